What follows belongs to an exercise in optimizing a design on an open flow for small area and a short achievable clock period; a production flow would make more cautious choices. Where RTL was checked, it was by simulation tests only, not by an equivalence proof against the original. The runs stand in the order in which they began. Some may have run side by side, so a run need not build on the results above it, and the first need not be the original design. Not every run is shown, and edits may drop behaviour that the tests do not exercise. The RTL of runs 2 to 14, 17, 23 to 25, 27, 29, 38 to 41, 44, 45, 47, 48, 50 and 59 was laid out without a check of its function. The clock port is modelled as an ideal driver; clocking choices that lean on that would not hold on a real chip. Power figures rest on the tool's default switching activity, not on a simulated workload.

## flow/run.sh

```bash
#!/bin/bash
# synth_recipe.tcl (not shown) runs the flow's synth.tcl, then flattens the netlist and writes it again
# the make line also repeats each setting of config.mk as NAME=value (left out here)
make -C /OpenROAD-flow-scripts/flow DESIGN_CONFIG=/design/flow/config.mk WORK_HOME=/design/flow/orfs CLKGATE_MAP_FILE= SYNTH_SCRIPT=/design/flow/synth_recipe.tcl finish
```

## flow/design.v

```verilog
module fifo29(
    input Clk,
    input [31:0] dataIn,
    input RD,
    input WR,
    input EN,
    input Rst,
    output reg [31:0] dataOut,
    output EMPTY,
    output FULL
);
reg [31:0] FIFO [7:0];
reg [2:0] readCounter, writeCounter;
reg [3:0] Count;
wire do_rd = RD && Count > 0;
wire do_wr = WR && Count < 8;
assign EMPTY = (Count == 0);
assign FULL = (Count == 8);
always @(posedge Clk) begin
    if (EN) begin
        if (Rst) begin
            readCounter <= 0;
            writeCounter <= 0;
            Count <= 0;
        end else begin
            if (do_rd) begin
                dataOut <= FIFO[readCounter];
                readCounter <= (readCounter + 1) % 8;
            end
            if (do_wr) begin
                FIFO[writeCounter] <= dataIn;
                writeCounter <= (writeCounter + 1) % 8;
            end
            if (do_rd && !do_wr)
                Count <= Count - 1;
            else if (do_wr && !do_rd)
                Count <= Count + 1;
        end
    end
end
endmodule
```

## flow/constraint.sdc

```tcl
create_clock -name core_clock -period 3.0 [get_ports {Clk}]
set_input_delay 0.6000 -clock core_clock [delete_from_list [all_inputs] [get_ports {Clk}]]
set_output_delay 0.6000 -clock core_clock [all_outputs]
set_load 0.01 [all_outputs]
```

## flow/config.mk

```make
export PLATFORM = sky130hd
export DESIGN_NAME = fifo29
export DESIGN_NICKNAME = fifo29
export VERILOG_FILES = /design/flow/design.v
export SDC_FILE = /design/flow/constraint.sdc
export NUM_CORES = 4
export LEC_CHECK = 0
export CAP_MARGIN = 20
export CORE_MARGIN = 2
export CORE_UTILIZATION = 40
export SLEW_MARGIN = 20
```

==> impl_metrics.json, run 1 <==
{
  "via_per_inst": 5.11,
  "layout_commonest_cell": "edfxtp_1",
  "antenna_left": 0,
  "crit_family": "simple AND/OR/NAND/NOR gates",
  "antenna_found_initial": 0,
  "numPortBuffers": 70,
  "final_max_slew_viol_count": 0,
  "critPathMaxStageDelay_ns": 0.50,
  "syn_to_final_growth_pct": 20.6,
  "status": "no timing/DRC/antenna violations",
  "clockBufferDepth": 3,
  "routed_wl_um": 20600,
  "cap_violations": 0,
  "syn_nets": 511,
  "die_w_um": 171,
  "synthCells": 471,
  "leakage_uw": 0.00423,
  "grt_pass1_vias": 5518,
  "cts_sinks": 298,
  "grt_max_degree": 44,
  "period_needed_ns": 2.72,
  "ios": 71,
  "slowest_stage": "edfxtp_1",
  "ys.flop_type": "edfxtp_1",
  "die_h_um": 171,
  "required_ns": 3.28,
  "vias": 5019,
  "antennaDiodeCount": 0,
  "hold_violations": 0,
  "layout_common_cells": "298 x edfxtp_1, 70 x clkdlybuf4s50_1, 63 x mux4_2, 33 x mux2_2, 31 x clkbuf_16",
  "p_per_area_nw_per_um2": 632,
  "post-route-period-util_pct": 90.7,
  "yosysWarningCount": 1,
  "arrival_ns": 3.01,
  "cts_tree": "done",
  "layout.nets": 621,
  "rsz0062_at_grt": "no",
  "ys_types": 28,
  "place.gp.congestion": 0.768,
  "tns_ns": 0,
  "fmax_ghz": 0.367,
  "clkLatencyLatePin_ns": 0.54,
  "cts.clk_slew.worst_paths_ns": 0.06,
  "synth_area_um2": 11200,
  "crit_type": "register to register",
  "grt_usage_pct": 14.4,
  "ir_worst_vdd_v": 0.000416,
  "cp_common_cell": "nor2_1",
  "setup_viol": 0,
  "core_area_um2": 27700,
  "cp_max_fo": 7,
  "synth-seq-cells": 298,
  "worstPathCellList": "nor4_2 -> nand2b_1 -> nor2_1 -> xor2_1 -> ha_1 -> nor2_1 -> o21ai_0 -> a21boi_0 -> mux2_2",
  "synth_edf_count": 298,
  "rows": 61,
  "finalPower_uw": 8560,
  "hold_slack_ns": 0.628,
  "die_area_um2": 29400,
  "final_layout_size_suffix_gt1_share_pct": 28.3,
  "ys_seq_area_share_pct": 79.8,
  "wl_per_cell_um": 21.0,
  "hold_path.class": "register to register",
  "dp_hpwl_um": 11700,
  "critPathCaptureType": "register",
  "cts_root_buffer": "clkbuf_16",
  "dr.pass1.iters": 4,
  "drt_iter0_markers": 389,
  "grt_pass1_wl_um": 31800,
  "clock_skew_ns": 0.00910,
  "globalRoute.totalOverflow": 0,
  "postSynth.asyncResetShare_pct": 0,
  "syn-mean-instance-area_um2": 23.8,
  "initial_core_util_pct": 40.5,
  "cts_made_buffers": 30,
  "yosys.area.top_type": "edfxtp_1",
  "relSlewSlack_pct": 55.6,
  "netlist_top_cells_area": "edfxtp_1 80%, mux4_2 13%, mux2_2 3.3%, buf_6 0.60%, nor2_1 0.54%",
  "synth.top_cell.area_share_pct": 79.8,
  "cp-start-kind": "register",
  "cp_num_buf_inv": 0,
  "h-tree-depth": 1,
  "tightestPinTransition_ns": 0.666,
  "drc_errors": 0
}
[power by group]
group / internal, uW / switching (uW) / leakage (uW)
Combinational: 247 / 232 / 0.00110
Clock: 1960 / 1450 / 0.000436
Sequential: 4640 / 26.7 / 0.00269
Total: 6850 / 1710 / 0.00423
[final timing paths]
check             startpoint              end  slack (ns)  cells past startpoint
max                 Count[0]         Count[2]        0.28                      9
min reg2reg  writeCounter[0]  writeCounter[0]        0.63                      1
min          writeCounter[0]  writeCounter[0]        0.63                      1
max reg2reg         Count[0]         Count[2]        0.28                      9
[layer usage]
metal  up-vias  wire length (um)  track usage, %
li1       2202                 -               -
met1      2685              8530            18.3
met2       105             11000            26.0
met3        27               725            2.19
met4         0               342            3.32
met5         -                 0               0
[registers in the layout, indices dropped and copies added, names as in the netlist]
signal / cells
writeCounter: 3
FIFO: 256
Count: 4
readCounter: 3
dataOut: 32
[synthesized netlist by cell type, types with 3 or more instances]
master      n
buf_2       3
mux2_2     33
nor2_1     16
buf_1       3
ha_1        3
nand2b_1    4
buf_6       6
mux4_2     63
edfxtp_1  298
nor3_1      3
o21ai_0     5
clkbuf_1    7
nor2b_1     5
[logic make-up (layout without fill, tap and decap cells)]
family / Yosys count / count (layout) / synth area share [%]
muxes: 98 / 98 / 16.3
xor gates and xnor gates: 3 / 3 / 0.234
and+or+nand+nor: 37 / 37 / 1.66
adders and majority gates: 3 / 3 / 0.335
AOI/OAI and AO/OA: 11 / 11 / 0.591
buffers and inverters: 21 / 154 / 1.14
DFF: 298 / 298 / 79.8
[final cells by class]
cell class	count	area (um^2)
inverter	2	7.51
sequential	298	8950
clock inverter	17	103
clock buffer	38	802
fill	2259	14200
multi-input combinational	152	2230
timing repair buffer	97	966
tap	378	473
[through the flow]
step / utilization [%] / cells / area (um^2) / setup WS, ns
global route: 48.8 / 982 / 13500 / 0.0718
detailed placement: 45.5 / 927 / 12600 / 0.0296
floorplan: - / 471 / 11200 / 0.149
finish: 48.8 / 982 / 13500 / 0.278
CTS: 48.8 / 982 / 13500 / 0.241
global placement: 45.5 / 927 / 12600 / 0.203
[repair_timing]
action	CTS	global route
setup buffers	0	0
gates resized for setup	0	1
endpoints found under the setup margin	0	1
hold buffers	0	0
==> run 2, diff against run 1 <==
==> flow/design.v (replaced) <==
module fifo29(
    input Clk,
    input [31:0] dataIn,
    input RD,
    input WR,
    input EN,
    input Rst,
    output reg [31:0] dataOut,
    output EMPTY,
    output FULL
);
reg [31:0] FIFO [7:0];
reg [2:0] readCounter, writeCounter;
reg emptyR, fullR;
wire act = EN && !Rst;
wire do_rd = RD && !emptyR;
wire do_wr = WR && !fullR;
wire [2:0] rdNext = readCounter + 3'd1;
wire [2:0] wrNext = writeCounter + 3'd1;
wire lastWord = (rdNext == writeCounter);
wire lastSlot = (wrNext == readCounter);
assign EMPTY = emptyR;
assign FULL = fullR;
always @(posedge Clk) begin
    if (EN) begin
        if (Rst) begin
            readCounter <= 0;
            writeCounter <= 0;
            emptyR <= 1'b1;
            fullR <= 1'b0;
        end else begin
            if (do_rd)
                readCounter <= rdNext;
            if (do_wr)
                writeCounter <= wrNext;
            if (do_rd && !do_wr) begin
                emptyR <= lastWord;
                fullR <= 1'b0;
            end else if (do_wr && !do_rd) begin
                emptyR <= 1'b0;
                fullR <= lastSlot;
            end
        end
    end
end
always @(posedge Clk) begin
    if (act && do_wr)
        FIFO[writeCounter] <= dataIn;
    if (act && do_rd)
        dataOut <= FIFO[readCounter];
end
endmodule
==> run 2 against run 1 <==
Against the previous run: non-clock buffer count decreased by 1; die area decreased by 0.90%; worst hold slack gained 0.049 ns; synthesized cell count is 3.8% lower; clock power barely moved; global-route usage about the same; final cell count is 2.0% lower; count of clock-buffer cells in the layout rose by 1; combinational power fell by 11%; sequential cell count shrank 2.
==> impl_metrics.json, run 2 <==
{
  "grt_pass1_vias": 5252,
  "p_per_area_nw_per_um2": 633,
  "cp_num_buf_inv": 2,
  "h-tree-depth": 1,
  "cts.clk_slew.worst_paths_ns": 0.06,
  "synthCells": 453,
  "ys_seq_area_share_pct": 80.0,
  "layout_common_cells": "296 x edfxtp_1, 70 x clkdlybuf4s50_1, 55 x mux4_2, 32 x mux2_2, 31 x clkbuf_16",
  "finalInstanceArea_um2": 13400,
  "rows": 61,
  "reg2reg_depth": 3,
  "dp_hpwl_um": 11900,
  "leakage_uw": 0.00421,
  "layout.nets": 600,
  "dr.pass1.iters": 4,
  "worstPathCellList": "clkdlybuf4s50_1 -> nand2b_1 -> or3b_2 -> nor3_4 -> buf_4",
  "synthSimpleGateAreaFrac_pct": 1.17,
  "cts_sinks": 296,
  "setup_viol": 0,
  "grt_max_degree": 41,
  "cts_made_buffers": 30,
  "hold_path_end": "writeCounter[0]",
  "ys_types": 25,
  "finalPower_uw": 8470,
  "crit_type": "input pin to register",
  "period_needed_ns": 2.15,
  "antenna_left": 0,
  "core_area_um2": 27600,
  "ios": 71,
  "max_flop_register": "FIFO",
  "synth.top_cell.area_share_pct": 80.0,
  "synth-seq-cells": 296,
  "synth_top_family_by_area": "multiplexers",
  "post-route-period-util_pct": 71.8,
  "hold_depth": 1,
  "clock_skew_ns": 0.00845,
  "die_area_um2": 29100,
  "postSynth.asyncResetShare_pct": 0,
  "seq_area_um2": 8890,
  "final_max_slew_viol_count": 0,
  "antenna_found_initial": 0,
  "via_per_inst": 4.97,
  "ys.flop_type": "edfxtp_1",
  "critPathCaptureType": "register",
  "largest_reg_flops": 256,
  "cts_resized": 0,
  "place.gp.congestion": 0.721,
  "initial_core_util_pct": 40.3,
  "regToRegSetupSlack_ns": 0.97,
  "status": "no timing/DRC/antenna violations",
  "drc_errors": 0,
  "crit_family": "simple AND/OR/NAND/NOR gates",
  "largest_registers": "FIFO x256, dataOut x32",
  "synth-xor-area-share_pct": 0.630,
  "routed_wl_um": 20200,
  "arrival_ns": 2.37,
  "place_area_um2": 12500,
  "r2r_end": "dataOut[2]",
  "critPathLaunch": "EN",
  "required_ns": 3.22,
  "die_h_um": 171,
  "tightestPinTransition_ns": 0.618,
  "cap_violations": 0,
  "clkLatencyLatePin_ns": 0.54,
  "critPathMaxStageDelay_ns": 0.60,
  "slowest_stage": "or3b_2",
  "hold_path.class": "register to register",
  "cp_max_fo": 19,
  "synth_area_um2": 11100,
  "pre_cts_ws_ns": 0.272,
  "yosys.area.top_type": "edfxtp_1"
}
[run 2: cell types whose count changed after synthesis, moves of 4 or more]
cell | before | now
mux4_1 | 1 | 9
mux4_2 | 63 | 55
nor2_1 | 16 | 11
o21ai_0 | 5 | 0
xnor2_1 | 2 | 6
[run 2: worst reg2reg max path, delay by kind of cell (launching register included)]
family	cells	cell delay [ns]
buffers and inverters	1	0.48
flip-flops	1	0.39
multiplexers	2	0.91
[run 2: report_power, final]
group          internal [uW]  total (uW)  leakage (uW)  switching (uW)
Clock                   1970        3430      0.000449            1460
Combinational            219         426       0.00108             207
Sequential              4600        4610       0.00267            16.0
[run 2: layer usage]
layer | global-route usage [%] | vias up | part of all wire [%]
met3 | 2.80 | 27 | 4.9
met2 | 24.4 | 105 | 50
li1 | - | 2143 | -
met4 | 3.20 | 0 | 1.5
met5 | 0 | - | 0
met1 | 19.4 | 2510 | 44
[run 2: cells by family after synthesis]
kind of cell | count (synthesis)
AOI/OAI and AO/OA | 4
xor gates and xnor gates | 8
adders and majority gates | 2
buffers and inverters | 21
DFF | 296
muxes | 96
and+or+nand+nor | 26
[run 2: layout make-up]
| cell class | count | share of cell area, % |
|---|---|---|
| Multi-Input combinational cell | 136 | 16.2 |
| Tap cell | 378 | 3.54 |
| Clock inverter | 15 | 0.758 |
| Antenna cell | 1 | 0.0187 |
| Inverter | 1 | 0.0281 |
| Timing Repair Buffer | 96 | 6.98 |
| Clock buffer | 39 | 6.02 |
| Sequential cell | 296 | 66.4 |
[run 2: metrics by stage]
step | util (%) | std cells | setup TNS, ns | hold slack (ns)
2_1_floorplan | - | 453 | -19.59 | 0.615
3_3_place_gp | 45.2 | 907 | 0 | 0.650
3_5_place_dp | 45.2 | 907 | 0 | 0.671
4_1_cts | 48.5 | 961 | 0 | 0.680
5_1_grt | 48.5 | 961 | 0 | 0.720
6_report | 48.5 | 962 | 0 | 0.677
==> run 3, diff against run 2 <==
--- a/flow/design.v
+++ b/flow/design.v
@@ -17,2 +17,4 @@
 wire do_wr = WR && !fullR;
+wire rdGo = act && do_rd;
+wire wrGo = act && do_wr;
 wire [2:0] rdNext = readCounter + 3'd1;
@@ -46,7 +48,15 @@
 always @(posedge Clk) begin
-    if (act && do_wr)
+    if (wrGo)
         FIFO[writeCounter] <= dataIn;
-    if (act && do_rd)
-        dataOut <= FIFO[readCounter];
 end
+wire [7:0] rdSel = {8{rdGo}} & (8'd1 << readCounter);
+reg [31:0] rdData;
+integer k;
+always @* begin
+    rdData = dataOut & {32{!rdGo}};
+    for (k = 0; k < 8; k = k + 1)
+        rdData = rdData | (FIFO[k] & {32{rdSel[k]}});
+end
+always @(posedge Clk)
+    dataOut <= rdData;
 endmodule
==> run 3 against run 2 <==
Against the previous run: worst setup slack lost 0.21 ns; global-route usage increased by 1.8 points; first-iteration DRC count rose by 87%; register-to-register slack lost 0.34 ns; worst hold slack got worse by 0.19 ns; synthesized cell count increased by 34%; combinational power rose by 81%; clock power rose by 2%; wire length up 16%; core utilization rose by 0.44 points; critical endpoint is now dataOut[30]; largest cell class unchanged; largest power group unchanged.
==> impl_metrics.json, run 3 <==
{
  "globalRoute.totalOverflow": 0,
  "tns_ns": 0,
  "arrival_ns": 2.78,
  "yosys.area.top_type": "edfxtp_1",
  "hold_violations": 0,
  "antennaDiodeCount": 0,
  "placed_cells": 1000,
  "post_cts_buffers": 0,
  "dp_hpwl_um": 13000,
  "ios": 71,
  "yosysWarningCount": 1,
  "status": "no timing/DRC/antenna violations",
  "layout_common_cells": "264 x edfxtp_1, 70 x clkdlybuf4s50_1, 50 x mux2_2, 37 x nor2_1",
  "cap_violations": 0,
  "clkLatencyLatePin_ns": 0.55,
  "cts-hold-fix-buffers": 0,
  "cp_common_cell": "ha_1",
  "ys_seq_area_share_pct": 78.0,
  "hold_path.class": "register to register",
  "post-route-period-util_pct": 78.9,
  "relSlewSlack_pct": 36.8,
  "grt_pass1_vias": 6098,
  "cts_resized": 0,
  "netlist_top_cells_area": "edfxtp_1 72%, dfxtp_1 5.8%, mux2_2 5.1%, a222oi_1 2.9%, a31oi_1 1.8%",
  "drt_iter0_markers": 595,
  "slowest_stage": "a222oi_1",
  "h-tree-depth": 1,
  "critPathMaxStageDelay_ns": 0.55,
  "cp-start-kind": "register",
  "ys.flop_type": "edfxtp_1",
  "p_per_area_nw_per_um2": 680,
  "cts_root_buffer": "clkbuf_16",
  "synth.top_cell.area_share_pct": 72.1,
  "crit_type": "register to register",
  "dr.pass1.iters": 8,
  "cp_max_fo": 20,
  "largest_reg_flops": 256,
  "synth_edf_count": 264,
  "die_h_um": 170,
  "final_max_slew_viol_count": 0,
  "grt_pass1_wl_um": 35400,
  "worstPathCellList": "ha_1 -> ha_1 -> buf_4 -> a222oi_1 -> a31oi_1",
  "clockBufferDepth": 3,
  "cts.clk_slew.worst_paths_ns": 0.06,
  "hold_slack_ns": 0.488,
  "numPortBuffers": 70,
  "leakage_uw": 0.00429,
  "initial_core_util_pct": 40.8,
  "syn_nets": 651,
  "rsz0062_at_grt": "no",
  "fmax_ghz": 0.423,
  "ir_worst_vdd_v": 0.000547,
  "synth-seq-cells": 296,
  "synth_area_um2": 11000,
  "tightestPinTransition_ns": 0.947,
  "core_area_um2": 27000,
  "drc_errors": 0,
  "place.gp.congestion": 0.728,
  "max_flop_register": "FIFO",
  "synthCells": 607,
  "ys_types": 33,
  "antenna_found_initial": 0,
  "die_w_um": 170,
  "via_per_inst": 5.62,
  "setup_viol": 0,
  "layout_commonest_cell": "edfxtp_1",
  "grt_usage_pct": 16.2,
  "routed_wl_um": 23500,
  "rows": 60,
  "clock_skew_ns": 0.0103,
  "syn-mean-instance-area_um2": 18.1,
  "period_needed_ns": 2.37,
  "cts_made_buffers": 30,
  "wl_per_cell_um": 22.2,
  "cp_num_buf_inv": 1,
  "yosys.cell_count.top_type": "edfxtp_1",
  "largest_registers": "FIFO x256, dataOut x32",
  "layout.nets": 735,
  "grt_max_degree": 65,
  "antenna_left": 0,
  "vias": 5937,
  "die_area_um2": 28800,
  "final_layout_size_suffix_gt1_share_pct": 18.9,
  "postSynth.asyncResetShare_pct": 0,
  "fin_cells": 1056,
  "crit_family": "adder cells",
  "finalPower_uw": 8970,
  "cts_tree": "done",
  "synthTopCellsByCount": "264 x edfxtp_1, 50 x mux2_2, 43 x nor2_1",
  "syn_to_final_growth_pct": 20.1,
  "critPathCaptureType": "register",
  "required_ns": 3.41,
  "cts_sinks": 296
}
-- run 3: final cells by class --
type,instances,area [um^2]
Clock inverter,6,32.5
Sequential cell,296,8570
Multi-Input combinational cell,268,2280
Fill cell,2178,13700
Inverter,3,11.3
Timing Repair Buffer,92,978
Clock buffer,50,907
Tap cell,341,427
-- run 3: kinds of logic after synthesis --
logic type	after synthesis	share of synthesized area [%]
adder cells (fa/ha/maj)	7	0.797
AO/OA/AOI/OAI	136	9.89
flip-flops	296	78.0
multiplexers	60	6.49
XOR/XNOR	6	0.478
buffers and inverters	43	1.97
AND/OR/NAND/NOR	59	2.42
-- run 3: worst register-to-register path, stage by stage, from the launching register on --
cell	delay (ns)
edfxtp_1	0.49
ha_1	0.27
ha_1	0.43
buf_4	0.35
a222oi_1	0.55
a31oi_1	0.14
-- run 3: metrics by stage --
step                      worst slack [ns]  utilization, %  instance area (um^2)
after floorplan                    -0.0439               -                 11000
after global placement               0.286            45.5                 12300
after detailed placement             0.293            45.5                 12300
after CTS                            0.652            49.0                 13200
after global routing                 0.569            49.0                 13200
final                                0.633            49.0                 13200
-- run 3: report_power, final --
part,switching (uW),internal (uW),total (uW)
combinational,376,393,770
sequential,77.1,4620,4700
clock,1460,2050,3510
total,1910,7060,8970
-- run 3: final timing paths --
| check | endpoint | startpoint | cells past startpoint | slack [ns] |
|---|---|---|---|---|
| max reg2reg | dataOut[30] | readCounter[0] | 5 | 0.63 |
| min reg2reg | dataOut[13] | dataOut[13] | 2 | 0.49 |
| max | dataOut[30] | readCounter[0] | 5 | 0.63 |
| min | dataOut[13] | dataOut[13] | 2 | 0.49 |
-- run 3: metal layers --
| metal | share of wire (%) | GRT usage, % | wire length (um) | up-vias |
|---|---|---|---|---|
| met4 | 2.2 | 4.01 | 505 | 0 |
| met1 | 43 | 21.9 | 10100 | 3027 |
| met5 | 0 | 0 | 0 | - |
| met2 | 48 | 27.7 | 11400 | 211 |
| met3 | 6.5 | 2.43 | 1520 | 37 |
| li1 | - | - | - | 2662 |
==> run 4, diff against run 3 <==
--- a/flow/config.mk
+++ b/flow/config.mk
@@ -7,2 +7,3 @@
 export LEC_CHECK = 0
+export ABC_AREA = 1
 export CAP_MARGIN = 20
==> run 4 against run 3 <==
Against the previous run: final area increased by 5.8%; synthesized area increased by 7.1%; highest routed layer unchanged; still clean on timing, DRC and antenna; die area increased by 6.9%; critical path type unchanged; combinational power decreased by 5.2%; power increased by 0.90%; worst setup slack improved by 0.24 ns.
==> impl_metrics.json, run 4 <==
{
  "netlist_top_cells_area": "edfxtp_1 67%, nand3_1 8.2%, nand2_1 7.5%, dfxtp_1 5.4%, nor2_1 3.6%",
  "crit_family": "simple AND/OR/NAND/NOR gates",
  "r2r-start": "readCounter[0]",
  "vias": 7197,
  "r2r_end": "dataOut[31]",
  "period_needed_ns": 2.13,
  "synthCells": 1001,
  "clockBufferDepth": 3,
  "rows": 62,
  "required_ns": 3.43,
  "hold_slack_ns": 0.530,
  "synth.top_cell.area_share_pct": 67.3,
  "cp_num_buf_inv": 1,
  "pre_cts_ws_ns": 0.348,
  "cts_made_buffers": 30,
  "post_cts_buffers": 0,
  "max_flop_register": "FIFO",
  "synth_edf_count": 264,
  "hold_depth": 4,
  "yosys.area.top_type": "edfxtp_1",
  "cts_root_buffer": "clkbuf_16",
  "cts_resized": 0,
  "place.gp.congestion": 0.763,
  "worstPathCellList": "ha_1 -> ha_1 -> buf_4 -> nand2_1 -> nor2_1 -> nor2_1 -> nand3_1",
  "cts.clk_slew.worst_paths_ns": 0.06,
  "syn-mean-instance-area_um2": 11.8,
  "fin_cells": 1492,
  "cts_sinks": 296,
  "setup_viol": 0,
  "ys.flop_type": "edfxtp_1",
  "rsz0062_at_grt": "no",
  "largest_reg_flops": 256,
  "drt_iter0_markers": 567,
  "critPathMaxStageDelay_ns": 0.48,
  "status": "no timing/DRC/antenna violations",
  "dr.pass1.iters": 5,
  "min_from": "FIFO[6][5]",
  "antenna_left": 0,
  "post-route-period-util_pct": 70.9,
  "core_area_um2": 28900,
  "layout_common_cells": "264 x edfxtp_1, 235 x nand2_1, 194 x nand3_1, 107 x nor2_1, 82 x inv_1",
  "routed_wl_um": 25600,
  "grt_pass1_vias": 7033,
  "critPathCaptureType": "register",
  "fmax_ghz": 0.470,
  "ys_seq_area_share_pct": 72.8,
  "syn_nets": 1045,
  "globalRoute.totalOverflow": 0,
  "layout.nets": 1128,
  "clock_skew_ns": 0.00731,
  "cts_tree": "done",
  "largest_registers": "FIFO x256, dataOut x32",
  "grt_pass1_wl_um": 40000,
  "reg2reg_depth": 7,
  "cts-hold-fix-buffers": 0,
  "layout_commonest_cell": "edfxtp_1",
  "clkLatencyLatePin_ns": 0.55,
  "postSynth.asyncResetShare_pct": 0,
  "die_area_um2": 30800,
  "dp_hpwl_um": 15200,
  "tightestPinTransition_ns": 0.535,
  "initial_core_util_pct": 40.8,
  "regToRegSetupSlack_ns": 0.87,
  "numPortBuffers": 70,
  "p_per_area_nw_per_um2": 648,
  "antennaDiodeCount": 0,
  "grt_max_degree": 71,
  "synth_area_um2": 11800,
  "fin_ws_ns": 0.872,
  "die_w_um": 176,
  "hold_path_end": "dataOut[5]",
  "synthTopCellsByCount": "264 x edfxtp_1, 235 x nand2_1, 194 x nand3_1",
  "synth-seq-cells": 296,
  "ir_worst_vdd_v": 0.000389,
  "finalPower_uw": 9050,
  "antenna_found_initial": 0,
  "ys_types": 29,
  "cp_max_fo": 26,
  "leakage_uw": 0.00535,
  "yosysWarningCount": 1,
  "relSlewSlack_pct": 64.3,
  "final_layout_size_suffix_gt1_share_pct": 8.03,
  "arrival_ns": 2.56,
  "die_h_um": 176,
  "h-tree-depth": 1,
  "cap_violations": 0,
  "yosys.cell_count.top_type": "edfxtp_1",
  "hold_violations": 0,
  "final_max_slew_viol_count": 0,
  "via_per_inst": 4.82,
  "grt_usage_pct": 16.8,
  "crit_type": "register to register",
  "wl_per_cell_um": 17.2,
  "drc_errors": 0,
  "syn_to_final_growth_pct": 18.6,
  "placed_cells": 1436,
  "slowest_stage": "edfxtp_1",
  "ios": 71,
  "hold_path.class": "register to register",
  "cp-start-kind": "register"
}
==> run 4: per-layer routing <==
metal	routed length, um	GRT usage, %
met2	12400	28.8
met4	503	3.75
met3	1180	2.45
met5	0	0
met1	11500	22.9
==> run 4: stage by stage <==
stage	setup TNS (ns)	utilization (%)	instance area, um^2
6_report	0	48.4	14000
5_1_grt	0	48.4	14000
4_1_cts	0	48.4	14000
3_5_place_dp	0	45.1	13000
3_3_place_gp	0	45.1	13000
2_1_floorplan	-95.86	-	11800
==> run 4: worst register-to-register path, stage by stage (launching register included) <==
cell,delay [ns]
edfxtp_1,0.48
ha_1,0.27
ha_1,0.18
buf_4,0.26
nand2_1,0.46
nor2_1,0.08
nor2_1,0.19
nand3_1,0.09
==> run 4: area by class of cell <==
class / count / area (um^2)
timing repair buffer: 97 / 1030
inverter: 85 / 322
tap: 384 / 480
clock buffer: 50 / 907
sequential: 296 / 8570
multi-input combinational: 574 / 2600
clock inverter: 6 / 57.6
fill: 2565 / 14900
==> run 4: cells by family after synthesis <==
family,after synthesis,share of synthesized area (%)
compound gates,7,0.340
xor+xnor,3,0.223
fa+ha+maj,7,0.744
buf+inv,131,5.59
flops,296,72.8
simple gates,557,20.3
==> run 4: report_power, final <==
part / total, uW / switching [uW] / internal (uW)
Sequential: 4720 / 93.7 / 4630
Combinational: 730 / 373 / 357
Clock: 3610 / 1470 / 2130
==> run 4: worst max path at each step <==
stage          slack (ns)           start  cells after the start           to
2_1_floorplan       -0.75             Rst                      6   FIFO[3][0]
3_3_place_gp         0.32              WR                      8  FIFO[3][17]
3_5_place_dp         0.35              WR                      8  FIFO[3][20]
4_1_cts              0.80  readCounter[0]                      7  dataOut[31]
5_1_grt              0.72              WR                      8  FIFO[3][17]
6_report             0.87  readCounter[0]                      7  dataOut[31]
==> run 5, diff against run 4 <==
--- a/flow/design.v
+++ b/flow/design.v
@@ -51,10 +51,8 @@
 end
-wire [7:0] rdSel = {8{rdGo}} & (8'd1 << readCounter);
-reg [31:0] rdData;
-integer k;
-always @* begin
-    rdData = dataOut & {32{!rdGo}};
-    for (k = 0; k < 8; k = k + 1)
-        rdData = rdData | (FIFO[k] & {32{rdSel[k]}});
-end
+wire [7:0] rdDec = {8{rdGo}} & (8'd1 << readCounter);
+wire [31:0] rdData;
+fifo29_rdmux rdmux (.sel(rdDec), .hold(!rdGo), .q(dataOut),
+    .w0(FIFO[0]), .w1(FIFO[1]), .w2(FIFO[2]), .w3(FIFO[3]),
+    .w4(FIFO[4]), .w5(FIFO[5]), .w6(FIFO[6]), .w7(FIFO[7]),
+    .y(rdData));
 always @(posedge Clk)
@@ -62 +60,25 @@
 endmodule
+module fifo29_rdmux(
+    input [7:0] sel,
+    input hold,
+    input [31:0] q,
+    input [31:0] w0, w1, w2, w3, w4, w5, w6, w7,
+    output [31:0] y
+);
+wire [31:0] n0, n1, n2;
+genvar b;
+generate
+    for (b = 0; b < 32; b = b + 1) begin : gBit
+        fifo29_aoi222 g0 (.a0(w0[b]), .s0(sel[0]), .a1(w1[b]), .s1(sel[1]), .a2(w2[b]), .s2(sel[2]), .y(n0[b]));
+        fifo29_aoi222 g1 (.a0(w3[b]), .s0(sel[3]), .a1(w4[b]), .s1(sel[4]), .a2(w5[b]), .s2(sel[5]), .y(n1[b]));
+        fifo29_aoi222 g2 (.a0(w6[b]), .s0(sel[6]), .a1(w7[b]), .s1(sel[7]), .a2(q[b]), .s2(hold), .y(n2[b]));
+    end
+endgenerate
+assign y = ~(n0 & n1 & n2);
+endmodule
+module fifo29_aoi222(
+    input a0, s0, a1, s1, a2, s2,
+    output y
+);
+assign y = ~((a0 & s0) | (a1 & s1) | (a2 & s2));
+endmodule
--- a/flow/config.mk
+++ b/flow/config.mk
@@ -7,3 +7,2 @@
 export LEC_CHECK = 0
-export ABC_AREA = 1
 export CAP_MARGIN = 20
@@ -12 +11,3 @@
 export SLEW_MARGIN = 20
+export SYNTH_HIERARCHICAL = 1
+export SYNTH_MINIMUM_KEEP_SIZE = 0
==> run 5 against run 4 <==
Against the previous run: synthesized cell count shrank 52%; largest cell class unchanged; critical path type is now register to output pin; non-clock buffer count rose by 4; core utilization increased by 1.8 points; synthesized area decreased by 14%; final area fell by 10%.
==> impl_metrics.json, run 5 <==
{
  "status": "no timing/DRC/antenna violations",
  "syn_to_final_growth_pct": 24.1,
  "cts_root_buffer": "clkbuf_16",
  "required_ns": 2.40,
  "die_w_um": 163,
  "vias": 5563,
  "min_from": "FIFO[4][3]",
  "synth_area_um2": 10100,
  "post_cts_buffers": 0,
  "numPortBuffers": 70,
  "clkLatencyLatePin_ns": 0.55,
  "antenna_found_initial": 1,
  "tns_ns": 0,
  "cts.clk_slew.worst_paths_ns": 0.06,
  "largest_registers": "FIFO x256, dataOut x32",
  "place.gp.congestion": 0.783,
  "hold_violations": 0,
  "yosys.cell_count.top_type": "edfxtp_1",
  "critPathLaunch": "dataOut[4]",
  "nFillCells": 2050,
  "layout_common_cells": "264 x edfxtp_1, 96 x a222oi_1, 70 x clkdlybuf4s50_1, 32 x nand3_1, 32 x dfxtp_1",
  "post-route-period-util_pct": 71.5,
  "dp_hpwl_um": 13200,
  "yosysWarningCount": 7,
  "syn-mean-instance-area_um2": 20.9,
  "fmax_ghz": 0.466,
  "layout.nets": 656,
  "slowest_stage": "clkdlybuf4s50_1",
  "dr.pass1.iters": 9,
  "antenna_left": 0,
  "grt_pass1_wl_um": 34700,
  "pre_cts_ws_ns": 0.324,
  "clock_skew_ns": 0.0172,
  "wl_per_cell_um": 23.5,
  "grt_usage_pct": 17.2,
  "cp-start-kind": "register",
  "drc_errors": 0,
  "postSynth.asyncResetShare_pct": 0,
  "cts-hold-fix-buffers": 0,
  "core_area_um2": 25000,
  "crit_family": "buffers and inverters",
  "cap_violations": 0,
  "tightestPinTransition_ns": 0.546,
  "synthTopCellsByCount": "264 x edfxtp_1, 96 x a222oi_1, 32 x dfxtp_1, 32 x nand3_1, 11 x nor2_1",
  "routed_wl_um": 22700,
  "rows": 58,
  "grt_max_degree": 33,
  "r2r-start": "readCounter[0]",
  "die_area_um2": 26500,
  "ios": 71,
  "cts_resized": 0,
  "syn_nets": 527,
  "leakage_uw": 0.00408,
  "cp_num_buf_inv": 1,
  "ir_worst_vdd_v": 0.000408,
  "final_max_slew_viol_count": 0,
  "cts_tree": "done",
  "clockBufferDepth": 3,
  "critPathMaxStageDelay_ns": 0.58,
  "synthCells": 483,
  "synth.top_cell.area_share_pct": 78.5,
  "final_layout_size_suffix_gt1_share_pct": 13.1,
  "critPathCaptureType": "output pin",
  "setup_viol": 0,
  "globalRoute.totalOverflow": 0,
  "grt_pass1_vias": 5783,
  "layout_commonest_cell": "edfxtp_1",
  "ys_types": 28,
  "die_h_um": 163,
  "via_per_inst": 5.76,
  "ys.flop_type": "edfxtp_1",
  "max_flop_register": "FIFO",
  "p_per_area_nw_per_um2": 701,
  "hold_path.class": "register to register",
  "synth-seq-cells": 296,
  "cts_made_buffers": 29,
  "initial_core_util_pct": 40.5,
  "synth_edf_count": 264,
  "yosys.area.top_type": "edfxtp_1",
  "h-tree-depth": 1,
  "antennaDiodeCount": 0,
  "drt_iter0_markers": 880,
  "netlist_top_cells_area": "edfxtp_1 78%, a222oi_1 9.5%, dfxtp_1 6.3%, nand3_1 1.6%, ha_1 0.87%",
  "crit_type": "register to output pin",
  "ys_seq_area_share_pct": 84.8,
  "period_needed_ns": 2.14,
  "arrival_ns": 1.54,
  "worstPathCellList": "clkdlybuf4s50_1",
  "rsz0062_at_grt": "no",
  "relSlewSlack_pct": 63.6,
  "fin_ws_ns": 0.855,
  "cp_max_fo": 2,
  "cts_sinks": 296,
  "largest_reg_flops": 256
}
[run 5: worst paths after layout]
kind | end | slack, ns | depth (start not counted)
worst max-delay path | dataOut[4] | 0.86 | 1
worst min-delay path | dataOut[3] | 0.47 | 2
worst min register to register | dataOut[3] | 0.47 | 2
worst max register to register | dataOut[4] | 0.90 | 6
[run 5: area by class of cell]
class	count	area, um^2	area share [%]
sequential	296	8570	68.3
clock inverter	18	144	1.15
inverter	4	15.0	0.120
clock buffer	36	772	6.16
tap	330	413	3.29
timing repair buffer	101	1060	8.44
multi-input combinational	180	1570	12.5
[run 5: routing by layer]
layer / GRT usage, % / part of all wire [%] / up-vias
li1: - / - / 2443
met1: 23.4 / 41 / 2854
met2: 29.1 / 50 / 234
met3: 2.95 / 7.8 / 30
met4: 4.22 / 1.5 / 2
met5: 0 / 0.057 / -
[run 5: stage by stage]
step                      total power (uW)  instance area [um^2]  hold slack, ns  instances  utilization, %
after floorplan                       5030                 10100           0.445        483               -
after detailed placement              5450                 11600           0.459        911            46.6
final                                 8790                 12500           0.473        965            50.2
after CTS                             8870                 12500           0.473        965            50.2
after global placement                5430                 11600           0.455        911            46.6
after global routing                  9100                 12500           0.495        965            50.2
[run 5: power breakdown]
part / switching [uW] / internal (uW)
registers: 99.2 / 4630
logic: 268 / 358
clock network: 1440 / 1990
total: 1810 / 6980
[run 5: Yosys stat by module, one instance, submodules excluded]
module,times used,cells inside
fifo29,1,355
fifo29_rdmux,1,32
fifo29_aoi222,96,1
[run 5: cell families after synthesis]
logic type	count (synthesis)	synth area share, %
buffers and inverters	7	0.272
XOR/XNOR	6	0.520
AO/OA/AOI/OAI	100	9.85
AND/OR/NAND/NOR	67	3.69
adder cells (fa/ha/maj)	7	0.867
flip-flops	296	84.8
==> run 6, diff against run 5 <==
==> flow/flow/run.sh (new file) <==
#!/bin/bash
set -euo pipefail
bash standard.sh "BUFFER_PORTS_ARGS=-buffer_cell sky130_fd_sc_hd__buf_2" finish > flow.log 2>&1
==> flow/standard.sh (new file) <==
#!/bin/bash
# synth_recipe.tcl (not shown) runs the flow's synth.tcl, then flattens the netlist and writes it again
# the make line also repeats each setting of config.mk as NAME=value (left out here)
make -C /OpenROAD-flow-scripts/flow DESIGN_CONFIG=/design/flow/config.mk WORK_HOME=/design/flow/orfs CLKGATE_MAP_FILE= SYNTH_SCRIPT=/design/flow/synth_recipe.tcl "${@:-finish}"
removed: flow/run.sh
==> run 6 against run 5 <==
Against the previous run: clock power up 13%; critical endpoint is now dataOut[1]; final area decreased by 2.3%; global-route usage up 0.78 points; sequential cell count did not move; wire length rose by 4.5%; die area is the same; power grew 3.4%; fmax shrank 2.8%; worst hold slack lost 0.16 ns.
==> impl_metrics.json, run 6 <==
{
  "leakage_uw": 0.00413,
  "synth-seq-cells": 296,
  "grt_max_degree": 33,
  "grt_usage_pct": 18.0,
  "routed_wl_um": 23700,
  "die_h_um": 163,
  "relSlewSlack_pct": 53.1,
  "placed_cells": 904,
  "postSynth.asyncResetShare_pct": 0,
  "largest_registers": "FIFO x256, dataOut x32",
  "numPortBuffers": 70,
  "syn-mean-instance-area_um2": 20.9,
  "synth_edf_count": 264,
  "yosys.cell_count.top_type": "edfxtp_1",
  "globalRoute.totalOverflow": 0,
  "synth_area_um2": 10100,
  "ys_types": 28,
  "tns_ns": 0,
  "syn_nets": 527,
  "cts_made_buffers": 30,
  "cp_max_fo": 10,
  "hold_slack_ns": 0.314,
  "pre_cts_ws_ns": 0.500,
  "final_layout_size_suffix_gt1_share_pct": 24.3,
  "layout.nets": 650,
  "wl_per_cell_um": 24.7,
  "ys.flop_type": "edfxtp_1",
  "place.gp.congestion": 0.793,
  "cts_resized": 0,
  "netlist_top_cells_area": "edfxtp_1 78%, a222oi_1 9.5%, dfxtp_1 6.3%, nand3_1 1.6%, ha_1 0.87%",
  "cp-start-kind": "register",
  "post-route-period-util_pct": 73.6,
  "layout_common_cells": "264 x edfxtp_1, 96 x a222oi_1, 70 x buf_2, 32 x nand3_1, 32 x dfxtp_1",
  "max_flop_register": "FIFO",
  "antenna_found_initial": 4,
  "ir_worst_vdd_v": 0.000453,
  "core_area_um2": 25000,
  "arrival_ns": 2.69,
  "initial_core_util_pct": 40.5,
  "post_cts_buffers": 0,
  "h-tree-depth": 1,
  "rows": 58,
  "cap_violations": 0,
  "wl_met3_um": 2090,
  "wl_met1_um": 9730,
  "fin_ws_ns": 0.793,
  "dr_wl_met2_um": 11500,
  "worstPathCellList": "nor2b_1 -> and3b_1 -> and3_1 -> buf_4 -> a222oi_1 -> nand3_1",
  "critPathCaptureType": "register",
  "yosysWarningCount": 7,
  "cts_sinks": 296,
  "ys_seq_area_share_pct": 84.8,
  "crit_type": "register to register",
  "clockBufferDepth": 3,
  "cts.clk_slew.worst_paths_ns": 0.06,
  "cp_num_buf_inv": 1,
  "grt_pass1_wl_um": 35400,
  "regToRegSetupSlack_ns": 0.79,
  "required_ns": 3.48,
  "synthCells": 483,
  "clkLatencyLatePin_ns": 0.55,
  "fmax_ghz": 0.453,
  "period_needed_ns": 2.21,
  "setup_viol": 0,
  "maxUsedRoutingLayer": "met5",
  "dr.pass1.iters": 6,
  "fin_util_pct": 49.1,
  "grt_pass1_vias": 5783,
  "via_per_inst": 5.77,
  "critPathMaxStageDelay_ns": 0.65,
  "cts_root_buffer": "clkbuf_16",
  "yosys.area.top_type": "edfxtp_1",
  "clock_skew_ns": 0.0115,
  "slowest_stage": "and3_1",
  "dp_hpwl_um": 12100,
  "p_per_area_nw_per_um2": 741,
  "hold_path.class": "input pin to register",
  "vias": 5545,
  "status": "no timing/DRC/antenna violations",
  "rsz0062_at_grt": "no",
  "drt_iter0_markers": 782,
  "die_area_um2": 26500,
  "tightestPinTransition_ns": 0.704,
  "synth.top_cell.area_share_pct": 78.5,
  "syn_to_final_growth_pct": 21.3,
  "antenna_left": 0,
  "die_w_um": 163,
  "layout_commonest_cell": "edfxtp_1",
  "final_max_slew_viol_count": 0,
  "crit_family": "simple AND/OR/NAND/NOR gates",
  "ios": 71,
  "cts_tree": "done",
  "hold_violations": 0,
  "drc_errors": 0,
  "synthTopCellsByCount": "264 x edfxtp_1, 96 x a222oi_1, 32 x dfxtp_1, 32 x nand3_1, 11 x nor2_1",
  "fin_cells": 961,
  "cts-hold-fix-buffers": 0,
  "largest_reg_flops": 256
}
==> run 6: cell counts after synthesis <==
No cell type changed its count.
==> run 6: modules after synthesis, one instance, submodules excluded <==
module	flip-flops and latches	cells
fifo29_rdmux	0	32
fifo29_aoi222	0	1
fifo29	296	355
==> run 6: cell type report <==
| cell class | count | area (um^2) |
|---|---|---|
| multi-input combinational | 180 | 1570 |
| clock buffer | 39 | 846 |
| inverter | 4 | 15.0 |
| tap | 330 | 413 |
| fill | 2068 | 12700 |
| antenna | 1 | 2.50 |
| sequential | 296 | 8570 |
| timing repair buffer | 94 | 631 |
| clock inverter | 17 | 213 |
==> run 6: worst register-to-register path, stage by stage, from the launching register on <==
cell      delay [ns]
edfxtp_1        0.38
nor2b_1         0.21
and3b_1         0.32
and3_1          0.65
buf_4           0.32
a222oi_1        0.13
nand3_1         0.12
==> run 6: final timing paths <==
| path | end | depth (start not counted) | from |
|---|---|---|---|
| worst max-delay path | dataOut[1] | 6 | emptyR |
| worst min-delay path | FIFO[1][6] | 1 | dataIn[6] |
| worst max register to register | dataOut[1] | 6 | emptyR |
| worst min register to register | dataOut[24] | 2 | FIFO[4][24] |
==> run 6: per-stage QoR <==
stage	area (um^2)	total power, uW
finish	12300	9090
global route	12300	9390
CTS	12300	9160
detailed placement	11200	5290
global placement	11200	5270
floorplan	10100	5030
==> run 6: per-layer routing <==
metal,GRT usage (%),up-vias
met5,0,-
met4,4.38,6
met3,3.95,40
met2,29.1,255
met1,25.0,2807
li1,-,2437
==> run 6: logic make-up after synthesis <==
group           after synthesis  share of synthesized area [%]
compound gates              100                           9.85
buf+inv                       7                          0.272
simple gates                 67                           3.69
fa+ha+maj                     7                          0.867
flops                       296                           84.8
xor+xnor                      6                          0.520
==> run 6: where the power goes <==
part / switching, uW / total (uW) / internal (uW)
Combinational: 256 / 481 / 225
Sequential: 90.7 / 4720 / 4620
Clock: 1480 / 3890 / 2410
==> run 7, diff against run 6 <==
--- a/flow/config.mk
+++ b/flow/config.mk
@@ -10,2 +10,5 @@
 export CORE_UTILIZATION = 40
+export CTS_BUF_LIST = sky130_fd_sc_hd__clkbuf_16
+export CTS_CLUSTER_DIAMETER = 80
+export CTS_CLUSTER_SIZE = 25
 export SLEW_MARGIN = 20
==> run 7 against run 6 <==
Against the previous run: synthesized cell count stayed put; clock skew grew 0.0064 ns; die area did not move; critical path type unchanged; largest cell class unchanged; largest power group unchanged.
==> impl_metrics.json, run 7 <==
{
  "status": "no timing/DRC/antenna violations",
  "leakage_uw": 0.00384,
  "globalRoute.totalOverflow": 0,
  "critical_path_depth": 6,
  "ys_types": 28,
  "grt_pass1_vias": 5625,
  "cts_made_buffers": 15,
  "max_flop_register": "FIFO",
  "antenna_left": 0,
  "multi_input_area_um2": 1570,
  "r2r-start": "emptyR",
  "power.internal_uw": 5840,
  "synth-seq-cells": 296,
  "layout_common_cells": "264 x edfxtp_1, 96 x a222oi_1, 70 x buf_2, 32 x nand3_1, 32 x dfxtp_1",
  "syn_to_final_growth_pct": 15.1,
  "cp-start-kind": "register",
  "cts_tree": "done",
  "place_area_um2": 11200,
  "relSlewSlack_pct": 55.4,
  "hold_depth": 1,
  "fin_util_pct": 46.6,
  "yosysWarningCount": 7,
  "tns_ns": 0,
  "syn-mean-instance-area_um2": 20.9,
  "p_sw_uw": 1520,
  "seq_area_um2": 8570,
  "hold_path_end": "FIFO[1][6]",
  "pwr-share-clk_pct": 29.5,
  "top_usage_layer": "met2",
  "critPathMaxStageDelay_ns": 0.63,
  "nFillCells": 2139,
  "ys_seq_area_share_pct": 84.8,
  "setup_viol": 0,
  "finalPower_uw": 7360,
  "via_per_inst": 5.91,
  "reg2reg_depth": 6,
  "rows": 58,
  "die_w_um": 163,
  "ir_worst_vdd_v": 0.000309,
  "required_ns": 3.43,
  "initial_core_util_pct": 40.5,
  "synthTopCellsByCount": "264 x edfxtp_1, 96 x a222oi_1, 32 x dfxtp_1, 32 x nand3_1, 11 x nor2_1",
  "numPortBuffers": 70,
  "antenna_found_initial": 5,
  "met1_usage_pct": 24.4,
  "postSynth.asyncResetShare_pct": 0,
  "layout_commonest_cell": "edfxtp_1",
  "arrival_ns": 2.63,
  "die_area_um2": 26500,
  "layout.nets": 635,
  "final_max_slew_viol_count": 0,
  "core_area_um2": 25000,
  "grtUsageMet2_pct": 28.6,
  "largest_reg_flops": 256,
  "netlist_top_cells_area": "edfxtp_1 78%, a222oi_1 9.5%, dfxtp_1 6.3%, nand3_1 1.6%, ha_1 0.87%",
  "clockBufferDepth": 3,
  "syn_nets": 527,
  "r2r_end": "dataOut[30]",
  "seq_power_share_pct": 63.9,
  "hold_slack_ns": 0.355,
  "rsz0062_at_grt": "no",
  "synthCells": 483,
  "min_from": "dataIn[6]",
  "wl_per_cell_um": 25.1,
  "synth.top_cell.area_share_pct": 78.5,
  "hold_violations": 0,
  "cp_num_buf_inv": 1,
  "drc_errors": 0,
  "dr.pass1.iters": 8,
  "cts_root_buffer": "clkbuf_16",
  "post-route-period-util_pct": 73.1,
  "die_h_um": 163,
  "cp_max_fo": 10,
  "grt_pass1_wl_um": 34600,
  "critPathCaptureType": "register",
  "post_cts_buffers": 0,
  "fmax_ghz": 0.456,
  "synth_area_um2": 10100,
  "final_layout_size_suffix_gt1_share_pct": 20.7,
  "period_needed_ns": 2.19,
  "cap_violations": 0,
  "ios": 71,
  "fin_ws_ns": 0.806,
  "cts_sinks": 296,
  "drt_iter0_markers": 792,
  "grt_usage_pct": 17.6,
  "regToRegSetupSlack_ns": 0.81,
  "ys.flop_type": "edfxtp_1",
  "grt_max_degree": 33,
  "largest_registers": "FIFO x256, dataOut x32",
  "slowest_stage": "and3_1",
  "crit_type": "register to register",
  "worstPathCellList": "nor2b_1 -> and3b_1 -> and3_1 -> buf_4 -> a222oi_1 -> nand3_1",
  "combPwrFrac_pct": 6.5,
  "clkLatencyLatePin_ns": 0.50,
  "place.gp.congestion": 0.793,
  "placed_cells": 904,
  "use_met3_pct": 3.59,
  "clock_skew_ns": 0.0180,
  "tightestPinTransition_ns": 0.669,
  "fin_cells": 927,
  "dp_hpwl_um": 12100
}
## run 7: cell counts after synthesis
No cell type changed its count.
## run 7: final cells by class
| class | count | area share [%] |
|---|---|---|
| Sequential cell | 296 | 73.7 |
| Multi-Input combinational cell | 180 | 13.5 |
| Timing Repair Buffer | 94 | 5.42 |
| Tap cell | 330 | 3.55 |
| Clock buffer | 15 | 3.23 |
| Clock inverter | 6 | 0.463 |
| Inverter | 4 | 0.129 |
| Antenna cell | 2 | 0.0430 |
## run 7: metal layers
metal	vias up	routed length, um
met4	6	418
met1	2804	9550
met5	-	28
met3	31	1980
li1	2387	-
met2	249	11300
## run 7: logic make-up (layout without fill, tap and decap cells)
group / Yosys count / in the layout / synth area share, %
compound gates: 100 / 100 / 9.85
fa+ha+maj: 7 / 7 / 0.867
buf+inv: 7 / 119 / 0.272
simple gates: 67 / 67 / 3.69
flops: 296 / 296 / 84.8
xor+xnor: 6 / 6 / 0.520
other cells: 0 / 2 / 0
## run 7: modules after synthesis (local to each module, per instance)
module	area, um^2	cells	times used
fifo29	8980	355	1
fifo29_aoi222	10.0	1	96
fifo29_rdmux	160	32	1
## run 7: worst max-delay path by stage
| stage | startpoint | end |
|---|---|---|
| 2_1_floorplan | Rst | FIFO[2][0] |
| 3_3_place_gp | RD | dataOut[23] |
| 3_5_place_dp | RD | dataOut[30] |
| 4_1_cts | emptyR | dataOut[30] |
| 5_1_grt | emptyR | dataOut[7] |
| 6_report | emptyR | dataOut[30] |
## run 7: power groups by stage
| stage | logic [uW] | registers (uW) | clock network (uW) |
|---|---|---|---|
| 2_1_floorplan | 197 | 4830 | 0 |
| 3_3_place_gp | 472 | 4800 | 0 |
| 3_5_place_dp | 487 | 4800 | 0 |
| 4_1_cts | 489 | 4710 | 2240 |
| 5_1_grt | 531 | 4720 | 2390 |
| 6_report | 480 | 4710 | 2170 |
==> run 8, diff against run 7 <==
--- a/flow/config.mk
+++ b/flow/config.mk
@@ -10,5 +10,3 @@
 export CORE_UTILIZATION = 40
-export CTS_BUF_LIST = sky130_fd_sc_hd__clkbuf_16
-export CTS_CLUSTER_DIAMETER = 80
-export CTS_CLUSTER_SIZE = 25
+export SETUP_SLACK_MARGIN = 1.4
 export SLEW_MARGIN = 20
==> run 8 against run 7 <==
Against the previous run: sequential cell count unchanged; register-to-register slack improved by 0.23 ns; critical path type unchanged; final cell count increased by 11%; combinational power increased by 47%; worst hold slack got worse by 0.034 ns; sequential power increased by 1%; core utilization increased by 8.7 points; critical path depth decreased by 2.
==> impl_metrics.json, run 8 <==
{
  "final_layout_size_suffix_gt1_share_pct": 38.1,
  "finalInstanceArea_um2": 13800,
  "tns_ns": 0,
  "postSynth.asyncResetShare_pct": 0,
  "leakage_uw": 0.00469,
  "synthTopCellsByCount": "264 x edfxtp_1, 96 x a222oi_1, 32 x dfxtp_1, 32 x nand3_1, 11 x nor2_1",
  "largest_reg_flops": 256,
  "dp_hpwl_um": 11900,
  "min_from": "dataIn[17]",
  "crit_path_end": "FIFO[0][22]",
  "hold_slack_ns": 0.322,
  "ios": 71,
  "ys_types": 28,
  "critical_path_depth": 4,
  "rsz0062_at_grt": "yes",
  "yosys.area.top_type": "edfxtp_1",
  "die_area_um2": 26500,
  "ys.flop_type": "edfxtp_1",
  "critPathMaxStageDelay_ns": 0.57,
  "cts_root_buffer": "clkbuf_16",
  "arrival_ns": 2.19,
  "dr.pass1.iters": 9,
  "ys_seq_area_share_pct": 84.8,
  "hold_path.class": "input pin to register",
  "antenna_found_initial": 3,
  "synth-seq-cells": 296,
  "core_area_um2": 25000,
  "max_flop_register": "FIFO",
  "vias": 6175,
  "slowest_stage": "or4b_4",
  "r2r_end": "FIFO[0][22]",
  "post-route-period-util_pct": 65.5,
  "largest_registers": "FIFO x256, dataOut x32",
  "grt_pass1_vias": 6111,
  "required_ns": 3.23,
  "layout_common_cells": "264 x edfxtp_1, 96 x a222oi_1, 56 x buf_6, 39 x clkbuf_16, 38 x buf_2",
  "h-tree-depth": 1,
  "cts_tree": "done",
  "setup_viol": 0,
  "netlist_top_cells_area": "edfxtp_1 78%, a222oi_1 9.5%, dfxtp_1 6.3%, nand3_1 1.6%, ha_1 0.87%",
  "syn-mean-instance-area_um2": 20.9,
  "fin_util_pct": 55.3,
  "drc_errors": 0,
  "synthCells": 483,
  "yosys.cell_count.top_type": "edfxtp_1",
  "syn_to_final_growth_pct": 36.7,
  "die_w_um": 163,
  "worstPathCellList": "nand2b_4 -> or4b_4 -> nor3_4 -> buf_12",
  "period_needed_ns": 1.97,
  "fin_ws_ns": 1.03,
  "r2r-start": "fullR",
  "routed_wl_um": 29100,
  "initial_core_util_pct": 40.5,
  "rows": 58,
  "grt_usage_pct": 20.8,
  "tightestPinTransition_ns": 0.467,
  "clkLatencyLatePin_ns": 0.55,
  "reg2reg_depth": 4,
  "syn_nets": 527,
  "synth_area_um2": 10100,
  "cp-start-kind": "register",
  "status": "no timing/DRC/antenna violations",
  "cts.clk_slew.worst_paths_ns": 0.07,
  "p_per_area_nw_per_um2": 641,
  "critPathCaptureType": "register",
  "fmax_ghz": 0.509,
  "layout_commonest_cell": "edfxtp_1",
  "crit_family": "simple AND/OR/NAND/NOR gates",
  "hold_violations": 0,
  "place.gp.congestion": 0.776,
  "regToRegSetupSlack_ns": 1.03,
  "synth.top_cell.area_share_pct": 78.5,
  "yosysWarningCount": 7,
  "drt_iter0_markers": 1031,
  "via_per_inst": 5.98,
  "cts_made_buffers": 28,
  "cp_num_buf_inv": 1,
  "numPortBuffers": 70,
  "clockBufferDepth": 3,
  "cp_max_fo": 32,
  "antenna_left": 0,
  "cts_sinks": 296,
  "hold_path_end": "FIFO[3][17]",
  "cap_violations": 0,
  "wl_per_cell_um": 28.2,
  "grt_max_degree": 33,
  "synth_edf_count": 264,
  "clock_skew_ns": 0.0109,
  "grt_pass1_wl_um": 40100,
  "globalRoute.totalOverflow": 0,
  "relSlewSlack_pct": 68.8,
  "pre_cts_ws_ns": 0.603,
  "place_area_um2": 11100,
  "ir_worst_vdd_v": 0.000338,
  "crit_type": "register to register",
  "critPathLaunch": "fullR",
  "die_h_um": 163,
  "layout.nets": 723,
  "final_max_slew_viol_count": 0,
  "hold_depth": 1
}
## run 8: cell counts after synthesis
Identical to the previous run, type by type.
## run 8: per-stage QoR
stage,std cells,power [uW]
2_1_floorplan,483,5030
4_1_cts,1009,8850
5_1_grt,1031,9110
3_5_place_dp,898,5280
3_3_place_gp,898,5270
6_report,1032,8860
## run 8: metal layers
layer / global-route usage [%] / part of all wire [%] / wire length (um) / vias up
li1: - / - / - / 2600
met1: 27.4 / 38 / 11000 / 3159
met2: 34.0 / 48 / 14000 / 361
met3: 4.94 / 11 / 3340 / 53
met4: 7.24 / 2.5 / 738 / 2
met5: 0 / 0.045 / 13 / -
## run 8: layout make-up
type	instances	area, um^2
fill	1888	11200
sequential	296	8610
timing repair buffer	163	2170
multi-input combinational	186	1710
clock buffer	33	741
tap	330	413
clock inverter	18	133
inverter	4	23.8
antenna	2	5.00
## run 8: cells by family (layout without fill, tap and decap cells)
kind of cell | Yosys count | in the layout | synth area share [%]
buffers and inverters | 7 | 218 | 0.272
and+or+nand+nor | 67 | 73 | 3.69
AOI/OAI and AO/OA | 100 | 100 | 9.85
xor gates and xnor gates | 6 | 6 | 0.520
DFF | 296 | 296 | 84.8
adders and majority gates | 7 | 7 | 0.867
other | 0 | 2 | 0
## run 8: report_power, final
part	leakage (uW)	total, uW	switching [uW]	internal (uW)
Sequential	0.00266	4760	111	4650
Combinational	0.00162	704	299	405
Clock	0.000422	3390	1470	1920
Total	0.00469	8860	1880	6980
## run 8: what timing repair did
| item | in CTS | in global routing |
|---|---|---|
| setup endpoints to repair | 324 | 320 |
| cloned | 21 | 13 |
| hold buffers | 0 | 0 |
| resized for setup | 145 | 23 |
| pin swaps | 37 | 26 |
| buffers inserted | 39 | 8 |
## run 8: worst register-to-register path, stage by stage (launching register included)
cell and delay (ns):
edfxtp_1 0.42, nand2b_4 0.17, or4b_4 0.57, nor3_4 0.20, buf_12 0.24
==> run 9, diff against run 8 <==
--- a/flow/design.v
+++ b/flow/design.v
@@ -47,9 +47,22 @@
 end
+wire [7:0] wrSlot = {8{!fullR}} & (8'd1 << writeCounter);
+wire [7:0] rdSlot = {8{!emptyR}} & (8'd1 << readCounter);
+wire [7:0] wrEn, rdSel;
+wire rdAny;
+genvar g;
+generate
+    for (g = 0; g < 8; g = g + 1) begin : gPort
+        fifo29_gate4 gw (.en(EN), .req(WR), .rst(Rst), .ok(wrSlot[g]), .y(wrEn[g]));
+        fifo29_gate4 gr (.en(EN), .req(RD), .rst(Rst), .ok(rdSlot[g]), .y(rdSel[g]));
+    end
+endgenerate
+fifo29_gate4 gh (.en(EN), .req(RD), .rst(Rst), .ok(!emptyR), .y(rdAny));
+integer i;
 always @(posedge Clk) begin
-    if (wrGo)
-        FIFO[writeCounter] <= dataIn;
+    for (i = 0; i < 8; i = i + 1)
+        if (wrEn[i])
+            FIFO[i] <= dataIn;
 end
-wire [7:0] rdDec = {8{rdGo}} & (8'd1 << readCounter);
 wire [31:0] rdData;
-fifo29_rdmux rdmux (.sel(rdDec), .hold(!rdGo), .q(dataOut),
+fifo29_rdmux rdmux (.sel(rdSel), .hold(!rdAny), .q(dataOut),
     .w0(FIFO[0]), .w1(FIFO[1]), .w2(FIFO[2]), .w3(FIFO[3]),
@@ -84 +97,7 @@
 endmodule
+module fifo29_gate4(
+    input en, req, rst, ok,
+    output y
+);
+assign y = en & req & !rst & ok;
+endmodule
--- a/flow/config.mk
+++ b/flow/config.mk
@@ -10,3 +10,6 @@
 export CORE_UTILIZATION = 40
-export SETUP_SLACK_MARGIN = 1.4
+export CTS_BUF_LIST = sky130_fd_sc_hd__clkbuf_16
+export CTS_CLUSTER_DIAMETER = 80
+export CTS_CLUSTER_SIZE = 25
+export SETUP_SLACK_MARGIN = 1.2
 export SLEW_MARGIN = 20
==> run 9 against run 8 <==
Against the previous run: critical endpoint is now dataOut[16]; sequential cell count did not move; critical path type unchanged; largest power group unchanged; non-clock buffer count decreased by 42; worst hold slack better by 0.045 ns.
==> impl_metrics.json, run 9 <==
{
  "antenna_left": 0,
  "grt_max_degree": 33,
  "p_sw_uw": 1610,
  "initial_core_util_pct": 40.9,
  "cts_made_buffers": 15,
  "grt_usage_pct": 19.3,
  "dr_wl_met2_um": 13600,
  "globalRoute.totalOverflow": 0,
  "final_layout_size_suffix_gt1_share_pct": 30.5,
  "yosysWarningCount": 9,
  "hold_slack_ns": 0.367,
  "pwr-share-clk_pct": 29.3,
  "drt_iter0_markers": 1035,
  "cts.clk_slew.worst_paths_ns": 0.10,
  "switching_share_pct": 21.5,
  "grt_pass1_wl_um": 38100,
  "fin_util_pct": 50.6,
  "die_w_um": 165,
  "finalInstanceArea_um2": 12800,
  "r2r-start": "readCounter[0]",
  "grt_pass1_vias": 6042,
  "wl_met3_um": 3670,
  "synthTopCellsByCount": "264 x edfxtp_1, 96 x a222oi_1, 32 x dfxtp_1, 32 x nand3_1, 17 x and4b_1",
  "ys_seq_area_share_pct": 82.9,
  "hold_path.class": "input pin to register",
  "nFillCells": 2047,
  "routed_wl_um": 28700,
  "largest_reg_flops": 256,
  "netlist_top_cells_area": "edfxtp_1 77%, a222oi_1 9.3%, dfxtp_1 6.2%, and4b_1 1.6%, nand3_1 1.5%",
  "min_from": "dataIn[31]",
  "use_met3_pct": 5.27,
  "arrival_ns": 2.35,
  "cts_sinks": 296,
  "tns_ns": 0,
  "ir_worst_vdd_v": 0.000415,
  "placed_cells": 908,
  "largest_registers": "FIFO x256, dataOut x32",
  "power.internal_uw": 5900,
  "cts_root_buffer": "clkbuf_16",
  "clockBufferDepth": 3,
  "cp_max_fo": 8,
  "rsz0062_at_grt": "yes",
  "cts_tree": "done",
  "synth_edf_count": 264,
  "numPortBuffers": 70,
  "setup_viol": 0,
  "ys.flop_type": "edfxtp_1",
  "h-tree-depth": 1,
  "clock_skew_ns": 0.0113,
  "synth_area_um2": 10300,
  "seq_power_share_pct": 62.7,
  "core_area_um2": 25300,
  "hold_violations": 0,
  "die_h_um": 165,
  "wl_per_cell_um": 28.9,
  "worstPathCellList": "buf_6 -> ha_4 -> and3_4 -> and4b_4 -> clkbuf_16 -> a222oi_1 -> nand3_1",
  "layout_common_cells": "264 x edfxtp_1, 96 x a222oi_1, 70 x buf_2, 32 x nand3_1, 32 x dfxtp_1",
  "dr.pass1.iters": 10,
  "fin_cells": 992,
  "syn-mean-instance-area_um2": 20.6,
  "fin_ws_ns": 1.01,
  "grtUsageMet2_pct": 31.8,
  "met1_usage_pct": 26.0,
  "cp_num_buf_inv": 2,
  "hold_depth": 1,
  "clkLatencyLatePin_ns": 0.50,
  "layout_commonest_cell": "edfxtp_1",
  "p_per_area_nw_per_um2": 589,
  "via_per_inst": 6.21,
  "finalPower_uw": 7520,
  "layout.nets": 701,
  "critPathLaunch": "readCounter[0]",
  "drc_errors": 0,
  "crit_type": "register to register",
  "ios": 71,
  "crit_family": "simple AND/OR/NAND/NOR gates",
  "die_area_um2": 27100,
  "required_ns": 3.37,
  "top_usage_layer": "met2",
  "syn_to_final_growth_pct": 23.5,
  "place_area_um2": 11200,
  "critical_path_depth": 7,
  "vias": 6165,
  "post-route-period-util_pct": 66.3,
  "status": "no timing/DRC/antenna violations",
  "slowest_stage": "edfxtp_1",
  "wl_met1_um": 10900,
  "combPwrFrac_pct": 8.0,
  "leakage_uw": 0.00426,
  "yosys.cell_count.top_type": "edfxtp_1",
  "max_flop_register": "FIFO",
  "reg2reg_depth": 7,
  "cp-start-kind": "register",
  "antenna_found_initial": 3,
  "maxUsedRoutingLayer": "met5",
  "rows": 58,
  "yosys.area.top_type": "edfxtp_1",
  "fmax_ghz": 0.503,
  "critPathMaxStageDelay_ns": 0.48,
  "critPathCaptureType": "register",
  "cap_violations": 0,
  "pre_cts_ws_ns": 0.548
}
run 9: cell count changes after synthesis, sizes merged, moves of 2 or more:
cell    delta
and3       -3
and4b     +17
clkbuf     -2
ha         +5
inv        +4
nand2b     -3
nor2       -6
nor2b      +4
nor3       -2
nor3b      +6
run 9: layout make-up:
class | count | area [um^2] | area share (%)
inverter | 8 | 33.8 | 0.264
clock inverter | 10 | 63.8 | 0.500
timing repair buffer | 121 | 1160 | 9.08
tap | 330 | 413 | 3.23
clock buffer | 15 | 375 | 2.94
antenna | 2 | 5.00 | 0.0392
sequential | 296 | 8570 | 67.1
multi-input combinational | 210 | 2150 | 16.9
run 9: power by group through the flow:
stage / clock (uW) / sequential [uW] / combinational, uW
6_report: 2200 / 4710 / 600
5_1_grt: 2390 / 4730 / 656
4_1_cts: 2220 / 4710 / 562
3_5_place_dp: 0 / 4810 / 511
3_3_place_gp: 0 / 4810 / 489
2_1_floorplan: 0 / 4840 / 213
run 9: modules after synthesis, one instance, submodules excluded:
module	cells	flip-flops and latches	cell area, um^2
fifo29_gate4	1	0	10.0
fifo29_rdmux	32	0	160
fifo29_aoi222	1	0	10.0
fifo29	356	296	9050
run 9: cells by family after synthesis:
group                    count (synthesis)  share of synthesized area (%)
buffers and inverters                   10                          0.448
AND/OR/NAND/NOR                         77                           5.09
AO/OA/AOI/OAI                          100                           9.62
XOR/XNOR                                 6                          0.508
flip-flops                             296                           82.9
adder cells (fa/ha/maj)                 12                           1.45
run 9: path summary, 6_finish.rpt:
kind                               endpoint  slack (ns)
worst max-delay path            dataOut[16]        1.01
worst min-delay path            FIFO[5][31]        0.37
worst max register to register  dataOut[16]        1.01
worst min register to register  dataOut[28]        0.48
run 9: repair_timing:
action / CTS / global route
hold endpoints to repair: 0 / 0
hold buffers: 0 / 0
setup buffers: 27 / 5
setup endpoints to repair: 289 / 289
pin swaps: 14 / 19
cloned: 11 / 14
resized for setup: 37 / 54
==> run 10, diff against run 9 <==
==> flow/design.v (replaced) <==
module fifo29(
    input Clk,
    input [31:0] dataIn,
    input RD,
    input WR,
    input EN,
    input Rst,
    output reg [31:0] dataOut,
    output EMPTY,
    output FULL
);
reg [31:0] FIFO [7:0];
reg [7:0] rdOk, wrOk;
reg emptyR, fullR;
wire act = EN && !Rst;
wire rdGo = act && RD && !emptyR;
wire wrGo = act && WR && !fullR;
wire [7:0] rdPtr = emptyR ? wrOk : rdOk;
wire [7:0] wrPtr = fullR ? rdOk : wrOk;
wire [7:0] rdPtrInc = {rdPtr[6:0], rdPtr[7]};
wire [7:0] wrPtrInc = {wrPtr[6:0], wrPtr[7]};
wire lastWord = |(rdPtrInc & wrPtr);
wire lastSlot = |(wrPtrInc & rdPtr);
wire [7:0] rdPtrN = rdGo ? rdPtrInc : rdPtr;
wire [7:0] wrPtrN = wrGo ? wrPtrInc : wrPtr;
wire emptyN = (rdGo && !wrGo) ? lastWord : (wrGo ? 1'b0 : emptyR);
wire fullN = (wrGo && !rdGo) ? lastSlot : (rdGo ? 1'b0 : fullR);
assign EMPTY = emptyR;
assign FULL = fullR;
always @(posedge Clk) begin
    if (EN) begin
        if (Rst) begin
            rdOk <= 8'd0;
            wrOk <= 8'd1;
            emptyR <= 1'b1;
            fullR <= 1'b0;
        end else begin
            rdOk <= rdPtrN & {8{!emptyN}};
            wrOk <= wrPtrN & {8{!fullN}};
            emptyR <= emptyN;
            fullR <= fullN;
        end
    end
end
wire [7:0] wrEn = {8{act && WR}} & wrOk;
integer i;
always @(posedge Clk) begin
    for (i = 0; i < 8; i = i + 1)
        if (wrEn[i])
            FIFO[i] <= dataIn;
end
wire [7:0] rdSel = {8{act && RD}} & rdOk;
wire [31:0] rdData;
fifo29_rdmux rdmux (.sel(rdSel), .hold(!rdGo), .q(dataOut),
    .w0(FIFO[0]), .w1(FIFO[1]), .w2(FIFO[2]), .w3(FIFO[3]),
    .w4(FIFO[4]), .w5(FIFO[5]), .w6(FIFO[6]), .w7(FIFO[7]),
    .y(rdData));
always @(posedge Clk)
    dataOut <= rdData;
endmodule
module fifo29_rdmux(
    input [7:0] sel,
    input hold,
    input [31:0] q,
    input [31:0] w0, w1, w2, w3, w4, w5, w6, w7,
    output [31:0] y
);
wire [31:0] n0, n1, n2;
genvar b;
generate
    for (b = 0; b < 32; b = b + 1) begin : gBit
        fifo29_aoi222 g0 (.a0(w0[b]), .s0(sel[0]), .a1(w1[b]), .s1(sel[1]), .a2(w2[b]), .s2(sel[2]), .y(n0[b]));
        fifo29_aoi222 g1 (.a0(w3[b]), .s0(sel[3]), .a1(w4[b]), .s1(sel[4]), .a2(w5[b]), .s2(sel[5]), .y(n1[b]));
        fifo29_aoi222 g2 (.a0(w6[b]), .s0(sel[6]), .a1(w7[b]), .s1(sel[7]), .a2(q[b]), .s2(hold), .y(n2[b]));
    end
endgenerate
assign y = ~(n0 & n1 & n2);
endmodule
module fifo29_aoi222(
    input a0, s0, a1, s1, a2, s2,
    output y
);
assign y = ~((a0 & s0) | (a1 & s1) | (a2 & s2));
endmodule
==> run 10 against run 9 <==
Against the previous run: critical endpoint is now rdOk[7]; critical path type unchanged; non-clock buffer count is 9 lower; core utilization is 2.9 points lower; sequential power is 3% higher; wire length is 6.2% lower; critical path depth is 2 lower; die area is 4.6% higher; fmax is 0.31% higher; combinational power is 16% lower; clock skew is 0.012 ns higher; still clean; via count is 3.0% higher.
==> impl_metrics.json, run 10 <==
{
  "top_usage_layer": "met2",
  "drc_errors": 0,
  "slowest_stage": "edfxtp_1",
  "synth_edf_count": 274,
  "clockBufferDepth": 3,
  "synth_area_um2": 10800,
  "finalInstanceArea_um2": 12800,
  "hold_depth": 1,
  "layout_commonest_cell": "edfxtp_1",
  "critPathCaptureType": "register",
  "reg2reg_depth": 5,
  "cap_violations": 0,
  "hold_path_end": "FIFO[3][24]",
  "tightestPinTransition_ns": 0.631,
  "drt_iter0_markers": 1034,
  "cts_root_buffer": "clkbuf_16",
  "place.gp.congestion": 0.846,
  "max_flop_register": "FIFO",
  "initial_core_util_pct": 40.5,
  "synthAdderAreaFrac_pct": 0,
  "critical_path_depth": 5,
  "hold_violations": 0,
  "tns_ns": 0,
  "final_max_slew_viol_count": 0,
  "netlist_top_cells_area": "edfxtp_1 76%, a222oi_1 8.9%, dfxtp_1 5.9%, nand3_1 1.5%, mux2i_1 1.5%",
  "ys.flop_type": "edfxtp_1",
  "core_area_um2": 26700,
  "cts_sinks": 306,
  "rsz0062_at_grt": "yes",
  "antenna_left": 0,
  "cp-start-kind": "register",
  "grt_pass1_wl_um": 39500,
  "post_cts_buffers": 6,
  "cts_made_buffers": 16,
  "r2r-start": "rdOk[0]",
  "synthSimpleGateAreaFrac_pct": 4.17,
  "cp_max_fo": 6,
  "via_per_inst": 6.13,
  "rows": 60,
  "vias": 6352,
  "cts_tree": "done",
  "largest_registers": "FIFO x256, dataOut x32",
  "wl_met3_um": 2360,
  "globalRoute.totalOverflow": 0,
  "dp_hpwl_um": 15200,
  "synth-xor-area-share_pct": 0,
  "wl_per_cell_um": 25.9,
  "setup_viol": 0,
  "use_met3_pct": 3.27,
  "die_area_um2": 28400,
  "relSlewSlack_pct": 57.9,
  "period_needed_ns": 1.98,
  "ys_seq_area_share_pct": 81.9,
  "wl_met1_um": 10900,
  "grtUsageMet2_pct": 30.4,
  "status": "no timing/DRC/antenna violations",
  "clkLatencyLatePin_ns": 0.50,
  "r2r_end": "rdOk[7]",
  "critPathMaxStageDelay_ns": 0.59,
  "ir_worst_vdd_v": 0.000650,
  "grt_max_degree": 34,
  "crit_family": "flip-flops",
  "postSynth.asyncResetShare_pct": 0,
  "syn_nets": 598,
  "layout.nets": 721,
  "maxUsedRoutingLayer": "met4",
  "nFillCells": 2251,
  "die_w_um": 169,
  "final_layout_size_suffix_gt1_share_pct": 25.1,
  "cp_num_buf_inv": 0,
  "grt_usage_pct": 18.5
}
run 10: cell types whose count changed after synthesis, moves of 6 or more:
cell      previous run  this run
edfxtp_1           264       274
clkbuf_1             0         7
ha_1                12         0
a21oi_1              0        28
nor3b_1              6         0
nor2_1               5        31
mux2i_1              0        16
o22ai_1              0         8
run 10: power by group:
group	leakage, uW	internal [uW]	switching (uW)	total [uW]
Clock	0.000273	1050	1280	2330
Combinational	0.000997	208	298	506
Sequential	0.00277	4760	83.1	4850
Total	0.00403	6020	1660	7680
run 10: final cells by class:
| cell class | instances | area [um^2] | area share [%] |
|---|---|---|---|
| Sequential cell | 306 | 8870 | 69.5 |
| Multi-Input combinational cell | 243 | 2140 | 16.8 |
| Timing Repair Buffer | 112 | 810 | 6.35 |
| Tap cell | 341 | 427 | 3.35 |
| Clock buffer | 17 | 425 | 3.34 |
| Clock inverter | 11 | 57.6 | 0.451 |
| Inverter | 5 | 22.5 | 0.177 |
| Antenna cell | 1 | 2.50 | 0.0196 |
run 10: modules after synthesis (local to each module, per instance):
module,flip-flops and latches,cells,times used
fifo29_rdmux,0,32,1
fifo29,306,433,1
fifo29_aoi222,0,1,96
run 10: worst max path at each step:
stage / startpoint / to / slack (ns)
4_1_cts: fullR / rdOk[7] / 1.08
2_1_floorplan: Rst / dataOut[0] / 0.94
3_3_place_gp: Rst / dataOut[29] / 0.53
5_1_grt: fullR / rdOk[7] / 0.97
3_5_place_dp: RD / dataOut[12] / 0.45
6_report: rdOk[0] / rdOk[7] / 1.02
run 10: through the flow:
| step | setup WS [ns] | util (%) | power [uW] | cells |
|---|---|---|---|---|
| global route | 0.971 | 47.7 | 7950 | 1035 |
| detailed placement | 0.453 | 44.6 | 5390 | 990 |
| CTS | 1.08 | 47.3 | 7710 | 1026 |
| finish | 1.02 | 47.7 | 7680 | 1036 |
| floorplan | 0.936 | - | 5150 | 561 |
| global placement | 0.534 | 44.6 | 5370 | 990 |
==> run 11, diff against run 10 <==
==> flow/design.v: back to that of run 9 <==
==> flow/flow/run.sh (replaced) <==
#!/bin/bash
# The standard layout (standard.sh), with two changes:
#  - plain buffers (buf_2) instead of delay buffers on the ports;
#  - a hand-built two-level clock tree, made by flow/pre_cts.tcl before CTS.
# ORFS's own logs stay under orfs/logs; make's output goes to flow.log.
set -euo pipefail
here=$(pwd)
bash standard.sh "BUFFER_PORTS_ARGS=-buffer_cell sky130_fd_sc_hd__buf_2" \
  "PRE_CTS_TCL=$here/flow/pre_cts.tcl" finish > flow.log 2>&1
==> flow/flow/mtree.tcl (new file) <==

# balanced k-means: points are {obj x y}; returns list of cluster index per point, and centers
proc bk_means {pts k iters} {
  set n [llength $pts]
  set sorted [lsort -real -index 1 $pts]
  set cx {}; set cy {}
  for {set c 0} {$c < $k} {incr c} {
    set s [lindex $sorted [expr {int(($c + 0.5) * $n / $k)}]]
    lappend cx [lindex $s 1]; lappend cy [lindex $s 2]
  }
  set cap [expr {int(ceil(1.05 * $n / $k))}]
  for {set iter 0} {$iter < $iters} {incr iter} {
    # all (point, cluster, distance) triples, greedily assigned shortest first under capacity
    set trip {}
    for {set i 0} {$i < $n} {incr i} {
      set p [lindex $pts $i]
      for {set c 0} {$c < $k} {incr c} {
        lappend trip [list $i $c [expr {abs([lindex $p 1]-[lindex $cx $c]) + abs([lindex $p 2]-[lindex $cy $c])}]]
      }
    }
    set asg [lrepeat $n -1]
    set cnt [lrepeat $k 0]
    foreach t [lsort -real -index 2 $trip] {
      lassign $t i c d
      if {[lindex $asg $i] >= 0 || [lindex $cnt $c] >= $cap} continue
      lset asg $i $c
      lset cnt $c [expr {[lindex $cnt $c] + 1}]
    }
    set sx [lrepeat $k 0.0]; set sy [lrepeat $k 0.0]
    for {set i 0} {$i < $n} {incr i} {
      set c [lindex $asg $i]; set p [lindex $pts $i]
      lset sx $c [expr {[lindex $sx $c] + [lindex $p 1]}]
      lset sy $c [expr {[lindex $sy $c] + [lindex $p 2]}]
    }
    for {set c 0} {$c < $k} {incr c} {
      if {[lindex $cnt $c] > 0} {
        lset cx $c [expr {[lindex $sx $c] / [lindex $cnt $c]}]
        lset cy $c [expr {[lindex $sy $c] / [lindex $cnt $c]}]
      }
    }
  }
  return [list $asg $cx $cy $cnt]
}

proc mt_buffer {block master name innet x y} {
  set net [odb::dbNet_create $block ${name}_net]
  $net setSigType CLOCK
  set b [odb::dbInst_create $block $master $name]
  [$b findITerm A] connect $innet
  [$b findITerm X] connect $net
  $b setLocation [expr {int($x) - [$master getWidth]/2}] [expr {int($y)}]
  $b setPlacementStatus PLACED
  $b setSourceType TIMING
  return $net
}

proc manual_clock_tree {nleaf nmid leafcell midcell} {
  set block [ord::get_db_block]
  set clknet [$block findNet Clk]
  set sinks {}
  foreach it [$clknet getITerms] {
    set inst [$it getInst]
    lassign [$inst getLocation] x y
    set m [$inst getMaster]
    lappend sinks [list $it [expr {$x + [$m getWidth]/2}] [expr {$y + [$m getHeight]/2}]]
  }
  lassign [bk_means $sinks $nleaf 30] asg cx cy cnt
  set leafm [[ord::get_db] findMaster $leafcell]
  set leafin [lrepeat $nleaf $clknet]
  if {$nmid > 0} {
    set midm [[ord::get_db] findMaster $midcell]
    set lpts {}
    for {set c 0} {$c < $nleaf} {incr c} { lappend lpts [list $c [lindex $cx $c] [lindex $cy $c]] }
    lassign [bk_means $lpts $nmid 30] masg mx my mcnt
    set midnets {}
    for {set m 0} {$m < $nmid} {incr m} {
      lappend midnets [mt_buffer $block $midm clkbuf_mid_$m $clknet [lindex $mx $m] [lindex $my $m]]
    }
    for {set c 0} {$c < $nleaf} {incr c} { lset leafin $c [lindex $midnets [lindex $masg $c]] }
    puts "manual clock tree: mids $mcnt"
  }
  set leafnets {}
  for {set c 0} {$c < $nleaf} {incr c} {
    lappend leafnets [mt_buffer $block $leafm clkbuf_leaf_$c [lindex $leafin $c] [lindex $cx $c] [lindex $cy $c]]
  }
  for {set i 0} {$i < [llength $sinks]} {incr i} {
    set it [lindex [lindex $sinks $i] 0]
    $it disconnect
    $it connect [lindex $leafnets [lindex $asg $i]]
  }
  $clknet setSigType CLOCK
  puts "manual clock tree: [llength $sinks] sinks, $nleaf leaves, counts $cnt"
}
==> flow/flow/pre_cts.tcl (new file) <==
# Hook run by ORFS before CTS: build a shallow clock tree by hand (port -> 4 middle
# buffers -> 12 leaf buffers -> flip-flops). TritonCTS then finds the clock already
# buffered and leaves it alone.
source [file join [file dirname [info script]] mtree.tcl]
manual_clock_tree 12 4 sky130_fd_sc_hd__clkbuf_16 sky130_fd_sc_hd__clkbuf_16
--- a/flow/config.mk
+++ b/flow/config.mk
@@ -10,5 +10,2 @@
 export CORE_UTILIZATION = 40
-export CTS_BUF_LIST = sky130_fd_sc_hd__clkbuf_16
-export CTS_CLUSTER_DIAMETER = 80
-export CTS_CLUSTER_SIZE = 25
 export SETUP_SLACK_MARGIN = 1.2
==> run 11 against run 10 <==
Against the previous run: still clean; clock power down 12%; core utilization increased by 4.0 points; synthesized area shrank 4.5%; sequential share of layout area is 4.0 points lower; fmax grew 2.6%; via count fell by 1.4%; worst hold slack improved by 0.12 ns; wire length is 7.9% higher; synthesized cell count down 11%; power down 3.7%; worst setup slack improved by 0.050 ns; register-to-register slack improved by 0.05 ns; highest routed layer is now met5.
==> impl_metrics.json, run 11 <==
{
  "status": "no timing/DRC/antenna violations",
  "layout.nets": 716,
  "die_area_um2": 27100,
  "drt_iter0_markers": 1058,
  "relSlewSlack_pct": 74.6,
  "syn-mean-instance-area_um2": 20.6,
  "max_flop_register": "FIFO",
  "postSynth.asyncResetShare_pct": 0,
  "top_power_group": "sequential cells",
  "pg_seq_uw": 4710,
  "rows": 58,
  "crit_family": "simple AND/OR/NAND/NOR gates",
  "yosys.area.top_type": "edfxtp_1",
  "combPwrFrac_pct": 8.6,
  "die_w_um": 165,
  "setup_viol": 0,
  "place_area_um2": 11200,
  "wl_met1_um": 11100,
  "yosysWarningCount": 9,
  "hold_depth": 2,
  "place.gp.congestion": 0.804,
  "final_max_slew_viol_count": 0,
  "ir_worst_vdd_v": 0.000306,
  "antenna_left": 0,
  "min_from": "FIFO[7][28]",
  "worstPathCellList": "ha_2 -> ha_4 -> nor2b_4 -> and4b_4 -> buf_12 -> a222oi_1 -> nand3_1",
  "grt_pass1_wl_um": 39600,
  "clock_skew_ns": 0.0424,
  "arrival_ns": 2.09,
  "dp_hpwl_um": 11800,
  "fmax_ghz": 0.517,
  "layout_common_cells": "264 x edfxtp_1, 96 x a222oi_1, 67 x buf_2, 32 x nand3_1, 32 x dfxtp_1",
  "grt_max_degree": 33,
  "final_layout_size_suffix_gt1_share_pct": 31.9,
  "met1_usage_pct": 27.5,
  "cts-hold-fix-buffers": 0,
  "fin_cells": 996,
  "critPathCaptureType": "register",
  "synth_edf_count": 264,
  "hold_path.class": "register to register",
  "p_comb_uw": 638,
  "post-route-period-util_pct": 64.5,
  "numPortBuffers": 70,
  "antenna_found_initial": 2,
  "grt_usage_pct": 20.0,
  "globalRoute.totalOverflow": 0,
  "synth.top_cell.area_share_pct": 76.7,
  "switching_share_pct": 20.5,
  "synthCells": 501,
  "slowest_stage": "edfxtp_1",
  "top_usage_layer": "met2",
  "leakage_uw": 0.00436,
  "p_sw_uw": 1510,
  "yosys.cell_count.top_type": "edfxtp_1",
  "use_met3_pct": 3.87,
  "critical_path_depth": 7,
  "placed_cells": 908,
  "initial_core_util_pct": 40.9,
  "ios": 71,
  "finalPower_uw": 7400,
  "dr.pass1.iters": 10,
  "core_area_um2": 25300,
  "largest_registers": "FIFO x256, dataOut x32",
  "grt_pass1_vias": 6129,
  "regToRegSetupSlack_ns": 1.07,
  "largest_reg_flops": 256,
  "powerClk_uw": 2050,
  "ys.flop_type": "edfxtp_1",
  "p_per_area_nw_per_um2": 566,
  "tightestPinTransition_ns": 0.381,
  "cts.clk_slew.worst_paths_ns": 0.09
}
==> run 11: changes by cell type in the layout (fill, tap and decap cells not counted), sizes merged, moves of 10 or more <==
cell / change
a21oi: -29
nor2: -26
buf: +18
and4b: +16
mux2i: -16
ha: +12
edfxtp: -10
==> run 11: area by class of cell, without the clock buffers <==
class / instances / area, um^2
antenna: 1 / 2.50
fill: 1989 / 12200
multi-input combinational: 209 / 2150
tap: 330 / 413
sequential: 296 / 8570
inverter: 8 / 38.8
timing repair buffer: 136 / 1500
==> run 11: timing repair <==
action                                 CTS  global route
endpoints found under the hold margin    0             0
pin swaps                               23            25
gates cloned                            17            11
setup buffers                           36             7
resized for setup                       80            41
setup endpoints to repair              288           257
==> run 11: logic make-up (layout without fill, tap and decap cells) <==
family / Yosys count / count (layout) / share of synthesized area [%]
other: 0 / 1 / 0
and+or+nand+nor: 77 / 91 / 5.09
DFF: 296 / 296 / 82.9
xor gates and xnor gates: 6 / 6 / 0.508
AOI/OAI and AO/OA: 100 / 100 / 9.62
buffers and inverters: 10 / 160 / 0.448
adders and majority gates: 12 / 12 / 1.45
==> run 11: worst register-to-register path: cells and delay by family (launching register included) <==
kind	cells	cell delay (ns)
AND/OR/NAND/NOR	3	0.47
flip-flops	1	0.45
adder cells (fa/ha/maj)	2	0.39
AO/OA/AOI/OAI	1	0.34
buffers and inverters	1	0.15
==> run 11: through the flow <==
stage | setup WS, ns | utilization (%) | hold slack (ns)
after floorplan | 1.20 | - | 0.445
after global placement | 0.642 | 44.3 | 0.453
after detailed placement | 0.548 | 44.3 | 0.464
after CTS | 1.01 | 50.0 | 0.463
after global routing | 0.987 | 51.7 | 0.506
final | 1.07 | 51.8 | 0.481
==> run 11: worst max-delay path by stage <==
stage,startpoint,to,slack [ns]
after floorplan,writeCounter[0],FIFO[7][0],1.20
after global placement,Rst,dataOut[21],0.64
after detailed placement,EN,dataOut[0],0.55
after CTS,EN,dataOut[0],1.01
after global routing,readCounter[1],dataOut[0],0.99
final,readCounter[1],dataOut[26],1.07
==> run 12, diff against run 11 <==
--- a/flow/design.v
+++ b/flow/design.v
@@ -19,4 +19,4 @@
 wire wrGo = act && do_wr;
-wire [2:0] rdNext = readCounter + 3'd1;
-wire [2:0] wrNext = writeCounter + 3'd1;
+wire [2:0] rdNext = {readCounter[2] ^ (readCounter[1] & readCounter[0]), readCounter[1] ^ readCounter[0], !readCounter[0]};
+wire [2:0] wrNext = {writeCounter[2] ^ (writeCounter[1] & writeCounter[0]), writeCounter[1] ^ writeCounter[0], !writeCounter[0]};
 wire lastWord = (rdNext == writeCounter);
@@ -25,23 +25,13 @@
 assign FULL = fullR;
+wire hold = !EN;
+wire clear = EN && Rst;
+wire [2:0] rdStep = rdGo ? rdNext : readCounter;
+wire [2:0] wrStep = wrGo ? wrNext : writeCounter;
+wire emptyStep = (rdGo && !wrGo) ? lastWord : (wrGo ? 1'b0 : emptyR);
+wire fullStep = (wrGo && !rdGo) ? lastSlot : (rdGo ? 1'b0 : fullR);
 always @(posedge Clk) begin
-    if (EN) begin
-        if (Rst) begin
-            readCounter <= 0;
-            writeCounter <= 0;
-            emptyR <= 1'b1;
-            fullR <= 1'b0;
-        end else begin
-            if (do_rd)
-                readCounter <= rdNext;
-            if (do_wr)
-                writeCounter <= wrNext;
-            if (do_rd && !do_wr) begin
-                emptyR <= lastWord;
-                fullR <= 1'b0;
-            end else if (do_wr && !do_rd) begin
-                emptyR <= 1'b0;
-                fullR <= lastSlot;
-            end
-        end
-    end
+    readCounter <= ({3{act}} & rdStep) | ({3{hold}} & readCounter);
+    writeCounter <= ({3{act}} & wrStep) | ({3{hold}} & writeCounter);
+    emptyR <= (act & emptyStep) | clear | (hold & emptyR);
+    fullR <= (act & fullStep) | (hold & fullR);
 end
--- a/flow/config.mk
+++ b/flow/config.mk
@@ -10,3 +10,3 @@
 export CORE_UTILIZATION = 40
-export SETUP_SLACK_MARGIN = 1.2
+export SETUP_SLACK_MARGIN = 1.5
 export SLEW_MARGIN = 20
==> run 12 against run 11 <==
Against the previous run: via count grew 5.2%; final area grew 5.3%; critical path depth shrank 1; fmax grew 2.8%; clock skew shrank 0.00088 ns; clock power grew 2%; worst hold slack lost 0.0052 ns.
==> impl_metrics.json, run 12 <==
{
  "status": "no timing/DRC/antenna violations",
  "routed_wl_um": 31000,
  "min_from": "FIFO[1][21]",
  "worstPathCellList": "ha_4 -> ha_1 -> and2b_2 -> and4b_4 -> a222oi_1 -> nand3_1",
  "synthMuxAreaShare_pct": 0.109,
  "hold_path.class": "register to register",
  "grt_pass1_wl_um": 41800,
  "drc_errors": 0,
  "cp_max_fo": 8,
  "synth_edf_count": 256,
  "synthSimpleGateAreaFrac_pct": 4.88,
  "crit_type": "register to register",
  "period_needed_ns": 1.88,
  "syn_nets": 559,
  "arrival_ns": 2.07,
  "critPathCaptureType": "register",
  "netlist_top_cells_area": "edfxtp_1 75%, a222oi_1 9.3%, dfxtp_1 7.8%, and4b_1 1.7%, nand3_1 1.7%",
  "numPortBuffers": 70,
  "cts_resized": 98,
  "die_area_um2": 27000,
  "regToRegSetupSlack_ns": 1.12,
  "hold_violations": 0,
  "syn-mean-instance-area_um2": 20.2,
  "max_flop_register": "FIFO",
  "crit_path_end": "dataOut[8]",
  "reg2reg_depth": 6,
  "relSlewSlack_pct": 73.6,
  "largest_registers": "FIFO x256, dataOut x32",
  "fin_cells": 1043,
  "layout_commonest_cell": "edfxtp_1",
  "setup_viol": 0,
  "rows": 58,
  "critPathMaxStageDelay_ns": 0.37,
  "place.gp.congestion": 0.722,
  "synth-xor-area-share_pct": 0.426,
  "crit_family": "simple AND/OR/NAND/NOR gates",
  "wl_per_cell_um": 29.7,
  "synth_top_family_by_area": "compound AO/OA/AOI/OAI gates",
  "multi_input_area_um2": 2230,
  "via_per_inst": 6.32,
  "tns_ns": 0,
  "critPathLaunch": "readCounter[1]",
  "cap_violations": 0,
  "placed_cells": 914,
  "cp_num_buf_inv": 0,
  "antenna_found_initial": 1,
  "cts.clk_slew.worst_paths_ns": 0.09,
  "synthTopCellsByCount": "256 x edfxtp_1, 96 x a222oi_1, 40 x dfxtp_1",
  "die_h_um": 164,
  "required_ns": 3.18,
  "antenna_left": 0,
  "final_layout_size_suffix_gt1_share_pct": 36.7,
  "initial_core_util_pct": 40.8,
  "r2r_end": "dataOut[8]",
  "fin_ws_ns": 1.12,
  "tightestPinTransition_ns": 0.396,
  "synth_area_um2": 10300,
  "globalRoute.totalOverflow": 0,
  "ios": 71,
  "core_area_um2": 25200,
  "critical_path_depth": 6,
  "finalPower_uw": 8190,
  "final_max_slew_viol_count": 0,
  "hold_depth": 2,
  "fmax_ghz": 0.531,
  "p_per_area_nw_per_um2": 595,
  "clkLatencyLatePin_ns": 0.32,
  "synth-seq-cells": 296,
  "yosys.cell_count.top_type": "edfxtp_1",
  "largest_reg_flops": 256,
  "post-route-period-util_pct": 62.7
}
==> run 12: changes by cell type after synthesis, sizes merged, moves of 3 or more <==
cell    previous run  this run
dfxtp             32        40
edfxtp           264       256
and3               3         9
nor3b              6         1
inv                8        12
nor2               5         1
a22o               0         3
o21a               3         0
o21ai              0         3
==> run 12: per-layer routing <==
metal / track usage, % / share of wire, % / up-vias
met4: 4.67 / 3.3 / 2
met5: 0 / 0.042 / -
met1: 29.1 / 37 / 3317
li1: - / - / 2759
met2: 34.8 / 47 / 435
met3: 5.30 / 13 / 74
==> run 12: area by class of cell, without the clock buffers <==
type	count	area share, %
Sequential cell	296	61.9
Multi-Input combinational cell	219	16.2
Timing Repair Buffer	170	15.6
Tap cell	330	3.00
Inverter	12	0.400
==> run 12: kinds of logic after synthesis <==
kind of cell,Yosys count
AOI/OAI and AO/OA,107
xor gates and xnor gates,5
adders and majority gates,12
buffers and inverters,13
DFF,296
muxes,1
and+or+nand+nor,76
==> run 12: per-module statistics from Yosys (local to each module, per instance) <==
module         flip-flops and latches  copies in the design  cells inside
fifo29_rdmux                        0                     1            32
fifo29                            296                     1           365
fifo29_aoi222                       0                    96             1
fifo29_gate4                        0                    17             1
==> run 12: worst reg2reg max path, stage by stage, from the launching register on <==
cell	delay, ns
dfxtp_4	0.37
ha_4	0.17
ha_1	0.17
and2b_2	0.27
and4b_4	0.31
a222oi_1	0.33
nand3_1	0.14
==> run 12: stage by stage <==
| stage | cell area [um^2] | hold slack, ns | util, % |
|---|---|---|---|
| after CTS | 13400 | 0.461 | 53.3 |
| after detailed placement | 11300 | 0.462 | 44.7 |
| final | 13800 | 0.476 | 54.7 |
| after floorplan | 10400 | 0.445 | - |
| after global placement | 11300 | 0.449 | 44.7 |
| after global routing | 13800 | 0.501 | 54.7 |
==> run 12: report_power, final <==
part / switching (uW) / internal, uW
Sequential: 177 / 4750
Combinational: 576 / 600
Clock: 1130 / 963
==> run 13, diff against run 12 <==
--- a/flow/design.v
+++ b/flow/design.v
@@ -12,13 +12,11 @@
 reg [31:0] FIFO [7:0];
-reg [2:0] readCounter, writeCounter;
+reg [7:0] rdPtr, wrPtr;
 reg emptyR, fullR;
 wire act = EN && !Rst;
-wire do_rd = RD && !emptyR;
-wire do_wr = WR && !fullR;
-wire rdGo = act && do_rd;
-wire wrGo = act && do_wr;
-wire [2:0] rdNext = {readCounter[2] ^ (readCounter[1] & readCounter[0]), readCounter[1] ^ readCounter[0], !readCounter[0]};
-wire [2:0] wrNext = {writeCounter[2] ^ (writeCounter[1] & writeCounter[0]), writeCounter[1] ^ writeCounter[0], !writeCounter[0]};
-wire lastWord = (rdNext == writeCounter);
-wire lastSlot = (wrNext == readCounter);
+wire rdGo = act && RD && !emptyR;
+wire wrGo = act && WR && !fullR;
+wire [7:0] rdPtrInc = {rdPtr[6:0], rdPtr[7]};
+wire [7:0] wrPtrInc = {wrPtr[6:0], wrPtr[7]};
+wire lastWord = |(rdPtrInc & wrPtr);
+wire lastSlot = |(wrPtrInc & rdPtr);
 assign EMPTY = emptyR;
@@ -27,4 +25,4 @@
 wire clear = EN && Rst;
-wire [2:0] rdStep = rdGo ? rdNext : readCounter;
-wire [2:0] wrStep = wrGo ? wrNext : writeCounter;
+wire [7:0] rdStep = rdGo ? rdPtrInc : rdPtr;
+wire [7:0] wrStep = wrGo ? wrPtrInc : wrPtr;
 wire emptyStep = (rdGo && !wrGo) ? lastWord : (wrGo ? 1'b0 : emptyR);
@@ -32,4 +30,4 @@
 always @(posedge Clk) begin
-    readCounter <= ({3{act}} & rdStep) | ({3{hold}} & readCounter);
-    writeCounter <= ({3{act}} & wrStep) | ({3{hold}} & writeCounter);
+    rdPtr <= ({8{act}} & rdStep) | ({8{hold}} & rdPtr) | {7'd0, clear};
+    wrPtr <= ({8{act}} & wrStep) | ({8{hold}} & wrPtr) | {7'd0, clear};
     emptyR <= (act & emptyStep) | clear | (hold & emptyR);
@@ -37,4 +35,4 @@
 end
-wire [7:0] wrSlot = {8{!fullR}} & (8'd1 << writeCounter);
-wire [7:0] rdSlot = {8{!emptyR}} & (8'd1 << readCounter);
+wire [7:0] wrSlot = {8{!fullR}} & wrPtr;
+wire [7:0] rdSlot = {8{!emptyR}} & rdPtr;
 wire [7:0] wrEn, rdSel;
==> run 13 against run 12 <==
Against the previous run: still clean; via count shrank 0.93%; worst hold slack gained 0.0026 ns; sequential share of layout area grew 1.5 points; clock power is essentially flat; synthesized area grew 2.1%; highest routed layer unchanged; sequential cell count grew 10; wire length shrank 3.3%; largest power group unchanged; worst setup slack gained 0.085 ns; synthesized cell count grew 2.9%; first-iteration DRC count shrank 4.6%.
==> impl_metrics.json, run 13 <==
{
  "via_per_inst": 6.20,
  "die_area_um2": 27600,
  "rows": 59,
  "reg2reg_depth": 8,
  "initial_core_util_pct": 40.5,
  "clock_skew_ns": 0.0313,
  "yosys.area.top_type": "edfxtp_1",
  "nFillCells": 1962,
  "multi_input_area_um2": 1850,
  "hold_violations": 0,
  "synth_edf_count": 256,
  "postSynth.asyncResetShare_pct": 0,
  "largest_reg_flops": 256,
  "layout_common_cells": "256 x edfxtp_1, 96 x a222oi_1, 65 x buf_2, 43 x dfxtp_1, 33 x buf_12",
  "globalRoute.totalOverflow": 0,
  "final_max_slew_viol_count": 0,
  "netlist_top_cells_area": "edfxtp_1 73%, dfxtp_1 9.5%, a222oi_1 9.1%, and4b_1 1.6%, nand3_1 1.5%",
  "numPortBuffers": 70,
  "setup_viol": 0,
  "grt_max_degree": 33,
  "drc_errors": 0,
  "place.gp.congestion": 0.768,
  "die_h_um": 166,
  "yosys.cell_count.top_type": "edfxtp_1",
  "antenna_left": 0,
  "grt_pass1_vias": 6344,
  "synthTopCellsByCount": "256 x edfxtp_1, 96 x a222oi_1, 50 x dfxtp_1",
  "maxUsedRoutingLayer": "met5",
  "crit_type": "input pin to register",
  "largest_registers": "FIFO x256, dataOut x32",
  "synthCells": 525,
  "grt_pass1_wl_um": 41600,
  "clkLatencyLatePin_ns": 0.32,
  "max_flop_register": "FIFO",
  "tightestPinTransition_ns": 0.474,
  "antenna_found_initial": 3,
  "critPathCaptureType": "register",
  "layout_commonest_cell": "edfxtp_1",
  "wl_met1_um": 11400,
  "ir_worst_vdd_v": 0.000485,
  "crit_path_end": "dataOut[5]",
  "status": "no timing/DRC/antenna violations",
  "cts.clk_slew.worst_paths_ns": 0.10,
  "grtUsageMet2_pct": 33.9,
  "cap_violations": 0,
  "wl_per_cell_um": 28.5,
  "arrival_ns": 1.96,
  "fmax_ghz": 0.557,
  "synth-seq-cells": 306,
  "syn-mean-instance-area_um2": 20.0,
  "grt_usage_pct": 20.2,
  "slowest_stage": "and4b_1",
  "tns_ns": 0,
  "top_usage_layer": "met2",
  "synth_area_um2": 10500,
  "layout.nets": 755,
  "cp-start-kind": "input pin",
  "r2r-start": "emptyR",
  "ios": 71,
  "ys_seq_area_share_pct": 82.7,
  "cp_max_fo": 6,
  "dp_hpwl_um": 12700,
  "worstPathCellList": "buf_16 -> and4b_1 -> clkinvlp_4 -> buf_12 -> buf_4 -> buf_6 -> a222oi_1 -> nand3_1",
  "critPathLaunch": "Rst",
  "ys_types": 34,
  "regToRegSetupSlack_ns": 1.23,
  "synth.top_cell.area_share_pct": 73.2,
  "dr.pass1.iters": 6,
  "period_needed_ns": 1.80,
  "vias": 6526,
  "ys.flop_type": "edfxtp_1"
}
run 13: changes by cell type in the layout (fill, tap and decap cells not counted), moves of 5 or more:
cell and change:
buf_6 +6, buf_16 +5, dfxtp_1 +12, dfxtp_4 -5, buf_12 -7, and4b_4 -20, a22oi_1 +9, and3_4 -8
nor2b_1 +10, a22o_1 +8, ha_4 -8
run 13: kinds of logic after synthesis:
family          Yosys count  synth area share (%)
buf+inv                  12                 0.548
simple gates             78                  4.90
mux                       2                 0.250
flops                   306                  82.7
compound gates          127                  11.6
run 13: worst min path at each step:
stage                             end  slack, ns  cells after the start         from
after floorplan            dataOut[0]       0.44                      2   FIFO[4][0]
after global placement    dataOut[17]       0.45                      2  FIFO[4][17]
after detailed placement  dataOut[30]       0.46                      2  FIFO[4][30]
after CTS                 dataOut[30]       0.46                      2  FIFO[4][30]
after global routing      dataOut[14]       0.50                      2  FIFO[4][14]
final                     dataOut[30]       0.48                      2  FIFO[4][30]
run 13: area by class of cell, without the clock buffers:
type	count	area share [%]
flip-flops and latches	306	63.3
repair buffers	177	16.9
diodes	2	0.0364
inverters	8	0.246
multi-input cells	209	13.5
well taps	335	3.05
run 13: report_power, final:
part	total, uW	switching [uW]	internal (uW)
combinational	899	444	456
clock	2110	1150	964
sequential	5010	178	4840
run 13: what timing repair did:
action | CTS | global route
resized for setup | 76 | 31
setup buffers | 41 | 21
cloned | 24 | 7
pin swaps | 21 | 16
endpoints found under the hold margin | 0 | 0
endpoints found under the setup margin | 306 | 272
run 13: through the flow:
| stage | instance area [um^2] | worst slack (ns) | hold WS, ns | total power [uW] | instances |
|---|---|---|---|---|---|
| floorplan | 10500 | 1.30 | 0.445 | 5460 | 525 |
| global placement | 11500 | 0.708 | 0.449 | 5850 | 942 |
| detailed placement | 11500 | 0.673 | 0.457 | 5880 | 942 |
| CTS | 13300 | 1.02 | 0.457 | 7620 | 1023 |
| global route | 13700 | 1.13 | 0.498 | 8290 | 1052 |
| finish | 13700 | 1.20 | 0.479 | 8020 | 1053 |
==> run 14, diff against run 13 <==
--- a/flow/config.mk
+++ b/flow/config.mk
@@ -9,3 +9,3 @@
 export CORE_MARGIN = 2
-export CORE_UTILIZATION = 40
+export CORE_UTILIZATION = 55
 export SETUP_SLACK_MARGIN = 1.5
==> run 14 against run 13 <==
Against the previous run: still clean on timing, DRC and antenna; via count shrank 3.2%; combinational power shrank 2%; critical path type unchanged; core utilization grew 17 points; largest power group unchanged; final area shrank 4.4%; critical path depth shrank 2; sequential share of layout area grew 3.0 points.
==> impl_metrics.json, run 14 <==
{
  "regToRegSetupSlack_ns": 1.32,
  "largest_reg_flops": 256,
  "drt_iter0_markers": 815,
  "die_w_um": 142,
  "fin_cells": 929,
  "nFillCells": 1153,
  "period_needed_ns": 1.69,
  "die_area_um2": 20200,
  "clock_skew_ns": 0.0266,
  "core_area_um2": 18700,
  "hold_depth": 2,
  "netlist_top_cells_area": "edfxtp_1 73%, dfxtp_1 9.5%, a222oi_1 9.1%, and4b_1 1.6%, nand3_1 1.5%",
  "tns_ns": 0,
  "r2r_end": "dataOut[11]",
  "critPathCaptureType": "register",
  "hold_path_end": "dataOut[14]",
  "cp_num_buf_inv": 3,
  "fmax_ghz": 0.593,
  "final_layout_size_suffix_gt1_share_pct": 31.3,
  "drc_errors": 0,
  "rsz0062_at_grt": "yes",
  "hold_slack_ns": 0.478,
  "yosysWarningCount": 9,
  "antenna_found_initial": 2,
  "ys_types": 34,
  "syn_nets": 562,
  "leakage_uw": 0.00446,
  "final_max_slew_viol_count": 0,
  "arrival_ns": 1.86,
  "syn-mean-instance-area_um2": 20.0,
  "p_per_area_nw_per_um2": 605,
  "grt_usage_pct": 26.2,
  "dr.pass1.iters": 6,
  "max_flop_register": "FIFO",
  "post_cts_buffers": 43,
  "ys.flop_type": "edfxtp_1",
  "synthTopCellsByCount": "256 x edfxtp_1, 96 x a222oi_1, 50 x dfxtp_1",
  "hold_path.class": "register to register",
  "crit_type": "input pin to register",
  "rows": 50,
  "via_per_inst": 6.80,
  "cap_violations": 0,
  "yosys.cell_count.top_type": "edfxtp_1",
  "synth-seq-cells": 306,
  "place_area_um2": 11300,
  "yosys.area.top_type": "edfxtp_1",
  "numPortBuffers": 70,
  "cp_max_fo": 32,
  "place.gp.congestion": 0.831,
  "tightestPinTransition_ns": 0.458,
  "cp-start-kind": "input pin",
  "layout_commonest_cell": "edfxtp_1",
  "required_ns": 3.18,
  "grt_pass1_vias": 6249,
  "ios": 71,
  "cts_resized": 66,
  "worstPathCellList": "buf_16 -> and4b_1 -> clkinv_1 -> buf_12 -> a222oi_1 -> nand3_1",
  "cts.clk_slew.worst_paths_ns": 0.10,
  "grt_pass1_wl_um": 38900,
  "grt_max_degree": 33,
  "relSlewSlack_pct": 69.5,
  "routed_wl_um": 27000,
  "layout_common_cells": "256 x edfxtp_1, 96 x a222oi_1, 68 x buf_2, 39 x dfxtp_1, 32 x nand3_1",
  "min_from": "FIFO[4][14]",
  "postSynth.asyncResetShare_pct": 0,
  "slowest_stage": "a222oi_1",
  "synthCells": 525,
  "hold_violations": 0,
  "initial_core_util_pct": 56.2,
  "vias": 6315,
  "ir_worst_vdd_v": 0.000663,
  "status": "no timing/DRC/antenna violations",
  "reg2reg_depth": 5,
  "synth_area_um2": 10500,
  "pre_cts_ws_ns": 0.734,
  "r2r-start": "emptyR",
  "dp_hpwl_um": 11700,
  "wl_per_cell_um": 29.0,
  "crit_family": "compound AO/OA/AOI/OAI gates",
  "placed_cells": 835,
  "globalRoute.totalOverflow": 0,
  "largest_registers": "FIFO x256, dataOut x32",
  "layout.nets": 732,
  "die_h_um": 142,
  "setup_viol": 0,
  "fin_ws_ns": 1.31,
  "critPathMaxStageDelay_ns": 0.44,
  "finalInstanceArea_um2": 13100,
  "clkLatencyLatePin_ns": 0.32,
  "synth_edf_count": 256,
  "cts-hold-fix-buffers": 0,
  "antenna_left": 0,
  "ys_seq_area_share_pct": 82.7,
  "synth.top_cell.area_share_pct": 73.2,
  "post-route-period-util_pct": 56.2,
  "syn_to_final_growth_pct": 25.0
}
run 14: cell counts after synthesis:
No cell type changed its count.
run 14: area by class of cell, without the clock buffers:
class / count / area, um^2 / share of cell area (%)
Sequential cell: 306 / 8710 / 66.3
Antenna cell: 2 / 5.00 / 0.0381
Inverter: 8 / 30.0 / 0.229
Multi-Input combinational cell: 215 / 1970 / 15.0
Timing Repair Buffer: 148 / 1720 / 13.1
Tap cell: 234 / 293 / 2.23
run 14: cells by family (layout without fill, tap and decap cells):
group / count (synthesis) / after routing / synth area share [%]
DFF: 306 / 306 / 82.7
AOI/OAI and AO/OA: 127 / 127 / 11.6
buffers and inverters: 12 / 172 / 0.548
muxes: 2 / 2 / 0.250
and+or+nand+nor: 78 / 86 / 4.90
other: 0 / 2 / 0
run 14: where the power goes:
part           switching (uW)  internal (uW)
combinational             440            443
clock                    1120            963
sequential                140           4830
run 14: tightest hold or removal path: stages, from the launching register on:
cell and delay [ns]:
edfxtp_1 0.34, a222oi_1 0.06, nand3_1 0.07
run 14: Yosys stat by module, one instance, submodules excluded:
module / times used / flops+latches
fifo29: 1 / 306
fifo29_aoi222: 96 / 0
fifo29_gate4: 17 / 0
fifo29_rdmux: 1 / 0
run 14: how the worst max path moves through the flow:
stage / start / endpoint / cells after the start
floorplan: emptyR / dataOut[0] / 6
global placement: Rst / dataOut[21] / 5
detailed placement: Rst / dataOut[3] / 5
CTS: RD / dataOut[3] / 5
global route: Rst / dataOut[11] / 6
finish: Rst / dataOut[11] / 6
run 14: metrics by stage:
stage | utilization [%] | power, uW
floorplan | - | 5460
global placement | 60.2 | 5810
detailed placement | 60.2 | 5830
CTS | 69.3 | 7590
global route | 70.2 | 8200
finish | 70.2 | 7940
run 14: layer usage:
| metal | vias up | track usage (%) | wire (um) |
|---|---|---|---|
| li1 | 2743 | - | - |
| met1 | 3188 | 36.1 | 10500 |
| met2 | 319 | 43.5 | 13200 |
| met3 | 65 | 4.61 | 2500 |
| met4 | 0 | 7.84 | 777 |
| met5 | - | 0 | 0 |
==> run 15, diff against run 14 <==
==> flow/design.v (replaced) <==
module fifo29(
    input Clk,
    input [31:0] dataIn,
    input RD,
    input WR,
    input EN,
    input Rst,
    output reg [31:0] dataOut,
    output reg EMPTY,
    output reg FULL
);
reg [31:0] FIFO [7:0];
reg [7:0] rdPtr, wrPtr;
reg notEmpty, notFull;
wire act = EN && !Rst;
wire rdGo = act && RD && notEmpty;
wire wrGo = act && WR && notFull;
wire [7:0] rdPtrInc = {rdPtr[6:0], rdPtr[7]};
wire [7:0] wrPtrInc = {wrPtr[6:0], wrPtr[7]};
wire lastWord = |(rdPtrInc & wrPtr);
wire lastSlot = |(wrPtrInc & rdPtr);
wire hold = !EN;
wire clear = EN && Rst;
wire [7:0] rdStep = rdGo ? rdPtrInc : rdPtr;
wire [7:0] wrStep = wrGo ? wrPtrInc : wrPtr;
wire emptyStep = (rdGo && !wrGo) ? lastWord : (wrGo ? 1'b0 : !notEmpty);
wire fullStep = (wrGo && !rdGo) ? lastSlot : (rdGo ? 1'b0 : !notFull);
wire emptyNext = (act & emptyStep) | clear | (hold & !notEmpty);
wire fullNext = (act & fullStep) | (hold & !notFull);
always @(posedge Clk) begin
    rdPtr <= ({8{act}} & rdStep) | ({8{hold}} & rdPtr) | {7'd0, clear};
    wrPtr <= ({8{act}} & wrStep) | ({8{hold}} & wrPtr) | {7'd0, clear};
    notEmpty <= !emptyNext;
    notFull <= !fullNext;
    EMPTY <= emptyNext;
    FULL <= fullNext;
end
wire [7:0] wrSlot = {8{notFull}} & wrPtr;
wire [7:0] rdSlot = {8{notEmpty}} & rdPtr;
wire [31:0] wrEn [7:0];
wire [31:0] rdSel [7:0];
wire [31:0] rdHold;
genvar g, c;
generate
    for (c = 0; c < 4; c = c + 1) begin : gLane
        for (g = 0; g < 8; g = g + 1) begin : gWord
            fifo29_gate4 gw (.en(EN), .req(WR), .rst(Rst), .ok(wrSlot[g]), .y(wrEn[g][8*c]));
            fifo29_gate4 gr (.en(EN), .req(RD), .rst(Rst), .ok(rdSlot[g]), .y(rdSel[g][8*c]));
            assign wrEn[g][8*c+7:8*c+1] = {7{wrEn[g][8*c]}};
            assign rdSel[g][8*c+7:8*c+1] = {7{rdSel[g][8*c]}};
        end
        fifo29_nand4 gh (.en(EN), .req(RD), .rst(Rst), .ok(notEmpty), .y(rdHold[8*c]));
        assign rdHold[8*c+7:8*c+1] = {7{rdHold[8*c]}};
    end
endgenerate
integer i, b;
always @(posedge Clk) begin
    for (i = 0; i < 8; i = i + 1)
        for (b = 0; b < 32; b = b + 1)
            if (wrEn[i][b])
                FIFO[i][b] <= dataIn[b];
end
wire [31:0] rdData;
genvar k;
generate
    for (k = 0; k < 32; k = k + 1) begin : gBit
        wire n0, n1, n2;
        fifo29_aoi222 g0 (.a0(FIFO[0][k]), .s0(rdSel[0][k]), .a1(FIFO[1][k]), .s1(rdSel[1][k]), .a2(FIFO[2][k]), .s2(rdSel[2][k]), .y(n0));
        fifo29_aoi222 g1 (.a0(FIFO[3][k]), .s0(rdSel[3][k]), .a1(FIFO[4][k]), .s1(rdSel[4][k]), .a2(FIFO[5][k]), .s2(rdSel[5][k]), .y(n1));
        fifo29_aoi222 g2 (.a0(FIFO[6][k]), .s0(rdSel[6][k]), .a1(FIFO[7][k]), .s1(rdSel[7][k]), .a2(dataOut[k]), .s2(rdHold[k]), .y(n2));
        assign rdData[k] = ~(n0 & n1 & n2);
    end
endgenerate
always @(posedge Clk)
    dataOut <= rdData;
endmodule
module fifo29_aoi222(
    input a0, s0, a1, s1, a2, s2,
    output y
);
assign y = ~((a0 & s0) | (a1 & s1) | (a2 & s2));
endmodule
module fifo29_gate4(
    input en, req, rst, ok,
    output y
);
assign y = en & req & !rst & ok;
endmodule
module fifo29_nand4(
    input en, req, rst, ok,
    output y
);
assign y = !(en & req & !rst & ok);
endmodule
--- a/flow/config.mk
+++ b/flow/config.mk
@@ -9,3 +9,3 @@
 export CORE_MARGIN = 2
-export CORE_UTILIZATION = 55
+export CORE_UTILIZATION = 40
 export SETUP_SLACK_MARGIN = 1.5
==> run 15 against run 14 <==
Against the previous run: first-iteration DRC count rose by 35%; critical path depth decreased by 1; synthesized cell count up 10%; sequential share of layout area is 0.67 points higher; critical path type is now register to register; largest cell class unchanged; critical endpoint is now dataOut[1].
==> impl_metrics.json, run 15 <==
{
  "ys.flop_type": "edfxtp_1",
  "required_ns": 3.14,
  "relSlewSlack_pct": 71.2,
  "numPortBuffers": 70,
  "syn_to_final_growth_pct": 18.2,
  "die_area_um2": 28900,
  "initial_core_util_pct": 40.8,
  "pg_seq_uw": 5080,
  "layout_common_cells": "256 x edfxtp_1, 96 x a222oi_1, 66 x buf_2, 51 x and4b_4, 48 x dfxtp_1",
  "grt_pass1_wl_um": 39900,
  "routed_wl_um": 27100,
  "tightestPinTransition_ns": 0.431,
  "drc_errors": 0,
  "dp_hpwl_um": 16000,
  "syn_nets": 617,
  "cts-hold-fix-buffers": 0,
  "max_flop_register": "FIFO",
  "ys_types": 32,
  "cp_max_fo": 8,
  "combPwrFrac_pct": 12.5,
  "synth.top_cell.area_share_pct": 69.7,
  "post-route-period-util_pct": 54.1,
  "grt_usage_pct": 18.0,
  "rows": 60,
  "ios": 71,
  "cts.clk_slew.worst_paths_ns": 0.10,
  "antennaDiodeCount": 0,
  "setup_viol": 0,
  "tns_ns": 0,
  "antenna_found_initial": 0,
  "synth-seq-cells": 308,
  "die_h_um": 170,
  "powerClk_uw": 2120,
  "power.internal_uw": 6360,
  "wl_per_cell_um": 26.1,
  "fin_cells": 1036,
  "status": "no timing/DRC/antenna violations",
  "period_needed_ns": 1.62,
  "vias": 6591,
  "dr.pass1.iters": 9,
  "p_comb_uw": 1020,
  "nFillCells": 2224,
  "via_per_inst": 6.36,
  "yosys.area.top_type": "edfxtp_1",
  "fmax_ghz": 0.616,
  "syn-mean-instance-area_um2": 19.0,
  "clock_skew_ns": 0.0399,
  "grtUsageMet2_pct": 29.6,
  "grt_pass1_vias": 6634,
  "ys_seq_area_share_pct": 79.1,
  "rsz0062_at_grt": "yes",
  "final_max_slew_viol_count": 0,
  "p_per_area_nw_per_um2": 630,
  "layout_commonest_cell": "edfxtp_1",
  "postSynth.asyncResetShare_pct": 0,
  "synthTopCellsByCount": "256 x edfxtp_1, 96 x a222oi_1, 64 x and4b_1",
  "met1_usage_pct": 25.5,
  "largest_registers": "FIFO x256, dataOut x32",
  "top_usage_layer": "met2",
  "top_power_group": "sequential cells",
  "antenna_left": 0,
  "largest_reg_flops": 256,
  "cap_violations": 0,
  "cp-start-kind": "register",
  "layout.nets": 734,
  "clkLatencyLatePin_ns": 0.33,
  "placed_cells": 993,
  "hold_path.class": "register to register",
  "p_sw_uw": 1850,
  "hold_violations": 0,
  "switching_share_pct": 22.5,
  "synthCells": 580,
  "arrival_ns": 1.76,
  "globalRoute.totalOverflow": 0,
  "drt_iter0_markers": 1104,
  "die_w_um": 170,
  "final_layout_size_suffix_gt1_share_pct": 30.8,
  "critPathCaptureType": "register",
  "ir_worst_vdd_v": 0.000296,
  "yosysWarningCount": 9,
  "yosys.cell_count.top_type": "edfxtp_1",
  "crit_type": "register to register",
  "leakage_uw": 0.00428,
  "seq_power_share_pct": 61.8,
  "grt_max_degree": 41,
  "netlist_top_cells_area": "edfxtp_1 70%, dfxtp_1 9.4%, a222oi_1 8.7%, and4b_1 5.8%, nand3_1 1.5%",
  "synth_area_um2": 11000,
  "synth_edf_count": 256,
  "pwr-share-clk_pct": 25.8,
  "use_met3_pct": 2.09,
  "finalPower_uw": 8220,
  "core_area_um2": 27000,
  "hold_slack_ns": 0.479,
  "place.gp.congestion": 0.847
}
-- run 15: worst max-delay path, stage by stage (launching register included) --
cell and delay, ns:
dfxtp_4 0.40, buf_6 0.15, and2_4 0.16, and4b_4 0.26, a222oi_1 0.37, nand3_1 0.12
-- run 15: final timing paths --
path	start	endpoint	slack, ns	cells after the start
setup / recovery	notEmpty	dataOut[1]	1.38	5
hold / removal	FIFO[4][30]	dataOut[30]	0.48	2
setup reg to reg	notEmpty	dataOut[1]	1.38	5
hold reg to reg	FIFO[4][30]	dataOut[30]	0.48	2
-- run 15: what timing repair did --
action,4_1_cts,5_1_grt
gates resized for setup,155,33
pin swaps,27,38
cloned,8,0
setup endpoints to repair,308,289
setup buffers,15,4
-- run 15: cell type report, without the clock buffers --
| type | instances | area (um^2) | share of cell area (%) |
|---|---|---|---|
| multi-input cells | 264 | 2560 | 19.6 |
| well taps | 341 | 427 | 3.27 |
| flip-flops and latches | 308 | 8740 | 67.0 |
| inverters | 4 | 15.0 | 0.115 |
| repair buffers | 103 | 901 | 6.91 |
-- run 15: per-layer routing --
metal / part of all wire [%] / vias up
met3: 7.4 / 50
met2: 48 / 293
met1: 42 / 3354
met5: 0 / -
met4: 2.8 / 0
li1: - / 2894
-- run 15: per-module statistics from Yosys, one instance, submodules excluded --
module / cells / copies in the design / flops+latches / cell area [um^2]
fifo29: 416 / 1 / 308 / 9400
fifo29_aoi222: 1 / 96 / 0 / 10.0
fifo29_gate4: 1 / 64 / 0 / 10.0
fifo29_nand4: 1 / 4 / 0 / 8.76
-- run 15: cell families after synthesis --
kind of cell	synth area share, %
AOI/OAI and AO/OA	11.3
and+or+nand+nor	9.24
DFF	79.1
buffers and inverters	0.306
-- run 15: through the flow --
stage          util [%]  setup slack [ns]  cell area, um^2
2_1_floorplan         -              1.57            11000
3_3_place_gp       43.8             0.679            11800
3_5_place_dp       43.8             0.560            11800
4_1_cts            47.9              1.11            13000
5_1_grt            48.3              1.30            13000
6_report           48.3              1.38            13000
==> run 16, diff against run 15 <==
--- a/flow/config.mk
+++ b/flow/config.mk
@@ -9,3 +9,3 @@
 export CORE_MARGIN = 2
-export CORE_UTILIZATION = 40
+export CORE_UTILIZATION = 70
 export SETUP_SLACK_MARGIN = 1.5
==> run 16 against run 15 <==
Against the previous run: critical path depth is 1 lower; synthesized cell count did not move; core utilization rose by 37 points; sequential power barely moved; fmax down 4.9%; wire length grew 0.54%; register-to-register slack lost 0.08 ns; highest routed layer unchanged; sequential share of layout area is 0.26 points higher; clock skew is 0.00084 ns lower; final cell count decreased by 12%; power is essentially flat; first-iteration DRC count is 19% higher.
==> impl_metrics.json, run 16 <==
{
  "tightestPinTransition_ns": 0.498,
  "synthSimpleGateAreaFrac_pct": 9.24,
  "cts.clk_slew.worst_paths_ns": 0.10,
  "grt_max_degree": 42,
  "hold_path.class": "register to register",
  "rsz0062_at_grt": "yes",
  "core_area_um2": 15300,
  "syn_to_final_growth_pct": 17.8,
  "tns_ns": 0,
  "largest_reg_flops": 256,
  "synthTopCellsByCount": "256 x edfxtp_1, 96 x a222oi_1, 64 x and4b_1",
  "wl_met3_um": 2880,
  "layout_common_cells": "256 x edfxtp_1, 96 x a222oi_1, 67 x buf_2, 54 x and4b_4, 46 x dfxtp_1",
  "min_from": "FIFO[4][20]",
  "ios": 71,
  "p_per_area_nw_per_um2": 632,
  "post-route-period-util_pct": 56.9,
  "reg2reg_depth": 4,
  "finalInstanceArea_um2": 13000,
  "cap_violations": 0,
  "dr_wl_met2_um": 13300,
  "via_per_inst": 7.69,
  "ir_worst_vdd_v": 0.000767,
  "r2r-start": "notEmpty",
  "status": "no timing/DRC/antenna violations",
  "pre_cts_ws_ns": 0.497,
  "required_ns": 3.18,
  "die_area_um2": 16800,
  "syn_nets": 617,
  "synthCells": 580,
  "synthMuxAreaShare_pct": 0,
  "critPathLaunch": "notEmpty",
  "dr.pass1.iters": 7,
  "antenna_found_initial": 0,
  "dp_hpwl_um": 14600,
  "hold_violations": 0,
  "initial_core_util_pct": 72.0,
  "layout.nets": 741,
  "r2r_end": "dataOut[31]",
  "cts-hold-fix-buffers": 0,
  "syn-mean-instance-area_um2": 19.0,
  "die_h_um": 130,
  "ys.flop_type": "edfxtp_1",
  "globalRoute.totalOverflow": 0,
  "arrival_ns": 1.88,
  "rows": 45,
  "synth-xor-area-share_pct": 0,
  "placed_cells": 861,
  "crit_path_end": "dataOut[31]",
  "setup_viol": 0,
  "wl_per_cell_um": 29.8,
  "routed_wl_um": 27200,
  "largest_registers": "FIFO x256, dataOut x32",
  "cp_max_fo": 8,
  "period_needed_ns": 1.71,
  "max_flop_register": "FIFO",
  "layout_commonest_cell": "edfxtp_1",
  "ys_seq_area_share_pct": 79.1,
  "fin_cells": 913,
  "fin_ws_ns": 1.29,
  "ys_types": 32,
  "synth_edf_count": 256,
  "final_layout_size_suffix_gt1_share_pct": 31.8,
  "hold_slack_ns": 0.478,
  "place_area_um2": 11700,
  "leakage_uw": 0.00431,
  "cp-start-kind": "register",
  "place.gp.congestion": 0.893,
  "antenna_left": 0,
  "final_max_slew_viol_count": 0,
  "crit_type": "register to register",
  "synth_top_family_by_area": "compound AO/OA/AOI/OAI gates",
  "vias": 7025,
  "yosys.cell_count.top_type": "edfxtp_1",
  "synth-seq-cells": 308,
  "critPathCaptureType": "register",
  "regToRegSetupSlack_ns": 1.29,
  "yosys.area.top_type": "edfxtp_1",
  "maxUsedRoutingLayer": "met4",
  "synth.top_cell.area_share_pct": 69.7,
  "synth_compound_area_share_pct": 11.3,
  "grt_pass1_vias": 6750,
  "drc_errors": 0,
  "grt_usage_pct": 31.8,
  "die_w_um": 130,
  "netlist_top_cells_area": "edfxtp_1 70%, dfxtp_1 9.4%, a222oi_1 8.7%, and4b_1 5.8%, nand3_1 1.5%",
  "finalPower_uw": 8220,
  "fmax_ghz": 0.586,
  "synthAdderAreaFrac_pct": 0,
  "clkLatencyLatePin_ns": 0.32,
  "fin_util_pct": 84.9,
  "synth_area_um2": 11000,
  "numPortBuffers": 70,
  "relSlewSlack_pct": 66.8,
  "grt_pass1_wl_um": 39500,
  "yosysWarningCount": 9,
  "clock_skew_ns": 0.0391,
  "wl_met1_um": 10200,
  "postSynth.asyncResetShare_pct": 0,
  "drt_iter0_markers": 1309,
  "antennaDiodeCount": 0
}
==> run 16: cell counts after synthesis <==
Identical to the previous run, type by type.
==> run 16: cell families after synthesis <==
kind of cell,Yosys count
compound gates,133
buf+inv,8
flops,308
simple gates,131
==> run 16: worst min-delay path by stage <==
stage	slack, ns	cells after the start	endpoint
final	0.48	2	dataOut[20]
after global routing	0.51	2	dataOut[16]
after CTS	0.46	2	dataOut[29]
after detailed placement	0.46	2	dataOut[27]
after global placement	0.45	2	dataOut[20]
after floorplan	0.44	2	dataOut[0]
==> run 16: layout make-up, without the clock buffers <==
cell class                      instances  area, um^2
Fill cell                             717        2320
Inverter                                4        15.0
Multi-Input combinational cell        264        2590
Sequential cell                       308        8740
Tap cell                              211         264
Timing Repair Buffer                  110         985
==> run 16: per-layer routing <==
metal / up-vias / global-route usage [%]
met2: 530 / 51.7
met4: 0 / 11.3
met1: 3523 / 44.9
li1: 2897 / -
met5: - / 0
met3: 75 / 5.12
==> run 16: Yosys stat by module (local to each module, per instance) <==
module	copies in the design	flops+latches
fifo29_nand4	4	0
fifo29_gate4	64	0
fifo29_aoi222	96	0
fifo29	1	308
==> run 16: power by group <==
| group | switching, uW | leakage (uW) | internal, uW |
|---|---|---|---|
| clock | 1130 | 0.000197 | 963 |
| combinational | 550 | 0.00137 | 517 |
| sequential | 172 | 0.00274 | 4890 |
| total | 1850 | 0.00431 | 6370 |
==> run 16: critical path, stage by stage (launching register included) <==
cell	delay [ns]
dfxtp_4	0.39
and2_1	0.22
and4b_1	0.33
a222oi_1	0.43
nand3_1	0.18
==> run 16: timing repair <==
action / CTS / global route
buffers inserted: 19 / 8
endpoints found under the setup margin: 308 / 295
pin swaps: 55 / 23
hold endpoints to repair: 0 / 0
resized for setup: 154 / 48
cloned: 9 / 0
==> run 17, diff against run 16 <==
--- a/flow/design.v
+++ b/flow/design.v
@@ -12,3 +12,3 @@
 reg [31:0] FIFO [7:0];
-reg [7:0] rdPtr, wrPtr;
+reg [7:0] rdOk, wrOk;
 reg notEmpty, notFull;
@@ -17,2 +17,4 @@
 wire wrGo = act && WR && notFull;
+wire [7:0] rdPtr = notEmpty ? rdOk : wrOk;
+wire [7:0] wrPtr = notFull ? wrOk : rdOk;
 wire [7:0] rdPtrInc = {rdPtr[6:0], rdPtr[7]};
@@ -30,4 +32,4 @@
 always @(posedge Clk) begin
-    rdPtr <= ({8{act}} & rdStep) | ({8{hold}} & rdPtr) | {7'd0, clear};
-    wrPtr <= ({8{act}} & wrStep) | ({8{hold}} & wrPtr) | {7'd0, clear};
+    rdOk <= ({8{act & !emptyStep}} & rdStep) | ({8{hold}} & rdOk);
+    wrOk <= ({8{act & !fullStep}} & wrStep) | ({8{hold}} & wrOk) | {7'd0, clear};
     notEmpty <= !emptyNext;
@@ -37,4 +39,4 @@
 end
-wire [7:0] wrSlot = {8{notFull}} & wrPtr;
-wire [7:0] rdSlot = {8{notEmpty}} & rdPtr;
+wire [7:0] wrSlot = wrOk;
+wire [7:0] rdSlot = rdOk;
 wire [31:0] wrEn [7:0];
--- a/flow/config.mk
+++ b/flow/config.mk
@@ -9,4 +9,4 @@
 export CORE_MARGIN = 2
-export CORE_UTILIZATION = 70
-export SETUP_SLACK_MARGIN = 1.5
+export CORE_UTILIZATION = 55
+export SETUP_SLACK_MARGIN = 1.6
 export SLEW_MARGIN = 20
==> run 17 against run 16 <==
Against the previous run: critical path depth is 2 higher; first-iteration DRC count is 0.76% lower; wire length is 7.9% higher; fmax is 14% lower.
==> impl_metrics.json, run 17 <==
{
  "place.gp.congestion": 0.833,
  "rsz0062_at_grt": "yes",
  "fin_util_pct": 68.8,
  "tns_ns": 0,
  "via_per_inst": 6.96,
  "clkLatencyLatePin_ns": 0.32,
  "die_h_um": 148,
  "initial_core_util_pct": 56.0,
  "multi_input_area_um2": 2940,
  "synth_edf_count": 256,
  "dr.pass1.iters": 10,
  "cp-start-kind": "register",
  "vias": 7258,
  "grt_pass1_wl_um": 44000,
  "yosysWarningCount": 9,
  "syn_to_final_growth_pct": 22.7,
  "tightestPinTransition_ns": 0.546,
  "seq_area_um2": 8780,
  "pg_seq_uw": 5650,
  "critPathMaxStageDelay_ns": 0.53,
  "numPortBuffers": 70,
  "arrival_ns": 2.21,
  "nFillCells": 1328,
  "ys_types": 31,
  "setup_viol": 0,
  "syn_nets": 664,
  "hold_violations": 0,
  "slowest_stage": "or4_4",
  "synthTopCellsByCount": "256 x edfxtp_1, 96 x a222oi_1, 64 x and4b_1",
  "cp_num_buf_inv": 1,
  "power.internal_uw": 7390,
  "cts.clk_slew.worst_paths_ns": 0.11,
  "required_ns": 3.23,
  "layout.nets": 812,
  "ir_worst_vdd_v": 0.000550,
  "drt_iter0_markers": 1299,
  "ys.flop_type": "edfxtp_1",
  "dr_wl_met2_um": 14200,
  "hold_path.class": "register to register",
  "wl_met1_um": 11400,
  "p_comb_uw": 2450,
  "die_w_um": 148,
  "post-route-period-util_pct": 65.9,
  "place_area_um2": 12000,
  "yosys.area.top_type": "edfxtp_1",
  "synthCells": 627,
  "drc_errors": 0,
  "dp_hpwl_um": 15200,
  "p_sw_uw": 2830,
  "yosys.cell_count.top_type": "edfxtp_1",
  "finalInstanceArea_um2": 13900,
  "netlist_top_cells_area": "edfxtp_1 68%, dfxtp_1 9.2%, a222oi_1 8.5%, and4b_1 5.6%, nand3_1 1.5%",
  "layout_commonest_cell": "edfxtp_1",
  "maxUsedRoutingLayer": "met4",
  "crit_type": "register to register",
  "cp_max_fo": 8,
  "grt_pass1_vias": 7432,
  "ys_seq_area_share_pct": 77.0,
  "antennaDiodeCount": 0,
  "wl_met3_um": 2880,
  "synth.top_cell.area_share_pct": 67.8,
  "grt_max_degree": 41,
  "layout_common_cells": "256 x edfxtp_1, 96 x a222oi_1, 57 x buf_2, 51 x and4b_4, 39 x dfxtp_2",
  "crit_family": "compound AO/OA/AOI/OAI gates",
  "synth-seq-cells": 308,
  "critPathCaptureType": "register",
  "routed_wl_um": 29300,
  "die_area_um2": 21800,
  "final_layout_size_suffix_gt1_share_pct": 37.9,
  "rows": 52,
  "largest_reg_flops": 256,
  "p_per_area_nw_per_um2": 735,
  "grt_usage_pct": 26.3,
  "largest_registers": "FIFO x256, dataOut x32",
  "final_max_slew_viol_count": 0,
  "relSlewSlack_pct": 63.4,
  "powerClk_uw": 2130,
  "top_power_group": "sequential cells",
  "synth_area_um2": 11300,
  "antenna_left": 0,
  "syn-mean-instance-area_um2": 18.1,
  "period_needed_ns": 1.98,
  "ios": 71,
  "worstPathCellList": "buf_6 -> mux2i_4 -> o22ai_1 -> or4_4 -> a31o_4 -> o22ai_2",
  "globalRoute.totalOverflow": 0,
  "combPwrFrac_pct": 23.9,
  "fmax_ghz": 0.506,
  "clock_skew_ns": 0.0261,
  "pwr-share-clk_pct": 20.8,
  "postSynth.asyncResetShare_pct": 0,
  "seq_power_share_pct": 55.3,
  "wl_per_cell_um": 28.1,
  "switching_share_pct": 27.7,
  "antenna_found_initial": 0,
  "leakage_uw": 0.00464,
  "core_area_um2": 20200,
  "max_flop_register": "FIFO",
  "cap_violations": 0,
  "status": "no timing/DRC/antenna violations"
}
run 17: cell families (layout without fill, tap and decap cells):
family | after synthesis | count (layout) | share of synthesized area (%)
and+or+nand+nor | 134 | 134 | 8.78
AOI/OAI and AO/OA | 150 | 150 | 11.8
DFF | 308 | 308 | 77.0
muxes | 16 | 16 | 1.52
buffers and inverters | 19 | 165 | 0.905
run 17: metrics by stage:
stage / setup WS (ns) / cells / power (uW) / hold slack, ns
5_1_grt: 0.961 / 1043 / 10600 / 0.508
6_report: 1.02 / 1043 / 10200 / 0.482
2_1_floorplan: 1.20 / 627 / 6460 / 0.445
4_1_cts: 1.14 / 1035 / 9420 / 0.461
3_3_place_gp: 0.591 / 961 / 7060 / 0.453
3_5_place_dp: 0.492 / 961 / 7110 / 0.460
run 17: routing by layer:
metal / track usage, % / vias to the layer above
li1: - / 3108
met5: 0 / -
met1: 37.6 / 3642
met2: 42.9 / 435
met3: 3.73 / 73
met4: 7.60 / 0
run 17: final cells by class, without the clock buffers:
type	count	area share (%)
well taps	270	2.43
flip-flops and latches	308	63.1
inverters	11	0.297
repair buffers	138	10.2
multi-input cells	300	21.1
run 17: per-module statistics from Yosys, one instance, submodules excluded:
module | times used | area, um^2
fifo29_gate4 | 64 | 10.0
fifo29_aoi222 | 96 | 10.0
fifo29 | 1 | 9700
fifo29_nand4 | 4 | 8.76
run 17: final timing paths:
check         startpoint          end  slack, ns  cells past startpoint
max             notEmpty      rdOk[5]       1.02                      6
min          FIFO[4][26]  dataOut[26]       0.48                      2
max reg2reg     notEmpty      rdOk[5]       1.02                      6
min reg2reg  FIFO[4][26]  dataOut[26]       0.48                      2
run 17: timing repair:
action / CTS / global route
hold buffers: 0 / 0
gates resized for setup: 203 / 64
endpoints found under the setup margin: 308 / 221
setup buffers: 42 / 8
pin swaps: 45 / 16
gates cloned: 16 / 0
==> run 18, diff against run 17 <==
--- a/flow/design.v
+++ b/flow/design.v
@@ -12,3 +12,3 @@
 reg [31:0] FIFO [7:0];
-reg [7:0] rdOk, wrOk;
+reg [7:0] rdPtr, wrPtr;
 reg notEmpty, notFull;
@@ -17,4 +17,2 @@
 wire wrGo = act && WR && notFull;
-wire [7:0] rdPtr = notEmpty ? rdOk : wrOk;
-wire [7:0] wrPtr = notFull ? wrOk : rdOk;
 wire [7:0] rdPtrInc = {rdPtr[6:0], rdPtr[7]};
@@ -32,4 +30,4 @@
 always @(posedge Clk) begin
-    rdOk <= ({8{act & !emptyStep}} & rdStep) | ({8{hold}} & rdOk);
-    wrOk <= ({8{act & !fullStep}} & wrStep) | ({8{hold}} & wrOk) | {7'd0, clear};
+    rdPtr <= ({8{act}} & rdStep) | ({8{hold}} & rdPtr) | {7'd0, clear};
+    wrPtr <= ({8{act}} & wrStep) | ({8{hold}} & wrPtr) | {7'd0, clear};
     notEmpty <= !emptyNext;
@@ -39,4 +37,4 @@
 end
-wire [7:0] wrSlot = wrOk;
-wire [7:0] rdSlot = rdOk;
+wire [7:0] wrSlot = {8{notFull}} & wrPtr;
+wire [7:0] rdSlot = {8{notEmpty}} & rdPtr;
 wire [31:0] wrEn [7:0];
--- a/flow/config.mk
+++ b/flow/config.mk
@@ -10,3 +10,3 @@
 export CORE_UTILIZATION = 55
-export SETUP_SLACK_MARGIN = 1.6
+export SETUP_SLACK_MARGIN = 1.5
 export SLEW_MARGIN = 20
==> run 18 against run 17 <==
Against the previous run: final area shrank 6.6%; global-route usage fell by 2.7 points; clock skew shrank 0.0087 ns; worst hold slack worse by 0.0096 ns; critical path type unchanged; largest power group unchanged; highest routed layer unchanged.
==> impl_metrics.json, run 18 <==
{
  "hold_depth": 2,
  "place_area_um2": 11700,
  "hold_path.class": "register to register",
  "leakage_uw": 0.00429,
  "synthCells": 580,
  "die_w_um": 146,
  "vias": 6626,
  "grt_pass1_vias": 6500,
  "dp_hpwl_um": 15000,
  "rows": 51,
  "via_per_inst": 6.91,
  "combPwrFrac_pct": 12.5,
  "fin_ws_ns": 1.40,
  "grt_pass1_wl_um": 39000,
  "drt_iter0_markers": 974,
  "p_comb_uw": 1020,
  "seq_power_share_pct": 61.9,
  "arrival_ns": 1.79,
  "use_met3_pct": 2.54,
  "status": "no timing/DRC/antenna violations",
  "syn-mean-instance-area_um2": 19.0,
  "netlist_top_cells_area": "edfxtp_1 70%, dfxtp_1 9.4%, a222oi_1 8.7%, and4b_1 5.8%, nand3_1 1.5%",
  "dr.pass1.iters": 7,
  "nFillCells": 1369,
  "hold_path_end": "dataOut[29]",
  "crit_type": "register to register",
  "powerClk_uw": 2090,
  "pre_cts_ws_ns": 0.617,
  "antenna_left": 0,
  "synth.top_cell.area_share_pct": 69.7,
  "ys_seq_area_share_pct": 79.1,
  "worstPathCellList": "and2_2 -> and4b_4 -> buf_4 -> a222oi_1 -> nand3_1",
  "initial_core_util_pct": 56.3,
  "min_from": "FIFO[4][29]",
  "ys_types": 32,
  "cp_max_fo": 6,
  "hold_violations": 0,
  "die_area_um2": 21200,
  "slowest_stage": "dfxtp_2",
  "reg2reg_depth": 5,
  "post-route-period-util_pct": 53.3,
  "r2r_end": "dataOut[1]",
  "placed_cells": 916,
  "regToRegSetupSlack_ns": 1.40,
  "pg_seq_uw": 5060,
  "critPathCaptureType": "register",
  "grt_max_degree": 37,
  "largest_reg_flops": 256,
  "fin_util_pct": 66.4,
  "clkLatencyLatePin_ns": 0.31,
  "switching_share_pct": 22.1,
  "wl_per_cell_um": 27.2,
  "hold_slack_ns": 0.473,
  "final_max_slew_viol_count": 0,
  "yosysWarningCount": 9,
  "top_usage_layer": "met2",
  "globalRoute.totalOverflow": 0,
  "setup_viol": 0,
  "tightestPinTransition_ns": 0.360,
  "die_h_um": 146,
  "relSlewSlack_pct": 76.0,
  "required_ns": 3.19,
  "wl_met3_um": 2280,
  "largest_registers": "FIFO x256, dataOut x32",
  "yosys.cell_count.top_type": "edfxtp_1",
  "synth_edf_count": 256,
  "tns_ns": 0,
  "top_power_group": "sequential cells",
  "ir_worst_vdd_v": 0.000488,
  "critPathMaxStageDelay_ns": 0.37,
  "r2r-start": "rdPtr[6]",
  "fmax_ghz": 0.625,
  "numPortBuffers": 70,
  "syn_to_final_growth_pct": 17.9,
  "maxUsedRoutingLayer": "met4",
  "synth_area_um2": 11000,
  "layout.nets": 733,
  "drc_errors": 0,
  "dr_wl_met2_um": 12300,
  "synthTopCellsByCount": "256 x edfxtp_1, 96 x a222oi_1, 64 x and4b_1",
  "cts.clk_slew.worst_paths_ns": 0.10,
  "synth-seq-cells": 308,
  "p_sw_uw": 1800,
  "finalInstanceArea_um2": 13000,
  "grt_usage_pct": 23.7,
  "cts-hold-fix-buffers": 0,
  "cp-start-kind": "register",
  "wl_met1_um": 10900,
  "finalPower_uw": 8180,
  "p_per_area_nw_per_um2": 629,
  "fin_cells": 959,
  "place.gp.congestion": 0.758,
  "met1_usage_pct": 35.1,
  "yosys.area.top_type": "edfxtp_1",
  "power.internal_uw": 6370,
  "cap_violations": 0,
  "layout_common_cells": "256 x edfxtp_1, 96 x a222oi_1, 66 x buf_2, 59 x and4b_4, 48 x dfxtp_1",
  "antennaDiodeCount": 0,
  "core_area_um2": 19600,
  "ys.flop_type": "edfxtp_1",
  "antenna_found_initial": 0,
  "postSynth.asyncResetShare_pct": 0
}
==> run 18: cell types whose count changed after synthesis, moves of 10 or more <==
cell	previous run	this run
nand2_1	24	2
a22oi_1	1	12
and2_1	1	17
a22o_1	0	10
mux2i_1	15	0
o21ai_0	27	0
==> run 18: cell type report, without the clock buffers <==
| cell class | instances | area [um^2] | share of cell area, % |
|---|---|---|---|
| tap | 265 | 332 | 2.55 |
| sequential | 308 | 8740 | 67.2 |
| multi-input combinational | 264 | 2560 | 19.7 |
| timing repair buffer | 102 | 961 | 7.39 |
| inverter | 4 | 15.0 | 0.115 |
==> run 18: timing repair <==
item	4_1_cts	5_1_grt
endpoints found under the setup margin	308	196
setup buffers	10	7
cloned	10	0
resized for setup	145	50
pin swaps	31	20
==> run 18: worst max-delay path: cells and delay by family, from the launching register on <==
kind / cells / cell delay [ns]
AOI/OAI and AO/OA: 1 / 0.35
buffers and inverters: 1 / 0.14
DFF: 1 / 0.37
and+or+nand+nor: 3 / 0.62
==> run 18: how the worst max path moves through the flow <==
stage | slack [ns] | from | to | cells after the start
final | 1.40 | rdPtr[6] | dataOut[1] | 5
after global routing | 1.34 | rdPtr[7] | dataOut[0] | 4
after CTS | 1.19 | EN | dataOut[23] | 5
after detailed placement | 0.62 | Rst | dataOut[17] | 4
after global placement | 0.64 | Rst | dataOut[23] | 4
after floorplan | 1.57 | Rst | dataOut[0] | 3
==> run 18: logic make-up (layout without fill, tap and decap cells) <==
group | after synthesis | in the layout | share of synthesized area (%)
DFF | 308 | 308 | 79.1
and+or+nand+nor | 131 | 131 | 9.24
AOI/OAI and AO/OA | 133 | 133 | 11.3
buffers and inverters | 8 | 122 | 0.306
==> run 18: modules after synthesis, one instance, submodules excluded <==
module         cell area, um^2  flops+latches  times used  cells inside
fifo29_aoi222             10.0              0          96             1
fifo29                    9400            308           1           416
fifo29_gate4              10.0              0          64             1
fifo29_nand4              8.76              0           4             1
==> run 19, diff against run 18 <==
--- a/flow/config.mk
+++ b/flow/config.mk
@@ -10,3 +10,3 @@
 export CORE_UTILIZATION = 55
-export SETUP_SLACK_MARGIN = 1.5
+export SETUP_SLACK_MARGIN = 1.3
 export SLEW_MARGIN = 20
==> run 19 against run 18 <==
Against the previous run: die area did not move; largest cell class unchanged; final cell count fell by 1.5%; critical endpoint is now dataOut[20]; sequential cell count did not move; highest routed layer unchanged; worst hold slack got worse by 0.0012 ns; combinational power fell by 6%; clock skew fell by 0.0040 ns; wire length fell by 3.2%; core utilization fell by 1.7 points; sequential share of layout area rose by 1.7 points; critical path depth fell by 1; critical path type unchanged; sequential power barely moved.
==> impl_metrics.json, run 19 <==
{
  "status": "no timing/DRC/antenna violations",
  "period_needed_ns": 1.62,
  "arrival_ns": 1.80,
  "dp_hpwl_um": 15000,
  "top_power_group": "sequential cells",
  "vias": 6506,
  "drc_errors": 0,
  "synth_edf_count": 256,
  "globalRoute.totalOverflow": 0,
  "core_area_um2": 19600,
  "crit_type": "register to register",
  "die_area_um2": 21200,
  "wl_per_cell_um": 26.7,
  "pg_seq_uw": 5060,
  "synth_compound_area_share_pct": 11.3,
  "nFillCells": 1411,
  "drt_iter0_markers": 859,
  "initial_core_util_pct": 56.3,
  "final_max_slew_viol_count": 0,
  "cp_max_fo": 8,
  "slowest_stage": "dfxtp_1",
  "syn_to_final_growth_pct": 14.9,
  "grt_pass1_wl_um": 38100,
  "fmax_ghz": 0.617,
  "dr.pass1.iters": 9,
  "grt_max_degree": 73,
  "pre_cts_ws_ns": 0.617,
  "grt_usage_pct": 23.1,
  "ys_types": 32,
  "die_w_um": 146,
  "synth-xor-area-share_pct": 0,
  "antenna_found_initial": 0,
  "die_h_um": 146,
  "layout_common_cells": "256 x edfxtp_1, 96 x a222oi_1, 66 x buf_2, 50 x dfxtp_1, 40 x and4b_4",
  "numPortBuffers": 70,
  "tns_ns": 0,
  "syn_nets": 617,
  "yosysWarningCount": 9,
  "hold_path.class": "register to register",
  "ir_worst_vdd_v": 0.000492,
  "fin_ws_ns": 1.38,
  "cts.clk_slew.worst_paths_ns": 0.10,
  "max_flop_register": "FIFO",
  "p_comb_uw": 955,
  "synth_area_um2": 11000,
  "ys_seq_area_share_pct": 79.1,
  "finalInstanceArea_um2": 12700,
  "layout_commonest_cell": "edfxtp_1",
  "leakage_uw": 0.00419,
  "grt_pass1_vias": 6323,
  "ios": 71,
  "yosys.area.top_type": "edfxtp_1",
  "powerClk_uw": 2090,
  "antennaDiodeCount": 0,
  "placed_cells": 916,
  "largest_reg_flops": 256,
  "antenna_left": 0,
  "switching_share_pct": 22.0,
  "combPwrFrac_pct": 11.8,
  "synthCells": 580,
  "critPathCaptureType": "register",
  "synthSimpleGateAreaFrac_pct": 9.24,
  "routed_wl_um": 25200,
  "synthTopCellsByCount": "256 x edfxtp_1, 96 x a222oi_1, 64 x and4b_1",
  "final_layout_size_suffix_gt1_share_pct": 25.6,
  "seq_power_share_pct": 62.4,
  "netlist_top_cells_area": "edfxtp_1 70%, dfxtp_1 9.4%, a222oi_1 8.7%, and4b_1 5.8%, nand3_1 1.5%",
  "place.gp.congestion": 0.758,
  "synthMuxAreaShare_pct": 0,
  "syn-mean-instance-area_um2": 19.0,
  "yosys.cell_count.top_type": "edfxtp_1"
}
run 19: cell count changes in the layout (fill, tap and decap cells not counted), moves of 3 or more:
| cell | previous run | this run |
|---|---|---|
| buf_6 | 4 | 1 |
| buf_16 | 9 | 5 |
| and2_2 | 11 | 1 |
| and4b_4 | 59 | 40 |
| and2_4 | 4 | 0 |
| buf_4 | 13 | 8 |
| and4b_2 | 5 | 22 |
| and2_1 | 2 | 16 |
run 19: what timing repair did:
item                       in CTS  in global routing
cloned                          7                  0
setup endpoints to repair     308                130
setup buffers                   6                  0
resized for setup             124                 10
pin swaps                      26                  4
run 19: layer usage:
| layer | track usage [%] | vias to the layer above | wire, um | part of all wire [%] |
|---|---|---|---|---|
| met5 | 0 | - | 0 | 0 |
| met4 | 4.02 | 0 | 447 | 1.8 |
| met3 | 2.57 | 41 | 1880 | 7.4 |
| met2 | 37.8 | 301 | 12000 | 48 |
| met1 | 34.7 | 3314 | 10900 | 43 |
| li1 | - | 2850 | - | - |
run 19: critical path, delay by kind of cell, from the launching register on:
family | cells | cell delay, ns
flops | 1 | 0.39
compound gates | 1 | 0.39
simple gates | 3 | 0.71
run 19: final timing paths:
| check | from | slack [ns] | cells after the start | end |
|---|---|---|---|---|
| worst max-delay path | rdPtr[6] | 1.38 | 4 | dataOut[20] |
| worst min-delay path | FIFO[4][29] | 0.47 | 2 | dataOut[29] |
| worst max register to register | rdPtr[6] | 1.38 | 4 | dataOut[20] |
| worst min register to register | FIFO[4][29] | 0.47 | 2 | dataOut[29] |
run 19: cell type report, without the clock buffers:
type / instances / area [um^2] / share of cell area (%)
sequential: 308 / 8730 / 68.9
timing repair buffer: 88 / 744 / 5.87
inverter: 4 / 15.0 / 0.118
tap: 265 / 332 / 2.62
multi-input combinational: 264 / 2450 / 19.3
run 19: per-module statistics from Yosys (local to each module, per instance):
module | flops+latches | cells | copies in the design
fifo29 | 308 | 416 | 1
fifo29_gate4 | 0 | 1 | 64
fifo29_nand4 | 0 | 1 | 4
fifo29_aoi222 | 0 | 1 | 96
==> run 20, diff against run 19 <==
--- a/flow/config.mk
+++ b/flow/config.mk
@@ -10,3 +10,3 @@
 export CORE_UTILIZATION = 55
-export SETUP_SLACK_MARGIN = 1.3
+export SETUP_SLACK_MARGIN = 1.5
 export SLEW_MARGIN = 20
@@ -14 +14,2 @@
 export SYNTH_MINIMUM_KEEP_SIZE = 0
+export TNS_END_PERCENT = 10
==> run 20 against run 19 <==
Against the previous run: power rose by 0.16%; sequential power barely moved; clock skew rose by 0.0015 ns; synthesized cell count did not move; via count did not move; worst hold slack got worse by 0.0052 ns; combinational power rose by 2.5%; core utilization rose by 0.43 points; final area rose by 0.66%; sequential cell count did not move; critical path depth rose by 1; final cell count rose by 0.85%; critical path type unchanged; largest power group unchanged; highest routed layer unchanged.
==> impl_metrics.json, run 20 <==
{
  "status": "no timing/DRC/antenna violations",
  "cp_max_fo": 6,
  "p_sw_uw": 1780,
  "antenna_left": 0,
  "ir_worst_vdd_v": 0.000489,
  "pre_cts_ws_ns": 0.617,
  "synth_area_um2": 11000,
  "crit_type": "register to register",
  "regToRegSetupSlack_ns": 1.40,
  "cp-start-kind": "register",
  "largest_reg_flops": 256,
  "cts.clk_slew.worst_paths_ns": 0.10,
  "yosys.area.top_type": "edfxtp_1",
  "hold_path_end": "dataOut[29]",
  "vias": 6506,
  "drc_errors": 0,
  "via_per_inst": 6.83,
  "power.internal_uw": 6350,
  "synth-seq-cells": 308,
  "cts-hold-fix-buffers": 0,
  "syn_nets": 617,
  "yosysWarningCount": 9,
  "dr.pass1.iters": 10,
  "hold_depth": 2,
  "placed_cells": 916,
  "fin_ws_ns": 1.40,
  "die_w_um": 146,
  "arrival_ns": 1.78,
  "ys.flop_type": "edfxtp_1",
  "wl_per_cell_um": 26.6,
  "synth.top_cell.area_share_pct": 69.7,
  "ios": 71,
  "antennaDiodeCount": 0,
  "final_layout_size_suffix_gt1_share_pct": 27.6,
  "max_flop_register": "FIFO",
  "leakage_uw": 0.00425,
  "core_area_um2": 19600,
  "tightestPinTransition_ns": 0.432,
  "largest_registers": "FIFO x256, dataOut x32",
  "cts_resized": 112,
  "tns_ns": 0,
  "netlist_top_cells_area": "edfxtp_1 70%, dfxtp_1 9.4%, a222oi_1 8.7%, and4b_1 5.8%, nand3_1 1.5%",
  "grt_max_degree": 73,
  "r2r-start": "rdPtr[6]",
  "grt_pass1_vias": 6341,
  "switching_share_pct": 21.9,
  "routed_wl_um": 25300,
  "setup_viol": 0,
  "rsz0062_at_grt": "yes",
  "dp_hpwl_um": 15000,
  "relSlewSlack_pct": 71.1,
  "layout_common_cells": "256 x edfxtp_1, 96 x a222oi_1, 66 x buf_2, 48 x dfxtp_1, 37 x and4b_4",
  "hold_slack_ns": 0.466,
  "clkLatencyLatePin_ns": 0.30,
  "post_cts_buffers": 6,
  "postSynth.asyncResetShare_pct": 0,
  "drt_iter0_markers": 895,
  "seq_power_share_pct": 62.2,
  "layout_commonest_cell": "edfxtp_1",
  "clock_skew_ns": 0.0148,
  "ys_seq_area_share_pct": 79.1,
  "globalRoute.totalOverflow": 0,
  "die_h_um": 146,
  "syn-mean-instance-area_um2": 19.0,
  "post-route-period-util_pct": 53.2,
  "required_ns": 3.18,
  "syn_to_final_growth_pct": 15.7,
  "p_per_area_nw_per_um2": 637,
  "finalPower_uw": 8120,
  "initial_core_util_pct": 56.3,
  "numPortBuffers": 70,
  "die_area_um2": 21200,
  "cap_violations": 0,
  "synth_edf_count": 256,
  "fmax_ghz": 0.627,
  "hold_violations": 0,
  "hold_path.class": "register to register",
  "critPathCaptureType": "register",
  "synthTopCellsByCount": "256 x edfxtp_1, 96 x a222oi_1, 64 x and4b_1",
  "final_max_slew_viol_count": 0,
  "place.gp.congestion": 0.758,
  "combPwrFrac_pct": 12.0,
  "ys_types": 32,
  "layout.nets": 727,
  "r2r_end": "dataOut[1]",
  "grt_pass1_wl_um": 38000,
  "min_from": "FIFO[4][29]",
  "synthCells": 580,
  "antenna_found_initial": 0,
  "yosys.cell_count.top_type": "edfxtp_1",
  "period_needed_ns": 1.60,
  "grt_usage_pct": 23.1,
  "rows": 51,
  "fin_cells": 953,
  "reg2reg_depth": 5,
  "pwr-share-clk_pct": 25.7
}
-- run 20: cell counts after synthesis --
Identical to the previous run, type by type.
-- run 20: power groups by stage --
stage	sequential [uW]	clock, uW	combinational, uW
2_1_floorplan	5220	0	380
3_3_place_gp	5150	0	861
3_5_place_dp	5160	0	884
4_1_cts	5160	1670	953
5_1_grt	5090	2280	1060
6_report	5060	2090	979
-- run 20: cells by family after synthesis --
group	after synthesis	share of synthesized area [%]
buf+inv	8	0.306
simple gates	131	9.24
flops	308	79.1
compound gates	133	11.3
-- run 20: cell type report, without the clock buffers --
cell class	instances	area, um^2
multi-input cells	264	2450
repair buffers	96	826
well taps	265	332
fillers	1392	6830
flip-flops and latches	308	8740
inverters	4	15.0
-- run 20: worst max-delay path by stage --
stage                        start           to  slack (ns)  cells past startpoint
after floorplan                Rst   dataOut[0]        1.57                      3
after global placement         Rst  dataOut[23]        0.64                      4
after detailed placement       Rst  dataOut[17]        0.62                      4
after CTS                       EN  dataOut[23]        1.19                      5
after global routing      notEmpty  dataOut[23]        1.35                      5
final                     rdPtr[6]   dataOut[1]        1.40                      5
-- run 20: per-layer routing --
| metal | global-route usage, % | wire length (um) |
|---|---|---|
| met1 | 34.2 | 10700 |
| met2 | 37.8 | 12000 |
| met3 | 2.82 | 2170 |
| met4 | 4.12 | 553 |
| met5 | 0 | 0 |
-- run 20: critical path, stage by stage (launching register included) --
cell      delay (ns)
dfxtp_2         0.37
and2_2          0.26
and4b_4         0.24
buf_4           0.14
a222oi_1        0.34
nand3_1         0.12
-- run 20: stage by stage --
step,util [%],instance area [um^2]
3_5_place_dp,59.9,11700
5_1_grt,65.1,12800
3_3_place_gp,59.9,11700
4_1_cts,64.5,12600
2_1_floorplan,-,11000
6_report,65.1,12800
-- run 20: Yosys stat by module, one instance, submodules excluded --
module / times used / flip-flops and latches
fifo29_nand4: 4 / 0
fifo29: 1 / 308
fifo29_aoi222: 96 / 0
fifo29_gate4: 64 / 0
==> run 21, diff against run 20 <==
--- a/flow/config.mk
+++ b/flow/config.mk
@@ -10,2 +10,3 @@
 export CORE_UTILIZATION = 55
+export GPL_TIMING_DRIVEN = 0
 export SETUP_SLACK_MARGIN = 1.5
@@ -14,2 +15 @@
 export SYNTH_MINIMUM_KEEP_SIZE = 0
-export TNS_END_PERCENT = 10
==> run 21 against run 20 <==
Against the previous run: final cell count up 0.84%; sequential cell count unchanged; worst setup slack worse by 0.088 ns; clock skew up 0.025 ns; first-iteration DRC count up 1.5%; combinational power up 4%; sequential share of layout area down 1.2 points; sequential power about the same; core utilization up 1.2 points; final area up 1.8%; die area unchanged; largest power group unchanged.
==> impl_metrics.json, run 21 <==
{
  "core_area_um2": 19600,
  "numPortBuffers": 70,
  "final_max_slew_viol_count": 0,
  "synthAdderAreaFrac_pct": 0,
  "synthSimpleGateAreaFrac_pct": 9.24,
  "hold_depth": 2,
  "routed_wl_um": 26500,
  "crit_type": "register to register",
  "synthCells": 580,
  "relSlewSlack_pct": 73.3,
  "required_ns": 3.19,
  "ir_worst_vdd_v": 0.000500,
  "grt_pass1_vias": 6556,
  "yosysWarningCount": 9,
  "tns_ns": 0,
  "tightestPinTransition_ns": 0.400,
  "ios": 71,
  "fin_ws_ns": 1.32,
  "drt_iter0_markers": 908,
  "yosys.cell_count.top_type": "edfxtp_1",
  "postSynth.asyncResetShare_pct": 0,
  "ys_seq_area_share_pct": 79.1,
  "vias": 6747,
  "arrival_ns": 1.87,
  "die_w_um": 146,
  "finalPower_uw": 8180,
  "syn_to_final_growth_pct": 17.8,
  "max_flop_register": "FIFO",
  "fin_util_pct": 66.3,
  "antenna_left": 0,
  "syn_nets": 617,
  "ys.flop_type": "edfxtp_1",
  "globalRoute.totalOverflow": 0,
  "clock_skew_ns": 0.0398,
  "synth_area_um2": 11000,
  "place.gp.congestion": 0.845,
  "grt_max_degree": 38,
  "cp-start-kind": "register",
  "layout.nets": 735,
  "p_per_area_nw_per_um2": 629,
  "dr.pass1.iters": 8,
  "status": "no timing/DRC/antenna violations",
  "syn-mean-instance-area_um2": 19.0,
  "hold_path.class": "register to register",
  "synthMuxAreaShare_pct": 0,
  "largest_registers": "FIFO x256, dataOut x32",
  "seq_area_um2": 8740,
  "ys_types": 32,
  "multi_input_area_um2": 2550,
  "synth-xor-area-share_pct": 0,
  "synth.top_cell.area_share_pct": 69.7,
  "clkLatencyLatePin_ns": 0.32,
  "nFillCells": 1351,
  "layout_commonest_cell": "edfxtp_1",
  "setup_viol": 0,
  "antennaDiodeCount": 0,
  "synth-seq-cells": 308,
  "hold_slack_ns": 0.450,
  "netlist_top_cells_area": "edfxtp_1 70%, dfxtp_1 9.4%, a222oi_1 8.7%, and4b_1 5.8%, nand3_1 1.5%",
  "largest_reg_flops": 256,
  "yosys.area.top_type": "edfxtp_1",
  "leakage_uw": 0.00429,
  "initial_core_util_pct": 56.3,
  "antenna_found_initial": 0,
  "regToRegSetupSlack_ns": 1.32,
  "die_h_um": 146,
  "synthTopCellsByCount": "256 x edfxtp_1, 96 x a222oi_1, 64 x and4b_1",
  "grt_usage_pct": 24.0,
  "synth_top_family_by_area": "compound AO/OA/AOI/OAI gates",
  "fmax_ghz": 0.594,
  "reg2reg_depth": 6,
  "final_layout_size_suffix_gt1_share_pct": 30.0,
  "dp_hpwl_um": 14800,
  "drc_errors": 0,
  "rsz0062_at_grt": "yes",
  "layout_common_cells": "256 x edfxtp_1, 96 x a222oi_1, 68 x buf_2, 59 x and4b_4, 49 x dfxtp_1",
  "post-route-period-util_pct": 56.1,
  "critPathCaptureType": "register",
  "die_area_um2": 21200,
  "grt_pass1_wl_um": 39100,
  "hold_violations": 0,
  "via_per_inst": 7.02,
  "cp_max_fo": 6,
  "synth_edf_count": 256,
  "cts.clk_slew.worst_paths_ns": 0.10,
  "synth_compound_area_share_pct": 11.3,
  "rows": 51,
  "period_needed_ns": 1.68,
  "wl_per_cell_um": 27.6,
  "pre_cts_ws_ns": 0.217,
  "cap_violations": 0
}
[run 21: cell counts after synthesis]
No cell type changed its count.
[run 21: power breakdown]
group | leakage (uW) | switching (uW) | internal, uW | total, uW
clock network | 0.000197 | 1140 | 964 | 2110
logic | 0.00135 | 511 | 511 | 1020
registers | 0.00274 | 158 | 4890 | 5050
total | 0.00429 | 1810 | 6370 | 8180
[run 21: metal layers]
metal / vias to the layer above / part of all wire, % / GRT usage (%)
li1: 2882 / - / -
met1: 3453 / 40 / 34.3
met2: 359 / 49 / 39.2
met3: 53 / 9.2 / 3.23
met4: 0 / 2.6 / 7.16
met5: - / 0 / 0
[run 21: layout make-up, without the clock buffers]
class / instances / area share [%]
Tap cell: 265 / 2.55
Sequential cell: 308 / 67.2
Buffer: 4 / 0.270
Multi-Input combinational cell: 264 / 19.6
Inverter: 4 / 0.116
Timing Repair Buffer: 100 / 7.16
[run 21: per-module statistics from Yosys (local to each module, per instance)]
module,cells inside,area (um^2),times used,flip-flops and latches
fifo29,416,9400,1,308
fifo29_aoi222,1,10.0,96,0
fifo29_gate4,1,10.0,64,0
fifo29_nand4,1,8.76,4,0
[run 21: through the flow]
| step | cells | cell area [um^2] |
|---|---|---|
| floorplan | 580 | 11000 |
| global placement | 915 | 11700 |
| detailed placement | 915 | 11700 |
| CTS | 953 | 12800 |
| global route | 961 | 13000 |
| finish | 961 | 13000 |
[run 21: repair_timing]
action / in CTS / in global routing
pin swaps: 29 / 34
gates resized for setup: 150 / 42
hold buffers: 0 / 0
setup buffers: 12 / 7
endpoints found under the setup margin: 308 / 289
gates cloned: 10 / 1
[run 21: critical path: stages (launching register included)]
cell      delay [ns]
dfxtp_4         0.38
buf_6           0.13
and2_2          0.24
and4b_2         0.30
buf_12          0.14
a222oi_1        0.21
nand3_1         0.14
[run 21: path summary, 6_finish.rpt]
path	end	startpoint
max reg2reg	dataOut[4]	notEmpty
min	dataOut[0]	FIFO[4][0]
max	dataOut[4]	notEmpty
min reg2reg	dataOut[0]	FIFO[4][0]
==> run 22, diff against run 21 <==
--- a/flow/config.mk
+++ b/flow/config.mk
@@ -10,4 +10,3 @@
 export CORE_UTILIZATION = 55
-export GPL_TIMING_DRIVEN = 0
-export SETUP_SLACK_MARGIN = 1.5
+export SETUP_SLACK_MARGIN = 1.7
 export SLEW_MARGIN = 20
==> run 22 against run 21 <==
Against the previous run: final cell count up 3.0%; synthesized area is the same; via count increased by 2.5%; final area is 6.3% higher; sequential cell count stayed put; worst hold slack better by 0.019 ns; highest routed layer unchanged.
==> impl_metrics.json, run 22 <==
{
  "powerClk_uw": 2110,
  "seq_area_um2": 8800,
  "combPwrFrac_pct": 16.2,
  "synth.top_cell.area_share_pct": 69.7,
  "vias": 6914,
  "layout.nets": 764,
  "cp-start-kind": "input pin",
  "p_per_area_nw_per_um2": 627,
  "final_max_slew_viol_count": 0,
  "grt_usage_pct": 25.0,
  "dominant_cells": "sequential cells",
  "tns_ns": 0,
  "arrival_ns": 1.68,
  "syn_to_final_growth_pct": 25.2,
  "r2r-start": "notEmpty",
  "synth_area_um2": 11000,
  "p_comb_uw": 1400,
  "synth_edf_count": 256,
  "max_flop_register": "FIFO",
  "switching_share_pct": 22.0,
  "ys_types": 32,
  "syn_nets": 617,
  "via_per_inst": 6.98,
  "regToRegSetupSlack_ns": 1.51,
  "synthCells": 580,
  "largest_registers": "FIFO x256, dataOut x32",
  "clkLatencyLatePin_ns": 0.32,
  "antenna_left": 0,
  "antenna_found_initial": 0,
  "initial_core_util_pct": 56.3,
  "layout_commonest_cell": "edfxtp_1",
  "power.internal_uw": 6750,
  "finalPower_uw": 8660,
  "numPortBuffers": 70,
  "ios": 71,
  "antennaDiodeCount": 0,
  "rows": 51,
  "post-route-period-util_pct": 49.7,
  "cp_max_fo": 8,
  "pwr-share-clk_pct": 24.4,
  "netlist_top_cells_area": "edfxtp_1 70%, dfxtp_1 9.4%, a222oi_1 8.7%, and4b_1 5.8%, nand3_1 1.5%",
  "grt_pass1_wl_um": 40800,
  "place.gp.congestion": 0.777,
  "postSynth.asyncResetShare_pct": 0,
  "crit_type": "input pin to register",
  "die_h_um": 146,
  "critPathLaunch": "RD",
  "ir_worst_vdd_v": 0.000559,
  "routed_wl_um": 27600,
  "yosysWarningCount": 9,
  "leakage_uw": 0.00460,
  "nFillCells": 1249,
  "seq_power_share_pct": 59.4,
  "core_area_um2": 19600,
  "setup_viol": 0,
  "nonClockInverterCount": 4,
  "largest_reg_flops": 256,
  "rsz0062_at_grt": "yes",
  "relSlewSlack_pct": 75.2,
  "place_area_um2": 11800,
  "synthTopCellsByCount": "256 x edfxtp_1, 96 x a222oi_1, 64 x and4b_1",
  "grt_pass1_vias": 6903,
  "ys_seq_area_share_pct": 79.1,
  "pg_seq_uw": 5140,
  "drt_iter0_markers": 984,
  "fin_util_pct": 70.5,
  "critPathCaptureType": "register",
  "die_area_um2": 21200,
  "period_needed_ns": 1.49,
  "seq_area_share_pct": 63.7,
  "clock_skew_ns": 0.0381,
  "grt_max_degree": 28,
  "status": "no timing/DRC/antenna violations",
  "die_w_um": 146,
  "multi_input_area_share_pct": 19.2,
  "crit_path_end": "dataOut[10]",
  "top_power_group": "sequential cells",
  "hold_path.class": "register to register",
  "layout_common_cells": "256 x edfxtp_1, 96 x a222oi_1, 64 x and4b_4, 43 x dfxtp_2, 38 x buf_6",
  "seq_cells": 308,
  "p_sw_uw": 1910,
  "final_layout_size_suffix_gt1_share_pct": 41.1,
  "required_ns": 3.19,
  "dr.pass1.iters": 9,
  "synth-seq-cells": 308,
  "hold_violations": 0,
  "wl_per_cell_um": 27.9,
  "cts.clk_slew.worst_paths_ns": 0.11,
  "tightestPinTransition_ns": 0.372,
  "yosys.cell_count.top_type": "edfxtp_1",
  "multi_input_gates": 264,
  "dp_hpwl_um": 15000,
  "finalInstanceArea_um2": 13800,
  "multi_input_area_um2": 2660,
  "yosys.area.top_type": "edfxtp_1",
  "cap_violations": 0,
  "tapCellCount": 265,
  "r2r_end": "dataOut[10]",
  "ys.flop_type": "edfxtp_1",
  "drc_errors": 0,
  "reg2reg_depth": 4,
  "globalRoute.totalOverflow": 0,
  "fmax_ghz": 0.671,
  "syn-mean-instance-area_um2": 19.0
}
-- run 22: cell counts after synthesis --
No cell type changed its count.
-- run 22: timing repair --
item                       4_1_cts  5_1_grt
setup buffers                   18       21
setup endpoints to repair      308      333
pin swaps                       51       45
cloned                          18        2
gates resized for setup        139      148
hold buffers                     0        0
-- run 22: per-layer routing --
layer  global-route usage, %  routed length (um)  vias up
li1                        -                   -     2954
met1                    35.2               10900     3494
met2                    41.9               13400      396
met3                    4.08                2570       70
met4                    5.15                 719        0
met5                       0                   0        -
-- run 22: worst max-delay path: stages --
cell      delay (ns)
buf_16          0.12
buf_8           0.14
and4b_4         0.26
a222oi_1        0.42
nand3_1         0.13
-- run 22: per-module statistics from Yosys, one instance, submodules excluded --
module / area [um^2] / cells
fifo29_nand4: 8.76 / 1
fifo29_gate4: 10.0 / 1
fifo29: 9400 / 416
fifo29_aoi222: 10.0 / 1
-- run 22: logic make-up (layout without fill, tap and decap cells) --
family | count (synthesis) | in the layout | share of synthesized area, %
compound gates | 133 | 133 | 11.3
buf+inv | 8 | 153 | 0.306
flops | 308 | 308 | 79.1
simple gates | 131 | 131 | 9.24
-- run 22: through the flow --
stage | setup slack (ns) | hold slack, ns | cells
final | 1.51 | 0.469 | 990
after global routing | 1.43 | 0.491 | 990
after CTS | 1.15 | 0.457 | 967
after detailed placement | 0.612 | 0.458 | 915
after global placement | 0.633 | 0.449 | 915
after floorplan | 1.57 | 0.445 | 580
-- run 22: worst min-delay path by stage --
| stage | from | to | slack (ns) | cells past startpoint |
|---|---|---|---|---|
| after floorplan | FIFO[4][0] | dataOut[0] | 0.44 | 2 |
| after CTS | FIFO[4][3] | dataOut[3] | 0.46 | 2 |
| after detailed placement | FIFO[4][3] | dataOut[3] | 0.46 | 2 |
| after global placement | FIFO[4][12] | dataOut[12] | 0.45 | 2 |
| final | FIFO[4][3] | dataOut[3] | 0.47 | 2 |
| after global routing | FIFO[4][12] | dataOut[12] | 0.49 | 2 |
==> run 23, diff against run 22 <==
--- a/flow/design.v
+++ b/flow/design.v
@@ -14,2 +14,3 @@
 reg notEmpty, notFull;
+reg [7:0] rdOk;
 wire act = EN && !Rst;
@@ -29,4 +30,6 @@
 wire fullNext = (act & fullStep) | (hold & !notFull);
+wire [7:0] rdPtrNext = ({8{act}} & rdStep) | ({8{hold}} & rdPtr) | {7'd0, clear};
 always @(posedge Clk) begin
-    rdPtr <= ({8{act}} & rdStep) | ({8{hold}} & rdPtr) | {7'd0, clear};
+    rdPtr <= rdPtrNext;
+    rdOk <= rdPtrNext & {8{!emptyNext}};
     wrPtr <= ({8{act}} & wrStep) | ({8{hold}} & wrPtr) | {7'd0, clear};
@@ -38,3 +41,3 @@
 wire [7:0] wrSlot = {8{notFull}} & wrPtr;
-wire [7:0] rdSlot = {8{notEmpty}} & rdPtr;
+wire [7:0] rdSlot = rdOk;
 wire [31:0] wrEn [7:0];
--- a/flow/config.mk
+++ b/flow/config.mk
@@ -10,3 +10,3 @@
 export CORE_UTILIZATION = 55
-export SETUP_SLACK_MARGIN = 1.7
+export SETUP_SLACK_MARGIN = 1.5
 export SLEW_MARGIN = 20
@@ -14 +14,2 @@
 export SYNTH_MINIMUM_KEEP_SIZE = 0
+export TNS_END_PERCENT = 10
==> run 23 against run 22 <==
Against the previous run: still clean; global-route usage decreased by 0.56 points; critical path depth decreased by 3; worst setup slack worse by 0.048 ns; largest cell class unchanged.
==> impl_metrics.json, run 23 <==
{
  "yosys.area.top_type": "edfxtp_1",
  "relSlewSlack_pct": 59.1,
  "ys_seq_area_share_pct": 78.5,
  "setup_viol": 0,
  "r2r_end": "FIFO[2][13]",
  "clock_skew_ns": 0.0206,
  "grt_usage_pct": 24.4,
  "r2r-start": "wrPtr[2]",
  "yosysWarningCount": 9,
  "vias": 6702,
  "die_w_um": 148,
  "synth-seq-cells": 316,
  "syn_nets": 633,
  "postSynth.asyncResetShare_pct": 0,
  "leakage_uw": 0.00432,
  "final_layout_size_suffix_gt1_share_pct": 28.3,
  "yosys.cell_count.top_type": "edfxtp_1",
  "hold_depth": 2,
  "hold_path_end": "dataOut[4]",
  "grt_pass1_vias": 6690,
  "min_from": "FIFO[4][4]",
  "syn_to_final_growth_pct": 16.3,
  "required_ns": 2.99,
  "via_per_inst": 6.90,
  "ios": 71,
  "multi_input_area_um2": 2640,
  "fin_ws_ns": 1.46,
  "antenna_left": 0,
  "largest_registers": "FIFO x256, dataOut x32",
  "p_per_area_nw_per_um2": 634,
  "routed_wl_um": 27100,
  "crit_type": "register to register",
  "hold_path.class": "register to register",
  "arrival_ns": 1.53,
  "nFillCells": 1403,
  "numPortBuffers": 70,
  "antennaDiodeCount": 0,
  "netlist_top_cells_area": "edfxtp_1 68%, dfxtp_1 11%, a222oi_1 8.5%, and4b_1 5.7%, nand3_1 1.5%",
  "max_flop_register": "FIFO",
  "cts-hold-fix-buffers": 0,
  "antenna_found_initial": 0,
  "fmax_ghz": 0.650,
  "clkLatencyLatePin_ns": 0.32,
  "seq_area_um2": 8890,
  "synth_area_um2": 11300,
  "globalRoute.totalOverflow": 0,
  "ir_worst_vdd_v": 0.000529,
  "critPathCaptureType": "register",
  "final_max_slew_viol_count": 0,
  "layout_commonest_cell": "edfxtp_1",
  "synth.top_cell.area_share_pct": 67.9,
  "cp_max_fo": 8,
  "drc_errors": 0,
  "syn-mean-instance-area_um2": 19.0,
  "synthCells": 596,
  "tns_ns": 0,
  "synth_edf_count": 256,
  "drt_iter0_markers": 1111,
  "core_area_um2": 20200,
  "cp-start-kind": "register",
  "wl_per_cell_um": 27.8,
  "rsz0062_at_grt": "yes",
  "rows": 52,
  "status": "no timing/DRC/antenna violations",
  "die_h_um": 148,
  "dr.pass1.iters": 6,
  "ys_types": 31,
  "period_needed_ns": 1.54,
  "place.gp.congestion": 0.840,
  "cts.clk_slew.worst_paths_ns": 0.09,
  "post-route-period-util_pct": 51.3,
  "reg2reg_depth": 2,
  "die_area_um2": 21800,
  "layout.nets": 741,
  "layout_common_cells": "256 x edfxtp_1, 96 x a222oi_1, 66 x buf_2, 58 x dfxtp_1, 49 x and4b_4",
  "grt_pass1_wl_um": 40200,
  "tightestPinTransition_ns": 0.614,
  "regToRegSetupSlack_ns": 1.46,
  "initial_core_util_pct": 56.0,
  "hold_violations": 0,
  "synthTopCellsByCount": "256 x edfxtp_1, 96 x a222oi_1, 64 x and4b_1",
  "cap_violations": 0,
  "pre_cts_ws_ns": 0.534,
  "ys.flop_type": "edfxtp_1",
  "largest_reg_flops": 256,
  "dp_hpwl_um": 15500,
  "grt_max_degree": 37
}
## run 23: timing repair
item,in CTS,in global routing
gates cloned,12,0
hold endpoints to repair,0,0
pin swaps,30,4
setup buffers,7,0
resized for setup,131,26
endpoints found under the setup margin,316,301
## run 23: routing by layer
metal	global-route usage [%]	share of wire, %	up-vias
li1	-	-	2930
met1	35.8	42	3405
met2	39.4	47	323
met3	3.77	8.9	44
met4	5.48	2.5	0
met5	0	0	-
## run 23: area by class of cell, without the clock buffers
class | count | share of cell area, %
tap | 270 | 2.56
inverter | 4 | 0.114
sequential | 316 | 67.5
timing repair buffer | 94 | 6.69
multi-input combinational | 272 | 20.1
## run 23: logic make-up (layout without fill, tap and decap cells)
group                  count (synthesis)  count (layout)  synth area share (%)
buffers and inverters                  9             114                 0.464
AO/OA/AOI/OAI                        144             144                  12.2
flip-flops                           316             316                  78.5
AND/OR/NAND/NOR                      127             128                  8.89
## run 23: worst max-delay path by stage
stage | from | to | slack (ns) | cells past startpoint
floorplan | EN | rdOk[2] | 1.52 | 6
global route | wrPtr[2] | FIFO[2][13] | 1.43 | 2
finish | wrPtr[2] | FIFO[2][13] | 1.46 | 2
CTS | Rst | EMPTY | 1.27 | 6
detailed placement | Rst | dataOut[26] | 0.53 | 4
global placement | Rst | dataOut[26] | 0.55 | 4
## run 23: metrics by stage
step	instance area (um^2)	hold WS (ns)	power, uW	cells	utilization, %
finish	13200	0.480	8350	972	65.1
global placement	12000	0.451	6180	937	59.4
CTS	13100	0.463	8000	972	64.8
floorplan	11300	0.445	5770	596	-
global route	13200	0.502	8650	972	65.1
detailed placement	12000	0.456	6210	937	59.4
## run 23: where the power goes
part	leakage, uW	internal, uW	switching, uW	total (uW)
clock network	0.000197	964	1160	2120
logic	0.00132	509	512	1020
registers	0.00280	5010	196	5210
## run 23: critical path: stages, from the launching register on
cell     delay (ns)
dfxtp_1        0.45
and2_1         0.33
and4b_2        0.44
==> run 24, diff against run 23 <==
--- a/flow/design.v
+++ b/flow/design.v
@@ -14,3 +14,2 @@
 reg notEmpty, notFull;
-reg [7:0] rdOk;
 wire act = EN && !Rst;
@@ -30,6 +29,4 @@
 wire fullNext = (act & fullStep) | (hold & !notFull);
-wire [7:0] rdPtrNext = ({8{act}} & rdStep) | ({8{hold}} & rdPtr) | {7'd0, clear};
 always @(posedge Clk) begin
-    rdPtr <= rdPtrNext;
-    rdOk <= rdPtrNext & {8{!emptyNext}};
+    rdPtr <= ({8{act}} & rdStep) | ({8{hold}} & rdPtr) | {7'd0, clear};
     wrPtr <= ({8{act}} & wrStep) | ({8{hold}} & wrPtr) | {7'd0, clear};
@@ -41,3 +38,3 @@
 wire [7:0] wrSlot = {8{notFull}} & wrPtr;
-wire [7:0] rdSlot = rdOk;
+wire [7:0] rdSlot = {8{notEmpty}} & rdPtr;
 wire [31:0] wrEn [7:0];
@@ -47,11 +44,11 @@
 generate
-    for (c = 0; c < 4; c = c + 1) begin : gLane
+    for (c = 0; c < 2; c = c + 1) begin : gLane
         for (g = 0; g < 8; g = g + 1) begin : gWord
-            fifo29_gate4 gw (.en(EN), .req(WR), .rst(Rst), .ok(wrSlot[g]), .y(wrEn[g][8*c]));
-            fifo29_gate4 gr (.en(EN), .req(RD), .rst(Rst), .ok(rdSlot[g]), .y(rdSel[g][8*c]));
-            assign wrEn[g][8*c+7:8*c+1] = {7{wrEn[g][8*c]}};
-            assign rdSel[g][8*c+7:8*c+1] = {7{rdSel[g][8*c]}};
+            fifo29_gate4 gw (.en(EN), .req(WR), .rst(Rst), .ok(wrSlot[g]), .y(wrEn[g][16*c]));
+            fifo29_gate4 gr (.en(EN), .req(RD), .rst(Rst), .ok(rdSlot[g]), .y(rdSel[g][16*c]));
+            assign wrEn[g][16*c+15:16*c+1] = {15{wrEn[g][16*c]}};
+            assign rdSel[g][16*c+15:16*c+1] = {15{rdSel[g][16*c]}};
         end
-        fifo29_nand4 gh (.en(EN), .req(RD), .rst(Rst), .ok(notEmpty), .y(rdHold[8*c]));
-        assign rdHold[8*c+7:8*c+1] = {7{rdHold[8*c]}};
+        fifo29_nand4 gh (.en(EN), .req(RD), .rst(Rst), .ok(notEmpty), .y(rdHold[16*c]));
+        assign rdHold[16*c+15:16*c+1] = {15{rdHold[16*c]}};
     end
==> run 24 against run 23 <==
Against the previous run: register-to-register slack worse by 0.21 ns; sequential cell count down 8; sequential share of layout area up 0.81 points; worst setup slack worse by 0.21 ns; critical path depth rose by 2; clock power about the same; clock skew up 0.0064 ns; final cell count shrank 1.1%; first-iteration DRC count down 6.0%; fmax shrank 12%; critical path type unchanged; critical endpoint is now FIFO[2][1]; largest cell class unchanged.
==> impl_metrics.json, run 24 <==
{
  "status": "no timing/DRC/antenna violations",
  "largest_reg_flops": 256,
  "critPathMaxStageDelay_ns": 0.60,
  "die_w_um": 143,
  "synth_edf_count": 256,
  "grt_pass1_vias": 6174,
  "yosysWarningCount": 9,
  "arrival_ns": 1.78,
  "largest_registers": "FIFO x256, dataOut x32",
  "syn_nets": 583,
  "max_flop_register": "FIFO",
  "initial_core_util_pct": 55.5,
  "die_h_um": 143,
  "clock_skew_ns": 0.0270,
  "syn-mean-instance-area_um2": 19.6,
  "synth-seq-cells": 308,
  "worstPathCellList": "and2_1 -> and4b_2 -> buf_4 -> buf_8",
  "cap_violations": 0,
  "ir_worst_vdd_v": 0.000516,
  "globalRoute.totalOverflow": 0,
  "routed_wl_um": 26400,
  "relSlewSlack_pct": 71.1,
  "cts.clk_slew.worst_paths_ns": 0.10,
  "ys.flop_type": "edfxtp_1",
  "wl_met3_um": 2340,
  "p_per_area_nw_per_um2": 635,
  "rsz0062_at_grt": "yes",
  "maxUsedRoutingLayer": "met4",
  "antenna_found_initial": 1,
  "critPathCaptureType": "register",
  "netlist_top_cells_area": "edfxtp_1 72%, dfxtp_1 9.7%, a222oi_1 9.0%, and4b_1 3.0%, nand3_1 1.5%",
  "core_area_um2": 19300,
  "tns_ns": 0,
  "via_per_inst": 6.71,
  "use_met3_pct": 3.07,
  "nFillCells": 1326,
  "power.internal_uw": 6330,
  "numPortBuffers": 70,
  "place.gp.congestion": 0.761,
  "ios": 71,
  "dp_hpwl_um": 14100,
  "required_ns": 3.03,
  "layout_common_cells": "256 x edfxtp_1, 96 x a222oi_1, 66 x buf_2, 50 x dfxtp_1, 32 x nand3_1",
  "met1_usage_pct": 36.7,
  "grt_max_degree": 28,
  "final_layout_size_suffix_gt1_share_pct": 24.3,
  "pwr-share-clk_pct": 25.9,
  "dr.pass1.iters": 6,
  "fmax_ghz": 0.571,
  "crit_family": "flip-flops",
  "place_area_um2": 11600,
  "die_area_um2": 20600,
  "synth_area_um2": 10700,
  "tightestPinTransition_ns": 0.433,
  "rows": 51,
  "cp_num_buf_inv": 2,
  "ys_seq_area_share_pct": 81.6,
  "drc_errors": 0,
  "hold_violations": 0,
  "ys_types": 32,
  "slowest_stage": "dfxtp_1",
  "syn_to_final_growth_pct": 19.5,
  "grt_usage_pct": 24.9,
  "leakage_uw": 0.00440,
  "multi_input_area_um2": 1960,
  "wl_met1_um": 10900,
  "vias": 6447,
  "switching_share_pct": 21.9,
  "postSynth.asyncResetShare_pct": 0,
  "wl_per_cell_um": 27.5,
  "seq_power_share_pct": 62.4
}
run 24: path summary, 6_finish.rpt:
| path | start | end | slack [ns] | depth (start not counted) |
|---|---|---|---|---|
| max | notFull | FIFO[2][1] | 1.25 | 4 |
| min | FIFO[5][22] | dataOut[22] | 0.48 | 2 |
| max reg2reg | notFull | FIFO[2][1] | 1.25 | 4 |
| min reg2reg | FIFO[5][22] | dataOut[22] | 0.48 | 2 |
run 24: timing repair:
item	4_1_cts	5_1_grt
resized for setup	58	22
pin swaps	19	25
endpoints found under the setup margin	308	277
buffers inserted	11	10
endpoints found under the hold margin	0	0
gates cloned	12	0
run 24: cell type report, without the clock buffers:
type                       count  area share (%)
antenna                        1          0.0196
inverter                       4           0.117
multi-input combinational    230            15.3
sequential                   308            68.3
tap                          265            2.59
timing repair buffer         137            10.5
run 24: Yosys stat by module (local to each module, per instance):
module / flops+latches / times used / cell area (um^2)
fifo29_nand4: 0 / 2 / 8.76
fifo29: 308 / 1 / 9400
fifo29_gate4: 0 / 32 / 10.0
fifo29_aoi222: 0 / 96 / 10.0
run 24: kinds of logic after synthesis:
kind of cell | Yosys count | share of synthesized area (%)
flip-flops | 308 | 81.6
AO/OA/AOI/OAI | 133 | 11.7
AND/OR/NAND/NOR | 97 | 6.38
buffers and inverters | 8 | 0.316
run 24: metrics by stage:
step / hold slack [ns] / total power (uW) / worst slack, ns / cells / util [%]
floorplan: 0.445 / 5590 / 1.36 / 546 / -
global placement: 0.450 / 5980 / 0.740 / 911 / 60.4
detailed placement: 0.459 / 6020 / 0.610 / 911 / 60.4
CTS: 0.458 / 7750 / 1.20 / 950 / 65.5
global route: 0.493 / 8400 / 1.22 / 960 / 66.3
finish: 0.478 / 8110 / 1.25 / 961 / 66.3
run 24: power by group through the flow:
stage / sequential (uW) / clock (uW) / combinational, uW
after detailed placement: 5160 / 0 / 862
final: 5060 / 2110 / 947
after global placement: 5140 / 0 / 838
after CTS: 5160 / 1670 / 923
after global routing: 5090 / 2290 / 1030
after floorplan: 5220 / 0 / 368
==> run 25, diff against run 24 <==
--- a/flow/design.v
+++ b/flow/design.v
@@ -44,11 +44,11 @@
 generate
-    for (c = 0; c < 2; c = c + 1) begin : gLane
+    for (c = 0; c < 1; c = c + 1) begin : gLane
         for (g = 0; g < 8; g = g + 1) begin : gWord
-            fifo29_gate4 gw (.en(EN), .req(WR), .rst(Rst), .ok(wrSlot[g]), .y(wrEn[g][16*c]));
-            fifo29_gate4 gr (.en(EN), .req(RD), .rst(Rst), .ok(rdSlot[g]), .y(rdSel[g][16*c]));
-            assign wrEn[g][16*c+15:16*c+1] = {15{wrEn[g][16*c]}};
-            assign rdSel[g][16*c+15:16*c+1] = {15{rdSel[g][16*c]}};
+            fifo29_gate4 gw (.en(EN), .req(WR), .rst(Rst), .ok(wrSlot[g]), .y(wrEn[g][32*c]));
+            fifo29_gate4 gr (.en(EN), .req(RD), .rst(Rst), .ok(rdSlot[g]), .y(rdSel[g][32*c]));
+            assign wrEn[g][32*c+31:32*c+1] = {31{wrEn[g][32*c]}};
+            assign rdSel[g][32*c+31:32*c+1] = {31{rdSel[g][32*c]}};
         end
-        fifo29_nand4 gh (.en(EN), .req(RD), .rst(Rst), .ok(notEmpty), .y(rdHold[16*c]));
-        assign rdHold[16*c+15:16*c+1] = {15{rdHold[16*c]}};
+        fifo29_nand4 gh (.en(EN), .req(RD), .rst(Rst), .ok(notEmpty), .y(rdHold[32*c]));
+        assign rdHold[32*c+31:32*c+1] = {31{rdHold[32*c]}};
     end
==> run 25 against run 24 <==
Against the previous run: synthesized area shrank 1.6%; global-route usage shrank 0.069 points; worst setup slack gained 0.14 ns; still clean on timing, DRC and antenna; largest cell class unchanged; critical path depth grew 2; worst hold slack gained 0.0032 ns; first-iteration DRC count shrank 2.2%; clock power is essentially flat; wire length shrank 2.4%; power shrank 0.21%; final area shrank 1.1%.
==> impl_metrics.json, run 25 <==
{
  "status": "no timing/DRC/antenna violations",
  "r2r-start": "notEmpty",
  "required_ns": 3.18,
  "grt_pass1_vias": 6179,
  "antenna_found_initial": 2,
  "place.gp.congestion": 0.871,
  "synth_top_family_by_area": "compound AO/OA/AOI/OAI gates",
  "dr.pass1.iters": 9,
  "dp_hpwl_um": 13200,
  "postSynth.asyncResetShare_pct": 0,
  "final_layout_size_suffix_gt1_share_pct": 26.5,
  "fmax_ghz": 0.620,
  "core_area_um2": 18800,
  "grt_pass1_wl_um": 37600,
  "switching_share_pct": 21.9,
  "yosys.area.top_type": "edfxtp_1",
  "synth.top_cell.area_share_pct": 73.0,
  "combPwrFrac_pct": 11.3,
  "pg_seq_uw": 5070,
  "place_area_um2": 11400,
  "crit_family": "simple AND/OR/NAND/NOR gates",
  "die_h_um": 142,
  "cp_num_buf_inv": 2,
  "slowest_stage": "dfxtp_4",
  "p_comb_uw": 917,
  "cp-start-kind": "register",
  "min_from": "FIFO[4][22]",
  "antennaDiodeCount": 0,
  "via_per_inst": 6.91,
  "ios": 71,
  "critPathCaptureType": "register",
  "arrival_ns": 1.80,
  "synth_compound_area_share_pct": 11.9,
  "yosysWarningCount": 9,
  "period_needed_ns": 1.61,
  "initial_core_util_pct": 56.1,
  "cp_max_fo": 8,
  "crit_path_end": "dataOut[14]",
  "cts.clk_slew.worst_paths_ns": 0.10,
  "layout_commonest_cell": "edfxtp_1",
  "drt_iter0_markers": 1021,
  "clock_skew_ns": 0.0251,
  "synth_edf_count": 256,
  "rsz0062_at_grt": "yes",
  "ys.flop_type": "edfxtp_1",
  "post-route-period-util_pct": 53.7,
  "nFillCells": 1257,
  "largest_registers": "FIFO x256, dataOut x32",
  "wl_per_cell_um": 28.4,
  "seq_power_share_pct": 62.6,
  "tightestPinTransition_ns": 0.488,
  "vias": 6280,
  "p_per_area_nw_per_um2": 640,
  "synthCells": 529,
  "synth-xor-area-share_pct": 0,
  "numPortBuffers": 70,
  "reg2reg_depth": 6,
  "regToRegSetupSlack_ns": 1.39,
  "power.internal_uw": 6320,
  "setup_viol": 0,
  "grt_usage_pct": 24.8,
  "powerClk_uw": 2110,
  "max_flop_register": "FIFO",
  "globalRoute.totalOverflow": 0,
  "r2r_end": "dataOut[14]",
  "relSlewSlack_pct": 67.5,
  "synthTopCellsByCount": "256 x edfxtp_1, 96 x a222oi_1, 52 x dfxtp_1",
  "synthAdderAreaFrac_pct": 0,
  "p_sw_uw": 1770,
  "antenna_left": 0,
  "finalInstanceArea_um2": 12600
}
-- run 25: routing by layer --
| layer | track usage (%) | part of all wire [%] | up-vias |
|---|---|---|---|
| met1 | 35.8 | 40 | 3210 |
| met3 | 2.56 | 8.1 | 39 |
| met5 | 0 | 0.081 | - |
| met2 | 41.7 | 49 | 331 |
| li1 | - | - | 2696 |
| met4 | 5.26 | 2.2 | 4 |
-- run 25: modules after synthesis, one instance, submodules excluded --
module / cells / copies in the design / area, um^2 / flip-flops and latches
fifo29_gate4: 1 / 16 / 10.0 / 0
fifo29: 416 / 1 / 9400 / 308
fifo29_nand4: 1 / 1 / 8.76 / 0
fifo29_aoi222: 1 / 96 / 10.0 / 0
-- run 25: cell families (layout without fill, tap and decap cells) --
group / after synthesis / after routing
buffers and inverters: 8 / 154
flip-flops: 308 / 308
AND/OR/NAND/NOR: 80 / 80
AO/OA/AOI/OAI: 133 / 133
-- run 25: timing repair --
action | 4_1_cts | 5_1_grt
cloned | 8 | 2
setup endpoints to repair | 307 | 286
pin swaps | 27 | 28
hold buffers | 0 | 0
resized for setup | 69 | 17
buffers inserted | 24 | 9
-- run 25: stage by stage --
stage | hold WS, ns | worst slack [ns] | power, uW | utilization, % | cells
floorplan | 0.445 | 0.943 | 5580 | - | 529
global placement | 0.451 | 0.641 | 5970 | 60.9 | 850
detailed placement | 0.457 | 0.564 | 6010 | 60.9 | 850
CTS | 0.457 | 1.18 | 7730 | 66.6 | 898
global route | 0.499 | 1.33 | 8380 | 67.4 | 909
finish | 0.482 | 1.39 | 8100 | 67.4 | 909
-- run 25: cell type report, without the clock buffers --
cell class	instances	share of cell area [%]
Multi-Input combinational cell	213	14.4
Timing Repair Buffer	134	10.9
Sequential cell	308	69.2
Tap cell	234	2.32
Inverter	4	0.119
-- run 25: worst register-to-register path: stages (launching register included) --
cell	delay, ns
dfxtp_4	0.38
buf_6	0.14
and2_4	0.13
and4b_4	0.25
buf_12	0.16
a222oi_1	0.31
nand3_1	0.12
==> run 26, diff against run 25 <==
--- a/flow/design.v
+++ b/flow/design.v
@@ -14,2 +14,3 @@
 reg notEmpty, notFull;
+reg [7:0] rdOk;
 wire act = EN && !Rst;
@@ -29,4 +30,6 @@
 wire fullNext = (act & fullStep) | (hold & !notFull);
+wire [7:0] rdPtrNext = ({8{act}} & rdStep) | ({8{hold}} & rdPtr) | {7'd0, clear};
 always @(posedge Clk) begin
-    rdPtr <= ({8{act}} & rdStep) | ({8{hold}} & rdPtr) | {7'd0, clear};
+    rdPtr <= rdPtrNext;
+    rdOk <= rdPtrNext & {8{!emptyNext}};
     wrPtr <= ({8{act}} & wrStep) | ({8{hold}} & wrPtr) | {7'd0, clear};
@@ -38,3 +41,3 @@
 wire [7:0] wrSlot = {8{notFull}} & wrPtr;
-wire [7:0] rdSlot = {8{notEmpty}} & rdPtr;
+wire [7:0] rdSlot = rdOk;
 wire [31:0] wrEn [7:0];
@@ -44,11 +47,11 @@
 generate
-    for (c = 0; c < 1; c = c + 1) begin : gLane
+    for (c = 0; c < 2; c = c + 1) begin : gLane
         for (g = 0; g < 8; g = g + 1) begin : gWord
-            fifo29_gate4 gw (.en(EN), .req(WR), .rst(Rst), .ok(wrSlot[g]), .y(wrEn[g][32*c]));
-            fifo29_gate4 gr (.en(EN), .req(RD), .rst(Rst), .ok(rdSlot[g]), .y(rdSel[g][32*c]));
-            assign wrEn[g][32*c+31:32*c+1] = {31{wrEn[g][32*c]}};
-            assign rdSel[g][32*c+31:32*c+1] = {31{rdSel[g][32*c]}};
+            fifo29_gate4 gw (.en(EN), .req(WR), .rst(Rst), .ok(wrSlot[g]), .y(wrEn[g][16*c]));
+            fifo29_gate4 gr (.en(EN), .req(RD), .rst(Rst), .ok(rdSlot[g]), .y(rdSel[g][16*c]));
+            assign wrEn[g][16*c+15:16*c+1] = {15{wrEn[g][16*c]}};
+            assign rdSel[g][16*c+15:16*c+1] = {15{rdSel[g][16*c]}};
         end
-        fifo29_nand4 gh (.en(EN), .req(RD), .rst(Rst), .ok(notEmpty), .y(rdHold[32*c]));
-        assign rdHold[32*c+31:32*c+1] = {31{rdHold[32*c]}};
+        fifo29_nand4 gh (.en(EN), .req(RD), .rst(Rst), .ok(notEmpty), .y(rdHold[16*c]));
+        assign rdHold[16*c+15:16*c+1] = {15{rdHold[16*c]}};
     end
==> run 26 against run 25 <==
Against the previous run: sequential share of layout area grew 1.6 points; largest cell class unchanged; sequential cell count grew 8; register-to-register slack improved by 0.12 ns; final area down 0.51%; sequential power is 3% higher; core utilization is 2.9 points lower; critical path depth decreased by 3; worst hold slack lost 0.0094 ns; synthesized area up 4.4%; fmax is 7.8% higher; die area increased by 4.3%; clock skew decreased by 0.0025 ns.
==> impl_metrics.json, run 26 <==
{
  "syn_to_final_growth_pct": 14.4,
  "synth-seq-cells": 316,
  "ys_types": 31,
  "post-route-period-util_pct": 49.9,
  "p_per_area_nw_per_um2": 658,
  "regToRegSetupSlack_ns": 1.50,
  "max_flop_register": "FIFO",
  "grt_pass1_wl_um": 39500,
  "layout.nets": 717,
  "crit_type": "register to register",
  "r2r_end": "FIFO[4][10]",
  "finalPower_uw": 8280,
  "min_from": "FIFO[4][24]",
  "synth_edf_count": 256,
  "ir_worst_vdd_v": 0.000520,
  "rows": 51,
  "place.gp.congestion": 0.825,
  "die_area_um2": 21100,
  "wl_per_cell_um": 28.4,
  "cap_violations": 0,
  "pre_cts_ws_ns": 0.432,
  "layout_common_cells": "256 x edfxtp_1, 96 x a222oi_1, 67 x buf_2, 58 x dfxtp_1, 33 x nand3_1",
  "initial_core_util_pct": 56.3,
  "r2r-start": "wrPtr[4]",
  "routed_wl_um": 26800,
  "synth_top_family_by_area": "compound AO/OA/AOI/OAI gates",
  "syn_nets": 599,
  "yosys.cell_count.top_type": "edfxtp_1",
  "cp-start-kind": "register",
  "synth-xor-area-share_pct": 0,
  "largest_registers": "FIFO x256, dataOut x32",
  "drt_iter0_markers": 1062,
  "grt_max_degree": 30,
  "rsz0062_at_grt": "yes",
  "required_ns": 3.00,
  "arrival_ns": 1.50,
  "hold_slack_ns": 0.472,
  "syn-mean-instance-area_um2": 19.6,
  "fmax_ghz": 0.669,
  "status": "no timing/DRC/antenna violations",
  "ys_seq_area_share_pct": 80.9,
  "antenna_left": 0,
  "largest_reg_flops": 256,
  "yosys.area.top_type": "edfxtp_1",
  "synthMuxAreaShare_pct": 0,
  "cts-hold-fix-buffers": 0,
  "synthTopCellsByCount": "256 x edfxtp_1, 96 x a222oi_1, 60 x dfxtp_1",
  "setup_viol": 0,
  "die_h_um": 145,
  "place_area_um2": 11800,
  "final_max_slew_viol_count": 0,
  "core_area_um2": 19500,
  "vias": 6432,
  "clkLatencyLatePin_ns": 0.31,
  "seq_area_um2": 8890,
  "relSlewSlack_pct": 72.9,
  "leakage_uw": 0.00417,
  "grt_pass1_vias": 6352,
  "via_per_inst": 6.82,
  "synth_area_um2": 11000,
  "cts.clk_slew.worst_paths_ns": 0.11,
  "synthSimpleGateAreaFrac_pct": 6.09,
  "multi_input_area_um2": 2190,
  "die_w_um": 145,
  "netlist_top_cells_area": "edfxtp_1 70%, dfxtp_1 11%, a222oi_1 8.7%, and4b_1 2.9%, nand3_1 1.5%",
  "clock_skew_ns": 0.0226,
  "ios": 71,
  "globalRoute.totalOverflow": 0,
  "numPortBuffers": 70,
  "fin_ws_ns": 1.50,
  "grt_usage_pct": 24.6,
  "dp_hpwl_um": 13900,
  "synthCells": 562,
  "hold_path.class": "register to register",
  "drc_errors": 0,
  "synthAdderAreaFrac_pct": 0,
  "hold_violations": 0,
  "hold_path_end": "dataOut[24]",
  "nFillCells": 1399,
  "ys.flop_type": "edfxtp_1",
  "critPathLaunch": "wrPtr[4]",
  "synth_compound_area_share_pct": 12.5,
  "dr.pass1.iters": 7,
  "crit_path_end": "FIFO[4][10]",
  "finalInstanceArea_um2": 12600,
  "cp_max_fo": 12,
  "yosysWarningCount": 9,
  "antenna_found_initial": 1,
  "antennaDiodeCount": 0,
  "layout_commonest_cell": "edfxtp_1",
  "tns_ns": 0,
  "critPathCaptureType": "register",
  "final_layout_size_suffix_gt1_share_pct": 23.0,
  "period_needed_ns": 1.50,
  "postSynth.asyncResetShare_pct": 0,
  "reg2reg_depth": 3,
  "synth.top_cell.area_share_pct": 70.0,
  "tightestPinTransition_ns": 0.407,
  "hold_depth": 2
}
## run 26: changes by cell type in the layout (fill, tap and decap cells not counted), sizes merged, moves of 3 or more
cell and change:
o2bb2ai +9, nor2 -3, a21oi +3, dfxtp +8, a21boi +8, a22oi +5, buf -33, and2 -7
nand2 +4, and4b +22, o22ai -3, a22o -5
## run 26: through the flow
| step | instances | util, % |
|---|---|---|
| after floorplan | 562 | - |
| after global routing | 943 | 64.4 |
| after detailed placement | 911 | 60.3 |
| after CTS | 940 | 64.2 |
| after global placement | 911 | 60.3 |
| final | 943 | 64.4 |
## run 26: report_power, final
| group | leakage [uW] | switching (uW) | internal, uW |
|---|---|---|---|
| clock network | 0.000197 | 1170 | 965 |
| logic | 0.00117 | 477 | 456 |
| registers | 0.00280 | 195 | 5010 |
| total | 0.00417 | 1840 | 6430 |
## run 26: cell families (layout without fill, tap and decap cells)
group                  count (synthesis)  in the layout
AND/OR/NAND/NOR                       93             99
flip-flops                           316            316
AO/OA/AOI/OAI                        144            144
buffers and inverters                  9            119
## run 26: per-layer routing
metal	track usage (%)	wire length (um)
met1	37.8	11000
met5	0	13
met3	2.63	2500
met2	39.5	12700
met4	4.26	499
## run 26: repair_timing
action / 4_1_cts / 5_1_grt
resized for setup: 63 / 5
pin swaps: 10 / 6
buffers inserted: 3 / 2
endpoints found under the setup margin: 316 / 268
cloned: 10 / 1
## run 26: layout make-up, without the clock buffers
cell class,instances,share of cell area [%]
Multi-Input combinational cell,243,17.4
Inverter,4,0.119
Tap cell,265,2.64
Timing Repair Buffer,99,5.92
Sequential cell,316,70.7
## run 26: worst max-delay path, cell delays in order, from the launching register on
cell and delay, ns:
dfxtp_1 0.45, and2_1 0.18, and4b_2 0.33, buf_6 0.23
==> run 27, diff against run 26 <==
--- a/flow/design.v
+++ b/flow/design.v
@@ -47,11 +47,11 @@
 generate
-    for (c = 0; c < 2; c = c + 1) begin : gLane
+    for (c = 0; c < 1; c = c + 1) begin : gLane
         for (g = 0; g < 8; g = g + 1) begin : gWord
-            fifo29_gate4 gw (.en(EN), .req(WR), .rst(Rst), .ok(wrSlot[g]), .y(wrEn[g][16*c]));
-            fifo29_gate4 gr (.en(EN), .req(RD), .rst(Rst), .ok(rdSlot[g]), .y(rdSel[g][16*c]));
-            assign wrEn[g][16*c+15:16*c+1] = {15{wrEn[g][16*c]}};
-            assign rdSel[g][16*c+15:16*c+1] = {15{rdSel[g][16*c]}};
+            fifo29_gate4 gw (.en(EN), .req(WR), .rst(Rst), .ok(wrSlot[g]), .y(wrEn[g][32*c]));
+            fifo29_gate4 gr (.en(EN), .req(RD), .rst(Rst), .ok(rdSlot[g]), .y(rdSel[g][32*c]));
+            assign wrEn[g][32*c+31:32*c+1] = {31{wrEn[g][32*c]}};
+            assign rdSel[g][32*c+31:32*c+1] = {31{rdSel[g][32*c]}};
         end
-        fifo29_nand4 gh (.en(EN), .req(RD), .rst(Rst), .ok(notEmpty), .y(rdHold[16*c]));
-        assign rdHold[16*c+15:16*c+1] = {15{rdHold[16*c]}};
+        fifo29_nand4 gh (.en(EN), .req(RD), .rst(Rst), .ok(notEmpty), .y(rdHold[32*c]));
+        assign rdHold[32*c+31:32*c+1] = {31{rdHold[32*c]}};
     end
==> run 27 against run 26 <==
Against the previous run: sequential cell count unchanged; critical path type is now input pin to register; final cell count is 0.53% higher; combinational power grew 4.0%; largest power group unchanged; register-to-register slack got worse by 0.04 ns; first-iteration DRC count decreased by 20%; still clean on timing, DRC and antenna; synthesized area is 1.5% lower; worst hold slack gained 0.0085 ns; core utilization is 2.8 points higher; wire length is 1.7% higher.
==> impl_metrics.json, run 27 <==
{
  "antennaDiodeCount": 0,
  "cp-start-kind": "input pin",
  "yosys.area.top_type": "edfxtp_1",
  "initial_core_util_pct": 55.8,
  "ys_seq_area_share_pct": 82.1,
  "nFillCells": 1337,
  "synth.top_cell.area_share_pct": 71.0,
  "via_per_inst": 6.65,
  "syn_nets": 582,
  "layout.nets": 722,
  "max_flop_register": "FIFO",
  "arrival_ns": 1.75,
  "final_max_slew_viol_count": 0,
  "globalRoute.totalOverflow": 0,
  "hold_path.class": "register to register",
  "status": "no timing/DRC/antenna violations",
  "relSlewSlack_pct": 64.5,
  "setup_viol": 0,
  "period_needed_ns": 1.56,
  "ys_types": 31,
  "largest_registers": "FIFO x256, dataOut x32",
  "seq_area_um2": 8890,
  "numPortBuffers": 70,
  "dp_hpwl_um": 12700,
  "wl_per_cell_um": 28.7,
  "rsz0062_at_grt": "yes",
  "synthTopCellsByCount": "256 x edfxtp_1, 96 x a222oi_1, 60 x dfxtp_1",
  "crit_type": "input pin to register",
  "tightestPinTransition_ns": 0.533,
  "hold_violations": 0,
  "grt_max_degree": 33,
  "largest_reg_flops": 256,
  "syn_to_final_growth_pct": 20.5,
  "cp_max_fo": 12,
  "leakage_uw": 0.00436,
  "drc_errors": 0,
  "rows": 51,
  "synth_area_um2": 10800,
  "grt_pass1_wl_um": 38500,
  "finalInstanceArea_um2": 13000,
  "place_area_um2": 11700,
  "syn-mean-instance-area_um2": 19.9,
  "fmax_ghz": 0.641,
  "ys.flop_type": "edfxtp_1",
  "clkLatencyLatePin_ns": 0.32,
  "fin_cells": 948,
  "core_area_um2": 19400,
  "netlist_top_cells_area": "edfxtp_1 71%, dfxtp_1 11%, a222oi_1 8.9%, nand3_1 1.5%, and4b_1 1.5%",
  "synth-seq-cells": 316,
  "layout_common_cells": "256 x edfxtp_1, 96 x a222oi_1, 67 x buf_2, 59 x dfxtp_1, 33 x nand3_1",
  "antenna_left": 0,
  "ios": 71,
  "vias": 6305,
  "critPathCaptureType": "register",
  "cap_violations": 0,
  "finalPower_uw": 8320,
  "die_w_um": 144,
  "die_area_um2": 20800,
  "yosysWarningCount": 9,
  "hold_slack_ns": 0.481,
  "synthCells": 545,
  "cts.clk_slew.worst_paths_ns": 0.10,
  "cts_resized": 72,
  "post_cts_buffers": 19,
  "placed_cells": 894,
  "synth_edf_count": 256,
  "clock_skew_ns": 0.0283,
  "yosys.cell_count.top_type": "edfxtp_1",
  "grt_usage_pct": 25.3,
  "antenna_found_initial": 1,
  "required_ns": 3.19,
  "grt_pass1_vias": 6197,
  "routed_wl_um": 27200,
  "post-route-period-util_pct": 52.0,
  "tns_ns": 0,
  "dr.pass1.iters": 7,
  "p_per_area_nw_per_um2": 638,
  "drt_iter0_markers": 848,
  "cts-hold-fix-buffers": 0,
  "ir_worst_vdd_v": 0.000481,
  "layout_commonest_cell": "edfxtp_1",
  "postSynth.asyncResetShare_pct": 0,
  "die_h_um": 144,
  "multi_input_area_um2": 1950,
  "place.gp.congestion": 0.789,
  "final_layout_size_suffix_gt1_share_pct": 25.5
}
## run 27: cell count changes after synthesis
cell | previous run | this run
nand4b_1 | 2 | 1
and4b_1 | 32 | 16
## run 27: final timing paths
kind	endpoint	slack, ns	from	cells past startpoint
setup / recovery	dataOut[3]	1.44	Rst	6
hold reg to reg	dataOut[21]	0.48	FIFO[7][21]	2
hold / removal	dataOut[21]	0.48	FIFO[7][21]	2
setup reg to reg	FIFO[1][12]	1.46	notFull	4
## run 27: logic make-up after synthesis
| kind of cell | Yosys count | share of synthesized area, % |
|---|---|---|
| AOI/OAI and AO/OA | 144 | 12.7 |
| buffers and inverters | 9 | 0.486 |
| DFF | 316 | 82.1 |
| and+or+nand+nor | 76 | 4.63 |
## run 27: power breakdown
group	internal, uW	switching, uW	total, uW	leakage (uW)
Sequential	5010	190	5200	0.00280
Clock	965	1180	2150	0.000197
Combinational	485	485	970	0.00136
Total	6460	1860	8320	0.00436
## run 27: per-stage QoR
| stage | setup slack (ns) | utilization, % |
|---|---|---|
| 2_1_floorplan | 0.943 | - |
| 3_3_place_gp | 0.758 | 60.3 |
| 3_5_place_dp | 0.704 | 60.3 |
| 4_1_cts | 1.16 | 66.4 |
| 5_1_grt | 1.43 | 67.2 |
| 6_report | 1.44 | 67.2 |
## run 27: area by class of cell, without the clock buffers
class | instances | area share (%)
sequential | 316 | 68.2
multi-input combinational | 221 | 14.9
timing repair buffer | 126 | 11.1
tap | 265 | 2.54
inverter | 4 | 0.115
## run 27: layer usage
| layer | up-vias | wire length, um | track usage [%] |
|---|---|---|---|
| met3 | 36 | 2340 | 2.32 |
| met2 | 298 | 13400 | 43.7 |
| li1 | 2740 | - | - |
| met1 | 3231 | 11100 | 35.9 |
| met4 | 0 | 380 | 4.65 |
| met5 | - | 0 | 0 |
## run 27: critical path: stages
cell and delay, ns:
buf_16 0.11, nand4b_1 0.19, buf_6 0.18, buf_12 0.16
a222oi_1 0.36, nand3_1 0.14
==> run 28, diff against run 27 <==
--- a/flow/design.v
+++ b/flow/design.v
@@ -47,11 +47,11 @@
 generate
-    for (c = 0; c < 1; c = c + 1) begin : gLane
+    for (c = 0; c < 2; c = c + 1) begin : gLane
         for (g = 0; g < 8; g = g + 1) begin : gWord
-            fifo29_gate4 gw (.en(EN), .req(WR), .rst(Rst), .ok(wrSlot[g]), .y(wrEn[g][32*c]));
-            fifo29_gate4 gr (.en(EN), .req(RD), .rst(Rst), .ok(rdSlot[g]), .y(rdSel[g][32*c]));
-            assign wrEn[g][32*c+31:32*c+1] = {31{wrEn[g][32*c]}};
-            assign rdSel[g][32*c+31:32*c+1] = {31{rdSel[g][32*c]}};
+            fifo29_gate4 gw (.en(EN), .req(WR), .rst(Rst), .ok(wrSlot[g]), .y(wrEn[g][16*c]));
+            fifo29_gate4 gr (.en(EN), .req(RD), .rst(Rst), .ok(rdSlot[g]), .y(rdSel[g][16*c]));
+            assign wrEn[g][16*c+15:16*c+1] = {15{wrEn[g][16*c]}};
+            assign rdSel[g][16*c+15:16*c+1] = {15{rdSel[g][16*c]}};
         end
-        fifo29_nand4 gh (.en(EN), .req(RD), .rst(Rst), .ok(notEmpty), .y(rdHold[32*c]));
-        assign rdHold[32*c+31:32*c+1] = {31{rdHold[32*c]}};
+        fifo29_nand4 gh (.en(EN), .req(RD), .rst(Rst), .ok(notEmpty), .y(rdHold[16*c]));
+        assign rdHold[16*c+15:16*c+1] = {15{rdHold[16*c]}};
     end
--- a/flow/config.mk
+++ b/flow/config.mk
@@ -14,2 +14,2 @@
 export SYNTH_MINIMUM_KEEP_SIZE = 0
-export TNS_END_PERCENT = 10
+export TNS_END_PERCENT = 0
==> run 28 against run 27 <==
Against the previous run: still clean; synthesized area up 1.6%; register-to-register slack better by 0.09 ns; sequential share of layout area up 3.6 points; power down 0.71%; die area up 1.5%; final cell count down 1.3%; critical path depth down 1; global-route usage down 1.9 points; sequential power about the same; worst setup slack better by 0.066 ns; critical path type unchanged; largest cell class unchanged.
==> impl_metrics.json, run 28 <==
{
  "status": "no timing/DRC/antenna violations",
  "tightestPinTransition_ns": 0.467,
  "dr.pass1.iters": 6,
  "slowest_stage": "and4b_4",
  "fmax_ghz": 0.669,
  "layout_commonest_cell": "edfxtp_1",
  "vias": 6328,
  "crit_type": "input pin to register",
  "wl_met1_um": 10600,
  "critPathMaxStageDelay_ns": 0.28,
  "synth_area_um2": 11000,
  "leakage_uw": 0.00409,
  "wl_met3_um": 2430,
  "maxUsedRoutingLayer": "met4",
  "layout_common_cells": "256 x edfxtp_1, 96 x a222oi_1, 67 x buf_2, 58 x dfxtp_1, 33 x nand3_1",
  "required_ns": 3.16,
  "setup_viol": 0,
  "clkLatencyLatePin_ns": 0.32,
  "grt_usage_pct": 23.4,
  "final_max_slew_viol_count": 0,
  "cts-hold-fix-buffers": 0,
  "grt_pass1_vias": 6281,
  "relSlewSlack_pct": 68.8,
  "largest_reg_flops": 256,
  "routed_wl_um": 25700,
  "wl_per_cell_um": 27.4,
  "ios": 71,
  "crit_family": "simple AND/OR/NAND/NOR gates",
  "yosys.area.top_type": "edfxtp_1",
  "synth.top_cell.area_share_pct": 70.0,
  "grt_pass1_wl_um": 38000,
  "layout.nets": 709,
  "antenna_left": 0,
  "grt_max_degree": 53,
  "nFillCells": 1446,
  "max_flop_register": "FIFO",
  "globalRoute.totalOverflow": 0,
  "post-route-period-util_pct": 49.8,
  "syn_to_final_growth_pct": 12.7,
  "core_area_um2": 19500,
  "ys_seq_area_share_pct": 80.9,
  "arrival_ns": 1.66,
  "tns_ns": 0,
  "initial_core_util_pct": 56.3,
  "cts_resized": 48,
  "die_w_um": 145,
  "dr_wl_met2_um": 12100,
  "drt_iter0_markers": 954,
  "die_h_um": 145,
  "ir_worst_vdd_v": 0.000701,
  "worstPathCellList": "buf_16 -> and4b_4 -> buf_4 -> a222oi_1 -> nand3_1",
  "die_area_um2": 21100,
  "synth_edf_count": 256,
  "syn-mean-instance-area_um2": 19.6,
  "dp_hpwl_um": 13700,
  "ys_types": 31,
  "hold_slack_ns": 0.463,
  "finalInstanceArea_um2": 12400,
  "period_needed_ns": 1.49,
  "cts.clk_slew.worst_paths_ns": 0.10,
  "netlist_top_cells_area": "edfxtp_1 70%, dfxtp_1 11%, a222oi_1 8.7%, and4b_1 2.9%, nand3_1 1.5%",
  "rsz0062_at_grt": "yes",
  "yosys.cell_count.top_type": "edfxtp_1",
  "antenna_found_initial": 2,
  "critPathCaptureType": "register",
  "place_area_um2": 11800,
  "hold_violations": 0,
  "final_layout_size_suffix_gt1_share_pct": 21.8,
  "cap_violations": 0,
  "via_per_inst": 6.76,
  "yosysWarningCount": 9,
  "cp_max_fo": 54,
  "finalPower_uw": 8260,
  "cp_num_buf_inv": 2,
  "rows": 51,
  "synth-seq-cells": 316,
  "hold_path.class": "register to register",
  "p_per_area_nw_per_um2": 667,
  "synthTopCellsByCount": "256 x edfxtp_1, 96 x a222oi_1, 60 x dfxtp_1",
  "cp-start-kind": "input pin",
  "ys.flop_type": "edfxtp_1",
  "post_cts_buffers": 0,
  "drc_errors": 0,
  "numPortBuffers": 70,
  "clock_skew_ns": 0.0377,
  "largest_registers": "FIFO x256, dataOut x32",
  "syn_nets": 599,
  "place.gp.congestion": 0.829,
  "postSynth.asyncResetShare_pct": 0,
  "synthCells": 562
}
## run 28: cell types whose count changed after synthesis, sizes merged
| cell | change |
|---|---|
| and4b | +16 |
| nand4b | +1 |
## run 28: final timing paths
kind | from | slack, ns | depth (start not counted) | to
setup / recovery | Rst | 1.51 | 5 | dataOut[11]
hold / removal | FIFO[4][26] | 0.46 | 2 | dataOut[26]
setup reg to reg | wrPtr[2] | 1.55 | 3 | FIFO[2][11]
hold reg to reg | FIFO[4][26] | 0.46 | 2 | dataOut[26]
## run 28: power by group
group	total, uW	internal (uW)	switching [uW]
logic	913	437	476
clock network	2150	965	1180
registers	5200	5010	184
total	8260	6410	1840
## run 28: final cells by class, without the clock buffers
type	count	area, um^2	share of cell area (%)
Antenna cell	1	2.50	0.0202
Sequential cell	316	8890	71.8
Tap cell	265	332	2.68
Multi-Input combinational cell	242	2180	17.6
Inverter	4	15.0	0.121
Timing Repair Buffer	92	567	4.58
## run 28: modules after synthesis (local to each module, per instance)
module         times used  flops+latches
fifo29_nand4            2              0
fifo29_aoi222          96              0
fifo29                  1            316
fifo29_gate4           32              0
## run 28: routing by layer
metal | track usage, % | vias up
met1 | 35.2 | 3190
met4 | 4.02 | 0
met2 | 37.8 | 336
li1 | - | 2766
met3 | 3.01 | 36
met5 | 0 | -
## run 28: stage by stage
step           cells  setup slack (ns)  utilization, %
3_5_place_dp     911             0.478            60.3
3_3_place_gp     911             0.515            60.3
6_report         936              1.51            63.4
2_1_floorplan    562              1.36               -
4_1_cts          930              1.21            63.1
5_1_grt          936              1.41            63.4
## run 28: worst reg2reg max path, stage by stage (launching register included)
cell and delay (ns):
dfxtp_1 0.45, and2_1 0.17, and4b_1 0.18, buf_4 0.30
## run 28: kinds of logic after synthesis
logic type      share of synthesized area [%]
buf+inv                                 0.478
flops                                    80.9
compound gates                           12.5
simple gates                             6.09
==> run 29, diff against run 28 <==
--- a/flow/design.v
+++ b/flow/design.v
@@ -14,3 +14,3 @@
 reg notEmpty, notFull;
-reg [7:0] rdOk;
+reg [7:0] rdOk, wrOk;
 wire act = EN && !Rst;
@@ -31,2 +31,3 @@
 wire [7:0] rdPtrNext = ({8{act}} & rdStep) | ({8{hold}} & rdPtr) | {7'd0, clear};
+wire [7:0] wrPtrNext = ({8{act}} & wrStep) | ({8{hold}} & wrPtr) | {7'd0, clear};
 always @(posedge Clk) begin
@@ -34,3 +35,4 @@
     rdOk <= rdPtrNext & {8{!emptyNext}};
-    wrPtr <= ({8{act}} & wrStep) | ({8{hold}} & wrPtr) | {7'd0, clear};
+    wrPtr <= wrPtrNext;
+    wrOk <= wrPtrNext & {8{!fullNext}};
     notEmpty <= !emptyNext;
@@ -40,3 +42,3 @@
 end
-wire [7:0] wrSlot = {8{notFull}} & wrPtr;
+wire [7:0] wrSlot = wrOk;
 wire [7:0] rdSlot = rdOk;
==> run 29 against run 28 <==
Against the previous run: still clean on timing, DRC and antenna; synthesized cell count grew 2.8%; core utilization grew 0.47 points; critical path depth grew 1; global-route usage grew 0.44 points; power grew 3.1%; worst hold slack gained 0.014 ns; via count grew 2.2%; largest cell class unchanged; highest routed layer is now met5.
==> impl_metrics.json, run 29 <==
{
  "cp_max_fo": 8,
  "postSynth.asyncResetShare_pct": 0,
  "fin_ws_ns": 1.38,
  "synth_compound_area_share_pct": 11.6,
  "place.gp.congestion": 0.804,
  "post-route-period-util_pct": 53.9,
  "drc_errors": 0,
  "synth-xor-area-share_pct": 0,
  "ys.flop_type": "edfxtp_1",
  "synth.top_cell.area_share_pct": 69.0,
  "syn-mean-instance-area_um2": 19.3,
  "rsz0062_at_grt": "yes",
  "pwr-share-clk_pct": 25.3,
  "cap_violations": 0,
  "seq_power_share_pct": 62.8,
  "antenna_left": 0,
  "grt_max_degree": 55,
  "synthTopCellsByCount": "256 x edfxtp_1, 96 x a222oi_1, 68 x dfxtp_1",
  "place_area_um2": 12100,
  "clkLatencyLatePin_ns": 0.31,
  "hold_path.class": "register to register",
  "globalRoute.totalOverflow": 0,
  "nFillCells": 1470,
  "ys_seq_area_share_pct": 81.2,
  "layout_common_cells": "256 x edfxtp_1, 96 x a222oi_1, 66 x dfxtp_1, 66 x buf_2, 33 x nand3_1",
  "synth_edf_count": 256,
  "fin_util_pct": 63.9,
  "die_w_um": 146,
  "die_area_um2": 21400,
  "leakage_uw": 0.00433,
  "layout_commonest_cell": "edfxtp_1",
  "tns_ns": 0,
  "numPortBuffers": 70,
  "synthSimpleGateAreaFrac_pct": 6.64,
  "syn_to_final_growth_pct": 14.9,
  "cts-hold-fix-buffers": 0,
  "synthAdderAreaFrac_pct": 0,
  "tightestPinTransition_ns": 0.475,
  "largest_reg_flops": 256,
  "grtUsageMet2_pct": 38.4,
  "ir_worst_vdd_v": 0.000395,
  "synthMuxAreaShare_pct": 0,
  "dr.pass1.iters": 6,
  "cts.clk_slew.worst_paths_ns": 0.10,
  "ios": 71,
  "placed_cells": 944,
  "use_met3_pct": 3.41,
  "critPathCaptureType": "register",
  "status": "no timing/DRC/antenna violations",
  "grt_pass1_wl_um": 39000,
  "rows": 52,
  "final_max_slew_viol_count": 0,
  "dp_hpwl_um": 14000,
  "synth_area_um2": 11100,
  "arrival_ns": 1.81,
  "vias": 6469,
  "via_per_inst": 6.65,
  "power.internal_uw": 6610,
  "core_area_um2": 20000,
  "hold_violations": 0,
  "period_needed_ns": 1.62,
  "max_flop_register": "FIFO",
  "p_per_area_nw_per_um2": 665,
  "netlist_top_cells_area": "edfxtp_1 69%, dfxtp_1 12%, a222oi_1 8.6%, and4b_1 2.9%, nand3_1 1.5%",
  "final_layout_size_suffix_gt1_share_pct": 21.7,
  "antenna_found_initial": 2,
  "required_ns": 3.19,
  "combPwrFrac_pct": 11.8,
  "synthCells": 578,
  "grt_pass1_vias": 6566,
  "initial_core_util_pct": 55.6,
  "met1_usage_pct": 34.9,
  "relSlewSlack_pct": 68.3,
  "p_sw_uw": 1900,
  "yosys.cell_count.top_type": "edfxtp_1",
  "layout.nets": 741,
  "yosys.area.top_type": "edfxtp_1",
  "finalPower_uw": 8510,
  "clock_skew_ns": 0.0154,
  "synth_top_family_by_area": "compound AO/OA/AOI/OAI gates",
  "cp-start-kind": "input pin",
  "largest_registers": "FIFO x256, dataOut x32",
  "yosysWarningCount": 9,
  "synth-seq-cells": 324,
  "die_h_um": 146,
  "fin_cells": 973,
  "fmax_ghz": 0.618,
  "hold_slack_ns": 0.477,
  "ys_types": 35,
  "grt_usage_pct": 23.8,
  "top_usage_layer": "met2",
  "routed_wl_um": 25800,
  "crit_type": "input pin to register",
  "pre_cts_ws_ns": 0.475,
  "switching_share_pct": 22.4,
  "wl_per_cell_um": 26.5,
  "setup_viol": 0,
  "syn_nets": 615,
  "finalInstanceArea_um2": 12800,
  "drt_iter0_markers": 893
}
[run 29: changes by cell type in the layout (fill, tap and decap cells not counted), moves of 9 or more]
cell and delta:
and4b_4 -14, and4b_1 +11, buf_4 +11, and2_1 -9, nor2b_1 +9
[run 29: power groups by stage]
stage          Sequential, uW  Combinational (uW)  Clock (uW)
4_1_cts                  5450                1010        1700
5_1_grt                  5380                1100        2350
2_1_floorplan            5510                 445           0
6_report                 5350                1010        2160
3_5_place_dp             5450                 969           0
3_3_place_gp             5440                 946           0
[run 29: critical path: stages]
cell and delay (ns):
buf_16 0.13, buf_12 0.13, and4b_4 0.23, buf_12 0.16
a222oi_1 0.42, nand3_1 0.12
[run 29: cell type report, without the clock buffers]
cell class              count  area [um^2]  area share (%)
diodes                      1         2.50          0.0195
inverters                   5         18.8           0.147
multi-input cells         242         2060            16.1
flip-flops and latches    324         9050            70.7
well taps                 270          338            2.64
repair buffers            115          930            7.26
[run 29: cells by family (layout without fill, tap and decap cells)]
logic type / after synthesis / after routing
compound gates: 141 / 141
buf+inv: 12 / 136
flops: 324 / 324
other cells: 0 / 1
simple gates: 101 / 101
[run 29: path summary, 6_finish.rpt]
path / start / to / slack, ns / depth (start not counted)
worst min register to register: FIFO[4][17] / dataOut[17] / 0.48 / 2
worst min-delay path: FIFO[4][17] / dataOut[17] / 0.48 / 2
worst max register to register: notEmpty / dataOut[6] / 1.50 / 5
worst max-delay path: EN / dataOut[13] / 1.38 / 6
[run 29: timing repair]
action	CTS	global route
endpoints found under the setup margin	324	113
endpoints found under the hold margin	0	0
resized for setup	41	5
gates cloned	6	0
buffers inserted	6	0
pin swaps	8	3
[run 29: layer usage]
metal | up-vias | wire length [um]
li1 | 2834 | -
met1 | 3265 | 10500
met2 | 326 | 12200
met3 | 42 | 2440
met4 | 2 | 616
met5 | - | 11
[run 29: Yosys stat by module (local to each module, per instance)]
module | cells inside | copies in the design
fifo29_aoi222 | 1 | 96
fifo29 | 448 | 1
fifo29_nand4 | 1 | 2
fifo29_gate4 | 1 | 32
==> run 30, diff against run 29 <==
--- a/flow/design.v
+++ b/flow/design.v
@@ -14,3 +14,3 @@
 reg notEmpty, notFull;
-reg [7:0] rdOk, wrOk;
+reg [7:0] rdOk;
 wire act = EN && !Rst;
@@ -31,3 +31,2 @@
 wire [7:0] rdPtrNext = ({8{act}} & rdStep) | ({8{hold}} & rdPtr) | {7'd0, clear};
-wire [7:0] wrPtrNext = ({8{act}} & wrStep) | ({8{hold}} & wrPtr) | {7'd0, clear};
 always @(posedge Clk) begin
@@ -35,4 +34,3 @@
     rdOk <= rdPtrNext & {8{!emptyNext}};
-    wrPtr <= wrPtrNext;
-    wrOk <= wrPtrNext & {8{!fullNext}};
+    wrPtr <= ({8{act}} & wrStep) | ({8{hold}} & wrPtr) | {7'd0, clear};
     notEmpty <= !emptyNext;
@@ -42,3 +40,3 @@
 end
-wire [7:0] wrSlot = wrOk;
+wire [7:0] wrSlot = {8{notFull}} & wrPtr;
 wire [7:0] rdSlot = rdOk;
--- a/flow/config.mk
+++ b/flow/config.mk
@@ -10,3 +10,3 @@
 export CORE_UTILIZATION = 55
-export SETUP_SLACK_MARGIN = 1.5
+export SETUP_SLACK_MARGIN = 1.6
 export SLEW_MARGIN = 20
==> run 30 against run 29 <==
Against the previous run: synthesized area down 1.3%; worst hold slack lost 0.016 ns; critical path depth unchanged; combinational power decreased by 9%; fmax grew 9.1%; sequential power is 3% lower; clock skew is 0.020 ns higher; die area is 1.3% lower; register-to-register slack improved by 0.04 ns; power is 3.0% lower; critical path type unchanged; largest power group unchanged.
==> impl_metrics.json, run 30 <==
{
  "status": "no timing/DRC/antenna violations",
  "synth-seq-cells": 316,
  "via_per_inst": 6.74,
  "met1_usage_pct": 35.2,
  "synth_area_um2": 11000,
  "tightestPinTransition_ns": 0.474,
  "cts.clk_slew.worst_paths_ns": 0.10,
  "netlist_top_cells_area": "edfxtp_1 70%, dfxtp_1 11%, a222oi_1 8.7%, and4b_1 2.9%, nand3_1 1.5%",
  "globalRoute.totalOverflow": 0,
  "grt_usage_pct": 23.4,
  "grtUsageMet2_pct": 37.8,
  "grt_pass1_wl_um": 38000,
  "switching_share_pct": 22.3,
  "worstPathCellList": "buf_12 -> buf_6 -> nand2b_1 -> nor3_4 -> nand4_4 -> and2_1",
  "finalPower_uw": 8260,
  "antenna_found_initial": 2,
  "dr_wl_met2_um": 12300,
  "period_needed_ns": 1.48,
  "layout_common_cells": "256 x edfxtp_1, 96 x a222oi_1, 67 x buf_2, 58 x dfxtp_1, 33 x nand3_1",
  "largest_reg_flops": 256,
  "combPwrFrac_pct": 11.1,
  "use_met3_pct": 3.01,
  "ir_worst_vdd_v": 0.000705,
  "antenna_left": 0,
  "wl_per_cell_um": 27.6,
  "cp_num_buf_inv": 2,
  "synth.top_cell.area_share_pct": 70.0,
  "setup_viol": 0,
  "regToRegSetupSlack_ns": 1.54,
  "maxUsedRoutingLayer": "met4",
  "postSynth.asyncResetShare_pct": 0,
  "powerClk_uw": 2140,
  "nFillCells": 1441,
  "hold_path.class": "register to register",
  "numPortBuffers": 70,
  "core_area_um2": 19500,
  "critPathMaxStageDelay_ns": 0.22,
  "reg2reg_depth": 3,
  "pwr-share-clk_pct": 25.9,
  "rows": 51,
  "synthCells": 562,
  "slowest_stage": "nor3_4",
  "ys_seq_area_share_pct": 80.9,
  "p_comb_uw": 920,
  "cp-start-kind": "input pin",
  "layout_commonest_cell": "edfxtp_1",
  "dr.pass1.iters": 9,
  "p_sw_uw": 1840,
  "relSlewSlack_pct": 68.4,
  "seq_power_share_pct": 62.9,
  "crit_family": "simple AND/OR/NAND/NOR gates",
  "initial_core_util_pct": 56.3,
  "p_per_area_nw_per_um2": 665,
  "min_from": "FIFO[4][26]",
  "crit_type": "input pin to register",
  "final_layout_size_suffix_gt1_share_pct": 21.9,
  "layout.nets": 710,
  "yosys.cell_count.top_type": "edfxtp_1",
  "ios": 71,
  "drc_errors": 0,
  "post-route-period-util_pct": 49.4,
  "arrival_ns": 1.68,
  "syn-mean-instance-area_um2": 19.6,
  "pg_seq_uw": 5190,
  "place.gp.congestion": 0.829,
  "clkLatencyLatePin_ns": 0.32,
  "r2r-start": "wrPtr[2]",
  "hold_violations": 0,
  "top_power_group": "sequential cells",
  "power.internal_uw": 6420,
  "yosys.area.top_type": "edfxtp_1"
}
==> run 30: cell types whose count changed after synthesis, moves of 4 or more <==
cell	delta
a21boi_1	+8
dfxtp_1	-8
a22o_1	+4
nor2b_1	-9
a21oi_1	-4
o2bb2ai_2	+6
and2_1	+9
and4_1	-5
o2bb2ai_1	-7
nor2b_2	-7
==> run 30: cell families (layout without fill, tap and decap cells) <==
logic type             Yosys count  count (layout)  share of synthesized area, %
AOI/OAI and AO/OA              144             144                          12.5
DFF                            316             316                          80.9
other                            0               1                             0
buffers and inverters            9             113                         0.478
and+or+nand+nor                 93              98                          6.09
==> run 30: layout make-up, without the clock buffers <==
cell class | count | share of cell area (%)
diodes | 1 | 0.0202
repair buffers | 93 | 4.77
inverters | 4 | 0.121
well taps | 265 | 2.67
flip-flops and latches | 316 | 71.6
multi-input cells | 242 | 17.5
==> run 30: timing repair <==
action	4_1_cts	5_1_grt
setup buffers	0	3
setup endpoints to repair	316	331
cloned	3	3
gates resized for setup	48	3
pin swaps	3	2
==> run 30: worst max-delay path by stage <==
stage	startpoint	endpoint	slack, ns
detailed placement	Rst	dataOut[1]	0.48
global placement	Rst	dataOut[1]	0.51
floorplan	Rst	dataOut[0]	1.36
global route	RD	dataOut[0]	1.46
finish	EN	EMPTY	1.52
CTS	Rst	dataOut[11]	1.21
==> run 30: Yosys stat by module (local to each module, per instance) <==
module         area [um^2]  copies in the design
fifo29_nand4          8.76                     2
fifo29_aoi222         10.0                    96
fifo29_gate4          10.0                    32
fifo29                9690                     1
==> run 30: per-stage QoR <==
step / hold slack, ns / cell area (um^2) / util (%) / instances / setup WS (ns)
5_1_grt: 0.481 / 12400 / 63.6 / 937 / 1.46
4_1_cts: 0.460 / 12300 / 63.1 / 930 / 1.21
2_1_floorplan: 0.445 / 11000 / - / 562 / 1.36
3_5_place_dp: 0.460 / 11800 / 60.3 / 911 / 0.478
3_3_place_gp: 0.449 / 11800 / 60.3 / 911 / 0.515
6_report: 0.461 / 12400 / 63.6 / 937 / 1.52
==> run 31, diff against run 30 <==
==> flow/flow/run.sh (replaced) <==
#!/bin/bash
# The standard layout (standard.sh), with these changes:
#  - plain buffers (buf_2) instead of delay buffers on the ports;
#  - a hand-built two-level clock tree, made by flow/pre_cts.tcl before CTS;
#  - any extra ORFS make variables listed one per line in flow/extra_args.txt.
# ORFS's own logs stay under orfs/logs; make's output goes to flow.log.
set -euo pipefail
here=$(pwd)
args=("BUFFER_PORTS_ARGS=-buffer_cell sky130_fd_sc_hd__buf_2" "PRE_CTS_TCL=$here/flow/pre_cts.tcl")
if [[ -f flow/extra_args.txt ]]; then
  while IFS= read -r line; do
    [[ -n "$line" ]] && args+=("$line")
  done < flow/extra_args.txt
fi
bash standard.sh "${args[@]}" finish > flow.log 2>&1
==> flow/flow/extra_args.txt (new file) <==
RECOVER_POWER=100
--- a/flow/config.mk
+++ b/flow/config.mk
@@ -10,3 +10,3 @@
 export CORE_UTILIZATION = 55
-export SETUP_SLACK_MARGIN = 1.6
+export SETUP_SLACK_MARGIN = 1.5
 export SLEW_MARGIN = 20
==> run 31 against run 30 <==
Against the previous run: clock power hardly changed; fmax is 23% lower; synthesized area stayed put; combinational power is 7.8% lower; worst hold slack hardly changed; final area is 1.1% lower; power is 0.70% lower; synthesized cell count stayed put; via count is 0.38% lower; critical path depth is 1 lower; first-iteration DRC count is 5.4% higher; sequential share of layout area is 0.82 points higher; critical path type unchanged; largest power group unchanged; highest routed layer unchanged.
==> impl_metrics.json, run 31 <==
{
  "dr_wl_met2_um": 12100,
  "yosys.area.top_type": "edfxtp_1",
  "clkLatencyLatePin_ns": 0.32,
  "p_sw_uw": 1850,
  "leakage_uw": 0.00387,
  "arrival_ns": 2.17,
  "antennaDiodeCount": 0,
  "layout_commonest_cell": "edfxtp_1",
  "synth.top_cell.area_share_pct": 70.0,
  "combPwrFrac_pct": 10.3,
  "synth-seq-cells": 316,
  "min_from": "FIFO[4][26]",
  "ir_worst_vdd_v": 0.000701,
  "cts-hold-fix-buffers": 0,
  "die_h_um": 145,
  "power.internal_uw": 6350,
  "final_layout_size_suffix_gt1_share_pct": 10.9,
  "ios": 71,
  "initial_core_util_pct": 56.3,
  "rsz0062_at_grt": "yes",
  "relSlewSlack_pct": 23.8,
  "drc_errors": 0,
  "r2r_end": "dataOut[11]",
  "grt_usage_pct": 23.4,
  "ys_seq_area_share_pct": 80.9,
  "yosys.cell_count.top_type": "edfxtp_1",
  "numPortBuffers": 70,
  "crit_type": "input pin to register",
  "wl_per_cell_um": 27.4,
  "cts.clk_slew.worst_paths_ns": 0.10,
  "maxUsedRoutingLayer": "met4",
  "syn_to_final_growth_pct": 11.6,
  "required_ns": 3.25,
  "hold_depth": 2,
  "nFillCells": 1472,
  "die_w_um": 145,
  "hold_violations": 0,
  "synth_area_um2": 11000,
  "clock_skew_ns": 0.0386,
  "post_cts_buffers": 0,
  "wl_met3_um": 2370,
  "grt_max_degree": 53,
  "grt_pass1_vias": 6281,
  "max_flop_register": "FIFO",
  "netlist_top_cells_area": "edfxtp_1 70%, dfxtp_1 11%, a222oi_1 8.7%, and4b_1 2.9%, nand3_1 1.5%",
  "cap_violations": 0,
  "largest_reg_flops": 256,
  "hold_path.class": "register to register",
  "r2r-start": "notEmpty",
  "pwr-share-clk_pct": 26.2,
  "switching_share_pct": 22.6,
  "drt_iter0_markers": 955,
  "reg2reg_depth": 4,
  "final_max_slew_viol_count": 0,
  "fin_util_pct": 62.8,
  "post-route-period-util_pct": 64.1,
  "seq_power_share_pct": 63.5,
  "rows": 51,
  "layout.nets": 709,
  "status": "no timing/DRC/antenna violations",
  "critPathCaptureType": "register",
  "vias": 6289,
  "tns_ns": 0,
  "hold_path_end": "dataOut[26]",
  "syn_nets": 599,
  "largest_registers": "FIFO x256, dataOut x32",
  "place.gp.congestion": 0.829,
  "routed_wl_um": 25600,
  "p_per_area_nw_per_um2": 668,
  "core_area_um2": 19500,
  "antenna_found_initial": 1,
  "ys.flop_type": "edfxtp_1",
  "critPathLaunch": "Rst",
  "syn-mean-instance-area_um2": 19.6,
  "crit_path_end": "dataOut[22]",
  "cp-start-kind": "input pin",
  "postSynth.asyncResetShare_pct": 0,
  "yosysWarningCount": 9,
  "dr.pass1.iters": 7,
  "regToRegSetupSlack_ns": 1.24,
  "globalRoute.totalOverflow": 0,
  "synthCells": 562,
  "setup_viol": 0,
  "ys_types": 31,
  "wl_met1_um": 10700,
  "dp_hpwl_um": 13700,
  "grt_pass1_wl_um": 38000,
  "period_needed_ns": 1.92,
  "fmax_ghz": 0.520,
  "cts_resized": 48,
  "synthTopCellsByCount": "256 x edfxtp_1, 96 x a222oi_1, 60 x dfxtp_1",
  "layout_common_cells": "256 x edfxtp_1, 96 x a222oi_1, 69 x clkbuf_1, 58 x dfxtp_1, 33 x nand3_1",
  "synth_edf_count": 256,
  "via_per_inst": 6.73,
  "tightestPinTransition_ns": 1.14,
  "antenna_left": 0,
  "cp_max_fo": 54,
  "die_area_um2": 21100
}
run 31: cell counts after synthesis:
No cell type changed its count.
run 31: through the flow:
| step | instance area [um^2] | setup WS, ns | power (uW) | hold slack (ns) | instances |
|---|---|---|---|---|---|
| 2_1_floorplan | 11000 | 1.36 | 5750 | 0.445 | 562 |
| 3_3_place_gp | 11800 | 0.515 | 6140 | 0.449 | 911 |
| 3_5_place_dp | 11800 | 0.478 | 6180 | 0.460 | 911 |
| 4_1_cts | 12300 | 1.21 | 7900 | 0.460 | 930 |
| 5_1_grt | 12300 | 1.03 | 8510 | 0.481 | 935 |
| 6_report | 12300 | 1.08 | 8200 | 0.461 | 935 |
run 31: critical path: stages:
cell	delay, ns
buf_16	0.18
nand4b_1	0.14
clkbuf_1	0.85
a222oi_1	0.22
nand3_1	0.17
run 31: area by class of cell, without the clock buffers:
class | count | area (um^2) | area share (%)
flip-flops and latches | 316 | 8890 | 72.5
well taps | 265 | 332 | 2.70
repair buffers | 92 | 472 | 3.84
multi-input cells | 242 | 2160 | 17.6
inverters | 4 | 15.0 | 0.122
run 31: power by group through the flow:
| stage | sequential, uW | clock (uW) | combinational [uW] |
|---|---|---|---|
| 4_1_cts | 5290 | 1690 | 918 |
| 6_report | 5200 | 2150 | 848 |
| 5_1_grt | 5230 | 2340 | 931 |
| 2_1_floorplan | 5350 | 0 | 404 |
| 3_5_place_dp | 5290 | 0 | 893 |
| 3_3_place_gp | 5280 | 0 | 867 |
run 31: cell families (layout without fill, tap and decap cells):
family | after synthesis | in the layout | share of synthesized area (%)
buffers and inverters | 9 | 112 | 0.478
AO/OA/AOI/OAI | 144 | 144 | 12.5
flip-flops | 316 | 316 | 80.9
AND/OR/NAND/NOR | 93 | 98 | 6.09
run 31: routing by layer:
layer	vias up	GRT usage (%)
li1	2764	-
met1	3181	35.2
met2	315	37.8
met3	29	3.01
met4	0	4.02
met5	-	0
==> run 32, diff against run 31 <==
--- a/flow/config.mk
+++ b/flow/config.mk
@@ -9,3 +9,3 @@
 export CORE_MARGIN = 2
-export CORE_UTILIZATION = 55
+export CORE_UTILIZATION = 65
 export SETUP_SLACK_MARGIN = 1.5
removed: flow/flow/extra_args.txt
==> run 32 against run 31 <==
Against the previous run: final cell count decreased by 4.0%; critical endpoint is now dataOut[14]; sequential cell count unchanged; global-route usage increased by 4.2 points; clock skew increased by 0.0012 ns; highest routed layer unchanged; power increased by 0.65%; die area decreased by 15%; via count increased by 3.5%.
==> impl_metrics.json, run 32 <==
{
  "status": "no timing/DRC/antenna violations",
  "drc_errors": 0,
  "required_ns": 3.17,
  "synth_area_um2": 11000,
  "die_area_um2": 18000,
  "reg2reg_depth": 4,
  "drt_iter0_markers": 986,
  "fin_ws_ns": 1.45,
  "layout.nets": 716,
  "core_area_um2": 16600,
  "die_w_um": 134,
  "syn-mean-instance-area_um2": 19.6,
  "cp_max_fo": 23,
  "period_needed_ns": 1.55,
  "largest_reg_flops": 256,
  "yosys.area.top_type": "edfxtp_1",
  "ir_worst_vdd_v": 0.000636,
  "initial_core_util_pct": 66.3,
  "hold_path.class": "register to register",
  "leakage_uw": 0.00415,
  "synth.top_cell.area_share_pct": 70.0,
  "setup_viol": 0,
  "r2r_end": "dataOut[14]",
  "finalPower_uw": 8250,
  "hold_violations": 0,
  "worstPathCellList": "buf_8 -> nand4b_1 -> buf_6 -> a222oi_1 -> nand3_1",
  "fmax_ghz": 0.645,
  "wl_per_cell_um": 27.8,
  "syn_to_final_growth_pct": 13.1,
  "synth_edf_count": 256,
  "layout_common_cells": "256 x edfxtp_1, 96 x a222oi_1, 67 x buf_2, 58 x dfxtp_1, 33 x nand3_1",
  "grt_pass1_wl_um": 37300,
  "grt_max_degree": 29,
  "final_max_slew_viol_count": 0,
  "via_per_inst": 7.25,
  "grt_pass1_vias": 6421,
  "hold_path_end": "dataOut[8]",
  "regToRegSetupSlack_ns": 1.49,
  "rows": 47,
  "die_h_um": 134,
  "layout_commonest_cell": "edfxtp_1",
  "ys.flop_type": "edfxtp_1",
  "placed_cells": 866,
  "grt_usage_pct": 27.5,
  "crit_type": "input pin to register",
  "p_per_area_nw_per_um2": 664,
  "final_layout_size_suffix_gt1_share_pct": 23.2,
  "tns_ns": 0,
  "post-route-period-util_pct": 51.7,
  "postSynth.asyncResetShare_pct": 0,
  "ios": 71,
  "hold_depth": 2,
  "ys_seq_area_share_pct": 80.9,
  "crit_path_end": "dataOut[14]",
  "critPathLaunch": "RD",
  "clock_skew_ns": 0.0398,
  "r2r-start": "notEmpty",
  "place.gp.congestion": 0.788,
  "dp_hpwl_um": 13600,
  "fin_cells": 898,
  "min_from": "FIFO[7][8]",
  "yosysWarningCount": 9,
  "relSlewSlack_pct": 69.0,
  "largest_registers": "FIFO x256, dataOut x32",
  "antenna_found_initial": 1,
  "slowest_stage": "a222oi_1",
  "dr.pass1.iters": 10,
  "finalInstanceArea_um2": 12400,
  "critPathCaptureType": "register",
  "rsz0062_at_grt": "yes",
  "yosys.cell_count.top_type": "edfxtp_1",
  "synthTopCellsByCount": "256 x edfxtp_1, 96 x a222oi_1, 60 x dfxtp_1",
  "syn_nets": 599,
  "max_flop_register": "FIFO",
  "place_area_um2": 11700,
  "antenna_left": 0,
  "critPathMaxStageDelay_ns": 0.35,
  "tightestPinTransition_ns": 0.465,
  "cts.clk_slew.worst_paths_ns": 0.09,
  "routed_wl_um": 25000,
  "nFillCells": 1024,
  "vias": 6508,
  "synth-seq-cells": 316,
  "synthCells": 562,
  "clkLatencyLatePin_ns": 0.33,
  "pre_cts_ws_ns": 0.576,
  "cp-start-kind": "input pin",
  "netlist_top_cells_area": "edfxtp_1 70%, dfxtp_1 11%, a222oi_1 8.7%, and4b_1 2.9%, nand3_1 1.5%",
  "crit_family": "buffers and inverters",
  "ys_types": 31,
  "globalRoute.totalOverflow": 0,
  "cap_violations": 0,
  "critical_path_depth": 5,
  "numPortBuffers": 70,
  "cp_num_buf_inv": 2,
  "arrival_ns": 1.72
}
[run 32: Yosys stat by module (local to each module, per instance)]
| module | cells | cell area (um^2) | times used | flops+latches |
|---|---|---|---|---|
| fifo29 | 432 | 9690 | 1 | 316 |
| fifo29_aoi222 | 1 | 10.0 | 96 | 0 |
| fifo29_gate4 | 1 | 10.0 | 32 | 0 |
| fifo29_nand4 | 1 | 8.76 | 2 | 0 |
[run 32: cell families after synthesis]
family,Yosys count,synth area share [%]
AO/OA/AOI/OAI,144,12.5
buffers and inverters,9,0.478
AND/OR/NAND/NOR,93,6.09
flip-flops,316,80.9
[run 32: layout make-up, without the clock buffers]
type | count | area [um^2] | area share [%]
flip-flops and latches | 316 | 8890 | 71.5
inverters | 4 | 15.0 | 0.121
multi-input cells | 239 | 2140 | 17.2
well taps | 220 | 275 | 2.21
diodes | 1 | 2.50 | 0.0201
repair buffers | 102 | 704 | 5.67
[run 32: worst reg2reg max path, delay by kind of cell, from the launching register on]
family	cells	cell delay (ns)
flops	1	0.41
simple gates	2	0.36
compound gates	1	0.35
buf+inv	1	0.23
[run 32: power by group]
part / leakage [uW] / internal (uW) / switching [uW]
clock network: 0.000197 / 964 / 1160
registers: 0.00280 / 5010 / 182
logic: 0.00115 / 447 / 486
[run 32: repair_timing]
item	CTS	global route
gates cloned	5	0
pin swaps	6	6
gates resized for setup	52	9
endpoints found under the setup margin	316	286
buffers inserted	5	5
hold buffers	0	0
[run 32: per-layer routing]
metal	vias to the layer above	global-route usage (%)	wire length [um]
met5	-	0	0
met4	0	6.67	530
met3	41	2.87	2440
met2	400	45.0	12100
met1	3293	41.1	9930
li1	2774	-	-
[run 32: stage by stage]
stage	hold slack, ns	util [%]
after global placement	0.452	70.7
after detailed placement	0.460	70.7
after global routing	0.480	75.0
after floorplan	0.445	-
final	0.472	75.0
after CTS	0.460	74.7
==> run 33, diff against run 32 <==
==> flow/flow/extra_args.txt (new file) <==
BUFFER_PORTS_ARGS=-buffer_cell sky130_fd_sc_hd__buf_1
--- a/flow/config.mk
+++ b/flow/config.mk
@@ -9,4 +9,4 @@
 export CORE_MARGIN = 2
-export CORE_UTILIZATION = 65
-export SETUP_SLACK_MARGIN = 1.5
+export CORE_UTILIZATION = 55
+export SETUP_SLACK_MARGIN = 1.6
 export SLEW_MARGIN = 20
==> run 33 against run 32 <==
Against the previous run: fmax fell by 11%; clock skew barely moved; critical endpoint is now dataOut[26]; largest cell class unchanged; synthesized cell count did not move.
==> impl_metrics.json, run 33 <==
{
  "core_area_um2": 19500,
  "grt_max_degree": 29,
  "hold_path.class": "register to register",
  "syn-mean-instance-area_um2": 19.6,
  "layout_commonest_cell": "edfxtp_1",
  "r2r_end": "FIFO[4][25]",
  "r2r-start": "notFull",
  "cts-hold-fix-buffers": 0,
  "leakage_uw": 0.00396,
  "final_layout_size_suffix_gt1_share_pct": 12.0,
  "hold_slack_ns": 0.465,
  "hold_depth": 2,
  "die_w_um": 145,
  "grtUsageMet2_pct": 37.1,
  "use_met3_pct": 2.07,
  "via_per_inst": 6.55,
  "cp_max_fo": 8,
  "routed_wl_um": 23900,
  "crit_path_end": "dataOut[26]",
  "final_max_slew_viol_count": 0,
  "synth_edf_count": 256,
  "met1_usage_pct": 32.4,
  "relSlewSlack_pct": 61.8,
  "fin_cells": 942,
  "ys_seq_area_share_pct": 80.9,
  "fmax_ghz": 0.573,
  "rsz0062_at_grt": "yes",
  "cts_resized": 27,
  "finalPower_uw": 8150,
  "cap_violations": 0,
  "post_cts_buffers": 4,
  "netlist_top_cells_area": "edfxtp_1 70%, dfxtp_1 11%, a222oi_1 8.7%, and4b_1 2.9%, nand3_1 1.5%",
  "hold_violations": 0,
  "synth-seq-cells": 316,
  "die_h_um": 145,
  "reg2reg_depth": 2,
  "numPortBuffers": 70,
  "antennaDiodeCount": 0,
  "drc_errors": 0,
  "wl_per_cell_um": 25.4,
  "place.gp.congestion": 0.819,
  "postSynth.asyncResetShare_pct": 0,
  "globalRoute.totalOverflow": 0,
  "period_needed_ns": 1.74,
  "ys.flop_type": "edfxtp_1",
  "largest_registers": "FIFO x256, dataOut x32",
  "largest_reg_flops": 256,
  "syn_to_final_growth_pct": 12.0,
  "regToRegSetupSlack_ns": 1.35,
  "antenna_left": 0,
  "grt_pass1_wl_um": 36000,
  "placed_cells": 920,
  "dp_hpwl_um": 13700,
  "hold_path_end": "dataOut[4]",
  "cts.clk_slew.worst_paths_ns": 0.10,
  "synthTopCellsByCount": "256 x edfxtp_1, 96 x a222oi_1, 60 x dfxtp_1",
  "top_usage_layer": "met2",
  "cp-start-kind": "input pin",
  "post-route-period-util_pct": 58.1,
  "synth.top_cell.area_share_pct": 70.0,
  "clock_skew_ns": 0.0397,
  "tightestPinTransition_ns": 0.574,
  "synthCells": 562,
  "die_area_um2": 21100,
  "vias": 6170,
  "clkLatencyLatePin_ns": 0.32,
  "yosys.area.top_type": "edfxtp_1",
  "min_from": "FIFO[4][4]",
  "yosysWarningCount": 9,
  "drt_iter0_markers": 838,
  "rows": 51,
  "critPathLaunch": "Rst",
  "arrival_ns": 1.94,
  "ys_types": 31,
  "ios": 71,
  "grt_pass1_vias": 5932,
  "setup_viol": 0,
  "critPathCaptureType": "register",
  "ir_worst_vdd_v": 0.000481,
  "required_ns": 3.19,
  "crit_type": "input pin to register",
  "max_flop_register": "FIFO",
  "yosys.cell_count.top_type": "edfxtp_1",
  "synth_area_um2": 11000,
  "tns_ns": 0,
  "p_per_area_nw_per_um2": 663,
  "layout_common_cells": "256 x edfxtp_1, 96 x a222oi_1, 66 x buf_1, 59 x dfxtp_1, 33 x nand3_1",
  "grt_usage_pct": 22.0,
  "dr.pass1.iters": 8,
  "status": "no timing/DRC/antenna violations",
  "antenna_found_initial": 0,
  "initial_core_util_pct": 56.3,
  "layout.nets": 716,
  "syn_nets": 599
}
[run 33: cell counts after synthesis]
No cell type changed its count.
[run 33: report_power, final]
| group | leakage (uW) | internal [uW] | switching, uW | total (uW) |
|---|---|---|---|---|
| Clock | 0.000197 | 964 | 1150 | 2110 |
| Combinational | 0.000959 | 377 | 473 | 850 |
| Sequential | 0.00280 | 5010 | 176 | 5190 |
| Total | 0.00396 | 6350 | 1800 | 8150 |
[run 33: per-stage QoR]
stage	utilization (%)	cell area, um^2	setup WS [ns]
3_3_place_gp	60.2	11800	0.682
2_1_floorplan	-	11000	1.36
5_1_grt	63.0	12300	1.27
3_5_place_dp	60.2	11800	0.635
4_1_cts	62.9	12300	0.956
6_report	63.0	12300	1.26
[run 33: logic make-up after synthesis]
group	share of synthesized area (%)
buffers and inverters	0.478
DFF	80.9
AOI/OAI and AO/OA	12.5
and+or+nand+nor	6.09
[run 33: layout make-up, without the clock buffers]
| class | count | area [um^2] |
|---|---|---|
| multi-input combinational | 237 | 2070 |
| inverter | 4 | 15.0 |
| tap | 265 | 332 |
| fill | 1445 | 7220 |
| sequential | 316 | 8890 |
| timing repair buffer | 104 | 603 |
[run 33: per-layer routing]
layer | vias up | share of wire (%)
met4 | 0 | 1.8
met3 | 30 | 8.2
met5 | - | 0
li1 | 2762 | -
met2 | 289 | 48
met1 | 3089 | 42
[run 33: critical path, cell delays in order]
cell	delay, ns
buf_8	0.11
buf_16	0.12
nand4b_1	0.30
buf_6	0.25
a222oi_1	0.40
nand3_1	0.16
[run 33: modules after synthesis, one instance, submodules excluded]
| module | area [um^2] | flip-flops and latches | cells inside | copies in the design |
|---|---|---|---|---|
| fifo29_gate4 | 10.0 | 0 | 1 | 32 |
| fifo29_aoi222 | 10.0 | 0 | 1 | 96 |
| fifo29 | 9690 | 316 | 432 | 1 |
| fifo29_nand4 | 8.76 | 0 | 1 | 2 |
==> run 34, diff against run 33 <==
--- a/flow/config.mk
+++ b/flow/config.mk
@@ -9,3 +9,3 @@
 export CORE_MARGIN = 2
-export CORE_UTILIZATION = 55
+export CORE_UTILIZATION = 50
 export SETUP_SLACK_MARGIN = 1.6
removed: flow/flow/extra_args.txt
==> run 34 against run 33 <==
Against the previous run: critical path depth is 5 lower; register-to-register slack better by 0.21 ns; clock power is 2% higher; highest routed layer is now met5; still clean; largest power group unchanged; final cell count is 0.74% higher; via count is 1.2% higher; synthesized cell count stayed put; global-route usage is 0.77 points lower.
==> impl_metrics.json, run 34 <==
{
  "crit_family": "flip-flops",
  "synth_edf_count": 256,
  "ios": 71,
  "via_per_inst": 6.58,
  "die_w_um": 152,
  "crit_type": "register to output pin",
  "netlist_top_cells_area": "edfxtp_1 70%, dfxtp_1 11%, a222oi_1 8.7%, and4b_1 2.9%, nand3_1 1.5%",
  "grt_usage_pct": 21.3,
  "synth_area_um2": 11000,
  "clock_skew_ns": 0.0480,
  "reg2reg_depth": 4,
  "antenna_found_initial": 4,
  "yosys.area.top_type": "edfxtp_1",
  "hold_path.class": "register to register",
  "grt_max_degree": 35,
  "arrival_ns": 0.89,
  "r2r-start": "rdPtr[5]",
  "slowest_stage": "dfxtp_1",
  "synth_top_family_by_area": "compound AO/OA/AOI/OAI gates",
  "post_cts_buffers": 0,
  "seq_power_share_pct": 63.0,
  "yosysWarningCount": 9,
  "use_met3_pct": 2.56,
  "top_usage_layer": "met2",
  "min_from": "FIFO[7][21]",
  "status": "no timing/DRC/antenna violations",
  "pre_cts_ws_ns": 0.620,
  "vias": 6242,
  "p_per_area_nw_per_um2": 661,
  "hold_depth": 2,
  "hold_violations": 0,
  "worstPathCellList": "buf_2",
  "synthAdderAreaFrac_pct": 0,
  "synth-xor-area-share_pct": 0,
  "cts.clk_slew.worst_paths_ns": 0.10,
  "tns_ns": 0,
  "final_layout_size_suffix_gt1_share_pct": 22.0,
  "synth-seq-cells": 316,
  "maxUsedRoutingLayer": "met5",
  "critPathCaptureType": "output pin",
  "cp_num_buf_inv": 1,
  "grtUsageMet2_pct": 37.8,
  "synth.top_cell.area_share_pct": 70.0,
  "initial_core_util_pct": 50.7,
  "grt_pass1_vias": 6338,
  "synthMuxAreaShare_pct": 0,
  "layout_commonest_cell": "edfxtp_1",
  "combPwrFrac_pct": 11.1,
  "postSynth.asyncResetShare_pct": 0,
  "layout.nets": 707,
  "grt_pass1_wl_um": 38400,
  "cts-hold-fix-buffers": 0,
  "period_needed_ns": 1.49,
  "ys_types": 31,
  "core_area_um2": 21700,
  "largest_registers": "FIFO x256, dataOut x32",
  "place.gp.congestion": 0.777,
  "setup_viol": 0,
  "hold_path_end": "dataOut[21]",
  "final_max_slew_viol_count": 0,
  "largest_reg_flops": 256,
  "wl_met3_um": 1910,
  "syn-mean-instance-area_um2": 19.6,
  "power.internal_uw": 6420,
  "r2r_end": "rdOk[4]",
  "rows": 54,
  "antenna_left": 0,
  "dr.pass1.iters": 9,
  "numPortBuffers": 70,
  "fin_util_pct": 57.8,
  "clkLatencyLatePin_ns": 0.33
}
-- run 34: cell families after synthesis --
| logic type | after synthesis |
|---|---|
| DFF | 316 |
| AOI/OAI and AO/OA | 144 |
| and+or+nand+nor | 93 |
| buffers and inverters | 9 |
-- run 34: repair_timing --
| action | 4_1_cts | 5_1_grt |
|---|---|---|
| endpoints found under the setup margin | 316 | 328 |
| cloned | 5 | 0 |
| resized for setup | 80 | 5 |
| pin swaps | 5 | 1 |
-- run 34: worst max path at each step --
stage,start,endpoint,slack [ns],depth (start not counted)
after floorplan,Rst,dataOut[0],1.36,3
after global placement,Rst,dataOut[19],0.74,4
after detailed placement,Rst,dataOut[4],0.62,4
after CTS,Rst,dataOut[4],1.23,5
after global routing,Rst,dataOut[5],1.46,5
final,dataOut[3],dataOut[3],1.51,1
-- run 34: through the flow --
stage | hold WS (ns) | std cells | instance area, um^2 | total power (uW)
after global placement | 0.452 | 927 | 11800 | 6160
final | 0.459 | 949 | 12500 | 8280
after global routing | 0.486 | 948 | 12500 | 8580
after floorplan | 0.445 | 562 | 11000 | 5750
after CTS | 0.455 | 948 | 12500 | 7930
after detailed placement | 0.455 | 927 | 11800 | 6190
-- run 34: final cells by class, without the clock buffers --
cell class              instances  area, um^2
well taps                     280         350
repair buffers                 90         671
inverters                       4        15.0
diodes                          1        2.50
multi-input cells             242        2190
flip-flops and latches        316        8890
fillers                      1618        9160
-- run 34: per-module statistics from Yosys, one instance, submodules excluded --
module / cells inside / flip-flops and latches / copies in the design
fifo29_gate4: 1 / 0 / 32
fifo29: 432 / 316 / 1
fifo29_nand4: 1 / 0 / 2
fifo29_aoi222: 1 / 0 / 96
-- run 34: power by group through the flow --
stage | Combinational (uW) | Sequential (uW) | Clock (uW)
5_1_grt | 1000 | 5250 | 2330
6_report | 916 | 5220 | 2150
4_1_cts | 923 | 5320 | 1690
3_3_place_gp | 863 | 5300 | 0
3_5_place_dp | 887 | 5310 | 0
2_1_floorplan | 404 | 5350 | 0
==> run 35, diff against run 34 <==
--- a/flow/config.mk
+++ b/flow/config.mk
@@ -9,4 +9,4 @@
 export CORE_MARGIN = 2
-export CORE_UTILIZATION = 50
-export SETUP_SLACK_MARGIN = 1.6
+export CORE_UTILIZATION = 55
+export SETUP_SLACK_MARGIN = 1.7
 export SLEW_MARGIN = 20
==> run 35 against run 34 <==
Against the previous run: still clean on timing, DRC and antenna; final cell count is 1.3% lower; power fell by 0.33%; worst hold slack better by 0.0022 ns; combinational power is 0.4% higher; critical path type is now input pin to register; critical endpoint is now EMPTY.
==> impl_metrics.json, run 35 <==
{
  "status": "no timing/DRC/antenna violations",
  "post-route-period-util_pct": 49.4,
  "setup_viol": 0,
  "worstPathCellList": "buf_12 -> buf_6 -> nand2b_1 -> nor3_4 -> nand4_4 -> and2_1",
  "grt_usage_pct": 23.4,
  "rsz0062_at_grt": "yes",
  "ios": 71,
  "layout.nets": 710,
  "relSlewSlack_pct": 68.4,
  "fmax_ghz": 0.675,
  "p_sw_uw": 1840,
  "seq_cells": 316,
  "synth_area_um2": 11000,
  "max_flop_register": "FIFO",
  "met1_usage_pct": 35.2,
  "ir_worst_vdd_v": 0.000705,
  "cp_max_fo": 37,
  "hold_violations": 0,
  "drt_iter0_markers": 906,
  "via_per_inst": 6.74,
  "ys_seq_area_share_pct": 80.9,
  "grt_pass1_wl_um": 38000,
  "final_max_slew_viol_count": 0,
  "drc_errors": 0,
  "dp_hpwl_um": 13700,
  "cts.clk_slew.worst_paths_ns": 0.10,
  "cp_num_buf_inv": 2,
  "synth.top_cell.area_share_pct": 70.0,
  "antennaDiodeCount": 1,
  "power.internal_uw": 6420,
  "slowest_stage": "nor3_4",
  "initial_core_util_pct": 56.3,
  "vias": 6313,
  "nFillCells": 1441,
  "clock_skew_ns": 0.0357,
  "routed_wl_um": 25800,
  "die_h_um": 145,
  "dr.pass1.iters": 9,
  "crit_family": "simple AND/OR/NAND/NOR gates",
  "synth_edf_count": 256,
  "tapCellCount": 265,
  "yosys.cell_count.top_type": "edfxtp_1",
  "grt_pass1_vias": 6281,
  "pwr-share-clk_pct": 25.9,
  "clkLatencyLatePin_ns": 0.32,
  "grt_max_degree": 53,
  "switching_share_pct": 22.3,
  "rows": 51,
  "layout_commonest_cell": "edfxtp_1",
  "grtUsageMet2_pct": 37.8,
  "multi_input_area_share_pct": 17.5,
  "globalRoute.totalOverflow": 0,
  "ys.flop_type": "edfxtp_1",
  "yosysWarningCount": 9,
  "postSynth.asyncResetShare_pct": 0,
  "core_area_um2": 19500,
  "synthTopCellsByCount": "256 x edfxtp_1, 96 x a222oi_1, 60 x dfxtp_1",
  "layout_common_cells": "256 x edfxtp_1, 96 x a222oi_1, 67 x buf_2, 58 x dfxtp_1, 33 x nand3_1",
  "ys_types": 31,
  "synth-seq-cells": 316,
  "dominant_cells": "sequential cells",
  "arrival_ns": 1.68,
  "largest_reg_flops": 256,
  "leakage_uw": 0.00410,
  "seq_area_share_pct": 71.6,
  "place.gp.congestion": 0.829,
  "largest_registers": "FIFO x256, dataOut x32",
  "cap_violations": 0,
  "critPathMaxStageDelay_ns": 0.22,
  "hold_path.class": "register to register",
  "tns_ns": 0,
  "required_ns": 3.19,
  "netlist_top_cells_area": "edfxtp_1 70%, dfxtp_1 11%, a222oi_1 8.7%, and4b_1 2.9%, nand3_1 1.5%",
  "fin_util_pct": 63.6,
  "p_per_area_nw_per_um2": 665,
  "syn_nets": 599,
  "cp-start-kind": "input pin",
  "numPortBuffers": 70,
  "tightestPinTransition_ns": 0.474,
  "combPwrFrac_pct": 11.1,
  "die_w_um": 145,
  "wl_per_cell_um": 27.6,
  "multi_input_gates": 242,
  "nonClockInverterCount": 4,
  "die_area_um2": 21100,
  "seq_power_share_pct": 62.9,
  "top_usage_layer": "met2",
  "final_layout_size_suffix_gt1_share_pct": 21.9,
  "yosys.area.top_type": "edfxtp_1",
  "antenna_found_initial": 2,
  "multi_input_area_um2": 2180,
  "synthCells": 562,
  "antenna_left": 0,
  "crit_type": "input pin to register",
  "syn_to_final_growth_pct": 12.9,
  "critPathCaptureType": "register",
  "seq_area_um2": 8890,
  "period_needed_ns": 1.48,
  "use_met3_pct": 3.01,
  "syn-mean-instance-area_um2": 19.6
}
==> run 35: cell counts after synthesis <==
No cell type changed its count.
==> run 35: layer usage <==
| layer | share of wire [%] | up-vias |
|---|---|---|
| met3 | 8.5 | 28 |
| met2 | 48 | 294 |
| met5 | 0 | - |
| met1 | 42 | 3229 |
| li1 | - | 2762 |
| met4 | 1.7 | 0 |
==> run 35: worst reg2reg max path: cells and delay by family (launching register included) <==
kind          cells  cell delay [ns]
simple gates      2             0.35
buf+inv           1             0.30
flops             1             0.45
==> run 35: per-stage QoR <==
stage	instance area, um^2	setup slack [ns]	hold WS, ns	power (uW)	instances
2_1_floorplan	11000	1.36	0.445	5750	562
3_3_place_gp	11800	0.515	0.449	6140	911
3_5_place_dp	11800	0.478	0.460	6180	911
4_1_cts	12300	1.21	0.460	7900	930
5_1_grt	12400	1.46	0.481	8570	937
6_report	12400	1.52	0.461	8260	937
==> run 35: final timing paths <==
check / from / endpoint / slack [ns] / cells after the start
max: EN / EMPTY / 1.52 / 6
min: FIFO[4][26] / dataOut[26] / 0.46 / 2
max reg2reg: wrPtr[2] / FIFO[2][2] / 1.54 / 3
min reg2reg: FIFO[4][26] / dataOut[26] / 0.46 / 2
==> run 35: timing repair <==
| action | CTS | global route |
|---|---|---|
| pin swaps | 3 | 2 |
| gates resized for setup | 48 | 3 |
| hold buffers | 0 | 0 |
| setup buffers | 0 | 3 |
| cloned | 3 | 3 |
| endpoints found under the setup margin | 316 | 346 |
==> run 35: power by group through the flow <==
stage,clock [uW],sequential [uW],combinational [uW]
floorplan,0,5350,404
global placement,0,5280,867
detailed placement,0,5290,893
CTS,1690,5290,918
global route,2340,5230,1000
finish,2140,5190,920
==> run 35: cells by family (layout without fill, tap and decap cells) <==
group | count (synthesis) | count (layout) | share of synthesized area [%]
AOI/OAI and AO/OA | 144 | 144 | 12.5
other | 0 | 1 | 0
buffers and inverters | 9 | 113 | 0.478
and+or+nand+nor | 93 | 98 | 6.09
DFF | 316 | 316 | 80.9
==> run 36, diff against run 35 <==
--- a/flow/config.mk
+++ b/flow/config.mk
@@ -9,4 +9,4 @@
 export CORE_MARGIN = 2
-export CORE_UTILIZATION = 55
-export SETUP_SLACK_MARGIN = 1.7
+export CORE_UTILIZATION = 60
+export SETUP_SLACK_MARGIN = 1.6
 export SLEW_MARGIN = 20
==> run 36 against run 35 <==
Against the previous run: still clean; worst setup slack got worse by 0.033 ns; worst hold slack improved by 0.016 ns; power increased by 0.18%; global-route usage increased by 2.9 points; final cell count decreased by 2.7%; clock skew decreased by 0.0090 ns; final area increased by 1.5%; wire length about the same; core utilization increased by 6.6 points; sequential power about the same; clock power about the same; synthesized cell count unchanged; critical path type unchanged; largest cell class unchanged; largest power group unchanged.
==> impl_metrics.json, run 36 <==
{
  "fmax_ghz": 0.660,
  "cp_max_fo": 14,
  "maxUsedRoutingLayer": "met5",
  "power.internal_uw": 6440,
  "yosys.cell_count.top_type": "edfxtp_1",
  "routed_wl_um": 25800,
  "pwr-share-clk_pct": 25.8,
  "netlist_top_cells_area": "edfxtp_1 70%, dfxtp_1 11%, a222oi_1 8.7%, and4b_1 2.9%, nand3_1 1.5%",
  "wl_per_cell_um": 28.3,
  "die_h_um": 139,
  "status": "no timing/DRC/antenna violations",
  "hold_depth": 2,
  "finalPower_uw": 8270,
  "final_max_slew_viol_count": 0,
  "antenna_left": 0,
  "grtUsageMet2_pct": 41.4,
  "rsz0062_at_grt": "yes",
  "arrival_ns": 1.70,
  "synth-seq-cells": 316,
  "use_met3_pct": 3.96,
  "synth.top_cell.area_share_pct": 70.0,
  "cap_violations": 0,
  "largest_reg_flops": 256,
  "grt_usage_pct": 26.3,
  "relSlewSlack_pct": 69.3,
  "globalRoute.totalOverflow": 0,
  "dr.pass1.iters": 8,
  "rows": 49,
  "drt_iter0_markers": 1105,
  "required_ns": 3.19,
  "ys_types": 31,
  "wl_met3_um": 2520,
  "post-route-period-util_pct": 50.5,
  "drc_errors": 0,
  "max_flop_register": "FIFO",
  "synthAdderAreaFrac_pct": 0,
  "hold_violations": 0,
  "tns_ns": 0,
  "antenna_found_initial": 2,
  "setup_viol": 0,
  "period_needed_ns": 1.51,
  "crit_type": "input pin to register",
  "syn_nets": 599,
  "clock_skew_ns": 0.0267,
  "hold_path.class": "register to register",
  "final_layout_size_suffix_gt1_share_pct": 22.9,
  "layout.nets": 720,
  "switching_share_pct": 22.2,
  "p_sw_uw": 1840,
  "synth-xor-area-share_pct": 0,
  "worstPathCellList": "bufbuf_16 -> and4b_4 -> buf_4 -> a222oi_1 -> nand3_1",
  "critPathMaxStageDelay_ns": 0.30,
  "via_per_inst": 7.05,
  "synth_top_family_by_area": "compound AO/OA/AOI/OAI gates",
  "synthMuxAreaShare_pct": 0,
  "postSynth.asyncResetShare_pct": 0,
  "met1_usage_pct": 39.4,
  "place.gp.congestion": 0.838,
  "wl_met1_um": 10700,
  "cts.clk_slew.worst_paths_ns": 0.10,
  "ys_seq_area_share_pct": 80.9,
  "die_area_um2": 19400,
  "synthTopCellsByCount": "256 x edfxtp_1, 96 x a222oi_1, 60 x dfxtp_1",
  "ys.flop_type": "edfxtp_1",
  "numPortBuffers": 70,
  "grt_max_degree": 31,
  "combPwrFrac_pct": 11.3,
  "synth_compound_area_share_pct": 12.5,
  "synth_edf_count": 256,
  "top_usage_layer": "met2",
  "yosys.area.top_type": "edfxtp_1"
}
==> run 36: worst paths after layout <==
kind	from	end	slack [ns]
setup / recovery	Rst	dataOut[7]	1.49
hold / removal	FIFO[4][10]	dataOut[10]	0.48
setup reg to reg	notEmpty	dataOut[22]	1.55
hold reg to reg	FIFO[4][10]	dataOut[10]	0.48
==> run 36: power groups by stage <==
stage	combinational, uW	sequential, uW	clock (uW)
floorplan	404	5350	0
global placement	856	5280	0
detailed placement	891	5290	0
CTS	938	5300	1690
global route	1020	5230	2310
finish	938	5200	2130
==> run 36: timing repair <==
action | in CTS | in global routing
setup buffers | 7 | 2
endpoints found under the hold margin | 0 | 0
endpoints found under the setup margin | 316 | 334
cloned | 9 | 0
resized for setup | 72 | 6
pin swaps | 13 | 4
==> run 36: stage by stage <==
step | worst slack, ns | util [%] | hold slack [ns] | cell area [um^2] | cells
2_1_floorplan | 1.36 | - | 0.445 | 11000 | 562
3_3_place_gp | 0.768 | 65.3 | 0.449 | 11700 | 876
3_5_place_dp | 0.645 | 65.3 | 0.457 | 11700 | 876
4_1_cts | 1.19 | 69.9 | 0.459 | 12600 | 908
5_1_grt | 1.45 | 70.1 | 0.502 | 12600 | 911
6_report | 1.49 | 70.1 | 0.477 | 12600 | 912
==> run 36: critical path: cells and delay by family <==
family	cells	cell delay (ns)
AOI/OAI and AO/OA	1	0.30
buffers and inverters	2	0.41
and+or+nand+nor	2	0.39
==> run 36: cell type report, without the clock buffers <==
class / count / area (um^2)
inverter: 4 / 15.0
timing repair buffer: 103 / 830
antenna: 2 / 5.00
tap: 229 / 287
sequential: 316 / 8890
fill: 1166 / 5360
multi-input combinational: 242 / 2170
==> run 36: logic make-up after synthesis <==
logic type / count (synthesis)
AO/OA/AOI/OAI: 144
AND/OR/NAND/NOR: 93
buffers and inverters: 9
flip-flops: 316
==> run 37, diff against run 36 <==
--- a/flow/config.mk
+++ b/flow/config.mk
@@ -9,3 +9,4 @@
 export CORE_MARGIN = 2
-export CORE_UTILIZATION = 60
+export CORE_UTILIZATION = 55
+export PLACE_DENSITY = 0.7
 export SETUP_SLACK_MARGIN = 1.6
==> run 37 against run 36 <==
Against the previous run: register-to-register slack barely moved; core utilization fell by 5.9 points; worst setup slack improved by 0.042 ns; final area fell by 0.52%; sequential cell count did not move; combinational power fell by 1%; sequential power barely moved; critical path depth did not move; worst hold slack got worse by 0.014 ns; sequential share of layout area rose by 0.38 points; clock power barely moved; wire length fell by 1.7%; highest routed layer is now met4.
==> impl_metrics.json, run 37 <==
{
  "status": "no timing/DRC/antenna violations",
  "largest_registers": "FIFO x256, dataOut x32",
  "cp_max_fo": 25,
  "routed_wl_um": 25400,
  "yosysWarningCount": 9,
  "cap_violations": 0,
  "layout.nets": 712,
  "place.gp.congestion": 0.844,
  "power.internal_uw": 6430,
  "tightestPinTransition_ns": 0.557,
  "hold_path_end": "dataOut[16]",
  "post-route-period-util_pct": 49.1,
  "yosys.cell_count.top_type": "edfxtp_1",
  "syn-mean-instance-area_um2": 19.6,
  "yosys.area.top_type": "edfxtp_1",
  "p_comb_uw": 927,
  "synthCells": 562,
  "rows": 51,
  "pg_seq_uw": 5220,
  "final_layout_size_suffix_gt1_share_pct": 22.7,
  "dp_hpwl_um": 13600,
  "r2r-start": "wrPtr[5]",
  "cp-start-kind": "input pin",
  "leakage_uw": 0.00415,
  "largest_reg_flops": 256,
  "arrival_ns": 1.65,
  "grtUsageMet2_pct": 37.4,
  "regToRegSetupSlack_ns": 1.55,
  "top_power_group": "sequential cells",
  "ys.flop_type": "edfxtp_1",
  "max_flop_register": "FIFO",
  "clock_skew_ns": 0.0341,
  "fin_util_pct": 64.2,
  "cp_num_buf_inv": 2,
  "critPathCaptureType": "register",
  "ys_seq_area_share_pct": 80.9,
  "final_max_slew_viol_count": 0,
  "postSynth.asyncResetShare_pct": 0,
  "required_ns": 3.18,
  "relSlewSlack_pct": 62.9,
  "via_per_inst": 6.85,
  "antenna_found_initial": 2,
  "synth.top_cell.area_share_pct": 70.0,
  "wl_per_cell_um": 27.0,
  "numPortBuffers": 70,
  "tns_ns": 0,
  "core_area_um2": 19500,
  "setup_viol": 0,
  "cts.clk_slew.worst_paths_ns": 0.10,
  "ys_types": 31,
  "slowest_stage": "a222oi_1",
  "min_from": "FIFO[7][16]",
  "r2r_end": "FIFO[5][0]",
  "met1_usage_pct": 33.1,
  "initial_core_util_pct": 56.3,
  "netlist_top_cells_area": "edfxtp_1 70%, dfxtp_1 11%, a222oi_1 8.7%, and4b_1 2.9%, nand3_1 1.5%",
  "synth-seq-cells": 316,
  "syn_nets": 599,
  "grt_usage_pct": 22.8,
  "vias": 6440,
  "top_usage_layer": "met2",
  "hold_depth": 2,
  "crit_type": "input pin to register",
  "p_sw_uw": 1840,
  "critPathLaunch": "RD",
  "layout_commonest_cell": "edfxtp_1",
  "combPwrFrac_pct": 11.2,
  "drt_iter0_markers": 1103,
  "seq_power_share_pct": 63.1,
  "dr.pass1.iters": 6,
  "critPathMaxStageDelay_ns": 0.35
}
==> run 37: cell families after synthesis <==
family | synth area share (%)
compound gates | 12.5
flops | 80.9
simple gates | 6.09
buf+inv | 0.478
==> run 37: through the flow <==
step                setup slack, ns  power, uW  hold WS (ns)  cell area (um^2)  cells
floorplan                      1.36       5750         0.445             11000    562
global placement              0.572       6140         0.449             11800    911
detailed placement            0.459       6180         0.456             11800    911
CTS                            1.19       7900         0.456             12300    930
global route                   1.50       8540         0.482             12500    939
finish                         1.53       8260         0.463             12500    940
==> run 37: timing repair <==
item / CTS / global route
hold buffers: 0 / 0
pin swaps: 3 / 9
gates resized for setup: 51 / 18
endpoints found under the setup margin: 316 / 331
cloned: 3 / 3
buffers inserted: 0 / 5
==> run 37: modules after synthesis (local to each module, per instance) <==
module	times used	area, um^2
fifo29_aoi222	96	10.0
fifo29_gate4	32	10.0
fifo29_nand4	2	8.76
fifo29	1	9690
==> run 37: routing by layer <==
metal / share of wire, % / vias to the layer above / wire (um)
met5: 0 / - / 0
met4: 2.0 / 0 / 506
met3: 10 / 35 / 2620
met2: 49 / 372 / 12400
met1: 39 / 3256 / 9820
li1: - / 2777 / -
==> run 37: worst max path at each step <==
stage / slack [ns] / cells past startpoint / end
6_report: 1.53 / 5 / dataOut[15]
5_1_grt: 1.50 / 5 / dataOut[6]
4_1_cts: 1.19 / 4 / dataOut[10]
3_5_place_dp: 0.46 / 4 / dataOut[26]
3_3_place_gp: 0.57 / 4 / dataOut[31]
2_1_floorplan: 1.36 / 3 / dataOut[0]
==> run 37: layout make-up, without the clock buffers <==
cell class / instances / area [um^2] / area share [%]
diodes: 2 / 5.00 / 0.0399
well taps: 265 / 332 / 2.64
multi-input cells: 241 / 2190 / 17.5
flip-flops and latches: 316 / 8890 / 70.9
repair buffers: 96 / 698 / 5.57
inverters: 4 / 15.0 / 0.120
==> run 37: worst min-delay path: stages (launching register included) <==
cell      delay, ns
edfxtp_1       0.33
a222oi_1       0.06
nand3_1        0.08
==> run 38, diff against run 37 <==
--- a/flow/design.v
+++ b/flow/design.v
@@ -16,21 +16,21 @@
 wire act = EN && !Rst;
-wire rdGo = act && RD && notEmpty;
-wire wrGo = act && WR && notFull;
+wire hold = !EN;
+wire clear = EN && Rst;
 wire [7:0] rdPtrInc = {rdPtr[6:0], rdPtr[7]};
 wire [7:0] wrPtrInc = {wrPtr[6:0], wrPtr[7]};
-wire lastWord = |(rdPtrInc & wrPtr);
-wire lastSlot = |(wrPtrInc & rdPtr);
-wire hold = !EN;
-wire clear = EN && Rst;
-wire [7:0] rdStep = rdGo ? rdPtrInc : rdPtr;
-wire [7:0] wrStep = wrGo ? wrPtrInc : wrPtr;
-wire emptyStep = (rdGo && !wrGo) ? lastWord : (wrGo ? 1'b0 : !notEmpty);
-wire fullStep = (wrGo && !rdGo) ? lastSlot : (rdGo ? 1'b0 : !notFull);
-wire emptyNext = (act & emptyStep) | clear | (hold & !notEmpty);
-wire fullNext = (act & fullStep) | (hold & !notFull);
-wire [7:0] rdPtrNext = ({8{act}} & rdStep) | ({8{hold}} & rdPtr) | {7'd0, clear};
+wire oneWord = notEmpty & |(rdPtrInc & wrPtr);
+wire oneSlot = notFull & |(wrPtrInc & rdPtr);
+wire r = RD & notEmpty;
+wire w = WR & notFull;
+wire emptyAct = !w & (!notEmpty | (RD & oneWord));
+wire fullAct = !r & (!notFull | (WR & oneSlot));
+wire [7:0] rdPtrAct = r ? rdPtrInc : rdPtr;
+wire [7:0] wrPtrAct = w ? wrPtrInc : wrPtr;
+wire [7:0] rdOkAct = r ? (rdPtrInc & {8{w | !oneWord}}) : (rdPtr & {8{w | notEmpty}});
+wire emptyNext = (act & emptyAct) | clear | (hold & !notEmpty);
+wire fullNext = (act & fullAct) | (hold & !notFull);
 always @(posedge Clk) begin
-    rdPtr <= rdPtrNext;
-    rdOk <= rdPtrNext & {8{!emptyNext}};
-    wrPtr <= ({8{act}} & wrStep) | ({8{hold}} & wrPtr) | {7'd0, clear};
+    rdPtr <= ({8{act}} & rdPtrAct) | ({8{hold}} & rdPtr) | {7'd0, clear};
+    wrPtr <= ({8{act}} & wrPtrAct) | ({8{hold}} & wrPtr) | {7'd0, clear};
+    rdOk <= ({8{act}} & rdOkAct) | ({8{hold}} & rdOk);
     notEmpty <= !emptyNext;
--- a/flow/config.mk
+++ b/flow/config.mk
@@ -10,3 +10,2 @@
 export CORE_UTILIZATION = 55
-export PLACE_DENSITY = 0.7
 export SETUP_SLACK_MARGIN = 1.6
==> run 38 against run 37 <==
Against the previous run: combinational power increased by 2%; register-to-register slack is essentially flat; synthesized area increased by 0.63%; critical path type unchanged.
==> impl_metrics.json, run 38 <==
{
  "grt_pass1_vias": 6429,
  "ys_types": 29,
  "rsz0062_at_grt": "yes",
  "antenna_left": 0,
  "status": "no timing/DRC/antenna violations",
  "rows": 51,
  "synthCells": 571,
  "wl_per_cell_um": 27.3,
  "globalRoute.totalOverflow": 0,
  "cp_max_fo": 22,
  "die_w_um": 146,
  "ys_seq_area_share_pct": 80.4,
  "cap_violations": 0,
  "synth_area_um2": 11100,
  "critPathLaunch": "RD",
  "layout_common_cells": "256 x edfxtp_1, 96 x a222oi_1, 66 x buf_2, 46 x dfxtp_1, 32 x nand3_1",
  "p_per_area_nw_per_um2": 646,
  "post_cts_buffers": 9,
  "grt_max_degree": 35,
  "crit_type": "input pin to register",
  "ir_worst_vdd_v": 0.000556,
  "antenna_found_initial": 1,
  "fmax_ghz": 0.672,
  "die_h_um": 146,
  "synthTopCellsByCount": "256 x edfxtp_1, 96 x a222oi_1, 60 x dfxtp_1",
  "regToRegSetupSlack_ns": 1.55,
  "finalPower_uw": 8260,
  "layout.nets": 736,
  "routed_wl_um": 26200,
  "dr.pass1.iters": 6,
  "cts_resized": 76,
  "grt_pass1_wl_um": 38600,
  "netlist_top_cells_area": "edfxtp_1 70%, dfxtp_1 11%, a222oi_1 8.7%, and4b_1 2.9%, nand3_1 1.4%",
  "antennaDiodeCount": 0,
  "ios": 71,
  "cts-hold-fix-buffers": 0,
  "clkLatencyLatePin_ns": 0.33,
  "arrival_ns": 1.65,
  "ys.flop_type": "edfxtp_1",
  "syn_to_final_growth_pct": 15.7,
  "synth_edf_count": 256,
  "cp-start-kind": "input pin",
  "via_per_inst": 6.69,
  "period_needed_ns": 1.49,
  "maxUsedRoutingLayer": "met5",
  "cts.clk_slew.worst_paths_ns": 0.10,
  "final_layout_size_suffix_gt1_share_pct": 25.5,
  "r2r_end": "EMPTY",
  "critPathCaptureType": "register",
  "required_ns": 3.16,
  "die_area_um2": 21300,
  "place_area_um2": 11900,
  "core_area_um2": 19600,
  "grt_usage_pct": 23.7,
  "postSynth.asyncResetShare_pct": 0,
  "yosys.cell_count.top_type": "edfxtp_1",
  "initial_core_util_pct": 56.4,
  "setup_viol": 0,
  "fin_cells": 962,
  "clock_skew_ns": 0.0392,
  "wl_met3_um": 2110,
  "fin_util_pct": 65.3,
  "wl_met1_um": 11000,
  "largest_reg_flops": 256,
  "yosys.area.top_type": "edfxtp_1",
  "fin_ws_ns": 1.51,
  "drt_iter0_markers": 971,
  "final_max_slew_viol_count": 0,
  "max_flop_register": "FIFO",
  "post-route-period-util_pct": 49.6,
  "layout_commonest_cell": "edfxtp_1",
  "syn_nets": 608,
  "vias": 6440,
  "place.gp.congestion": 0.788,
  "tightestPinTransition_ns": 0.499,
  "finalInstanceArea_um2": 12800,
  "crit_path_end": "dataOut[5]",
  "placed_cells": 921,
  "synth-seq-cells": 316,
  "synth.top_cell.area_share_pct": 69.5,
  "tns_ns": 0,
  "pre_cts_ws_ns": 0.687,
  "numPortBuffers": 70,
  "dr_wl_met2_um": 12800,
  "syn-mean-instance-area_um2": 19.4,
  "largest_registers": "FIFO x256, dataOut x32",
  "hold_slack_ns": 0.446,
  "drc_errors": 0,
  "dp_hpwl_um": 14100,
  "leakage_uw": 0.00428,
  "hold_path.class": "register to register",
  "hold_violations": 0,
  "reg2reg_depth": 4,
  "yosysWarningCount": 9,
  "relSlewSlack_pct": 66.8,
  "r2r-start": "rdPtr[5]"
}
## run 38: cell types whose count changed after synthesis, moves of 2 or more
cell       change
a22oi_1        +2
mux2i_1        +8
nor2_1         +3
o21ai_0        +2
clkbuf_1       +3
o2bb2ai_2      +2
a21boi_1       -7
a22o_1         -2
o2bb2ai_1      +7
## run 38: where the power goes
part | leakage (uW) | switching, uW | internal, uW | total, uW
Sequential | 0.00281 | 180 | 5010 | 5190
Combinational | 0.00128 | 482 | 462 | 944
Clock | 0.000197 | 1160 | 964 | 2120
## run 38: worst max-delay path, cell delays in order
cell,delay (ns)
buf_8,0.14
and4b_2,0.42
a222oi_1,0.32
nand3_1,0.16
## run 38: worst min-delay path by stage
stage	from	end	depth (start not counted)	slack (ns)
after CTS	FIFO[4][16]	dataOut[16]	2	0.46
after floorplan	rdOk[0]	rdOk[0]	1	0.44
after global placement	FIFO[4][27]	dataOut[27]	2	0.45
after global routing	FIFO[4][27]	dataOut[27]	2	0.47
after detailed placement	FIFO[4][16]	dataOut[16]	2	0.46
final	FIFO[4][27]	dataOut[27]	2	0.45
## run 38: final cells by class, without the clock buffers
cell class                 instances  area (um^2)
fill                            1399         6800
tap                              265          332
sequential                       316         8920
inverter                           3         15.0
multi-input combinational        248         2230
timing repair buffer             114          897
## run 38: cell families (layout without fill, tap and decap cells)
kind of cell           Yosys count  after routing  synth area share [%]
flip-flops                     316            316                  80.4
AND/OR/NAND/NOR                 90             92                  5.61
AO/OA/AOI/OAI                  147            148                  12.8
buffers and inverters           10            133                 0.441
multiplexers                     8              8                 0.724
## run 38: Yosys stat by module, one instance, submodules excluded
module         area [um^2]  copies in the design  cells
fifo29                9760                     1    441
fifo29_nand4          8.76                     2      1
fifo29_gate4          10.0                    32      1
fifo29_aoi222         10.0                    96      1
## run 38: metal layers
metal	vias up	global-route usage, %
met5	-	0
met4	2	3.09
met3	28	3.64
met2	267	40.2
met1	3302	33.8
li1	2841	-
==> run 39, diff against run 38 <==
--- a/flow/config.mk
+++ b/flow/config.mk
@@ -9,3 +9,3 @@
 export CORE_MARGIN = 2
-export CORE_UTILIZATION = 55
+export CORE_UTILIZATION = 50
 export SETUP_SLACK_MARGIN = 1.6
==> run 39 against run 38 <==
Against the previous run: core utilization is 7.9 points lower; synthesized area stayed put; synthesized cell count is the same; register-to-register slack worse by 0.04 ns; power is 0.31% lower; critical path depth shrank 1; sequential share of layout area up 1.4 points; sequential cell count did not move; global-route usage decreased by 2.5 points.
==> impl_metrics.json, run 39 <==
{
  "fin_cells": 962,
  "drt_iter0_markers": 958,
  "wl_met1_um": 10700,
  "critical_path_depth": 3,
  "largest_registers": "FIFO x256, dataOut x32",
  "leakage_uw": 0.00417,
  "netlist_top_cells_area": "edfxtp_1 70%, dfxtp_1 11%, a222oi_1 8.7%, and4b_1 2.9%, nand3_1 1.4%",
  "fin_ws_ns": 1.51,
  "wl_met3_um": 1920,
  "dp_hpwl_um": 14300,
  "syn_to_final_growth_pct": 13.0,
  "placed_cells": 942,
  "synth_compound_area_share_pct": 12.8,
  "synthSimpleGateAreaFrac_pct": 5.61,
  "critPathMaxStageDelay_ns": 0.48,
  "synthAdderAreaFrac_pct": 0,
  "layout_commonest_cell": "edfxtp_1",
  "numPortBuffers": 70,
  "place.gp.congestion": 0.811,
  "hold_violations": 0,
  "fmax_ghz": 0.671,
  "combPwrFrac_pct": 10.9,
  "ys_types": 29,
  "cp-start-kind": "register",
  "rows": 54,
  "seq_power_share_pct": 63.2,
  "post-route-period-util_pct": 49.7,
  "wl_per_cell_um": 26.6,
  "required_ns": 3.02,
  "synthTopCellsByCount": "256 x edfxtp_1, 96 x a222oi_1, 60 x dfxtp_1",
  "yosys.area.top_type": "edfxtp_1",
  "grt_pass1_vias": 6355,
  "ios": 71,
  "hold_path.class": "register to register",
  "maxUsedRoutingLayer": "met4",
  "layout_common_cells": "256 x edfxtp_1, 96 x a222oi_1, 66 x buf_2, 58 x dfxtp_1, 32 x nand3_1",
  "grt_usage_pct": 21.1,
  "grt_pass1_wl_um": 38200,
  "die_h_um": 153,
  "die_w_um": 153,
  "multi_input_area_um2": 2200,
  "reg2reg_depth": 3,
  "clkLatencyLatePin_ns": 0.31,
  "ir_worst_vdd_v": 0.000362,
  "largest_reg_flops": 256,
  "cap_violations": 0,
  "synth.top_cell.area_share_pct": 69.5,
  "core_area_um2": 21800,
  "via_per_inst": 6.60,
  "power.internal_uw": 6410,
  "tns_ns": 0,
  "ys_seq_area_share_pct": 80.4,
  "rsz0062_at_grt": "yes",
  "worstPathCellList": "and2_1 -> and4b_4 -> buf_12",
  "cts.clk_slew.worst_paths_ns": 0.10,
  "max_flop_register": "FIFO",
  "grt_max_degree": 52,
  "synthMuxAreaShare_pct": 0.724,
  "globalRoute.totalOverflow": 0,
  "clock_skew_ns": 0.0195,
  "setup_viol": 0,
  "yosys.cell_count.top_type": "edfxtp_1",
  "syn_nets": 608,
  "crit_family": "simple AND/OR/NAND/NOR gates",
  "synth-xor-area-share_pct": 0,
  "hold_slack_ns": 0.470,
  "antenna_found_initial": 1,
  "status": "no timing/DRC/antenna violations",
  "finalInstanceArea_um2": 12500,
  "dr.pass1.iters": 8,
  "vias": 6350
}
==> run 39: cell type report, without the clock buffers <==
class	count	share of cell area, %
Antenna cell	1	0.0200
Timing Repair Buffer	99	5.17
Sequential cell	316	71.1
Inverter	3	0.0901
Tap cell	280	2.80
Multi-Input combinational cell	247	17.6
==> run 39: modules after synthesis, one instance, submodules excluded <==
| module | area [um^2] | cells inside |
|---|---|---|
| fifo29 | 9760 | 441 |
| fifo29_gate4 | 10.0 | 1 |
| fifo29_nand4 | 8.76 | 1 |
| fifo29_aoi222 | 10.0 | 1 |
==> run 39: cells by family (layout without fill, tap and decap cells) <==
logic type	after synthesis	after routing
other	0	1
buffers and inverters	10	118
flip-flops	316	316
AND/OR/NAND/NOR	90	91
AO/OA/AOI/OAI	147	148
multiplexers	8	8
==> run 39: final timing paths <==
kind | startpoint | endpoint | slack, ns
max | wrPtr[4] | FIFO[4][6] | 1.51
max reg2reg | wrPtr[4] | FIFO[4][6] | 1.51
min reg2reg | FIFO[4][6] | dataOut[6] | 0.47
min | FIFO[4][6] | dataOut[6] | 0.47
==> run 39: routing by layer <==
| metal | global-route usage (%) | up-vias |
|---|---|---|
| li1 | - | 2808 |
| met3 | 1.71 | 30 |
| met1 | 31.0 | 3245 |
| met2 | 35.3 | 267 |
| met4 | 4.50 | 0 |
| met5 | 0 | - |
==> run 39: power by group through the flow <==
stage          Clock, uW  Combinational [uW]  Sequential (uW)
4_1_cts             1690                 904             5310
6_report            2130                 896             5210
2_1_floorplan          0                 394             5350
3_3_place_gp           0                 854             5290
3_5_place_dp           0                 881             5300
5_1_grt             2320                 984             5240
==> run 39: worst min-delay path, cell delays in order (launching register included) <==
cell      delay [ns]
edfxtp_1        0.33
a222oi_1        0.06
nand3_1         0.06
==> run 39: what timing repair did <==
| item | CTS | global route |
|---|---|---|
| endpoints found under the setup margin | 316 | 333 |
| setup buffers | 1 | 0 |
| gates resized for setup | 42 | 5 |
| cloned | 2 | 0 |
| pin swaps | 6 | 2 |
| hold buffers | 0 | 0 |
==> run 40, diff against run 39 <==
--- a/flow/design.v
+++ b/flow/design.v
@@ -48,5 +48,8 @@
     for (c = 0; c < 2; c = c + 1) begin : gLane
+        wire reqRd, reqWr;
+        fifo29_req qr (.en(EN), .req(RD), .rst(Rst), .y(reqRd));
+        fifo29_req qw (.en(EN), .req(WR), .rst(Rst), .y(reqWr));
         for (g = 0; g < 8; g = g + 1) begin : gWord
-            fifo29_gate4 gw (.en(EN), .req(WR), .rst(Rst), .ok(wrSlot[g]), .y(wrEn[g][16*c]));
-            fifo29_gate4 gr (.en(EN), .req(RD), .rst(Rst), .ok(rdSlot[g]), .y(rdSel[g][16*c]));
+            fifo29_and2 gw (.a(reqWr), .b(wrSlot[g]), .y(wrEn[g][16*c]));
+            fifo29_and2 gr (.a(reqRd), .b(rdSlot[g]), .y(rdSel[g][16*c]));
             assign wrEn[g][16*c+15:16*c+1] = {15{wrEn[g][16*c]}};
@@ -54,3 +57,3 @@
         end
-        fifo29_nand4 gh (.en(EN), .req(RD), .rst(Rst), .ok(notEmpty), .y(rdHold[16*c]));
+        fifo29_nand2 gh (.a(reqRd), .b(notEmpty), .y(rdHold[16*c]));
         assign rdHold[16*c+15:16*c+1] = {15{rdHold[16*c]}};
@@ -85,13 +88,19 @@
 endmodule
-module fifo29_gate4(
-    input en, req, rst, ok,
+module fifo29_req(
+    input en, req, rst,
     output y
 );
-assign y = en & req & !rst & ok;
+assign y = en & req & !rst;
 endmodule
-module fifo29_nand4(
-    input en, req, rst, ok,
+module fifo29_and2(
+    input a, b,
     output y
 );
-assign y = !(en & req & !rst & ok);
+assign y = a & b;
 endmodule
+module fifo29_nand2(
+    input a, b,
+    output y
+);
+assign y = !(a & b);
+endmodule
==> run 40 against run 39 <==
Against the previous run: synthesized cell count up 0.70%; sequential share of layout area up 1.0 points; wire length up 1.6%; sequential power about the same; critical path depth up 2; critical path type is now input pin to register; critical endpoint is now dataOut[7].
==> impl_metrics.json, run 40 <==
{
  "status": "no timing/DRC/antenna violations",
  "p_per_area_nw_per_um2": 670,
  "tns_ns": 0,
  "min_from": "FIFO[7][12]",
  "multi_input_area_share_pct": 17.9,
  "required_ns": 3.19,
  "tightestPinTransition_ns": 0.580,
  "postSynth.asyncResetShare_pct": 0,
  "vias": 6212,
  "placed_cells": 918,
  "die_h_um": 152,
  "seq_area_um2": 8890,
  "antenna_found_initial": 0,
  "cts-hold-fix-buffers": 0,
  "antenna_left": 0,
  "initial_core_util_pct": 50.5,
  "hold_path_end": "dataOut[12]",
  "clock_skew_ns": 0.0302,
  "yosys.area.top_type": "edfxtp_1",
  "grt_pass1_wl_um": 37700,
  "cap_violations": 0,
  "syn_to_final_growth_pct": 12.3,
  "yosys.cell_count.top_type": "edfxtp_1",
  "grt_pass1_vias": 6268,
  "crit_family": "simple AND/OR/NAND/NOR gates",
  "layout_common_cells": "256 x edfxtp_1, 96 x a222oi_1, 67 x buf_2, 59 x dfxtp_1, 34 x and2_4",
  "layout.nets": 705,
  "ys_seq_area_share_pct": 81.1,
  "synth_area_um2": 11000,
  "multi_input_area_um2": 2200,
  "drt_iter0_markers": 858,
  "arrival_ns": 1.86,
  "r2r_end": "EMPTY",
  "hold_path.class": "register to register",
  "numPortBuffers": 70,
  "finalInstanceArea_um2": 12300,
  "yosysWarningCount": 9,
  "period_needed_ns": 1.68,
  "layout_commonest_cell": "edfxtp_1",
  "netlist_top_cells_area": "edfxtp_1 70%, dfxtp_1 11%, a222oi_1 8.8%, and2_1 2.3%, nand3_1 1.5%",
  "relSlewSlack_pct": 61.1,
  "largest_registers": "FIFO x256, dataOut x32",
  "die_area_um2": 23100,
  "place_area_um2": 11700,
  "die_w_um": 152,
  "largest_reg_flops": 256,
  "antennaDiodeCount": 0,
  "rsz0062_at_grt": "yes",
  "grt_max_degree": 29,
  "ir_worst_vdd_v": 0.000329,
  "via_per_inst": 6.57,
  "fin_cells": 946,
  "setup_viol": 0,
  "fmax_ghz": 0.596,
  "critPathMaxStageDelay_ns": 0.38,
  "hold_depth": 2,
  "worstPathCellList": "buf_12 -> and3b_2 -> and2_2 -> a222oi_1 -> nand3_1",
  "clkLatencyLatePin_ns": 0.32,
  "synthCells": 575,
  "regToRegSetupSlack_ns": 1.39,
  "syn-mean-instance-area_um2": 19.1,
  "globalRoute.totalOverflow": 0,
  "syn_nets": 612,
  "slowest_stage": "a222oi_1",
  "crit_type": "input pin to register",
  "cp-start-kind": "input pin",
  "ys.flop_type": "edfxtp_1",
  "drc_errors": 0,
  "hold_violations": 0,
  "synth-seq-cells": 316,
  "dp_hpwl_um": 13800,
  "cts.clk_slew.worst_paths_ns": 0.11,
  "critPathCaptureType": "register",
  "ios": 71,
  "fin_util_pct": 56.8,
  "seq_area_share_pct": 72.2,
  "cp_num_buf_inv": 1,
  "rows": 54,
  "synth.top_cell.area_share_pct": 70.1,
  "dominant_cells": "sequential cells",
  "ys_types": 28,
  "leakage_uw": 0.00407,
  "dr.pass1.iters": 7,
  "cp_max_fo": 11,
  "multi_input_gates": 255,
  "tapCellCount": 280,
  "grt_usage_pct": 21.1,
  "r2r-start": "wrPtr[4]",
  "core_area_um2": 21700,
  "nFillCells": 1673,
  "reg2reg_depth": 4,
  "synth_edf_count": 256,
  "routed_wl_um": 26000,
  "seq_cells": 316,
  "max_flop_register": "FIFO",
  "final_max_slew_viol_count": 0,
  "synthTopCellsByCount": "256 x edfxtp_1, 96 x a222oi_1, 60 x dfxtp_1",
  "place.gp.congestion": 0.830,
  "final_layout_size_suffix_gt1_share_pct": 22.4,
  "post-route-period-util_pct": 55.9,
  "nonClockInverterCount": 4,
  "wl_per_cell_um": 27.4
}
-- run 40: tightest hold or removal path, stage by stage (launching register included) --
cell and delay (ns):
edfxtp_1 0.33, a222oi_1 0.06, nand3_1 0.07
-- run 40: worst max-delay path by stage --
stage | from | to | depth (start not counted)
final | Rst | dataOut[7] | 5
after global routing | rdPtr[1] | EMPTY | 4
after CTS | EN | dataOut[12] | 5
after detailed placement | RD | notEmpty | 5
after global placement | RD | notEmpty | 5
after floorplan | RD | dataOut[0] | 4
-- run 40: cells by family (layout without fill, tap and decap cells) --
logic type / Yosys count / in the layout / synth area share [%]
compound gates: 147 / 148 / 13.0
simple gates: 94 / 99 / 4.79
flops: 316 / 316 / 81.1
mux: 8 / 8 / 0.730
buf+inv: 10 / 95 / 0.445
-- run 40: modules after synthesis (local to each module, per instance) --
module | flip-flops and latches | cell area [um^2] | copies in the design
fifo29 | 316 | 9760 | 1
fifo29_and2 | 0 | 6.26 | 32
fifo29_aoi222 | 0 | 10.0 | 96
fifo29_nand2 | 0 | 3.75 | 2
fifo29_req | 0 | 8.76 | 4
-- run 40: per-stage QoR --
stage                     worst slack [ns]  power (uW)  hold slack [ns]
after floorplan                       1.43        5750            0.442
after global placement               0.731        6140            0.451
after detailed placement             0.740        6170            0.460
after CTS                             1.06        7880            0.460
after global routing                  1.31        8550            0.492
final                                 1.32        8250            0.471
-- run 40: per-layer routing --
metal  wire length (um)  vias up  part of all wire [%]  track usage (%)
met5                  0        -                     0                0
met4                447        0                   1.7             3.47
met3               2140       34                   8.2             1.77
met2              12800      311                    49             36.1
met1              10500     3153                    41             30.6
li1                   -     2714                     -                -
-- run 40: power breakdown --
group	total [uW]	switching (uW)	leakage, uW	internal [uW]
registers	5210	199	0.00280	5010
clock network	2150	1180	0.000197	966
logic	897	462	0.00107	435
total	8250	1840	0.00407	6410
-- run 40: what timing repair did --
item,CTS,global route
setup buffers,3,1
setup endpoints to repair,315,344
pin swaps,6,5
gates cloned,6,2
resized for setup,35,6
==> run 41, diff against run 40 <==
--- a/flow/config.mk
+++ b/flow/config.mk
@@ -9,3 +9,3 @@
 export CORE_MARGIN = 2
-export CORE_UTILIZATION = 50
+export CORE_UTILIZATION = 55
 export SETUP_SLACK_MARGIN = 1.6
==> run 41 against run 40 <==
Against the previous run: still clean on timing, DRC and antenna; synthesized area unchanged; worst hold slack improved by 0.0056 ns; core utilization increased by 6.3 points; power decreased by 0.23%; clock skew increased by 0.0038 ns; die area decreased by 8.9%; global-route usage increased by 2.5 points; sequential cell count unchanged; critical path type unchanged; critical endpoint is now dataOut[30]; largest power group unchanged; highest routed layer unchanged.
==> impl_metrics.json, run 41 <==
{
  "initial_core_util_pct": 56.1,
  "critPathCaptureType": "register",
  "netlist_top_cells_area": "edfxtp_1 70%, dfxtp_1 11%, a222oi_1 8.8%, and2_1 2.3%, nand3_1 1.5%",
  "dr_wl_met2_um": 12200,
  "cp-start-kind": "input pin",
  "rsz0062_at_grt": "yes",
  "postSynth.asyncResetShare_pct": 0,
  "synth.top_cell.area_share_pct": 70.1,
  "max_flop_register": "FIFO",
  "layout_common_cells": "256 x edfxtp_1, 96 x a222oi_1, 67 x buf_2, 55 x dfxtp_1, 35 x and2_4",
  "fmax_ghz": 0.633,
  "ys.flop_type": "edfxtp_1",
  "die_w_um": 145,
  "cts.clk_slew.worst_paths_ns": 0.10,
  "antenna_found_initial": 0,
  "clkLatencyLatePin_ns": 0.33,
  "wl_per_cell_um": 27.9,
  "cp_max_fo": 16,
  "crit_type": "input pin to register",
  "syn-mean-instance-area_um2": 19.1,
  "grt_pass1_vias": 6166,
  "post-route-period-util_pct": 52.7,
  "grt_usage_pct": 23.6,
  "synthMuxAreaShare_pct": 0.730,
  "yosys.cell_count.top_type": "edfxtp_1",
  "die_area_um2": 21100,
  "antenna_left": 0,
  "syn_to_final_growth_pct": 12.3,
  "final_max_slew_viol_count": 0,
  "synth_top_family_by_area": "compound AO/OA/AOI/OAI gates",
  "dp_hpwl_um": 13900,
  "synth_compound_area_share_pct": 13.0,
  "ios": 71,
  "clock_skew_ns": 0.0341,
  "syn_nets": 612,
  "routed_wl_um": 26000,
  "grt_max_degree": 29,
  "ys_seq_area_share_pct": 81.1,
  "synthCells": 575,
  "largest_registers": "FIFO x256, dataOut x32",
  "vias": 6239,
  "p_per_area_nw_per_um2": 668,
  "hold_path.class": "input pin to register",
  "rows": 51,
  "hold_slack_ns": 0.476,
  "synth-seq-cells": 316,
  "wl_met3_um": 2490,
  "required_ns": 3.17,
  "core_area_um2": 19500,
  "largest_reg_flops": 256,
  "yosys.area.top_type": "edfxtp_1",
  "grt_pass1_wl_um": 38200,
  "via_per_inst": 6.70,
  "ys_types": 28,
  "synthSimpleGateAreaFrac_pct": 4.79,
  "tns_ns": 0,
  "antennaDiodeCount": 0,
  "status": "no timing/DRC/antenna violations",
  "relSlewSlack_pct": 75.9,
  "tightestPinTransition_ns": 0.361,
  "wl_met1_um": 10900,
  "yosysWarningCount": 9,
  "ir_worst_vdd_v": 0.000435,
  "numPortBuffers": 70,
  "layout_commonest_cell": "edfxtp_1",
  "layout.nets": 705,
  "globalRoute.totalOverflow": 0,
  "maxUsedRoutingLayer": "met4",
  "synthAdderAreaFrac_pct": 0,
  "synth_edf_count": 256,
  "place.gp.congestion": 0.845,
  "drc_errors": 0,
  "leakage_uw": 0.00406,
  "synth_area_um2": 11000,
  "hold_violations": 0,
  "period_needed_ns": 1.58,
  "synth-xor-area-share_pct": 0,
  "drt_iter0_markers": 859,
  "setup_viol": 0,
  "synthTopCellsByCount": "256 x edfxtp_1, 96 x a222oi_1, 60 x dfxtp_1",
  "dr.pass1.iters": 9,
  "arrival_ns": 1.75,
  "die_h_um": 145,
  "cap_violations": 0,
  "final_layout_size_suffix_gt1_share_pct": 22.8
}
-- run 41: cell counts after synthesis --
No cell type changed its count.
-- run 41: repair_timing --
action                                  CTS  global route
endpoints found under the setup margin  316           347
hold buffers                              0             0
gates cloned                              6             2
buffers inserted                          2             0
hold endpoints to repair                  0             0
resized for setup                        34            14
pin swaps                                10             7
-- run 41: path summary, 6_finish.rpt --
kind	startpoint	end	slack [ns]	cells after the start
min reg2reg	FIFO[4][31]	dataOut[31]	0.48	2
max	Rst	dataOut[30]	1.42	5
max reg2reg	rdPtr[6]	EMPTY	1.48	4
min	EN	notEmpty	0.48	2
-- run 41: final cells by class, without the clock buffers --
class	count	area [um^2]
Timing Repair Buffer	75	453
Inverter	3	11.3
Fill cell	1438	7210
Sequential cell	316	8900
Multi-Input combinational cell	256	2220
Tap cell	265	332
-- run 41: Yosys stat by module (local to each module, per instance) --
module | cell area (um^2) | flip-flops and latches
fifo29_aoi222 | 10.0 | 0
fifo29_and2 | 6.26 | 0
fifo29_req | 8.76 | 0
fifo29 | 9760 | 316
fifo29_nand2 | 3.75 | 0
-- run 41: where the power goes --
group	total, uW	internal, uW	leakage (uW)	switching, uW
Clock	2130	965	0.000197	1160
Sequential	5200	5010	0.00280	192
Combinational	901	437	0.00106	465
-- run 41: metal layers --
| layer | vias to the layer above | track usage [%] |
|---|---|---|
| met3 | 31 | 2.52 |
| li1 | 2719 | - |
| met2 | 323 | 38.0 |
| met1 | 3166 | 35.9 |
| met5 | - | 0 |
| met4 | 0 | 3.82 |
-- run 41: through the flow --
stage,utilization [%],worst slack (ns),cell area (um^2),total power (uW),cells
finish,63.1,1.42,12300,8230,931
CTS,62.8,1.08,12300,7880,929
global placement,59.9,0.829,11700,6130,905
floorplan,-,1.43,11000,5750,575
global route,63.1,1.38,12300,8510,931
detailed placement,59.9,0.774,11700,6160,905
-- run 41: worst max-delay path, cell delays in order --
cell	delay [ns]
buf_12	0.12
and3b_4	0.40
nand2_8	0.15
a222oi_1	0.34
nand3_1	0.13
==> run 42, diff against run 41 <==
==> flow/design.v: back to that of run 26 <==
--- a/flow/config.mk
+++ b/flow/config.mk
@@ -9,3 +9,4 @@
 export CORE_MARGIN = 2
-export CORE_UTILIZATION = 55
+export CORE_UTILIZATION = 50
+export PLACE_DENSITY = 0.7
 export SETUP_SLACK_MARGIN = 1.6
==> run 42 against run 41 <==
Against the previous run: sequential share of layout area shrank 2.2 points; die area is 10% higher; still clean; global-route usage is 3.6 points lower; synthesized cell count fell by 2.3%; wire length shrank 3.0%; largest cell class unchanged; worst hold slack improved by 0.0041 ns; critical path depth unchanged.
==> impl_metrics.json, run 42 <==
{
  "tightestPinTransition_ns": 0.604,
  "syn-mean-instance-area_um2": 19.6,
  "routed_wl_um": 25200,
  "syn_to_final_growth_pct": 15.4,
  "ys_types": 31,
  "crit_type": "input pin to register",
  "yosys.area.top_type": "edfxtp_1",
  "die_w_um": 152,
  "seq_area_um2": 8890,
  "drc_errors": 0,
  "yosys.cell_count.top_type": "edfxtp_1",
  "arrival_ns": 1.56,
  "setup_viol": 0,
  "globalRoute.totalOverflow": 0,
  "hold_depth": 2,
  "reg2reg_depth": 3,
  "dr.pass1.iters": 9,
  "wl_per_cell_um": 26.3,
  "period_needed_ns": 1.53,
  "grt_max_degree": 33,
  "layout_commonest_cell": "edfxtp_1",
  "multi_input_area_um2": 2200,
  "final_max_slew_viol_count": 0,
  "regToRegSetupSlack_ns": 1.52,
  "netlist_top_cells_area": "edfxtp_1 70%, dfxtp_1 11%, a222oi_1 8.7%, and4b_1 2.9%, nand3_1 1.5%",
  "synth-seq-cells": 316,
  "grt_usage_pct": 20.0,
  "cap_violations": 0,
  "fin_ws_ns": 1.47,
  "rows": 54,
  "cts-hold-fix-buffers": 0,
  "hold_path.class": "register to register",
  "synth_area_um2": 11000,
  "grt_pass1_wl_um": 36500,
  "antenna_found_initial": 1,
  "place.gp.congestion": 0.793,
  "tns_ns": 0,
  "max_flop_register": "FIFO",
  "ios": 71,
  "synthTopCellsByCount": "256 x edfxtp_1, 96 x a222oi_1, 60 x dfxtp_1",
  "layout.nets": 714,
  "nFillCells": 1539,
  "post-route-period-util_pct": 51.0,
  "place_area_um2": 11800,
  "hold_slack_ns": 0.480,
  "ys.flop_type": "edfxtp_1",
  "status": "no timing/DRC/antenna violations",
  "clkLatencyLatePin_ns": 0.31,
  "drt_iter0_markers": 912,
  "leakage_uw": 0.00419,
  "critPathCaptureType": "register",
  "cp_max_fo": 8,
  "fmax_ghz": 0.654,
  "largest_registers": "FIFO x256, dataOut x32",
  "antenna_left": 0,
  "dp_hpwl_um": 13800,
  "hold_violations": 0,
  "pre_cts_ws_ns": 0.812,
  "via_per_inst": 6.60,
  "syn_nets": 599,
  "ir_worst_vdd_v": 0.000372,
  "numPortBuffers": 70,
  "synth.top_cell.area_share_pct": 70.0,
  "core_area_um2": 21700,
  "largest_reg_flops": 256,
  "layout_common_cells": "256 x edfxtp_1, 96 x a222oi_1, 67 x buf_2, 58 x dfxtp_1, 33 x nand3_1",
  "finalInstanceArea_um2": 12700,
  "vias": 6308,
  "required_ns": 3.03,
  "initial_core_util_pct": 50.7,
  "die_area_um2": 23200,
  "relSlewSlack_pct": 59.7,
  "die_h_um": 152,
  "final_layout_size_suffix_gt1_share_pct": 23.4,
  "yosysWarningCount": 9,
  "synth_edf_count": 256,
  "synthCells": 562,
  "ys_seq_area_share_pct": 80.9,
  "clock_skew_ns": 0.0260,
  "rsz0062_at_grt": "yes",
  "cp-start-kind": "input pin",
  "cts.clk_slew.worst_paths_ns": 0.09,
  "postSynth.asyncResetShare_pct": 0,
  "p_per_area_nw_per_um2": 654,
  "grt_pass1_vias": 6283
}
-- run 42: worst paths after layout --
| kind | from | to |
|---|---|---|
| max reg2reg | rdPtr[6] | rdOk[3] |
| min | FIFO[4][10] | dataOut[10] |
| max | Rst | FIFO[0][12] |
| min reg2reg | FIFO[4][10] | dataOut[10] |
-- run 42: layer usage --
| layer | vias up | global-route usage, % | routed length (um) |
|---|---|---|---|
| li1 | 2771 | - | - |
| met1 | 3199 | 27.1 | 9890 |
| met2 | 300 | 34.6 | 12600 |
| met3 | 38 | 2.90 | 2200 |
| met4 | 0 | 4.58 | 518 |
| met5 | - | 0 | 0 |
-- run 42: per-stage QoR --
step	total power, uW	utilization (%)	std cells
after floorplan	5750	-	562
after global routing	8580	58.5	956
final	8290	58.5	956
after global placement	6140	54.4	927
after CTS	7900	57.2	945
after detailed placement	6180	54.4	927
-- run 42: final cells by class, without the clock buffers --
type / count / area share [%]
Tap cell: 280 / 2.76
Timing Repair Buffer: 98 / 6.47
Sequential cell: 316 / 70.1
Antenna cell: 1 / 0.0197
Inverter: 4 / 0.118
Multi-Input combinational cell: 241 / 17.4
-- run 42: timing repair --
| action | CTS | global route |
|---|---|---|
| gates resized for setup | 64 | 33 |
| endpoints found under the setup margin | 316 | 329 |
| pin swaps | 4 | 6 |
| setup buffers | 0 | 4 |
| cloned | 2 | 6 |
-- run 42: critical path, stage by stage --
cell,delay [ns]
buf_16,0.12
buf_12,0.13
buf_8,0.12
and4b_2,0.38
clkbuf_16,0.20
-- run 42: logic make-up (layout without fill, tap and decap cells) --
logic type,count (synthesis),after routing,synth area share [%]
and+or+nand+nor,93,97,6.09
DFF,316,316,80.9
AOI/OAI and AO/OA,144,144,12.5
buffers and inverters,9,118,0.478
other,0,1,0
-- run 42: where the power goes --
| part | internal (uW) | switching [uW] |
|---|---|---|
| clock network | 965 | 1170 |
| logic | 467 | 481 |
| registers | 5010 | 198 |
==> run 43, diff against run 42 <==
==> flow/flow/pre_cts.tcl (replaced) <==
# Hook run by ORFS before CTS: build a shallow clock tree by hand (port -> 4 middle
# buffers -> 16 leaf buffers -> flip-flops). TritonCTS then finds the clock already
# buffered and leaves it alone.
source [file join [file dirname [info script]] mtree.tcl]
manual_clock_tree 16 4 sky130_fd_sc_hd__clkbuf_16 sky130_fd_sc_hd__clkbuf_16
--- a/flow/config.mk
+++ b/flow/config.mk
@@ -10,3 +10,2 @@
 export CORE_UTILIZATION = 50
-export PLACE_DENSITY = 0.7
 export SETUP_SLACK_MARGIN = 1.6
==> run 43 against run 42 <==
Against the previous run: die area is the same; final cell count fell by 0.52%; synthesized cell count stayed put; clock power increased by 12%; register-to-register slack hardly changed; critical path depth up 1; worst setup slack better by 0.044 ns; sequential cell count did not move; highest routed layer is now met5; via count down 1.3%; critical path type unchanged.
==> impl_metrics.json, run 43 <==
{
  "layout_common_cells": "256 x edfxtp_1, 96 x a222oi_1, 67 x buf_2, 59 x dfxtp_1, 33 x nand3_1",
  "rsz0062_at_grt": "yes",
  "arrival_ns": 1.72,
  "critPathCaptureType": "register",
  "rows": 54,
  "post-route-period-util_pct": 49.5,
  "hold_path.class": "register to register",
  "synthCells": 562,
  "p_per_area_nw_per_um2": 676,
  "ys_seq_area_share_pct": 80.9,
  "ir_worst_vdd_v": 0.000571,
  "placed_cells": 927,
  "wl_met1_um": 9870,
  "yosys.area.top_type": "edfxtp_1",
  "hold_violations": 0,
  "synth.top_cell.area_share_pct": 70.0,
  "clkLatencyLatePin_ns": 0.33,
  "drc_errors": 0,
  "cts-hold-fix-buffers": 0,
  "tightestPinTransition_ns": 0.489,
  "reg2reg_depth": 3,
  "vias": 6224,
  "cts.clk_slew.worst_paths_ns": 0.08,
  "fmax_ghz": 0.674,
  "required_ns": 3.23,
  "status": "no timing/DRC/antenna violations",
  "syn-mean-instance-area_um2": 19.6,
  "fin_cells": 951,
  "die_h_um": 152,
  "layout.nets": 709,
  "dr_wl_met2_um": 12800,
  "tns_ns": 0,
  "die_w_um": 152,
  "relSlewSlack_pct": 67.4,
  "core_area_um2": 21700,
  "power.internal_uw": 6650,
  "max_flop_register": "FIFO",
  "largest_registers": "FIFO x256, dataOut x32",
  "grt_max_degree": 33,
  "largest_reg_flops": 256,
  "netlist_top_cells_area": "edfxtp_1 70%, dfxtp_1 11%, a222oi_1 8.7%, and4b_1 2.9%, nand3_1 1.5%",
  "switching_share_pct": 21.9,
  "multi_input_area_um2": 2170,
  "globalRoute.totalOverflow": 0,
  "postSynth.asyncResetShare_pct": 0,
  "place.gp.congestion": 0.777,
  "grt_usage_pct": 20.8,
  "final_layout_size_suffix_gt1_share_pct": 22.1,
  "clock_skew_ns": 0.0405,
  "antenna_found_initial": 2,
  "seq_power_share_pct": 61.3,
  "via_per_inst": 6.54,
  "initial_core_util_pct": 50.7,
  "p_sw_uw": 1870,
  "setup_viol": 0,
  "synthTopCellsByCount": "256 x edfxtp_1, 96 x a222oi_1, 60 x dfxtp_1",
  "crit_type": "input pin to register",
  "ys_types": 31,
  "wl_per_cell_um": 26.4,
  "antenna_left": 0,
  "numPortBuffers": 70,
  "yosysWarningCount": 9,
  "cap_violations": 0,
  "hold_depth": 2,
  "period_needed_ns": 1.48,
  "yosys.cell_count.top_type": "edfxtp_1",
  "combPwrFrac_pct": 10.7,
  "grt_pass1_vias": 6342,
  "syn_nets": 599,
  "nFillCells": 1603,
  "synth_edf_count": 256,
  "syn_to_final_growth_pct": 14.6,
  "dr.pass1.iters": 9,
  "grt_pass1_wl_um": 37800,
  "finalPower_uw": 8510,
  "final_max_slew_viol_count": 0,
  "ys.flop_type": "edfxtp_1",
  "pwr-share-clk_pct": 28.0,
  "drt_iter0_markers": 894,
  "leakage_uw": 0.00415,
  "synth-seq-cells": 316,
  "cp_max_fo": 32,
  "seq_area_um2": 8890,
  "dp_hpwl_um": 13900,
  "ios": 71,
  "layout_commonest_cell": "edfxtp_1",
  "die_area_um2": 23200,
  "wl_met3_um": 1870,
  "synth_area_um2": 11000,
  "maxUsedRoutingLayer": "met5",
  "cp-start-kind": "input pin",
  "routed_wl_um": 25100
}
## run 43: area by class of cell, without the clock buffers
cell class	count	share of cell area, %
multi-input cells	240	17.2
flip-flops and latches	316	70.6
well taps	280	2.78
inverters	4	0.119
repair buffers	90	5.33
diodes	1	0.0199
## run 43: worst paths after layout
path               from          end  slack (ns)
max reg2reg     notFull  FIFO[6][23]        1.52
max                 Rst      rdOk[6]        1.52
min          FIFO[4][6]   dataOut[6]        0.46
min reg2reg  FIFO[4][6]   dataOut[6]        0.46
## run 43: timing repair
item,CTS,global route
cloned,3,0
gates resized for setup,81,1
pin swaps,4,0
buffers inserted,0,0
hold endpoints to repair,0,0
endpoints found under the setup margin,316,321
## run 43: logic make-up after synthesis
group,Yosys count,share of synthesized area (%)
and+or+nand+nor,93,6.09
AOI/OAI and AO/OA,144,12.5
DFF,316,80.9
buffers and inverters,9,0.478
## run 43: per-layer routing
layer	global-route usage [%]	up-vias
li1	-	2761
met1	27.2	3141
met2	37.5	278
met3	2.47	42
met4	4.72	2
met5	0	-
## run 43: power groups by stage
stage	registers, uW	logic (uW)	clock network (uW)
after floorplan	5350	404	0
after global placement	5300	863	0
after detailed placement	5310	887	0
after CTS	5320	921	1950
after global routing	5240	996	2590
final	5210	913	2380
## run 43: worst max-delay path: stages
cell and delay (ns):
buf_12 0.15, buf_6 0.16, nand2b_4 0.16, nor3_4 0.21, nand4_2 0.22, a21boi_1 0.21
## run 43: metrics by stage
step / worst slack, ns / util [%] / hold WS (ns) / instance area, um^2
2_1_floorplan: 1.36 / - / 0.445 / 11000
3_3_place_gp: 0.736 / 54.4 / 0.452 / 11800
3_5_place_dp: 0.620 / 54.4 / 0.455 / 11800
4_1_cts: 1.24 / 58.1 / 0.455 / 12600
5_1_grt: 1.42 / 58.1 / 0.473 / 12600
6_report: 1.52 / 58.1 / 0.458 / 12600
==> run 44, diff against run 43 <==
--- a/flow/design.v
+++ b/flow/design.v
@@ -49,4 +49,4 @@
         for (g = 0; g < 8; g = g + 1) begin : gWord
-            fifo29_gate4 gw (.en(EN), .req(WR), .rst(Rst), .ok(wrSlot[g]), .y(wrEn[g][16*c]));
-            fifo29_gate4 gr (.en(EN), .req(RD), .rst(Rst), .ok(rdSlot[g]), .y(rdSel[g][16*c]));
+            fifo29_and2 gw (.a(WR), .b(wrSlot[g]), .y(wrEn[g][16*c]));
+            fifo29_and3 gr (.a(EN), .b(RD), .c(rdSlot[g]), .y(rdSel[g][16*c]));
             assign wrEn[g][16*c+15:16*c+1] = {15{wrEn[g][16*c]}};
@@ -54,3 +54,3 @@
         end
-        fifo29_nand4 gh (.en(EN), .req(RD), .rst(Rst), .ok(notEmpty), .y(rdHold[16*c]));
+        fifo29_nand3 gh (.a(EN), .b(RD), .c(notEmpty), .y(rdHold[16*c]));
         assign rdHold[16*c+15:16*c+1] = {15{rdHold[16*c]}};
@@ -85,13 +85,19 @@
 endmodule
-module fifo29_gate4(
-    input en, req, rst, ok,
+module fifo29_and2(
+    input a, b,
     output y
 );
-assign y = en & req & !rst & ok;
+assign y = a & b;
 endmodule
-module fifo29_nand4(
-    input en, req, rst, ok,
+module fifo29_and3(
+    input a, b, c,
     output y
 );
-assign y = !(en & req & !rst & ok);
+assign y = a & b & c;
 endmodule
+module fifo29_nand3(
+    input a, b, c,
+    output y
+);
+assign y = !(a & b & c);
+endmodule
==> flow/flow/pre_cts.tcl (replaced) <==
# Hook run by ORFS before CTS: build a shallow clock tree by hand (port -> 4 middle
# buffers -> 12 leaf buffers -> flip-flops). TritonCTS then finds the clock already
# buffered and leaves it alone.
source [file join [file dirname [info script]] mtree.tcl]
manual_clock_tree 12 4 sky130_fd_sc_hd__clkbuf_16 sky130_fd_sc_hd__clkbuf_16
==> run 44 against run 43 <==
Against the previous run: power grew 1.0%; highest routed layer unchanged; sequential power grew 3%; worst setup slack gained 0.063 ns; combinational power grew 25%; still clean on timing, DRC and antenna; fmax grew 4.5%; die area shrank 1.1%; worst hold slack gained 0.024 ns; final cell count grew 1.9%; critical path type is now register to output pin; final area grew 1.2%; register-to-register slack gained 0.06 ns; via count shrank 1.3%; core utilization grew 2.2 points.
==> impl_metrics.json, run 44 <==
{
  "largest_reg_flops": 256,
  "die_w_um": 151,
  "dp_hpwl_um": 13800,
  "grt_pass1_wl_um": 37600,
  "dr.pass1.iters": 10,
  "fmax_ghz": 0.704,
  "nonClockInverterCount": 4,
  "required_ns": 2.40,
  "cp_num_buf_inv": 1,
  "synthTopCellsByCount": "256 x edfxtp_1, 96 x a222oi_1, 60 x dfxtp_1",
  "syn_to_final_growth_pct": 17.4,
  "crit_type": "register to output pin",
  "clock_skew_ns": 0.0351,
  "routed_wl_um": 25400,
  "period_needed_ns": 1.42,
  "hold_path.class": "register to register",
  "initial_core_util_pct": 51.3,
  "numPortBuffers": 70,
  "tightestPinTransition_ns": 0.564,
  "die_h_um": 151,
  "tapCellCount": 275,
  "final_max_slew_viol_count": 0,
  "synthAdderAreaFrac_pct": 0,
  "die_area_um2": 22900,
  "yosys.area.top_type": "edfxtp_1",
  "synth.top_cell.area_share_pct": 70.8,
  "antennaDiodeCount": 2,
  "hold_violations": 0,
  "layout.nets": 731,
  "antenna_found_initial": 2,
  "layout_common_cells": "256 x edfxtp_1, 96 x a222oi_1, 67 x buf_2, 48 x dfxtp_1, 33 x nand3_1",
  "grt_max_degree": 29,
  "tns_ns": 0,
  "postSynth.asyncResetShare_pct": 0,
  "cap_violations": 0,
  "seq_area_um2": 8910,
  "critPathMaxStageDelay_ns": 0.35,
  "cts_resized": 51,
  "ys_seq_area_share_pct": 81.8,
  "wl_per_cell_um": 26.2,
  "status": "no timing/DRC/antenna violations",
  "multi_input_gates": 240,
  "synthSimpleGateAreaFrac_pct": 4.99,
  "antenna_left": 0,
  "ys.flop_type": "edfxtp_1",
  "ys_types": 29,
  "synth_edf_count": 256,
  "max_flop_register": "FIFO",
  "layout_commonest_cell": "edfxtp_1",
  "slowest_stage": "dfxtp_2",
  "nFillCells": 1566,
  "finalInstanceArea_um2": 12700,
  "place.gp.congestion": 0.792,
  "cts-hold-fix-buffers": 0,
  "cts.clk_slew.worst_paths_ns": 0.10,
  "place_area_um2": 11800,
  "fin_cells": 969,
  "synthCells": 562,
  "synth_area_um2": 10900,
  "dominant_cells": "sequential cells",
  "relSlewSlack_pct": 62.4,
  "multi_input_area_share_pct": 16.5,
  "largest_registers": "FIFO x256, dataOut x32",
  "rsz0062_at_grt": "yes",
  "critPathCaptureType": "output pin",
  "syn-mean-instance-area_um2": 19.3,
  "core_area_um2": 21200,
  "cp-start-kind": "register",
  "cp_max_fo": 2,
  "multi_input_area_um2": 2100,
  "worstPathCellList": "buf_2"
}
-- run 44: cell count changes in the layout (fill, tap and decap cells not counted), sizes merged, moves of 2 or more --
| cell | delta |
|---|---|
| and2 | +16 |
| and4b | -34 |
| nand4b | -2 |
| buf | +26 |
| and3 | +17 |
| nand3 | +3 |
| clkbuf | -4 |
-- run 44: per-layer routing --
metal  GRT usage (%)  wire length (um)  up-vias
met5               0                15        -
li1                -                 -     2758
met3            1.90              1860       29
met2            39.4             13100      248
met4            4.58               488        2
met1            30.0              9960     3105
-- run 44: through the flow --
stage | util [%] | hold slack (ns) | setup slack [ns] | power (uW)
6_report | 60.3 | 0.481 | 1.58 | 8600
3_5_place_dp | 55.7 | 0.456 | 0.780 | 6450
2_1_floorplan | - | 0.445 | 1.54 | 5930
4_1_cts | 59.6 | 0.457 | 1.26 | 8220
3_3_place_gp | 55.7 | 0.450 | 0.827 | 6390
5_1_grt | 60.2 | 0.496 | 1.55 | 8890
-- run 44: power by group --
part	internal (uW)	switching, uW	total (uW)	leakage (uW)
clock network	964	1150	2120	0.000197
registers	5120	227	5350	0.00282
logic	545	592	1140	0.00125
-- run 44: per-module statistics from Yosys, one instance, submodules excluded --
| module | area, um^2 | times used |
|---|---|---|
| fifo29 | 9690 | 1 |
| fifo29_aoi222 | 10.0 | 96 |
| fifo29_and2 | 6.26 | 16 |
| fifo29_and3 | 6.26 | 16 |
| fifo29_nand3 | 5.00 | 2 |
-- run 44: kinds of logic after synthesis --
| logic type | Yosys count |
|---|---|
| DFF | 316 |
| AOI/OAI and AO/OA | 144 |
| and+or+nand+nor | 93 |
| buffers and inverters | 9 |
-- run 44: path summary, 6_finish.rpt --
path              cells after the start       start          to  slack (ns)
setup / recovery                      1  dataOut[4]  dataOut[4]        1.58
hold / removal                        2  FIFO[7][4]  dataOut[4]        0.48
setup reg to reg                      4    notEmpty  dataOut[8]        1.58
hold reg to reg                       2  FIFO[7][4]  dataOut[4]        0.48
==> run 45, diff against run 44 <==
--- a/flow/config.mk
+++ b/flow/config.mk
@@ -9,3 +9,3 @@
 export CORE_MARGIN = 2
-export CORE_UTILIZATION = 50
+export CORE_UTILIZATION = 55
 export SETUP_SLACK_MARGIN = 1.6
==> run 45 against run 44 <==
Against the previous run: wire length fell by 3.3%; final cell count fell by 1.2%; clock skew rose by 0.015 ns; critical path depth rose by 5; sequential power barely moved; core utilization rose by 4.7 points; sequential cell count did not move; fmax fell by 5.1%; worst hold slack got worse by 0.0086 ns; via count did not move; critical path type is now input pin to register; largest power group unchanged; highest routed layer unchanged.
==> impl_metrics.json, run 45 <==
{
  "multi_input_area_share_pct": 15.9,
  "setup_viol": 0,
  "drt_iter0_markers": 852,
  "core_area_um2": 19400,
  "grt_pass1_vias": 6009,
  "antenna_left": 0,
  "layout_commonest_cell": "edfxtp_1",
  "pwr-share-clk_pct": 25.0,
  "tns_ns": 0,
  "ys_seq_area_share_pct": 81.8,
  "period_needed_ns": 1.50,
  "cts.clk_slew.worst_paths_ns": 0.09,
  "cp_max_fo": 7,
  "ys_types": 29,
  "required_ns": 3.18,
  "dp_hpwl_um": 13500,
  "combPwrFrac_pct": 12.3,
  "final_max_slew_viol_count": 0,
  "rows": 51,
  "synth-seq-cells": 316,
  "synth.top_cell.area_share_pct": 70.8,
  "largest_registers": "FIFO x256, dataOut x32",
  "globalRoute.totalOverflow": 0,
  "synth_edf_count": 256,
  "postSynth.asyncResetShare_pct": 0,
  "hold_depth": 2,
  "grt_usage_pct": 23.2,
  "syn-mean-instance-area_um2": 19.3,
  "wl_per_cell_um": 25.7,
  "p_sw_uw": 1930,
  "drc_errors": 0,
  "syn_to_final_growth_pct": 16.1,
  "fmax_ghz": 0.668,
  "tapCellCount": 265,
  "p_per_area_nw_per_um2": 674,
  "cp_common_cell": "buf_12",
  "cap_violations": 0,
  "switching_share_pct": 22.7,
  "seq_area_share_pct": 70.5,
  "multi_input_area_um2": 2010,
  "leakage_uw": 0.00427,
  "largest_reg_flops": 256,
  "reg2reg_depth": 3,
  "ys.flop_type": "edfxtp_1",
  "hold_path.class": "register to register",
  "antennaDiodeCount": 4,
  "relSlewSlack_pct": 72.1,
  "min_from": "FIFO[4][11]",
  "ir_worst_vdd_v": 0.000553,
  "ios": 71,
  "power.internal_uw": 6570,
  "yosys.area.top_type": "edfxtp_1",
  "layout_common_cells": "256 x edfxtp_1, 96 x a222oi_1, 68 x buf_2, 58 x dfxtp_1, 33 x nand3_1",
  "hold_path_end": "dataOut[11]",
  "die_w_um": 145,
  "post-route-period-util_pct": 49.9,
  "synth_area_um2": 10900,
  "r2r_end": "FIFO[4][9]",
  "nFillCells": 1380,
  "dominant_cells": "sequential cells",
  "clock_skew_ns": 0.0504,
  "multi_input_gates": 237,
  "crit_type": "input pin to register",
  "r2r-start": "notFull",
  "grt_pass1_wl_um": 35900,
  "critPathCaptureType": "register",
  "crit_family": "buffers and inverters",
  "synthTopCellsByCount": "256 x edfxtp_1, 96 x a222oi_1, 60 x dfxtp_1",
  "slowest_stage": "a222oi_1",
  "fin_ws_ns": 1.50,
  "synthCells": 562,
  "antenna_found_initial": 3,
  "seq_cells": 316,
  "seq_area_um2": 8890,
  "worstPathCellList": "buf_16 -> and3_4 -> buf_12 -> buf_12 -> a222oi_1 -> nand3_1",
  "status": "no timing/DRC/antenna violations",
  "syn_nets": 599,
  "final_layout_size_suffix_gt1_share_pct": 23.5,
  "via_per_inst": 6.42,
  "routed_wl_um": 24600,
  "max_flop_register": "FIFO",
  "die_area_um2": 20900,
  "cp-start-kind": "input pin",
  "numPortBuffers": 70,
  "critPathMaxStageDelay_ns": 0.34,
  "regToRegSetupSlack_ns": 1.56,
  "die_h_um": 145,
  "dr.pass1.iters": 9,
  "nonClockInverterCount": 4,
  "arrival_ns": 1.68,
  "seq_power_share_pct": 62.7,
  "initial_core_util_pct": 56.0,
  "yosysWarningCount": 9,
  "clkLatencyLatePin_ns": 0.32,
  "rsz0062_at_grt": "yes",
  "tightestPinTransition_ns": 0.419,
  "vias": 6142,
  "hold_violations": 0,
  "yosys.cell_count.top_type": "edfxtp_1",
  "layout.nets": 727,
  "grt_max_degree": 29,
  "cp_num_buf_inv": 3
}
-- run 45: cell counts after synthesis --
No cell type changed its count.
-- run 45: worst max path at each step --
stage / depth (start not counted) / start / slack (ns) / to
floorplan: 6 / EN / 1.54 / rdOk[0]
global placement: 4 / EN / 0.85 / dataOut[2]
detailed placement: 4 / EN / 0.79 / dataOut[4]
CTS: 5 / EN / 1.19 / dataOut[13]
global route: 5 / EN / 1.50 / dataOut[10]
finish: 6 / RD / 1.50 / dataOut[0]
-- run 45: logic make-up after synthesis --
logic type | share of synthesized area (%)
simple gates | 4.99
flops | 81.8
compound gates | 12.7
buf+inv | 0.484
-- run 45: metal layers --
metal  up-vias  wire length (um)  global-route usage [%]
met5         -                12                       0
met2       257             12300                    40.5
li1       2737                 -                       -
met3        29              1760                    2.81
met4         2               482                    5.72
met1      3117             10000                    31.4
-- run 45: power groups by stage --
stage                     Clock, uW  Sequential (uW)  Combinational [uW]
after detailed placement          0             5410                1020
after global routing           2310             5360                1150
after CTS                      1690             5420                1040
after floorplan                   0             5470                 467
after global placement            0             5400                 986
final                          2120             5330                1050
-- run 45: Yosys stat by module, one instance, submodules excluded --
module,flops+latches,area (um^2)
fifo29,316,9690
fifo29_and2,0,6.26
fifo29_and3,0,6.26
fifo29_aoi222,0,10.0
fifo29_nand3,0,5.00
-- run 45: metrics by stage --
stage               instance area [um^2]  utilization [%]  hold slack, ns  total power [uW]  std cells
floorplan                          10900                -           0.445              5930        562
global placement                   11800             60.8           0.453              6390        924
detailed placement                 11800             60.8           0.465              6430        924
CTS                                12400             64.0           0.465              8150        945
global route                       12600             65.0           0.501              8820        954
finish                             12600             65.0           0.473              8490        957
-- run 45: repair_timing --
action | CTS | global route
endpoints found under the hold margin | 0 | 0
pin swaps | 11 | 6
cloned | 4 | 2
endpoints found under the setup margin | 316 | 333
hold buffers | 0 | 0
setup buffers | 1 | 6
resized for setup | 30 | 11
==> run 46, diff against run 45 <==
--- a/flow/design.v
+++ b/flow/design.v
@@ -50,3 +50,3 @@
             fifo29_and2 gw (.a(WR), .b(wrSlot[g]), .y(wrEn[g][16*c]));
-            fifo29_and3 gr (.a(EN), .b(RD), .c(rdSlot[g]), .y(rdSel[g][16*c]));
+            fifo29_gate4 gr (.en(EN), .req(RD), .rst(Rst), .ok(rdSlot[g]), .y(rdSel[g][16*c]));
             assign wrEn[g][16*c+15:16*c+1] = {15{wrEn[g][16*c]}};
@@ -54,3 +54,3 @@
         end
-        fifo29_nand3 gh (.a(EN), .b(RD), .c(notEmpty), .y(rdHold[16*c]));
+        fifo29_nand4 gh (.en(EN), .req(RD), .rst(Rst), .ok(notEmpty), .y(rdHold[16*c]));
         assign rdHold[16*c+15:16*c+1] = {15{rdHold[16*c]}};
@@ -85,2 +85,8 @@
 endmodule
+module fifo29_gate4(
+    input en, req, rst, ok,
+    output y
+);
+assign y = en & req & !rst & ok;
+endmodule
 module fifo29_and2(
@@ -91,13 +97,7 @@
 endmodule
-module fifo29_and3(
-    input a, b, c,
+module fifo29_nand4(
+    input en, req, rst, ok,
     output y
 );
-assign y = a & b & c;
+assign y = !(en & req & !rst & ok);
 endmodule
-module fifo29_nand3(
-    input a, b, c,
-    output y
-);
-assign y = !(a & b & c);
-endmodule
==> run 46 against run 45 <==
Against the previous run: final cell count is 2.8% lower; core utilization is 2.0 points lower; sequential cell count stayed put; global-route usage is 0.080 points lower; power is 0.39% lower; register-to-register slack hardly changed; sequential share of layout area is 2.0 points higher; die area is 0.60% higher; first-iteration DRC count is 11% higher; highest routed layer is now met4.
==> impl_metrics.json, run 46 <==
{
  "synthCells": 562,
  "fmax_ghz": 0.671,
  "layout.nets": 703,
  "critPathCaptureType": "register",
  "final_max_slew_viol_count": 0,
  "period_needed_ns": 1.49,
  "synthTopCellsByCount": "256 x edfxtp_1, 96 x a222oi_1, 60 x dfxtp_1",
  "ios": 71,
  "ys.flop_type": "edfxtp_1",
  "synth_area_um2": 10900,
  "top_usage_layer": "met2",
  "nFillCells": 1384,
  "core_area_um2": 19500,
  "globalRoute.totalOverflow": 0,
  "wl_met1_um": 10600,
  "required_ns": 3.19,
  "syn_nets": 599,
  "combPwrFrac_pct": 11.9,
  "layout_commonest_cell": "edfxtp_1",
  "netlist_top_cells_area": "edfxtp_1 70%, dfxtp_1 11%, a222oi_1 8.8%, nand3_1 1.5%, and2_1 1.5%",
  "p_per_area_nw_per_um2": 690,
  "largest_registers": "FIFO x256, dataOut x32",
  "leakage_uw": 0.00402,
  "synth_edf_count": 256,
  "clock_skew_ns": 0.0239,
  "vias": 6222,
  "wl_per_cell_um": 27.0,
  "die_area_um2": 21000,
  "tns_ns": 0,
  "drc_errors": 0,
  "status": "no timing/DRC/antenna violations",
  "grt_pass1_vias": 6055,
  "yosys.area.top_type": "edfxtp_1",
  "grt_max_degree": 37,
  "layout_common_cells": "256 x edfxtp_1, 96 x a222oi_1, 67 x buf_2, 58 x dfxtp_1, 33 x nand3_1",
  "final_layout_size_suffix_gt1_share_pct": 21.4,
  "syn-mean-instance-area_um2": 19.4,
  "p_sw_uw": 1920,
  "ys_types": 31,
  "hold_path.class": "register to register",
  "maxUsedRoutingLayer": "met4",
  "via_per_inst": 6.69,
  "cts.clk_slew.worst_paths_ns": 0.10,
  "ys_seq_area_share_pct": 81.3,
  "slowest_stage": "a222oi_1",
  "tightestPinTransition_ns": 0.439,
  "antenna_found_initial": 2,
  "met1_usage_pct": 35.1,
  "yosysWarningCount": 9,
  "antenna_left": 0,
  "seq_area_um2": 8890,
  "worstPathCellList": "buf_12 -> and4b_4 -> a222oi_1 -> nand3_1",
  "arrival_ns": 1.68,
  "cts-hold-fix-buffers": 0,
  "seq_power_share_pct": 63.0,
  "max_flop_register": "FIFO",
  "dr_wl_met2_um": 11800,
  "hold_slack_ns": 0.472,
  "hold_violations": 0,
  "rsz0062_at_grt": "yes",
  "place.gp.congestion": 0.800,
  "rows": 51,
  "cp-start-kind": "input pin",
  "post-route-period-util_pct": 49.7,
  "numPortBuffers": 70,
  "dp_hpwl_um": 13700,
  "syn_to_final_growth_pct": 12.1,
  "setup_viol": 0,
  "routed_wl_um": 25100,
  "cap_violations": 0,
  "synth.top_cell.area_share_pct": 70.3,
  "initial_core_util_pct": 56.2,
  "die_h_um": 145,
  "ir_worst_vdd_v": 0.000422,
  "critPathMaxStageDelay_ns": 0.48,
  "grt_usage_pct": 23.1,
  "synthAdderAreaFrac_pct": 0,
  "synth_compound_area_share_pct": 12.6,
  "multi_input_area_um2": 2090,
  "power.internal_uw": 6550,
  "synth-seq-cells": 316,
  "largest_reg_flops": 256,
  "die_w_um": 145,
  "clkLatencyLatePin_ns": 0.31,
  "wl_met3_um": 2110,
  "synthSimpleGateAreaFrac_pct": 5.58,
  "synth_top_family_by_area": "compound AO/OA/AOI/OAI gates",
  "relSlewSlack_pct": 70.8,
  "synth-xor-area-share_pct": 0,
  "crit_type": "input pin to register",
  "grtUsageMet2_pct": 36.4,
  "dr.pass1.iters": 8,
  "synthMuxAreaShare_pct": 0,
  "drt_iter0_markers": 943,
  "cp_max_fo": 37,
  "pwr-share-clk_pct": 25.1,
  "switching_share_pct": 22.6,
  "grt_pass1_wl_um": 37300,
  "yosys.cell_count.top_type": "edfxtp_1",
  "postSynth.asyncResetShare_pct": 0,
  "use_met3_pct": 3.14
}
-- run 46: what timing repair did --
item,4_1_cts,5_1_grt
pin swaps,3,4
cloned,2,1
endpoints found under the setup margin,316,317
gates resized for setup,44,5
buffers inserted,0,0
-- run 46: cell families after synthesis --
group | after synthesis
AND/OR/NAND/NOR | 93
flip-flops | 316
AO/OA/AOI/OAI | 144
buffers and inverters | 9
-- run 46: worst max-delay path, delay by kind of cell --
| family | cells | cell delay [ns] |
|---|---|---|
| compound gates | 1 | 0.48 |
| simple gates | 2 | 0.41 |
| buf+inv | 1 | 0.17 |
-- run 46: worst paths after layout --
path | start | to | slack, ns | cells past startpoint
worst max register to register | wrPtr[3] | FIFO[3][12] | 1.57 | 3
worst min register to register | FIFO[4][16] | dataOut[16] | 0.47 | 2
worst min-delay path | FIFO[4][16] | dataOut[16] | 0.47 | 2
worst max-delay path | Rst | dataOut[21] | 1.51 | 4
-- run 46: stage by stage --
step / utilization (%) / setup WS, ns / area, um^2 / power [uW] / instances
global placement: 60.2 / 0.617 / 11700 / 6370 / 910
global route: 63.0 / 1.46 / 12300 / 8790 / 930
CTS: 62.8 / 1.19 / 12200 / 8130 / 928
finish: 63.0 / 1.51 / 12300 / 8460 / 930
detailed placement: 60.2 / 0.593 / 11700 / 6410 / 910
floorplan: - / 1.36 / 10900 / 5930 / 562
-- run 46: area by class of cell, without the clock buffers --
cell class	instances	area share [%]
sequential	316	72.6
multi-input combinational	240	17.1
timing repair buffer	88	4.25
inverter	4	0.123
tap	265	2.71
antenna	1	0.0204
-- run 46: power by group through the flow --
stage | Sequential [uW] | Combinational, uW | Clock, uW
6_report | 5330 | 1010 | 2120
5_1_grt | 5370 | 1100 | 2330
4_1_cts | 5430 | 1020 | 1690
3_5_place_dp | 5420 | 995 | 0
3_3_place_gp | 5400 | 971 | 0
2_1_floorplan | 5480 | 451 | 0
==> run 47, diff against run 46 <==
--- a/flow/design.v
+++ b/flow/design.v
@@ -42,3 +42,3 @@
 wire [7:0] rdSlot = rdOk;
-wire [31:0] wrEn [7:0];
+wire [7:0] wrEn = wrSlot;
 wire [31:0] rdSel [7:0];
@@ -49,5 +49,3 @@
         for (g = 0; g < 8; g = g + 1) begin : gWord
-            fifo29_and2 gw (.a(WR), .b(wrSlot[g]), .y(wrEn[g][16*c]));
             fifo29_gate4 gr (.en(EN), .req(RD), .rst(Rst), .ok(rdSlot[g]), .y(rdSel[g][16*c]));
-            assign wrEn[g][16*c+15:16*c+1] = {15{wrEn[g][16*c]}};
             assign rdSel[g][16*c+15:16*c+1] = {15{rdSel[g][16*c]}};
@@ -58,8 +56,7 @@
 endgenerate
-integer i, b;
+integer i;
 always @(posedge Clk) begin
     for (i = 0; i < 8; i = i + 1)
-        for (b = 0; b < 32; b = b + 1)
-            if (wrEn[i][b])
-                FIFO[i][b] <= dataIn[b];
+        if (wrEn[i])
+            FIFO[i] <= dataIn;
 end
@@ -91,8 +88,2 @@
 endmodule
-module fifo29_and2(
-    input a, b,
-    output y
-);
-assign y = a & b;
-endmodule
 module fifo29_nand4(
==> run 47 against run 46 <==
Against the previous run: still clean; synthesized area fell by 0.92%; power rose by 2.0%; synthesized cell count fell by 2.8%; die area fell by 0.89%; sequential cell count did not move; sequential share of layout area fell by 0.43 points; critical path type unchanged; critical endpoint is now dataOut[28].
==> impl_metrics.json, run 47 <==
{
  "status": "no timing/DRC/antenna violations",
  "wl_met1_um": 10400,
  "required_ns": 3.18,
  "core_area_um2": 19400,
  "tightestPinTransition_ns": 0.410,
  "hold_path_end": "dataOut[25]",
  "combPwrFrac_pct": 12.3,
  "yosys.cell_count.top_type": "edfxtp_1",
  "antenna_found_initial": 1,
  "final_layout_size_suffix_gt1_share_pct": 23.3,
  "fin_ws_ns": 1.47,
  "period_needed_ns": 1.53,
  "maxUsedRoutingLayer": "met5",
  "ys.flop_type": "edfxtp_1",
  "cts-hold-fix-buffers": 0,
  "pwr-share-clk_pct": 24.9,
  "ys_types": 31,
  "yosys.area.top_type": "edfxtp_1",
  "syn-mean-instance-area_um2": 19.8,
  "use_met3_pct": 2.85,
  "crit_family": "buffers and inverters",
  "slowest_stage": "a222oi_1",
  "clock_skew_ns": 0.0363,
  "yosysWarningCount": 9,
  "drc_errors": 0,
  "dr.pass1.iters": 7,
  "p_sw_uw": 1990,
  "r2r-start": "notEmpty",
  "clkLatencyLatePin_ns": 0.32,
  "switching_share_pct": 23.0,
  "numPortBuffers": 70,
  "vias": 6131,
  "layout.nets": 691,
  "drt_iter0_markers": 819,
  "p_per_area_nw_per_um2": 700,
  "rows": 51,
  "die_area_um2": 20800,
  "layout_commonest_cell": "edfxtp_1",
  "finalPower_uw": 8630,
  "layout_common_cells": "256 x edfxtp_1, 96 x a222oi_1, 67 x buf_2, 58 x dfxtp_1, 33 x nand3_1",
  "hold_slack_ns": 0.470,
  "worstPathCellList": "buf_16 -> nand4b_1 -> buf_6 -> buf_12 -> a222oi_1 -> nand3_1",
  "die_w_um": 144,
  "top_usage_layer": "met2",
  "dr_wl_met2_um": 11800,
  "die_h_um": 144,
  "final_max_slew_viol_count": 0,
  "synthTopCellsByCount": "256 x edfxtp_1, 96 x a222oi_1, 60 x dfxtp_1",
  "setup_viol": 0,
  "place.gp.congestion": 0.735,
  "power.internal_uw": 6640,
  "crit_type": "input pin to register",
  "cts.clk_slew.worst_paths_ns": 0.10,
  "post-route-period-util_pct": 50.9,
  "grtUsageMet2_pct": 38.2,
  "cp_max_fo": 8,
  "rsz0062_at_grt": "yes",
  "cts_resized": 42,
  "syn_to_final_growth_pct": 13.9,
  "grt_max_degree": 37,
  "routed_wl_um": 25000,
  "post_cts_buffers": 0,
  "relSlewSlack_pct": 72.6,
  "regToRegSetupSlack_ns": 1.52,
  "hold_path.class": "register to register",
  "synthCells": 546,
  "globalRoute.totalOverflow": 0,
  "ys_seq_area_share_pct": 82.1,
  "wl_per_cell_um": 27.3,
  "initial_core_util_pct": 55.8,
  "dp_hpwl_um": 13700,
  "grt_pass1_vias": 6025,
  "grt_pass1_wl_um": 36000,
  "reg2reg_depth": 5,
  "tns_ns": 0,
  "hold_violations": 0,
  "r2r_end": "dataOut[28]",
  "critPathCaptureType": "register",
  "fmax_ghz": 0.655,
  "ir_worst_vdd_v": 0.000447,
  "antenna_left": 0,
  "syn_nets": 583,
  "cp-start-kind": "input pin",
  "ios": 71,
  "arrival_ns": 1.71,
  "hold_depth": 2,
  "postSynth.asyncResetShare_pct": 0,
  "wl_met3_um": 2360,
  "synth_edf_count": 256,
  "leakage_uw": 0.00408,
  "synth_area_um2": 10800,
  "synth.top_cell.area_share_pct": 71.0,
  "min_from": "FIFO[1][25]",
  "synth-seq-cells": 316,
  "largest_reg_flops": 256,
  "critPathMaxStageDelay_ns": 0.37,
  "max_flop_register": "FIFO",
  "met1_usage_pct": 34.4,
  "pre_cts_ws_ns": 0.578,
  "via_per_inst": 6.68,
  "cap_violations": 0,
  "grt_usage_pct": 23.2
}
[run 47: cell count changes in the layout (fill, tap and decap cells not counted), sizes merged]
| cell | delta |
|---|---|
| buf | +1 |
| and2 | -16 |
| and4b | -1 |
| clkbuf | +4 |
[run 47: cell type report, without the clock buffers]
type	instances	area (um^2)
flip-flops and latches	316	8890
well taps	265	332
repair buffers	93	693
diodes	1	2.50
inverters	4	15.0
fillers	1423	7070
multi-input cells	223	1990
[run 47: logic make-up (layout without fill, tap and decap cells)]
family,after synthesis,count (layout),synth area share (%)
buffers and inverters,9,113,0.485
AOI/OAI and AO/OA,144,144,12.7
DFF,316,316,82.1
and+or+nand+nor,77,79,4.70
other,0,1,0
[run 47: power by group through the flow]
stage / logic, uW / clock network [uW] / registers [uW]
6_report: 1060 / 2150 / 5420
5_1_grt: 1160 / 2310 / 5460
4_1_cts: 1040 / 1690 / 5520
3_5_place_dp: 1030 / 0 / 5510
3_3_place_gp: 1000 / 0 / 5490
2_1_floorplan: 463 / 0 / 5570
[run 47: through the flow]
stage | instance area (um^2) | instances | util, %
floorplan | 10800 | 546 | -
global placement | 11600 | 891 | 59.8
detailed placement | 11600 | 891 | 59.8
CTS | 12100 | 909 | 62.5
global route | 12300 | 917 | 63.6
finish | 12300 | 918 | 63.6
[run 47: how the worst max path moves through the flow]
stage,startpoint,endpoint,slack (ns),depth (start not counted)
floorplan,notFull,FIFO[1][0],1.35,2
global placement,Rst,dataOut[25],0.63,4
detailed placement,Rst,dataOut[28],0.58,4
CTS,Rst,dataOut[13],1.20,5
global route,Rst,dataOut[28],1.42,6
finish,Rst,dataOut[28],1.47,6
[run 47: Yosys stat by module (local to each module, per instance)]
module,flip-flops and latches,cells inside,cell area (um^2),copies in the design
fifo29_gate4,0,1,10.0,16
fifo29_nand4,0,1,8.76,2
fifo29_aoi222,0,1,10.0,96
fifo29,316,432,9690,1
[run 47: tightest hold or removal path: cells and delay by family (launching register included)]
family	cells	cell delay [ns]
compound gates	1	0.06
simple gates	1	0.08
flops	1	0.32
==> run 48, diff against run 47 <==
--- a/flow/config.mk
+++ b/flow/config.mk
@@ -9,3 +9,3 @@
 export CORE_MARGIN = 2
-export CORE_UTILIZATION = 55
+export CORE_UTILIZATION = 50
 export SETUP_SLACK_MARGIN = 1.6
==> run 48 against run 47 <==
Against the previous run: core utilization is 5.9 points lower; clock skew barely moved; sequential share of layout area up 0.81 points; combinational power hardly changed; worst hold slack better by 0.0066 ns; critical path depth is 2 lower; fmax rose by 0.71%; global-route usage fell by 1.7 points; highest routed layer is now met4.
==> impl_metrics.json, run 48 <==
{
  "setup_viol": 0,
  "hold_path.class": "register to register",
  "post-route-period-util_pct": 50.5,
  "grt_pass1_wl_um": 36500,
  "place.gp.congestion": 0.840,
  "wl_per_cell_um": 27.5,
  "place_area_um2": 11600,
  "synthCells": 546,
  "seq_power_share_pct": 63.1,
  "vias": 6128,
  "final_layout_size_suffix_gt1_share_pct": 22.5,
  "largest_registers": "FIFO x256, dataOut x32",
  "rows": 53,
  "crit_type": "input pin to register",
  "numPortBuffers": 70,
  "drt_iter0_markers": 1004,
  "top_usage_layer": "met2",
  "largest_reg_flops": 256,
  "nFillCells": 1604,
  "pre_cts_ws_ns": 0.566,
  "dp_hpwl_um": 13800,
  "post_cts_buffers": 0,
  "netlist_top_cells_area": "edfxtp_1 71%, dfxtp_1 11%, a222oi_1 8.9%, nand3_1 1.5%, and4b_1 1.5%",
  "routed_wl_um": 25300,
  "final_max_slew_viol_count": 0,
  "clkLatencyLatePin_ns": 0.32,
  "status": "no timing/DRC/antenna violations",
  "fin_cells": 921,
  "grtUsageMet2_pct": 35.7,
  "ir_worst_vdd_v": 0.000522,
  "ys_seq_area_share_pct": 82.1,
  "syn-mean-instance-area_um2": 19.8,
  "crit_family": "simple AND/OR/NAND/NOR gates",
  "clock_skew_ns": 0.0360,
  "cp-start-kind": "input pin",
  "switching_share_pct": 23.1,
  "synthTopCellsByCount": "256 x edfxtp_1, 96 x a222oi_1, 60 x dfxtp_1",
  "via_per_inst": 6.65,
  "regToRegSetupSlack_ns": 1.56,
  "antenna_left": 0,
  "cp_num_buf_inv": 1,
  "critPathCaptureType": "register",
  "grt_max_degree": 37,
  "p_per_area_nw_per_um2": 706,
  "antenna_found_initial": 2,
  "ys_types": 31,
  "fmax_ghz": 0.660,
  "grt_pass1_vias": 5869,
  "required_ns": 3.17,
  "critPathMaxStageDelay_ns": 0.45,
  "ys.flop_type": "edfxtp_1",
  "placed_cells": 899,
  "relSlewSlack_pct": 71.0,
  "die_h_um": 151,
  "rsz0062_at_grt": "yes",
  "p_sw_uw": 1990,
  "pwr-share-clk_pct": 24.9,
  "cts.clk_slew.worst_paths_ns": 0.10,
  "cp_max_fo": 38,
  "met1_usage_pct": 31.9,
  "finalPower_uw": 8610,
  "synth-seq-cells": 316,
  "finalInstanceArea_um2": 12200,
  "fin_util_pct": 57.6,
  "die_area_um2": 22900,
  "core_area_um2": 21200,
  "dr.pass1.iters": 9,
  "hold_violations": 0,
  "layout_common_cells": "256 x edfxtp_1, 96 x a222oi_1, 67 x buf_2, 57 x dfxtp_1, 33 x nand3_1",
  "syn_to_final_growth_pct": 12.6,
  "power.internal_uw": 6620,
  "layout.nets": 683,
  "initial_core_util_pct": 51.2,
  "cap_violations": 0,
  "globalRoute.totalOverflow": 0,
  "tns_ns": 0,
  "hold_slack_ns": 0.477,
  "period_needed_ns": 1.52,
  "yosys.area.top_type": "edfxtp_1",
  "synth_area_um2": 10800,
  "drc_errors": 0,
  "worstPathCellList": "buf_12 -> and4b_4 -> a222oi_1 -> nand3_1",
  "yosysWarningCount": 9,
  "fin_ws_ns": 1.48,
  "arrival_ns": 1.69,
  "ios": 71,
  "max_flop_register": "FIFO",
  "postSynth.asyncResetShare_pct": 0,
  "layout_commonest_cell": "edfxtp_1",
  "tightestPinTransition_ns": 0.435,
  "yosys.cell_count.top_type": "edfxtp_1",
  "die_w_um": 151,
  "synth_edf_count": 256,
  "slowest_stage": "a222oi_1",
  "syn_nets": 583,
  "grt_usage_pct": 21.6,
  "use_met3_pct": 2.32,
  "combPwrFrac_pct": 12.0,
  "leakage_uw": 0.00400,
  "synth.top_cell.area_share_pct": 71.0
}
## run 48: changes by cell type in the layout (fill, tap and decap cells not counted), moves of 2 or more
cell,change
and4b_2,+2
buf_16,-2
dfxtp_2,+2
buf_6,+3
clkbuf_16,-4
buf_4,-7
## run 48: logic make-up after synthesis
| kind of cell | synth area share (%) |
|---|---|
| compound gates | 12.7 |
| buf+inv | 0.485 |
| flops | 82.1 |
| simple gates | 4.70 |
## run 48: timing repair
item	4_1_cts	5_1_grt
resized for setup	38	25
hold buffers	0	0
endpoints found under the setup margin	248	284
pin swaps	2	5
gates cloned	2	2
## run 48: tightest hold or removal path: stages (launching register included)
cell      delay [ns]
edfxtp_1        0.33
a222oi_1        0.07
nand3_1         0.06
## run 48: layer usage
metal	wire length (um)	share of wire (%)
met3	2280	9.0
met1	10400	41
met2	12200	48
met4	411	1.6
met5	0	0
## run 48: worst paths after layout
check / cells after the start / startpoint / end
worst min register to register: 2 / FIFO[4][26] / dataOut[26]
worst max register to register: 2 / wrPtr[4] / FIFO[4][14]
worst min-delay path: 2 / FIFO[4][26] / dataOut[26]
worst max-delay path: 4 / Rst / dataOut[15]
## run 48: area by class of cell, without the clock buffers
class | count | area [um^2] | share of cell area [%]
antenna | 2 | 5.00 | 0.0411
sequential | 316 | 8890 | 72.9
multi-input combinational | 225 | 2020 | 16.6
inverter | 4 | 15.0 | 0.123
tap | 275 | 344 | 2.82
timing repair buffer | 83 | 514 | 4.22
## run 48: power by group through the flow
stage | registers, uW | logic [uW] | clock network (uW)
6_report | 5430 | 1030 | 2150
5_1_grt | 5470 | 1130 | 2340
4_1_cts | 5530 | 1030 | 1690
3_5_place_dp | 5520 | 1020 | 0
3_3_place_gp | 5510 | 981 | 0
2_1_floorplan | 5570 | 463 | 0
## run 48: per-module statistics from Yosys, one instance, submodules excluded
module	cells inside	area, um^2	flip-flops and latches
fifo29_nand4	1	8.76	0
fifo29_gate4	1	10.0	0
fifo29	432	9690	316
fifo29_aoi222	1	10.0	0
==> run 49, diff against run 48 <==
--- a/flow/design.v
+++ b/flow/design.v
@@ -42,3 +42,3 @@
 wire [7:0] rdSlot = rdOk;
-wire [7:0] wrEn = wrSlot;
+wire [31:0] wrEn [7:0];
 wire [31:0] rdSel [7:0];
@@ -49,3 +49,5 @@
         for (g = 0; g < 8; g = g + 1) begin : gWord
+            fifo29_and2 gw (.a(WR), .b(wrSlot[g]), .y(wrEn[g][16*c]));
             fifo29_gate4 gr (.en(EN), .req(RD), .rst(Rst), .ok(rdSlot[g]), .y(rdSel[g][16*c]));
+            assign wrEn[g][16*c+15:16*c+1] = {15{wrEn[g][16*c]}};
             assign rdSel[g][16*c+15:16*c+1] = {15{rdSel[g][16*c]}};
@@ -56,7 +58,8 @@
 endgenerate
-integer i;
+integer i, b;
 always @(posedge Clk) begin
     for (i = 0; i < 8; i = i + 1)
-        if (wrEn[i])
-            FIFO[i] <= dataIn;
+        for (b = 0; b < 32; b = b + 1)
+            if (wrEn[i][b])
+                FIFO[i][b] <= dataIn[b];
 end
@@ -88,2 +91,8 @@
 endmodule
+module fifo29_and2(
+    input a, b,
+    output y
+);
+assign y = a & b;
+endmodule
 module fifo29_nand4(
==> run 49 against run 48 <==
Against the previous run: worst hold slack gained 0.0021 ns; synthesized area grew 0.92%; clock power is essentially flat; critical path type is now register to output pin; via count shrank 0.20%; sequential share of layout area shrank 0.75 points; first-iteration DRC count shrank 12%; still clean; largest power group unchanged; worst setup slack gained 0.048 ns; clock skew shrank 0.0097 ns.
==> impl_metrics.json, run 49 <==
{
  "globalRoute.totalOverflow": 0,
  "critPathLaunch": "dataOut[27]",
  "synth.top_cell.area_share_pct": 70.3,
  "ir_worst_vdd_v": 0.000781,
  "drt_iter0_markers": 882,
  "rsz0062_at_grt": "yes",
  "hold_depth": 2,
  "fmax_ghz": 0.681,
  "status": "no timing/DRC/antenna violations",
  "cp-start-kind": "register",
  "antenna_left": 0,
  "synth_edf_count": 256,
  "grt_pass1_wl_um": 37100,
  "crit_family": "flip-flops",
  "grt_usage_pct": 20.6,
  "ys.flop_type": "edfxtp_1",
  "place.gp.congestion": 0.738,
  "wl_per_cell_um": 26.4,
  "layout_common_cells": "256 x edfxtp_1, 96 x a222oi_1, 67 x buf_2, 58 x dfxtp_1, 33 x nand3_1",
  "synth-seq-cells": 316,
  "ys_types": 31,
  "hold_violations": 0,
  "core_area_um2": 21600,
  "period_needed_ns": 1.47,
  "cp_num_buf_inv": 1,
  "initial_core_util_pct": 50.5,
  "critPathCaptureType": "output pin",
  "post-route-period-util_pct": 48.9,
  "die_w_um": 152,
  "setup_viol": 0,
  "p_comb_uw": 1000,
  "pre_cts_ws_ns": 0.600,
  "largest_reg_flops": 256,
  "cp_max_fo": 2,
  "pwr-share-clk_pct": 25.3,
  "seq_power_share_pct": 62.9,
  "hold_path.class": "register to register",
  "routed_wl_um": 25000,
  "synthTopCellsByCount": "256 x edfxtp_1, 96 x a222oi_1, 60 x dfxtp_1",
  "slowest_stage": "dfxtp_1",
  "required_ns": 2.40,
  "tns_ns": 0,
  "layout_commonest_cell": "edfxtp_1",
  "p_per_area_nw_per_um2": 689,
  "reg2reg_depth": 4,
  "yosys.area.top_type": "edfxtp_1",
  "critPathMaxStageDelay_ns": 0.40,
  "crit_type": "register to output pin",
  "rows": 54,
  "arrival_ns": 0.87,
  "grt_pass1_vias": 6206,
  "tightestPinTransition_ns": 0.432,
  "powerClk_uw": 2150,
  "cap_violations": 0,
  "r2r-start": "notEmpty",
  "die_area_um2": 23100,
  "dp_hpwl_um": 13600,
  "yosysWarningCount": 9,
  "critical_path_depth": 1,
  "grt_max_degree": 36,
  "final_max_slew_viol_count": 0,
  "cts.clk_slew.worst_paths_ns": 0.10,
  "vias": 6116,
  "synthCells": 562,
  "yosys.cell_count.top_type": "edfxtp_1",
  "synth_area_um2": 10900,
  "clock_skew_ns": 0.0263,
  "layout.nets": 706,
  "largest_registers": "FIFO x256, dataOut x32",
  "netlist_top_cells_area": "edfxtp_1 70%, dfxtp_1 11%, a222oi_1 8.8%, nand3_1 1.5%, and2_1 1.5%",
  "postSynth.asyncResetShare_pct": 0,
  "ys_seq_area_share_pct": 81.3,
  "max_flop_register": "FIFO",
  "dr.pass1.iters": 9,
  "top_power_group": "sequential cells",
  "syn-mean-instance-area_um2": 19.4,
  "pg_seq_uw": 5330,
  "via_per_inst": 6.45,
  "min_from": "FIFO[1][11]",
  "final_layout_size_suffix_gt1_share_pct": 21.4,
  "cts-hold-fix-buffers": 0,
  "syn_to_final_growth_pct": 12.7,
  "leakage_uw": 0.00405,
  "syn_nets": 599,
  "antenna_found_initial": 1,
  "combPwrFrac_pct": 11.8,
  "numPortBuffers": 70,
  "p_sw_uw": 1940,
  "relSlewSlack_pct": 71.2,
  "switching_share_pct": 22.8,
  "drc_errors": 0,
  "ios": 71,
  "fin_ws_ns": 1.53,
  "power.internal_uw": 6550,
  "clkLatencyLatePin_ns": 0.32,
  "worstPathCellList": "buf_2",
  "die_h_um": 152
}
==> run 49: worst paths after layout <==
kind,endpoint,slack [ns]
max,dataOut[27],1.53
min,dataOut[11],0.48
max reg2reg,dataOut[30],1.60
min reg2reg,dataOut[11],0.48
==> run 49: what timing repair did <==
item | 4_1_cts | 5_1_grt
setup endpoints to repair | 316 | 338
gates cloned | 1 | 1
pin swaps | 1 | 6
buffers inserted | 0 | 4
resized for setup | 40 | 9
==> run 49: cell type report, without the clock buffers <==
type / instances / area, um^2
timing repair buffer: 93 / 599
fill: 1652 / 9300
multi-input combinational: 238 / 2060
tap: 280 / 350
sequential: 316 / 8890
inverter: 4 / 15.0
antenna: 1 / 2.50
==> run 49: logic make-up after synthesis <==
logic type	after synthesis	share of synthesized area, %
AO/OA/AOI/OAI	144	12.6
AND/OR/NAND/NOR	93	5.58
flip-flops	316	81.3
buffers and inverters	9	0.481
==> run 49: metrics by stage <==
step,hold slack [ns],std cells,total power [uW],instance area [um^2],utilization [%]
2_1_floorplan,0.445,562,5930,10900,-
3_3_place_gp,0.455,925,6380,11700,54.2
3_5_place_dp,0.459,925,6420,11700,54.2
4_1_cts,0.458,942,8130,12200,56.6
5_1_grt,0.506,947,8800,12300,57.0
6_report,0.479,948,8480,12300,57.0
==> run 49: modules after synthesis (local to each module, per instance) <==
| module | area (um^2) | copies in the design |
|---|---|---|
| fifo29_aoi222 | 10.0 | 96 |
| fifo29_and2 | 6.26 | 16 |
| fifo29_gate4 | 10.0 | 16 |
| fifo29 | 9690 | 1 |
| fifo29_nand4 | 8.76 | 2 |
==> run 49: metal layers <==
metal,wire (um),global-route usage (%),vias up
li1,-,-,2713
met1,9920,27.8,3113
met2,12700,37.0,244
met5,13,0,-
met4,622,4.63,2
met3,1720,1.60,44
==> run 49: worst min-delay path: cells and delay by family, from the launching register on <==
kind / cells / cell delay [ns]
AOI/OAI and AO/OA: 1 / 0.06
DFF: 1 / 0.33
and+or+nand+nor: 1 / 0.07
==> run 50, diff against run 49 <==
--- a/flow/design.v
+++ b/flow/design.v
@@ -14,3 +14,3 @@
 reg notEmpty, notFull;
-reg [7:0] rdOk;
+reg [7:0] rdOk, wrOk;
 wire act = EN && !Rst;
@@ -31,2 +31,3 @@
 wire [7:0] rdPtrNext = ({8{act}} & rdStep) | ({8{hold}} & rdPtr) | {7'd0, clear};
+wire [7:0] wrPtrNext = ({8{act}} & wrStep) | ({8{hold}} & wrPtr) | {7'd0, clear};
 always @(posedge Clk) begin
@@ -34,3 +35,4 @@
     rdOk <= rdPtrNext & {8{!emptyNext}};
-    wrPtr <= ({8{act}} & wrStep) | ({8{hold}} & wrPtr) | {7'd0, clear};
+    wrPtr <= wrPtrNext;
+    wrOk <= wrPtrNext & {8{!fullNext}};
     notEmpty <= !emptyNext;
@@ -40,5 +42,5 @@
 end
-wire [7:0] wrSlot = {8{notFull}} & wrPtr;
+wire [7:0] wrSlot = wrOk;
 wire [7:0] rdSlot = rdOk;
-wire [31:0] wrEn [7:0];
+wire [7:0] wrEn = wrSlot;
 wire [31:0] rdSel [7:0];
@@ -49,5 +51,3 @@
         for (g = 0; g < 8; g = g + 1) begin : gWord
-            fifo29_and2 gw (.a(WR), .b(wrSlot[g]), .y(wrEn[g][16*c]));
             fifo29_gate4 gr (.en(EN), .req(RD), .rst(Rst), .ok(rdSlot[g]), .y(rdSel[g][16*c]));
-            assign wrEn[g][16*c+15:16*c+1] = {15{wrEn[g][16*c]}};
             assign rdSel[g][16*c+15:16*c+1] = {15{rdSel[g][16*c]}};
@@ -58,8 +58,7 @@
 endgenerate
-integer i, b;
+integer i;
 always @(posedge Clk) begin
     for (i = 0; i < 8; i = i + 1)
-        for (b = 0; b < 32; b = b + 1)
-            if (wrEn[i][b])
-                FIFO[i][b] <= dataIn[b];
+        if (wrEn[i])
+            FIFO[i] <= dataIn;
 end
@@ -91,8 +90,2 @@
 endmodule
-module fifo29_and2(
-    input a, b,
-    output y
-);
-assign y = a & b;
-endmodule
 module fifo29_nand4(
==> run 50 against run 49 <==
Against the previous run: still clean; combinational power rose by 15%; die area up 0.45%; core utilization is 0.95 points higher; sequential cell count is 8 higher; largest power group unchanged; highest routed layer unchanged.
==> impl_metrics.json, run 50 <==
{
  "status": "no timing/DRC/antenna violations",
  "tightestPinTransition_ns": 0.603,
  "synth_area_um2": 11000,
  "pre_cts_ws_ns": 0.581,
  "cts.clk_slew.worst_paths_ns": 0.09,
  "layout_commonest_cell": "edfxtp_1",
  "tns_ns": 0,
  "globalRoute.totalOverflow": 0,
  "place_area_um2": 11800,
  "post-route-period-util_pct": 52.6,
  "cts-hold-fix-buffers": 0,
  "hold_slack_ns": 0.482,
  "slowest_stage": "a222oi_1",
  "initial_core_util_pct": 50.6,
  "largest_registers": "FIFO x256, dataOut x32",
  "fin_ws_ns": 1.42,
  "grt_max_degree": 33,
  "place.gp.congestion": 0.799,
  "critPathCaptureType": "register",
  "worstPathCellList": "buf_16 -> and4b_4 -> buf_12 -> a222oi_1 -> nand3_1",
  "grt_pass1_vias": 6097,
  "antenna_left": 0,
  "final_max_slew_viol_count": 0,
  "p_per_area_nw_per_um2": 711,
  "yosysWarningCount": 9,
  "critPathMaxStageDelay_ns": 0.45,
  "reg2reg_depth": 4,
  "synthTopCellsByCount": "256 x edfxtp_1, 96 x a222oi_1, 68 x dfxtp_1",
  "die_area_um2": 23200,
  "clock_skew_ns": 0.0239,
  "hold_violations": 0,
  "drt_iter0_markers": 913,
  "crit_path_end": "dataOut[2]",
  "arrival_ns": 1.75,
  "vias": 6183,
  "yosys.cell_count.top_type": "edfxtp_1",
  "critical_path_depth": 5,
  "finalInstanceArea_um2": 12600,
  "netlist_top_cells_area": "edfxtp_1 70%, dfxtp_1 12%, a222oi_1 8.8%, nand3_1 1.5%, and4b_1 1.5%",
  "cap_violations": 0,
  "max_flop_register": "FIFO",
  "leakage_uw": 0.00423,
  "grt_usage_pct": 20.7,
  "yosys.area.top_type": "edfxtp_1",
  "rows": 54,
  "ys.flop_type": "edfxtp_1",
  "ios": 71,
  "cp_num_buf_inv": 2,
  "routed_wl_um": 24900,
  "fmax_ghz": 0.634,
  "synthCells": 562,
  "synth_edf_count": 256,
  "required_ns": 3.17,
  "clkLatencyLatePin_ns": 0.31,
  "syn_to_final_growth_pct": 14.4,
  "postSynth.asyncResetShare_pct": 0,
  "r2r-start": "rdOk[3]",
  "placed_cells": 927,
  "fin_util_pct": 57.9,
  "crit_family": "compound AO/OA/AOI/OAI gates",
  "rsz0062_at_grt": "yes",
  "ir_worst_vdd_v": 0.000320,
  "layout.nets": 713,
  "finalPower_uw": 8930,
  "final_layout_size_suffix_gt1_share_pct": 21.1,
  "die_h_um": 152,
  "r2r_end": "dataOut[2]",
  "largest_reg_flops": 256,
  "numPortBuffers": 70,
  "syn-mean-instance-area_um2": 19.5,
  "relSlewSlack_pct": 59.8,
  "via_per_inst": 6.47,
  "wl_per_cell_um": 26.1,
  "dr.pass1.iters": 8,
  "regToRegSetupSlack_ns": 1.49,
  "ys_types": 35,
  "layout_common_cells": "256 x edfxtp_1, 96 x a222oi_1, 67 x buf_2, 66 x dfxtp_1, 33 x nand3_1",
  "die_w_um": 152,
  "fin_cells": 955,
  "dp_hpwl_um": 12600,
  "critPathLaunch": "Rst",
  "syn_nets": 599,
  "drc_errors": 0,
  "hold_path.class": "register to register",
  "crit_type": "input pin to register",
  "setup_viol": 0,
  "cp-start-kind": "input pin",
  "ys_seq_area_share_pct": 82.4,
  "cp_max_fo": 19,
  "synth-seq-cells": 324,
  "period_needed_ns": 1.58,
  "grt_pass1_wl_um": 37300,
  "synth.top_cell.area_share_pct": 70.0,
  "core_area_um2": 21700,
  "antenna_found_initial": 2
}
[run 50: cell types whose count changed in the layout (fill, tap and decap cells not counted), sizes merged, moves of 3 or more]
cell    change
a22o        -4
and2       -25
a21boi      -8
nand2b      -3
and4        +5
dfxtp       +8
buf         +9
a21oi       +3
nor2b      +17
[run 50: area by class of cell, without the clock buffers]
cell class,count,area [um^2]
flip-flops and latches,324,9050
fillers,1664,9130
repair buffers,103,832
well taps,280,350
multi-input cells,226,1900
inverters,5,21.3
diodes,1,2.50
[run 50: where the power goes]
part	internal (uW)	switching [uW]
sequential	5390	244
combinational	500	655
clock	965	1170
[run 50: worst register-to-register path, cell delays in order, from the launching register on]
cell,delay [ns]
dfxtp_1,0.33
and4b_4,0.25
buf_12,0.16
a222oi_1,0.45
nand3_1,0.17
[run 50: routing by layer]
layer	global-route usage, %	wire (um)	up-vias
met5	0	13	-
met4	4.01	605	2
met3	2.47	2070	46
met2	34.3	11900	264
met1	30.3	10400	3143
li1	-	-	2728
[run 50: cells by family (layout without fill, tap and decap cells)]
logic type,Yosys count,in the layout,share of synthesized area (%)
buf+inv,12,124,0.501
other cells,0,1,0
compound gates,141,141,11.8
flops,324,324,82.4
simple gates,85,85,5.28
[run 50: worst min path at each step]
stage | to | cells past startpoint | start | slack, ns
finish | dataOut[28] | 2 | FIFO[4][28] | 0.48
global route | dataOut[24] | 2 | FIFO[4][24] | 0.50
CTS | dataOut[4] | 2 | FIFO[4][4] | 0.46
detailed placement | dataOut[4] | 2 | FIFO[4][4] | 0.46
global placement | dataOut[11] | 2 | FIFO[4][11] | 0.45
floorplan | dataOut[0] | 2 | FIFO[4][0] | 0.44
[run 50: what timing repair did]
item	in CTS	in global routing
gates resized for setup	34	15
setup endpoints to repair	68	85
buffers inserted	3	3
cloned	5	0
pin swaps	6	11
==> run 51, diff against run 50 <==
--- a/flow/design.v
+++ b/flow/design.v
@@ -14,3 +14,3 @@
 reg notEmpty, notFull;
-reg [7:0] rdOk, wrOk;
+reg [7:0] rdOk;
 wire act = EN && !Rst;
@@ -31,3 +31,2 @@
 wire [7:0] rdPtrNext = ({8{act}} & rdStep) | ({8{hold}} & rdPtr) | {7'd0, clear};
-wire [7:0] wrPtrNext = ({8{act}} & wrStep) | ({8{hold}} & wrPtr) | {7'd0, clear};
 always @(posedge Clk) begin
@@ -35,4 +34,3 @@
     rdOk <= rdPtrNext & {8{!emptyNext}};
-    wrPtr <= wrPtrNext;
-    wrOk <= wrPtrNext & {8{!fullNext}};
+    wrPtr <= ({8{act}} & wrStep) | ({8{hold}} & wrPtr) | {7'd0, clear};
     notEmpty <= !emptyNext;
@@ -42,5 +40,5 @@
 end
-wire [7:0] wrSlot = wrOk;
+wire [7:0] wrSlot = {8{notFull}} & wrPtr;
 wire [7:0] rdSlot = rdOk;
-wire [7:0] wrEn = wrSlot;
+wire [31:0] wrEn [7:0];
 wire [31:0] rdSel [7:0];
@@ -51,3 +49,5 @@
         for (g = 0; g < 8; g = g + 1) begin : gWord
+            fifo29_and2 gw (.a(WR), .b(wrSlot[g]), .y(wrEn[g][16*c]));
             fifo29_gate4 gr (.en(EN), .req(RD), .rst(Rst), .ok(rdSlot[g]), .y(rdSel[g][16*c]));
+            assign wrEn[g][16*c+15:16*c+1] = {15{wrEn[g][16*c]}};
             assign rdSel[g][16*c+15:16*c+1] = {15{rdSel[g][16*c]}};
@@ -58,7 +58,8 @@
 endgenerate
-integer i;
+integer i, b;
 always @(posedge Clk) begin
     for (i = 0; i < 8; i = i + 1)
-        if (wrEn[i])
-            FIFO[i] <= dataIn;
+        for (b = 0; b < 32; b = b + 1)
+            if (wrEn[i][b])
+                FIFO[i][b] <= dataIn[b];
 end
@@ -90,2 +91,8 @@
 endmodule
+module fifo29_and2(
+    input a, b,
+    output y
+);
+assign y = a & b;
+endmodule
 module fifo29_nand4(
--- a/flow/config.mk
+++ b/flow/config.mk
@@ -10,2 +10,3 @@
 export CORE_UTILIZATION = 50
+export GPL_ROUTABILITY_DRIVEN = 0
 export SETUP_SLACK_MARGIN = 1.6
==> run 51 against run 50 <==
Against the previous run: highest routed layer unchanged; largest power group unchanged; combinational power fell by 13%; sequential share of layout area rose by 0.13 points; sequential power fell by 5.5%; clock skew rose by 0.0024 ns; still clean on timing, DRC and antenna; register-to-register slack improved by 0.11 ns.
==> impl_metrics.json, run 51 <==
{
  "ir_worst_vdd_v": 0.000781,
  "ios": 71,
  "leakage_uw": 0.00405,
  "layout.nets": 706,
  "die_w_um": 152,
  "synth-xor-area-share_pct": 0,
  "rows": 54,
  "synthAdderAreaFrac_pct": 0,
  "hold_slack_ns": 0.479,
  "synth_top_family_by_area": "compound AO/OA/AOI/OAI gates",
  "top_usage_layer": "met2",
  "drt_iter0_markers": 882,
  "initial_core_util_pct": 50.5,
  "fin_util_pct": 57.0,
  "critPathMaxStageDelay_ns": 0.40,
  "final_max_slew_viol_count": 0,
  "max_flop_register": "FIFO",
  "synthSimpleGateAreaFrac_pct": 5.58,
  "layout_common_cells": "256 x edfxtp_1, 96 x a222oi_1, 67 x buf_2, 58 x dfxtp_1, 33 x nand3_1",
  "tightestPinTransition_ns": 0.432,
  "dp_hpwl_um": 13600,
  "ys_seq_area_share_pct": 81.3,
  "critical_path_depth": 1,
  "grt_usage_pct": 20.6,
  "cts-hold-fix-buffers": 0,
  "grt_pass1_wl_um": 37100,
  "setup_viol": 0,
  "synth-seq-cells": 316,
  "worstPathCellList": "buf_2",
  "largest_registers": "FIFO x256, dataOut x32",
  "hold_violations": 0,
  "numPortBuffers": 70,
  "cp_max_fo": 2,
  "globalRoute.totalOverflow": 0,
  "nFillCells": 1652,
  "clkLatencyLatePin_ns": 0.32,
  "rsz0062_at_grt": "yes",
  "routed_wl_um": 25000,
  "cap_violations": 0,
  "yosysWarningCount": 9,
  "dr.pass1.iters": 9,
  "pre_cts_ws_ns": 0.600,
  "grt_max_degree": 36,
  "fmax_ghz": 0.681,
  "fin_ws_ns": 1.53,
  "synth_compound_area_share_pct": 12.6,
  "syn-mean-instance-area_um2": 19.4,
  "required_ns": 2.40,
  "hold_path.class": "register to register",
  "yosys.cell_count.top_type": "edfxtp_1",
  "crit_family": "flip-flops",
  "synth_area_um2": 10900,
  "layout_commonest_cell": "edfxtp_1",
  "met1_usage_pct": 27.8,
  "synthMuxAreaShare_pct": 0,
  "final_layout_size_suffix_gt1_share_pct": 21.4,
  "drc_errors": 0,
  "crit_type": "register to output pin",
  "cp_num_buf_inv": 1,
  "yosys.area.top_type": "edfxtp_1",
  "r2r-start": "notEmpty",
  "hold_depth": 2,
  "critPathLaunch": "dataOut[27]",
  "min_from": "FIFO[1][11]",
  "ys_types": 31,
  "tns_ns": 0,
  "largest_reg_flops": 256,
  "vias": 6116,
  "syn_to_final_growth_pct": 12.7,
  "wl_per_cell_um": 26.4,
  "period_needed_ns": 1.47,
  "relSlewSlack_pct": 71.2,
  "antenna_found_initial": 1,
  "die_area_um2": 23100,
  "synth.top_cell.area_share_pct": 70.3,
  "reg2reg_depth": 4,
  "core_area_um2": 21600,
  "syn_nets": 599,
  "slowest_stage": "dfxtp_1",
  "use_met3_pct": 1.60,
  "status": "no timing/DRC/antenna violations",
  "grt_pass1_vias": 6206,
  "arrival_ns": 0.87,
  "antenna_left": 0,
  "p_per_area_nw_per_um2": 689,
  "post-route-period-util_pct": 48.9,
  "place_area_um2": 11700,
  "via_per_inst": 6.45,
  "ys.flop_type": "edfxtp_1",
  "synthCells": 562,
  "cts.clk_slew.worst_paths_ns": 0.10,
  "die_h_um": 152,
  "grtUsageMet2_pct": 37.0,
  "synth_edf_count": 256,
  "clock_skew_ns": 0.0263,
  "netlist_top_cells_area": "edfxtp_1 70%, dfxtp_1 11%, a222oi_1 8.8%, nand3_1 1.5%, and2_1 1.5%",
  "cp-start-kind": "register",
  "finalInstanceArea_um2": 12300,
  "postSynth.asyncResetShare_pct": 0,
  "critPathCaptureType": "output pin",
  "synthTopCellsByCount": "256 x edfxtp_1, 96 x a222oi_1, 60 x dfxtp_1"
}
==> run 51: worst paths after layout <==
path / to / slack (ns)
worst max-delay path: dataOut[27] / 1.53
worst max register to register: dataOut[30] / 1.60
worst min-delay path: dataOut[11] / 0.48
worst min register to register: dataOut[11] / 0.48
==> run 51: area by class of cell, without the clock buffers <==
class	instances	area, um^2	share of cell area, %
multi-input combinational	238	2060	16.7
timing repair buffer	93	599	4.87
tap	280	350	2.84
inverter	4	15.0	0.122
sequential	316	8890	72.2
antenna	1	2.50	0.0203
==> run 51: timing repair <==
item / CTS / global route
pin swaps: 1 / 6
gates resized for setup: 40 / 9
setup buffers: 0 / 4
endpoints found under the setup margin: 316 / 338
gates cloned: 1 / 1
==> run 51: metrics by stage <==
stage	total power, uW	instances
floorplan	5930	562
global placement	6380	925
detailed placement	6420	925
CTS	8130	942
global route	8800	947
finish	8480	948
==> run 51: kinds of logic after synthesis <==
group | after synthesis
buf+inv | 9
simple gates | 93
compound gates | 144
flops | 316
==> run 51: where the power goes <==
group	internal (uW)	switching, uW	total (uW)	leakage [uW]
logic	468	536	1000	0.00103
clock network	965	1180	2150	0.000197
registers	5110	220	5330	0.00282
==> run 51: per-layer routing <==
layer / vias to the layer above / routed length [um]
met4: 2 / 622
met1: 3113 / 9920
met5: - / 13
met3: 44 / 1720
li1: 2713 / -
met2: 244 / 12700
==> run 51: Yosys stat by module, one instance, submodules excluded <==
module	flops+latches	times used	cell area, um^2
fifo29	316	1	9690
fifo29_aoi222	0	96	10.0
fifo29_and2	0	16	6.26
fifo29_gate4	0	16	10.0
fifo29_nand4	0	2	8.76
==> run 52, diff against run 51 <==
==> flow/flow/pre_cts.tcl (replaced) <==
# Hook run by ORFS before CTS: build a shallow clock tree by hand (port -> 4 middle
# buffers -> 16 leaf buffers -> flip-flops). TritonCTS then finds the clock already
# buffered and leaves it alone.
source [file join [file dirname [info script]] mtree.tcl]
manual_clock_tree 16 4 sky130_fd_sc_hd__clkbuf_16 sky130_fd_sc_hd__clkbuf_16
--- a/flow/config.mk
+++ b/flow/config.mk
@@ -10,3 +10,2 @@
 export CORE_UTILIZATION = 50
-export GPL_ROUTABILITY_DRIVEN = 0
 export SETUP_SLACK_MARGIN = 1.6
==> run 52 against run 51 <==
Against the previous run: still clean on timing, DRC and antenna; synthesized cell count is the same; critical path depth grew 4; core utilization grew 0.55 points; largest cell class unchanged; highest routed layer unchanged.
==> impl_metrics.json, run 52 <==
{
  "status": "no timing/DRC/antenna violations",
  "cts.clk_slew.worst_paths_ns": 0.08,
  "clock_skew_ns": 0.0334,
  "globalRoute.totalOverflow": 0,
  "cap_violations": 0,
  "final_layout_size_suffix_gt1_share_pct": 22.1,
  "synthCells": 562,
  "numPortBuffers": 70,
  "synth-seq-cells": 316,
  "place.gp.congestion": 0.738,
  "post-route-period-util_pct": 50.0,
  "rsz0062_at_grt": "yes",
  "min_from": "FIFO[4][14]",
  "die_w_um": 152,
  "grt_usage_pct": 22.0,
  "antenna_found_initial": 1,
  "dp_hpwl_um": 13600,
  "tightestPinTransition_ns": 0.427,
  "multi_input_area_um2": 2150,
  "synth_edf_count": 256,
  "layout_common_cells": "256 x edfxtp_1, 96 x a222oi_1, 67 x buf_2, 58 x dfxtp_1, 33 x nand3_1",
  "relSlewSlack_pct": 71.5,
  "largest_registers": "FIFO x256, dataOut x32",
  "cp-start-kind": "input pin",
  "max_flop_register": "FIFO",
  "period_needed_ns": 1.50,
  "fmax_ghz": 0.666,
  "layout_commonest_cell": "edfxtp_1",
  "tns_ns": 0,
  "layout.nets": 712,
  "synth_area_um2": 10900,
  "critPathCaptureType": "register",
  "via_per_inst": 6.52,
  "wl_per_cell_um": 27.5,
  "drc_errors": 0,
  "reg2reg_depth": 3,
  "die_h_um": 152,
  "vias": 6216,
  "post_cts_buffers": 0,
  "required_ns": 3.17,
  "synthTopCellsByCount": "256 x edfxtp_1, 96 x a222oi_1, 60 x dfxtp_1",
  "die_area_um2": 23100,
  "p_per_area_nw_per_um2": 705,
  "setup_viol": 0,
  "ir_worst_vdd_v": 0.000848,
  "grt_pass1_vias": 6367,
  "dr.pass1.iters": 9,
  "crit_type": "input pin to register",
  "syn-mean-instance-area_um2": 19.4,
  "ys_seq_area_share_pct": 81.3,
  "hold_violations": 0,
  "drt_iter0_markers": 1020,
  "routed_wl_um": 26200,
  "r2r_end": "FIFO[7][31]",
  "syn_to_final_growth_pct": 13.8,
  "initial_core_util_pct": 50.5,
  "ys_types": 31,
  "final_max_slew_viol_count": 0,
  "antenna_left": 0,
  "grt_pass1_wl_um": 39000,
  "largest_reg_flops": 256,
  "yosysWarningCount": 9,
  "seq_area_um2": 8890,
  "core_area_um2": 21600,
  "cts-hold-fix-buffers": 0,
  "hold_path_end": "dataOut[14]",
  "r2r-start": "wrPtr[7]",
  "netlist_top_cells_area": "edfxtp_1 70%, dfxtp_1 11%, a222oi_1 8.8%, nand3_1 1.5%, and2_1 1.5%",
  "critPathLaunch": "Rst",
  "leakage_uw": 0.00410,
  "postSynth.asyncResetShare_pct": 0,
  "fin_ws_ns": 1.50,
  "rows": 54,
  "ys.flop_type": "edfxtp_1",
  "hold_path.class": "register to register",
  "clkLatencyLatePin_ns": 0.32,
  "synth.top_cell.area_share_pct": 70.3,
  "grt_max_degree": 43,
  "yosys.area.top_type": "edfxtp_1",
  "pre_cts_ws_ns": 0.600,
  "cp_max_fo": 42,
  "syn_nets": 599,
  "ios": 71,
  "regToRegSetupSlack_ns": 1.59,
  "hold_depth": 2,
  "arrival_ns": 1.67,
  "nFillCells": 1640,
  "yosys.cell_count.top_type": "edfxtp_1"
}
run 52: metal layers:
layer	up-vias	global-route usage [%]	wire, um
li1	2746	-	-
met1	3131	29.2	10100
met2	288	39.0	13100
met3	49	2.45	2240
met4	2	5.61	836
met5	-	0	13
run 52: metrics by stage:
step / instances / utilization [%] / cell area (um^2) / total power (uW) / hold WS (ns)
after floorplan: 562 / - / 10900 / 5930 / 0.445
after global placement: 925 / 54.2 / 11700 / 6380 / 0.455
after detailed placement: 925 / 54.2 / 11700 / 6420 / 0.459
after CTS: 953 / 57.5 / 12400 / 8410 / 0.458
after global routing: 953 / 57.5 / 12400 / 9090 / 0.494
final: 954 / 57.5 / 12400 / 8770 / 0.473
run 52: what timing repair did:
item,CTS,global route
gates resized for setup,48,2
cloned,8,0
pin swaps,1,0
endpoints found under the setup margin,316,330
run 52: kinds of logic after synthesis:
kind of cell,share of synthesized area (%)
flops,81.3
compound gates,12.6
buf+inv,0.481
simple gates,5.58
run 52: how the worst max path moves through the flow:
stage                  endpoint  slack, ns  depth (start not counted)
floorplan            dataOut[0]       1.36                          3
global placement    dataOut[14]       0.66                          4
detailed placement  dataOut[13]       0.60                          4
CTS                 dataOut[13]       1.21                          5
global route         dataOut[4]       1.45                          5
finish              dataOut[26]       1.50                          5
run 52: where the power goes:
group	internal, uW	switching (uW)
combinational	467	543
sequential	5120	230
clock	1190	1220
total	6780	1990
run 52: critical path, cell delays in order:
cell	delay (ns)
buf_12	0.15
nand4b_1	0.18
buf_4	0.23
a222oi_1	0.37
nand3_1	0.12
run 52: Yosys stat by module, one instance, submodules excluded:
module,cell area [um^2],times used,cells
fifo29_nand4,8.76,2,1
fifo29_aoi222,10.0,96,1
fifo29,9690,1,432
fifo29_and2,6.26,16,1
fifo29_gate4,10.0,16,1
run 52: layout make-up, without the clock buffers:
class / instances / area share (%)
timing repair buffer: 88 / 4.22
tap: 280 / 2.82
multi-input combinational: 245 / 17.3
inverter: 4 / 0.121
sequential: 316 / 71.5
antenna: 1 / 0.0201
==> run 53, diff against run 52 <==
--- a/flow/config.mk
+++ b/flow/config.mk
@@ -10,2 +10,3 @@
 export CORE_UTILIZATION = 50
+export PLACE_DENSITY = 0.65
 export SETUP_SLACK_MARGIN = 1.6
==> run 53 against run 52 <==
Against the previous run: final area shrank 0.33%; clock power hardly changed; combinational power about the same; first-iteration DRC count shrank 2.6%; critical path depth is 1 lower.
==> impl_metrics.json, run 53 <==
{
  "status": "no timing/DRC/antenna violations",
  "synth-xor-area-share_pct": 0,
  "p_per_area_nw_per_um2": 706,
  "dp_hpwl_um": 13900,
  "relSlewSlack_pct": 67.8,
  "rows": 54,
  "max_flop_register": "FIFO",
  "layout_commonest_cell": "edfxtp_1",
  "rsz0062_at_grt": "yes",
  "layout_common_cells": "256 x edfxtp_1, 96 x a222oi_1, 67 x buf_2, 58 x dfxtp_1, 33 x nand3_1",
  "cp_max_fo": 38,
  "setup_viol": 0,
  "synth_compound_area_share_pct": 12.6,
  "power.internal_uw": 6780,
  "cap_violations": 0,
  "critPathCaptureType": "register",
  "synthSimpleGateAreaFrac_pct": 5.58,
  "antenna_found_initial": 2,
  "cts.clk_slew.worst_paths_ns": 0.08,
  "vias": 6275,
  "syn-mean-instance-area_um2": 19.4,
  "ios": 71,
  "place.gp.congestion": 0.774,
  "grt_usage_pct": 21.2,
  "cp-start-kind": "input pin",
  "synthCells": 562,
  "drc_errors": 0,
  "synth_top_family_by_area": "compound AO/OA/AOI/OAI gates",
  "grt_pass1_vias": 6247,
  "switching_share_pct": 22.6,
  "ys_seq_area_share_pct": 81.3,
  "required_ns": 3.17,
  "clkLatencyLatePin_ns": 0.33,
  "initial_core_util_pct": 50.5,
  "final_layout_size_suffix_gt1_share_pct": 21.7,
  "synth-seq-cells": 316,
  "hold_violations": 0,
  "combPwrFrac_pct": 11.6,
  "post_cts_buffers": 0,
  "hold_slack_ns": 0.477,
  "largest_registers": "FIFO x256, dataOut x32",
  "synthAdderAreaFrac_pct": 0,
  "synth.top_cell.area_share_pct": 70.3,
  "yosys.area.top_type": "edfxtp_1",
  "die_w_um": 152,
  "yosys.cell_count.top_type": "edfxtp_1",
  "arrival_ns": 1.65,
  "pwr-share-clk_pct": 27.4,
  "post-route-period-util_pct": 49.1,
  "numPortBuffers": 70,
  "crit_type": "input pin to register",
  "synth_area_um2": 10900,
  "syn_nets": 599,
  "synthTopCellsByCount": "256 x edfxtp_1, 96 x a222oi_1, 60 x dfxtp_1",
  "grt_max_degree": 37,
  "tightestPinTransition_ns": 0.483,
  "netlist_top_cells_area": "edfxtp_1 70%, dfxtp_1 11%, a222oi_1 8.8%, nand3_1 1.5%, and2_1 1.5%",
  "antenna_left": 0,
  "layout.nets": 708,
  "yosysWarningCount": 9,
  "ys_types": 31,
  "globalRoute.totalOverflow": 0,
  "drt_iter0_markers": 993,
  "die_h_um": 152,
  "syn_to_final_growth_pct": 13.4,
  "final_max_slew_viol_count": 0,
  "largest_reg_flops": 256,
  "wl_per_cell_um": 27.1,
  "leakage_uw": 0.00408,
  "clock_skew_ns": 0.0382,
  "cts-hold-fix-buffers": 0,
  "core_area_um2": 21600,
  "seq_power_share_pct": 61.0,
  "via_per_inst": 6.61,
  "period_needed_ns": 1.47,
  "fmax_ghz": 0.679,
  "routed_wl_um": 25700,
  "p_sw_uw": 1980,
  "die_area_um2": 23100,
  "synthMuxAreaShare_pct": 0,
  "postSynth.asyncResetShare_pct": 0,
  "fin_util_pct": 57.3,
  "tns_ns": 0,
  "cts_resized": 41,
  "hold_path.class": "register to register",
  "dr.pass1.iters": 9,
  "ys.flop_type": "edfxtp_1",
  "grt_pass1_wl_um": 38300,
  "synth_edf_count": 256,
  "ir_worst_vdd_v": 0.000481
}
[run 53: cell counts after synthesis]
No cell type changed its count.
[run 53: per-stage QoR]
stage	instances	setup WS (ns)	instance area, um^2	total power, uW
6_report	950	1.53	12400	8750
5_1_grt	949	1.48	12400	9060
4_1_cts	947	1.21	12300	8410
3_5_place_dp	925	0.588	11700	6430
3_3_place_gp	925	0.617	11700	6370
2_1_floorplan	562	1.36	10900	5930
[run 53: kinds of logic after synthesis]
family,count (synthesis)
AO/OA/AOI/OAI,144
buffers and inverters,9
flip-flops,316
AND/OR/NAND/NOR,93
[run 53: modules after synthesis, one instance, submodules excluded]
module	area [um^2]	copies in the design	flip-flops and latches
fifo29_aoi222	10.0	96	0
fifo29	9690	1	316
fifo29_nand4	8.76	2	0
fifo29_and2	6.26	16	0
fifo29_gate4	10.0	16	0
[run 53: layout make-up, without the clock buffers]
class                   instances  area (um^2)
fillers                      1623         9230
repair buffers                 88          532
flip-flops and latches        316         8890
well taps                     280          350
multi-input cells             241         2100
diodes                          1         2.50
inverters                       4         15.0
[run 53: power by group through the flow]
stage          registers [uW]  clock network [uW]  logic (uW)
2_1_floorplan            5480                   0         451
3_3_place_gp             5410                   0         962
3_5_place_dp             5430                   0        1000
4_1_cts                  5440                1950        1020
5_1_grt                  5380                2590        1090
6_report                 5340                2400        1010
[run 53: per-layer routing]
layer | share of wire (%) | global-route usage [%]
met4 | 1.9 | 4.23
met3 | 9.8 | 2.77
met5 | 0.043 | 0
met2 | 50 | 37.4
met1 | 38 | 28.6
[run 53: path summary, 6_finish.rpt]
path / start / endpoint / slack, ns / cells past startpoint
worst max register to register: rdOk[0] / dataOut[12] / 1.62 / 3
worst max-delay path: Rst / dataOut[12] / 1.53 / 4
worst min register to register: FIFO[4][5] / dataOut[5] / 0.48 / 2
worst min-delay path: FIFO[4][5] / dataOut[5] / 0.48 / 2
[run 53: critical path, cell delays in order]
cell and delay, ns:
buf_16 0.17, and4b_4 0.29, a222oi_1 0.43, nand3_1 0.13
==> run 54, diff against run 53 <==
==> flow/flow/pre_cts.tcl (replaced) <==
# Hook run by ORFS before CTS: build a shallow clock tree by hand (port -> 4 middle
# buffers -> 12 leaf buffers -> flip-flops). TritonCTS then finds the clock already
# buffered and leaves it alone.
source [file join [file dirname [info script]] mtree.tcl]
manual_clock_tree 12 4 sky130_fd_sc_hd__clkbuf_16 sky130_fd_sc_hd__clkbuf_16
--- a/flow/config.mk
+++ b/flow/config.mk
@@ -9,4 +9,3 @@
 export CORE_MARGIN = 2
-export CORE_UTILIZATION = 50
-export PLACE_DENSITY = 0.65
+export CORE_UTILIZATION = 45
 export SETUP_SLACK_MARGIN = 1.6
==> run 54 against run 53 <==
Against the previous run: power fell by 3.3%; via count fell by 1.7%; wire length fell by 2.2%; critical endpoint is now dataOut[6]; first-iteration DRC count fell by 4.0%; global-route usage fell by 2.7 points; synthesized cell count did not move; die area rose by 11%; final area fell by 0.30%; sequential share of layout area rose by 0.22 points; clock power fell by 12%.
==> impl_metrics.json, run 54 <==
{
  "met1_usage_pct": 26.4,
  "antenna_left": 0,
  "antenna_found_initial": 1,
  "die_area_um2": 25600,
  "layout_common_cells": "256 x edfxtp_1, 96 x a222oi_1, 67 x buf_2, 58 x dfxtp_1, 33 x nand3_1",
  "synth_edf_count": 256,
  "slowest_stage": "a222oi_1",
  "finalPower_uw": 8460,
  "synth_area_um2": 10900,
  "cp_max_fo": 39,
  "critPathMaxStageDelay_ns": 0.37,
  "layout.nets": 705,
  "ys_seq_area_share_pct": 81.3,
  "die_w_um": 160,
  "core_area_um2": 24100,
  "place.gp.congestion": 0.744,
  "yosysWarningCount": 9,
  "netlist_top_cells_area": "edfxtp_1 70%, dfxtp_1 11%, a222oi_1 8.8%, nand3_1 1.5%, and2_1 1.5%",
  "rows": 57,
  "synth.top_cell.area_share_pct": 70.3,
  "dp_hpwl_um": 13500,
  "synthTopCellsByCount": "256 x edfxtp_1, 96 x a222oi_1, 60 x dfxtp_1",
  "ios": 71,
  "p_per_area_nw_per_um2": 685,
  "syn_to_final_growth_pct": 13.1,
  "seq_power_share_pct": 63.1,
  "hold_slack_ns": 0.456,
  "cap_violations": 0,
  "crit_family": "simple AND/OR/NAND/NOR gates",
  "tns_ns": 0,
  "r2r-start": "notEmpty",
  "hold_path.class": "register to register",
  "pwr-share-clk_pct": 25.1,
  "critPathCaptureType": "register",
  "dr.pass1.iters": 8,
  "ys.flop_type": "edfxtp_1",
  "layout_commonest_cell": "edfxtp_1",
  "rsz0062_at_grt": "yes",
  "status": "no timing/DRC/antenna violations",
  "use_met3_pct": 1.90,
  "relSlewSlack_pct": 72.9,
  "period_needed_ns": 1.49,
  "routed_wl_um": 25200,
  "required_ns": 3.16,
  "die_h_um": 160,
  "cts-hold-fix-buffers": 0,
  "leakage_uw": 0.00404,
  "post-route-period-util_pct": 49.6,
  "drc_errors": 0,
  "synthCells": 562,
  "via_per_inst": 6.23,
  "max_flop_register": "FIFO",
  "pre_cts_ws_ns": 0.613,
  "crit_type": "input pin to register",
  "combPwrFrac_pct": 11.8,
  "grt_pass1_vias": 6156,
  "worstPathCellList": "buf_12 -> and4b_2 -> a222oi_1 -> nand3_1",
  "final_max_slew_viol_count": 0,
  "switching_share_pct": 22.6,
  "final_layout_size_suffix_gt1_share_pct": 21.3,
  "initial_core_util_pct": 45.3,
  "hold_violations": 0,
  "grtUsageMet2_pct": 31.8,
  "synth-seq-cells": 316,
  "critPathLaunch": "Rst",
  "ys_types": 31,
  "top_usage_layer": "met2",
  "postSynth.asyncResetShare_pct": 0,
  "largest_reg_flops": 256,
  "tightestPinTransition_ns": 0.407,
  "setup_viol": 0,
  "globalRoute.totalOverflow": 0,
  "clkLatencyLatePin_ns": 0.32,
  "post_cts_buffers": 0,
  "drt_iter0_markers": 953,
  "grt_usage_pct": 18.4,
  "yosys.cell_count.top_type": "edfxtp_1",
  "vias": 6169,
  "syn_nets": 599,
  "grt_max_degree": 37,
  "largest_registers": "FIFO x256, dataOut x32",
  "numPortBuffers": 70,
  "yosys.area.top_type": "edfxtp_1",
  "fmax_ghz": 0.672,
  "ir_worst_vdd_v": 0.000373,
  "arrival_ns": 1.65,
  "p_sw_uw": 1920,
  "cts.clk_slew.worst_paths_ns": 0.10,
  "cp_num_buf_inv": 1,
  "grt_pass1_wl_um": 36400,
  "cp-start-kind": "input pin",
  "min_from": "FIFO[4][23]",
  "clock_skew_ns": 0.0324,
  "syn-mean-instance-area_um2": 19.4,
  "wl_per_cell_um": 25.4,
  "power.internal_uw": 6550,
  "fin_ws_ns": 1.51
}
-- run 54: cell counts after synthesis --
Identical to the previous run, type by type.
-- run 54: modules after synthesis, one instance, submodules excluded --
module	cells	area (um^2)	copies in the design
fifo29_and2	1	6.26	16
fifo29_nand4	1	8.76	2
fifo29_aoi222	1	10.0	96
fifo29_gate4	1	10.0	16
fifo29	432	9690	1
-- run 54: repair_timing --
action / CTS / global route
pin swaps: 2 / 4
gates cloned: 2 / 3
setup endpoints to repair: 316 / 323
resized for setup: 41 / 8
-- run 54: kinds of logic (layout without fill, tap and decap cells) --
family                 Yosys count  count (layout)  share of synthesized area [%]
flip-flops                     316             316                           81.3
AO/OA/AOI/OAI                  144             144                           12.6
buffers and inverters            9             108                          0.481
other                            0               1                              0
AND/OR/NAND/NOR                 93              98                           5.58
-- run 54: through the flow --
stage,utilization (%),cells,instance area [um^2]
finish,51.3,991,12400
global route,51.3,990,12400
CTS,51.0,987,12300
detailed placement,48.9,969,11800
global placement,48.9,969,11800
floorplan,-,562,10900
-- run 54: layout make-up, without the clock buffers --
type	count	area, um^2
flip-flops and latches	316	8890
repair buffers	88	529
multi-input cells	242	2110
diodes	1	2.50
fillers	2004	11700
inverters	4	15.0
well taps	324	405
-- run 54: final timing paths --
kind / cells after the start / slack (ns) / to
max: 4 / 1.51 / dataOut[6]
min: 2 / 0.46 / dataOut[23]
max reg2reg: 4 / 1.59 / dataOut[15]
min reg2reg: 2 / 0.46 / dataOut[23]
-- run 54: per-layer routing --
metal	wire length [um]	share of wire, %
met1	10000	40
met2	12500	50
met3	2350	9.3
met4	315	1.3
met5	0	0
-- run 54: power by group through the flow --
stage | Clock [uW] | Combinational, uW | Sequential, uW
after floorplan | 0 | 451 | 5480
after global placement | 0 | 957 | 5420
after detailed placement | 0 | 987 | 5430
after CTS | 1690 | 1000 | 5440
after global routing | 2310 | 1100 | 5370
final | 2120 | 1000 | 5340
==> run 55, diff against run 54 <==
--- a/flow/config.mk
+++ b/flow/config.mk
@@ -9,4 +9,4 @@
 export CORE_MARGIN = 2
-export CORE_UTILIZATION = 45
-export SETUP_SLACK_MARGIN = 1.6
+export CORE_UTILIZATION = 50
+export SETUP_SLACK_MARGIN = 1.7
 export SLEW_MARGIN = 20
==> run 55 against run 54 <==
Against the previous run: wire length down 0.69%; worst hold slack better by 0.023 ns; worst setup slack improved by 0.021 ns; core utilization grew 5.7 points; die area is 9.8% lower; power grew 0.25%; combinational power is essentially flat; via count is 0.86% lower; clock power about the same; synthesized cell count unchanged; synthesized area unchanged; final cell count is 4.3% lower; critical path type is now register to output pin.
==> impl_metrics.json, run 55 <==
{
  "status": "no timing/DRC/antenna violations",
  "cts.clk_slew.worst_paths_ns": 0.10,
  "min_from": "FIFO[1][11]",
  "synthAdderAreaFrac_pct": 0,
  "yosysWarningCount": 9,
  "cap_violations": 0,
  "synthMuxAreaShare_pct": 0,
  "syn-mean-instance-area_um2": 19.4,
  "syn_nets": 599,
  "final_max_slew_viol_count": 0,
  "place.gp.congestion": 0.738,
  "fin_util_pct": 57.0,
  "wl_per_cell_um": 26.4,
  "place_area_um2": 11700,
  "max_flop_register": "FIFO",
  "clkLatencyLatePin_ns": 0.32,
  "cp-start-kind": "register",
  "critical_path_depth": 1,
  "die_h_um": 152,
  "dp_hpwl_um": 13600,
  "largest_registers": "FIFO x256, dataOut x32",
  "netlist_top_cells_area": "edfxtp_1 70%, dfxtp_1 11%, a222oi_1 8.8%, nand3_1 1.5%, and2_1 1.5%",
  "grt_max_degree": 36,
  "crit_path_end": "dataOut[27]",
  "regToRegSetupSlack_ns": 1.60,
  "hold_depth": 2,
  "hold_slack_ns": 0.479,
  "synth_compound_area_share_pct": 12.6,
  "r2r_end": "dataOut[30]",
  "post-route-period-util_pct": 48.9,
  "synthCells": 562,
  "clock_skew_ns": 0.0263,
  "synthSimpleGateAreaFrac_pct": 5.58,
  "reg2reg_depth": 4,
  "layout_common_cells": "256 x edfxtp_1, 96 x a222oi_1, 67 x buf_2, 58 x dfxtp_1, 33 x nand3_1",
  "r2r-start": "notEmpty",
  "relSlewSlack_pct": 71.2,
  "synth.top_cell.area_share_pct": 70.3,
  "critPathLaunch": "dataOut[27]",
  "tns_ns": 0,
  "layout_commonest_cell": "edfxtp_1",
  "synth-xor-area-share_pct": 0,
  "period_needed_ns": 1.47,
  "placed_cells": 925,
  "cp_num_buf_inv": 1,
  "p_per_area_nw_per_um2": 689,
  "hold_path.class": "register to register",
  "antenna_left": 0,
  "leakage_uw": 0.00405,
  "dr.pass1.iters": 9,
  "finalInstanceArea_um2": 12300,
  "grt_pass1_wl_um": 37100,
  "crit_family": "flip-flops",
  "rows": 54,
  "drc_errors": 0,
  "fin_cells": 948,
  "synth_top_family_by_area": "compound AO/OA/AOI/OAI gates",
  "synth_edf_count": 256,
  "finalPower_uw": 8480,
  "antenna_found_initial": 1,
  "tightestPinTransition_ns": 0.432,
  "cts-hold-fix-buffers": 0,
  "numPortBuffers": 70,
  "critPathMaxStageDelay_ns": 0.40,
  "routed_wl_um": 25000,
  "grt_pass1_vias": 6206,
  "slowest_stage": "dfxtp_1",
  "core_area_um2": 21600,
  "via_per_inst": 6.45,
  "synthTopCellsByCount": "256 x edfxtp_1, 96 x a222oi_1, 60 x dfxtp_1",
  "hold_path_end": "dataOut[11]",
  "hold_violations": 0,
  "setup_viol": 0,
  "pre_cts_ws_ns": 0.600,
  "postSynth.asyncResetShare_pct": 0,
  "fin_ws_ns": 1.53,
  "ys.flop_type": "edfxtp_1",
  "final_layout_size_suffix_gt1_share_pct": 21.4,
  "ys_types": 31,
  "yosys.area.top_type": "edfxtp_1",
  "ys_seq_area_share_pct": 81.3,
  "synth-seq-cells": 316,
  "ir_worst_vdd_v": 0.000781,
  "syn_to_final_growth_pct": 12.7,
  "die_area_um2": 23100,
  "vias": 6116,
  "initial_core_util_pct": 50.5,
  "yosys.cell_count.top_type": "edfxtp_1",
  "crit_type": "register to output pin",
  "rsz0062_at_grt": "yes",
  "ios": 71,
  "drt_iter0_markers": 882,
  "required_ns": 2.40,
  "globalRoute.totalOverflow": 0,
  "synth_area_um2": 10900,
  "arrival_ns": 0.87,
  "layout.nets": 706,
  "grt_usage_pct": 20.6,
  "worstPathCellList": "buf_2",
  "critPathCaptureType": "output pin",
  "cp_max_fo": 2,
  "die_w_um": 152
}
==> run 55: cell type report, without the clock buffers <==
| class | instances | area, um^2 |
|---|---|---|
| Antenna cell | 1 | 2.50 |
| Fill cell | 1652 | 9300 |
| Inverter | 4 | 15.0 |
| Multi-Input combinational cell | 238 | 2060 |
| Sequential cell | 316 | 8890 |
| Tap cell | 280 | 350 |
| Timing Repair Buffer | 93 | 599 |
==> run 55: modules after synthesis (local to each module, per instance) <==
module | flops+latches | cells inside | times used | area, um^2
fifo29_gate4 | 0 | 1 | 16 | 10.0
fifo29 | 316 | 432 | 1 | 9690
fifo29_aoi222 | 0 | 1 | 96 | 10.0
fifo29_and2 | 0 | 1 | 16 | 6.26
fifo29_nand4 | 0 | 1 | 2 | 8.76
==> run 55: per-layer routing <==
metal  share of wire [%]  track usage [%]  vias to the layer above  routed length [um]
met5               0.052                0                        -                  13
met4                 2.5             4.63                        2                 622
met3                 6.9             1.60                       44                1720
met2                  51             37.0                      244               12700
met1                  40             27.8                     3113                9920
li1                    -                -                     2713                   -
==> run 55: worst reg2reg max path, delay by kind of cell, from the launching register on <==
kind                   cells  cell delay, ns
AOI/OAI and AO/OA          1            0.35
buffers and inverters      1            0.23
and+or+nand+nor            2            0.24
DFF                        1            0.45
==> run 55: cell families after synthesis <==
| group | count (synthesis) |
|---|---|
| AO/OA/AOI/OAI | 144 |
| buffers and inverters | 9 |
| flip-flops | 316 |
| AND/OR/NAND/NOR | 93 |
==> run 55: where the power goes <==
| part | switching [uW] | leakage (uW) | internal [uW] |
|---|---|---|---|
| Combinational | 536 | 0.00103 | 468 |
| Sequential | 220 | 0.00282 | 5110 |
| Clock | 1180 | 0.000197 | 965 |
==> run 55: repair_timing <==
item,4_1_cts,5_1_grt
buffers inserted,0,4
cloned,1,1
pin swaps,1,6
resized for setup,40,9
endpoints found under the setup margin,316,349
==> run 56, diff against run 55 <==
--- a/flow/flow/run.sh
+++ b/flow/flow/run.sh
@@ -4,2 +4,3 @@
 #  - a hand-built two-level clock tree, made by flow/pre_cts.tcl before CTS;
+#  - area recovery after global routing that keeps the worst slack (flow/post_grt.tcl);
 #  - any extra ORFS make variables listed one per line in flow/extra_args.txt.
@@ -8,3 +9,4 @@
 here=$(pwd)
-args=("BUFFER_PORTS_ARGS=-buffer_cell sky130_fd_sc_hd__buf_2" "PRE_CTS_TCL=$here/flow/pre_cts.tcl")
+args=("BUFFER_PORTS_ARGS=-buffer_cell sky130_fd_sc_hd__buf_2" "PRE_CTS_TCL=$here/flow/pre_cts.tcl"
+      "POST_GLOBAL_ROUTE_TCL=$here/flow/post_grt.tcl")
 if [[ -f flow/extra_args.txt ]]; then
==> flow/flow/downsize.tcl (new file) <==
# Area recovery that keeps timing: try each sized-up logic cell at smaller drive
# strengths of the same cell and keep the smallest one that leaves the worst setup
# slack no lower than it was (less a small allowance). Clock buffers, flip-flops'
# cell types and anything without smaller versions are left alone.
proc ds_candidates {master} {
  if {![regexp {^(sky130_fd_sc_hd__[a-z0-9]+)_([0-9]+)$} $master -> base size]} { return {} }
  set out {}
  foreach s {0 1 2 3 4 6 8 12 16} {
    if {$s >= $size} break
    set lc [get_lib_cells -quiet */${base}_$s]
    if {$lc ne ""} { lappend out [get_name $lc] }
  }
  return $out
}

proc downsize_keep_timing {allow} {
  set block [ord::get_db_block]
  set target [expr {[sta::worst_slack_cmd max] - $allow * 1e-9}]
  set insts {}
  foreach inst [$block getInsts] {
    set m [[$inst getMaster] getName]
    if {[string match *clkbuf* $m] || [string match *tap* $m] || [string match *fill* $m] || [string match *decap* $m]} continue
    if {[$inst isDoNotTouch]} continue
    set c [ds_candidates $m]
    if {$c eq {}} continue
    lappend insts [list $inst $m $c [[$inst getMaster] getWidth]]
  }
  set saved 0; set n 0
  foreach e [lsort -integer -decreasing -index 3 $insts] {
    lassign $e inst m cands w
    set name [$inst getName]
    set kept $m
    foreach c $cands {
      replace_cell [get_cells $name] [get_lib_cells */$c]
      if {[sta::worst_slack_cmd max] >= $target} { set kept $c; break }
    }
    if {$kept ne $m} {
      replace_cell [get_cells $name] [get_lib_cells */$kept]
      incr n
    } else {
      replace_cell [get_cells $name] [get_lib_cells */$m]
    }
  }
  puts "downsize_keep_timing: resized $n cells, worst slack [sta::worst_slack_cmd max] (target $target)"
}
==> flow/flow/post_grt.tcl (new file) <==
# Hook run by ORFS at the end of global routing: give back the area of cells that
# repair sized up more than timing needs (flow/downsize.tcl), fix any slew or
# capacitance limit that opens, and route the changed nets again.
source [file join [file dirname [info script]] downsize.tcl]
global_route -start_incremental
downsize_keep_timing 0.0
repair_design -slew_margin $::env(SLEW_MARGIN) -cap_margin $::env(CAP_MARGIN) -match_cell_footprint
detailed_placement
global_route -end_incremental
estimate_parasitics -global_routing
report_worst_slack -max
report_design_area
write_guides $::env(RESULTS_DIR)/route.guide
--- a/flow/config.mk
+++ b/flow/config.mk
@@ -10,3 +10,3 @@
 export CORE_UTILIZATION = 50
-export SETUP_SLACK_MARGIN = 1.7
+export SETUP_SLACK_MARGIN = 1.6
 export SLEW_MARGIN = 20
==> run 56 against run 55 <==
Against the previous run: the run now fails in global routing; synthesized cell count unchanged; synthesized area is the same.
==> impl_metrics.json, run 56 <==
{
  "stop_stage": "global routing",
  "grt_max_degree": 36,
  "cts-hold-fix-buffers": 0,
  "toolErrorMsg": "[ERROR EST-0104] inconsistent parasitics state",
  "place.gp.congestion": 0.738,
  "synth_edf_count": 256,
  "numPortBuffers": 70,
  "synthMuxAreaShare_pct": 0,
  "synthTopCellsByCount": "256 x edfxtp_1, 96 x a222oi_1, 60 x dfxtp_1",
  "yosys.area.top_type": "edfxtp_1",
  "synthSimpleGateAreaFrac_pct": 5.58,
  "yosysWarningCount": 9,
  "synth-xor-area-share_pct": 0,
  "post_cts_buffers": 0,
  "antenna_found_initial": 1,
  "synthCells": 562,
  "postGrtWorstEndpoint": "dataOut[6]$_DFF_P_/D",
  "dp_hpwl_um": 13600,
  "postSynth.asyncResetShare_pct": 0,
  "pre_cts_ws_ns": 0.600,
  "initial_core_util_pct": 50.5,
  "die_h_um": 152,
  "synth.top_cell.area_share_pct": 70.3,
  "synth_top_family_by_area": "compound AO/OA/AOI/OAI gates",
  "yosys.cell_count.top_type": "edfxtp_1",
  "synth-seq-cells": 316,
  "rows": 54,
  "ys.flop_type": "edfxtp_1",
  "synth_compound_area_share_pct": 12.6,
  "syn-mean-instance-area_um2": 19.4,
  "synthAdderAreaFrac_pct": 0,
  "status": "stopped before the end",
  "syn_nets": 599,
  "worstEndpointType": "register data pin",
  "synth_area_um2": 10900,
  "ys_types": 31,
  "netlist_top_cells_area": "edfxtp_1 70%, dfxtp_1 11%, a222oi_1 8.8%, nand3_1 1.5%, and2_1 1.5%",
  "ys_seq_area_share_pct": 81.3,
  "die_w_um": 152,
  "ios": 71
}
[run 56: cell counts after synthesis]
Identical to the previous run, type by type.
[run 56: how the worst min path moves through the flow]
stage,slack (ns),cells past startpoint,endpoint,startpoint
floorplan,0.44,2,dataOut[0],FIFO[4][0]
global placement,0.45,2,dataOut[4],FIFO[4][4]
detailed placement,0.46,2,dataOut[14],FIFO[4][14]
CTS,0.46,2,dataOut[15],FIFO[4][15]
[run 56: cells by family after synthesis]
kind of cell | count (synthesis)
AND/OR/NAND/NOR | 93
buffers and inverters | 9
AO/OA/AOI/OAI | 144
flip-flops | 316
[run 56: stage by stage]
stage / instances / instance area [um^2] / power (uW) / hold WS (ns) / utilization [%]
after CTS: 942 / 12200 / 8130 / 0.458 / 56.6
after detailed placement: 925 / 11700 / 6420 / 0.459 / 54.2
after global placement: 925 / 11700 / 6380 / 0.455 / 54.2
after floorplan: 562 / 10900 / 5930 / 0.445 / -
[run 56: timing repair]
| item | in CTS |
|---|---|
| gates cloned | 1 |
| gates resized for setup | 40 |
| pin swaps | 1 |
| setup endpoints to repair | 316 |
[run 56: per-module statistics from Yosys, one instance, submodules excluded]
module / times used / flops+latches / area (um^2) / cells
fifo29_nand4: 2 / 0 / 8.76 / 1
fifo29: 1 / 316 / 9690 / 432
fifo29_gate4: 16 / 0 / 10.0 / 1
fifo29_aoi222: 96 / 0 / 10.0 / 1
fifo29_and2: 16 / 0 / 6.26 / 1
[run 56: power groups by stage]
stage	Clock, uW	Sequential [uW]	Combinational, uW
CTS	1690	5430	1010
detailed placement	0	5430	994
global placement	0	5410	967
floorplan	0	5480	451
==> run 57, diff against run 56 <==
--- a/flow/flow/downsize.tcl
+++ b/flow/flow/downsize.tcl
@@ -2,4 +2,5 @@
 # strengths of the same cell and keep the smallest one that leaves the worst setup
-# slack no lower than it was (less a small allowance). Clock buffers, flip-flops'
-# cell types and anything without smaller versions are left alone.
+# slack no lower than it was (less a small allowance) and adds no max-slew or
+# max-capacitance violation. Clock buffers and cells without smaller versions are
+# left alone; a flip-flop may only change drive strength, never its cell type.
 proc ds_candidates {master} {
@@ -18,2 +19,4 @@
   set target [expr {[sta::worst_slack_cmd max] - $allow * 1e-9}]
+  set slew0 [sta::max_slew_violation_count]
+  set cap0 [sta::max_capacitance_violation_count]
   set insts {}
@@ -34,3 +37,5 @@
       replace_cell [get_cells $name] [get_lib_cells */$c]
-      if {[sta::worst_slack_cmd max] >= $target} { set kept $c; break }
+      if {[sta::worst_slack_cmd max] >= $target
+          && [sta::max_slew_violation_count] <= $slew0
+          && [sta::max_capacitance_violation_count] <= $cap0} { set kept $c; break }
     }
@@ -43,3 +48,4 @@
   }
-  puts "downsize_keep_timing: resized $n cells, worst slack [sta::worst_slack_cmd max] (target $target)"
+  puts "downsize_keep_timing: resized $n cells, worst slack [sta::worst_slack_cmd max] (target $target),\
+ slew violations $slew0 -> [sta::max_slew_violation_count], cap violations $cap0 -> [sta::max_capacitance_violation_count]"
 }
==> flow/flow/post_grt.tcl (replaced) <==
# Hook run by ORFS at the end of global routing: give back the area of cells that
# repair sized up more than timing needs (flow/downsize.tcl), and route the changed
# nets again.
source [file join [file dirname [info script]] downsize.tcl]
global_route -start_incremental
downsize_keep_timing 0.0
global_route -end_incremental
estimate_parasitics -global_routing
report_worst_slack -max
report_design_area
write_guides $::env(RESULTS_DIR)/route.guide
--- a/flow/config.mk
+++ b/flow/config.mk
@@ -9,3 +9,3 @@
 export CORE_MARGIN = 2
-export CORE_UTILIZATION = 50
+export CORE_UTILIZATION = 55
 export SETUP_SLACK_MARGIN = 1.6
==> run 57 against run 56 <==
Against the previous run: the run now finishes clean; synthesized area stayed put; synthesized cell count stayed put.
==> impl_metrics.json, run 57 <==
{
  "initial_core_util_pct": 56.2,
  "die_area_um2": 21000,
  "grt_max_degree": 37,
  "layout_commonest_cell": "edfxtp_1",
  "arrival_ns": 1.91,
  "final_layout_size_suffix_gt1_share_pct": 9.19,
  "synth-xor-area-share_pct": 0,
  "synthMuxAreaShare_pct": 0,
  "synth_edf_count": 256,
  "hold_path.class": "register to register",
  "die_w_um": 145,
  "synthAdderAreaFrac_pct": 0,
  "place.gp.congestion": 0.800,
  "syn_to_final_growth_pct": 10.3,
  "synth_top_family_by_area": "compound AO/OA/AOI/OAI gates",
  "yosysWarningCount": 9,
  "cap_violations": 0,
  "yosys.cell_count.top_type": "edfxtp_1",
  "fin_ws_ns": 1.30,
  "crit_family": "simple AND/OR/NAND/NOR gates",
  "synthCells": 562,
  "ys.flop_type": "edfxtp_1",
  "ir_worst_vdd_v": 0.000415,
  "critPathMaxStageDelay_ns": 0.31,
  "cp_max_fo": 25,
  "core_area_um2": 19500,
  "grt_usage_pct": 23.1,
  "combPwrFrac_pct": 11.0,
  "numPortBuffers": 70,
  "synth_compound_area_share_pct": 12.6,
  "via_per_inst": 6.66,
  "post_cts_buffers": 0,
  "globalRoute.totalOverflow": 0,
  "critPathCaptureType": "register",
  "syn-mean-instance-area_um2": 19.4,
  "synthTopCellsByCount": "256 x edfxtp_1, 96 x a222oi_1, 60 x dfxtp_1",
  "syn_nets": 599,
  "ios": 71,
  "p_sw_uw": 1910,
  "tns_ns": 0,
  "synth-seq-cells": 316,
  "synthSimpleGateAreaFrac_pct": 5.58,
  "synth_area_um2": 10900,
  "layout_common_cells": "256 x edfxtp_1, 96 x a222oi_1, 66 x buf_1, 58 x dfxtp_1, 33 x nand3_1",
  "relSlewSlack_pct": 63.5,
  "antenna_found_initial": 2,
  "hold_violations": 0,
  "layout.nets": 703,
  "drc_errors": 0,
  "setup_viol": 0,
  "tightestPinTransition_ns": 0.542,
  "synth.top_cell.area_share_pct": 70.3,
  "post-route-period-util_pct": 56.8,
  "p_per_area_nw_per_um2": 695,
  "cts-hold-fix-buffers": 0,
  "switching_share_pct": 22.8,
  "vias": 6196,
  "die_h_um": 145,
  "leakage_uw": 0.00379,
  "clock_skew_ns": 0.0240,
  "cp_num_buf_inv": 1,
  "largest_registers": "FIFO x256, dataOut x32",
  "ys_seq_area_share_pct": 81.3,
  "fmax_ghz": 0.587,
  "ys_types": 31,
  "slowest_stage": "nor3_1",
  "power.internal_uw": 6470,
  "cts_resized": 44,
  "grt_pass1_vias": 6055,
  "yosys.area.top_type": "edfxtp_1",
  "dp_hpwl_um": 13700,
  "grt_pass1_wl_um": 37300,
  "max_flop_register": "FIFO",
  "seq_power_share_pct": 63.6,
  "pre_cts_ws_ns": 0.593,
  "routed_wl_um": 25200,
  "netlist_top_cells_area": "edfxtp_1 70%, dfxtp_1 11%, a222oi_1 8.8%, nand3_1 1.5%, and2_1 1.5%",
  "clkLatencyLatePin_ns": 0.31,
  "period_needed_ns": 1.70,
  "rows": 51,
  "cp-start-kind": "input pin",
  "postSynth.asyncResetShare_pct": 0,
  "worstPathCellList": "buf_6 -> nand2_1 -> nor3_1 -> nand4_2 -> and2_0",
  "largest_reg_flops": 256,
  "cts.clk_slew.worst_paths_ns": 0.10,
  "status": "no timing/DRC/antenna violations",
  "antenna_left": 0,
  "required_ns": 3.20,
  "final_max_slew_viol_count": 0,
  "wl_per_cell_um": 27.0,
  "drt_iter0_markers": 871,
  "pwr-share-clk_pct": 25.4,
  "dr.pass1.iters": 6,
  "crit_type": "input pin to register"
}
## run 57: cell counts after synthesis
No cell type changed its count.
## run 57: per-layer routing
metal	share of wire (%)	vias to the layer above	GRT usage, %
met3	8.7	36	3.14
li1	-	2710	-
met4	1.8	0	4.90
met2	47	289	36.4
met1	42	3161	35.1
met5	0	-	0
## run 57: tightest hold or removal path, delay by kind of cell (launching register included)
kind / cells / cell delay, ns
AND/OR/NAND/NOR: 1 / 0.07
AO/OA/AOI/OAI: 1 / 0.06
flip-flops: 1 / 0.33
## run 57: power by group through the flow
stage	clock, uW	sequential, uW	combinational (uW)
4_1_cts	1690	5430	1020
2_1_floorplan	0	5480	451
3_3_place_gp	0	5400	971
3_5_place_dp	0	5420	995
6_report	2130	5330	918
## run 57: logic make-up (layout without fill, tap and decap cells)
| logic type | Yosys count | after routing |
|---|---|---|
| AO/OA/AOI/OAI | 144 | 144 |
| other | 0 | 1 |
| buffers and inverters | 9 | 108 |
| AND/OR/NAND/NOR | 93 | 96 |
| flip-flops | 316 | 316 |
## run 57: area by class of cell, without the clock buffers
type	instances	area [um^2]
diodes	1	2.50
fillers	1437	7400
inverters	4	15.0
multi-input cells	240	2000
flip-flops and latches	316	8890
well taps	265	332
repair buffers	88	422
## run 57: worst paths after layout
check | startpoint | to | slack, ns | cells past startpoint
max | RD | EMPTY | 1.30 | 5
min | FIFO[4][16] | dataOut[16] | 0.48 | 2
max reg2reg | notEmpty | EMPTY | 1.38 | 4
min reg2reg | FIFO[4][16] | dataOut[16] | 0.48 | 2
## run 57: through the flow
step,hold WS [ns],std cells,cell area (um^2),utilization [%],power (uW)
final,0.477,930,12100,62.0,8380
after floorplan,0.445,562,10900,-,5930
after global placement,0.448,910,11700,60.2,6370
after detailed placement,0.456,910,11700,60.2,6410
after CTS,0.456,928,12200,62.8,8130
==> run 58, diff against run 57 <==
--- a/flow/config.mk
+++ b/flow/config.mk
@@ -9,3 +9,3 @@
 export CORE_MARGIN = 2
-export CORE_UTILIZATION = 55
+export CORE_UTILIZATION = 50
 export SETUP_SLACK_MARGIN = 1.6
==> run 58 against run 57 <==
Against the previous run: still clean on timing, DRC and antenna; core utilization decreased by 5.7 points; power is 0.41% higher; global-route usage is 2.5 points lower; synthesized cell count is the same; sequential share of layout area decreased by 0.69 points; clock skew is 0.0016 ns higher; final area up 0.94%; die area is 9.7% higher; register-to-register slack better by 0.09 ns; worst setup slack improved by 0.18 ns; clock power about the same; critical endpoint is now rdOk[3]; highest routed layer is now met5.
==> impl_metrics.json, run 58 <==
{
  "cp_max_fo": 10,
  "arrival_ns": 1.73,
  "hold_violations": 0,
  "synthTopCellsByCount": "256 x edfxtp_1, 96 x a222oi_1, 60 x dfxtp_1",
  "synth-seq-cells": 316,
  "cts_resized": 40,
  "critPathMaxStageDelay_ns": 0.44,
  "tns_ns": 0,
  "cap_violations": 0,
  "critPathCaptureType": "register",
  "drt_iter0_markers": 925,
  "ios": 71,
  "layout.nets": 706,
  "synth.top_cell.area_share_pct": 70.3,
  "synth_area_um2": 10900,
  "rows": 54,
  "syn-mean-instance-area_um2": 19.4,
  "synth_edf_count": 256,
  "ys_seq_area_share_pct": 81.3,
  "dp_hpwl_um": 13600,
  "grt_pass1_wl_um": 37100,
  "place.gp.congestion": 0.738,
  "yosys.cell_count.top_type": "edfxtp_1",
  "globalRoute.totalOverflow": 0,
  "ir_worst_vdd_v": 0.000770,
  "initial_core_util_pct": 50.5,
  "syn_nets": 599,
  "antenna_found_initial": 1,
  "status": "no timing/DRC/antenna violations",
  "crit_type": "register to register",
  "grt_usage_pct": 20.6,
  "leakage_uw": 0.00381,
  "layout_commonest_cell": "edfxtp_1",
  "numPortBuffers": 70,
  "die_h_um": 152,
  "slowest_stage": "dfxtp_2",
  "p_per_area_nw_per_um2": 691,
  "worstPathCellList": "nand2_1 -> nor3_4 -> nand4_4 -> a21boi_0",
  "dr.pass1.iters": 7,
  "cts-hold-fix-buffers": 0,
  "die_w_um": 152,
  "die_area_um2": 23100,
  "wl_per_cell_um": 26.3,
  "tightestPinTransition_ns": 0.519,
  "fmax_ghz": 0.655,
  "yosysWarningCount": 9,
  "period_needed_ns": 1.53,
  "final_layout_size_suffix_gt1_share_pct": 10.2,
  "antenna_left": 0,
  "grt_pass1_vias": 6206,
  "relSlewSlack_pct": 65.4,
  "largest_registers": "FIFO x256, dataOut x32",
  "vias": 6146,
  "hold_slack_ns": 0.480,
  "grt_max_degree": 36,
  "max_flop_register": "FIFO",
  "syn_to_final_growth_pct": 11.4,
  "post_cts_buffers": 0,
  "ys_types": 31,
  "postSynth.asyncResetShare_pct": 0,
  "yosys.area.top_type": "edfxtp_1",
  "post-route-period-util_pct": 50.9,
  "routed_wl_um": 24900,
  "pre_cts_ws_ns": 0.600,
  "clock_skew_ns": 0.0257,
  "antennaDiodeCount": 0,
  "required_ns": 3.21,
  "critPathLaunch": "notEmpty",
  "r2r-start": "notEmpty",
  "netlist_top_cells_area": "edfxtp_1 70%, dfxtp_1 11%, a222oi_1 8.8%, nand3_1 1.5%, and2_1 1.5%",
  "synthCells": 562,
  "fin_ws_ns": 1.47,
  "via_per_inst": 6.49,
  "cts.clk_slew.worst_paths_ns": 0.10,
  "clkLatencyLatePin_ns": 0.32,
  "core_area_um2": 21600,
  "hold_path.class": "register to register",
  "ys.flop_type": "edfxtp_1",
  "min_from": "FIFO[1][11]",
  "drc_errors": 0,
  "cp-start-kind": "register",
  "final_max_slew_viol_count": 0,
  "largest_reg_flops": 256,
  "setup_viol": 0,
  "layout_common_cells": "256 x edfxtp_1, 96 x a222oi_1, 69 x buf_1, 58 x dfxtp_1, 33 x nand3_1"
}
## run 58: cell counts after synthesis
No cell type changed its count.
## run 58: where the power goes
group	internal (uW)	switching [uW]
sequential	5120	225
clock	965	1180
combinational	393	533
## run 58: path summary, 6_finish.rpt
path                       to  slack [ns]  cells past startpoint
setup reg to reg      rdOk[3]        1.47                      4
hold / removal    dataOut[11]        0.48                      2
hold reg to reg   dataOut[11]        0.48                      2
setup / recovery      rdOk[3]        1.47                      4
## run 58: logic make-up (layout without fill, tap and decap cells)
logic type | count (synthesis) | count (layout) | synth area share (%)
DFF | 316 | 316 | 81.3
AOI/OAI and AO/OA | 144 | 144 | 12.6
and+or+nand+nor | 93 | 94 | 5.58
buffers and inverters | 9 | 113 | 0.481
## run 58: per-module statistics from Yosys, one instance, submodules excluded
module,times used,cells inside,flip-flops and latches
fifo29,1,432,316
fifo29_and2,16,1,0
fifo29_aoi222,96,1,0
fifo29_gate4,16,1,0
fifo29_nand4,2,1,0
## run 58: layout make-up, without the clock buffers
cell class | instances | area [um^2]
fill | 1682 | 9450
sequential | 316 | 8890
inverter | 4 | 15.0
multi-input combinational | 238 | 2040
timing repair buffer | 93 | 479
tap | 280 | 350
## run 58: metal layers
metal	GRT usage [%]	up-vias	share of wire, %
li1	-	2708	-
met1	27.8	3132	40
met2	37.0	260	51
met3	1.60	44	6.4
met4	4.63	2	2.6
met5	0	-	0.052
## run 58: critical path: cells and delay by family (launching register included)
kind	cells	cell delay [ns]
and+or+nand+nor	3	0.72
DFF	1	0.44
AOI/OAI and AO/OA	1	0.25
## run 58: stage by stage
step / util, % / total power, uW / instance area, um^2 / std cells
floorplan: - / 5930 / 10900 / 562
detailed placement: 54.2 / 6420 / 11700 / 925
finish: 56.3 / 8410 / 12200 / 947
global placement: 54.2 / 6380 / 11700 / 925
CTS: 56.6 / 8130 / 12200 / 942
==> run 59, diff against run 58 <==
--- a/flow/design.v
+++ b/flow/design.v
@@ -50,3 +50,3 @@
             fifo29_and2 gw (.a(WR), .b(wrSlot[g]), .y(wrEn[g][16*c]));
-            fifo29_gate4 gr (.en(EN), .req(RD), .rst(Rst), .ok(rdSlot[g]), .y(rdSel[g][16*c]));
+            fifo29_and3 gr (.a(EN), .b(RD), .c(rdSlot[g]), .y(rdSel[g][16*c]));
             assign wrEn[g][16*c+15:16*c+1] = {15{wrEn[g][16*c]}};
@@ -54,3 +54,3 @@
         end
-        fifo29_nand4 gh (.en(EN), .req(RD), .rst(Rst), .ok(notEmpty), .y(rdHold[16*c]));
+        fifo29_nand3 gh (.a(EN), .b(RD), .c(notEmpty), .y(rdHold[16*c]));
         assign rdHold[16*c+15:16*c+1] = {15{rdHold[16*c]}};
@@ -85,8 +85,2 @@
 endmodule
-module fifo29_gate4(
-    input en, req, rst, ok,
-    output y
-);
-assign y = en & req & !rst & ok;
-endmodule
 module fifo29_and2(
@@ -97,7 +91,13 @@
 endmodule
-module fifo29_nand4(
-    input en, req, rst, ok,
+module fifo29_and3(
+    input a, b, c,
     output y
 );
-assign y = !(en & req & !rst & ok);
+assign y = a & b & c;
 endmodule
+module fifo29_nand3(
+    input a, b, c,
+    output y
+);
+assign y = !(a & b & c);
+endmodule
--- a/flow/flow/run.sh
+++ b/flow/flow/run.sh
@@ -4,3 +4,2 @@
 #  - a hand-built two-level clock tree, made by flow/pre_cts.tcl before CTS;
-#  - area recovery after global routing that keeps the worst slack (flow/post_grt.tcl);
 #  - any extra ORFS make variables listed one per line in flow/extra_args.txt.
@@ -9,4 +8,3 @@
 here=$(pwd)
-args=("BUFFER_PORTS_ARGS=-buffer_cell sky130_fd_sc_hd__buf_2" "PRE_CTS_TCL=$here/flow/pre_cts.tcl"
-      "POST_GLOBAL_ROUTE_TCL=$here/flow/post_grt.tcl")
+args=("BUFFER_PORTS_ARGS=-buffer_cell sky130_fd_sc_hd__buf_2" "PRE_CTS_TCL=$here/flow/pre_cts.tcl")
 if [[ -f flow/extra_args.txt ]]; then
--- a/flow/config.mk
+++ b/flow/config.mk
@@ -10,3 +10,3 @@
 export CORE_UTILIZATION = 50
-export SETUP_SLACK_MARGIN = 1.6
+export SETUP_SLACK_MARGIN = 1.5
 export SLEW_MARGIN = 20
removed: flow/flow/downsize.tcl
removed: flow/flow/post_grt.tcl
==> run 59 against run 58 <==
Against the previous run: final area increased by 2.5%; fmax increased by 4.4%; wire length increased by 2.1%; synthesized area decreased by 0.62%; first-iteration DRC count decreased by 13%; critical path depth decreased by 3; combinational power increased by 12%; via count increased by 1.2%; largest power group unchanged.
==> impl_metrics.json, run 59 <==
{
  "antennaDiodeCount": 0,
  "nFillCells": 1579,
  "grt_pass1_vias": 6315,
  "yosys.cell_count.top_type": "edfxtp_1",
  "leakage_uw": 0.00420,
  "grt_max_degree": 29,
  "globalRoute.totalOverflow": 0,
  "finalPower_uw": 8520,
  "initial_core_util_pct": 51.3,
  "rsz0062_at_grt": "yes",
  "synth-seq-cells": 316,
  "ys_types": 29,
  "hold_depth": 2,
  "die_h_um": 151,
  "seq_area_um2": 8890,
  "hold_path.class": "register to register",
  "ios": 71,
  "grt_usage_pct": 22.2,
  "synthCells": 562,
  "routed_wl_um": 25400,
  "final_max_slew_viol_count": 0,
  "clock_skew_ns": 0.0367,
  "dr.pass1.iters": 10,
  "status": "no timing/DRC/antenna violations",
  "required_ns": 2.40,
  "multi_input_gates": 238,
  "post-route-period-util_pct": 48.7,
  "critical_path_depth": 1,
  "drt_iter0_markers": 807,
  "netlist_top_cells_area": "edfxtp_1 71%, dfxtp_1 11%, a222oi_1 8.8%, nand3_1 1.6%, and2_1 1.5%",
  "hold_violations": 0,
  "synth_area_um2": 10900,
  "cp_num_buf_inv": 1,
  "die_area_um2": 22900,
  "crit_family": "flip-flops",
  "tightestPinTransition_ns": 0.581,
  "antenna_left": 0,
  "cap_violations": 0,
  "postSynth.asyncResetShare_pct": 0,
  "setup_viol": 0,
  "synthAdderAreaFrac_pct": 0,
  "cts.clk_slew.worst_paths_ns": 0.10,
  "multi_input_area_share_pct": 15.9,
  "layout.nets": 724,
  "critPathMaxStageDelay_ns": 0.39,
  "cp-start-kind": "register",
  "synthMuxAreaShare_pct": 0,
  "yosysWarningCount": 9,
  "synth_top_family_by_area": "compound AO/OA/AOI/OAI gates",
  "worstPathCellList": "buf_2",
  "core_area_um2": 21200,
  "synthTopCellsByCount": "256 x edfxtp_1, 96 x a222oi_1, 60 x dfxtp_1",
  "arrival_ns": 0.86,
  "via_per_inst": 6.48,
  "ir_worst_vdd_v": 0.000644,
  "rows": 53,
  "vias": 6219,
  "yosys.area.top_type": "edfxtp_1",
  "crit_type": "register to output pin",
  "fmax_ghz": 0.684,
  "largest_registers": "FIFO x256, dataOut x32",
  "numPortBuffers": 70,
  "tns_ns": 0,
  "relSlewSlack_pct": 61.2,
  "cp_max_fo": 2,
  "layout_common_cells": "256 x edfxtp_1, 96 x a222oi_1, 68 x buf_2, 59 x dfxtp_1, 35 x nand3_1",
  "synth-xor-area-share_pct": 0,
  "dp_hpwl_um": 14000,
  "nonClockInverterCount": 4,
  "syn_to_final_growth_pct": 14.9,
  "place.gp.congestion": 0.802,
  "synth.top_cell.area_share_pct": 70.8,
  "seq_area_share_pct": 71.2,
  "grt_pass1_wl_um": 38200,
  "period_needed_ns": 1.46,
  "critPathCaptureType": "output pin",
  "tapCellCount": 275,
  "antenna_found_initial": 0,
  "synth_edf_count": 256,
  "ys.flop_type": "edfxtp_1",
  "p_per_area_nw_per_um2": 683,
  "seq_cells": 316,
  "clkLatencyLatePin_ns": 0.32,
  "max_flop_register": "FIFO",
  "reg2reg_depth": 4,
  "slowest_stage": "dfxtp_1",
  "largest_reg_flops": 256,
  "final_layout_size_suffix_gt1_share_pct": 22.0,
  "syn-mean-instance-area_um2": 19.3,
  "layout_commonest_cell": "edfxtp_1",
  "synth_compound_area_share_pct": 12.7,
  "drc_errors": 0,
  "syn_nets": 599,
  "synthSimpleGateAreaFrac_pct": 4.99,
  "ys_seq_area_share_pct": 81.8,
  "multi_input_area_um2": 1990,
  "die_w_um": 151,
  "dominant_cells": "sequential cells",
  "wl_per_cell_um": 26.5
}
run 59: cell count changes in the layout (fill, tap and decap cells not counted), sizes merged:
| cell | before | now |
|---|---|---|
| and3 | 1 | 17 |
| and4b | 17 | 0 |
| buf | 92 | 110 |
| bufbuf | 0 | 1 |
| clkbuf | 17 | 16 |
| nand3 | 33 | 35 |
| nand4 | 1 | 2 |
| nand4b | 2 | 0 |
run 59: routing by layer:
layer	vias up	routed length (um)	share of wire [%]	track usage [%]
li1	2741	-	-	-
met1	3177	9980	39	29.6
met2	262	13000	51	39.7
met3	39	1830	7.2	2.14
met4	0	554	2.2	5.33
met5	-	0	0	0
run 59: timing repair:
item                       in CTS  in global routing
pin swaps                      15                  3
setup endpoints to repair     316                 74
hold buffers                    0                  0
cloned                          5                  1
setup buffers                   1                  1
gates resized for setup        35                  9
run 59: path summary, 6_finish.rpt:
| check | start | to | slack, ns |
|---|---|---|---|
| setup / recovery | dataOut[0] | dataOut[0] | 1.54 |
| hold / removal | FIFO[4][9] | dataOut[9] | 0.48 |
| setup reg to reg | wrPtr[6] | EMPTY | 1.55 |
| hold reg to reg | FIFO[4][9] | dataOut[9] | 0.48 |
run 59: cell families (layout without fill, tap and decap cells):
| group | Yosys count | in the layout |
|---|---|---|
| AO/OA/AOI/OAI | 144 | 144 |
| buffers and inverters | 9 | 131 |
| flip-flops | 316 | 316 |
| AND/OR/NAND/NOR | 93 | 94 |
run 59: metrics by stage:
step / instances / util [%] / instance area [um^2] / hold WS [ns] / worst slack, ns
finish: 960 / 59.0 / 12500 / 0.477 / 1.54
global route: 960 / 59.0 / 12500 / 0.506 / 1.48
CTS: 958 / 58.7 / 12400 / 0.456 / 1.19
detailed placement: 936 / 55.7 / 11800 / 0.456 / 0.955
global placement: 936 / 55.7 / 11800 / 0.451 / 0.978
floorplan: 562 / - / 10900 / 0.445 / 1.52
run 59: where the power goes:
part           internal (uW)  switching (uW)  total (uW)
Combinational            480             562        1040
Clock                    966            1200        2160
Sequential              5110             209        5320
==> run 60, diff against run 59 <==
--- a/flow/design.v
+++ b/flow/design.v
@@ -50,3 +50,3 @@
             fifo29_and2 gw (.a(WR), .b(wrSlot[g]), .y(wrEn[g][16*c]));
-            fifo29_and3 gr (.a(EN), .b(RD), .c(rdSlot[g]), .y(rdSel[g][16*c]));
+            fifo29_gate4 gr (.en(EN), .req(RD), .rst(Rst), .ok(rdSlot[g]), .y(rdSel[g][16*c]));
             assign wrEn[g][16*c+15:16*c+1] = {15{wrEn[g][16*c]}};
@@ -54,3 +54,3 @@
         end
-        fifo29_nand3 gh (.a(EN), .b(RD), .c(notEmpty), .y(rdHold[16*c]));
+        fifo29_nand4 gh (.en(EN), .req(RD), .rst(Rst), .ok(notEmpty), .y(rdHold[16*c]));
         assign rdHold[16*c+15:16*c+1] = {15{rdHold[16*c]}};
@@ -85,2 +85,8 @@
 endmodule
+module fifo29_gate4(
+    input en, req, rst, ok,
+    output y
+);
+assign y = en & req & !rst & ok;
+endmodule
 module fifo29_and2(
@@ -91,13 +97,7 @@
 endmodule
-module fifo29_and3(
-    input a, b, c,
+module fifo29_nand4(
+    input en, req, rst, ok,
     output y
 );
-assign y = a & b & c;
+assign y = !(en & req & !rst & ok);
 endmodule
-module fifo29_nand3(
-    input a, b, c,
-    output y
-);
-assign y = !(a & b & c);
-endmodule
--- a/flow/flow/run.sh
+++ b/flow/flow/run.sh
@@ -4,2 +4,3 @@
 #  - a hand-built two-level clock tree, made by flow/pre_cts.tcl before CTS;
+#  - area recovery after global routing that keeps the worst slack (flow/post_grt.tcl);
 #  - any extra ORFS make variables listed one per line in flow/extra_args.txt.
@@ -8,3 +9,4 @@
 here=$(pwd)
-args=("BUFFER_PORTS_ARGS=-buffer_cell sky130_fd_sc_hd__buf_2" "PRE_CTS_TCL=$here/flow/pre_cts.tcl")
+args=("BUFFER_PORTS_ARGS=-buffer_cell sky130_fd_sc_hd__buf_2" "PRE_CTS_TCL=$here/flow/pre_cts.tcl"
+      "POST_GLOBAL_ROUTE_TCL=$here/flow/post_grt.tcl")
 if [[ -f flow/extra_args.txt ]]; then
==> flow/flow/downsize.tcl (new file) <==
# Area recovery that keeps timing: try each sized-up logic cell at smaller drive
# strengths of the same cell and keep the smallest one that leaves the worst setup
# slack no lower than it was (less a small allowance) and adds no max-slew or
# max-capacitance violation. Clock buffers and cells without smaller versions are
# left alone; a flip-flop may only change drive strength, never its cell type.
proc ds_candidates {master} {
  if {![regexp {^(sky130_fd_sc_hd__[a-z0-9]+)_([0-9]+)$} $master -> base size]} { return {} }
  set out {}
  foreach s {0 1 2 3 4 6 8 12 16} {
    if {$s >= $size} break
    set lc [get_lib_cells -quiet */${base}_$s]
    if {$lc ne ""} { lappend out [get_name $lc] }
  }
  return $out
}

proc ds_inst_slack {name} {
  set worst 1e30
  foreach p [get_pins -of_objects [get_cells $name]] {
    set s [get_property $p slack_max]
    if {$s ne "" && $s ne "INF" && $s < $worst} { set worst $s }
  }
  return $worst
}

# guard: a cell is only made smaller if the paths through it keep at least this
# much more slack (ns) than the worst, as the later parasitics differ.
proc downsize_keep_timing {allow guard} {
  set block [ord::get_db_block]
  set target [expr {[sta::worst_slack_cmd max] - $allow * 1e-9}]
  set floor [expr {[sta::worst_slack_cmd max] * 1e9 + $guard}]
  set slew0 [sta::max_slew_violation_count]
  set cap0 [sta::max_capacitance_violation_count]
  set insts {}
  foreach inst [$block getInsts] {
    set m [[$inst getMaster] getName]
    if {[string match *clkbuf* $m] || [string match *tap* $m] || [string match *fill* $m] || [string match *decap* $m]} continue
    if {[$inst isDoNotTouch]} continue
    set c [ds_candidates $m]
    if {$c eq {}} continue
    lappend insts [list $inst $m $c [[$inst getMaster] getWidth]]
  }
  set saved 0; set n 0
  foreach e [lsort -integer -decreasing -index 3 $insts] {
    lassign $e inst m cands w
    set name [$inst getName]
    set kept $m
    if {[ds_inst_slack $name] < $floor} continue
    foreach c $cands {
      replace_cell [get_cells $name] [get_lib_cells */$c]
      if {[sta::worst_slack_cmd max] >= $target && [ds_inst_slack $name] >= $floor
          && [sta::max_slew_violation_count] <= $slew0
          && [sta::max_capacitance_violation_count] <= $cap0} { set kept $c; break }
    }
    if {$kept ne $m} {
      replace_cell [get_cells $name] [get_lib_cells */$kept]
      incr n
    } else {
      replace_cell [get_cells $name] [get_lib_cells */$m]
    }
  }
  puts "downsize_keep_timing: resized $n cells, worst slack [sta::worst_slack_cmd max] (target $target),\
 slew violations $slew0 -> [sta::max_slew_violation_count], cap violations $cap0 -> [sta::max_capacitance_violation_count]"
}
==> flow/flow/post_grt.tcl (new file) <==
# Hook run by ORFS at the end of global routing: give back the area of cells that
# repair sized up more than timing needs (flow/downsize.tcl), and route the changed
# nets again.
source [file join [file dirname [info script]] downsize.tcl]
global_route -start_incremental
downsize_keep_timing 0.0 0.15
global_route -end_incremental
estimate_parasitics -global_routing
report_worst_slack -max
report_design_area
write_guides $::env(RESULTS_DIR)/route.guide
--- a/flow/config.mk
+++ b/flow/config.mk
@@ -10,3 +10,3 @@
 export CORE_UTILIZATION = 50
-export SETUP_SLACK_MARGIN = 1.5
+export SETUP_SLACK_MARGIN = 1.6
 export SLEW_MARGIN = 20
==> run 60 against run 59 <==
Against the previous run: still clean; first-iteration DRC count grew 11%; sequential cell count unchanged; synthesized area increased by 0.62%; clock skew down 0.011 ns; critical path type is now input pin to register; critical endpoint is now dataOut[4]; largest power group unchanged.
==> impl_metrics.json, run 60 <==
{
  "initial_core_util_pct": 50.5,
  "ys_types": 31,
  "die_w_um": 152,
  "r2r-start": "notEmpty",
  "top_usage_layer": "met2",
  "antenna_found_initial": 1,
  "fin_cells": 947,
  "seq_area_um2": 8890,
  "nFillCells": 1661,
  "critPathCaptureType": "register",
  "cp_num_buf_inv": 2,
  "fin_ws_ns": 1.54,
  "ios": 71,
  "hold_violations": 0,
  "syn_to_final_growth_pct": 12.1,
  "via_per_inst": 6.49,
  "largest_reg_flops": 256,
  "routed_wl_um": 24900,
  "largest_registers": "FIFO x256, dataOut x32",
  "relSlewSlack_pct": 70.7,
  "yosysWarningCount": 9,
  "ys.flop_type": "edfxtp_1",
  "critical_path_depth": 5,
  "drc_errors": 0,
  "crit_family": "simple AND/OR/NAND/NOR gates",
  "cp_max_fo": 28,
  "globalRoute.totalOverflow": 0,
  "postSynth.asyncResetShare_pct": 0,
  "grt_pass1_vias": 6206,
  "netlist_top_cells_area": "edfxtp_1 70%, dfxtp_1 11%, a222oi_1 8.8%, nand3_1 1.5%, and2_1 1.5%",
  "hold_slack_ns": 0.482,
  "final_max_slew_viol_count": 0,
  "post-route-period-util_pct": 48.6,
  "yosys.area.top_type": "edfxtp_1",
  "period_needed_ns": 1.46,
  "core_area_um2": 21600,
  "grt_usage_pct": 20.6,
  "finalPower_uw": 8470,
  "crit_type": "input pin to register",
  "final_layout_size_suffix_gt1_share_pct": 15.6,
  "tns_ns": 0,
  "dp_hpwl_um": 13600,
  "place.gp.congestion": 0.738,
  "syn-mean-instance-area_um2": 19.4,
  "die_h_um": 152,
  "hold_path.class": "register to register",
  "critPathLaunch": "EN",
  "setup_viol": 0,
  "r2r_end": "rdOk[3]",
  "synth.top_cell.area_share_pct": 70.3,
  "cts.clk_slew.worst_paths_ns": 0.10,
  "finalInstanceArea_um2": 12200,
  "post_cts_buffers": 0,
  "synth_edf_count": 256,
  "rows": 54,
  "tightestPinTransition_ns": 0.439,
  "required_ns": 3.18,
  "numPortBuffers": 70,
  "clock_skew_ns": 0.0254,
  "die_area_um2": 23100,
  "pre_cts_ws_ns": 0.600,
  "regToRegSetupSlack_ns": 1.60,
  "placed_cells": 925,
  "wl_per_cell_um": 26.3,
  "drt_iter0_markers": 899,
  "cp-start-kind": "input pin",
  "synth-seq-cells": 316,
  "slowest_stage": "a222oi_1",
  "cap_violations": 0,
  "grtUsageMet2_pct": 37.0,
  "antenna_left": 0,
  "clkLatencyLatePin_ns": 0.32,
  "antennaDiodeCount": 0,
  "dr.pass1.iters": 8,
  "layout_common_cells": "256 x edfxtp_1, 96 x a222oi_1, 58 x dfxtp_1, 35 x buf_2, 33 x nand3_1",
  "synthCells": 562,
  "max_flop_register": "FIFO",
  "cts-hold-fix-buffers": 0,
  "layout_commonest_cell": "edfxtp_1",
  "p_per_area_nw_per_um2": 692,
  "multi_input_area_um2": 2030,
  "fin_util_pct": 56.6,
  "grt_pass1_wl_um": 37100,
  "place_area_um2": 11700,
  "ir_worst_vdd_v": 0.000779,
  "synth_area_um2": 10900,
  "grt_max_degree": 36,
  "vias": 6149,
  "worstPathCellList": "buf_12 -> and4b_4 -> buf_6 -> a222oi_1 -> nand3_1",
  "syn_nets": 599,
  "yosys.cell_count.top_type": "edfxtp_1",
  "fmax_ghz": 0.685,
  "met1_usage_pct": 27.8,
  "status": "no timing/DRC/antenna violations",
  "layout.nets": 706,
  "reg2reg_depth": 4,
  "leakage_uw": 0.00396,
  "synthTopCellsByCount": "256 x edfxtp_1, 96 x a222oi_1, 60 x dfxtp_1",
  "use_met3_pct": 1.60,
  "cts_resized": 40,
  "crit_path_end": "dataOut[4]",
  "critPathMaxStageDelay_ns": 0.34,
  "arrival_ns": 1.64,
  "ys_seq_area_share_pct": 81.3
}
==> run 60: layout make-up, without the clock buffers <==
class                      count  share of cell area [%]
multi-input combinational    238                    16.6
tap                          280                    2.86
sequential                   316                    72.6
timing repair buffer          93                    4.57
inverter                       4                   0.123
==> run 60: worst register-to-register path: cells and delay by family (launching register included) <==
family,cells,cell delay (ns)
flops,1,0.44
simple gates,1,0.38
compound gates,3,0.49
==> run 60: cell families (layout without fill, tap and decap cells) <==
| group | count (synthesis) | after routing | share of synthesized area (%) |
|---|---|---|---|
| AO/OA/AOI/OAI | 144 | 144 | 12.6 |
| buffers and inverters | 9 | 113 | 0.481 |
| flip-flops | 316 | 316 | 81.3 |
| AND/OR/NAND/NOR | 93 | 94 | 5.58 |
==> run 60: per-layer routing <==
| metal | vias up | part of all wire (%) |
|---|---|---|
| li1 | 2704 | - |
| met1 | 3154 | 40 |
| met2 | 247 | 51 |
| met3 | 42 | 6.6 |
| met4 | 2 | 2.5 |
| met5 | - | 0.052 |
==> run 60: worst min-delay path by stage <==
stage | startpoint | end | cells after the start
3_5_place_dp | FIFO[4][14] | dataOut[14] | 2
3_3_place_gp | FIFO[4][4] | dataOut[4] | 2
4_1_cts | FIFO[4][15] | dataOut[15] | 2
6_report | FIFO[4][27] | dataOut[27] | 2
2_1_floorplan | FIFO[4][0] | dataOut[0] | 2
==> run 60: Yosys stat by module (local to each module, per instance) <==
module | flops+latches | cells | times used | cell area (um^2)
fifo29 | 316 | 432 | 1 | 9690
fifo29_aoi222 | 0 | 1 | 96 | 10.0
fifo29_gate4 | 0 | 1 | 16 | 10.0
fifo29_nand4 | 0 | 1 | 2 | 8.76
fifo29_and2 | 0 | 1 | 16 | 6.26
==> run 60: report_power, final <==
group	total (uW)	internal (uW)	switching (uW)	leakage, uW
Combinational	993	460	533	0.000938
Clock	2140	965	1180	0.000197
Sequential	5340	5110	220	0.00282
==> run 61, diff against run 60 <==
--- a/flow/config.mk
+++ b/flow/config.mk
@@ -9,3 +9,3 @@
 export CORE_MARGIN = 2
-export CORE_UTILIZATION = 50
+export CORE_UTILIZATION = 52
 export SETUP_SLACK_MARGIN = 1.6
==> run 61 against run 60 <==
Against the previous run: largest power group unchanged; worst hold slack lost 0.0047 ns; combinational power down 3.8%; core utilization grew 1.9 points; fmax is 8.7% lower; critical path type unchanged; power is 0.70% lower; sequential share of layout area up 0.37 points.
==> impl_metrics.json, run 61 <==
{
  "synthCells": 562,
  "drt_iter0_markers": 871,
  "die_area_um2": 22200,
  "reg2reg_depth": 4,
  "synth_edf_count": 256,
  "layout.nets": 708,
  "critPathLaunch": "RD",
  "hold_depth": 2,
  "netlist_top_cells_area": "edfxtp_1 70%, dfxtp_1 11%, a222oi_1 8.8%, nand3_1 1.5%, and2_1 1.5%",
  "use_met3_pct": 2.32,
  "via_per_inst": 6.42,
  "cts-hold-fix-buffers": 0,
  "grtUsageMet2_pct": 39.0,
  "min_from": "FIFO[7][14]",
  "slowest_stage": "nand2_1",
  "final_max_slew_viol_count": 0,
  "dp_hpwl_um": 13500,
  "ios": 71,
  "status": "no timing/DRC/antenna violations",
  "yosysWarningCount": 9,
  "arrival_ns": 1.82,
  "numPortBuffers": 70,
  "cp_max_fo": 22,
  "largest_reg_flops": 256,
  "hold_path.class": "register to register",
  "max_flop_register": "FIFO",
  "grt_pass1_vias": 6099,
  "yosys.cell_count.top_type": "edfxtp_1",
  "die_h_um": 149,
  "cap_violations": 0,
  "placed_cells": 921,
  "ys_seq_area_share_pct": 81.3,
  "wl_per_cell_um": 25.7,
  "period_needed_ns": 1.60,
  "nFillCells": 1644,
  "top_usage_layer": "met2",
  "ys.flop_type": "edfxtp_1",
  "synth-seq-cells": 316,
  "ys_types": 31,
  "crit_family": "simple AND/OR/NAND/NOR gates",
  "vias": 6060,
  "layout_common_cells": "256 x edfxtp_1, 96 x a222oi_1, 59 x dfxtp_1, 55 x buf_1, 33 x nand3_1",
  "met1_usage_pct": 29.3,
  "cts_resized": 41,
  "finalPower_uw": 8410,
  "place.gp.congestion": 0.819,
  "required_ns": 3.22,
  "grt_pass1_wl_um": 36500,
  "syn_to_final_growth_pct": 11.5,
  "grt_usage_pct": 21.7,
  "setup_viol": 0,
  "core_area_um2": 20800,
  "hold_violations": 0,
  "final_layout_size_suffix_gt1_share_pct": 12.0,
  "cts.clk_slew.worst_paths_ns": 0.10,
  "rows": 53,
  "multi_input_area_um2": 2010,
  "r2r-start": "notEmpty",
  "dr.pass1.iters": 7,
  "largest_registers": "FIFO x256, dataOut x32",
  "p_per_area_nw_per_um2": 690,
  "worstPathCellList": "buf_4 -> nand2_1 -> nor3_4 -> nand4_4 -> a21boi_0",
  "critPathCaptureType": "register",
  "fmax_ghz": 0.626,
  "synth.top_cell.area_share_pct": 70.3,
  "initial_core_util_pct": 52.5,
  "drc_errors": 0,
  "seq_area_um2": 8890,
  "regToRegSetupSlack_ns": 1.51,
  "grt_max_degree": 29,
  "crit_type": "input pin to register",
  "layout_commonest_cell": "edfxtp_1",
  "syn_nets": 599,
  "antenna_found_initial": 1,
  "tightestPinTransition_ns": 0.473,
  "yosys.area.top_type": "edfxtp_1",
  "die_w_um": 149,
  "post-route-period-util_pct": 53.2,
  "relSlewSlack_pct": 68.4,
  "antennaDiodeCount": 0,
  "hold_path_end": "dataOut[14]",
  "fin_cells": 944,
  "postSynth.asyncResetShare_pct": 0,
  "cp-start-kind": "input pin",
  "antenna_left": 0,
  "r2r_end": "rdOk[3]",
  "synth_area_um2": 10900,
  "tns_ns": 0,
  "synthTopCellsByCount": "256 x edfxtp_1, 96 x a222oi_1, 60 x dfxtp_1",
  "syn-mean-instance-area_um2": 19.4,
  "cp_num_buf_inv": 1,
  "globalRoute.totalOverflow": 0,
  "critPathMaxStageDelay_ns": 0.29,
  "post_cts_buffers": 6,
  "clkLatencyLatePin_ns": 0.32,
  "leakage_uw": 0.00388,
  "routed_wl_um": 24300,
  "ir_worst_vdd_v": 0.000472,
  "clock_skew_ns": 0.0439
}
==> run 61: modules after synthesis (local to each module, per instance) <==
module / copies in the design / cells / flip-flops and latches
fifo29_gate4: 16 / 1 / 0
fifo29_aoi222: 96 / 1 / 0
fifo29: 1 / 432 / 316
fifo29_nand4: 2 / 1 / 0
fifo29_and2: 16 / 1 / 0
==> run 61: routing by layer <==
metal | wire, um | share of wire (%)
met3 | 1720 | 7.1
met5 | 0 | 0
met1 | 9800 | 40
met4 | 328 | 1.4
met2 | 12400 | 51
==> run 61: cell type report, without the clock buffers <==
class,count,area share (%)
Inverter,4,0.123
Tap cell,275,2.82
Multi-Input combinational cell,237,16.5
Sequential cell,316,73.0
Timing Repair Buffer,96,4.32
==> run 61: cell families after synthesis <==
| group | after synthesis | share of synthesized area, % |
|---|---|---|
| AND/OR/NAND/NOR | 93 | 5.58 |
| flip-flops | 316 | 81.3 |
| AO/OA/AOI/OAI | 144 | 12.6 |
| buffers and inverters | 9 | 0.481 |
==> run 61: metrics by stage <==
stage | hold slack [ns] | instance area, um^2 | utilization [%] | worst slack [ns]
after floorplan | 0.445 | 10900 | - | 1.36
after global placement | 0.452 | 11700 | 56.3 | 0.729
after detailed placement | 0.464 | 11700 | 56.3 | 0.639
after CTS | 0.465 | 12300 | 58.9 | 1.10
final | 0.477 | 12200 | 58.5 | 1.40
==> run 61: worst min-delay path, cell delays in order, from the launching register on <==
cell and delay [ns]:
edfxtp_1 0.33, a222oi_1 0.07, nand3_1 0.08
==> run 61: worst max-delay path by stage <==
stage	to	slack [ns]	depth (start not counted)
CTS	dataOut[3]	1.10	7
finish	rdOk[3]	1.40	5
floorplan	dataOut[0]	1.36	3
detailed placement	dataOut[29]	0.64	4
global placement	dataOut[29]	0.73	4
==> run 61: power breakdown <==
part	internal, uW	total [uW]	switching [uW]
Combinational	419	955	536
Sequential	5110	5330	220
Clock	964	2120	1160
==> run 62, diff against run 61 <==
--- a/flow/config.mk
+++ b/flow/config.mk
@@ -9,3 +9,3 @@
 export CORE_MARGIN = 2
-export CORE_UTILIZATION = 52
+export CORE_UTILIZATION = 50
 export SETUP_SLACK_MARGIN = 1.6
@@ -14,2 +14,2 @@
 export SYNTH_MINIMUM_KEEP_SIZE = 0
-export TNS_END_PERCENT = 0
+export TNS_END_PERCENT = 10
==> run 62 against run 61 <==
Against the previous run: still clean on timing, DRC and antenna; final area increased by 2.3%; critical path depth up 1; via count increased by 4.0%; fmax rose by 7.1%; core utilization decreased by 0.89 points; synthesized area unchanged; sequential share of layout area decreased by 1.5 points; register-to-register slack gained 0.02 ns.
==> impl_metrics.json, run 62 <==
{
  "synth_edf_count": 256,
  "pre_cts_ws_ns": 0.601,
  "grt_pass1_vias": 6226,
  "tightestPinTransition_ns": 0.494,
  "antenna_left": 0,
  "syn_to_final_growth_pct": 14.0,
  "cts_resized": 47,
  "arrival_ns": 1.70,
  "routed_wl_um": 26600,
  "die_w_um": 152,
  "top_usage_layer": "met2",
  "fin_cells": 958,
  "r2r-start": "wrPtr[6]",
  "postSynth.asyncResetShare_pct": 0,
  "max_flop_register": "FIFO",
  "hold_path.class": "register to register",
  "wl_per_cell_um": 27.8,
  "fmax_ghz": 0.671,
  "antenna_found_initial": 2,
  "yosysWarningCount": 9,
  "cp-start-kind": "input pin",
  "grt_pass1_wl_um": 38000,
  "period_needed_ns": 1.49,
  "ys_seq_area_share_pct": 81.3,
  "tns_ns": 0,
  "syn_nets": 599,
  "critPathLaunch": "Rst",
  "cp_num_buf_inv": 3,
  "final_max_slew_viol_count": 0,
  "leakage_uw": 0.00402,
  "synthCells": 562,
  "p_per_area_nw_per_um2": 684,
  "setup_viol": 0,
  "vias": 6303,
  "ys_types": 31,
  "placed_cells": 925,
  "cp_max_fo": 8,
  "worstPathCellList": "buf_16 -> nand4b_1 -> buf_6 -> buf_2 -> a222oi_1 -> nand3_1",
  "grtUsageMet2_pct": 38.3,
  "ys.flop_type": "edfxtp_1",
  "fin_ws_ns": 1.51,
  "grt_usage_pct": 21.5,
  "syn-mean-instance-area_um2": 19.4,
  "die_area_um2": 23100,
  "hold_violations": 0,
  "cts-hold-fix-buffers": 0,
  "final_layout_size_suffix_gt1_share_pct": 17.0,
  "status": "no timing/DRC/antenna violations",
  "core_area_um2": 21600,
  "synthTopCellsByCount": "256 x edfxtp_1, 96 x a222oi_1, 60 x dfxtp_1",
  "clkLatencyLatePin_ns": 0.33,
  "rows": 54,
  "synth_area_um2": 10900,
  "largest_reg_flops": 256,
  "ir_worst_vdd_v": 0.000435,
  "dr.pass1.iters": 8,
  "ios": 71,
  "largest_registers": "FIFO x256, dataOut x32",
  "dp_hpwl_um": 13600,
  "synth-seq-cells": 316,
  "numPortBuffers": 70,
  "cap_violations": 0,
  "post-route-period-util_pct": 49.7,
  "post_cts_buffers": 0,
  "die_h_um": 152,
  "critPathCaptureType": "register",
  "netlist_top_cells_area": "edfxtp_1 70%, dfxtp_1 11%, a222oi_1 8.8%, nand3_1 1.5%, and2_1 1.5%",
  "place.gp.congestion": 0.756,
  "synth.top_cell.area_share_pct": 70.3,
  "layout_commonest_cell": "edfxtp_1",
  "drc_errors": 0,
  "antennaDiodeCount": 0,
  "via_per_inst": 6.58,
  "yosys.area.top_type": "edfxtp_1",
  "crit_family": "buffers and inverters",
  "relSlewSlack_pct": 67.1,
  "slowest_stage": "a222oi_1",
  "met1_usage_pct": 28.6,
  "critPathMaxStageDelay_ns": 0.34,
  "clock_skew_ns": 0.0401,
  "grt_max_degree": 40,
  "use_met3_pct": 2.94,
  "layout.nets": 717,
  "required_ns": 3.20,
  "min_from": "FIFO[4][15]",
  "globalRoute.totalOverflow": 0,
  "initial_core_util_pct": 50.5,
  "yosys.cell_count.top_type": "edfxtp_1",
  "layout_common_cells": "256 x edfxtp_1, 96 x a222oi_1, 53 x dfxtp_1, 35 x buf_2, 35 x buf_1",
  "crit_type": "input pin to register",
  "cts.clk_slew.worst_paths_ns": 0.10,
  "drt_iter0_markers": 1105
}
## run 62: cell counts after synthesis
No cell type changed its count.
## run 62: through the flow
stage	instance area, um^2	hold slack, ns	power, uW	util, %
2_1_floorplan	10900	0.445	5930	-
3_3_place_gp	11700	0.450	6390	54.2
3_5_place_dp	11700	0.458	6420	54.2
4_1_cts	12300	0.459	8150	56.9
6_report	12500	0.449	8520	57.6
## run 62: power by group
part           switching, uW  internal (uW)  total (uW)
registers                235           5120        5350
logic                    545            479        1020
clock network           1180            965        2140
total                   1960           6560        8520
## run 62: cells by family after synthesis
| logic type | after synthesis | share of synthesized area (%) |
|---|---|---|
| AOI/OAI and AO/OA | 144 | 12.6 |
| buffers and inverters | 9 | 0.481 |
| DFF | 316 | 81.3 |
| and+or+nand+nor | 93 | 5.58 |
## run 62: Yosys stat by module (local to each module, per instance)
module	copies in the design	cell area (um^2)	cells inside	flip-flops and latches
fifo29	1	9690	432	316
fifo29_aoi222	96	10.0	1	0
fifo29_gate4	16	10.0	1	0
fifo29_nand4	2	8.76	1	0
fifo29_and2	16	6.26	1	0
## run 62: path summary, 6_finish.rpt
path / to / cells after the start / slack, ns
setup / recovery: dataOut[20] / 6 / 1.51
hold reg to reg: dataOut[15] / 2 / 0.45
setup reg to reg: rdOk[1] / 4 / 1.53
hold / removal: dataOut[15] / 2 / 0.45
## run 62: metal layers
layer	share of wire, %	vias up
met2	51	330
met5	0.10	-
met3	8.9	41
met1	38	3180
met4	1.8	4
li1	-	2748
## run 62: layout make-up, without the clock buffers
type / count / area, um^2
fill: 1691 / 9160
sequential: 316 / 8900
multi-input combinational: 243 / 2090
timing repair buffer: 99 / 698
tap: 280 / 350
inverter: 4 / 15.0
## run 62: worst min-delay path, cell delays in order (launching register included)
cell and delay (ns):
edfxtp_1 0.33, a222oi_1 0.06, nand3_1 0.06
==> run 63, diff against run 62 <==
--- a/flow/config.mk
+++ b/flow/config.mk
@@ -10,3 +10,3 @@
 export CORE_UTILIZATION = 50
-export SETUP_SLACK_MARGIN = 1.6
+export SETUP_SLACK_MARGIN = 1.7
 export SLEW_MARGIN = 20
@@ -14,2 +14,2 @@
 export SYNTH_MINIMUM_KEEP_SIZE = 0
-export TNS_END_PERCENT = 10
+export TNS_END_PERCENT = 0
==> run 63 against run 62 <==
Against the previous run: synthesized area did not move; die area unchanged; clock power about the same; wire length shrank 6.6%; critical path depth down 1; power decreased by 0.53%; via count down 2.4%.
==> impl_metrics.json, run 63 <==
{
  "status": "no timing/DRC/antenna violations",
  "fin_ws_ns": 1.54,
  "placed_cells": 925,
  "ys_seq_area_share_pct": 81.3,
  "min_from": "FIFO[4][27]",
  "required_ns": 3.18,
  "synth-seq-cells": 316,
  "largest_registers": "FIFO x256, dataOut x32",
  "die_area_um2": 23100,
  "place.gp.congestion": 0.738,
  "initial_core_util_pct": 50.5,
  "dr.pass1.iters": 8,
  "crit_type": "input pin to register",
  "period_needed_ns": 1.46,
  "final_max_slew_viol_count": 0,
  "synthCells": 562,
  "worstPathCellList": "buf_12 -> and4b_4 -> buf_6 -> a222oi_1 -> nand3_1",
  "antennaDiodeCount": 0,
  "finalInstanceArea_um2": 12200,
  "synth.top_cell.area_share_pct": 70.3,
  "p_per_area_nw_per_um2": 692,
  "rows": 54,
  "ys.flop_type": "edfxtp_1",
  "yosys.area.top_type": "edfxtp_1",
  "hold_violations": 0,
  "ir_worst_vdd_v": 0.000779,
  "grt_pass1_vias": 6206,
  "routed_wl_um": 24900,
  "r2r-start": "notEmpty",
  "hold_path.class": "register to register",
  "yosysWarningCount": 9,
  "wl_per_cell_um": 26.3,
  "post-route-period-util_pct": 48.6,
  "drt_iter0_markers": 899,
  "grt_usage_pct": 20.6,
  "syn_to_final_growth_pct": 12.1,
  "max_flop_register": "FIFO",
  "tns_ns": 0,
  "synthTopCellsByCount": "256 x edfxtp_1, 96 x a222oi_1, 60 x dfxtp_1",
  "finalPower_uw": 8470,
  "ys_types": 31,
  "relSlewSlack_pct": 70.7,
  "vias": 6149,
  "die_h_um": 152,
  "crit_family": "simple AND/OR/NAND/NOR gates",
  "largest_reg_flops": 256,
  "tightestPinTransition_ns": 0.439,
  "via_per_inst": 6.49,
  "arrival_ns": 1.64,
  "post_cts_buffers": 0,
  "cts-hold-fix-buffers": 0,
  "synth_edf_count": 256,
  "cap_violations": 0,
  "cts_resized": 40,
  "regToRegSetupSlack_ns": 1.60,
  "ios": 71,
  "setup_viol": 0,
  "slowest_stage": "a222oi_1",
  "final_layout_size_suffix_gt1_share_pct": 15.6,
  "fin_util_pct": 56.6,
  "antenna_found_initial": 1,
  "nFillCells": 1661,
  "seq_area_um2": 8890,
  "reg2reg_depth": 4,
  "globalRoute.totalOverflow": 0,
  "hold_slack_ns": 0.482,
  "core_area_um2": 21600,
  "cts.clk_slew.worst_paths_ns": 0.10,
  "critPathMaxStageDelay_ns": 0.34,
  "layout_commonest_cell": "edfxtp_1",
  "leakage_uw": 0.00396,
  "layout.nets": 706,
  "dp_hpwl_um": 13600,
  "clock_skew_ns": 0.0254,
  "synth_area_um2": 10900,
  "clkLatencyLatePin_ns": 0.32,
  "fin_cells": 947,
  "critPathCaptureType": "register",
  "r2r_end": "rdOk[3]",
  "place_area_um2": 11700,
  "cp_max_fo": 28,
  "grt_max_degree": 36,
  "fmax_ghz": 0.685,
  "cp-start-kind": "input pin",
  "multi_input_area_um2": 2030,
  "grt_pass1_wl_um": 37100,
  "die_w_um": 152,
  "hold_depth": 2,
  "pre_cts_ws_ns": 0.600,
  "numPortBuffers": 70,
  "netlist_top_cells_area": "edfxtp_1 70%, dfxtp_1 11%, a222oi_1 8.8%, nand3_1 1.5%, and2_1 1.5%",
  "drc_errors": 0,
  "hold_path_end": "dataOut[27]",
  "layout_common_cells": "256 x edfxtp_1, 96 x a222oi_1, 58 x dfxtp_1, 35 x buf_2, 33 x nand3_1",
  "syn_nets": 599,
  "cp_num_buf_inv": 2,
  "syn-mean-instance-area_um2": 19.4,
  "yosys.cell_count.top_type": "edfxtp_1",
  "postSynth.asyncResetShare_pct": 0,
  "antenna_left": 0
}
-- run 63: cell type report, without the clock buffers --
| class | count | area share [%] |
|---|---|---|
| well taps | 280 | 2.86 |
| repair buffers | 93 | 4.57 |
| flip-flops and latches | 316 | 72.6 |
| inverters | 4 | 0.123 |
| multi-input cells | 238 | 16.6 |
-- run 63: how the worst max path moves through the flow --
stage,from,end,slack [ns],cells after the start
floorplan,Rst,dataOut[0],1.36,3
global placement,Rst,dataOut[14],0.66,4
detailed placement,Rst,dataOut[13],0.60,4
CTS,EN,dataOut[30],1.21,5
finish,EN,dataOut[4],1.54,5
-- run 63: kinds of logic (layout without fill, tap and decap cells) --
logic type / count (synthesis) / after routing / share of synthesized area, %
AO/OA/AOI/OAI: 144 / 144 / 12.6
buffers and inverters: 9 / 113 / 0.481
flip-flops: 316 / 316 / 81.3
AND/OR/NAND/NOR: 93 / 94 / 5.58
-- run 63: power breakdown --
group / leakage, uW / switching [uW] / internal, uW / total (uW)
Combinational: 0.000938 / 533 / 460 / 993
Sequential: 0.00282 / 220 / 5110 / 5340
Clock: 0.000197 / 1180 / 965 / 2140
Total: 0.00396 / 1930 / 6540 / 8470
-- run 63: modules after synthesis (local to each module, per instance) --
module / flops+latches / cells inside / copies in the design
fifo29: 316 / 432 / 1
fifo29_and2: 0 / 1 / 16
fifo29_aoi222: 0 / 1 / 96
fifo29_gate4: 0 / 1 / 16
fifo29_nand4: 0 / 1 / 2
-- run 63: per-layer routing --
| layer | GRT usage [%] | wire length (um) | vias to the layer above |
|---|---|---|---|
| li1 | - | - | 2704 |
| met2 | 37.0 | 12800 | 247 |
| met3 | 1.60 | 1630 | 42 |
| met4 | 4.63 | 613 | 2 |
| met1 | 27.8 | 9840 | 3154 |
| met5 | 0 | 13 | - |
-- run 63: worst reg2reg max path, stage by stage, from the launching register on --
cell and delay (ns):
dfxtp_2 0.44, and3_1 0.38, a22oi_1 0.14, o2bb2ai_2 0.17, a21boi_1 0.18

==> separate check: timing with driven ports <==
In the flow no input, the clock included, has a driving cell. The finished layouts below were timed again as built, in two steps. Step 1 (the two cells are an assumption about what drives the block):
set clk [get_ports {Clk}]
set_driving_cell -lib_cell sky130_fd_sc_hd__clkbuf_16 $clk
set_driving_cell -lib_cell sky130_fd_sc_hd__buf_2 [delete_from_list [all_inputs] $clk]
Step 2 adds t to the input delays and takes it off the output delays; t is the mean of the earliest and latest rising clock arrival at the registers after step 1. Input paths then give back, and output paths get back, about the clock's delay inside the block. Slacks: no drivers / after step 1 / after step 2; pairs: no drivers / after step 1.
run | shift t [ns] | slack for setup (ns) | hold slack, ns | worst setup path after step 2
run 1 | 0.580 | 0.278 / 0.278 / -0.009 | 0.628 / 0.628 / 0.628 | input to register
run 2 | 0.583 | 0.847 / 0.864 / 0.281 | 0.677 / 0.677 / 0.677 | input to register
run 3 | 0.591 | 0.633 / 0.633 / 0.273 | 0.488 / 0.488 / 0.488 | input to register
run 4 | 0.591 | 0.872 / 0.827 / 0.345 | 0.530 / 0.530 / 0.530 | input to register
run 5 | 0.589 | 0.855 / 0.810 / 0.333 | 0.473 / 0.473 / 0.473 | input to register
run 6 | 0.589 | 0.793 / 0.793 / 0.482 | 0.314 / 0.296 / 0.466 | input to register
run 7 | 0.536 | 0.806 / 0.806 / 0.502 | 0.355 / 0.342 / 0.472 | input to register
run 8 | 0.589 | 1.034 / 1.034 / 0.681 | 0.322 / 0.304 / 0.469 | input to register
run 9 | 0.532 | 1.011 / 1.008 / 0.594 | 0.367 / 0.347 / 0.481 | input to register
run 10 | 0.531 | 1.017 / 1.017 / 0.663 | 0.366 / 0.346 / 0.479 | input to register
run 11 | 0.401 | 1.066 / 1.066 / 0.902 | 0.481 / 0.473 / 0.481 | input to register
run 12 | 0.415 | 1.118 / 1.118 / 0.870 | 0.476 / 0.447 / 0.476 | input to register
run 13 | 0.404 | 1.204 / 1.185 / 0.781 | 0.479 / 0.468 / 0.479 | input to register
run 14 | 0.398 | 1.314 / 1.218 / 0.820 | 0.478 / 0.473 / 0.478 | input to register
run 15 | 0.400 | 1.376 / 1.170 / 0.769 | 0.479 / 0.457 / 0.480 | input to register
run 16 | 0.408 | 1.292 / 1.219 / 0.811 | 0.478 / 0.464 / 0.478 | input to register
run 17 | 0.407 | 1.023 / 1.023 / 0.858 | 0.482 / 0.470 / 0.482 | input to register
run 18 | 0.399 | 1.400 / 1.378 / 0.978 | 0.473 / 0.473 / 0.473 | input to register
run 19 | 0.395 | 1.380 / 1.380 / 1.057 | 0.471 / 0.471 / 0.471 | input to register
run 20 | 0.394 | 1.404 / 1.404 / 1.048 | 0.466 / 0.466 / 0.466 | input to register
run 21 | 0.398 | 1.316 / 1.296 / 0.897 | 0.450 / 0.450 / 0.450 | input to register
run 22 | 0.404 | 1.509 / 1.254 / 0.850 | 0.469 / 0.469 / 0.469 | input to register
run 23 | 0.408 | 1.460 / 1.296 / 0.888 | 0.480 / 0.466 / 0.480 | input to register
run 24 | 0.399 | 1.249 / 1.249 / 0.984 | 0.478 / 0.476 / 0.478 | input to register
run 25 | 0.395 | 1.388 / 1.388 / 1.098 | 0.482 / 0.482 / 0.482 | input to register
run 26 | 0.406 | 1.504 / 1.455 / 1.076 | 0.472 / 0.463 / 0.472 | input to register
run 27 | 0.404 | 1.440 / 1.421 / 1.017 | 0.481 / 0.478 / 0.481 | input to register
run 28 | 0.399 | 1.506 / 1.449 / 1.118 | 0.463 / 0.463 / 0.463 | input to register
run 29 | 0.410 | 1.383 / 1.413 / 1.003 | 0.477 / 0.464 / 0.477 | input to register
run 30 | 0.400 | 1.518 / 1.459 / 1.145 | 0.461 / 0.461 / 0.461 | input to register
run 31 | 0.399 | 1.076 / 1.087 / 0.687 | 0.461 / 0.461 / 0.461 | input to register
run 32 | 0.397 | 1.449 / 1.377 / 0.980 | 0.472 / 0.471 / 0.472 | input to register
run 33 | 0.397 | 1.256 / 1.310 / 0.913 | 0.465 / 0.465 / 0.465 | input to register
run 34 | 0.402 | 1.514 / 1.420 / 1.153 | 0.459 / 0.459 / 0.459 | input to register
run 35 | 0.400 | 1.518 / 1.459 / 1.145 | 0.461 / 0.461 / 0.461 | input to register
run 36 | 0.398 | 1.486 / 1.350 / 0.952 | 0.477 / 0.467 / 0.477 | input to register
run 37 | 0.404 | 1.527 / 1.448 / 1.102 | 0.463 / 0.462 / 0.463 | input to register
run 38 | 0.405 | 1.512 / 1.420 / 1.064 | 0.446 / 0.446 / 0.446 | input to register
run 39 | 0.400 | 1.511 / 1.417 / 1.128 | 0.470 / 0.470 / 0.470 | input to register
run 40 | 0.403 | 1.322 / 1.333 / 0.930 | 0.471 / 0.469 / 0.471 | input to register
run 41 | 0.401 | 1.419 / 1.427 / 1.026 | 0.476 / 0.444 / 0.481 | input to register
run 42 | 0.397 | 1.471 / 1.410 / 1.013 | 0.480 / 0.476 / 0.480 | input to register
run 43 | 0.393 | 1.515 / 1.436 / 1.153 | 0.458 / 0.458 / 0.458 | input to register
run 44 | 0.390 | 1.579 / 1.491 / 1.115 | 0.481 / 0.480 / 0.481 | input to register
run 45 | 0.400 | 1.502 / 1.416 / 1.016 | 0.473 / 0.455 / 0.473 | input to register
run 46 | 0.396 | 1.509 / 1.450 / 1.147 | 0.472 / 0.472 / 0.472 | input to register
run 47 | 0.393 | 1.473 / 1.438 / 1.044 | 0.470 / 0.469 / 0.470 | input to register
run 48 | 0.395 | 1.484 / 1.451 / 1.119 | 0.477 / 0.469 / 0.477 | input to register
run 49 | 0.385 | 1.531 / 1.449 / 1.128 | 0.479 / 0.479 / 0.479 | input to register
run 50 | 0.406 | 1.423 / 1.365 / 0.959 | 0.482 / 0.464 / 0.482 | input to register
run 51 | 0.385 | 1.531 / 1.449 / 1.128 | 0.479 / 0.479 / 0.479 | input to register
run 52 | 0.393 | 1.500 / 1.457 / 1.149 | 0.473 / 0.467 / 0.473 | input to register
run 53 | 0.406 | 1.528 / 1.455 / 1.133 | 0.477 / 0.464 / 0.477 | input to register
run 54 | 0.400 | 1.511 / 1.441 / 1.139 | 0.456 / 0.456 / 0.456 | input to register
run 55 | 0.385 | 1.531 / 1.449 / 1.128 | 0.479 / 0.479 / 0.479 | input to register
run 57 | 0.395 | 1.297 / 1.355 / 0.960 | 0.477 / 0.477 / 0.477 | input to register
run 58 | 0.385 | 1.473 / 1.417 / 1.072 | 0.480 / 0.480 / 0.480 | input to register
run 59 | 0.390 | 1.538 / 1.437 / 1.047 | 0.477 / 0.477 / 0.477 | input to register
run 60 | 0.385 | 1.541 / 1.462 / 1.129 | 0.482 / 0.482 / 0.482 | input to register
run 61 | 0.399 | 1.403 / 1.442 / 1.060 | 0.477 / 0.478 / 0.478 | input to register
run 62 | 0.398 | 1.509 / 1.416 / 1.035 | 0.449 / 0.450 / 0.450 | input to register
run 63 | 0.385 | 1.541 / 1.462 / 1.129 | 0.482 / 0.482 / 0.482 | input to register
Met with ideal ports but missed after step 2: setup timing in run 1. For run 22, which loses most, drivers alone change the setup slack by -0.255 ns; drivers and shift together by -0.659 ns.
